What follows belongs to an exercise in optimizing a design on an open flow for small area, a short achievable clock period and few clock cycles per item; a production flow would make more cautious choices.
RTL that was checked went through simulation tests only; none was proved equivalent to the original.
The runs stand in the order in which they began. Some may have run side by side, so a run need not build on the results above it, and the first need not be the original design.
The series may have gaps, and a smaller design here may also do less where the tests do not look.
Only the layout flow was run in runs 3, 4, 10 and 15 to 22; the RTL was not checked for function there.
Power and IR drop assume default switching activity.

## run.sh

```bash
#!/bin/bash
# synth_recipe.tcl (not shown) runs the flow's synth.tcl, then flattens the netlist and writes it again
# the make line also repeats each setting of config.mk as NAME=value (left out here)
make -C /OpenROAD-flow-scripts/flow DESIGN_CONFIG=/design/flow/config.mk WORK_HOME=/design/flow/orfs CLKGATE_MAP_FILE= SYNTH_SCRIPT=/design/flow/synth_recipe.tcl finish
```

## design.v

```verilog
module mult_ctl(
	input reset,              
	input mul_bit_0,          
	input start,
	input clk,
	output logic done,
	output logic [1:0] current_state
);
	logic [5:0] count;        
	logic cnt_ne32;
	assign cnt_ne32 = (count != 6'd32);
	assign done = (current_state == 2'b10) & ~cnt_ne32;
	always_ff @(posedge clk, negedge reset)
		begin
			if(~reset)
				current_state <= 2'b00;
			else
				case(current_state)
					2'b00: current_state <= start ? 2'b01 : 2'b00;      
					2'b01: current_state <= mul_bit_0 ? 2'b11 : 2'b10;  
					2'b11: current_state <= 2'b10;                      
					2'b10: current_state <= cnt_ne32 ? 2'b01 : 2'b00;   
				endcase
		end
	always_ff @(posedge clk, negedge reset)
		begin
			if(~reset)
				count <= 6'd0;
			else if(start || (count > 6'd32))
				count <= 6'd0;
			else if(current_state == 2'b10)
				count <= count + 6'd1;
		end
endmodule
module mult( 
  input  reset,
  input  clk,
  input  [31:0] a_in,
  input  [31:0] b_in,
  input  start,
  output logic [63:0] product,
  output logic done);
  logic [31:0] mult_reg;
  logic [31:0] prod_reg_hi;
  logic [31:0] prod_reg_lo;
  logic        carry;       
  logic [1:0] state;
  always_ff @(posedge clk, negedge reset)
	begin
		if(~reset)
			product <= 0;
		else	
			product <= {prod_reg_hi[31:0], prod_reg_lo[31:0]};
	end
  always_ff @(posedge clk, negedge reset)
	begin
		if(~reset)
			mult_reg <= 0;
		else	
			mult_reg <=a_in;
	end
  always_ff @ (posedge clk, negedge reset)
	begin
		if(~reset)
			{carry, prod_reg_hi} <= 0;
		else if (start)
			{carry, prod_reg_hi} <= 0;
		else if (state == 2'b11) 
			{carry, prod_reg_hi} <= {1'b0, prod_reg_hi} + {1'b0, mult_reg};
		else if(state == 2'b10) 
			{carry, prod_reg_hi} <= {1'b0, carry, prod_reg_hi[31:1]};
		else
			{carry, prod_reg_hi} <= {carry, prod_reg_hi};
	end
	always_ff @(posedge clk, negedge reset)
		begin
			if(~reset)
				prod_reg_lo <= 0;
			else if(start)
				prod_reg_lo <= b_in;
			else if(state == 2'b10) 
				prod_reg_lo <= {prod_reg_hi[0],prod_reg_lo[31:1]};
			else
				prod_reg_lo <= prod_reg_lo;
		end
mult_ctl mul(
	.reset(reset),
	.mul_bit_0(prod_reg_lo[0]),
	.start(start),
	.clk(clk),
	.done(done),
	.current_state(state)
);
endmodule
```

## constraint.sdc

```tcl
create_clock -name core_clock -period 3.5 [get_ports {clk}]
set_input_delay 0.7000 -clock core_clock [delete_from_list [all_inputs] [get_ports {clk}]]
set_output_delay 0.7000 -clock core_clock [all_outputs]
set_load 0.01 [all_outputs]
```

## config.mk

```make
export PLATFORM = sky130hd
export DESIGN_NAME = mult
export DESIGN_NICKNAME = mult
export VERILOG_FILES = /design/flow/design.v
export SDC_FILE = /design/flow/constraint.sdc
export NUM_CORES = 4
export LEC_CHECK = 0
export CAP_MARGIN = 20
export CORE_MARGIN = 2
export CORE_UTILIZATION = 40
export PLACE_DENSITY = 0.6
export SLEW_MARGIN = 20
```

==> summary.txt, run 1 <==
Status
  – Status: complete, no violations

Finish
  – Post-layout util: 53.3%
  – Filler cells: 1557
  – Fin cells: 1028
  – Layout cells sized above 1: 6.38%
  – Commonest cells after routing, fill and taps aside: dfrtp_1 (169), clkdlybuf4s50_1 (129), nand2_1 (70)
  – Post-Layout Inst Area: 9640 µm²
  – Most common cell after layout, fill and taps aside: dfrtp_1
  – Area grow syn2layout: 29.8%
  – Final nets: 889
  – Antenna cell count: 0
  – Max reg flops: 64

Timing
  – Final setup margin: 0.543 ns
  – Final Slew Violations: 0
  – Fin Hold WS: 0.0959 ns
  – Fmax achieved: 338 MHz
  – Worst-Margin Slew: 0.680 ns
  – Relative slew slack: 54.6%
  – Hold Fails Final Rpt: 0
  – Final min period: 2.96 ns
  – Setup TNS: 0 ns
  – RSZ-0062 raised after global routing: false
  – Final setup fails: 0
  – Part of the cycle the worst path needs: 84.5%
  – Setup Skew: 0.0120 ns

Floorplanning
  – Die W: 140 µm
  – Die area: 19700 µm²
  – Total I/O pin count: 132
  – Num rows: 49
  – Initial Util: 41.1%
  – Core area: 18100 µm²
  – Die span in y: 140 µm

Pwr
  – Leakage: 4.41 nW
  – NetSw: 3.02 mW
  – Clk network pwr share: 24.7%
  – Sequential Power Share: 34.4%
  – Sw frac: 35.8%
  – Pint: 5.40 mW
  – Pwr/cell area: 874 nW/µm²
  – Tot Pwr: 8.42 mW
  – Peak VDD IR: 0.445 mV
  – Part of the power in combinational logic: 40.9%

Flow run
  – MaxCap Viol Count: 0

Global routing
  – Total congestion overflow: 0
  – Largest net degree at the start of global routing: 108
  – Gr usage total: 18.6%
  – Vias in the first global route: 5686
  – Initial antenna violation count: 0
  – First-pass GRT wire length: 29200 µm

Clocking
  – Post_cts resized: 0
  – CTS buffer count: 17
  – CTS clock-pin slew for the worst setup and hold paths: 0.06 ns
  – Clock Tree Buf Depth: 2
  – Max H-tree Level: 4
  – CTS Hold Bufs: 0
  – Clock Sinks: 169
  – Post-CTS setup buffer count: 0
  – Clock latency at the later pin of the worst-skew pair: 0.43 ns
  – CTS tree: built
  – Clock root cell: clkbuf_16

Routing
  – Iter 0 DRT Violations: 430
  – WL final: 17700 µm
  – WL met2: 8150 µm
  – Top sig layer: met4
  – DRC violations left: 0
  – Drt pass-1 iters: 6
  – Routed wl met3: 956 µm
  – Via count of the routed design: 5512
  – Antenna-violating nets left: 0
  – Routed wire length per instance: 17.2 µm
  – Vias per inst: 5.36
  – M1 WL: 8370 µm

Worst setup path
  – WP data required: 3.83 ns
  – CP Class: register to register
  – Crit. End Element: register
  – Critical Path Source Type: register
  – Crit path max fanout: 5
  – WP data arrival: 3.29 ns

Synth
  – Syn Std Cell Area: 7420 µm²
  – Post-synthesis sequential area ratio: 57.0%
  – Mapped Nets: 763
  – Post-Synthesis Cells: 661
  – Post-synth EDFFs: 0
  – Top_reg_cell synth: dfrtp_1
  – Synthesized flop and latch total: 169
  – Ys Warns: 2
  – Post-synthesis cell type count: 55
  – Syn Area/Cell: 11.2 µm²
  – Ys async rst share: 100%

Placed design
  – IO Port Bufs: 131
  – DP Worst Slack: 0.575 ns
  – Post-DP HPWL: 12400 µm
  – Cell Area, Placed: 8980 µm²
  – DP Cell Count: 997
  – Placer Congestion: 0.905

Min path
  – Worst hold path class: input port to asynchronous set/reset pin
==> power groups by stage <==
stage                     Clock (mW)  Sequential (mW)  Combinational (mW)
after global placement             0             2.92                3.39
after detailed placement           0             2.93                3.43
final                           2.08             2.89                3.45
after CTS                       2.13             2.90                3.45
after global routing            2.22             2.96                3.80
after floorplan                    0             2.92                2.15
==> worst paths after layout <==
kind                                 from               to  slack (ns)  cells past startpoint
max in group asynchronous           reset     mult_reg[24]        2.59                      2
min reg2reg                prod_reg_lo[8]       product[8]        0.39                      0
max                        prod_reg_hi[0]  prod_reg_hi[22]        0.54                     10
min in group core_clock    prod_reg_lo[8]       product[8]        0.39                      0
min                                 reset   prod_reg_lo[4]         0.1                      1
max reg2reg                prod_reg_hi[0]  prod_reg_hi[22]        0.54                     10
==> area by class of cell <==
class	count	area (µm²)	area share, %
Timing Repair Buffer	139	1390	14.4
Multi-Input combinational cell	451	3040	31.5
Clock inverter	10	190	1.97
Clock buffer	21	470	4.88
Tap cell	229	287	2.97
Sequential cell	169	4230	43.9
Inverter	9	33.8	0.350
==> layer usage <==
| metal | vias to the layer above | global-route usage (%) |
|---|---|---|
| met5 | - | 0 |
| met3 | 23 | 4.27 |
| met1 | 2685 | 25.6 |
| met2 | 190 | 29.8 |
| li1 | 2614 | - |
| met4 | 0 | 5.10 |
==> worst max-delay path: stages, from the launching register on <==
cell and delay, ns:
dfrtp_1 0.41, ha_1 0.23, fa_1 0.43, a211oi_1 0.35, o21ai_1 0.15, a21oi_2 0.31, o21ai_0 0.28, a21oi_1 0.29
xnor2_1 0.15, a21oi_1 0.08, nor3_1 0.20
==> synth_stat cells (5+ instances only) <==
cell type,number,area [µm²]
dfrtp_1,169,4230
nand2_1,70,263
o21ai_0,52,260
nor2_1,51,191
mux2i_1,48,480
a21oi_1,44,220
ha_1,34,425
clkbuf_1,26,97.6
a211oi_1,19,143
xnor2_1,17,149
a21o_1,15,113
xor2_1,14,123
o22ai_1,11,68.8
inv_1,9,33.8
nand4_1,7,43.8
nor3_1,6,30.0
o21a_1,5,37.5
==> kinds of logic (layout without fill, tap and decap cells) <==
| family | Yosys count | in the layout | synth area share, % |
|---|---|---|---|
| compound gates | 185 | 185 | 15.9 |
| xor+xnor | 31 | 31 | 3.66 |
| fa+ha+maj | 35 | 35 | 6.00 |
| buf+inv | 41 | 179 | 2.17 |
| flops | 169 | 169 | 57.0 |
| simple gates | 152 | 152 | 8.81 |
| mux | 48 | 48 | 6.47 |
Testbench counts, summed over its fixed seeds: cycles 196,588, items 2,400.
==> inputs of run 2 (changes only) <==
==> design.v (replaced) <==
module mult_benc(input x2, input x1, input x0, input e1, input e2, input en,
                 input g, output one, output two, output neg);
  logic b1, b2;
  mult_enc u_enc (.x2(x2), .x1(x1), .x0(x0), .one(b1), .two(b2));
  mult_mux u_m1 (.s(g), .a(b1), .b(e1), .y(one));
  mult_mux u_m2 (.s(g), .a(b2), .b(e2), .y(two));
  mult_mux u_m3 (.s(g), .a(x2), .b(en), .y(neg));
endmodule
module mult_enc(input x2, input x1, input x0, output one, output two);
  assign one = x1 ^ x0;
  assign two = (x2 & ~x1 & ~x0) | (~x2 & x1 & x0);
endmodule
module mult_mux(input s, input a, input b, output y);
  assign y = s ? b : a;
endmodule
module mult_fa(input a, input b, input c, output s, output co);
  assign s  = a ^ b ^ c;
  assign co = (a & b) | (a & c) | (b & c);
endmodule
module mult_fx(input a, input b, input c, output s, output co);
  logic t;
  mult_x2 u_x0 (.a(a), .b(b), .y(t));
  mult_x2 u_x1 (.a(t), .b(c), .y(s));
  mult_mj u_mj (.a(a), .b(b), .c(c), .y(co));
endmodule
module mult_x2(input a, input b, output y);
  assign y = a ^ b;
endmodule
module mult_mj(input a, input b, input c, output y);
  assign y = (a & b) | (a & c) | (b & c);
endmodule
module mult_ha(input a, input b, output s, output co);
  assign s  = a ^ b;
  assign co = a & b;
endmodule
module mult_pc_nnnnt(input gh, input ph, input gl, input pl, output g, output p);
  wire gt = ~gh | (~ph & ~gl);
  wire pt = ~ph & ~pl;
  assign g = gt;
  assign p = pt;
endmodule
module mult_pc_nnttn(input gh, input ph, input gl, input pl, output g, output p);
  wire gt = ~gh | (~ph & gl);
  wire pt = ~ph & pl;
  assign g = ~gt;
  assign p = ~pt;
endmodule
module mult_pc_ttnnt(input gh, input ph, input gl, input pl, output g, output p);
  wire gt = gh | (ph & ~gl);
  wire pt = ph & ~pl;
  assign g = gt;
  assign p = pt;
endmodule
module mult_pc_ttttn(input gh, input ph, input gl, input pl, output g, output p);
  wire gt = gh | (ph & gl);
  wire pt = ph & pl;
  assign g = ~gt;
  assign p = ~pt;
endmodule
module mult(
  input  reset,
  input  clk,
  input  [31:0] a_in,
  input  [31:0] b_in,
  input  start,
  output logic [63:0] product,
  output logic done);
  logic p1, m;
  logic [8:0] g;
  logic [63:0] s_reg, c_reg;
  logic [11:0] b_reg;                   
  logic [5:0] eone, etwo, eneg;         
  logic [5:0] none, ntwo, nneg;
  logic [5:0] ng, ns;
  logic [63:0] accs, accc;
  always_ff @(posedge clk, negedge reset)
    if (~reset) begin
      p1 <= 1'b0;
      m  <= 1'b0;
    end else begin
      p1 <= start & ~g[8];
      m  <= (start & ~g[8]) | p1;
    end
  genvar j;
  generate
    for (j = 0; j <= 8; j = j + 1) begin : g_g
      always_ff @(posedge clk, negedge reset)
        if (~reset)
          g[j] <= 1'b0;
        else
          g[j] <= (start & ~g[j]) | m;
    end
  endgenerate
  assign done = g[8] & ~m;
  always_ff @(posedge clk)
    b_reg <= b_in[11:0];
  logic [12:0] nf;
  assign nf = p1 ? {b_reg, 1'b0} : b_in[23:11];
  generate
    for (j = 0; j < 6; j = j + 1) begin : g_enc
      assign none[j] = nf[2*j+1] ^ nf[2*j];
      assign ntwo[j] = (nf[2*j+2] & ~nf[2*j+1] & ~nf[2*j]) | (~nf[2*j+2] & nf[2*j+1] & nf[2*j]);
      assign nneg[j] = nf[2*j+2];
    end
  endgenerate
  always_ff @(posedge clk) begin
    if ((start & ~g[8]) | p1) begin
      eone <= none;
      etwo <= ntwo;
      eneg <= nneg;
    end else begin
      eone <= 6'b0;
      etwo <= 6'b0;
      eneg <= 6'b0;
    end
  end
  logic [8:0] sf;
  assign sf = b_in[31:23];
  logic [32:0] pp0;
  logic [1:0] one0, two0, neg0;
  logic [32:0] pp1;
  logic [1:0] one1, two1, neg1;
  logic [32:0] pp2;
  logic [1:0] one2, two2, neg2;
  logic [32:0] pp3;
  logic [1:0] one3, two3, neg3;
  logic [32:0] pp4;
  logic [1:0] one4, two4, neg4;
  logic [32:0] pp5;
  logic [1:0] one5, two5, neg5;
  mult_benc u_benc0_0 (.x2(sf[2]), .x1(sf[1]), .x0(sf[0]), .e1(eone[0]), .e2(etwo[0]), .en(eneg[0]), .g(g[8]), .one(one0[0]), .two(two0[0]), .neg(neg0[0]));
  mult_benc u_benc0_1 (.x2(sf[2]), .x1(sf[1]), .x0(sf[0]), .e1(eone[0]), .e2(etwo[0]), .en(eneg[0]), .g(g[8]), .one(one0[1]), .two(two0[1]), .neg(neg0[1]));
  assign ng[0] = neg0[0];
  assign ns[0] = ~neg0[1];
  mult_benc u_benc1_0 (.x2(sf[4]), .x1(sf[3]), .x0(sf[2]), .e1(eone[1]), .e2(etwo[1]), .en(eneg[1]), .g(g[8]), .one(one1[0]), .two(two1[0]), .neg(neg1[0]));
  mult_benc u_benc1_1 (.x2(sf[4]), .x1(sf[3]), .x0(sf[2]), .e1(eone[1]), .e2(etwo[1]), .en(eneg[1]), .g(g[8]), .one(one1[1]), .two(two1[1]), .neg(neg1[1]));
  assign ng[1] = neg1[0];
  assign ns[1] = ~neg1[1];
  mult_benc u_benc2_0 (.x2(sf[6]), .x1(sf[5]), .x0(sf[4]), .e1(eone[2]), .e2(etwo[2]), .en(eneg[2]), .g(g[8]), .one(one2[0]), .two(two2[0]), .neg(neg2[0]));
  mult_benc u_benc2_1 (.x2(sf[6]), .x1(sf[5]), .x0(sf[4]), .e1(eone[2]), .e2(etwo[2]), .en(eneg[2]), .g(g[8]), .one(one2[1]), .two(two2[1]), .neg(neg2[1]));
  assign ng[2] = neg2[0];
  assign ns[2] = ~neg2[1];
  mult_benc u_benc3_0 (.x2(sf[8]), .x1(sf[7]), .x0(sf[6]), .e1(eone[3]), .e2(etwo[3]), .en(eneg[3]), .g(g[8]), .one(one3[0]), .two(two3[0]), .neg(neg3[0]));
  mult_benc u_benc3_1 (.x2(sf[8]), .x1(sf[7]), .x0(sf[6]), .e1(eone[3]), .e2(etwo[3]), .en(eneg[3]), .g(g[8]), .one(one3[1]), .two(two3[1]), .neg(neg3[1]));
  assign ng[3] = neg3[0];
  assign ns[3] = ~neg3[1];
  assign one4[0] = eone[4];
  assign two4[0] = etwo[4];
  assign neg4[0] = eneg[4];
  assign one4[1] = eone[4];
  assign two4[1] = etwo[4];
  assign neg4[1] = eneg[4];
  assign ng[4] = neg4[0];
  assign ns[4] = ~neg4[1];
  assign one5[0] = eone[5];
  assign two5[0] = etwo[5];
  assign neg5[0] = eneg[5];
  assign one5[1] = eone[5];
  assign two5[1] = etwo[5];
  assign neg5[1] = eneg[5];
  assign ng[5] = neg5[0];
  assign ns[5] = ~neg5[1];
  assign pp0[16:0]  = (({a_in[16:0]} & {17{one0[0]}}) | ({a_in[15:0], 1'b0} & {17{two0[0]}})) ^ {17{neg0[0]}};
  assign pp0[32:17] = (({1'b0, a_in[31:17]} & {16{one0[1]}}) | ({a_in[31:16]} & {16{two0[1]}})) ^ {16{neg0[1]}};
  assign pp1[16:0]  = (({a_in[16:0]} & {17{one1[0]}}) | ({a_in[15:0], 1'b0} & {17{two1[0]}})) ^ {17{neg1[0]}};
  assign pp1[32:17] = (({1'b0, a_in[31:17]} & {16{one1[1]}}) | ({a_in[31:16]} & {16{two1[1]}})) ^ {16{neg1[1]}};
  assign pp2[16:0]  = (({a_in[16:0]} & {17{one2[0]}}) | ({a_in[15:0], 1'b0} & {17{two2[0]}})) ^ {17{neg2[0]}};
  assign pp2[32:17] = (({1'b0, a_in[31:17]} & {16{one2[1]}}) | ({a_in[31:16]} & {16{two2[1]}})) ^ {16{neg2[1]}};
  assign pp3[16:0]  = (({a_in[16:0]} & {17{one3[0]}}) | ({a_in[15:0], 1'b0} & {17{two3[0]}})) ^ {17{neg3[0]}};
  assign pp3[32:17] = (({1'b0, a_in[31:17]} & {16{one3[1]}}) | ({a_in[31:16]} & {16{two3[1]}})) ^ {16{neg3[1]}};
  assign pp4[16:0]  = (({a_in[16:0]} & {17{one4[0]}}) | ({a_in[15:0], 1'b0} & {17{two4[0]}})) ^ {17{neg4[0]}};
  assign pp4[32:17] = (({1'b0, a_in[31:17]} & {16{one4[1]}}) | ({a_in[31:16]} & {16{two4[1]}})) ^ {16{neg4[1]}};
  assign pp5[16:0]  = (({a_in[16:0]} & {17{one5[0]}}) | ({a_in[15:0], 1'b0} & {17{two5[0]}})) ^ {17{neg5[0]}};
  assign pp5[32:17] = (({1'b0, a_in[31:17]} & {16{one5[1]}}) | ({a_in[31:16]} & {16{two5[1]}})) ^ {16{neg5[1]}};
  logic [63:0] sh_s, sh_c, init_s;
  assign sh_s = {s_reg[51:0], 12'b0};
  assign sh_c = {c_reg[51:0], 12'b0};
  assign init_s = 64'h0000005555555600;
  logic [63:0] c_init;
  assign c_init = {24'b0, a_in & {32{b_in[31]}}, 8'b0};
  assign accs[14:0] = g[0] ? sh_s[14:0] : init_s[14:0];
  assign accc[14:0] = g[0] ? sh_c[14:0] : c_init[14:0];
  assign accs[21:15] = g[1] ? sh_s[21:15] : init_s[21:15];
  assign accc[21:15] = g[1] ? sh_c[21:15] : c_init[21:15];
  assign accs[28:22] = g[2] ? sh_s[28:22] : init_s[28:22];
  assign accc[28:22] = g[2] ? sh_c[28:22] : c_init[28:22];
  assign accs[35:29] = g[3] ? sh_s[35:29] : init_s[35:29];
  assign accc[35:29] = g[3] ? sh_c[35:29] : c_init[35:29];
  assign accs[42:36] = g[4] ? sh_s[42:36] : init_s[42:36];
  assign accc[42:36] = g[4] ? sh_c[42:36] : c_init[42:36];
  assign accs[49:43] = g[5] ? sh_s[49:43] : init_s[49:43];
  assign accc[49:43] = g[5] ? sh_c[49:43] : c_init[49:43];
  assign accs[56:50] = g[6] ? sh_s[56:50] : init_s[56:50];
  assign accc[56:50] = g[6] ? sh_c[56:50] : c_init[56:50];
  assign accs[63:57] = g[7] ? sh_s[63:57] : init_s[63:57];
  assign accc[63:57] = g[7] ? sh_c[63:57] : c_init[63:57];
  logic t1, t2;
  logic t3, t4;
  logic t5, t6;
  logic t7, t8;
  logic t9, t10;
  logic t11, t12;
  logic t13, t14;
  logic t15, t16;
  logic t17, t18;
  logic t19, t20;
  logic t21, t22;
  logic t23, t24;
  logic t25, t26;
  logic t27, t28;
  logic t29, t30;
  logic t31, t32;
  logic t33, t34;
  logic t35, t36;
  logic t37, t38;
  logic t39, t40;
  logic t41, t42;
  logic t43, t44;
  logic t45, t46;
  logic t47, t48;
  logic t49, t50;
  logic t51, t52;
  logic t53, t54;
  logic t55, t56;
  logic t57, t58;
  logic t59, t60;
  logic t61, t62;
  logic t63, t64;
  logic t65, t66;
  logic t67, t68;
  logic t69, t70;
  logic t71, t72;
  logic t73, t74;
  logic t75, t76;
  logic t77, t78;
  logic t79, t80;
  logic t81, t82;
  logic t83, t84;
  logic t85, t86;
  logic t87, t88;
  logic t89, t90;
  logic t91, t92;
  logic t93, t94;
  logic t95, t96;
  logic t97, t98;
  logic t99, t100;
  logic t101, t102;
  logic t103, t104;
  logic t105, t106;
  logic t107, t108;
  logic t109, t110;
  logic t111, t112;
  logic t113, t114;
  logic t115, t116;
  logic t117, t118;
  logic t119, t120;
  logic t121, t122;
  logic t123, t124;
  logic t125, t126;
  logic t127, t128;
  logic t129, t130;
  logic t131, t132;
  logic t133, t134;
  logic t135, t136;
  logic t137, t138;
  logic t139, t140;
  logic t141, t142;
  logic t143, t144;
  logic t145, t146;
  logic t147, t148;
  logic t149, t150;
  logic t151, t152;
  logic t153, t154;
  logic t155, t156;
  logic t157, t158;
  logic t159, t160;
  logic t161, t162;
  logic t163, t164;
  logic t165, t166;
  logic t167, t168;
  logic t169, t170;
  logic t171, t172;
  logic t173, t174;
  logic t175, t176;
  logic t177, t178;
  logic t179, t180;
  logic t181, t182;
  logic t183, t184;
  logic t185, t186;
  logic t187, t188;
  logic t189, t190;
  logic t191, t192;
  logic t193, t194;
  logic t195, t196;
  logic t197, t198;
  logic t199, t200;
  logic t201, t202;
  logic t203, t204;
  logic t205, t206;
  logic t207, t208;
  logic t209, t210;
  logic t211, t212;
  logic t213, t214;
  logic t215, t216;
  logic t217, t218;
  logic t219, t220;
  logic t221, t222;
  logic t223, t224;
  logic t225, t226;
  logic t227, t228;
  logic t229, t230;
  logic t231, t232;
  logic t233, t234;
  logic t235, t236;
  logic t237, t238;
  logic t239, t240;
  logic t241, t242;
  logic t243, t244;
  logic t245, t246;
  logic t247, t248;
  logic t249, t250;
  logic t251, t252;
  logic t253, t254;
  logic t255, t256;
  logic t257, t258;
  logic t259, t260;
  logic t261, t262;
  logic t263, t264;
  logic t265, t266;
  logic t267, t268;
  logic t269, t270;
  logic t271, t272;
  logic t273, t274;
  logic t275, t276;
  logic t277, t278;
  logic t279, t280;
  logic t281, t282;
  logic t283, t284;
  logic t285, t286;
  logic t287, t288;
  logic t289, t290;
  logic t291, t292;
  logic t293, t294;
  logic t295, t296;
  logic t297, t298;
  logic t299, t300;
  logic t301, t302;
  logic t303, t304;
  logic t305, t306;
  logic t307, t308;
  logic t309, t310;
  logic t311, t312;
  logic t313, t314;
  logic t315, t316;
  logic t317, t318;
  logic t319, t320;
  logic t321, t322;
  logic t323, t324;
  logic t325, t326;
  logic t327, t328;
  logic t329, t330;
  logic t331, t332;
  logic t333, t334;
  logic t335, t336;
  logic t337, t338;
  logic t339, t340;
  logic t341, t342;
  logic t343, t344;
  logic t345, t346;
  logic t347, t348;
  logic t349, t350;
  logic t351, t352;
  logic t353, t354;
  logic t355, t356;
  logic t357, t358;
  logic t359, t360;
  logic t361, t362;
  logic t363, t364;
  logic t365, t366;
  logic t367, t368;
  logic t369, t370;
  logic t371, t372;
  logic t373, t374;
  logic t375, t376;
  logic t377, t378;
  logic t379, t380;
  logic t381, t382;
  logic t383, t384;
  logic t385, t386;
  logic t387, t388;
  logic t389, t390;
  logic t391, t392;
  logic t393, t394;
  logic t395, t396;
  logic t397, t398;
  logic t399, t400;
  logic t401, t402;
  logic t403, t404;
  logic t405, t406;
  logic t407, t408;
  logic t409, t410;
  logic t411, t412;
  logic t413, t414;
  logic t415, t416;
  logic t417, t418;
  logic t419, t420;
  logic t421, t422;
  logic t423, t424;
  logic t425, t426;
  logic t427, t428;
  logic t429, t430;
  logic t431, t432;
  logic t433, t434;
  logic t435, t436;
  logic t437, t438;
  logic t439, t440;
  logic t441, t442;
  logic t443, t444;
  logic t445, t446;
  logic t447, t448;
  logic t449, t450;
  mult_ha u_t0 (.a(ng[1]), .b(pp0[2]), .s(t1), .co(t2));
  mult_ha u_t1 (.a(pp0[3]), .b(pp1[1]), .s(t3), .co(t4));
  mult_ha u_t2 (.a(ng[2]), .b(pp0[4]), .s(t5), .co(t6));
  mult_fa u_t3 (.a(pp1[2]), .b(pp2[0]), .c(t4), .s(t7), .co(t8));
  mult_ha u_t4 (.a(pp0[5]), .b(pp1[3]), .s(t9), .co(t10));
  mult_fa u_t5 (.a(pp2[1]), .b(t6), .c(t9), .s(t11), .co(t12));
  mult_ha u_t6 (.a(ng[3]), .b(pp0[6]), .s(t13), .co(t14));
  mult_fa u_t7 (.a(pp1[4]), .b(pp2[2]), .c(pp3[0]), .s(t15), .co(t16));
  mult_fa u_t8 (.a(t10), .b(t13), .c(t15), .s(t17), .co(t18));
  mult_ha u_t9 (.a(pp0[7]), .b(pp1[5]), .s(t19), .co(t20));
  mult_fa u_t10 (.a(pp2[3]), .b(pp3[1]), .c(t14), .s(t21), .co(t22));
  mult_fa u_t11 (.a(t19), .b(t16), .c(t21), .s(t23), .co(t24));
  mult_fa u_t12 (.a(ng[4]), .b(accc[8]), .c(pp4[0]), .s(t25), .co(t26));
  mult_fa u_t13 (.a(t25), .b(pp0[8]), .c(pp1[6]), .s(t27), .co(t28));
  mult_fa u_t14 (.a(pp2[4]), .b(pp3[2]), .c(t20), .s(t29), .co(t30));
  mult_fa u_t15 (.a(t27), .b(t29), .c(t22), .s(t31), .co(t32));
  mult_ha u_t16 (.a(accs[9]), .b(accc[9]), .s(t33), .co(t34));
  mult_fa u_t17 (.a(pp4[1]), .b(t33), .c(t26), .s(t35), .co(t36));
  mult_fa u_t18 (.a(pp0[9]), .b(pp1[7]), .c(pp2[5]), .s(t37), .co(t38));
  mult_fx u_t19 (.a(pp3[3]), .b(t35), .c(t28), .s(t39), .co(t40));
  mult_fa u_t20 (.a(t37), .b(t39), .c(t30), .s(t41), .co(t42));
  mult_fa u_t21 (.a(accs[10]), .b(ng[5]), .c(accc[10]), .s(t43), .co(t44));
  mult_fx u_t22 (.a(pp4[2]), .b(pp5[0]), .c(t34), .s(t45), .co(t46));
  mult_fa u_t23 (.a(t43), .b(t45), .c(pp0[10]), .s(t47), .co(t48));
  mult_fa u_t24 (.a(pp1[8]), .b(pp2[6]), .c(pp3[4]), .s(t49), .co(t50));
  mult_fx u_t25 (.a(t36), .b(t47), .c(t38), .s(t51), .co(t52));
  mult_fx u_t26 (.a(t49), .b(t51), .c(t40), .s(t53), .co(t54));
  mult_ha u_t27 (.a(accc[11]), .b(pp4[3]), .s(t55), .co(t56));
  mult_fa u_t28 (.a(pp5[1]), .b(t55), .c(t44), .s(t57), .co(t58));
  mult_fa u_t29 (.a(pp0[11]), .b(pp1[9]), .c(pp2[7]), .s(t59), .co(t60));
  mult_fa u_t30 (.a(pp3[5]), .b(t46), .c(t57), .s(t61), .co(t62));
  mult_fx u_t31 (.a(t48), .b(t50), .c(t59), .s(t63), .co(t64));
  mult_fx u_t32 (.a(t61), .b(t52), .c(t63), .s(t65), .co(t66));
  mult_fx u_t33 (.a(accs[12]), .b(accc[12]), .c(pp4[4]), .s(t67), .co(t68));
  mult_fx u_t34 (.a(pp5[2]), .b(t56), .c(t67), .s(t69), .co(t70));
  mult_fa u_t35 (.a(pp0[12]), .b(pp1[10]), .c(pp2[8]), .s(t71), .co(t72));
  mult_fx u_t36 (.a(pp3[6]), .b(t69), .c(t58), .s(t73), .co(t74));
  mult_fx u_t37 (.a(t60), .b(t71), .c(t73), .s(t75), .co(t76));
  mult_fx u_t38 (.a(t62), .b(t64), .c(t75), .s(t77), .co(t78));
  mult_fx u_t39 (.a(accs[13]), .b(accc[13]), .c(pp4[5]), .s(t79), .co(t80));
  mult_fx u_t40 (.a(pp5[3]), .b(t79), .c(t68), .s(t81), .co(t82));
  mult_fa u_t41 (.a(pp0[13]), .b(pp1[11]), .c(pp2[9]), .s(t83), .co(t84));
  mult_fa u_t42 (.a(pp3[7]), .b(t70), .c(t81), .s(t85), .co(t86));
  mult_fx u_t43 (.a(t72), .b(t83), .c(t74), .s(t87), .co(t88));
  mult_fx u_t44 (.a(t85), .b(t87), .c(t76), .s(t89), .co(t90));
  mult_fx u_t45 (.a(accs[14]), .b(accc[14]), .c(pp4[6]), .s(t91), .co(t92));
  mult_fa u_t46 (.a(pp5[4]), .b(t91), .c(t80), .s(t93), .co(t94));
  mult_fa u_t47 (.a(pp0[14]), .b(pp1[12]), .c(pp2[10]), .s(t95), .co(t96));
  mult_fa u_t48 (.a(pp3[8]), .b(t93), .c(t82), .s(t97), .co(t98));
  mult_fx u_t49 (.a(t84), .b(t95), .c(t86), .s(t99), .co(t100));
  mult_fx u_t50 (.a(t97), .b(t99), .c(t88), .s(t101), .co(t102));
  mult_fx u_t51 (.a(accs[15]), .b(accc[15]), .c(pp4[7]), .s(t103), .co(t104));
  mult_fx u_t52 (.a(pp5[5]), .b(t103), .c(t92), .s(t105), .co(t106));
  mult_fa u_t53 (.a(pp0[15]), .b(pp1[13]), .c(pp2[11]), .s(t107), .co(t108));
  mult_fx u_t54 (.a(pp3[9]), .b(t105), .c(t94), .s(t109), .co(t110));
  mult_fx u_t55 (.a(t96), .b(t107), .c(t109), .s(t111), .co(t112));
  mult_fx u_t56 (.a(t98), .b(t111), .c(t100), .s(t113), .co(t114));
  mult_fx u_t57 (.a(accs[16]), .b(accc[16]), .c(pp4[8]), .s(t115), .co(t116));
  mult_fx u_t58 (.a(pp5[6]), .b(t115), .c(t104), .s(t117), .co(t118));
  mult_fa u_t59 (.a(pp0[16]), .b(pp1[14]), .c(pp2[12]), .s(t119), .co(t120));
  mult_fx u_t60 (.a(pp3[10]), .b(t117), .c(t106), .s(t121), .co(t122));
  mult_fx u_t61 (.a(t108), .b(t119), .c(t121), .s(t123), .co(t124));
  mult_fx u_t62 (.a(t110), .b(t123), .c(t112), .s(t125), .co(t126));
  mult_fx u_t63 (.a(accs[17]), .b(accc[17]), .c(pp4[9]), .s(t127), .co(t128));
  mult_fx u_t64 (.a(pp5[7]), .b(t127), .c(t116), .s(t129), .co(t130));
  mult_fa u_t65 (.a(pp0[17]), .b(pp1[15]), .c(pp2[13]), .s(t131), .co(t132));
  mult_fx u_t66 (.a(pp3[11]), .b(t129), .c(t118), .s(t133), .co(t134));
  mult_fx u_t67 (.a(t120), .b(t131), .c(t133), .s(t135), .co(t136));
  mult_fx u_t68 (.a(t122), .b(t135), .c(t124), .s(t137), .co(t138));
  mult_fx u_t69 (.a(accs[18]), .b(accc[18]), .c(pp4[10]), .s(t139), .co(t140));
  mult_fx u_t70 (.a(pp5[8]), .b(t139), .c(t128), .s(t141), .co(t142));
  mult_fa u_t71 (.a(pp0[18]), .b(pp1[16]), .c(pp2[14]), .s(t143), .co(t144));
  mult_fx u_t72 (.a(pp3[12]), .b(t141), .c(t130), .s(t145), .co(t146));
  mult_fx u_t73 (.a(t132), .b(t143), .c(t145), .s(t147), .co(t148));
  mult_fx u_t74 (.a(t134), .b(t147), .c(t136), .s(t149), .co(t150));
  mult_fx u_t75 (.a(accs[19]), .b(accc[19]), .c(pp4[11]), .s(t151), .co(t152));
  mult_fx u_t76 (.a(pp5[9]), .b(t151), .c(t140), .s(t153), .co(t154));
  mult_fa u_t77 (.a(pp0[19]), .b(pp1[17]), .c(pp2[15]), .s(t155), .co(t156));
  mult_fx u_t78 (.a(pp3[13]), .b(t153), .c(t142), .s(t157), .co(t158));
  mult_fx u_t79 (.a(t144), .b(t155), .c(t157), .s(t159), .co(t160));
  mult_fx u_t80 (.a(t146), .b(t159), .c(t148), .s(t161), .co(t162));
  mult_fx u_t81 (.a(accs[20]), .b(accc[20]), .c(pp4[12]), .s(t163), .co(t164));
  mult_fx u_t82 (.a(pp5[10]), .b(t163), .c(t152), .s(t165), .co(t166));
  mult_fa u_t83 (.a(pp0[20]), .b(pp1[18]), .c(pp2[16]), .s(t167), .co(t168));
  mult_fx u_t84 (.a(pp3[14]), .b(t165), .c(t154), .s(t169), .co(t170));
  mult_fx u_t85 (.a(t156), .b(t167), .c(t169), .s(t171), .co(t172));
  mult_fx u_t86 (.a(t158), .b(t171), .c(t160), .s(t173), .co(t174));
  mult_fx u_t87 (.a(accs[21]), .b(accc[21]), .c(pp4[13]), .s(t175), .co(t176));
  mult_fx u_t88 (.a(pp5[11]), .b(t175), .c(t164), .s(t177), .co(t178));
  mult_fa u_t89 (.a(pp0[21]), .b(pp1[19]), .c(pp2[17]), .s(t179), .co(t180));
  mult_fx u_t90 (.a(pp3[15]), .b(t177), .c(t166), .s(t181), .co(t182));
  mult_fx u_t91 (.a(t168), .b(t179), .c(t181), .s(t183), .co(t184));
  mult_fx u_t92 (.a(t170), .b(t183), .c(t172), .s(t185), .co(t186));
  mult_fx u_t93 (.a(accs[22]), .b(accc[22]), .c(pp4[14]), .s(t187), .co(t188));
  mult_fx u_t94 (.a(pp5[12]), .b(t187), .c(t176), .s(t189), .co(t190));
  mult_fa u_t95 (.a(pp0[22]), .b(pp1[20]), .c(pp2[18]), .s(t191), .co(t192));
  mult_fx u_t96 (.a(pp3[16]), .b(t189), .c(t178), .s(t193), .co(t194));
  mult_fx u_t97 (.a(t180), .b(t191), .c(t193), .s(t195), .co(t196));
  mult_fx u_t98 (.a(t182), .b(t195), .c(t184), .s(t197), .co(t198));
  mult_fx u_t99 (.a(accs[23]), .b(accc[23]), .c(pp4[15]), .s(t199), .co(t200));
  mult_fx u_t100 (.a(pp5[13]), .b(t199), .c(t188), .s(t201), .co(t202));
  mult_fa u_t101 (.a(pp0[23]), .b(pp1[21]), .c(pp2[19]), .s(t203), .co(t204));
  mult_fx u_t102 (.a(pp3[17]), .b(t201), .c(t190), .s(t205), .co(t206));
  mult_fx u_t103 (.a(t192), .b(t203), .c(t205), .s(t207), .co(t208));
  mult_fx u_t104 (.a(t194), .b(t207), .c(t196), .s(t209), .co(t210));
  mult_fx u_t105 (.a(accs[24]), .b(accc[24]), .c(pp4[16]), .s(t211), .co(t212));
  mult_fx u_t106 (.a(pp5[14]), .b(t211), .c(t200), .s(t213), .co(t214));
  mult_fa u_t107 (.a(pp0[24]), .b(pp1[22]), .c(pp2[20]), .s(t215), .co(t216));
  mult_fx u_t108 (.a(pp3[18]), .b(t213), .c(t202), .s(t217), .co(t218));
  mult_fx u_t109 (.a(t204), .b(t215), .c(t217), .s(t219), .co(t220));
  mult_fx u_t110 (.a(t206), .b(t219), .c(t208), .s(t221), .co(t222));
  mult_fx u_t111 (.a(accs[25]), .b(accc[25]), .c(pp4[17]), .s(t223), .co(t224));
  mult_fx u_t112 (.a(pp5[15]), .b(t223), .c(t212), .s(t225), .co(t226));
  mult_fa u_t113 (.a(pp0[25]), .b(pp1[23]), .c(pp2[21]), .s(t227), .co(t228));
  mult_fx u_t114 (.a(pp3[19]), .b(t225), .c(t214), .s(t229), .co(t230));
  mult_fx u_t115 (.a(t216), .b(t227), .c(t229), .s(t231), .co(t232));
  mult_fx u_t116 (.a(t218), .b(t231), .c(t220), .s(t233), .co(t234));
  mult_fx u_t117 (.a(accs[26]), .b(accc[26]), .c(pp4[18]), .s(t235), .co(t236));
  mult_fx u_t118 (.a(pp5[16]), .b(t235), .c(t224), .s(t237), .co(t238));
  mult_fa u_t119 (.a(pp0[26]), .b(pp1[24]), .c(pp2[22]), .s(t239), .co(t240));
  mult_fx u_t120 (.a(pp3[20]), .b(t237), .c(t226), .s(t241), .co(t242));
  mult_fx u_t121 (.a(t228), .b(t239), .c(t241), .s(t243), .co(t244));
  mult_fx u_t122 (.a(t230), .b(t243), .c(t232), .s(t245), .co(t246));
  mult_fx u_t123 (.a(accs[27]), .b(accc[27]), .c(pp4[19]), .s(t247), .co(t248));
  mult_fx u_t124 (.a(pp5[17]), .b(t247), .c(t236), .s(t249), .co(t250));
  mult_fa u_t125 (.a(pp0[27]), .b(pp1[25]), .c(pp2[23]), .s(t251), .co(t252));
  mult_fx u_t126 (.a(pp3[21]), .b(t249), .c(t238), .s(t253), .co(t254));
  mult_fx u_t127 (.a(t240), .b(t251), .c(t253), .s(t255), .co(t256));
  mult_fx u_t128 (.a(t242), .b(t255), .c(t244), .s(t257), .co(t258));
  mult_fx u_t129 (.a(accs[28]), .b(accc[28]), .c(pp4[20]), .s(t259), .co(t260));
  mult_fx u_t130 (.a(pp5[18]), .b(t259), .c(t248), .s(t261), .co(t262));
  mult_fa u_t131 (.a(pp0[28]), .b(pp1[26]), .c(pp2[24]), .s(t263), .co(t264));
  mult_fx u_t132 (.a(pp3[22]), .b(t261), .c(t250), .s(t265), .co(t266));
  mult_fx u_t133 (.a(t252), .b(t263), .c(t265), .s(t267), .co(t268));
  mult_fx u_t134 (.a(t254), .b(t267), .c(t256), .s(t269), .co(t270));
  mult_fx u_t135 (.a(accs[29]), .b(accc[29]), .c(pp4[21]), .s(t271), .co(t272));
  mult_fx u_t136 (.a(pp5[19]), .b(t271), .c(t260), .s(t273), .co(t274));
  mult_fa u_t137 (.a(pp0[29]), .b(pp1[27]), .c(pp2[25]), .s(t275), .co(t276));
  mult_fx u_t138 (.a(pp3[23]), .b(t273), .c(t262), .s(t277), .co(t278));
  mult_fx u_t139 (.a(t264), .b(t275), .c(t277), .s(t279), .co(t280));
  mult_fx u_t140 (.a(t266), .b(t279), .c(t268), .s(t281), .co(t282));
  mult_fx u_t141 (.a(accs[30]), .b(accc[30]), .c(pp4[22]), .s(t283), .co(t284));
  mult_fx u_t142 (.a(pp5[20]), .b(t283), .c(t272), .s(t285), .co(t286));
  mult_fa u_t143 (.a(pp0[30]), .b(pp1[28]), .c(pp2[26]), .s(t287), .co(t288));
  mult_fx u_t144 (.a(pp3[24]), .b(t285), .c(t274), .s(t289), .co(t290));
  mult_fx u_t145 (.a(t276), .b(t287), .c(t289), .s(t291), .co(t292));
  mult_fx u_t146 (.a(t278), .b(t291), .c(t280), .s(t293), .co(t294));
  mult_fx u_t147 (.a(accs[31]), .b(accc[31]), .c(pp4[23]), .s(t295), .co(t296));
  mult_fx u_t148 (.a(pp5[21]), .b(t295), .c(t284), .s(t297), .co(t298));
  mult_fa u_t149 (.a(pp0[31]), .b(pp1[29]), .c(pp2[27]), .s(t299), .co(t300));
  mult_fx u_t150 (.a(pp3[25]), .b(t297), .c(t286), .s(t301), .co(t302));
  mult_fx u_t151 (.a(t288), .b(t299), .c(t301), .s(t303), .co(t304));
  mult_fx u_t152 (.a(t290), .b(t303), .c(t292), .s(t305), .co(t306));
  mult_fx u_t153 (.a(accs[32]), .b(accc[32]), .c(pp4[24]), .s(t307), .co(t308));
  mult_fx u_t154 (.a(pp5[22]), .b(t307), .c(t296), .s(t309), .co(t310));
  mult_fa u_t155 (.a(pp0[32]), .b(pp1[30]), .c(pp2[28]), .s(t311), .co(t312));
  mult_fx u_t156 (.a(pp3[26]), .b(t309), .c(t298), .s(t313), .co(t314));
  mult_fx u_t157 (.a(t300), .b(t311), .c(t313), .s(t315), .co(t316));
  mult_fx u_t158 (.a(t302), .b(t315), .c(t304), .s(t317), .co(t318));
  mult_fa u_t159 (.a(accs[33]), .b(ns[0]), .c(accc[33]), .s(t319), .co(t320));
  mult_fx u_t160 (.a(pp4[25]), .b(pp5[23]), .c(t319), .s(t321), .co(t322));
  mult_fx u_t161 (.a(t308), .b(t321), .c(pp1[31]), .s(t323), .co(t324));
  mult_fx u_t162 (.a(pp2[29]), .b(pp3[27]), .c(t310), .s(t325), .co(t326));
  mult_fx u_t163 (.a(t323), .b(t312), .c(t325), .s(t327), .co(t328));
  mult_fx u_t164 (.a(t314), .b(t327), .c(t316), .s(t329), .co(t330));
  mult_ha u_t165 (.a(accs[34]), .b(accc[34]), .s(t331), .co(t332));
  mult_fx u_t166 (.a(pp4[26]), .b(pp5[24]), .c(t331), .s(t333), .co(t334));
  mult_fa u_t167 (.a(t320), .b(t333), .c(pp1[32]), .s(t335), .co(t336));
  mult_fx u_t168 (.a(pp2[30]), .b(pp3[28]), .c(t322), .s(t337), .co(t338));
  mult_fx u_t169 (.a(t335), .b(t324), .c(t337), .s(t339), .co(t340));
  mult_fx u_t170 (.a(t326), .b(t339), .c(t328), .s(t341), .co(t342));
  mult_ha u_t171 (.a(accs[35]), .b(ns[1]), .s(t343), .co(t344));
  mult_fa u_t172 (.a(accc[35]), .b(pp4[27]), .c(pp5[25]), .s(t345), .co(t346));
  mult_fx u_t173 (.a(t332), .b(t343), .c(t345), .s(t347), .co(t348));
  mult_fx u_t174 (.a(pp2[31]), .b(pp3[29]), .c(t347), .s(t349), .co(t350));
  mult_fa u_t175 (.a(t334), .b(t336), .c(t349), .s(t351), .co(t352));
  mult_fx u_t176 (.a(t338), .b(t340), .c(t351), .s(t353), .co(t354));
  mult_fx u_t177 (.a(accs[36]), .b(accc[36]), .c(pp4[28]), .s(t355), .co(t356));
  mult_fx u_t178 (.a(pp5[26]), .b(t344), .c(t355), .s(t357), .co(t358));
  mult_fx u_t179 (.a(t346), .b(t357), .c(pp2[32]), .s(t359), .co(t360));
  mult_fa u_t180 (.a(pp3[30]), .b(t348), .c(t359), .s(t361), .co(t362));
  mult_fx u_t181 (.a(t350), .b(t361), .c(t352), .s(t363), .co(t364));
  mult_ha u_t182 (.a(accs[37]), .b(ns[2]), .s(t365), .co(t366));
  mult_fa u_t183 (.a(accc[37]), .b(pp4[29]), .c(pp5[27]), .s(t367), .co(t368));
  mult_fx u_t184 (.a(t365), .b(t356), .c(t367), .s(t369), .co(t370));
  mult_fa u_t185 (.a(pp3[31]), .b(t358), .c(t369), .s(t371), .co(t372));
  mult_fa u_t186 (.a(t360), .b(t371), .c(t362), .s(t373), .co(t374));
  mult_fa u_t187 (.a(accs[38]), .b(accc[38]), .c(pp4[30]), .s(t375), .co(t376));
  mult_fx u_t188 (.a(pp5[28]), .b(t366), .c(t375), .s(t377), .co(t378));
  mult_fa u_t189 (.a(t368), .b(t377), .c(pp3[32]), .s(t379), .co(t380));
  mult_fa u_t190 (.a(t370), .b(t379), .c(t372), .s(t381), .co(t382));
  mult_ha u_t191 (.a(accs[39]), .b(ns[3]), .s(t383), .co(t384));
  mult_fa u_t192 (.a(accc[39]), .b(pp4[31]), .c(pp5[29]), .s(t385), .co(t386));
  mult_fa u_t193 (.a(t383), .b(t376), .c(t385), .s(t387), .co(t388));
  mult_fa u_t194 (.a(t378), .b(t387), .c(t380), .s(t389), .co(t390));
  mult_fa u_t195 (.a(accs[40]), .b(accc[40]), .c(pp4[32]), .s(t391), .co(t392));
  mult_fa u_t196 (.a(pp5[30]), .b(t384), .c(t391), .s(t393), .co(t394));
  mult_fa u_t197 (.a(t386), .b(t393), .c(t388), .s(t395), .co(t396));
  mult_ha u_t198 (.a(accs[41]), .b(ns[4]), .s(t397), .co(t398));
  mult_fa u_t199 (.a(accc[41]), .b(pp5[31]), .c(t397), .s(t399), .co(t400));
  mult_fa u_t200 (.a(t392), .b(t399), .c(t394), .s(t401), .co(t402));
  mult_fa u_t201 (.a(accs[42]), .b(accc[42]), .c(pp5[32]), .s(t403), .co(t404));
  mult_fa u_t202 (.a(t398), .b(t403), .c(t400), .s(t405), .co(t406));
  mult_ha u_t203 (.a(accs[43]), .b(ns[5]), .s(t407), .co(t408));
  mult_fa u_t204 (.a(accc[43]), .b(t407), .c(t404), .s(t409), .co(t410));
  mult_fa u_t205 (.a(accs[44]), .b(accc[44]), .c(t408), .s(t411), .co(t412));
  mult_ha u_t206 (.a(accs[45]), .b(accc[45]), .s(t413), .co(t414));
  mult_ha u_t207 (.a(accs[46]), .b(accc[46]), .s(t415), .co(t416));
  mult_ha u_t208 (.a(accs[47]), .b(accc[47]), .s(t417), .co(t418));
  mult_ha u_t209 (.a(accs[48]), .b(accc[48]), .s(t419), .co(t420));
  mult_ha u_t210 (.a(accs[49]), .b(accc[49]), .s(t421), .co(t422));
  mult_ha u_t211 (.a(accs[50]), .b(accc[50]), .s(t423), .co(t424));
  mult_ha u_t212 (.a(accs[51]), .b(accc[51]), .s(t425), .co(t426));
  mult_ha u_t213 (.a(accs[52]), .b(accc[52]), .s(t427), .co(t428));
  mult_ha u_t214 (.a(accs[53]), .b(accc[53]), .s(t429), .co(t430));
  mult_ha u_t215 (.a(accs[54]), .b(accc[54]), .s(t431), .co(t432));
  mult_ha u_t216 (.a(accs[55]), .b(accc[55]), .s(t433), .co(t434));
  mult_ha u_t217 (.a(accs[56]), .b(accc[56]), .s(t435), .co(t436));
  mult_ha u_t218 (.a(accs[57]), .b(accc[57]), .s(t437), .co(t438));
  mult_ha u_t219 (.a(accs[58]), .b(accc[58]), .s(t439), .co(t440));
  mult_ha u_t220 (.a(accs[59]), .b(accc[59]), .s(t441), .co(t442));
  mult_ha u_t221 (.a(accs[60]), .b(accc[60]), .s(t443), .co(t444));
  mult_ha u_t222 (.a(accs[61]), .b(accc[61]), .s(t445), .co(t446));
  mult_ha u_t223 (.a(accs[62]), .b(accc[62]), .s(t447), .co(t448));
  mult_ha u_t224 (.a(accs[63]), .b(accc[63]), .s(t449), .co(t450));
  logic [63:0] s_nxt, c_nxt;
  assign s_nxt[0] = pp0[0];
  assign c_nxt[0] = ng[0];
  assign s_nxt[1] = pp0[1];
  assign c_nxt[1] = 1'b0;
  assign s_nxt[2] = pp1[0];
  assign c_nxt[2] = t1;
  assign s_nxt[3] = t2;
  assign c_nxt[3] = t3;
  assign s_nxt[4] = t5;
  assign c_nxt[4] = t7;
  assign s_nxt[5] = t8;
  assign c_nxt[5] = t11;
  assign s_nxt[6] = t12;
  assign c_nxt[6] = t17;
  assign s_nxt[7] = t18;
  assign c_nxt[7] = t23;
  assign s_nxt[8] = t24;
  assign c_nxt[8] = t31;
  assign s_nxt[9] = t32;
  assign c_nxt[9] = t41;
  assign s_nxt[10] = t42;
  assign c_nxt[10] = t53;
  assign s_nxt[11] = t54;
  assign c_nxt[11] = t65;
  assign s_nxt[12] = t66;
  assign c_nxt[12] = t77;
  assign s_nxt[13] = t78;
  assign c_nxt[13] = t89;
  assign s_nxt[14] = t90;
  assign c_nxt[14] = t101;
  assign s_nxt[15] = t102;
  assign c_nxt[15] = t113;
  assign s_nxt[16] = t114;
  assign c_nxt[16] = t125;
  assign s_nxt[17] = t126;
  assign c_nxt[17] = t137;
  assign s_nxt[18] = t138;
  assign c_nxt[18] = t149;
  assign s_nxt[19] = t150;
  assign c_nxt[19] = t161;
  assign s_nxt[20] = t162;
  assign c_nxt[20] = t173;
  assign s_nxt[21] = t174;
  assign c_nxt[21] = t185;
  assign s_nxt[22] = t186;
  assign c_nxt[22] = t197;
  assign s_nxt[23] = t198;
  assign c_nxt[23] = t209;
  assign s_nxt[24] = t210;
  assign c_nxt[24] = t221;
  assign s_nxt[25] = t222;
  assign c_nxt[25] = t233;
  assign s_nxt[26] = t234;
  assign c_nxt[26] = t245;
  assign s_nxt[27] = t246;
  assign c_nxt[27] = t257;
  assign s_nxt[28] = t258;
  assign c_nxt[28] = t269;
  assign s_nxt[29] = t270;
  assign c_nxt[29] = t281;
  assign s_nxt[30] = t282;
  assign c_nxt[30] = t293;
  assign s_nxt[31] = t294;
  assign c_nxt[31] = t305;
  assign s_nxt[32] = t306;
  assign c_nxt[32] = t317;
  assign s_nxt[33] = t318;
  assign c_nxt[33] = t329;
  assign s_nxt[34] = t330;
  assign c_nxt[34] = t341;
  assign s_nxt[35] = t342;
  assign c_nxt[35] = t353;
  assign s_nxt[36] = t354;
  assign c_nxt[36] = t363;
  assign s_nxt[37] = t364;
  assign c_nxt[37] = t373;
  assign s_nxt[38] = t374;
  assign c_nxt[38] = t381;
  assign s_nxt[39] = t382;
  assign c_nxt[39] = t389;
  assign s_nxt[40] = t390;
  assign c_nxt[40] = t395;
  assign s_nxt[41] = t396;
  assign c_nxt[41] = t401;
  assign s_nxt[42] = t402;
  assign c_nxt[42] = t405;
  assign s_nxt[43] = t406;
  assign c_nxt[43] = t409;
  assign s_nxt[44] = t410;
  assign c_nxt[44] = t411;
  assign s_nxt[45] = t412;
  assign c_nxt[45] = t413;
  assign s_nxt[46] = t414;
  assign c_nxt[46] = t415;
  assign s_nxt[47] = t416;
  assign c_nxt[47] = t417;
  assign s_nxt[48] = t418;
  assign c_nxt[48] = t419;
  assign s_nxt[49] = t420;
  assign c_nxt[49] = t421;
  assign s_nxt[50] = t422;
  assign c_nxt[50] = t423;
  assign s_nxt[51] = t424;
  assign c_nxt[51] = t425;
  assign s_nxt[52] = t426;
  assign c_nxt[52] = t427;
  assign s_nxt[53] = t428;
  assign c_nxt[53] = t429;
  assign s_nxt[54] = t430;
  assign c_nxt[54] = t431;
  assign s_nxt[55] = t432;
  assign c_nxt[55] = t433;
  assign s_nxt[56] = t434;
  assign c_nxt[56] = t435;
  assign s_nxt[57] = t436;
  assign c_nxt[57] = t437;
  assign s_nxt[58] = t438;
  assign c_nxt[58] = t439;
  assign s_nxt[59] = t440;
  assign c_nxt[59] = t441;
  assign s_nxt[60] = t442;
  assign c_nxt[60] = t443;
  assign s_nxt[61] = t444;
  assign c_nxt[61] = t445;
  assign s_nxt[62] = t446;
  assign c_nxt[62] = t447;
  assign s_nxt[63] = t448;
  assign c_nxt[63] = t449;
  always_ff @(posedge clk) begin
    s_reg <= s_nxt;
    c_reg <= c_nxt;
  end
  logic [63:0] pa_p, pa_g;
  mult_ha u_pa_pg0 (.a(s_reg[0]), .b(c_reg[0]), .s(pa_p[0]), .co(pa_g[0]));
  mult_ha u_pa_pg1 (.a(s_reg[1]), .b(c_reg[1]), .s(pa_p[1]), .co(pa_g[1]));
  mult_ha u_pa_pg2 (.a(s_reg[2]), .b(c_reg[2]), .s(pa_p[2]), .co(pa_g[2]));
  mult_ha u_pa_pg3 (.a(s_reg[3]), .b(c_reg[3]), .s(pa_p[3]), .co(pa_g[3]));
  mult_ha u_pa_pg4 (.a(s_reg[4]), .b(c_reg[4]), .s(pa_p[4]), .co(pa_g[4]));
  mult_ha u_pa_pg5 (.a(s_reg[5]), .b(c_reg[5]), .s(pa_p[5]), .co(pa_g[5]));
  mult_ha u_pa_pg6 (.a(s_reg[6]), .b(c_reg[6]), .s(pa_p[6]), .co(pa_g[6]));
  mult_ha u_pa_pg7 (.a(s_reg[7]), .b(c_reg[7]), .s(pa_p[7]), .co(pa_g[7]));
  mult_ha u_pa_pg8 (.a(s_reg[8]), .b(c_reg[8]), .s(pa_p[8]), .co(pa_g[8]));
  mult_ha u_pa_pg9 (.a(s_reg[9]), .b(c_reg[9]), .s(pa_p[9]), .co(pa_g[9]));
  mult_ha u_pa_pg10 (.a(s_reg[10]), .b(c_reg[10]), .s(pa_p[10]), .co(pa_g[10]));
  mult_ha u_pa_pg11 (.a(s_reg[11]), .b(c_reg[11]), .s(pa_p[11]), .co(pa_g[11]));
  mult_ha u_pa_pg12 (.a(s_reg[12]), .b(c_reg[12]), .s(pa_p[12]), .co(pa_g[12]));
  mult_ha u_pa_pg13 (.a(s_reg[13]), .b(c_reg[13]), .s(pa_p[13]), .co(pa_g[13]));
  mult_ha u_pa_pg14 (.a(s_reg[14]), .b(c_reg[14]), .s(pa_p[14]), .co(pa_g[14]));
  mult_ha u_pa_pg15 (.a(s_reg[15]), .b(c_reg[15]), .s(pa_p[15]), .co(pa_g[15]));
  mult_ha u_pa_pg16 (.a(s_reg[16]), .b(c_reg[16]), .s(pa_p[16]), .co(pa_g[16]));
  mult_ha u_pa_pg17 (.a(s_reg[17]), .b(c_reg[17]), .s(pa_p[17]), .co(pa_g[17]));
  mult_ha u_pa_pg18 (.a(s_reg[18]), .b(c_reg[18]), .s(pa_p[18]), .co(pa_g[18]));
  mult_ha u_pa_pg19 (.a(s_reg[19]), .b(c_reg[19]), .s(pa_p[19]), .co(pa_g[19]));
  mult_ha u_pa_pg20 (.a(s_reg[20]), .b(c_reg[20]), .s(pa_p[20]), .co(pa_g[20]));
  mult_ha u_pa_pg21 (.a(s_reg[21]), .b(c_reg[21]), .s(pa_p[21]), .co(pa_g[21]));
  mult_ha u_pa_pg22 (.a(s_reg[22]), .b(c_reg[22]), .s(pa_p[22]), .co(pa_g[22]));
  mult_ha u_pa_pg23 (.a(s_reg[23]), .b(c_reg[23]), .s(pa_p[23]), .co(pa_g[23]));
  mult_ha u_pa_pg24 (.a(s_reg[24]), .b(c_reg[24]), .s(pa_p[24]), .co(pa_g[24]));
  mult_ha u_pa_pg25 (.a(s_reg[25]), .b(c_reg[25]), .s(pa_p[25]), .co(pa_g[25]));
  mult_ha u_pa_pg26 (.a(s_reg[26]), .b(c_reg[26]), .s(pa_p[26]), .co(pa_g[26]));
  mult_ha u_pa_pg27 (.a(s_reg[27]), .b(c_reg[27]), .s(pa_p[27]), .co(pa_g[27]));
  mult_ha u_pa_pg28 (.a(s_reg[28]), .b(c_reg[28]), .s(pa_p[28]), .co(pa_g[28]));
  mult_ha u_pa_pg29 (.a(s_reg[29]), .b(c_reg[29]), .s(pa_p[29]), .co(pa_g[29]));
  mult_ha u_pa_pg30 (.a(s_reg[30]), .b(c_reg[30]), .s(pa_p[30]), .co(pa_g[30]));
  mult_ha u_pa_pg31 (.a(s_reg[31]), .b(c_reg[31]), .s(pa_p[31]), .co(pa_g[31]));
  mult_ha u_pa_pg32 (.a(s_reg[32]), .b(c_reg[32]), .s(pa_p[32]), .co(pa_g[32]));
  mult_ha u_pa_pg33 (.a(s_reg[33]), .b(c_reg[33]), .s(pa_p[33]), .co(pa_g[33]));
  mult_ha u_pa_pg34 (.a(s_reg[34]), .b(c_reg[34]), .s(pa_p[34]), .co(pa_g[34]));
  mult_ha u_pa_pg35 (.a(s_reg[35]), .b(c_reg[35]), .s(pa_p[35]), .co(pa_g[35]));
  mult_ha u_pa_pg36 (.a(s_reg[36]), .b(c_reg[36]), .s(pa_p[36]), .co(pa_g[36]));
  mult_ha u_pa_pg37 (.a(s_reg[37]), .b(c_reg[37]), .s(pa_p[37]), .co(pa_g[37]));
  mult_ha u_pa_pg38 (.a(s_reg[38]), .b(c_reg[38]), .s(pa_p[38]), .co(pa_g[38]));
  mult_ha u_pa_pg39 (.a(s_reg[39]), .b(c_reg[39]), .s(pa_p[39]), .co(pa_g[39]));
  mult_ha u_pa_pg40 (.a(s_reg[40]), .b(c_reg[40]), .s(pa_p[40]), .co(pa_g[40]));
  mult_ha u_pa_pg41 (.a(s_reg[41]), .b(c_reg[41]), .s(pa_p[41]), .co(pa_g[41]));
  mult_ha u_pa_pg42 (.a(s_reg[42]), .b(c_reg[42]), .s(pa_p[42]), .co(pa_g[42]));
  mult_ha u_pa_pg43 (.a(s_reg[43]), .b(c_reg[43]), .s(pa_p[43]), .co(pa_g[43]));
  mult_ha u_pa_pg44 (.a(s_reg[44]), .b(c_reg[44]), .s(pa_p[44]), .co(pa_g[44]));
  mult_ha u_pa_pg45 (.a(s_reg[45]), .b(c_reg[45]), .s(pa_p[45]), .co(pa_g[45]));
  mult_ha u_pa_pg46 (.a(s_reg[46]), .b(c_reg[46]), .s(pa_p[46]), .co(pa_g[46]));
  mult_ha u_pa_pg47 (.a(s_reg[47]), .b(c_reg[47]), .s(pa_p[47]), .co(pa_g[47]));
  mult_ha u_pa_pg48 (.a(s_reg[48]), .b(c_reg[48]), .s(pa_p[48]), .co(pa_g[48]));
  mult_ha u_pa_pg49 (.a(s_reg[49]), .b(c_reg[49]), .s(pa_p[49]), .co(pa_g[49]));
  mult_ha u_pa_pg50 (.a(s_reg[50]), .b(c_reg[50]), .s(pa_p[50]), .co(pa_g[50]));
  mult_ha u_pa_pg51 (.a(s_reg[51]), .b(c_reg[51]), .s(pa_p[51]), .co(pa_g[51]));
  mult_ha u_pa_pg52 (.a(s_reg[52]), .b(c_reg[52]), .s(pa_p[52]), .co(pa_g[52]));
  mult_ha u_pa_pg53 (.a(s_reg[53]), .b(c_reg[53]), .s(pa_p[53]), .co(pa_g[53]));
  mult_ha u_pa_pg54 (.a(s_reg[54]), .b(c_reg[54]), .s(pa_p[54]), .co(pa_g[54]));
  mult_ha u_pa_pg55 (.a(s_reg[55]), .b(c_reg[55]), .s(pa_p[55]), .co(pa_g[55]));
  mult_ha u_pa_pg56 (.a(s_reg[56]), .b(c_reg[56]), .s(pa_p[56]), .co(pa_g[56]));
  mult_ha u_pa_pg57 (.a(s_reg[57]), .b(c_reg[57]), .s(pa_p[57]), .co(pa_g[57]));
  mult_ha u_pa_pg58 (.a(s_reg[58]), .b(c_reg[58]), .s(pa_p[58]), .co(pa_g[58]));
  mult_ha u_pa_pg59 (.a(s_reg[59]), .b(c_reg[59]), .s(pa_p[59]), .co(pa_g[59]));
  mult_ha u_pa_pg60 (.a(s_reg[60]), .b(c_reg[60]), .s(pa_p[60]), .co(pa_g[60]));
  mult_ha u_pa_pg61 (.a(s_reg[61]), .b(c_reg[61]), .s(pa_p[61]), .co(pa_g[61]));
  mult_ha u_pa_pg62 (.a(s_reg[62]), .b(c_reg[62]), .s(pa_p[62]), .co(pa_g[62]));
  mult_ha u_pa_pg63 (.a(s_reg[63]), .b(c_reg[63]), .s(pa_p[63]), .co(pa_g[63]));
  logic pa0_1_g, pa0_1_p;
  mult_pc_ttttn u_pa0_1 (.gh(pa_g[1]), .ph(pa_p[1]), .gl(pa_g[0]), .pl(pa_p[0]), .g(pa0_1_g), .p(pa0_1_p));
  logic pa0_3_g, pa0_3_p;
  mult_pc_ttttn u_pa0_3 (.gh(pa_g[3]), .ph(pa_p[3]), .gl(pa_g[2]), .pl(pa_p[2]), .g(pa0_3_g), .p(pa0_3_p));
  logic pa0_5_g, pa0_5_p;
  mult_pc_ttttn u_pa0_5 (.gh(pa_g[5]), .ph(pa_p[5]), .gl(pa_g[4]), .pl(pa_p[4]), .g(pa0_5_g), .p(pa0_5_p));
  logic pa0_7_g, pa0_7_p;
  mult_pc_ttttn u_pa0_7 (.gh(pa_g[7]), .ph(pa_p[7]), .gl(pa_g[6]), .pl(pa_p[6]), .g(pa0_7_g), .p(pa0_7_p));
  logic pa0_9_g, pa0_9_p;
  mult_pc_ttttn u_pa0_9 (.gh(pa_g[9]), .ph(pa_p[9]), .gl(pa_g[8]), .pl(pa_p[8]), .g(pa0_9_g), .p(pa0_9_p));
  logic pa0_11_g, pa0_11_p;
  mult_pc_ttttn u_pa0_11 (.gh(pa_g[11]), .ph(pa_p[11]), .gl(pa_g[10]), .pl(pa_p[10]), .g(pa0_11_g), .p(pa0_11_p));
  logic pa0_13_g, pa0_13_p;
  mult_pc_ttttn u_pa0_13 (.gh(pa_g[13]), .ph(pa_p[13]), .gl(pa_g[12]), .pl(pa_p[12]), .g(pa0_13_g), .p(pa0_13_p));
  logic pa0_15_g, pa0_15_p;
  mult_pc_ttttn u_pa0_15 (.gh(pa_g[15]), .ph(pa_p[15]), .gl(pa_g[14]), .pl(pa_p[14]), .g(pa0_15_g), .p(pa0_15_p));
  logic pa0_17_g, pa0_17_p;
  mult_pc_ttttn u_pa0_17 (.gh(pa_g[17]), .ph(pa_p[17]), .gl(pa_g[16]), .pl(pa_p[16]), .g(pa0_17_g), .p(pa0_17_p));
  logic pa0_19_g, pa0_19_p;
  mult_pc_ttttn u_pa0_19 (.gh(pa_g[19]), .ph(pa_p[19]), .gl(pa_g[18]), .pl(pa_p[18]), .g(pa0_19_g), .p(pa0_19_p));
  logic pa0_21_g, pa0_21_p;
  mult_pc_ttttn u_pa0_21 (.gh(pa_g[21]), .ph(pa_p[21]), .gl(pa_g[20]), .pl(pa_p[20]), .g(pa0_21_g), .p(pa0_21_p));
  logic pa0_23_g, pa0_23_p;
  mult_pc_ttttn u_pa0_23 (.gh(pa_g[23]), .ph(pa_p[23]), .gl(pa_g[22]), .pl(pa_p[22]), .g(pa0_23_g), .p(pa0_23_p));
  logic pa0_25_g, pa0_25_p;
  mult_pc_ttttn u_pa0_25 (.gh(pa_g[25]), .ph(pa_p[25]), .gl(pa_g[24]), .pl(pa_p[24]), .g(pa0_25_g), .p(pa0_25_p));
  logic pa0_27_g, pa0_27_p;
  mult_pc_ttttn u_pa0_27 (.gh(pa_g[27]), .ph(pa_p[27]), .gl(pa_g[26]), .pl(pa_p[26]), .g(pa0_27_g), .p(pa0_27_p));
  logic pa0_29_g, pa0_29_p;
  mult_pc_ttttn u_pa0_29 (.gh(pa_g[29]), .ph(pa_p[29]), .gl(pa_g[28]), .pl(pa_p[28]), .g(pa0_29_g), .p(pa0_29_p));
  logic pa0_31_g, pa0_31_p;
  mult_pc_ttttn u_pa0_31 (.gh(pa_g[31]), .ph(pa_p[31]), .gl(pa_g[30]), .pl(pa_p[30]), .g(pa0_31_g), .p(pa0_31_p));
  logic pa0_33_g, pa0_33_p;
  mult_pc_ttttn u_pa0_33 (.gh(pa_g[33]), .ph(pa_p[33]), .gl(pa_g[32]), .pl(pa_p[32]), .g(pa0_33_g), .p(pa0_33_p));
  logic pa0_35_g, pa0_35_p;
  mult_pc_ttttn u_pa0_35 (.gh(pa_g[35]), .ph(pa_p[35]), .gl(pa_g[34]), .pl(pa_p[34]), .g(pa0_35_g), .p(pa0_35_p));
  logic pa0_37_g, pa0_37_p;
  mult_pc_ttttn u_pa0_37 (.gh(pa_g[37]), .ph(pa_p[37]), .gl(pa_g[36]), .pl(pa_p[36]), .g(pa0_37_g), .p(pa0_37_p));
  logic pa0_39_g, pa0_39_p;
  mult_pc_ttttn u_pa0_39 (.gh(pa_g[39]), .ph(pa_p[39]), .gl(pa_g[38]), .pl(pa_p[38]), .g(pa0_39_g), .p(pa0_39_p));
  logic pa0_41_g, pa0_41_p;
  mult_pc_ttttn u_pa0_41 (.gh(pa_g[41]), .ph(pa_p[41]), .gl(pa_g[40]), .pl(pa_p[40]), .g(pa0_41_g), .p(pa0_41_p));
  logic pa0_43_g, pa0_43_p;
  mult_pc_ttttn u_pa0_43 (.gh(pa_g[43]), .ph(pa_p[43]), .gl(pa_g[42]), .pl(pa_p[42]), .g(pa0_43_g), .p(pa0_43_p));
  logic pa0_45_g, pa0_45_p;
  mult_pc_ttttn u_pa0_45 (.gh(pa_g[45]), .ph(pa_p[45]), .gl(pa_g[44]), .pl(pa_p[44]), .g(pa0_45_g), .p(pa0_45_p));
  logic pa0_47_g, pa0_47_p;
  mult_pc_ttttn u_pa0_47 (.gh(pa_g[47]), .ph(pa_p[47]), .gl(pa_g[46]), .pl(pa_p[46]), .g(pa0_47_g), .p(pa0_47_p));
  logic pa0_49_g, pa0_49_p;
  mult_pc_ttttn u_pa0_49 (.gh(pa_g[49]), .ph(pa_p[49]), .gl(pa_g[48]), .pl(pa_p[48]), .g(pa0_49_g), .p(pa0_49_p));
  logic pa0_51_g, pa0_51_p;
  mult_pc_ttttn u_pa0_51 (.gh(pa_g[51]), .ph(pa_p[51]), .gl(pa_g[50]), .pl(pa_p[50]), .g(pa0_51_g), .p(pa0_51_p));
  logic pa0_53_g, pa0_53_p;
  mult_pc_ttttn u_pa0_53 (.gh(pa_g[53]), .ph(pa_p[53]), .gl(pa_g[52]), .pl(pa_p[52]), .g(pa0_53_g), .p(pa0_53_p));
  logic pa0_55_g, pa0_55_p;
  mult_pc_ttttn u_pa0_55 (.gh(pa_g[55]), .ph(pa_p[55]), .gl(pa_g[54]), .pl(pa_p[54]), .g(pa0_55_g), .p(pa0_55_p));
  logic pa0_57_g, pa0_57_p;
  mult_pc_ttttn u_pa0_57 (.gh(pa_g[57]), .ph(pa_p[57]), .gl(pa_g[56]), .pl(pa_p[56]), .g(pa0_57_g), .p(pa0_57_p));
  logic pa0_59_g, pa0_59_p;
  mult_pc_ttttn u_pa0_59 (.gh(pa_g[59]), .ph(pa_p[59]), .gl(pa_g[58]), .pl(pa_p[58]), .g(pa0_59_g), .p(pa0_59_p));
  logic pa0_61_g, pa0_61_p;
  mult_pc_ttttn u_pa0_61 (.gh(pa_g[61]), .ph(pa_p[61]), .gl(pa_g[60]), .pl(pa_p[60]), .g(pa0_61_g), .p(pa0_61_p));
  logic pa0_63_g, pa0_63_p;
  mult_pc_ttttn u_pa0_63 (.gh(pa_g[63]), .ph(pa_p[63]), .gl(pa_g[62]), .pl(pa_p[62]), .g(pa0_63_g), .p(pa0_63_p));
  logic pa1_2_g, pa1_2_p;
  mult_pc_ttnnt u_pa1_2 (.gh(pa_g[2]), .ph(pa_p[2]), .gl(pa0_1_g), .pl(pa0_1_p), .g(pa1_2_g), .p(pa1_2_p));
  logic pa1_3_g, pa1_3_p;
  mult_pc_nnnnt u_pa1_3 (.gh(pa0_3_g), .ph(pa0_3_p), .gl(pa0_1_g), .pl(pa0_1_p), .g(pa1_3_g), .p(pa1_3_p));
  logic pa1_6_g, pa1_6_p;
  mult_pc_ttnnt u_pa1_6 (.gh(pa_g[6]), .ph(pa_p[6]), .gl(pa0_5_g), .pl(pa0_5_p), .g(pa1_6_g), .p(pa1_6_p));
  logic pa1_7_g, pa1_7_p;
  mult_pc_nnnnt u_pa1_7 (.gh(pa0_7_g), .ph(pa0_7_p), .gl(pa0_5_g), .pl(pa0_5_p), .g(pa1_7_g), .p(pa1_7_p));
  logic pa1_10_g, pa1_10_p;
  mult_pc_ttnnt u_pa1_10 (.gh(pa_g[10]), .ph(pa_p[10]), .gl(pa0_9_g), .pl(pa0_9_p), .g(pa1_10_g), .p(pa1_10_p));
  logic pa1_11_g, pa1_11_p;
  mult_pc_nnnnt u_pa1_11 (.gh(pa0_11_g), .ph(pa0_11_p), .gl(pa0_9_g), .pl(pa0_9_p), .g(pa1_11_g), .p(pa1_11_p));
  logic pa1_14_g, pa1_14_p;
  mult_pc_ttnnt u_pa1_14 (.gh(pa_g[14]), .ph(pa_p[14]), .gl(pa0_13_g), .pl(pa0_13_p), .g(pa1_14_g), .p(pa1_14_p));
  logic pa1_15_g, pa1_15_p;
  mult_pc_nnnnt u_pa1_15 (.gh(pa0_15_g), .ph(pa0_15_p), .gl(pa0_13_g), .pl(pa0_13_p), .g(pa1_15_g), .p(pa1_15_p));
  logic pa1_18_g, pa1_18_p;
  mult_pc_ttnnt u_pa1_18 (.gh(pa_g[18]), .ph(pa_p[18]), .gl(pa0_17_g), .pl(pa0_17_p), .g(pa1_18_g), .p(pa1_18_p));
  logic pa1_19_g, pa1_19_p;
  mult_pc_nnnnt u_pa1_19 (.gh(pa0_19_g), .ph(pa0_19_p), .gl(pa0_17_g), .pl(pa0_17_p), .g(pa1_19_g), .p(pa1_19_p));
  logic pa1_22_g, pa1_22_p;
  mult_pc_ttnnt u_pa1_22 (.gh(pa_g[22]), .ph(pa_p[22]), .gl(pa0_21_g), .pl(pa0_21_p), .g(pa1_22_g), .p(pa1_22_p));
  logic pa1_23_g, pa1_23_p;
  mult_pc_nnnnt u_pa1_23 (.gh(pa0_23_g), .ph(pa0_23_p), .gl(pa0_21_g), .pl(pa0_21_p), .g(pa1_23_g), .p(pa1_23_p));
  logic pa1_26_g, pa1_26_p;
  mult_pc_ttnnt u_pa1_26 (.gh(pa_g[26]), .ph(pa_p[26]), .gl(pa0_25_g), .pl(pa0_25_p), .g(pa1_26_g), .p(pa1_26_p));
  logic pa1_27_g, pa1_27_p;
  mult_pc_nnnnt u_pa1_27 (.gh(pa0_27_g), .ph(pa0_27_p), .gl(pa0_25_g), .pl(pa0_25_p), .g(pa1_27_g), .p(pa1_27_p));
  logic pa1_30_g, pa1_30_p;
  mult_pc_ttnnt u_pa1_30 (.gh(pa_g[30]), .ph(pa_p[30]), .gl(pa0_29_g), .pl(pa0_29_p), .g(pa1_30_g), .p(pa1_30_p));
  logic pa1_31_g, pa1_31_p;
  mult_pc_nnnnt u_pa1_31 (.gh(pa0_31_g), .ph(pa0_31_p), .gl(pa0_29_g), .pl(pa0_29_p), .g(pa1_31_g), .p(pa1_31_p));
  logic pa1_34_g, pa1_34_p;
  mult_pc_ttnnt u_pa1_34 (.gh(pa_g[34]), .ph(pa_p[34]), .gl(pa0_33_g), .pl(pa0_33_p), .g(pa1_34_g), .p(pa1_34_p));
  logic pa1_35_g, pa1_35_p;
  mult_pc_nnnnt u_pa1_35 (.gh(pa0_35_g), .ph(pa0_35_p), .gl(pa0_33_g), .pl(pa0_33_p), .g(pa1_35_g), .p(pa1_35_p));
  logic pa1_38_g, pa1_38_p;
  mult_pc_ttnnt u_pa1_38 (.gh(pa_g[38]), .ph(pa_p[38]), .gl(pa0_37_g), .pl(pa0_37_p), .g(pa1_38_g), .p(pa1_38_p));
  logic pa1_39_g, pa1_39_p;
  mult_pc_nnnnt u_pa1_39 (.gh(pa0_39_g), .ph(pa0_39_p), .gl(pa0_37_g), .pl(pa0_37_p), .g(pa1_39_g), .p(pa1_39_p));
  logic pa1_42_g, pa1_42_p;
  mult_pc_ttnnt u_pa1_42 (.gh(pa_g[42]), .ph(pa_p[42]), .gl(pa0_41_g), .pl(pa0_41_p), .g(pa1_42_g), .p(pa1_42_p));
  logic pa1_43_g, pa1_43_p;
  mult_pc_nnnnt u_pa1_43 (.gh(pa0_43_g), .ph(pa0_43_p), .gl(pa0_41_g), .pl(pa0_41_p), .g(pa1_43_g), .p(pa1_43_p));
  logic pa1_46_g, pa1_46_p;
  mult_pc_ttnnt u_pa1_46 (.gh(pa_g[46]), .ph(pa_p[46]), .gl(pa0_45_g), .pl(pa0_45_p), .g(pa1_46_g), .p(pa1_46_p));
  logic pa1_47_g, pa1_47_p;
  mult_pc_nnnnt u_pa1_47 (.gh(pa0_47_g), .ph(pa0_47_p), .gl(pa0_45_g), .pl(pa0_45_p), .g(pa1_47_g), .p(pa1_47_p));
  logic pa1_50_g, pa1_50_p;
  mult_pc_ttnnt u_pa1_50 (.gh(pa_g[50]), .ph(pa_p[50]), .gl(pa0_49_g), .pl(pa0_49_p), .g(pa1_50_g), .p(pa1_50_p));
  logic pa1_51_g, pa1_51_p;
  mult_pc_nnnnt u_pa1_51 (.gh(pa0_51_g), .ph(pa0_51_p), .gl(pa0_49_g), .pl(pa0_49_p), .g(pa1_51_g), .p(pa1_51_p));
  logic pa1_54_g, pa1_54_p;
  mult_pc_ttnnt u_pa1_54 (.gh(pa_g[54]), .ph(pa_p[54]), .gl(pa0_53_g), .pl(pa0_53_p), .g(pa1_54_g), .p(pa1_54_p));
  logic pa1_55_g, pa1_55_p;
  mult_pc_nnnnt u_pa1_55 (.gh(pa0_55_g), .ph(pa0_55_p), .gl(pa0_53_g), .pl(pa0_53_p), .g(pa1_55_g), .p(pa1_55_p));
  logic pa1_58_g, pa1_58_p;
  mult_pc_ttnnt u_pa1_58 (.gh(pa_g[58]), .ph(pa_p[58]), .gl(pa0_57_g), .pl(pa0_57_p), .g(pa1_58_g), .p(pa1_58_p));
  logic pa1_59_g, pa1_59_p;
  mult_pc_nnnnt u_pa1_59 (.gh(pa0_59_g), .ph(pa0_59_p), .gl(pa0_57_g), .pl(pa0_57_p), .g(pa1_59_g), .p(pa1_59_p));
  logic pa1_62_g, pa1_62_p;
  mult_pc_ttnnt u_pa1_62 (.gh(pa_g[62]), .ph(pa_p[62]), .gl(pa0_61_g), .pl(pa0_61_p), .g(pa1_62_g), .p(pa1_62_p));
  logic pa1_63_g, pa1_63_p;
  mult_pc_nnnnt u_pa1_63 (.gh(pa0_63_g), .ph(pa0_63_p), .gl(pa0_61_g), .pl(pa0_61_p), .g(pa1_63_g), .p(pa1_63_p));
  logic pa2_4_g, pa2_4_p;
  mult_pc_ttttn u_pa2_4 (.gh(pa_g[4]), .ph(pa_p[4]), .gl(pa1_3_g), .pl(pa1_3_p), .g(pa2_4_g), .p(pa2_4_p));
  logic pa2_5_g, pa2_5_p;
  mult_pc_nnttn u_pa2_5 (.gh(pa0_5_g), .ph(pa0_5_p), .gl(pa1_3_g), .pl(pa1_3_p), .g(pa2_5_g), .p(pa2_5_p));
  logic pa2_6_g, pa2_6_p;
  mult_pc_ttttn u_pa2_6 (.gh(pa1_6_g), .ph(pa1_6_p), .gl(pa1_3_g), .pl(pa1_3_p), .g(pa2_6_g), .p(pa2_6_p));
  logic pa2_7_g, pa2_7_p;
  mult_pc_ttttn u_pa2_7 (.gh(pa1_7_g), .ph(pa1_7_p), .gl(pa1_3_g), .pl(pa1_3_p), .g(pa2_7_g), .p(pa2_7_p));
  logic pa2_12_g, pa2_12_p;
  mult_pc_ttttn u_pa2_12 (.gh(pa_g[12]), .ph(pa_p[12]), .gl(pa1_11_g), .pl(pa1_11_p), .g(pa2_12_g), .p(pa2_12_p));
  logic pa2_13_g, pa2_13_p;
  mult_pc_nnttn u_pa2_13 (.gh(pa0_13_g), .ph(pa0_13_p), .gl(pa1_11_g), .pl(pa1_11_p), .g(pa2_13_g), .p(pa2_13_p));
  logic pa2_14_g, pa2_14_p;
  mult_pc_ttttn u_pa2_14 (.gh(pa1_14_g), .ph(pa1_14_p), .gl(pa1_11_g), .pl(pa1_11_p), .g(pa2_14_g), .p(pa2_14_p));
  logic pa2_15_g, pa2_15_p;
  mult_pc_ttttn u_pa2_15 (.gh(pa1_15_g), .ph(pa1_15_p), .gl(pa1_11_g), .pl(pa1_11_p), .g(pa2_15_g), .p(pa2_15_p));
  logic pa2_20_g, pa2_20_p;
  mult_pc_ttttn u_pa2_20 (.gh(pa_g[20]), .ph(pa_p[20]), .gl(pa1_19_g), .pl(pa1_19_p), .g(pa2_20_g), .p(pa2_20_p));
  logic pa2_21_g, pa2_21_p;
  mult_pc_nnttn u_pa2_21 (.gh(pa0_21_g), .ph(pa0_21_p), .gl(pa1_19_g), .pl(pa1_19_p), .g(pa2_21_g), .p(pa2_21_p));
  logic pa2_22_g, pa2_22_p;
  mult_pc_ttttn u_pa2_22 (.gh(pa1_22_g), .ph(pa1_22_p), .gl(pa1_19_g), .pl(pa1_19_p), .g(pa2_22_g), .p(pa2_22_p));
  logic pa2_23_g, pa2_23_p;
  mult_pc_ttttn u_pa2_23 (.gh(pa1_23_g), .ph(pa1_23_p), .gl(pa1_19_g), .pl(pa1_19_p), .g(pa2_23_g), .p(pa2_23_p));
  logic pa2_28_g, pa2_28_p;
  mult_pc_ttttn u_pa2_28 (.gh(pa_g[28]), .ph(pa_p[28]), .gl(pa1_27_g), .pl(pa1_27_p), .g(pa2_28_g), .p(pa2_28_p));
  logic pa2_29_g, pa2_29_p;
  mult_pc_nnttn u_pa2_29 (.gh(pa0_29_g), .ph(pa0_29_p), .gl(pa1_27_g), .pl(pa1_27_p), .g(pa2_29_g), .p(pa2_29_p));
  logic pa2_30_g, pa2_30_p;
  mult_pc_ttttn u_pa2_30 (.gh(pa1_30_g), .ph(pa1_30_p), .gl(pa1_27_g), .pl(pa1_27_p), .g(pa2_30_g), .p(pa2_30_p));
  logic pa2_31_g, pa2_31_p;
  mult_pc_ttttn u_pa2_31 (.gh(pa1_31_g), .ph(pa1_31_p), .gl(pa1_27_g), .pl(pa1_27_p), .g(pa2_31_g), .p(pa2_31_p));
  logic pa2_36_g, pa2_36_p;
  mult_pc_ttttn u_pa2_36 (.gh(pa_g[36]), .ph(pa_p[36]), .gl(pa1_35_g), .pl(pa1_35_p), .g(pa2_36_g), .p(pa2_36_p));
  logic pa2_37_g, pa2_37_p;
  mult_pc_nnttn u_pa2_37 (.gh(pa0_37_g), .ph(pa0_37_p), .gl(pa1_35_g), .pl(pa1_35_p), .g(pa2_37_g), .p(pa2_37_p));
  logic pa2_38_g, pa2_38_p;
  mult_pc_ttttn u_pa2_38 (.gh(pa1_38_g), .ph(pa1_38_p), .gl(pa1_35_g), .pl(pa1_35_p), .g(pa2_38_g), .p(pa2_38_p));
  logic pa2_39_g, pa2_39_p;
  mult_pc_ttttn u_pa2_39 (.gh(pa1_39_g), .ph(pa1_39_p), .gl(pa1_35_g), .pl(pa1_35_p), .g(pa2_39_g), .p(pa2_39_p));
  logic pa2_44_g, pa2_44_p;
  mult_pc_ttttn u_pa2_44 (.gh(pa_g[44]), .ph(pa_p[44]), .gl(pa1_43_g), .pl(pa1_43_p), .g(pa2_44_g), .p(pa2_44_p));
  logic pa2_45_g, pa2_45_p;
  mult_pc_nnttn u_pa2_45 (.gh(pa0_45_g), .ph(pa0_45_p), .gl(pa1_43_g), .pl(pa1_43_p), .g(pa2_45_g), .p(pa2_45_p));
  logic pa2_46_g, pa2_46_p;
  mult_pc_ttttn u_pa2_46 (.gh(pa1_46_g), .ph(pa1_46_p), .gl(pa1_43_g), .pl(pa1_43_p), .g(pa2_46_g), .p(pa2_46_p));
  logic pa2_47_g, pa2_47_p;
  mult_pc_ttttn u_pa2_47 (.gh(pa1_47_g), .ph(pa1_47_p), .gl(pa1_43_g), .pl(pa1_43_p), .g(pa2_47_g), .p(pa2_47_p));
  logic pa2_52_g, pa2_52_p;
  mult_pc_ttttn u_pa2_52 (.gh(pa_g[52]), .ph(pa_p[52]), .gl(pa1_51_g), .pl(pa1_51_p), .g(pa2_52_g), .p(pa2_52_p));
  logic pa2_53_g, pa2_53_p;
  mult_pc_nnttn u_pa2_53 (.gh(pa0_53_g), .ph(pa0_53_p), .gl(pa1_51_g), .pl(pa1_51_p), .g(pa2_53_g), .p(pa2_53_p));
  logic pa2_54_g, pa2_54_p;
  mult_pc_ttttn u_pa2_54 (.gh(pa1_54_g), .ph(pa1_54_p), .gl(pa1_51_g), .pl(pa1_51_p), .g(pa2_54_g), .p(pa2_54_p));
  logic pa2_55_g, pa2_55_p;
  mult_pc_ttttn u_pa2_55 (.gh(pa1_55_g), .ph(pa1_55_p), .gl(pa1_51_g), .pl(pa1_51_p), .g(pa2_55_g), .p(pa2_55_p));
  logic pa2_60_g, pa2_60_p;
  mult_pc_ttttn u_pa2_60 (.gh(pa_g[60]), .ph(pa_p[60]), .gl(pa1_59_g), .pl(pa1_59_p), .g(pa2_60_g), .p(pa2_60_p));
  logic pa2_61_g, pa2_61_p;
  mult_pc_nnttn u_pa2_61 (.gh(pa0_61_g), .ph(pa0_61_p), .gl(pa1_59_g), .pl(pa1_59_p), .g(pa2_61_g), .p(pa2_61_p));
  logic pa2_62_g, pa2_62_p;
  mult_pc_ttttn u_pa2_62 (.gh(pa1_62_g), .ph(pa1_62_p), .gl(pa1_59_g), .pl(pa1_59_p), .g(pa2_62_g), .p(pa2_62_p));
  logic pa2_63_g, pa2_63_p;
  mult_pc_ttttn u_pa2_63 (.gh(pa1_63_g), .ph(pa1_63_p), .gl(pa1_59_g), .pl(pa1_59_p), .g(pa2_63_g), .p(pa2_63_p));
  logic pa3_8_g, pa3_8_p;
  mult_pc_ttnnt u_pa3_8 (.gh(pa_g[8]), .ph(pa_p[8]), .gl(pa2_7_g), .pl(pa2_7_p), .g(pa3_8_g), .p(pa3_8_p));
  logic pa3_9_g, pa3_9_p;
  mult_pc_nnnnt u_pa3_9 (.gh(pa0_9_g), .ph(pa0_9_p), .gl(pa2_7_g), .pl(pa2_7_p), .g(pa3_9_g), .p(pa3_9_p));
  logic pa3_10_g, pa3_10_p;
  mult_pc_ttnnt u_pa3_10 (.gh(pa1_10_g), .ph(pa1_10_p), .gl(pa2_7_g), .pl(pa2_7_p), .g(pa3_10_g), .p(pa3_10_p));
  logic pa3_11_g, pa3_11_p;
  mult_pc_ttnnt u_pa3_11 (.gh(pa1_11_g), .ph(pa1_11_p), .gl(pa2_7_g), .pl(pa2_7_p), .g(pa3_11_g), .p(pa3_11_p));
  logic pa3_12_g, pa3_12_p;
  mult_pc_nnnnt u_pa3_12 (.gh(pa2_12_g), .ph(pa2_12_p), .gl(pa2_7_g), .pl(pa2_7_p), .g(pa3_12_g), .p(pa3_12_p));
  logic pa3_13_g, pa3_13_p;
  mult_pc_nnnnt u_pa3_13 (.gh(pa2_13_g), .ph(pa2_13_p), .gl(pa2_7_g), .pl(pa2_7_p), .g(pa3_13_g), .p(pa3_13_p));
  logic pa3_14_g, pa3_14_p;
  mult_pc_nnnnt u_pa3_14 (.gh(pa2_14_g), .ph(pa2_14_p), .gl(pa2_7_g), .pl(pa2_7_p), .g(pa3_14_g), .p(pa3_14_p));
  logic pa3_15_g, pa3_15_p;
  mult_pc_nnnnt u_pa3_15 (.gh(pa2_15_g), .ph(pa2_15_p), .gl(pa2_7_g), .pl(pa2_7_p), .g(pa3_15_g), .p(pa3_15_p));
  logic pa3_24_g, pa3_24_p;
  mult_pc_ttnnt u_pa3_24 (.gh(pa_g[24]), .ph(pa_p[24]), .gl(pa2_23_g), .pl(pa2_23_p), .g(pa3_24_g), .p(pa3_24_p));
  logic pa3_25_g, pa3_25_p;
  mult_pc_nnnnt u_pa3_25 (.gh(pa0_25_g), .ph(pa0_25_p), .gl(pa2_23_g), .pl(pa2_23_p), .g(pa3_25_g), .p(pa3_25_p));
  logic pa3_26_g, pa3_26_p;
  mult_pc_ttnnt u_pa3_26 (.gh(pa1_26_g), .ph(pa1_26_p), .gl(pa2_23_g), .pl(pa2_23_p), .g(pa3_26_g), .p(pa3_26_p));
  logic pa3_27_g, pa3_27_p;
  mult_pc_ttnnt u_pa3_27 (.gh(pa1_27_g), .ph(pa1_27_p), .gl(pa2_23_g), .pl(pa2_23_p), .g(pa3_27_g), .p(pa3_27_p));
  logic pa3_28_g, pa3_28_p;
  mult_pc_nnnnt u_pa3_28 (.gh(pa2_28_g), .ph(pa2_28_p), .gl(pa2_23_g), .pl(pa2_23_p), .g(pa3_28_g), .p(pa3_28_p));
  logic pa3_29_g, pa3_29_p;
  mult_pc_nnnnt u_pa3_29 (.gh(pa2_29_g), .ph(pa2_29_p), .gl(pa2_23_g), .pl(pa2_23_p), .g(pa3_29_g), .p(pa3_29_p));
  logic pa3_30_g, pa3_30_p;
  mult_pc_nnnnt u_pa3_30 (.gh(pa2_30_g), .ph(pa2_30_p), .gl(pa2_23_g), .pl(pa2_23_p), .g(pa3_30_g), .p(pa3_30_p));
  logic pa3_31_g, pa3_31_p;
  mult_pc_nnnnt u_pa3_31 (.gh(pa2_31_g), .ph(pa2_31_p), .gl(pa2_23_g), .pl(pa2_23_p), .g(pa3_31_g), .p(pa3_31_p));
  logic pa3_40_g, pa3_40_p;
  mult_pc_ttnnt u_pa3_40 (.gh(pa_g[40]), .ph(pa_p[40]), .gl(pa2_39_g), .pl(pa2_39_p), .g(pa3_40_g), .p(pa3_40_p));
  logic pa3_41_g, pa3_41_p;
  mult_pc_nnnnt u_pa3_41 (.gh(pa0_41_g), .ph(pa0_41_p), .gl(pa2_39_g), .pl(pa2_39_p), .g(pa3_41_g), .p(pa3_41_p));
  logic pa3_42_g, pa3_42_p;
  mult_pc_ttnnt u_pa3_42 (.gh(pa1_42_g), .ph(pa1_42_p), .gl(pa2_39_g), .pl(pa2_39_p), .g(pa3_42_g), .p(pa3_42_p));
  logic pa3_43_g, pa3_43_p;
  mult_pc_ttnnt u_pa3_43 (.gh(pa1_43_g), .ph(pa1_43_p), .gl(pa2_39_g), .pl(pa2_39_p), .g(pa3_43_g), .p(pa3_43_p));
  logic pa3_44_g, pa3_44_p;
  mult_pc_nnnnt u_pa3_44 (.gh(pa2_44_g), .ph(pa2_44_p), .gl(pa2_39_g), .pl(pa2_39_p), .g(pa3_44_g), .p(pa3_44_p));
  logic pa3_45_g, pa3_45_p;
  mult_pc_nnnnt u_pa3_45 (.gh(pa2_45_g), .ph(pa2_45_p), .gl(pa2_39_g), .pl(pa2_39_p), .g(pa3_45_g), .p(pa3_45_p));
  logic pa3_46_g, pa3_46_p;
  mult_pc_nnnnt u_pa3_46 (.gh(pa2_46_g), .ph(pa2_46_p), .gl(pa2_39_g), .pl(pa2_39_p), .g(pa3_46_g), .p(pa3_46_p));
  logic pa3_47_g, pa3_47_p;
  mult_pc_nnnnt u_pa3_47 (.gh(pa2_47_g), .ph(pa2_47_p), .gl(pa2_39_g), .pl(pa2_39_p), .g(pa3_47_g), .p(pa3_47_p));
  logic pa3_56_g, pa3_56_p;
  mult_pc_ttnnt u_pa3_56 (.gh(pa_g[56]), .ph(pa_p[56]), .gl(pa2_55_g), .pl(pa2_55_p), .g(pa3_56_g), .p(pa3_56_p));
  logic pa3_57_g, pa3_57_p;
  mult_pc_nnnnt u_pa3_57 (.gh(pa0_57_g), .ph(pa0_57_p), .gl(pa2_55_g), .pl(pa2_55_p), .g(pa3_57_g), .p(pa3_57_p));
  logic pa3_58_g, pa3_58_p;
  mult_pc_ttnnt u_pa3_58 (.gh(pa1_58_g), .ph(pa1_58_p), .gl(pa2_55_g), .pl(pa2_55_p), .g(pa3_58_g), .p(pa3_58_p));
  logic pa3_59_g, pa3_59_p;
  mult_pc_ttnnt u_pa3_59 (.gh(pa1_59_g), .ph(pa1_59_p), .gl(pa2_55_g), .pl(pa2_55_p), .g(pa3_59_g), .p(pa3_59_p));
  logic pa3_60_g, pa3_60_p;
  mult_pc_nnnnt u_pa3_60 (.gh(pa2_60_g), .ph(pa2_60_p), .gl(pa2_55_g), .pl(pa2_55_p), .g(pa3_60_g), .p(pa3_60_p));
  logic pa3_61_g, pa3_61_p;
  mult_pc_nnnnt u_pa3_61 (.gh(pa2_61_g), .ph(pa2_61_p), .gl(pa2_55_g), .pl(pa2_55_p), .g(pa3_61_g), .p(pa3_61_p));
  logic pa3_62_g, pa3_62_p;
  mult_pc_nnnnt u_pa3_62 (.gh(pa2_62_g), .ph(pa2_62_p), .gl(pa2_55_g), .pl(pa2_55_p), .g(pa3_62_g), .p(pa3_62_p));
  logic pa3_63_g, pa3_63_p;
  mult_pc_nnnnt u_pa3_63 (.gh(pa2_63_g), .ph(pa2_63_p), .gl(pa2_55_g), .pl(pa2_55_p), .g(pa3_63_g), .p(pa3_63_p));
  logic pa4_16_g, pa4_16_p;
  mult_pc_ttttn u_pa4_16 (.gh(pa_g[16]), .ph(pa_p[16]), .gl(pa3_15_g), .pl(pa3_15_p), .g(pa4_16_g), .p(pa4_16_p));
  logic pa4_17_g, pa4_17_p;
  mult_pc_nnttn u_pa4_17 (.gh(pa0_17_g), .ph(pa0_17_p), .gl(pa3_15_g), .pl(pa3_15_p), .g(pa4_17_g), .p(pa4_17_p));
  logic pa4_18_g, pa4_18_p;
  mult_pc_ttttn u_pa4_18 (.gh(pa1_18_g), .ph(pa1_18_p), .gl(pa3_15_g), .pl(pa3_15_p), .g(pa4_18_g), .p(pa4_18_p));
  logic pa4_19_g, pa4_19_p;
  mult_pc_ttttn u_pa4_19 (.gh(pa1_19_g), .ph(pa1_19_p), .gl(pa3_15_g), .pl(pa3_15_p), .g(pa4_19_g), .p(pa4_19_p));
  logic pa4_20_g, pa4_20_p;
  mult_pc_nnttn u_pa4_20 (.gh(pa2_20_g), .ph(pa2_20_p), .gl(pa3_15_g), .pl(pa3_15_p), .g(pa4_20_g), .p(pa4_20_p));
  logic pa4_21_g, pa4_21_p;
  mult_pc_nnttn u_pa4_21 (.gh(pa2_21_g), .ph(pa2_21_p), .gl(pa3_15_g), .pl(pa3_15_p), .g(pa4_21_g), .p(pa4_21_p));
  logic pa4_22_g, pa4_22_p;
  mult_pc_nnttn u_pa4_22 (.gh(pa2_22_g), .ph(pa2_22_p), .gl(pa3_15_g), .pl(pa3_15_p), .g(pa4_22_g), .p(pa4_22_p));
  logic pa4_23_g, pa4_23_p;
  mult_pc_nnttn u_pa4_23 (.gh(pa2_23_g), .ph(pa2_23_p), .gl(pa3_15_g), .pl(pa3_15_p), .g(pa4_23_g), .p(pa4_23_p));
  logic pa4_24_g, pa4_24_p;
  mult_pc_ttttn u_pa4_24 (.gh(pa3_24_g), .ph(pa3_24_p), .gl(pa3_15_g), .pl(pa3_15_p), .g(pa4_24_g), .p(pa4_24_p));
  logic pa4_25_g, pa4_25_p;
  mult_pc_ttttn u_pa4_25 (.gh(pa3_25_g), .ph(pa3_25_p), .gl(pa3_15_g), .pl(pa3_15_p), .g(pa4_25_g), .p(pa4_25_p));
  logic pa4_26_g, pa4_26_p;
  mult_pc_ttttn u_pa4_26 (.gh(pa3_26_g), .ph(pa3_26_p), .gl(pa3_15_g), .pl(pa3_15_p), .g(pa4_26_g), .p(pa4_26_p));
  logic pa4_27_g, pa4_27_p;
  mult_pc_ttttn u_pa4_27 (.gh(pa3_27_g), .ph(pa3_27_p), .gl(pa3_15_g), .pl(pa3_15_p), .g(pa4_27_g), .p(pa4_27_p));
  logic pa4_28_g, pa4_28_p;
  mult_pc_ttttn u_pa4_28 (.gh(pa3_28_g), .ph(pa3_28_p), .gl(pa3_15_g), .pl(pa3_15_p), .g(pa4_28_g), .p(pa4_28_p));
  logic pa4_29_g, pa4_29_p;
  mult_pc_ttttn u_pa4_29 (.gh(pa3_29_g), .ph(pa3_29_p), .gl(pa3_15_g), .pl(pa3_15_p), .g(pa4_29_g), .p(pa4_29_p));
  logic pa4_30_g, pa4_30_p;
  mult_pc_ttttn u_pa4_30 (.gh(pa3_30_g), .ph(pa3_30_p), .gl(pa3_15_g), .pl(pa3_15_p), .g(pa4_30_g), .p(pa4_30_p));
  logic pa4_31_g, pa4_31_p;
  mult_pc_ttttn u_pa4_31 (.gh(pa3_31_g), .ph(pa3_31_p), .gl(pa3_15_g), .pl(pa3_15_p), .g(pa4_31_g), .p(pa4_31_p));
  logic pa4_48_g, pa4_48_p;
  mult_pc_ttttn u_pa4_48 (.gh(pa_g[48]), .ph(pa_p[48]), .gl(pa3_47_g), .pl(pa3_47_p), .g(pa4_48_g), .p(pa4_48_p));
  logic pa4_49_g, pa4_49_p;
  mult_pc_nnttn u_pa4_49 (.gh(pa0_49_g), .ph(pa0_49_p), .gl(pa3_47_g), .pl(pa3_47_p), .g(pa4_49_g), .p(pa4_49_p));
  logic pa4_50_g, pa4_50_p;
  mult_pc_ttttn u_pa4_50 (.gh(pa1_50_g), .ph(pa1_50_p), .gl(pa3_47_g), .pl(pa3_47_p), .g(pa4_50_g), .p(pa4_50_p));
  logic pa4_51_g, pa4_51_p;
  mult_pc_ttttn u_pa4_51 (.gh(pa1_51_g), .ph(pa1_51_p), .gl(pa3_47_g), .pl(pa3_47_p), .g(pa4_51_g), .p(pa4_51_p));
  logic pa4_52_g, pa4_52_p;
  mult_pc_nnttn u_pa4_52 (.gh(pa2_52_g), .ph(pa2_52_p), .gl(pa3_47_g), .pl(pa3_47_p), .g(pa4_52_g), .p(pa4_52_p));
  logic pa4_53_g, pa4_53_p;
  mult_pc_nnttn u_pa4_53 (.gh(pa2_53_g), .ph(pa2_53_p), .gl(pa3_47_g), .pl(pa3_47_p), .g(pa4_53_g), .p(pa4_53_p));
  logic pa4_54_g, pa4_54_p;
  mult_pc_nnttn u_pa4_54 (.gh(pa2_54_g), .ph(pa2_54_p), .gl(pa3_47_g), .pl(pa3_47_p), .g(pa4_54_g), .p(pa4_54_p));
  logic pa4_55_g, pa4_55_p;
  mult_pc_nnttn u_pa4_55 (.gh(pa2_55_g), .ph(pa2_55_p), .gl(pa3_47_g), .pl(pa3_47_p), .g(pa4_55_g), .p(pa4_55_p));
  logic pa4_56_g, pa4_56_p;
  mult_pc_ttttn u_pa4_56 (.gh(pa3_56_g), .ph(pa3_56_p), .gl(pa3_47_g), .pl(pa3_47_p), .g(pa4_56_g), .p(pa4_56_p));
  logic pa4_57_g, pa4_57_p;
  mult_pc_ttttn u_pa4_57 (.gh(pa3_57_g), .ph(pa3_57_p), .gl(pa3_47_g), .pl(pa3_47_p), .g(pa4_57_g), .p(pa4_57_p));
  logic pa4_58_g, pa4_58_p;
  mult_pc_ttttn u_pa4_58 (.gh(pa3_58_g), .ph(pa3_58_p), .gl(pa3_47_g), .pl(pa3_47_p), .g(pa4_58_g), .p(pa4_58_p));
  logic pa4_59_g, pa4_59_p;
  mult_pc_ttttn u_pa4_59 (.gh(pa3_59_g), .ph(pa3_59_p), .gl(pa3_47_g), .pl(pa3_47_p), .g(pa4_59_g), .p(pa4_59_p));
  logic pa4_60_g, pa4_60_p;
  mult_pc_ttttn u_pa4_60 (.gh(pa3_60_g), .ph(pa3_60_p), .gl(pa3_47_g), .pl(pa3_47_p), .g(pa4_60_g), .p(pa4_60_p));
  logic pa4_61_g, pa4_61_p;
  mult_pc_ttttn u_pa4_61 (.gh(pa3_61_g), .ph(pa3_61_p), .gl(pa3_47_g), .pl(pa3_47_p), .g(pa4_61_g), .p(pa4_61_p));
  logic pa4_62_g, pa4_62_p;
  mult_pc_ttttn u_pa4_62 (.gh(pa3_62_g), .ph(pa3_62_p), .gl(pa3_47_g), .pl(pa3_47_p), .g(pa4_62_g), .p(pa4_62_p));
  logic pa4_63_g, pa4_63_p;
  mult_pc_ttttn u_pa4_63 (.gh(pa3_63_g), .ph(pa3_63_p), .gl(pa3_47_g), .pl(pa3_47_p), .g(pa4_63_g), .p(pa4_63_p));
  logic pa5_32_g, pa5_32_p;
  mult_pc_ttnnt u_pa5_32 (.gh(pa_g[32]), .ph(pa_p[32]), .gl(pa4_31_g), .pl(pa4_31_p), .g(pa5_32_g), .p(pa5_32_p));
  logic pa5_33_g, pa5_33_p;
  mult_pc_nnnnt u_pa5_33 (.gh(pa0_33_g), .ph(pa0_33_p), .gl(pa4_31_g), .pl(pa4_31_p), .g(pa5_33_g), .p(pa5_33_p));
  logic pa5_34_g, pa5_34_p;
  mult_pc_ttnnt u_pa5_34 (.gh(pa1_34_g), .ph(pa1_34_p), .gl(pa4_31_g), .pl(pa4_31_p), .g(pa5_34_g), .p(pa5_34_p));
  logic pa5_35_g, pa5_35_p;
  mult_pc_ttnnt u_pa5_35 (.gh(pa1_35_g), .ph(pa1_35_p), .gl(pa4_31_g), .pl(pa4_31_p), .g(pa5_35_g), .p(pa5_35_p));
  logic pa5_36_g, pa5_36_p;
  mult_pc_nnnnt u_pa5_36 (.gh(pa2_36_g), .ph(pa2_36_p), .gl(pa4_31_g), .pl(pa4_31_p), .g(pa5_36_g), .p(pa5_36_p));
  logic pa5_37_g, pa5_37_p;
  mult_pc_nnnnt u_pa5_37 (.gh(pa2_37_g), .ph(pa2_37_p), .gl(pa4_31_g), .pl(pa4_31_p), .g(pa5_37_g), .p(pa5_37_p));
  logic pa5_38_g, pa5_38_p;
  mult_pc_nnnnt u_pa5_38 (.gh(pa2_38_g), .ph(pa2_38_p), .gl(pa4_31_g), .pl(pa4_31_p), .g(pa5_38_g), .p(pa5_38_p));
  logic pa5_39_g, pa5_39_p;
  mult_pc_nnnnt u_pa5_39 (.gh(pa2_39_g), .ph(pa2_39_p), .gl(pa4_31_g), .pl(pa4_31_p), .g(pa5_39_g), .p(pa5_39_p));
  logic pa5_40_g, pa5_40_p;
  mult_pc_ttnnt u_pa5_40 (.gh(pa3_40_g), .ph(pa3_40_p), .gl(pa4_31_g), .pl(pa4_31_p), .g(pa5_40_g), .p(pa5_40_p));
  logic pa5_41_g, pa5_41_p;
  mult_pc_ttnnt u_pa5_41 (.gh(pa3_41_g), .ph(pa3_41_p), .gl(pa4_31_g), .pl(pa4_31_p), .g(pa5_41_g), .p(pa5_41_p));
  logic pa5_42_g, pa5_42_p;
  mult_pc_ttnnt u_pa5_42 (.gh(pa3_42_g), .ph(pa3_42_p), .gl(pa4_31_g), .pl(pa4_31_p), .g(pa5_42_g), .p(pa5_42_p));
  logic pa5_43_g, pa5_43_p;
  mult_pc_ttnnt u_pa5_43 (.gh(pa3_43_g), .ph(pa3_43_p), .gl(pa4_31_g), .pl(pa4_31_p), .g(pa5_43_g), .p(pa5_43_p));
  logic pa5_44_g, pa5_44_p;
  mult_pc_ttnnt u_pa5_44 (.gh(pa3_44_g), .ph(pa3_44_p), .gl(pa4_31_g), .pl(pa4_31_p), .g(pa5_44_g), .p(pa5_44_p));
  logic pa5_45_g, pa5_45_p;
  mult_pc_ttnnt u_pa5_45 (.gh(pa3_45_g), .ph(pa3_45_p), .gl(pa4_31_g), .pl(pa4_31_p), .g(pa5_45_g), .p(pa5_45_p));
  logic pa5_46_g, pa5_46_p;
  mult_pc_ttnnt u_pa5_46 (.gh(pa3_46_g), .ph(pa3_46_p), .gl(pa4_31_g), .pl(pa4_31_p), .g(pa5_46_g), .p(pa5_46_p));
  logic pa5_47_g, pa5_47_p;
  mult_pc_ttnnt u_pa5_47 (.gh(pa3_47_g), .ph(pa3_47_p), .gl(pa4_31_g), .pl(pa4_31_p), .g(pa5_47_g), .p(pa5_47_p));
  logic pa5_48_g, pa5_48_p;
  mult_pc_nnnnt u_pa5_48 (.gh(pa4_48_g), .ph(pa4_48_p), .gl(pa4_31_g), .pl(pa4_31_p), .g(pa5_48_g), .p(pa5_48_p));
  logic pa5_49_g, pa5_49_p;
  mult_pc_nnnnt u_pa5_49 (.gh(pa4_49_g), .ph(pa4_49_p), .gl(pa4_31_g), .pl(pa4_31_p), .g(pa5_49_g), .p(pa5_49_p));
  logic pa5_50_g, pa5_50_p;
  mult_pc_nnnnt u_pa5_50 (.gh(pa4_50_g), .ph(pa4_50_p), .gl(pa4_31_g), .pl(pa4_31_p), .g(pa5_50_g), .p(pa5_50_p));
  logic pa5_51_g, pa5_51_p;
  mult_pc_nnnnt u_pa5_51 (.gh(pa4_51_g), .ph(pa4_51_p), .gl(pa4_31_g), .pl(pa4_31_p), .g(pa5_51_g), .p(pa5_51_p));
  logic pa5_52_g, pa5_52_p;
  mult_pc_nnnnt u_pa5_52 (.gh(pa4_52_g), .ph(pa4_52_p), .gl(pa4_31_g), .pl(pa4_31_p), .g(pa5_52_g), .p(pa5_52_p));
  logic pa5_53_g, pa5_53_p;
  mult_pc_nnnnt u_pa5_53 (.gh(pa4_53_g), .ph(pa4_53_p), .gl(pa4_31_g), .pl(pa4_31_p), .g(pa5_53_g), .p(pa5_53_p));
  logic pa5_54_g, pa5_54_p;
  mult_pc_nnnnt u_pa5_54 (.gh(pa4_54_g), .ph(pa4_54_p), .gl(pa4_31_g), .pl(pa4_31_p), .g(pa5_54_g), .p(pa5_54_p));
  logic pa5_55_g, pa5_55_p;
  mult_pc_nnnnt u_pa5_55 (.gh(pa4_55_g), .ph(pa4_55_p), .gl(pa4_31_g), .pl(pa4_31_p), .g(pa5_55_g), .p(pa5_55_p));
  logic pa5_56_g, pa5_56_p;
  mult_pc_nnnnt u_pa5_56 (.gh(pa4_56_g), .ph(pa4_56_p), .gl(pa4_31_g), .pl(pa4_31_p), .g(pa5_56_g), .p(pa5_56_p));
  logic pa5_57_g, pa5_57_p;
  mult_pc_nnnnt u_pa5_57 (.gh(pa4_57_g), .ph(pa4_57_p), .gl(pa4_31_g), .pl(pa4_31_p), .g(pa5_57_g), .p(pa5_57_p));
  logic pa5_58_g, pa5_58_p;
  mult_pc_nnnnt u_pa5_58 (.gh(pa4_58_g), .ph(pa4_58_p), .gl(pa4_31_g), .pl(pa4_31_p), .g(pa5_58_g), .p(pa5_58_p));
  logic pa5_59_g, pa5_59_p;
  mult_pc_nnnnt u_pa5_59 (.gh(pa4_59_g), .ph(pa4_59_p), .gl(pa4_31_g), .pl(pa4_31_p), .g(pa5_59_g), .p(pa5_59_p));
  logic pa5_60_g, pa5_60_p;
  mult_pc_nnnnt u_pa5_60 (.gh(pa4_60_g), .ph(pa4_60_p), .gl(pa4_31_g), .pl(pa4_31_p), .g(pa5_60_g), .p(pa5_60_p));
  logic pa5_61_g, pa5_61_p;
  mult_pc_nnnnt u_pa5_61 (.gh(pa4_61_g), .ph(pa4_61_p), .gl(pa4_31_g), .pl(pa4_31_p), .g(pa5_61_g), .p(pa5_61_p));
  logic pa5_62_g, pa5_62_p;
  mult_pc_nnnnt u_pa5_62 (.gh(pa4_62_g), .ph(pa4_62_p), .gl(pa4_31_g), .pl(pa4_31_p), .g(pa5_62_g), .p(pa5_62_p));
  logic pa5_63_g, pa5_63_p;
  mult_pc_nnnnt u_pa5_63 (.gh(pa4_63_g), .ph(pa4_63_p), .gl(pa4_31_g), .pl(pa4_31_p), .g(pa5_63_g), .p(pa5_63_p));
  assign product[0] = pa_p[0];
  assign product[1] = pa_p[1] ^ pa_g[0];
  assign product[2] = ~(pa_p[2] ^ pa0_1_g);
  assign product[3] = pa_p[3] ^ pa1_2_g;
  assign product[4] = pa_p[4] ^ pa1_3_g;
  assign product[5] = ~(pa_p[5] ^ pa2_4_g);
  assign product[6] = ~(pa_p[6] ^ pa2_5_g);
  assign product[7] = ~(pa_p[7] ^ pa2_6_g);
  assign product[8] = ~(pa_p[8] ^ pa2_7_g);
  assign product[9] = pa_p[9] ^ pa3_8_g;
  assign product[10] = pa_p[10] ^ pa3_9_g;
  assign product[11] = pa_p[11] ^ pa3_10_g;
  assign product[12] = pa_p[12] ^ pa3_11_g;
  assign product[13] = pa_p[13] ^ pa3_12_g;
  assign product[14] = pa_p[14] ^ pa3_13_g;
  assign product[15] = pa_p[15] ^ pa3_14_g;
  assign product[16] = pa_p[16] ^ pa3_15_g;
  assign product[17] = ~(pa_p[17] ^ pa4_16_g);
  assign product[18] = ~(pa_p[18] ^ pa4_17_g);
  assign product[19] = ~(pa_p[19] ^ pa4_18_g);
  assign product[20] = ~(pa_p[20] ^ pa4_19_g);
  assign product[21] = ~(pa_p[21] ^ pa4_20_g);
  assign product[22] = ~(pa_p[22] ^ pa4_21_g);
  assign product[23] = ~(pa_p[23] ^ pa4_22_g);
  assign product[24] = ~(pa_p[24] ^ pa4_23_g);
  assign product[25] = ~(pa_p[25] ^ pa4_24_g);
  assign product[26] = ~(pa_p[26] ^ pa4_25_g);
  assign product[27] = ~(pa_p[27] ^ pa4_26_g);
  assign product[28] = ~(pa_p[28] ^ pa4_27_g);
  assign product[29] = ~(pa_p[29] ^ pa4_28_g);
  assign product[30] = ~(pa_p[30] ^ pa4_29_g);
  assign product[31] = ~(pa_p[31] ^ pa4_30_g);
  assign product[32] = ~(pa_p[32] ^ pa4_31_g);
  assign product[33] = pa_p[33] ^ pa5_32_g;
  assign product[34] = pa_p[34] ^ pa5_33_g;
  assign product[35] = pa_p[35] ^ pa5_34_g;
  assign product[36] = pa_p[36] ^ pa5_35_g;
  assign product[37] = pa_p[37] ^ pa5_36_g;
  assign product[38] = pa_p[38] ^ pa5_37_g;
  assign product[39] = pa_p[39] ^ pa5_38_g;
  assign product[40] = pa_p[40] ^ pa5_39_g;
  assign product[41] = pa_p[41] ^ pa5_40_g;
  assign product[42] = pa_p[42] ^ pa5_41_g;
  assign product[43] = pa_p[43] ^ pa5_42_g;
  assign product[44] = pa_p[44] ^ pa5_43_g;
  assign product[45] = pa_p[45] ^ pa5_44_g;
  assign product[46] = pa_p[46] ^ pa5_45_g;
  assign product[47] = pa_p[47] ^ pa5_46_g;
  assign product[48] = pa_p[48] ^ pa5_47_g;
  assign product[49] = pa_p[49] ^ pa5_48_g;
  assign product[50] = pa_p[50] ^ pa5_49_g;
  assign product[51] = pa_p[51] ^ pa5_50_g;
  assign product[52] = pa_p[52] ^ pa5_51_g;
  assign product[53] = pa_p[53] ^ pa5_52_g;
  assign product[54] = pa_p[54] ^ pa5_53_g;
  assign product[55] = pa_p[55] ^ pa5_54_g;
  assign product[56] = pa_p[56] ^ pa5_55_g;
  assign product[57] = pa_p[57] ^ pa5_56_g;
  assign product[58] = pa_p[58] ^ pa5_57_g;
  assign product[59] = pa_p[59] ^ pa5_58_g;
  assign product[60] = pa_p[60] ^ pa5_59_g;
  assign product[61] = pa_p[61] ^ pa5_60_g;
  assign product[62] = pa_p[62] ^ pa5_61_g;
  assign product[63] = pa_p[63] ^ pa5_62_g;
endmodule
==> flow/run.sh (new file) <==
#!/bin/bash
set -euo pipefail
export BUFFER_PORTS_ARGS="-buffer_cell sky130_fd_sc_hd__buf_4"
bash standard.sh > standard_flow.log 2>&1
==> standard.sh (new file) <==
#!/bin/bash
# synth_recipe.tcl (not shown) runs the flow's synth.tcl, then flattens the netlist and writes it again
# the make line also repeats each setting of config.mk as NAME=value (left out here)
make -C /OpenROAD-flow-scripts/flow DESIGN_CONFIG=/design/flow/config.mk WORK_HOME=/design/flow/orfs CLKGATE_MAP_FILE= SYNTH_SCRIPT=/design/flow/synth_recipe.tcl "${@:-finish}"
--- a/config.mk
+++ b/config.mk
@@ -8,5 +8,7 @@
 export CAP_MARGIN = 20
 export CORE_MARGIN = 2
-export CORE_UTILIZATION = 40
-export PLACE_DENSITY = 0.6
+export CORE_UTILIZATION = 60
+export GPL_TIMING_DRIVEN = 0
+export PLACE_DENSITY = 0.75
 export SLEW_MARGIN = 20
+export SYNTH_HIERARCHICAL = 1
removed: run.sh
==> summary.txt, run 2 <==
Status
  – Status: complete, no violations

Finish
  – Commonest cells after routing, fill and taps aside: xor2_1 (301), xnor2_1 (217), a22oi_1 (186)
  – Filler cells: 2283 (+47%)
  – Area occupied by multi-input gates: 14500 µm² (+380%)
  – Most common cell after layout, fill and taps aside: xor2_1
  – Post-layout util: 71.6% (+18 points)
  – Post-Layout Inst Area: 21200 µm² (+120%)
  – Layout cells sized above 1: 28.6% (+22 points)
  – Max reg flops: 64 (unchanged)
  – Register area: 3450 µm² (-18%)
  – Antenna cell count: 0 (unchanged)
  – Area grow syn2layout: 17.8%
  – Final nets: 2326 (+160%)

Clocking
  – Clock Tree Buf Depth: 2 (unchanged)
  – CTS buffer count: 17 (unchanged)
  – CTS clock-pin slew for the worst setup and hold paths: 0.07 ns (about the same)
  – Clock Sinks: 168 (-0.59%)
  – Clock root cell: clkbuf_16
  – CTS tree: built
  – Clock latency at the later pin of the worst-skew pair: 0.46 ns (+0.03 ns)
  – Max H-tree Level: 4 (unchanged)
  – CTS Hold Bufs: 0 (unchanged)

Floorplanning
  – Core area: 29600 µm² (+63%)
  – Initial Util: 60.8% (+20 points)
  – Num rows: 63 (+29%)
  – Die span in y: 177 µm (+26%)
  – Die area: 31300 µm² (+59%)
  – Die W: 177 µm (+26%)
  – Total I/O pin count: 132 (unchanged)

Routing
  – Vias per inst: 5.99 (+12%)
  – Antenna-violating nets left: 0 (unchanged)
  – Via count of the routed design: 15000 (+170%)
  – Drt pass-1 iters: 6 (unchanged)
  – WL final: 51700 µm (+190%)
  – Routed wire length per instance: 20.7 µm (+20%)
  – Iter 0 DRT Violations: 919 (+110%)
  – DRC violations left: 0 (unchanged)

Timing
  – Part of the cycle the worst path needs: 98.7% (+14 points)
  – Relative slew slack: 55.3% (+0.66 points)
  – Final min period: 3.45 ns (+0.498 ns)
  – Setup Skew: 0.0163 ns (+0.00423 ns)
  – Final setup margin: 0.0453 ns (-0.498 ns)
  – Final setup fails: 0 (unchanged)
  – Hold Fails Final Rpt: 0 (unchanged)
  – Final Slew Violations: 0 (unchanged)
  – Fmax achieved: 289 MHz (-14%)
  – Worst-Margin Slew: 0.670 ns (-0.00991 ns)

Worst setup path
  – WP data arrival: 2.75 ns (-0.54 ns)
  – Critical path, cell by cell: ha_4 > nand2_1 > nor2_2 > a21oi_4 > buf_12 > o21ai_4 > buf_12 > a21oi_4 > buf_12 > buf_12 > inv_1 > a21o_1 > xor2_1 > buf_4
  – Critical-path top delay cell: dfxtp_1
  – CP peak stage delay: 0.40 ns (-0.03 ns)
  – Most common cell on crit path: buf_12
  – CP Buf/Inv Count: 6 (+6)
  – Crit path max fanout: 5 (unchanged)
  – Crit path max-delay family: buffers and inverters
  – WP data required: 2.80 ns (-1.03 ns)
  – CP Class: register to output pin
  – Crit. End Element: output pin
  – Critical Path Source Type: register

Flow run
  – MaxCap Viol Count: 0 (unchanged)

Global routing
  – Initial antenna violation count: 0 (unchanged)
  – Largest net degree at the start of global routing: 17 (-84%)
  – Gr usage total: 32.5% (+14 points)
  – Vias in the first global route: 15000 (+160%)
  – First-pass GRT wire length: 79000 µm (+170%)
  – Total congestion overflow: 0 (unchanged)

Synth
  – Mapped Nets: 2148 (+180%)
  – Syn Std Cell Area: 18000 µm² (+140%)
  – Syn Area/Cell: 9.36 µm² (-17%)
  – Ys Warns: 7 (+5)
  – Post-Synthesis Cells: 1918 (+190%)

Placed design
  – Cell Area, Placed: 19500 µm² (+120%)
  – IO Port Bufs: 131 (unchanged)
  – DP Worst Slack: -0.908 ns (-1.48 ns)
  – Placer Congestion: 0.997 (+10%)
  – Post-DP HPWL: 39000 µm (+220%)

Min path
  – Worst hold path class: input port to asynchronous set/reset pin
run 2: path summary, 6_finish.rpt:
kind	start	endpoint	slack [ns]	cells past startpoint
worst max-delay path	c_reg[4]	product[47]	0.05	14
worst min-delay path	reset	g[4]	0.08	1
worst max register to register	g[8]	c_reg[15]	0.07	10
worst min register to register	b_reg[0]	etwo[0]	0.44	1
max in group asynchronous	reset	g[8]	3.22	1
min in group core_clock	b_in[7]	b_reg[7]	0.35	1
run 2: stage by stage:
stage	TNS, ns	hold WS, ns	std cells
after floorplan	0	0.404	1918
after global placement	-38.40	0.424	2439
after detailed placement	-44.79	0.437	2440
after CTS	0	0.0713	2493
after global routing	-0.144	0.0874	2499
final	0	0.0808	2499
run 2: area by class of cell:
cell class | count | area share [%]
Tap cell | 390 | 2.31
Buffer | 88 | 2.12
Inverter | 74 | 1.31
Clock inverter | 12 | 0.520
Multi-Input combinational cell | 1568 | 68.3
Timing Repair Buffer | 179 | 7.03
Clock buffer | 20 | 2.11
Sequential cell | 168 | 16.3
run 2: per-layer routing:
metal | vias to the layer above | track usage (%) | share of wire, %
li1 | 6949 | - | -
met1 | 7246 | 36.1 | 38
met2 | 598 | 59.2 | 51
met3 | 174 | 4.10 | 5.3
met4 | 0 | 19.4 | 6.2
met5 | - | 0 | 0
run 2: repair_timing:
item | CTS | global route
cloned | 2 | 0
setup buffers | 24 | 23
setup endpoints to repair | 99 | 76
pin swaps | 20 | 39
resized for setup | 76 | 117
Testbench counts for the RTL of run 2, summed over its fixed seeds: cycles 9,600, items 2,400.
Power of run 2 is left out: the tool's default activity adds up to more than one toggle a clock period on the data nets, which glitch-free logic cannot reach.
==> inputs of run 3 (changes only) <==
--- a/design.v
+++ b/design.v
@@ -1,9 +1,9 @@
 module mult_benc(input x2, input x1, input x0, input e1, input e2, input en,
-                 input g, output one, output two, output neg);
+                 input s, output one, output two, output neg);
   logic b1, b2;
   mult_enc u_enc (.x2(x2), .x1(x1), .x0(x0), .one(b1), .two(b2));
-  mult_mux u_m1 (.s(g), .a(b1), .b(e1), .y(one));
-  mult_mux u_m2 (.s(g), .a(b2), .b(e2), .y(two));
-  mult_mux u_m3 (.s(g), .a(x2), .b(en), .y(neg));
+  mult_ao u_a1 (.s(s), .x(b1), .e(e1), .y(one));
+  mult_ao u_a2 (.s(s), .x(b2), .e(e2), .y(two));
+  mult_ao u_a3 (.s(s), .x(x2), .e(en), .y(neg));
 endmodule
 module mult_enc(input x2, input x1, input x0, output one, output two);
@@ -11,6 +11,6 @@
   assign two = (x2 & ~x1 & ~x0) | (~x2 & x1 & x0);
 endmodule
-module mult_mux(input s, input a, input b, output y);
-  assign y = s ? b : a;
+module mult_ao(input s, input x, input e, output y);
+  assign y = e | (s & x);
 endmodule
 module mult_fa(input a, input b, input c, output s, output co);
@@ -66,6 +66,5 @@
   output logic [63:0] product,
   output logic done);
-  logic p1, m;
-  logic [8:0] g;
+  logic p1, m, g;
   logic [63:0] s_reg, c_reg;
   logic [11:0] b_reg;                   
@@ -78,19 +77,12 @@
       p1 <= 1'b0;
       m  <= 1'b0;
+      g  <= 1'b0;
     end else begin
-      p1 <= start & ~g[8];
-      m  <= (start & ~g[8]) | p1;
+      p1 <= start & ~g;
+      m  <= (start & ~g) | p1;
+      g  <= (start & ~g) | m;
     end
+  assign done = g & ~m;
   genvar j;
-  generate
-    for (j = 0; j <= 8; j = j + 1) begin : g_g
-      always_ff @(posedge clk, negedge reset)
-        if (~reset)
-          g[j] <= 1'b0;
-        else
-          g[j] <= (start & ~g[j]) | m;
-    end
-  endgenerate
-  assign done = g[8] & ~m;
   always_ff @(posedge clk)
     b_reg <= b_in[11:0];
@@ -105,5 +97,5 @@
   endgenerate
   always_ff @(posedge clk) begin
-    if ((start & ~g[8]) | p1) begin
+    if ((start & ~g) | p1) begin
       eone <= none;
       etwo <= ntwo;
@@ -129,18 +121,18 @@
   logic [32:0] pp5;
   logic [1:0] one5, two5, neg5;
-  mult_benc u_benc0_0 (.x2(sf[2]), .x1(sf[1]), .x0(sf[0]), .e1(eone[0]), .e2(etwo[0]), .en(eneg[0]), .g(g[8]), .one(one0[0]), .two(two0[0]), .neg(neg0[0]));
-  mult_benc u_benc0_1 (.x2(sf[2]), .x1(sf[1]), .x0(sf[0]), .e1(eone[0]), .e2(etwo[0]), .en(eneg[0]), .g(g[8]), .one(one0[1]), .two(two0[1]), .neg(neg0[1]));
+  mult_benc u_benc0_0 (.x2(sf[2]), .x1(sf[1]), .x0(sf[0]), .e1(eone[0]), .e2(etwo[0]), .en(eneg[0]), .s(start), .one(one0[0]), .two(two0[0]), .neg(neg0[0]));
+  mult_benc u_benc0_1 (.x2(sf[2]), .x1(sf[1]), .x0(sf[0]), .e1(eone[0]), .e2(etwo[0]), .en(eneg[0]), .s(start), .one(one0[1]), .two(two0[1]), .neg(neg0[1]));
   assign ng[0] = neg0[0];
   assign ns[0] = ~neg0[1];
-  mult_benc u_benc1_0 (.x2(sf[4]), .x1(sf[3]), .x0(sf[2]), .e1(eone[1]), .e2(etwo[1]), .en(eneg[1]), .g(g[8]), .one(one1[0]), .two(two1[0]), .neg(neg1[0]));
-  mult_benc u_benc1_1 (.x2(sf[4]), .x1(sf[3]), .x0(sf[2]), .e1(eone[1]), .e2(etwo[1]), .en(eneg[1]), .g(g[8]), .one(one1[1]), .two(two1[1]), .neg(neg1[1]));
+  mult_benc u_benc1_0 (.x2(sf[4]), .x1(sf[3]), .x0(sf[2]), .e1(eone[1]), .e2(etwo[1]), .en(eneg[1]), .s(start), .one(one1[0]), .two(two1[0]), .neg(neg1[0]));
+  mult_benc u_benc1_1 (.x2(sf[4]), .x1(sf[3]), .x0(sf[2]), .e1(eone[1]), .e2(etwo[1]), .en(eneg[1]), .s(start), .one(one1[1]), .two(two1[1]), .neg(neg1[1]));
   assign ng[1] = neg1[0];
   assign ns[1] = ~neg1[1];
-  mult_benc u_benc2_0 (.x2(sf[6]), .x1(sf[5]), .x0(sf[4]), .e1(eone[2]), .e2(etwo[2]), .en(eneg[2]), .g(g[8]), .one(one2[0]), .two(two2[0]), .neg(neg2[0]));
-  mult_benc u_benc2_1 (.x2(sf[6]), .x1(sf[5]), .x0(sf[4]), .e1(eone[2]), .e2(etwo[2]), .en(eneg[2]), .g(g[8]), .one(one2[1]), .two(two2[1]), .neg(neg2[1]));
+  mult_benc u_benc2_0 (.x2(sf[6]), .x1(sf[5]), .x0(sf[4]), .e1(eone[2]), .e2(etwo[2]), .en(eneg[2]), .s(start), .one(one2[0]), .two(two2[0]), .neg(neg2[0]));
+  mult_benc u_benc2_1 (.x2(sf[6]), .x1(sf[5]), .x0(sf[4]), .e1(eone[2]), .e2(etwo[2]), .en(eneg[2]), .s(start), .one(one2[1]), .two(two2[1]), .neg(neg2[1]));
   assign ng[2] = neg2[0];
   assign ns[2] = ~neg2[1];
-  mult_benc u_benc3_0 (.x2(sf[8]), .x1(sf[7]), .x0(sf[6]), .e1(eone[3]), .e2(etwo[3]), .en(eneg[3]), .g(g[8]), .one(one3[0]), .two(two3[0]), .neg(neg3[0]));
-  mult_benc u_benc3_1 (.x2(sf[8]), .x1(sf[7]), .x0(sf[6]), .e1(eone[3]), .e2(etwo[3]), .en(eneg[3]), .g(g[8]), .one(one3[1]), .two(two3[1]), .neg(neg3[1]));
+  mult_benc u_benc3_0 (.x2(sf[8]), .x1(sf[7]), .x0(sf[6]), .e1(eone[3]), .e2(etwo[3]), .en(eneg[3]), .s(start), .one(one3[0]), .two(two3[0]), .neg(neg3[0]));
+  mult_benc u_benc3_1 (.x2(sf[8]), .x1(sf[7]), .x0(sf[6]), .e1(eone[3]), .e2(etwo[3]), .en(eneg[3]), .s(start), .one(one3[1]), .two(two3[1]), .neg(neg3[1]));
   assign ng[3] = neg3[0];
   assign ns[3] = ~neg3[1];
@@ -179,20 +171,6 @@
   logic [63:0] c_init;
   assign c_init = {24'b0, a_in & {32{b_in[31]}}, 8'b0};
-  assign accs[14:0] = g[0] ? sh_s[14:0] : init_s[14:0];
-  assign accc[14:0] = g[0] ? sh_c[14:0] : c_init[14:0];
-  assign accs[21:15] = g[1] ? sh_s[21:15] : init_s[21:15];
-  assign accc[21:15] = g[1] ? sh_c[21:15] : c_init[21:15];
-  assign accs[28:22] = g[2] ? sh_s[28:22] : init_s[28:22];
-  assign accc[28:22] = g[2] ? sh_c[28:22] : c_init[28:22];
-  assign accs[35:29] = g[3] ? sh_s[35:29] : init_s[35:29];
-  assign accc[35:29] = g[3] ? sh_c[35:29] : c_init[35:29];
-  assign accs[42:36] = g[4] ? sh_s[42:36] : init_s[42:36];
-  assign accc[42:36] = g[4] ? sh_c[42:36] : c_init[42:36];
-  assign accs[49:43] = g[5] ? sh_s[49:43] : init_s[49:43];
-  assign accc[49:43] = g[5] ? sh_c[49:43] : c_init[49:43];
-  assign accs[56:50] = g[6] ? sh_s[56:50] : init_s[56:50];
-  assign accc[56:50] = g[6] ? sh_c[56:50] : c_init[56:50];
-  assign accs[63:57] = g[7] ? sh_s[63:57] : init_s[63:57];
-  assign accc[63:57] = g[7] ? sh_c[63:57] : c_init[63:57];
+  assign accs = start ? init_s : sh_s;
+  assign accc = start ? c_init : sh_c;
   logic t1, t2;
   logic t3, t4;
==> summary.txt, run 3 <==
Finish
  – Post-layout util: 73.2% (+1.6 points)
  – Max reg flops: 64 (unchanged)
  – Layout cells sized above 1: 28.4% (-0.26 points)
  – Area grow syn2layout: 19.9%
  – Commonest cells after routing, fill and taps aside: xor2_1 (288), xnor2_1 (223), a22oi_1 (186)
  – Most common cell after layout, fill and taps aside: xor2_1
  – Final nets: 2370 (+1.9%)
  – Antenna cell count: 0 (unchanged)

Clocking
  – CTS clock-pin slew for the worst setup and hold paths: 0.07 ns (about the same)
  – Max H-tree Level: 4 (unchanged)
  – Clock Tree Buf Depth: 2 (unchanged)
  – CTS Hold Bufs: 0 (unchanged)
  – Clock Sinks: 160 (-4.8%)
  – Clock root cell: clkbuf_16
  – CTS tree: built
  – CTS buffer count: 17 (unchanged)
  – Clock latency at the later pin of the worst-skew pair: 0.45 ns (about the same)

Timing
  – Hold Fails Final Rpt: 0 (unchanged)
  – Final min period: 3.52 ns (+0.0646 ns)
  – RSZ-0062 raised after global routing: true
  – Part of the cycle the worst path needs: 101% (+1.8 points)
  – Worst-Margin Slew: 0.636 ns (-0.0343 ns)
  – Setup Skew: 0.0225 ns (+0.00624 ns)
  – Fin Hold WS: 0.0392 ns (-0.0416 ns)
  – Relative slew slack: 57.3% (+2.0 points)
  – Fmax achieved: 284 MHz (-1.8%)
  – Final Slew Violations: 0 (unchanged)
  – Final setup margin: -0.0193 ns (-0.0646 ns)
  – Final setup fails: 1 (+1)

Placed design
  – DP Worst Slack: -1.40 ns (-0.495 ns)
  – IO Port Bufs: 131 (unchanged)
  – Placer Congestion: 0.951 (-4.7%)
  – Post-DP HPWL: 38800 µm (-0.71%)

Flow run
  – MaxCap Viol Count: 0 (unchanged)

Floorplanning
  – Initial Util: 61.1% (+0.32 points)
  – Die area: 30700 µm² (-2.1%)
  – Total I/O pin count: 132 (unchanged)
  – Num rows: 62 (-1.6%)
  – Die span in y: 175 µm (-1.0%)
  – Die W: 175 µm (-1.0%)
  – Core area: 28800 µm² (-2.6%)

Status
  – Fail Reasons: negative setup slack
  – Status: complete, but fails checks

Synth
  – Syn Area/Cell: 9.07 µm² (-3.2%)
  – Ys Warns: 7 (unchanged)
  – Post-Synthesis Cells: 1939 (+1.1%)
  – Syn Std Cell Area: 17600 µm² (-2.1%)
  – Mapped Nets: 2169 (+0.98%)

Global routing
  – Initial antenna violation count: 2 (+2)
  – Gr usage total: 32.9% (+0.37 points)
  – Largest net degree at the start of global routing: 32 (+15)
  – Vias in the first global route: 15200 (+1.5%)
  – First-pass GRT wire length: 79400 µm (+0.52%)
  – Total congestion overflow: 0 (unchanged)

Routing
  – Vias per inst: 5.92 (-1.2%)
  – Top sig layer: met4
  – WL final: 51600 µm (-0.23%)
  – WL met2: 25400 µm (-3.6%)
  – Antenna-violating nets left: 0 (unchanged)
  – Drt pass-1 iters: 6 (unchanged)
  – Routed wire length per instance: 20.3 µm (-1.7%)
  – M1 WL: 19700 µm (+1.2%)
  – Via count of the routed design: 15000 (+0.31%)
  – Iter 0 DRT Violations: 981 (+6.7%)
  – DRC violations left: 0 (unchanged)
  – Routed wl met3: 2920 µm (+7.4%)

Worst setup path
  – CP Class: register to output pin
  – Crit. End Element: output pin
  – Critical Path Source Type: register
  – WP data arrival: 2.82 ns (+0.07 ns)
  – WP data required: 2.80 ns (about the same)
  – Crit path max fanout: 8 (+3)

Min path
  – Worst hold path class: input port to asynchronous set/reset pin
==> run 3: cell count changes in the layout (fill, tap and decap cells not counted), sizes merged, moves of 12 or more <==
cell    before  now
and2        67    1
nor2b       31   88
nand2b      27   10
a22o        25    2
clkbuf      79   96
a21o        47   63
nand2      105  120
mux2        26    2
buf        208  220
o21ai       59   81
inv         80   99
or2          1   15
==> run 3: repair_timing <==
action                                  in CTS  in global routing
endpoints found under the setup margin      98                 83
gates resized for setup                     82                120
pin swaps                                   25                 52
buffers inserted                            23                 29
cloned                                       2                  0
==> run 3: per-stage QoR <==
stage,cells,instance area [µm²],setup TNS (ns)
floorplan,1939,17600,0
global placement,2454,19100,-67.31
detailed placement,2455,19100,-72.75
CTS,2512,20400,0
global route,2537,21100,-1.06
finish,2537,21100,-0.0193
==> run 3: final timing paths <==
kind / startpoint / end / slack, ns / cells past startpoint
max: c_reg[3] / product[35] / -0.02 / 12
min: reset / m / 0.04 / 1
max reg2reg: eneg[4] / s_reg[21] / 0.15 / 11
min reg2reg: b_reg[0] / etwo[0] / 0.47 / 1
max in group asynchronous: reset / p1 / 3.37 / 1
min in group core_clock: b_in[0] / b_reg[0] / 0.36 / 1
==> run 3: area by class of cell <==
class | instances | area [µm²]
Timing Repair Buffer | 184 | 1510
Inverter | 93 | 349
Clock inverter | 14 | 194
Multi-Input combinational cell | 1570 | 14300
Fill cell | 2120 | 7710
Buffer | 114 | 553
Sequential cell | 160 | 3230
Clock buffer | 18 | 450
Tap cell | 384 | 480
==> run 3: metal layers <==
layer  vias up  track usage, %
li1       7000               -
met1      7241            37.5
met2       596            57.5
met3       177            4.26
met4         0            22.2
met5         -               0
==> run 3: worst max-delay path, cell delays in order, from the launching register on <==
cell and delay [ns]:
dfxtp_2 0.34, ha_4 0.26, a21oi_4 0.18, o21ai_4 0.09, a21oi_4 0.24, o21ai_4 0.08
buf_12 0.14, a21oi_4 0.19, buf_12 0.16, inv_1 0.04, a21o_1 0.19, xor2_1 0.26
buf_4 0.18
Power of run 3 is not shown: the default activity estimate is doubtful for this run.
==> inputs of run 4 (changes only) <==
--- a/design.v
+++ b/design.v
@@ -410,196 +410,196 @@
   mult_fa u_t10 (.a(pp2[3]), .b(pp3[1]), .c(t14), .s(t21), .co(t22));
   mult_fa u_t11 (.a(t19), .b(t16), .c(t21), .s(t23), .co(t24));
-  mult_fa u_t12 (.a(ng[4]), .b(accc[8]), .c(pp4[0]), .s(t25), .co(t26));
+  mult_fx u_t12 (.a(ng[4]), .b(pp4[0]), .c(accc[8]), .s(t25), .co(t26));
   mult_fa u_t13 (.a(t25), .b(pp0[8]), .c(pp1[6]), .s(t27), .co(t28));
   mult_fa u_t14 (.a(pp2[4]), .b(pp3[2]), .c(t20), .s(t29), .co(t30));
   mult_fa u_t15 (.a(t27), .b(t29), .c(t22), .s(t31), .co(t32));
-  mult_ha u_t16 (.a(accs[9]), .b(accc[9]), .s(t33), .co(t34));
-  mult_fa u_t17 (.a(pp4[1]), .b(t33), .c(t26), .s(t35), .co(t36));
-  mult_fa u_t18 (.a(pp0[9]), .b(pp1[7]), .c(pp2[5]), .s(t37), .co(t38));
-  mult_fx u_t19 (.a(pp3[3]), .b(t35), .c(t28), .s(t39), .co(t40));
-  mult_fa u_t20 (.a(t37), .b(t39), .c(t30), .s(t41), .co(t42));
-  mult_fa u_t21 (.a(accs[10]), .b(ng[5]), .c(accc[10]), .s(t43), .co(t44));
-  mult_fx u_t22 (.a(pp4[2]), .b(pp5[0]), .c(t34), .s(t45), .co(t46));
-  mult_fa u_t23 (.a(t43), .b(t45), .c(pp0[10]), .s(t47), .co(t48));
-  mult_fa u_t24 (.a(pp1[8]), .b(pp2[6]), .c(pp3[4]), .s(t49), .co(t50));
-  mult_fx u_t25 (.a(t36), .b(t47), .c(t38), .s(t51), .co(t52));
-  mult_fx u_t26 (.a(t49), .b(t51), .c(t40), .s(t53), .co(t54));
-  mult_ha u_t27 (.a(accc[11]), .b(pp4[3]), .s(t55), .co(t56));
-  mult_fa u_t28 (.a(pp5[1]), .b(t55), .c(t44), .s(t57), .co(t58));
+  mult_ha u_t16 (.a(pp4[1]), .b(accs[9]), .s(t33), .co(t34));
+  mult_fa u_t17 (.a(accc[9]), .b(t33), .c(pp0[9]), .s(t35), .co(t36));
+  mult_fa u_t18 (.a(pp1[7]), .b(pp2[5]), .c(pp3[3]), .s(t37), .co(t38));
+  mult_fx u_t19 (.a(t26), .b(t35), .c(t28), .s(t39), .co(t40));
+  mult_fa u_t20 (.a(t37), .b(t30), .c(t39), .s(t41), .co(t42));
+  mult_fa u_t21 (.a(ng[5]), .b(pp4[2]), .c(pp5[0]), .s(t43), .co(t44));
+  mult_fx u_t22 (.a(accs[10]), .b(accc[10]), .c(t43), .s(t45), .co(t46));
+  mult_fa u_t23 (.a(t34), .b(pp0[10]), .c(pp1[8]), .s(t47), .co(t48));
+  mult_fa u_t24 (.a(pp2[6]), .b(pp3[4]), .c(t45), .s(t49), .co(t50));
+  mult_fx u_t25 (.a(t36), .b(t38), .c(t47), .s(t51), .co(t52));
+  mult_fa u_t26 (.a(t49), .b(t40), .c(t51), .s(t53), .co(t54));
+  mult_ha u_t27 (.a(pp4[3]), .b(pp5[1]), .s(t55), .co(t56));
+  mult_fa u_t28 (.a(accc[11]), .b(t55), .c(t44), .s(t57), .co(t58));
   mult_fa u_t29 (.a(pp0[11]), .b(pp1[9]), .c(pp2[7]), .s(t59), .co(t60));
-  mult_fa u_t30 (.a(pp3[5]), .b(t46), .c(t57), .s(t61), .co(t62));
-  mult_fx u_t31 (.a(t48), .b(t50), .c(t59), .s(t63), .co(t64));
-  mult_fx u_t32 (.a(t61), .b(t52), .c(t63), .s(t65), .co(t66));
-  mult_fx u_t33 (.a(accs[12]), .b(accc[12]), .c(pp4[4]), .s(t67), .co(t68));
-  mult_fx u_t34 (.a(pp5[2]), .b(t56), .c(t67), .s(t69), .co(t70));
+  mult_fa u_t30 (.a(pp3[5]), .b(t57), .c(t46), .s(t61), .co(t62));
+  mult_fx u_t31 (.a(t48), .b(t59), .c(t50), .s(t63), .co(t64));
+  mult_fa u_t32 (.a(t61), .b(t52), .c(t63), .s(t65), .co(t66));
+  mult_fx u_t33 (.a(pp4[4]), .b(pp5[2]), .c(accs[12]), .s(t67), .co(t68));
+  mult_fx u_t34 (.a(accc[12]), .b(t56), .c(t67), .s(t69), .co(t70));
   mult_fa u_t35 (.a(pp0[12]), .b(pp1[10]), .c(pp2[8]), .s(t71), .co(t72));
   mult_fx u_t36 (.a(pp3[6]), .b(t69), .c(t58), .s(t73), .co(t74));
   mult_fx u_t37 (.a(t60), .b(t71), .c(t73), .s(t75), .co(t76));
-  mult_fx u_t38 (.a(t62), .b(t64), .c(t75), .s(t77), .co(t78));
-  mult_fx u_t39 (.a(accs[13]), .b(accc[13]), .c(pp4[5]), .s(t79), .co(t80));
-  mult_fx u_t40 (.a(pp5[3]), .b(t79), .c(t68), .s(t81), .co(t82));
-  mult_fa u_t41 (.a(pp0[13]), .b(pp1[11]), .c(pp2[9]), .s(t83), .co(t84));
-  mult_fa u_t42 (.a(pp3[7]), .b(t70), .c(t81), .s(t85), .co(t86));
+  mult_fx u_t38 (.a(t62), .b(t75), .c(t64), .s(t77), .co(t78));
+  mult_fx u_t39 (.a(pp4[5]), .b(pp5[3]), .c(accs[13]), .s(t79), .co(t80));
+  mult_fx u_t40 (.a(accc[13]), .b(t79), .c(pp0[13]), .s(t81), .co(t82));
+  mult_fa u_t41 (.a(pp1[11]), .b(pp2[9]), .c(pp3[7]), .s(t83), .co(t84));
+  mult_fa u_t42 (.a(t68), .b(t70), .c(t81), .s(t85), .co(t86));
   mult_fx u_t43 (.a(t72), .b(t83), .c(t74), .s(t87), .co(t88));
-  mult_fx u_t44 (.a(t85), .b(t87), .c(t76), .s(t89), .co(t90));
-  mult_fx u_t45 (.a(accs[14]), .b(accc[14]), .c(pp4[6]), .s(t91), .co(t92));
-  mult_fa u_t46 (.a(pp5[4]), .b(t91), .c(t80), .s(t93), .co(t94));
-  mult_fa u_t47 (.a(pp0[14]), .b(pp1[12]), .c(pp2[10]), .s(t95), .co(t96));
-  mult_fa u_t48 (.a(pp3[8]), .b(t93), .c(t82), .s(t97), .co(t98));
+  mult_fa u_t44 (.a(t85), .b(t87), .c(t76), .s(t89), .co(t90));
+  mult_fx u_t45 (.a(pp4[6]), .b(pp5[4]), .c(accs[14]), .s(t91), .co(t92));
+  mult_fa u_t46 (.a(accc[14]), .b(t91), .c(pp0[14]), .s(t93), .co(t94));
+  mult_fa u_t47 (.a(pp1[12]), .b(pp2[10]), .c(pp3[8]), .s(t95), .co(t96));
+  mult_fa u_t48 (.a(t80), .b(t93), .c(t82), .s(t97), .co(t98));
   mult_fx u_t49 (.a(t84), .b(t95), .c(t86), .s(t99), .co(t100));
   mult_fx u_t50 (.a(t97), .b(t99), .c(t88), .s(t101), .co(t102));
-  mult_fx u_t51 (.a(accs[15]), .b(accc[15]), .c(pp4[7]), .s(t103), .co(t104));
-  mult_fx u_t52 (.a(pp5[5]), .b(t103), .c(t92), .s(t105), .co(t106));
-  mult_fa u_t53 (.a(pp0[15]), .b(pp1[13]), .c(pp2[11]), .s(t107), .co(t108));
-  mult_fx u_t54 (.a(pp3[9]), .b(t105), .c(t94), .s(t109), .co(t110));
+  mult_fx u_t51 (.a(pp4[7]), .b(pp5[5]), .c(accs[15]), .s(t103), .co(t104));
+  mult_fx u_t52 (.a(accc[15]), .b(t103), .c(pp0[15]), .s(t105), .co(t106));
+  mult_fa u_t53 (.a(pp1[13]), .b(pp2[11]), .c(pp3[9]), .s(t107), .co(t108));
+  mult_fx u_t54 (.a(t92), .b(t105), .c(t94), .s(t109), .co(t110));
   mult_fx u_t55 (.a(t96), .b(t107), .c(t109), .s(t111), .co(t112));
   mult_fx u_t56 (.a(t98), .b(t111), .c(t100), .s(t113), .co(t114));
-  mult_fx u_t57 (.a(accs[16]), .b(accc[16]), .c(pp4[8]), .s(t115), .co(t116));
-  mult_fx u_t58 (.a(pp5[6]), .b(t115), .c(t104), .s(t117), .co(t118));
-  mult_fa u_t59 (.a(pp0[16]), .b(pp1[14]), .c(pp2[12]), .s(t119), .co(t120));
-  mult_fx u_t60 (.a(pp3[10]), .b(t117), .c(t106), .s(t121), .co(t122));
+  mult_fx u_t57 (.a(pp4[8]), .b(pp5[6]), .c(accs[16]), .s(t115), .co(t116));
+  mult_fx u_t58 (.a(accc[16]), .b(t115), .c(pp0[16]), .s(t117), .co(t118));
+  mult_fa u_t59 (.a(pp1[14]), .b(pp2[12]), .c(pp3[10]), .s(t119), .co(t120));
+  mult_fx u_t60 (.a(t104), .b(t117), .c(t106), .s(t121), .co(t122));
   mult_fx u_t61 (.a(t108), .b(t119), .c(t121), .s(t123), .co(t124));
   mult_fx u_t62 (.a(t110), .b(t123), .c(t112), .s(t125), .co(t126));
-  mult_fx u_t63 (.a(accs[17]), .b(accc[17]), .c(pp4[9]), .s(t127), .co(t128));
-  mult_fx u_t64 (.a(pp5[7]), .b(t127), .c(t116), .s(t129), .co(t130));
-  mult_fa u_t65 (.a(pp0[17]), .b(pp1[15]), .c(pp2[13]), .s(t131), .co(t132));
-  mult_fx u_t66 (.a(pp3[11]), .b(t129), .c(t118), .s(t133), .co(t134));
+  mult_fx u_t63 (.a(pp4[9]), .b(pp5[7]), .c(accs[17]), .s(t127), .co(t128));
+  mult_fx u_t64 (.a(accc[17]), .b(t127), .c(pp0[17]), .s(t129), .co(t130));
+  mult_fa u_t65 (.a(pp1[15]), .b(pp2[13]), .c(pp3[11]), .s(t131), .co(t132));
+  mult_fx u_t66 (.a(t116), .b(t129), .c(t118), .s(t133), .co(t134));
   mult_fx u_t67 (.a(t120), .b(t131), .c(t133), .s(t135), .co(t136));
   mult_fx u_t68 (.a(t122), .b(t135), .c(t124), .s(t137), .co(t138));
-  mult_fx u_t69 (.a(accs[18]), .b(accc[18]), .c(pp4[10]), .s(t139), .co(t140));
-  mult_fx u_t70 (.a(pp5[8]), .b(t139), .c(t128), .s(t141), .co(t142));
-  mult_fa u_t71 (.a(pp0[18]), .b(pp1[16]), .c(pp2[14]), .s(t143), .co(t144));
-  mult_fx u_t72 (.a(pp3[12]), .b(t141), .c(t130), .s(t145), .co(t146));
+  mult_fx u_t69 (.a(pp4[10]), .b(pp5[8]), .c(accs[18]), .s(t139), .co(t140));
+  mult_fx u_t70 (.a(accc[18]), .b(t139), .c(pp0[18]), .s(t141), .co(t142));
+  mult_fa u_t71 (.a(pp1[16]), .b(pp2[14]), .c(pp3[12]), .s(t143), .co(t144));
+  mult_fx u_t72 (.a(t128), .b(t141), .c(t130), .s(t145), .co(t146));
   mult_fx u_t73 (.a(t132), .b(t143), .c(t145), .s(t147), .co(t148));
   mult_fx u_t74 (.a(t134), .b(t147), .c(t136), .s(t149), .co(t150));
-  mult_fx u_t75 (.a(accs[19]), .b(accc[19]), .c(pp4[11]), .s(t151), .co(t152));
-  mult_fx u_t76 (.a(pp5[9]), .b(t151), .c(t140), .s(t153), .co(t154));
-  mult_fa u_t77 (.a(pp0[19]), .b(pp1[17]), .c(pp2[15]), .s(t155), .co(t156));
-  mult_fx u_t78 (.a(pp3[13]), .b(t153), .c(t142), .s(t157), .co(t158));
+  mult_fx u_t75 (.a(pp4[11]), .b(pp5[9]), .c(accs[19]), .s(t151), .co(t152));
+  mult_fx u_t76 (.a(accc[19]), .b(t151), .c(pp0[19]), .s(t153), .co(t154));
+  mult_fa u_t77 (.a(pp1[17]), .b(pp2[15]), .c(pp3[13]), .s(t155), .co(t156));
+  mult_fx u_t78 (.a(t140), .b(t153), .c(t142), .s(t157), .co(t158));
   mult_fx u_t79 (.a(t144), .b(t155), .c(t157), .s(t159), .co(t160));
   mult_fx u_t80 (.a(t146), .b(t159), .c(t148), .s(t161), .co(t162));
-  mult_fx u_t81 (.a(accs[20]), .b(accc[20]), .c(pp4[12]), .s(t163), .co(t164));
-  mult_fx u_t82 (.a(pp5[10]), .b(t163), .c(t152), .s(t165), .co(t166));
-  mult_fa u_t83 (.a(pp0[20]), .b(pp1[18]), .c(pp2[16]), .s(t167), .co(t168));
-  mult_fx u_t84 (.a(pp3[14]), .b(t165), .c(t154), .s(t169), .co(t170));
+  mult_fx u_t81 (.a(pp4[12]), .b(pp5[10]), .c(accs[20]), .s(t163), .co(t164));
+  mult_fx u_t82 (.a(accc[20]), .b(t163), .c(pp0[20]), .s(t165), .co(t166));
+  mult_fa u_t83 (.a(pp1[18]), .b(pp2[16]), .c(pp3[14]), .s(t167), .co(t168));
+  mult_fx u_t84 (.a(t152), .b(t165), .c(t154), .s(t169), .co(t170));
   mult_fx u_t85 (.a(t156), .b(t167), .c(t169), .s(t171), .co(t172));
   mult_fx u_t86 (.a(t158), .b(t171), .c(t160), .s(t173), .co(t174));
-  mult_fx u_t87 (.a(accs[21]), .b(accc[21]), .c(pp4[13]), .s(t175), .co(t176));
-  mult_fx u_t88 (.a(pp5[11]), .b(t175), .c(t164), .s(t177), .co(t178));
-  mult_fa u_t89 (.a(pp0[21]), .b(pp1[19]), .c(pp2[17]), .s(t179), .co(t180));
-  mult_fx u_t90 (.a(pp3[15]), .b(t177), .c(t166), .s(t181), .co(t182));
+  mult_fx u_t87 (.a(pp4[13]), .b(pp5[11]), .c(accs[21]), .s(t175), .co(t176));
+  mult_fx u_t88 (.a(accc[21]), .b(t175), .c(pp0[21]), .s(t177), .co(t178));
+  mult_fa u_t89 (.a(pp1[19]), .b(pp2[17]), .c(pp3[15]), .s(t179), .co(t180));
+  mult_fx u_t90 (.a(t164), .b(t177), .c(t166), .s(t181), .co(t182));
   mult_fx u_t91 (.a(t168), .b(t179), .c(t181), .s(t183), .co(t184));
   mult_fx u_t92 (.a(t170), .b(t183), .c(t172), .s(t185), .co(t186));
-  mult_fx u_t93 (.a(accs[22]), .b(accc[22]), .c(pp4[14]), .s(t187), .co(t188));
-  mult_fx u_t94 (.a(pp5[12]), .b(t187), .c(t176), .s(t189), .co(t190));
-  mult_fa u_t95 (.a(pp0[22]), .b(pp1[20]), .c(pp2[18]), .s(t191), .co(t192));
-  mult_fx u_t96 (.a(pp3[16]), .b(t189), .c(t178), .s(t193), .co(t194));
+  mult_fx u_t93 (.a(pp4[14]), .b(pp5[12]), .c(accs[22]), .s(t187), .co(t188));
+  mult_fx u_t94 (.a(accc[22]), .b(t187), .c(pp0[22]), .s(t189), .co(t190));
+  mult_fa u_t95 (.a(pp1[20]), .b(pp2[18]), .c(pp3[16]), .s(t191), .co(t192));
+  mult_fx u_t96 (.a(t176), .b(t189), .c(t178), .s(t193), .co(t194));
   mult_fx u_t97 (.a(t180), .b(t191), .c(t193), .s(t195), .co(t196));
   mult_fx u_t98 (.a(t182), .b(t195), .c(t184), .s(t197), .co(t198));
-  mult_fx u_t99 (.a(accs[23]), .b(accc[23]), .c(pp4[15]), .s(t199), .co(t200));
-  mult_fx u_t100 (.a(pp5[13]), .b(t199), .c(t188), .s(t201), .co(t202));
-  mult_fa u_t101 (.a(pp0[23]), .b(pp1[21]), .c(pp2[19]), .s(t203), .co(t204));
-  mult_fx u_t102 (.a(pp3[17]), .b(t201), .c(t190), .s(t205), .co(t206));
+  mult_fx u_t99 (.a(pp4[15]), .b(pp5[13]), .c(accs[23]), .s(t199), .co(t200));
+  mult_fx u_t100 (.a(accc[23]), .b(t199), .c(pp0[23]), .s(t201), .co(t202));
+  mult_fa u_t101 (.a(pp1[21]), .b(pp2[19]), .c(pp3[17]), .s(t203), .co(t204));
+  mult_fx u_t102 (.a(t188), .b(t201), .c(t190), .s(t205), .co(t206));
   mult_fx u_t103 (.a(t192), .b(t203), .c(t205), .s(t207), .co(t208));
   mult_fx u_t104 (.a(t194), .b(t207), .c(t196), .s(t209), .co(t210));
-  mult_fx u_t105 (.a(accs[24]), .b(accc[24]), .c(pp4[16]), .s(t211), .co(t212));
-  mult_fx u_t106 (.a(pp5[14]), .b(t211), .c(t200), .s(t213), .co(t214));
-  mult_fa u_t107 (.a(pp0[24]), .b(pp1[22]), .c(pp2[20]), .s(t215), .co(t216));
-  mult_fx u_t108 (.a(pp3[18]), .b(t213), .c(t202), .s(t217), .co(t218));
+  mult_fx u_t105 (.a(pp4[16]), .b(pp5[14]), .c(accs[24]), .s(t211), .co(t212));
+  mult_fx u_t106 (.a(accc[24]), .b(t211), .c(pp0[24]), .s(t213), .co(t214));
+  mult_fa u_t107 (.a(pp1[22]), .b(pp2[20]), .c(pp3[18]), .s(t215), .co(t216));
+  mult_fx u_t108 (.a(t200), .b(t213), .c(t202), .s(t217), .co(t218));
   mult_fx u_t109 (.a(t204), .b(t215), .c(t217), .s(t219), .co(t220));
   mult_fx u_t110 (.a(t206), .b(t219), .c(t208), .s(t221), .co(t222));
-  mult_fx u_t111 (.a(accs[25]), .b(accc[25]), .c(pp4[17]), .s(t223), .co(t224));
-  mult_fx u_t112 (.a(pp5[15]), .b(t223), .c(t212), .s(t225), .co(t226));
-  mult_fa u_t113 (.a(pp0[25]), .b(pp1[23]), .c(pp2[21]), .s(t227), .co(t228));
-  mult_fx u_t114 (.a(pp3[19]), .b(t225), .c(t214), .s(t229), .co(t230));
+  mult_fx u_t111 (.a(pp4[17]), .b(pp5[15]), .c(accs[25]), .s(t223), .co(t224));
+  mult_fx u_t112 (.a(accc[25]), .b(t223), .c(pp0[25]), .s(t225), .co(t226));
+  mult_fa u_t113 (.a(pp1[23]), .b(pp2[21]), .c(pp3[19]), .s(t227), .co(t228));
+  mult_fx u_t114 (.a(t212), .b(t225), .c(t214), .s(t229), .co(t230));
   mult_fx u_t115 (.a(t216), .b(t227), .c(t229), .s(t231), .co(t232));
   mult_fx u_t116 (.a(t218), .b(t231), .c(t220), .s(t233), .co(t234));
-  mult_fx u_t117 (.a(accs[26]), .b(accc[26]), .c(pp4[18]), .s(t235), .co(t236));
-  mult_fx u_t118 (.a(pp5[16]), .b(t235), .c(t224), .s(t237), .co(t238));
-  mult_fa u_t119 (.a(pp0[26]), .b(pp1[24]), .c(pp2[22]), .s(t239), .co(t240));
-  mult_fx u_t120 (.a(pp3[20]), .b(t237), .c(t226), .s(t241), .co(t242));
+  mult_fx u_t117 (.a(pp4[18]), .b(pp5[16]), .c(accs[26]), .s(t235), .co(t236));
+  mult_fx u_t118 (.a(accc[26]), .b(t235), .c(pp0[26]), .s(t237), .co(t238));
+  mult_fa u_t119 (.a(pp1[24]), .b(pp2[22]), .c(pp3[20]), .s(t239), .co(t240));
+  mult_fx u_t120 (.a(t224), .b(t237), .c(t226), .s(t241), .co(t242));
   mult_fx u_t121 (.a(t228), .b(t239), .c(t241), .s(t243), .co(t244));
   mult_fx u_t122 (.a(t230), .b(t243), .c(t232), .s(t245), .co(t246));
-  mult_fx u_t123 (.a(accs[27]), .b(accc[27]), .c(pp4[19]), .s(t247), .co(t248));
-  mult_fx u_t124 (.a(pp5[17]), .b(t247), .c(t236), .s(t249), .co(t250));
-  mult_fa u_t125 (.a(pp0[27]), .b(pp1[25]), .c(pp2[23]), .s(t251), .co(t252));
-  mult_fx u_t126 (.a(pp3[21]), .b(t249), .c(t238), .s(t253), .co(t254));
+  mult_fx u_t123 (.a(pp4[19]), .b(pp5[17]), .c(accs[27]), .s(t247), .co(t248));
+  mult_fx u_t124 (.a(accc[27]), .b(t247), .c(pp0[27]), .s(t249), .co(t250));
+  mult_fa u_t125 (.a(pp1[25]), .b(pp2[23]), .c(pp3[21]), .s(t251), .co(t252));
+  mult_fx u_t126 (.a(t236), .b(t249), .c(t238), .s(t253), .co(t254));
   mult_fx u_t127 (.a(t240), .b(t251), .c(t253), .s(t255), .co(t256));
   mult_fx u_t128 (.a(t242), .b(t255), .c(t244), .s(t257), .co(t258));
-  mult_fx u_t129 (.a(accs[28]), .b(accc[28]), .c(pp4[20]), .s(t259), .co(t260));
-  mult_fx u_t130 (.a(pp5[18]), .b(t259), .c(t248), .s(t261), .co(t262));
-  mult_fa u_t131 (.a(pp0[28]), .b(pp1[26]), .c(pp2[24]), .s(t263), .co(t264));
-  mult_fx u_t132 (.a(pp3[22]), .b(t261), .c(t250), .s(t265), .co(t266));
+  mult_fx u_t129 (.a(pp4[20]), .b(pp5[18]), .c(accs[28]), .s(t259), .co(t260));
+  mult_fx u_t130 (.a(accc[28]), .b(t259), .c(pp0[28]), .s(t261), .co(t262));
+  mult_fa u_t131 (.a(pp1[26]), .b(pp2[24]), .c(pp3[22]), .s(t263), .co(t264));
+  mult_fx u_t132 (.a(t248), .b(t261), .c(t250), .s(t265), .co(t266));
   mult_fx u_t133 (.a(t252), .b(t263), .c(t265), .s(t267), .co(t268));
   mult_fx u_t134 (.a(t254), .b(t267), .c(t256), .s(t269), .co(t270));
-  mult_fx u_t135 (.a(accs[29]), .b(accc[29]), .c(pp4[21]), .s(t271), .co(t272));
-  mult_fx u_t136 (.a(pp5[19]), .b(t271), .c(t260), .s(t273), .co(t274));
-  mult_fa u_t137 (.a(pp0[29]), .b(pp1[27]), .c(pp2[25]), .s(t275), .co(t276));
-  mult_fx u_t138 (.a(pp3[23]), .b(t273), .c(t262), .s(t277), .co(t278));
+  mult_fx u_t135 (.a(pp4[21]), .b(pp5[19]), .c(accs[29]), .s(t271), .co(t272));
+  mult_fx u_t136 (.a(accc[29]), .b(t271), .c(pp0[29]), .s(t273), .co(t274));
+  mult_fa u_t137 (.a(pp1[27]), .b(pp2[25]), .c(pp3[23]), .s(t275), .co(t276));
+  mult_fx u_t138 (.a(t260), .b(t273), .c(t262), .s(t277), .co(t278));
   mult_fx u_t139 (.a(t264), .b(t275), .c(t277), .s(t279), .co(t280));
   mult_fx u_t140 (.a(t266), .b(t279), .c(t268), .s(t281), .co(t282));
-  mult_fx u_t141 (.a(accs[30]), .b(accc[30]), .c(pp4[22]), .s(t283), .co(t284));
-  mult_fx u_t142 (.a(pp5[20]), .b(t283), .c(t272), .s(t285), .co(t286));
-  mult_fa u_t143 (.a(pp0[30]), .b(pp1[28]), .c(pp2[26]), .s(t287), .co(t288));
-  mult_fx u_t144 (.a(pp3[24]), .b(t285), .c(t274), .s(t289), .co(t290));
+  mult_fx u_t141 (.a(pp4[22]), .b(pp5[20]), .c(accs[30]), .s(t283), .co(t284));
+  mult_fx u_t142 (.a(accc[30]), .b(t283), .c(pp0[30]), .s(t285), .co(t286));
+  mult_fa u_t143 (.a(pp1[28]), .b(pp2[26]), .c(pp3[24]), .s(t287), .co(t288));
+  mult_fx u_t144 (.a(t272), .b(t285), .c(t274), .s(t289), .co(t290));
   mult_fx u_t145 (.a(t276), .b(t287), .c(t289), .s(t291), .co(t292));
   mult_fx u_t146 (.a(t278), .b(t291), .c(t280), .s(t293), .co(t294));
-  mult_fx u_t147 (.a(accs[31]), .b(accc[31]), .c(pp4[23]), .s(t295), .co(t296));
-  mult_fx u_t148 (.a(pp5[21]), .b(t295), .c(t284), .s(t297), .co(t298));
-  mult_fa u_t149 (.a(pp0[31]), .b(pp1[29]), .c(pp2[27]), .s(t299), .co(t300));
-  mult_fx u_t150 (.a(pp3[25]), .b(t297), .c(t286), .s(t301), .co(t302));
+  mult_fx u_t147 (.a(pp4[23]), .b(pp5[21]), .c(accs[31]), .s(t295), .co(t296));
+  mult_fx u_t148 (.a(accc[31]), .b(t295), .c(pp0[31]), .s(t297), .co(t298));
+  mult_fa u_t149 (.a(pp1[29]), .b(pp2[27]), .c(pp3[25]), .s(t299), .co(t300));
+  mult_fx u_t150 (.a(t284), .b(t297), .c(t286), .s(t301), .co(t302));
   mult_fx u_t151 (.a(t288), .b(t299), .c(t301), .s(t303), .co(t304));
   mult_fx u_t152 (.a(t290), .b(t303), .c(t292), .s(t305), .co(t306));
-  mult_fx u_t153 (.a(accs[32]), .b(accc[32]), .c(pp4[24]), .s(t307), .co(t308));
-  mult_fx u_t154 (.a(pp5[22]), .b(t307), .c(t296), .s(t309), .co(t310));
-  mult_fa u_t155 (.a(pp0[32]), .b(pp1[30]), .c(pp2[28]), .s(t311), .co(t312));
-  mult_fx u_t156 (.a(pp3[26]), .b(t309), .c(t298), .s(t313), .co(t314));
+  mult_fx u_t153 (.a(pp4[24]), .b(pp5[22]), .c(accs[32]), .s(t307), .co(t308));
+  mult_fx u_t154 (.a(accc[32]), .b(t307), .c(pp0[32]), .s(t309), .co(t310));
+  mult_fa u_t155 (.a(pp1[30]), .b(pp2[28]), .c(pp3[26]), .s(t311), .co(t312));
+  mult_fx u_t156 (.a(t296), .b(t309), .c(t298), .s(t313), .co(t314));
   mult_fx u_t157 (.a(t300), .b(t311), .c(t313), .s(t315), .co(t316));
   mult_fx u_t158 (.a(t302), .b(t315), .c(t304), .s(t317), .co(t318));
-  mult_fa u_t159 (.a(accs[33]), .b(ns[0]), .c(accc[33]), .s(t319), .co(t320));
-  mult_fx u_t160 (.a(pp4[25]), .b(pp5[23]), .c(t319), .s(t321), .co(t322));
-  mult_fx u_t161 (.a(t308), .b(t321), .c(pp1[31]), .s(t323), .co(t324));
-  mult_fx u_t162 (.a(pp2[29]), .b(pp3[27]), .c(t310), .s(t325), .co(t326));
-  mult_fx u_t163 (.a(t323), .b(t312), .c(t325), .s(t327), .co(t328));
+  mult_fa u_t159 (.a(ns[0]), .b(pp4[25]), .c(pp5[23]), .s(t319), .co(t320));
+  mult_fx u_t160 (.a(accs[33]), .b(accc[33]), .c(t319), .s(t321), .co(t322));
+  mult_fa u_t161 (.a(pp1[31]), .b(pp2[29]), .c(pp3[27]), .s(t323), .co(t324));
+  mult_fx u_t162 (.a(t308), .b(t321), .c(t310), .s(t325), .co(t326));
+  mult_fx u_t163 (.a(t312), .b(t323), .c(t325), .s(t327), .co(t328));
   mult_fx u_t164 (.a(t314), .b(t327), .c(t316), .s(t329), .co(t330));
-  mult_ha u_t165 (.a(accs[34]), .b(accc[34]), .s(t331), .co(t332));
-  mult_fx u_t166 (.a(pp4[26]), .b(pp5[24]), .c(t331), .s(t333), .co(t334));
-  mult_fa u_t167 (.a(t320), .b(t333), .c(pp1[32]), .s(t335), .co(t336));
-  mult_fx u_t168 (.a(pp2[30]), .b(pp3[28]), .c(t322), .s(t337), .co(t338));
-  mult_fx u_t169 (.a(t335), .b(t324), .c(t337), .s(t339), .co(t340));
+  mult_ha u_t165 (.a(pp4[26]), .b(pp5[24]), .s(t331), .co(t332));
+  mult_fa u_t166 (.a(accs[34]), .b(accc[34]), .c(t331), .s(t333), .co(t334));
+  mult_fa u_t167 (.a(t320), .b(pp1[32]), .c(pp2[30]), .s(t335), .co(t336));
+  mult_fx u_t168 (.a(pp3[28]), .b(t333), .c(t322), .s(t337), .co(t338));
+  mult_fx u_t169 (.a(t324), .b(t335), .c(t337), .s(t339), .co(t340));
   mult_fx u_t170 (.a(t326), .b(t339), .c(t328), .s(t341), .co(t342));
-  mult_ha u_t171 (.a(accs[35]), .b(ns[1]), .s(t343), .co(t344));
-  mult_fa u_t172 (.a(accc[35]), .b(pp4[27]), .c(pp5[25]), .s(t345), .co(t346));
-  mult_fx u_t173 (.a(t332), .b(t343), .c(t345), .s(t347), .co(t348));
-  mult_fx u_t174 (.a(pp2[31]), .b(pp3[29]), .c(t347), .s(t349), .co(t350));
-  mult_fa u_t175 (.a(t334), .b(t336), .c(t349), .s(t351), .co(t352));
-  mult_fx u_t176 (.a(t338), .b(t340), .c(t351), .s(t353), .co(t354));
-  mult_fx u_t177 (.a(accs[36]), .b(accc[36]), .c(pp4[28]), .s(t355), .co(t356));
-  mult_fx u_t178 (.a(pp5[26]), .b(t344), .c(t355), .s(t357), .co(t358));
-  mult_fx u_t179 (.a(t346), .b(t357), .c(pp2[32]), .s(t359), .co(t360));
-  mult_fa u_t180 (.a(pp3[30]), .b(t348), .c(t359), .s(t361), .co(t362));
-  mult_fx u_t181 (.a(t350), .b(t361), .c(t352), .s(t363), .co(t364));
-  mult_ha u_t182 (.a(accs[37]), .b(ns[2]), .s(t365), .co(t366));
-  mult_fa u_t183 (.a(accc[37]), .b(pp4[29]), .c(pp5[27]), .s(t367), .co(t368));
-  mult_fx u_t184 (.a(t365), .b(t356), .c(t367), .s(t369), .co(t370));
-  mult_fa u_t185 (.a(pp3[31]), .b(t358), .c(t369), .s(t371), .co(t372));
+  mult_ha u_t171 (.a(ns[1]), .b(pp4[27]), .s(t343), .co(t344));
+  mult_fx u_t172 (.a(pp5[25]), .b(accs[35]), .c(accc[35]), .s(t345), .co(t346));
+  mult_fx u_t173 (.a(t332), .b(t343), .c(pp2[31]), .s(t347), .co(t348));
+  mult_fx u_t174 (.a(pp3[29]), .b(t345), .c(t334), .s(t349), .co(t350));
+  mult_fa u_t175 (.a(t347), .b(t336), .c(t349), .s(t351), .co(t352));
+  mult_fx u_t176 (.a(t338), .b(t351), .c(t340), .s(t353), .co(t354));
+  mult_fx u_t177 (.a(pp4[28]), .b(pp5[26]), .c(accs[36]), .s(t355), .co(t356));
+  mult_fa u_t178 (.a(accc[36]), .b(t344), .c(t355), .s(t357), .co(t358));
+  mult_fx u_t179 (.a(pp2[32]), .b(pp3[30]), .c(t346), .s(t359), .co(t360));
+  mult_fa u_t180 (.a(t357), .b(t348), .c(t359), .s(t361), .co(t362));
+  mult_fa u_t181 (.a(t350), .b(t361), .c(t352), .s(t363), .co(t364));
+  mult_ha u_t182 (.a(ns[2]), .b(pp4[29]), .s(t365), .co(t366));
+  mult_fa u_t183 (.a(pp5[27]), .b(accs[37]), .c(accc[37]), .s(t367), .co(t368));
+  mult_fx u_t184 (.a(t365), .b(pp3[31]), .c(t356), .s(t369), .co(t370));
+  mult_fa u_t185 (.a(t367), .b(t358), .c(t369), .s(t371), .co(t372));
   mult_fa u_t186 (.a(t360), .b(t371), .c(t362), .s(t373), .co(t374));
-  mult_fa u_t187 (.a(accs[38]), .b(accc[38]), .c(pp4[30]), .s(t375), .co(t376));
-  mult_fx u_t188 (.a(pp5[28]), .b(t366), .c(t375), .s(t377), .co(t378));
-  mult_fa u_t189 (.a(t368), .b(t377), .c(pp3[32]), .s(t379), .co(t380));
+  mult_fx u_t187 (.a(pp4[30]), .b(pp5[28]), .c(accs[38]), .s(t375), .co(t376));
+  mult_fa u_t188 (.a(accc[38]), .b(t366), .c(t375), .s(t377), .co(t378));
+  mult_fa u_t189 (.a(pp3[32]), .b(t368), .c(t377), .s(t379), .co(t380));
   mult_fa u_t190 (.a(t370), .b(t379), .c(t372), .s(t381), .co(t382));
-  mult_ha u_t191 (.a(accs[39]), .b(ns[3]), .s(t383), .co(t384));
-  mult_fa u_t192 (.a(accc[39]), .b(pp4[31]), .c(pp5[29]), .s(t385), .co(t386));
+  mult_ha u_t191 (.a(ns[3]), .b(pp4[31]), .s(t383), .co(t384));
+  mult_fa u_t192 (.a(pp5[29]), .b(accs[39]), .c(accc[39]), .s(t385), .co(t386));
   mult_fa u_t193 (.a(t383), .b(t376), .c(t385), .s(t387), .co(t388));
   mult_fa u_t194 (.a(t378), .b(t387), .c(t380), .s(t389), .co(t390));
-  mult_fa u_t195 (.a(accs[40]), .b(accc[40]), .c(pp4[32]), .s(t391), .co(t392));
-  mult_fa u_t196 (.a(pp5[30]), .b(t384), .c(t391), .s(t393), .co(t394));
+  mult_fa u_t195 (.a(pp4[32]), .b(pp5[30]), .c(accs[40]), .s(t391), .co(t392));
+  mult_fa u_t196 (.a(accc[40]), .b(t384), .c(t391), .s(t393), .co(t394));
   mult_fa u_t197 (.a(t386), .b(t393), .c(t388), .s(t395), .co(t396));
-  mult_ha u_t198 (.a(accs[41]), .b(ns[4]), .s(t397), .co(t398));
-  mult_fa u_t199 (.a(accc[41]), .b(pp5[31]), .c(t397), .s(t399), .co(t400));
+  mult_ha u_t198 (.a(ns[4]), .b(pp5[31]), .s(t397), .co(t398));
+  mult_fa u_t199 (.a(accs[41]), .b(accc[41]), .c(t397), .s(t399), .co(t400));
   mult_fa u_t200 (.a(t392), .b(t399), .c(t394), .s(t401), .co(t402));
-  mult_fa u_t201 (.a(accs[42]), .b(accc[42]), .c(pp5[32]), .s(t403), .co(t404));
+  mult_fa u_t201 (.a(pp5[32]), .b(accs[42]), .c(accc[42]), .s(t403), .co(t404));
   mult_fa u_t202 (.a(t398), .b(t403), .c(t400), .s(t405), .co(t406));
-  mult_ha u_t203 (.a(accs[43]), .b(ns[5]), .s(t407), .co(t408));
+  mult_ha u_t203 (.a(ns[5]), .b(accs[43]), .s(t407), .co(t408));
   mult_fa u_t204 (.a(accc[43]), .b(t407), .c(t404), .s(t409), .co(t410));
   mult_fa u_t205 (.a(accs[44]), .b(accc[44]), .c(t408), .s(t411), .co(t412));
==> flow/run.sh (replaced) <==
#!/bin/bash
set -euo pipefail
export BUFFER_PORTS_ARGS="-buffer_cell sky130_fd_sc_hd__buf_2"
bash standard.sh > standard_flow.log 2>&1
==> summary.txt, run 4 <==
Status
  – Status: complete, but fails checks
  – Fail Reasons: negative setup slack

Finish
  – Most common cell after layout, fill and taps aside: xor2_1
  – Layout cells sized above 1: 28.6% (+0.21 points)
  – Final nets: 2335 (-1.5%)
  – Max reg flops: 64 (unchanged)
  – Post-layout util: 71.0% (-2.2 points)
  – Commonest cells after routing, fill and taps aside: xor2_1 (286), xnor2_1 (219), a22oi_1 (186)
  – Area grow syn2layout: 16.3%

Floorplanning
  – Total I/O pin count: 132 (unchanged)
  – Num rows: 62 (unchanged)
  – Die area: 30600 µm² (-0.25%)
  – Core area: 28700 µm² (-0.27%)
  – Die W: 175 µm (-0.12%)
  – Initial Util: 61.1% (about the same)
  – Die span in y: 175 µm (-0.12%)

Routing
  – Iter 0 DRT Violations: 1137 (+16%)
  – Vias per inst: 6.02 (+1.7%)
  – Routed wire length per instance: 20.5 µm (+0.74%)
  – WL final: 51100 µm (-0.81%)
  – Via count of the routed design: 15000 (+0.15%)
  – Drt pass-1 iters: 6 (unchanged)
  – DRC violations left: 0 (unchanged)
  – Antenna-violating nets left: 0 (unchanged)

Worst setup path
  – CP Class: register to output pin
  – CP Buf/Inv Count: 3 (-1)
  – CP peak stage delay: 0.40 ns (+0.06 ns)
  – Crit. End Element: output pin
  – Critical Path Source Type: register
  – Crit path max-delay family: compound AO/OA/AOI/OAI gates
  – WP data arrival: 2.81 ns (about the same)
  – Critical path, cell by cell: ha_4 > a21oi_2 > o21ai_4 > a21oi_4 > o21ai_4 > a21oi_4 > buf_12 > inv_2 > a21o_1 > xor2_1 > buf_2
  – WP data required: 2.80 ns (about the same)
  – Critical-path top delay cell: dfxtp_1
  – Crit path max fanout: 8 (unchanged)

Clocking
  – Clock latency at the later pin of the worst-skew pair: 0.45 ns (about the same)
  – Max H-tree Level: 4 (unchanged)
  – Clock root cell: clkbuf_16
  – Clock Tree Buf Depth: 2 (unchanged)
  – Clock Sinks: 160 (unchanged)
  – CTS buffer count: 17 (unchanged)
  – CTS clock-pin slew for the worst setup and hold paths: 0.08 ns (about the same)
  – CTS tree: built
  – CTS Hold Bufs: 0 (unchanged)

Synth
  – Ys Warns: 7 (unchanged)
  – Syn Area/Cell: 9.09 µm² (+0.27%)
  – Syn Std Cell Area: 17500 µm² (-0.25%)
  – Post-Synthesis Cells: 1929 (-0.52%)
  – Mapped Nets: 2164 (-0.23%)

Min path
  – Worst hold path class: input port to asynchronous set/reset pin

Placed design
  – IO Port Bufs: 131 (unchanged)
  – Post-DP HPWL: 38900 µm (+0.29%)
  – Placer Congestion: 0.992 (+4.4%)

Timing
  – Fmax achieved: 285 MHz (+0.36%)
  – Hold Fails Final Rpt: 0 (unchanged)
  – Worst-Margin Slew: 0.597 ns (-0.0389 ns)
  – Final setup margin: -0.00653 ns (+0.0128 ns)
  – Final min period: 3.51 ns (-0.0128 ns)
  – RSZ-0062 raised after global routing: true
  – Final setup fails: 1 (unchanged)
  – Setup Skew: 0.0185 ns (-0.00400 ns)
  – Final Slew Violations: 0 (unchanged)
  – Relative slew slack: 59.0% (+1.8 points)
  – Part of the cycle the worst path needs: 100% (-0.36 points)

Global routing
  – First-pass GRT wire length: 79600 µm (+0.23%)
  – Gr usage total: 33.1% (+0.18 points)
  – Vias in the first global route: 15500 (+2.0%)
  – Total congestion overflow: 0 (unchanged)
  – Largest net degree at the start of global routing: 33 (+3.1%)
  – Initial antenna violation count: 1 (-1)

Flow run
  – MaxCap Viol Count: 0 (unchanged)
-- run 4: metal layers --
layer  GRT usage (%)  wire [µm]  vias to the layer above
met3            4.87       3080                      188
li1                -          -                     6919
met1            35.5      18800                     7262
met5               0          0                        -
met2            60.0      25800                      667
met4            22.3       3440                        0
-- run 4: worst paths after layout --
kind | startpoint | to | slack (ns) | cells after the start
max in group asynchronous | reset | m | 3.36 | 1
min in group core_clock | b_in[6] | b_reg[6] | 0.36 | 1
setup reg to reg | eneg[4] | c_reg[27] | 0.17 | 12
setup / recovery | s_reg[19] | product[33] | -0.007 | 11
hold / removal | reset | p1 | 0.04 | 1
hold reg to reg | b_reg[0] | etwo[0] | 0.45 | 1
-- run 4: layout make-up --
cell class | instances | area (µm²)
multi-input cells | 1560 | 14100
fillers | 2268 | 8310
flip-flops and latches | 160 | 3240
repair buffers | 172 | 1100
plain buffers | 96 | 519
well taps | 384 | 480
clock buffers | 18 | 429
inverters | 93 | 349
clock inverters | 14 | 169
diodes | 1 | 2.50
-- run 4: what timing repair did --
| action | 4_1_cts | 5_1_grt |
|---|---|---|
| resized for setup | 92 | 131 |
| cloned | 2 | 0 |
| setup buffers | 20 | 20 |
| pin swaps | 19 | 23 |
| endpoints found under the setup margin | 109 | 88 |
-- run 4: stage by stage --
step	TNS (ns)	instances	worst slack [ns]	hold WS [ns]	area (µm²)
2_1_floorplan	0	1929	0.0885	0.404	17600
3_3_place_gp	-67.54	2444	-1.10	0.432	18700
3_5_place_dp	-73.11	2445	-1.19	0.450	18700
4_1_cts	-0.0159	2499	-0.0119	0.0220	20000
5_1_grt	-0.173	2497	-0.0527	0.0237	20400
6_report	-0.00653	2498	-0.00653	0.0364	20400
Power of run 4 is not shown: the default activity estimate is doubtful for this run.
==> inputs of run 5 (changes only) <==
--- a/design.v
+++ b/design.v
@@ -415,9 +415,9 @@
   mult_fa u_t15 (.a(t27), .b(t29), .c(t22), .s(t31), .co(t32));
   mult_ha u_t16 (.a(pp4[1]), .b(accs[9]), .s(t33), .co(t34));
-  mult_fa u_t17 (.a(accc[9]), .b(t33), .c(pp0[9]), .s(t35), .co(t36));
+  mult_fx u_t17 (.a(accc[9]), .b(t33), .c(pp0[9]), .s(t35), .co(t36));
   mult_fa u_t18 (.a(pp1[7]), .b(pp2[5]), .c(pp3[3]), .s(t37), .co(t38));
   mult_fx u_t19 (.a(t26), .b(t35), .c(t28), .s(t39), .co(t40));
   mult_fa u_t20 (.a(t37), .b(t30), .c(t39), .s(t41), .co(t42));
-  mult_fa u_t21 (.a(ng[5]), .b(pp4[2]), .c(pp5[0]), .s(t43), .co(t44));
+  mult_fx u_t21 (.a(ng[5]), .b(pp4[2]), .c(pp5[0]), .s(t43), .co(t44));
   mult_fx u_t22 (.a(accs[10]), .b(accc[10]), .c(t43), .s(t45), .co(t46));
   mult_fa u_t23 (.a(t34), .b(pp0[10]), .c(pp1[8]), .s(t47), .co(t48));
@@ -430,5 +430,5 @@
   mult_fa u_t30 (.a(pp3[5]), .b(t57), .c(t46), .s(t61), .co(t62));
   mult_fx u_t31 (.a(t48), .b(t59), .c(t50), .s(t63), .co(t64));
-  mult_fa u_t32 (.a(t61), .b(t52), .c(t63), .s(t65), .co(t66));
+  mult_fx u_t32 (.a(t61), .b(t52), .c(t63), .s(t65), .co(t66));
   mult_fx u_t33 (.a(pp4[4]), .b(pp5[2]), .c(accs[12]), .s(t67), .co(t68));
   mult_fx u_t34 (.a(accc[12]), .b(t56), .c(t67), .s(t69), .co(t70));
@@ -440,9 +440,9 @@
   mult_fx u_t40 (.a(accc[13]), .b(t79), .c(pp0[13]), .s(t81), .co(t82));
   mult_fa u_t41 (.a(pp1[11]), .b(pp2[9]), .c(pp3[7]), .s(t83), .co(t84));
-  mult_fa u_t42 (.a(t68), .b(t70), .c(t81), .s(t85), .co(t86));
+  mult_fx u_t42 (.a(t68), .b(t70), .c(t81), .s(t85), .co(t86));
   mult_fx u_t43 (.a(t72), .b(t83), .c(t74), .s(t87), .co(t88));
-  mult_fa u_t44 (.a(t85), .b(t87), .c(t76), .s(t89), .co(t90));
+  mult_fx u_t44 (.a(t85), .b(t87), .c(t76), .s(t89), .co(t90));
   mult_fx u_t45 (.a(pp4[6]), .b(pp5[4]), .c(accs[14]), .s(t91), .co(t92));
-  mult_fa u_t46 (.a(accc[14]), .b(t91), .c(pp0[14]), .s(t93), .co(t94));
+  mult_fx u_t46 (.a(accc[14]), .b(t91), .c(pp0[14]), .s(t93), .co(t94));
   mult_fa u_t47 (.a(pp1[12]), .b(pp2[10]), .c(pp3[8]), .s(t95), .co(t96));
   mult_fa u_t48 (.a(t80), .b(t93), .c(t82), .s(t97), .co(t98));
@@ -564,5 +564,5 @@
   mult_fx u_t164 (.a(t314), .b(t327), .c(t316), .s(t329), .co(t330));
   mult_ha u_t165 (.a(pp4[26]), .b(pp5[24]), .s(t331), .co(t332));
-  mult_fa u_t166 (.a(accs[34]), .b(accc[34]), .c(t331), .s(t333), .co(t334));
+  mult_fx u_t166 (.a(accs[34]), .b(accc[34]), .c(t331), .s(t333), .co(t334));
   mult_fa u_t167 (.a(t320), .b(pp1[32]), .c(pp2[30]), .s(t335), .co(t336));
   mult_fx u_t168 (.a(pp3[28]), .b(t333), .c(t322), .s(t337), .co(t338));
@@ -579,12 +579,12 @@
   mult_fx u_t179 (.a(pp2[32]), .b(pp3[30]), .c(t346), .s(t359), .co(t360));
   mult_fa u_t180 (.a(t357), .b(t348), .c(t359), .s(t361), .co(t362));
-  mult_fa u_t181 (.a(t350), .b(t361), .c(t352), .s(t363), .co(t364));
+  mult_fx u_t181 (.a(t350), .b(t361), .c(t352), .s(t363), .co(t364));
   mult_ha u_t182 (.a(ns[2]), .b(pp4[29]), .s(t365), .co(t366));
   mult_fa u_t183 (.a(pp5[27]), .b(accs[37]), .c(accc[37]), .s(t367), .co(t368));
   mult_fx u_t184 (.a(t365), .b(pp3[31]), .c(t356), .s(t369), .co(t370));
-  mult_fa u_t185 (.a(t367), .b(t358), .c(t369), .s(t371), .co(t372));
+  mult_fx u_t185 (.a(t367), .b(t358), .c(t369), .s(t371), .co(t372));
   mult_fa u_t186 (.a(t360), .b(t371), .c(t362), .s(t373), .co(t374));
   mult_fx u_t187 (.a(pp4[30]), .b(pp5[28]), .c(accs[38]), .s(t375), .co(t376));
-  mult_fa u_t188 (.a(accc[38]), .b(t366), .c(t375), .s(t377), .co(t378));
+  mult_fx u_t188 (.a(accc[38]), .b(t366), .c(t375), .s(t377), .co(t378));
   mult_fa u_t189 (.a(pp3[32]), .b(t368), .c(t377), .s(t379), .co(t380));
   mult_fa u_t190 (.a(t370), .b(t379), .c(t372), .s(t381), .co(t382));
==> flow/run.sh (replaced) <==
#!/bin/bash
set -euo pipefail
export BUFFER_PORTS_ARGS="-buffer_cell sky130_fd_sc_hd__buf_4"
bash standard.sh > standard_flow.log 2>&1
==> summary.txt, run 5 <==
Global routing
  – First-pass GRT wire length: 80500 µm (+1.2%)
  – Initial antenna violation count: 0 (-1)
  – Largest net degree at the start of global routing: 33 (unchanged)
  – Total congestion overflow: 0 (unchanged)
  – Gr usage total: 33.4% (+0.26 points)
  – Vias in the first global route: 15500 (-0.17%)

Timing
  – Relative slew slack: 57.9% (-1.1 points)
  – Worst-Margin Slew: 0.614 ns (+0.0163 ns)
  – Fmax achieved: 292 MHz (+2.5%)
  – RSZ-0062 raised after global routing: true
  – Final min period: 3.42 ns (-0.0852 ns)
  – Setup Skew: 0.0178 ns (-0.000746 ns)
  – Final setup fails: 0 (-1)
  – Part of the cycle the worst path needs: 97.8% (-2.4 points)
  – Hold Fails Final Rpt: 0 (unchanged)
  – Final Slew Violations: 0 (unchanged)

Routing
  – Iter 0 DRT Violations: 916 (-19%)
  – WL final: 51200 µm (about the same)
  – Via count of the routed design: 15000 (-0.20%)
  – DRC violations left: 0 (unchanged)
  – Antenna-violating nets left: 0 (unchanged)
  – Drt pass-1 iters: 6 (unchanged)
  – Vias per inst: 5.95 (-1.1%)
  – Routed wire length per instance: 20.3 µm (-0.90%)

Clocking
  – Clock latency at the later pin of the worst-skew pair: 0.45 ns (about the same)
  – CTS clock-pin slew for the worst setup and hold paths: 0.08 ns (about the same)
  – Clock root cell: clkbuf_16
  – Clock Sinks: 160 (unchanged)
  – Max H-tree Level: 4 (unchanged)
  – CTS tree: built
  – CTS buffer count: 17 (unchanged)
  – Clock Tree Buf Depth: 2 (unchanged)

Placed design
  – Placer Congestion: 0.985 (-0.72%)
  – IO Port Bufs: 131 (unchanged)
  – Cell Area, Placed: 19100 µm² (+2.3%)
  – Post-DP HPWL: 39100 µm (+0.64%)

Min path
  – Worst hold path class: input port to asynchronous set/reset pin

Finish
  – Antenna cell count: 0 (-1)
  – Commonest cells after routing, fill and taps aside: xor2_1 (304), xnor2_1 (221), a22oi_1 (186)
  – Max reg flops: 64 (unchanged)
  – Filler cells: 2194 (-3.3%)
  – Area grow syn2layout: 18.2%
  – Final nets: 2351 (+0.69%)
  – Post-Layout Inst Area: 20800 µm² (+2.2%)
  – Most common cell after layout, fill and taps aside: xor2_1
  – Layout cells sized above 1: 28.8% (+0.23 points)
  – Post-layout util: 72.4% (+1.4 points)

Floorplanning
  – Core area: 28800 µm² (+0.27%)
  – Total I/O pin count: 132 (unchanged)
  – Initial Util: 61.2% (+0.14 points)
  – Die W: 175 µm (+0.24%)
  – Die area: 30800 µm² (+0.49%)
  – Die span in y: 175 µm (+0.24%)
  – Num rows: 62 (unchanged)

Worst setup path
  – Critical-path top delay cell: dfxtp_2
  – Crit path max fanout: 8 (unchanged)
  – Critical path, cell by cell: ha_4 > nand2_2 > o21ai_4 > a21oi_4 > buf_12 > o21ai_4 > a21oi_4 > buf_12 > o21ai_1 > xor2_1 > buf_4
  – CP Class: register to output pin
  – Crit. End Element: output pin
  – Critical Path Source Type: register
  – WP data required: 2.80 ns (about the same)
  – CP peak stage delay: 0.35 ns (-0.05 ns)
  – WP data arrival: 2.72 ns (-0.09 ns)
  – R2R setup slack: 0.16 ns (about the same)

Synth
  – Syn Area/Cell: 9.04 µm² (-0.53%)
  – Ys Warns: 7 (unchanged)
  – Syn Std Cell Area: 17600 µm² (+0.50%)
  – Mapped Nets: 2174 (+0.46%)
  – Post-Synthesis Cells: 1949 (+1.0%)

Status
  – Status: complete, no violations

Flow run
  – MaxCap Viol Count: 0 (unchanged)
[run 5: worst paths after layout]
check                           cells past startpoint      from          end
worst max-delay path                               11  s_reg[3]  product[34]
worst min-delay path                                1     reset            m
worst max register to register                     11   eone[5]    s_reg[32]
worst min register to register                      1  b_reg[0]      etwo[0]
max in group asynchronous                           1     reset           p1
min in group core_clock                             1   b_in[5]     b_reg[5]
[run 5: area by class of cell]
type,count,area (µm²),area share [%]
Tap cell,384,480,2.31
Inverter,93,349,1.68
Timing Repair Buffer,175,1410,6.76
Clock buffer,20,478,2.29
Clock inverter,11,116,0.558
Sequential cell,160,3240,15.6
Buffer,99,519,2.49
Multi-Input combinational cell,1580,14200,68.4
[run 5: worst max-delay path: cells and delay by family, from the launching register on]
family / cells / cell delay, ns
AOI/OAI and AO/OA: 5 / 0.83
buffers and inverters: 3 / 0.47
DFF: 1 / 0.35
adders and majority gates: 1 / 0.29
xor gates and xnor gates: 1 / 0.25
and+or+nand+nor: 1 / 0.06
[run 5: stage by stage]
step | cells | setup slack, ns | hold WS (ns) | TNS [ns]
finish | 2522 | 0.0787 | 0.0340 | 0
global route | 2522 | -0.0512 | 0.0259 | -0.132
CTS | 2521 | 0.00198 | 0.0272 | 0
detailed placement | 2466 | -0.999 | 0.440 | -58.85
global placement | 2464 | -0.932 | 0.435 | -53.57
floorplan | 1949 | 0.0885 | 0.404 | 0
[run 5: repair_timing]
item                       in CTS  in global routing
hold endpoints to repair        0                  0
hold buffers                    0                  0
buffers inserted               23                 20
pin swaps                      20                 28
gates cloned                    2                  0
setup endpoints to repair     100                 85
resized for setup             103                103
[run 5: metal layers]
layer / part of all wire, % / GRT usage [%]
met1: 38 / 36.7
met2: 51 / 60.3
met3: 5.3 / 4.72
met4: 5.7 / 20.9
met5: 0 / 0
Testbench counts for the RTL of run 5, summed over its fixed seeds: cycles 9,600, items 2,400.
Power of run 5 is not shown: the default activity estimate is doubtful for this run.
==> inputs of run 6 (changes only) <==
==> flow/run.sh (replaced) <==
#!/bin/bash
set -euo pipefail
export BUFFER_PORTS_ARGS="-buffer_cell sky130_fd_sc_hd__buf_2"
bash standard.sh > standard_flow.log 2>&1
--- a/config.mk
+++ b/config.mk
@@ -11,4 +11,5 @@
 export GPL_TIMING_DRIVEN = 0
 export PLACE_DENSITY = 0.75
+export SETUP_SLACK_MARGIN = 0.05
 export SLEW_MARGIN = 20
 export SYNTH_HIERARCHICAL = 1
==> summary.txt, run 6 <==
Synth
  – Post-Synthesis Cells: 1949 (unchanged)
  – Mapped Nets: 2174 (unchanged)
  – Syn Std Cell Area: 17600 µm² (unchanged)
  – Ys Warns: 7 (unchanged)
  – Syn Area/Cell: 9.04 µm² (unchanged)

Floorplanning
  – Core area: 28800 µm² (unchanged)
  – Die area: 30800 µm² (unchanged)
  – Num rows: 62 (unchanged)
  – Die W: 175 µm (unchanged)
  – Die span in y: 175 µm (unchanged)
  – Initial Util: 61.2% (unchanged)
  – Total I/O pin count: 132 (unchanged)

Worst setup path
  – CP peak stage delay: 0.56 ns (+0.21 ns)
  – Most common cell on crit path: xor2_1
  – Critical Path Source Type: input port
  – WP data arrival: 3.76 ns (+1.04 ns)
  – Crit. End Element: register
  – WP data required: 3.82 ns (+1.02 ns)
  – CP Class: input port to register
  – Crit path max-delay family: XOR/XNOR gates
  – Critical path, cell by cell: buf_2 > nand2b_1 > o22ai_2 > a21o_1 > clkbuf_4 > a22oi_1 > xnor2_1 > fa_1 > xor2_1 > xor2_1 > xor2_1 > xor2_1
  – Critical-path top delay cell: fa_1
  – Crit path max fanout: 13 (+5)
  – CP Buf/Inv Count: 2 (-1)

Timing
  – RSZ-0062 raised after global routing: true
  – Hold Fails Final Rpt: 0 (unchanged)
  – Relative slew slack: 58.3% (+0.39 points)
  – Part of the cycle the worst path needs: 98.2% (+0.42 points)
  – Final setup fails: 0 (unchanged)
  – Setup Skew: 0.0214 ns (+0.00360 ns)
  – Final min period: 3.44 ns (+0.0146 ns)
  – Fmax achieved: 291 MHz (-0.43%)
  – Final setup margin: 0.0641 ns (-0.0146 ns)
  – Final Slew Violations: 0 (unchanged)
  – Worst-Margin Slew: 0.608 ns (-0.00574 ns)

Placed design
  – IO Port Bufs: 131 (unchanged)
  – Post-DP HPWL: 39000 µm (-0.39%)
  – DP Worst Slack: -1.16 ns (-0.162 ns)
  – Placer Congestion: 0.945 (-4.1%)

Clocking
  – Clock root cell: clkbuf_16
  – CTS clock-pin slew for the worst setup and hold paths: 0.08 ns (about the same)
  – Clock latency at the later pin of the worst-skew pair: 0.44 ns (about the same)
  – CTS buffer count: 17 (unchanged)
  – CTS tree: built
  – Max H-tree Level: 4 (unchanged)
  – Clock Sinks: 160 (unchanged)
  – Clock Tree Buf Depth: 2 (unchanged)

Routing
  – Iter 0 DRT Violations: 1098 (+20%)
  – Routed wire length per instance: 20.4 µm (+0.70%)
  – DRC violations left: 0 (unchanged)
  – Antenna-violating nets left: 0 (unchanged)
  – Drt pass-1 iters: 7 (+1)
  – WL final: 51800 µm (+1.3%)
  – Via count of the routed design: 15200 (+1.1%)
  – Vias per inst: 5.98 (+0.55%)

Global routing
  – Total congestion overflow: 0 (unchanged)
  – First-pass GRT wire length: 80600 µm (about the same)
  – Gr usage total: 33.2% (-0.15 points)
  – Initial antenna violation count: 3 (+3)
  – Vias in the first global route: 15500 (+0.045%)
  – Largest net degree at the start of global routing: 33 (unchanged)

Status
  – Status: complete, no violations

Finish
  – Max reg flops: 64 (unchanged)
  – Commonest cells after routing, fill and taps aside: xor2_1 (304), xnor2_1 (218), a22oi_1 (186)
  – Most common cell after layout, fill and taps aside: xor2_1
  – Final nets: 2362 (+0.47%)
  – Area grow syn2layout: 17.9%
  – Layout cells sized above 1: 31.0% (+2.2 points)

Flow run
  – MaxCap Viol Count: 0 (unchanged)

Min path
  – Worst hold path class: input port to asynchronous set/reset pin
==> run 6: timing repair <==
action / 4_1_cts / 5_1_grt
endpoints found under the setup margin: 109 / 82
gates resized for setup: 130 / 127
hold buffers: 0 / 0
pin swaps: 27 / 35
gates cloned: 2 / 1
buffers inserted: 32 / 24
==> run 6: per-stage QoR <==
stage	instance area (µm²)	std cells	hold WS (ns)	util (%)	setup TNS [ns]
2_1_floorplan	17600	1949	0.404	-	0
3_3_place_gp	18800	2464	0.439	65.2	-63.78
3_5_place_dp	18800	2465	0.443	65.3	-71.69
4_1_cts	20200	2521	0.0253	70.2	0
5_1_grt	20800	2534	0.0238	72.2	0
6_report	20800	2536	0.0322	72.2	0
==> run 6: layout make-up <==
type	count	area [µm²]
buffer	97	542
tap	384	480
antenna	2	5.00
sequential	160	3250
fill	2201	8010
clock inverter	14	163
multi-input combinational	1580	14400
clock buffer	18	439
timing repair buffer	188	1180
inverter	93	349
==> run 6: worst register-to-register path, stage by stage, from the launching register on <==
cell and delay (ns):
dfxtp_1 0.39, clkbuf_4 0.28, buf_4 0.26, xnor2_1 0.20, xor2_1 0.19, xor2_1 0.26
xor2_1 0.22, xor2_1 0.30, xor2_1 0.28, xor2_2 0.16, maj3_2 0.39, maj3_2 0.31
==> run 6: final timing paths <==
check,end,slack [ns],depth (start not counted),start
max,c_reg[13],0.06,12,b_in[31]
min,g,0.03,1,reset
max reg2reg,s_reg[33],0.14,11,eneg[4]
min reg2reg,etwo[0],0.44,1,b_reg[0]
max in group asynchronous,m,3.37,1,reset
min in group core_clock,b_reg[1],0.35,1,b_in[1]
==> run 6: metal layers <==
layer  share of wire, %  vias up  wire [µm]  track usage [%]
li1                   -     7013          -                -
met1                 38     7306      19600             37.2
met2                 50      641      25900             60.3
met3                5.2      212       2700             3.85
met4                7.0        0       3650             19.9
met5                  0        -          0                0
Power of run 6 is not shown: the default activity estimate is doubtful for this run.
==> inputs of run 7 (changes only) <==
--- a/design.v
+++ b/design.v
@@ -8,6 +8,14 @@
 endmodule
 module mult_enc(input x2, input x1, input x0, output one, output two);
-  assign one = x1 ^ x0;
-  assign two = (x2 & ~x1 & ~x0) | (~x2 & x1 & x0);
+  logic t;
+  mult_x2 u_one (.a(x1), .b(x0), .y(one));
+  mult_xn2 u_t (.a(x2), .b(x1), .y(t));
+  mult_nor2 u_two (.a(one), .b(t), .y(two));
+endmodule
+module mult_xn2(input a, input b, output y);
+  assign y = ~(a ^ b);
+endmodule
+module mult_nor2(input a, input b, output y);
+  assign y = ~(a | b);
 endmodule
 module mult_ao(input s, input x, input e, output y);
==> summary.txt, run 7 <==
Status
  – Status: complete, no violations

Routing
  – Antenna-violating nets left: 0 (unchanged)
  – DRC violations left: 0 (unchanged)
  – Vias per inst: 5.96 (-0.31%)
  – Drt pass-1 iters: 6 (-1)
  – Via count of the routed design: 15000 (-1.3%)
  – Routed wire length per instance: 20.7 µm (+1.2%)
  – Iter 0 DRT Violations: 1003 (-8.7%)
  – WL final: 51900 µm (+0.17%)

Floorplanning
  – Total I/O pin count: 132 (unchanged)
  – Initial Util: 61.0% (-0.28 points)
  – Die span in y: 175 µm (-0.22%)
  – Core area: 28800 µm² (unchanged)
  – Die area: 30600 µm² (-0.44%)
  – Die W: 175 µm (-0.22%)
  – Num rows: 62 (unchanged)

Worst setup path
  – Critical Path Start: c_reg[22]
  – R2R setup slack: 0.20 ns (+0.06 ns)
  – Reg2reg end: s_reg[32]
  – Crit path max fanout: 7 (-6)
  – CP Class: register to output pin
  – Crit. End Element: output pin
  – CP endpoint: product[52]
  – R2r startpoint: etwo[5]
  – Critical Path Source Type: register
  – Reg2reg path depth: 11 (unchanged)
  – WP data arrival: 2.71 ns (-1.05 ns)
  – WP data required: 2.80 ns (-1.02 ns)

Synth
  – Mapped Nets: 2166 (-0.37%)
  – Syn Area/Cell: 9.04 µm² (about the same)
  – Post-Synthesis Cells: 1941 (-0.41%)
  – Ys Warns: 7 (unchanged)
  – Syn Std Cell Area: 17500 µm² (-0.45%)

Timing
  – RSZ-0062 raised after global routing: true
  – Final Slew Violations: 0 (unchanged)
  – Hold Fails Final Rpt: 0 (unchanged)
  – Fin Hold WS: 0.0294 ns (-0.00280 ns)
  – Setup Skew: 0.0178 ns (-0.00354 ns)
  – Relative slew slack: 59.4% (+1.1 points)
  – Worst-Margin Slew: 0.592 ns (-0.0161 ns)
  – Final min period: 3.41 ns (-0.0223 ns)
  – Final setup fails: 0 (unchanged)
  – Part of the cycle the worst path needs: 97.5% (-0.64 points)
  – Fmax achieved: 293 MHz (+0.65%)
  – Setup TNS: 0 ns (unchanged)

Clocking
  – Max H-tree Level: 4 (unchanged)
  – CTS clock-pin slew for the worst setup and hold paths: 0.08 ns (about the same)
  – Clock latency at the later pin of the worst-skew pair: 0.45 ns (about the same)
  – CTS buffer count: 17 (unchanged)
  – CTS Hold Bufs: 0 (unchanged)
  – CTS tree: built
  – Clock Tree Buf Depth: 2 (unchanged)
  – Clock Sinks: 160 (unchanged)
  – Clock root cell: clkbuf_16

Finish
  – Area occupied by multi-input gates: 14300 µm² (-0.37%)
  – Max reg flops: 64 (unchanged)
  – Fin cells: 2510 (-1.0%)
  – Layout cells sized above 1: 29.9% (-1.1 points)
  – Final nets: 2336 (-1.1%)
  – Post-Layout Inst Area: 20500 µm² (-1.2%)
  – Area grow syn2layout: 17.0%
  – Register area: 3240 µm² (-0.27%)
  – Commonest cells after routing, fill and taps aside: xor2_1 (299), xnor2_1 (229), a22oi_1 (186)
  – Most common cell after layout, fill and taps aside: xor2_1
  – Filler cells: 2283 (+3.7%)

Placed design
  – IO Port Bufs: 131 (unchanged)
  – Placer Congestion: 0.961 (+1.7%)
  – Cell Area, Placed: 18700 µm² (-0.43%)
  – DP Cell Count: 2457 (-0.32%)
  – Post-DP HPWL: 38900 µm (about the same)

Global routing
  – Initial antenna violation count: 2 (-1)
  – Total congestion overflow: 0 (unchanged)
  – First-pass GRT wire length: 79700 µm (-1.2%)
  – Largest net degree at the start of global routing: 33 (unchanged)
  – Vias in the first global route: 15300 (-1.2%)
  – Gr usage total: 33.3% (+0.057 points)

Flow run
  – MaxCap Viol Count: 0 (unchanged)

Min path
  – Worst hold path class: input port to asynchronous set/reset pin
==> run 7: final cells by class <==
| class | instances | area share (%) |
|---|---|---|
| multi-input combinational | 1572 | 69.7 |
| timing repair buffer | 168 | 4.96 |
| clock inverter | 14 | 0.725 |
| inverter | 93 | 1.70 |
| clock buffer | 18 | 2.09 |
| buffer | 99 | 2.67 |
| sequential | 160 | 15.8 |
| tap | 384 | 2.34 |
| antenna | 2 | 0.0244 |
==> run 7: repair_timing <==
action,4_1_cts,5_1_grt
cloned,2,0
buffers inserted,24,13
endpoints found under the setup margin,106,87
pin swaps,30,32
resized for setup,120,135
==> run 7: per-layer routing <==
| metal | share of wire [%] | track usage (%) | vias to the layer above |
|---|---|---|---|
| met5 | 0 | 0 | - |
| met4 | 6.1 | 20.5 | 0 |
| met3 | 5.6 | 5.40 | 181 |
| met2 | 51 | 60.7 | 599 |
| met1 | 37 | 35.8 | 7250 |
| li1 | - | - | 6940 |
==> run 7: how the worst min path moves through the flow <==
| stage | start | end | depth (start not counted) |
|---|---|---|---|
| CTS | reset | p1 | 1 |
| global route | reset | p1 | 1 |
| detailed placement | b_reg[0] | etwo[0] | 1 |
| floorplan | reset | g | 0 |
| finish | reset | p1 | 1 |
| global placement | b_reg[0] | etwo[0] | 1 |
==> run 7: stage by stage <==
step / util (%) / setup WS [ns]
after floorplan: - / 0.0885
after global placement: 65.0 / -1.06
after detailed placement: 65.0 / -1.20
after CTS: 69.7 / 0.0347
after global routing: 71.3 / -0.0107
final: 71.3 / 0.0864
==> run 7: critical path, cell delays in order (launching register included) <==
cell and delay [ns]:
dfxtp_1 0.36, ha_4 0.30, nand2_1 0.13, nor2_4 0.20, a21oi_4 0.08, buf_12 0.14
o21ai_4 0.18, buf_4 0.17, a21oi_4 0.04, buf_4 0.17, o21ai_1 0.15, xor2_1 0.17
buf_2 0.15
Testbench counts for the RTL of run 7, summed over its fixed seeds: cycles 9,600, items 2,400.
Power of run 7 is not shown: the default activity estimate is doubtful for this run.
==> inputs of run 8 (changes only) <==
--- a/config.mk
+++ b/config.mk
@@ -11,5 +11,5 @@
 export GPL_TIMING_DRIVEN = 0
 export PLACE_DENSITY = 0.75
-export SETUP_SLACK_MARGIN = 0.05
+export SETUP_SLACK_MARGIN = 0.2
 export SLEW_MARGIN = 20
 export SYNTH_HIERARCHICAL = 1
==> summary.txt, run 8 <==
Routing
  – Drt pass-1 iters: 9 (+3)
  – Iter 0 DRT Violations: 1146 (+14%)
  – Routed wire length per instance: 20.5 µm (-0.72%)
  – DRC violations left: 0 (unchanged)
  – Antenna-violating nets left: 0 (unchanged)
  – WL final: 53000 µm (+2.0%)
  – Vias per inst: 5.95 (-0.19%)
  – Via count of the routed design: 15400 (+2.6%)

Timing
  – Final Slew Violations: 0 (unchanged)
  – RSZ-0062 raised after global routing: true
  – Part of the cycle the worst path needs: 97.7% (+0.17 points)
  – Fmax achieved: 292 MHz (-0.17%)
  – Relative slew slack: 58.0% (-1.5 points)
  – Hold Fails Final Rpt: 0 (unchanged)
  – Setup TNS: 0 ns (unchanged)
  – Setup Skew: 0.0179 ns (+0.000117 ns)
  – Fin Hold WS: 0.0392 ns (+0.00979 ns)
  – Final min period: 3.42 ns (+0.00578 ns)
  – Final setup fails: 0 (unchanged)
  – Worst-Margin Slew: 0.613 ns (+0.0212 ns)

Synth
  – Mapped Nets: 2166 (unchanged)
  – Ys Warns: 7 (unchanged)
  – Syn Std Cell Area: 17500 µm² (unchanged)
  – Syn Area/Cell: 9.04 µm² (unchanged)
  – Post-Synthesis Cells: 1941 (unchanged)

Status
  – Status: complete, no violations

Floorplanning
  – Die W: 175 µm (unchanged)
  – Initial Util: 61.0% (unchanged)
  – Total I/O pin count: 132 (unchanged)
  – Die area: 30600 µm² (unchanged)
  – Die span in y: 175 µm (unchanged)
  – Core area: 28800 µm² (unchanged)
  – Num rows: 62 (unchanged)

Finish
  – Max reg flops: 64 (unchanged)
  – Filler cells: 2042 (-11%)
  – Most common cell after layout, fill and taps aside: xor2_1
  – Area grow syn2layout: 23.1%
  – Fin cells: 2580 (+2.8%)
  – Register area: 3270 µm² (+0.85%)
  – Layout cells sized above 1: 35.4% (+5.5 points)
  – Commonest cells after routing, fill and taps aside: xor2_1 (296), xnor2_1 (219), a22oi_1 (170)
  – Final nets: 2405 (+3.0%)
  – Area occupied by multi-input gates: 14600 µm² (+2.3%)
  – Post-layout util: 75.0% (+3.7 points)

Global routing
  – Largest net degree at the start of global routing: 33 (unchanged)
  – Gr usage total: 33.6% (+0.30 points)
  – Initial antenna violation count: 3 (+1)
  – Total congestion overflow: 0 (unchanged)
  – First-pass GRT wire length: 80600 µm (+1.2%)
  – Vias in the first global route: 15400 (+0.69%)

Worst setup path
  – Critical-path top delay cell: dfxtp_2
  – Crit. End Element: output pin
  – Critical path, cell by cell: ha_4 > a21oi_4 > o21ai_4 > a21oi_4 > o21ai_4 > buf_12 > a21oi_4 > buf_4 > o21ai_2 > xor2_1 > buf_2
  – Most common cell on crit path: a21oi_4
  – Critical Path Source Type: register
  – WP data arrival: 2.72 ns (about the same)
  – CP peak stage delay: 0.34 ns (-0.02 ns)
  – CP Class: register to output pin
  – Crit path max fanout: 6 (-1)
  – WP data required: 2.80 ns (about the same)

Clocking
  – Max H-tree Level: 4 (unchanged)
  – Clock root cell: clkbuf_16
  – Clock latency at the later pin of the worst-skew pair: 0.44 ns (about the same)
  – CTS tree: built
  – CTS buffer count: 17 (unchanged)
  – Clock Tree Buf Depth: 2 (unchanged)
  – CTS Hold Bufs: 0 (unchanged)
  – Clock Sinks: 160 (unchanged)
  – CTS clock-pin slew for the worst setup and hold paths: 0.08 ns (about the same)

Placed design
  – DP Cell Count: 2456 (-0.041%)
  – Placer Congestion: 0.978 (+1.8%)
  – Post-DP HPWL: 38100 µm (-2.1%)
  – IO Port Bufs: 131 (unchanged)

Min path
  – Worst hold path class: input port to asynchronous set/reset pin

Flow run
  – MaxCap Viol Count: 0 (unchanged)
-- run 8: worst paths after layout --
check	slack, ns	endpoint	cells after the start	from
max	0.08	product[51]	11	c_reg[17]
min	0.04	m	1	reset
max reg2reg	0.30	c_reg[23]	12	eone[4]
min reg2reg	0.46	etwo[0]	1	b_reg[0]
max in group asynchronous	3.35	p1	1	reset
min in group core_clock	0.35	b_reg[7]	1	b_in[7]
-- run 8: critical path: cells and delay by family, from the launching register on --
family	cells	cell delay, ns
xor+xnor	1	0.19
flops	1	0.34
fa+ha+maj	1	0.25
buf+inv	3	0.49
compound gates	6	1.02
-- run 8: layout make-up --
type,count,area share [%]
multi-input cells,1573,67.8
flip-flops and latches,160,15.2
repair buffers,223,6.84
plain buffers,112,3.48
well taps,384,2.23
clock buffers,18,1.99
inverters,93,1.62
clock inverters,14,0.893
diodes,3,0.0348
-- run 8: metrics by stage --
| step | cell area, µm² | worst slack, ns |
|---|---|---|
| after CTS | 20500 | 0.112 |
| after global routing | 21600 | 0.0188 |
| after floorplan | 17600 | 0.226 |
| after detailed placement | 18700 | -1.04 |
| final | 21600 | 0.0806 |
| after global placement | 18700 | -0.997 |
-- run 8: metal layers --
metal | vias to the layer above | track usage (%) | part of all wire (%)
met5 | - | 0 | 0
met4 | 0 | 20.4 | 6.3
met3 | 179 | 4.42 | 5.8
met2 | 702 | 60.9 | 50
met1 | 7392 | 37.2 | 38
li1 | 7085 | - | -
-- run 8: timing repair --
action | CTS | global route
endpoints found under the setup margin | 115 | 93
gates resized for setup | 212 | 216
pin swaps | 52 | 95
setup buffers | 43 | 49
cloned | 2 | 0
Power of run 8 is not shown: the default activity estimate is doubtful for this run.
==> inputs of run 9 (changes only) <==
--- a/config.mk
+++ b/config.mk
@@ -9,7 +9,8 @@
 export CORE_MARGIN = 2
 export CORE_UTILIZATION = 60
+export CTS_BUF_LIST = sky130_fd_sc_hd__clkbuf_8
 export GPL_TIMING_DRIVEN = 0
 export PLACE_DENSITY = 0.75
-export SETUP_SLACK_MARGIN = 0.2
+export SETUP_SLACK_MARGIN = 0.05
 export SLEW_MARGIN = 20
 export SYNTH_HIERARCHICAL = 1
==> summary.txt, run 9 <==
Timing
  – Part of the cycle the worst path needs: 98.5% (+0.80 points)
  – Relative slew slack: 58.9% (+0.89 points)
  – RSZ-0062 raised after global routing: true
  – Setup Skew: 0.0236 ns (+0.00563 ns)
  – Setup TNS: 0 ns (unchanged)
  – Hold Fails Final Rpt: 0 (unchanged)
  – Final Slew Violations: 0 (unchanged)
  – Final setup fails: 0 (unchanged)
  – Final min period: 3.45 ns (+0.0279 ns)
  – Worst-Margin Slew: 0.600 ns (-0.0129 ns)
  – Fmax achieved: 290 MHz (-0.81%)

Worst setup path
  – Critical Path Source Type: register
  – CP Class: register to output pin
  – Crit path max-delay family: compound AO/OA/AOI/OAI gates
  – Critical path, cell by cell: ha_4 > nand2_4 > o21ai_4 > a21oi_4 > buf_12 > o21ai_4 > buf_6 > a21oi_4 > buf_8 > o21ai_2 > xor2_1 > buf_2
  – Critical-path top delay cell: dfxtp_4
  – Crit. End Element: output pin
  – CP Buf/Inv Count: 4 (+1)
  – CP peak stage delay: 0.39 ns (+0.05 ns)
  – Crit path max fanout: 7 (+1)
  – WP data required: 2.80 ns (about the same)
  – WP data arrival: 2.75 ns (+0.03 ns)

Synth
  – Ys Warns: 7 (unchanged)
  – Post-Synthesis Cells: 1941 (unchanged)
  – Syn Std Cell Area: 17500 µm² (unchanged)
  – Syn Area/Cell: 9.04 µm² (unchanged)
  – Mapped Nets: 2166 (unchanged)

Floorplanning
  – Core area: 28800 µm² (unchanged)
  – Die span in y: 175 µm (unchanged)
  – Die area: 30600 µm² (unchanged)
  – Die W: 175 µm (unchanged)
  – Num rows: 62 (unchanged)
  – Total I/O pin count: 132 (unchanged)
  – Initial Util: 61.0% (unchanged)

Routing
  – Via count of the routed design: 14900 (-2.7%)
  – Antenna-violating nets left: 0 (unchanged)
  – Iter 0 DRT Violations: 1154 (+0.70%)
  – Drt pass-1 iters: 5 (-4)
  – DRC violations left: 0 (unchanged)
  – WL final: 51500 µm (-2.7%)
  – Routed wire length per instance: 20.5 µm (-0.33%)
  – Vias per inst: 5.93 (-0.31%)

Finish
  – Commonest cells after routing, fill and taps aside: xor2_1 (303), xnor2_1 (227), a22oi_1 (186)
  – Area occupied by multi-input gates: 14400 µm² (-1.7%)
  – Register area: 3260 µm² (-0.38%)
  – Final nets: 2344 (-2.5%)
  – Max reg flops: 64 (unchanged)
  – Post-layout util: 71.3% (-3.7 points)
  – Area grow syn2layout: 17.0%
  – Fin cells: 2518 (-2.4%)
  – Layout cells sized above 1: 30.9% (-4.5 points)
  – Filler cells: 2265 (+11%)
  – Most common cell after layout, fill and taps aside: xor2_1

Placed design
  – Placer Congestion: 0.961 (-1.8%)
  – IO Port Bufs: 131 (unchanged)
  – DP Cell Count: 2457 (+0.041%)
  – Post-DP HPWL: 38900 µm (+2.2%)

Clocking
  – CTS buffer count: 17 (unchanged)
  – CTS clock-pin slew for the worst setup and hold paths: 0.12 ns (+0.04 ns)
  – Clock Sinks: 160 (unchanged)
  – CTS tree: built
  – Clock latency at the later pin of the worst-skew pair: 0.48 ns (+0.04 ns)
  – Clock root cell: clkbuf_8
  – Clock Tree Buf Depth: 2 (unchanged)
  – Max H-tree Level: 4 (unchanged)

Global routing
  – Total congestion overflow: 0 (unchanged)
  – First-pass GRT wire length: 79500 µm (-1.4%)
  – Initial antenna violation count: 2 (-1)
  – Largest net degree at the start of global routing: 33 (unchanged)
  – Gr usage total: 33.1% (-0.48 points)
  – Vias in the first global route: 15200 (-1.1%)

Min path
  – Worst hold path class: input port to register

Flow run
  – MaxCap Viol Count: 0 (unchanged)

Status
  – Status: complete, no violations
## run 9: changes by cell type in the layout (fill, tap and decap cells not counted), moves of 12 or more
cell       delta
clkbuf_16    -16
buf_6        -14
a22oi_2      -16
clkbuf_4     -14
buf_4        -53
a22oi_1      +16
o21ai_1      -12
clkbuf_8     +17
## run 9: worst paths after layout
kind / cells after the start / slack [ns] / to / start
worst max-delay path: 12 / 0.05 / product[38] / c_reg[7]
worst max register to register: 11 / 0.14 / s_reg[32] / eneg[5]
max in group asynchronous: 2 / 2.88 / m / reset
min in group asynchronous: 2 / 0.52 / p1 / reset
worst min register to register: 1 / 0.44 / etwo[0] / b_reg[0]
worst min-delay path: 1 / 0.30 / b_reg[4] / b_in[4]
## run 9: cell type report
class                   instances  area share (%)
inverters                      93            1.70
repair buffers                177            5.48
diodes                          2          0.0244
clock inverters                15           0.744
multi-input cells            1572            70.1
plain buffers                  98            2.62
flip-flops and latches        160            15.9
clock buffers                  17            1.14
well taps                     384            2.34
## run 9: timing repair
| action | in CTS | in global routing |
|---|---|---|
| cloned | 2 | 1 |
| pin swaps | 35 | 41 |
| hold buffers | 1 | 0 |
| resized for setup | 123 | 159 |
| setup endpoints to repair | 107 | 88 |
| buffers inserted | 25 | 19 |
| endpoints found under the hold margin | 3 | 0 |
## run 9: routing by layer
| metal | part of all wire [%] | routed length (µm) | GRT usage [%] |
|---|---|---|---|
| met1 | 38 | 19400 | 36.3 |
| met2 | 51 | 26100 | 59.7 |
| met3 | 5.5 | 2830 | 4.77 |
| met4 | 6.2 | 3210 | 21.0 |
| met5 | 0 | 0 | 0 |
## run 9: metrics by stage
step           hold slack (ns)  area [µm²]  worst slack, ns
6_report                 0.305       20500           0.0527
5_1_grt                  0.282       20500          -0.0510
4_1_cts                  0.283       19900          0.00567
3_5_place_dp             0.448       18700            -1.20
3_3_place_gp             0.432       18700            -1.06
2_1_floorplan            0.404       17600           0.0885
Power of run 9 is not shown: the default activity estimate is doubtful for this run.
--- run 10: outline of the changes from run 9 ---
design.v: 1279 -> 1279 lines; modules unchanged: 14
  mult: edited, 1212 -> 1212 lines, shown in part
==> module mult, changes in run 10, first 27 of 414 lines <==
@@ -342,194 +342,194 @@
   mult_ha u_t1 (.a(pp0[3]), .b(pp1[1]), .s(t3), .co(t4));
   mult_ha u_t2 (.a(ng[2]), .b(pp0[4]), .s(t5), .co(t6));
-  mult_fa u_t3 (.a(pp1[2]), .b(pp2[0]), .c(t4), .s(t7), .co(t8));
+  mult_fa u_t3 (.a(pp1[2]), .b(t5), .c(t4), .s(t7), .co(t8));
   mult_ha u_t4 (.a(pp0[5]), .b(pp1[3]), .s(t9), .co(t10));
   mult_fa u_t5 (.a(pp2[1]), .b(t6), .c(t9), .s(t11), .co(t12));
-  mult_ha u_t6 (.a(ng[3]), .b(pp0[6]), .s(t13), .co(t14));
-  mult_fa u_t7 (.a(pp1[4]), .b(pp2[2]), .c(pp3[0]), .s(t15), .co(t16));
-  mult_fa u_t8 (.a(t10), .b(t13), .c(t15), .s(t17), .co(t18));
-  mult_ha u_t9 (.a(pp0[7]), .b(pp1[5]), .s(t19), .co(t20));
-  mult_fa u_t10 (.a(pp2[3]), .b(pp3[1]), .c(t14), .s(t21), .co(t22));
+  mult_ha u_t6 (.a(ng[3]), .b(pp2[2]), .s(t13), .co(t14));
+  mult_fa u_t7 (.a(pp1[4]), .b(pp0[6]), .c(t10), .s(t15), .co(t16));
+  mult_fa u_t8 (.a(t13), .b(pp3[0]), .c(t15), .s(t17), .co(t18));
+  mult_ha u_t9 (.a(pp1[5]), .b(pp2[3]), .s(t19), .co(t20));
+  mult_fa u_t10 (.a(pp3[1]), .b(t14), .c(pp0[7]), .s(t21), .co(t22));
   mult_fa u_t11 (.a(t19), .b(t16), .c(t21), .s(t23), .co(t24));
-  mult_fx u_t12 (.a(ng[4]), .b(pp4[0]), .c(accc[8]), .s(t25), .co(t26));
-  mult_fa u_t13 (.a(t25), .b(pp0[8]), .c(pp1[6]), .s(t27), .co(t28));
-  mult_fa u_t14 (.a(pp2[4]), .b(pp3[2]), .c(t20), .s(t29), .co(t30));
-  mult_fa u_t15 (.a(t27), .b(t29), .c(t22), .s(t31), .co(t32));
+  mult_fa u_t12 (.a(ng[4]), .b(pp2[4]), .c(pp4[0]), .s(t25), .co(t26));
+  mult_fa u_t13 (.a(accc[8]), .b(pp3[2]), .c(t20), .s(t27), .co(t28));
+  mult_fa u_t14 (.a(pp1[6]), .b(pp0[8]), .c(t25), .s(t29), .co(t30));
+  mult_fa u_t15 (.a(t27), .b(t22), .c(t29), .s(t31), .co(t32));
   mult_ha u_t16 (.a(pp4[1]), .b(accs[9]), .s(t33), .co(t34));
--- a/config.mk
+++ b/config.mk
@@ -9,5 +9,4 @@
 export CORE_MARGIN = 2
 export CORE_UTILIZATION = 60
-export CTS_BUF_LIST = sky130_fd_sc_hd__clkbuf_8
 export GPL_TIMING_DRIVEN = 0
 export PLACE_DENSITY = 0.75
==> summary.txt, run 10 <==
Timing
  – Part of the cycle the worst path needs: 100% (+1.7 points)
  – Relative slew slack: 55.8% (-3.1 points)
  – Hold Fails Final Rpt: 0 (unchanged)
  – RSZ-0062 raised after global routing: true
  – Final setup margin: -0.00827 ns (-0.0610 ns)
  – Final min period: 3.51 ns (+0.0610 ns)
  – Final setup fails: 4 (+4)
  – Fmax achieved: 285 MHz (-1.7%)
  – Final Slew Violations: 0 (unchanged)
  – Setup Skew: 0.0178 ns (-0.00576 ns)
  – Worst-Margin Slew: 0.663 ns (+0.0631 ns)

Worst setup path
  – Critical Path Start: c_reg[5]
  – Critical Path Source Type: register
  – WP data required: 2.80 ns (about the same)
  – Reg2reg path depth: 9 (-2)
  – CP Class: register to output pin
  – Most common cell on crit path: a21oi_4
  – CP peak stage delay: 0.37 ns (-0.02 ns)
  – R2r startpoint: etwo[4]
  – Critical path, cell by cell: ha_4 > a21oi_4 > o21ai_2 > a21oi_4 > o21ai_4 > buf_12 > a21oi_4 > buf_12 > inv_1 > a21o_1 > xor2_2 > buf_2
  – Critical-path top delay cell: dfxtp_4
  – R2R setup slack: 0.05 ns (-0.09 ns)
  – Crit path max fanout: 8 (+1)
  – Crit path depth: 12 (unchanged)
  – Crit path max-delay family: compound AO/OA/AOI/OAI gates
  – Crit. End Element: output pin
  – CP Buf/Inv Count: 4 (unchanged)
  – WP data arrival: 2.81 ns (+0.06 ns)

Floorplanning
  – Num rows: 61 (-1.6%)
  – Initial Util: 61.2% (+0.23 points)
  – Die W: 173 µm (-1.4%)
  – Die span in y: 173 µm (-1.4%)
  – Total I/O pin count: 132 (unchanged)
  – Die area: 29800 µm² (-2.8%)
  – Core area: 27900 µm² (-3.2%)

Synth
  – Post-Synthesis Cells: 1827 (-5.9%)
  – Syn Std Cell Area: 17000 µm² (-2.8%)
  – Mapped Nets: 2109 (-2.6%)
  – Syn Area/Cell: 9.33 µm² (+3.2%)
  – Ys Warns: 7 (unchanged)

Clocking
  – CTS Hold Bufs: 0 (-1)
  – Max H-tree Level: 4 (unchanged)
  – CTS tree: built
  – Clock latency at the later pin of the worst-skew pair: 0.46 ns (-0.02 ns)
  – Clock root cell: clkbuf_16
  – CTS buffer count: 17 (unchanged)
  – Clock Sinks: 160 (unchanged)
  – CTS clock-pin slew for the worst setup and hold paths: 0.08 ns (-0.04 ns)
  – Clock Tree Buf Depth: 2 (unchanged)

Finish
  – Post-layout util: 71.5% (+0.22 points)
  – Final nets: 2286 (-2.5%)
  – Filler cells: 2133 (-5.8%)
  – Max reg flops: 64 (unchanged)
  – Antenna cell count: 0 (-2)
  – Area grow syn2layout: 17.0% (about the same)
  – Most common cell after layout, fill and taps aside: xnor2_1
  – Commonest cells after routing, fill and taps aside: xnor2_1 (231), xor2_1 (197), a22oi_1 (186)
  – Layout cells sized above 1: 27.9% (-3.0 points)

Global routing
  – Total congestion overflow: 0 (unchanged)
  – Initial antenna violation count: 0 (-2)
  – Largest net degree at the start of global routing: 32 (-3.0%)
  – First-pass GRT wire length: 77800 µm (-2.1%)
  – Vias in the first global route: 14600 (-4.2%)
  – Gr usage total: 33.2% (+0.095 points)

Routing
  – Routed wire length per instance: 21.0 µm (+2.5%)
  – Iter 0 DRT Violations: 1274 (+10%)
  – Via count of the routed design: 14400 (-3.9%)
  – Antenna-violating nets left: 0 (unchanged)
  – Drt pass-1 iters: 6 (+1)
  – DRC violations left: 0 (unchanged)
  – WL final: 50200 µm (-2.5%)
  – Vias per inst: 6.00 (+1.0%)

Status
  – Status: complete, but fails checks
  – Fail Reasons: negative setup slack

Placed design
  – IO Port Bufs: 131 (unchanged)
  – Post-DP HPWL: 38100 µm (-2.1%)
  – Placer Congestion: 0.950 (-1.1%)

Min path
  – Worst hold path class: input port to asynchronous set/reset pin

Flow run
  – MaxCap Viol Count: 0 (unchanged)
-- run 10: repair_timing --
item	4_1_cts	5_1_grt
resized for setup	109	119
pin swaps	28	26
buffers inserted	26	11
gates cloned	2	0
endpoints found under the setup margin	110	74
-- run 10: worst paths after layout --
check / to
min in group core_clock: b_reg[5]
min: p1
max in group asynchronous: g
max reg2reg: s_reg[17]
max: product[33]
min reg2reg: etwo[0]
-- run 10: layout make-up --
type / instances / area (µm²) / share of cell area, %
sequential: 160 / 3260 / 16.4
multi-input combinational: 1458 / 13700 / 68.6
buffer: 106 / 536 / 2.69
clock inverter: 14 / 163 / 0.816
clock buffer: 18 / 439 / 2.20
inverter: 93 / 349 / 1.75
timing repair buffer: 168 / 1040 / 5.22
tap: 378 / 473 / 2.37
-- run 10: per-stage QoR --
stage | TNS [ns] | area [µm²] | hold WS, ns | setup slack (ns) | std cells
6_report | -0.0210 | 19900 | 0.0277 | -0.00827 | 2395
2_1_floorplan | 0 | 17100 | 0.404 | 0.0885 | 1827
4_1_cts | 0 | 19600 | 0.0227 | 0.0357 | 2392
5_1_grt | -0.143 | 19900 | 0.0153 | -0.0464 | 2395
3_3_place_gp | -70.36 | 18200 | 0.434 | -1.10 | 2336
3_5_place_dp | -73.31 | 18200 | 0.427 | -1.09 | 2337
-- run 10: metal layers --
layer	wire [µm]	global-route usage (%)	share of wire [%]	vias to the layer above
met4	3540	21.3	7.0	0
met2	24800	58.6	49	657
met1	18500	37.4	37	6948
li1	-	-	-	6551
met5	0	0	0	-
met3	3310	4.93	6.6	205
Power of run 10 is not shown: the default activity estimate is doubtful for this run.
==> inputs of run 11 (changes only) <==
--- a/design.v
+++ b/design.v
@@ -512,5 +512,5 @@
   mult_fx u_t104 (.a(t205), .b(t207), .c(t196), .s(t209), .co(t210));
   mult_fa u_t105 (.a(pp4[16]), .b(pp5[14]), .c(accs[24]), .s(t211), .co(t212));
-  mult_fa u_t106 (.a(pp2[20]), .b(pp3[18]), .c(accc[24]), .s(t213), .co(t214));
+  mult_fx u_t106 (.a(pp2[20]), .b(pp3[18]), .c(accc[24]), .s(t213), .co(t214));
   mult_fa u_t107 (.a(t200), .b(t211), .c(pp1[22]), .s(t215), .co(t216));
   mult_fa u_t108 (.a(pp0[24]), .b(t202), .c(t213), .s(t217), .co(t218));
@@ -522,5 +522,5 @@
   mult_fa u_t114 (.a(pp1[23]), .b(t214), .c(t225), .s(t229), .co(t230));
   mult_fx u_t115 (.a(t216), .b(t227), .c(t218), .s(t231), .co(t232));
-  mult_fa u_t116 (.a(t229), .b(t231), .c(t220), .s(t233), .co(t234));
+  mult_fx u_t116 (.a(t229), .b(t231), .c(t220), .s(t233), .co(t234));
   mult_fx u_t117 (.a(pp4[18]), .b(pp5[16]), .c(accs[26]), .s(t235), .co(t236));
   mult_fa u_t118 (.a(pp3[20]), .b(accc[26]), .c(t235), .s(t237), .co(t238));
@@ -529,5 +529,5 @@
   mult_fa u_t121 (.a(t228), .b(t239), .c(t230), .s(t243), .co(t244));
   mult_fx u_t122 (.a(t241), .b(t232), .c(t243), .s(t245), .co(t246));
-  mult_fa u_t123 (.a(pp4[19]), .b(pp5[17]), .c(accs[27]), .s(t247), .co(t248));
+  mult_fx u_t123 (.a(pp4[19]), .b(pp5[17]), .c(accs[27]), .s(t247), .co(t248));
   mult_fx u_t124 (.a(pp3[21]), .b(accc[27]), .c(t247), .s(t249), .co(t250));
   mult_fa u_t125 (.a(t236), .b(pp0[27]), .c(pp2[23]), .s(t251), .co(t252));
@@ -549,11 +549,11 @@
   mult_fx u_t141 (.a(pp4[22]), .b(pp5[20]), .c(accs[30]), .s(t283), .co(t284));
   mult_fa u_t142 (.a(accc[30]), .b(t272), .c(t283), .s(t285), .co(t286));
-  mult_fa u_t143 (.a(pp0[30]), .b(pp2[26]), .c(pp1[28]), .s(t287), .co(t288));
-  mult_fa u_t144 (.a(pp3[24]), .b(t274), .c(t285), .s(t289), .co(t290));
+  mult_fx u_t143 (.a(pp0[30]), .b(pp2[26]), .c(pp1[28]), .s(t287), .co(t288));
+  mult_fx u_t144 (.a(pp3[24]), .b(t274), .c(t285), .s(t289), .co(t290));
   mult_fx u_t145 (.a(t276), .b(t287), .c(t278), .s(t291), .co(t292));
   mult_fx u_t146 (.a(t289), .b(t291), .c(t280), .s(t293), .co(t294));
   mult_fx u_t147 (.a(pp4[23]), .b(pp5[21]), .c(accs[31]), .s(t295), .co(t296));
   mult_fx u_t148 (.a(accc[31]), .b(t295), .c(pp2[27]), .s(t297), .co(t298));
-  mult_fa u_t149 (.a(t284), .b(pp0[31]), .c(pp1[29]), .s(t299), .co(t300));
+  mult_fx u_t149 (.a(t284), .b(pp0[31]), .c(pp1[29]), .s(t299), .co(t300));
   mult_fa u_t150 (.a(pp3[25]), .b(t286), .c(t297), .s(t301), .co(t302));
   mult_fx u_t151 (.a(t288), .b(t299), .c(t290), .s(t303), .co(t304));
@@ -561,5 +561,5 @@
   mult_fx u_t153 (.a(pp5[22]), .b(pp4[24]), .c(accs[32]), .s(t307), .co(t308));
   mult_fa u_t154 (.a(accc[32]), .b(t307), .c(t296), .s(t309), .co(t310));
-  mult_fa u_t155 (.a(pp0[32]), .b(pp2[28]), .c(pp3[26]), .s(t311), .co(t312));
+  mult_fx u_t155 (.a(pp0[32]), .b(pp2[28]), .c(pp3[26]), .s(t311), .co(t312));
   mult_fx u_t156 (.a(pp1[30]), .b(t309), .c(t298), .s(t313), .co(t314));
   mult_fx u_t157 (.a(t300), .b(t311), .c(t302), .s(t315), .co(t316));
@@ -567,5 +567,5 @@
   mult_fa u_t159 (.a(pp5[23]), .b(ns[0]), .c(accs[33]), .s(t319), .co(t320));
   mult_fx u_t160 (.a(pp4[25]), .b(accc[33]), .c(t308), .s(t321), .co(t322));
-  mult_fa u_t161 (.a(t319), .b(pp1[31]), .c(pp2[29]), .s(t323), .co(t324));
+  mult_fx u_t161 (.a(t319), .b(pp1[31]), .c(pp2[29]), .s(t323), .co(t324));
   mult_fa u_t162 (.a(pp3[27]), .b(t321), .c(t310), .s(t325), .co(t326));
   mult_fx u_t163 (.a(t312), .b(t323), .c(t314), .s(t327), .co(t328));
@@ -573,5 +573,5 @@
   mult_ha u_t165 (.a(pp5[24]), .b(pp4[26]), .s(t331), .co(t332));
   mult_fa u_t166 (.a(accs[34]), .b(t331), .c(accc[34]), .s(t333), .co(t334));
-  mult_fa u_t167 (.a(t320), .b(pp2[30]), .c(pp1[32]), .s(t335), .co(t336));
+  mult_fx u_t167 (.a(t320), .b(pp2[30]), .c(pp1[32]), .s(t335), .co(t336));
   mult_fa u_t168 (.a(t333), .b(pp3[28]), .c(t322), .s(t337), .co(t338));
   mult_fx u_t169 (.a(t324), .b(t335), .c(t326), .s(t339), .co(t340));
==> summary.txt, run 11 <==
Timing
  – Relative slew slack: 55.8% (about the same)
  – Final Slew Violations: 0 (unchanged)
  – Fmax achieved: 290 MHz (+1.8%)
  – Part of the cycle the worst path needs: 98.5% (-1.8 points)
  – Setup Skew: 0.0149 ns (-0.00293 ns)
  – Hold Fails Final Rpt: 0 (unchanged)
  – Final setup margin: 0.0532 ns (+0.0615 ns)
  – Worst-Margin Slew: 0.663 ns (+0.000362 ns)
  – RSZ-0062 raised after global routing: true
  – Setup TNS: 0 ns (+0.0210 ns)
  – Final min period: 3.45 ns (-0.0615 ns)
  – Final setup fails: 0 (-4)

Clocking
  – Clock latency at the later pin of the worst-skew pair: 0.45 ns (about the same)
  – CTS Hold Bufs: 0 (unchanged)
  – CTS clock-pin slew for the worst setup and hold paths: 0.08 ns (about the same)
  – CTS tree: built
  – CTS buffer count: 17 (unchanged)
  – Max H-tree Level: 4 (unchanged)
  – Clock root cell: clkbuf_16
  – Clock Tree Buf Depth: 2 (unchanged)
  – Clock Sinks: 160 (unchanged)

Global routing
  – Vias in the first global route: 14900 (+2.1%)
  – First-pass GRT wire length: 78200 µm (+0.53%)
  – Gr usage total: 33.1% (about the same)
  – Total congestion overflow: 0 (unchanged)
  – Largest net degree at the start of global routing: 32 (unchanged)
  – Initial antenna violation count: 0 (unchanged)

Worst setup path
  – R2R setup slack: 0.07 ns (+0.02 ns)
  – Reg2reg path depth: 9 (unchanged)
  – Crit. End Element: output pin
  – Crit path max fanout: 7 (-1)
  – Critical Path Source Type: register
  – R2r startpoint: eneg[5]
  – CP Class: register to output pin
  – Reg2reg end: s_reg[17]
  – WP data arrival: 2.75 ns (-0.06 ns)
  – WP data required: 2.80 ns (about the same)

Finish
  – Max reg flops: 64 (unchanged)
  – Final nets: 2303 (+0.74%)
  – Layout cells sized above 1: 29.0% (+1.1 points)
  – Commonest cells after routing, fill and taps aside: xnor2_1 (230), xor2_1 (215), a22oi_1 (186)
  – Antenna cell count: 0 (unchanged)
  – Most common cell after layout, fill and taps aside: xnor2_1
  – Area grow syn2layout: 17.6%
  – Filler cells: 2102 (-1.5%)
  – Fin cells: 2421 (+1.1%)

Placed design
  – IO Port Bufs: 131 (unchanged)
  – DP Worst Slack: -1.17 ns (-0.0764 ns)
  – Post-DP HPWL: 38000 µm (-0.37%)
  – Placer Congestion: 0.961 (+1.1%)
  – DP Cell Count: 2355 (+0.77%)

Status
  – Status: complete, no violations

Routing
  – WL final: 50600 µm (+0.81%)
  – Drt pass-1 iters: 8 (+2)
  – Routed wire length per instance: 20.9 µm (-0.28%)
  – Antenna-violating nets left: 0 (unchanged)
  – DRC violations left: 0 (unchanged)
  – Vias per inst: 5.94 (-0.95%)
  – Iter 0 DRT Violations: 1137 (-11%)
  – Via count of the routed design: 14400 (+0.13%)

Flow run
  – MaxCap Viol Count: 0 (unchanged)

Min path
  – Worst hold path class: input port to asynchronous set/reset pin

Floorplanning
  – Die W: 173 µm (+0.23%)
  – Total I/O pin count: 132 (unchanged)
  – Initial Util: 61.3% (+0.12 points)
  – Die span in y: 173 µm (+0.23%)
  – Num rows: 61 (unchanged)
  – Die area: 29900 µm² (+0.45%)
  – Core area: 27900 µm² (+0.27%)

Synth
  – Post-Synthesis Cells: 1845 (+0.99%)
  – Ys Warns: 7 (unchanged)
  – Syn Std Cell Area: 17100 µm² (+0.46%)
  – Syn Area/Cell: 9.28 µm² (-0.52%)
  – Mapped Nets: 2118 (+0.43%)
-- run 11: changes by cell type in the layout (fill, tap and decap cells not counted), sizes merged --
cell      previous run  this run
clkinv               8         4
xor2               199       217
clkbuf              91        89
inv                 99       100
buf                201       212
bufinv               0         1
maj3                74        83
clkinvlp             0         1
fa                 118       109
-- run 11: stage by stage --
| step | area [µm²] | util [%] | hold WS (ns) |
|---|---|---|---|
| detailed placement | 18300 | 65.5 | 0.447 |
| finish | 20100 | 72.1 | 0.0469 |
| global route | 20100 | 72.1 | 0.0433 |
| global placement | 18300 | 65.4 | 0.428 |
| CTS | 19700 | 70.5 | 0.0373 |
| floorplan | 17100 | - | 0.404 |
-- run 11: critical path: stages (launching register included) --
cell     delay, ns
dfxtp_4       0.37
ha_4          0.26
a21oi_4       0.17
o21ai_2       0.10
a21oi_4       0.23
o21ai_4       0.15
a21oi_4       0.17
buf_6         0.12
buf_12        0.12
buf_6         0.10
inv_2         0.02
a21o_1        0.18
xor2_1        0.14
buf_2         0.15
-- run 11: worst max-delay path by stage --
stage | endpoint | start | slack [ns]
5_1_grt | s_reg[29] | etwo[4] | -0.05
4_1_cts | product[35] | s_reg[1] | 0.004
3_3_place_gp | s_reg[17] | start | -1.11
2_1_floorplan | product[49] | s_reg[35] | 0.09
6_report | product[47] | c_reg[5] | 0.05
3_5_place_dp | s_reg[17] | start | -1.17
-- run 11: what timing repair did --
action,in CTS,in global routing
buffers inserted,32,12
gates resized for setup,115,134
pin swaps,34,25
gates cloned,2,1
endpoints found under the hold margin,0,0
endpoints found under the setup margin,113,86
-- run 11: cell type report --
type	instances	area, µm²	area share (%)
tap	378	473	2.35
sequential	160	3260	16.2
clock buffer	19	443	2.20
clock inverter	13	145	0.721
multi-input combinational	1476	13800	68.7
inverter	93	349	1.73
buffer	106	529	2.63
timing repair buffer	176	1110	5.50
-- run 11: metal layers --
layer	wire (µm)	part of all wire (%)	GRT usage, %	up-vias
met5	0	0	0	-
met4	3150	6.2	20.1	0
met3	3060	6.0	3.83	174
met2	25600	50	59.4	649
met1	18900	37	37.8	6918
li1	-	-	-	6638
Testbench counts for the RTL of run 11, summed over its fixed seeds: cycles 9,600, items 2,400.
Power of run 11 is not shown: the default activity estimate is doubtful for this run.
==> inputs of run 12 (changes only) <==
--- a/config.mk
+++ b/config.mk
@@ -11,5 +11,5 @@
 export GPL_TIMING_DRIVEN = 0
 export PLACE_DENSITY = 0.75
-export SETUP_SLACK_MARGIN = 0.05
+export SETUP_SLACK_MARGIN = 0.1
 export SLEW_MARGIN = 20
 export SYNTH_HIERARCHICAL = 1
==> summary.txt, run 12 <==
Timing
  – Final setup fails: 0 (unchanged)
  – Final setup margin: 0.134 ns (+0.0812 ns)
  – Setup Skew: 0.0211 ns (+0.00621 ns)
  – Worst-Margin Slew: 0.609 ns (-0.0540 ns)
  – Final min period: 3.37 ns (-0.0812 ns)
  – Final Slew Violations: 0 (unchanged)
  – Fin Hold WS: 0.0418 ns (-0.00504 ns)
  – Hold Fails Final Rpt: 0 (unchanged)
  – Fmax achieved: 297 MHz (+2.4%)
  – RSZ-0062 raised after global routing: true
  – Part of the cycle the worst path needs: 96.2% (-2.3 points)
  – Relative slew slack: 58.2% (+2.4 points)

Placed design
  – Placer Congestion: 0.979 (+1.9%)
  – DP Cell Count: 2354 (-0.042%)
  – DP Worst Slack: -1.14 ns (+0.0265 ns)
  – Post-DP HPWL: 38200 µm (+0.55%)
  – IO Port Bufs: 131 (unchanged)

Finish
  – Final nets: 2306 (+0.13%)
  – Area grow syn2layout: 18.2%
  – Commonest cells after routing, fill and taps aside: xnor2_1 (230), xor2_1 (215), a22oi_1 (184)
  – Layout cells sized above 1: 29.1% (+0.10 points)
  – Fin cells: 2424 (+0.12%)
  – Antenna cell count: 0 (unchanged)
  – Max reg flops: 64 (unchanged)
  – Most common cell after layout, fill and taps aside: xnor2_1

Clocking
  – CTS Hold Bufs: 0 (unchanged)
  – CTS clock-pin slew for the worst setup and hold paths: 0.08 ns (about the same)
  – Clock Sinks: 160 (unchanged)
  – Clock root cell: clkbuf_16
  – Clock latency at the later pin of the worst-skew pair: 0.44 ns (about the same)
  – Max H-tree Level: 4 (unchanged)
  – CTS buffer count: 17 (unchanged)
  – CTS tree: built
  – Clock Tree Buf Depth: 2 (unchanged)

Status
  – Status: complete, no violations

Global routing
  – Total congestion overflow: 0 (unchanged)
  – Largest net degree at the start of global routing: 32 (unchanged)
  – Gr usage total: 33.2% (+0.10 points)
  – Vias in the first global route: 14900 (-0.11%)
  – First-pass GRT wire length: 78500 µm (+0.35%)
  – Initial antenna violation count: 0 (unchanged)

Floorplanning
  – Die W: 173 µm (unchanged)
  – Num rows: 61 (unchanged)
  – Initial Util: 61.3% (unchanged)
  – Core area: 27900 µm² (unchanged)
  – Die area: 29900 µm² (unchanged)
  – Total I/O pin count: 132 (unchanged)
  – Die span in y: 173 µm (unchanged)

Synth
  – Mapped Nets: 2118 (unchanged)
  – Post-Synthesis Cells: 1845 (unchanged)
  – Syn Area/Cell: 9.28 µm² (unchanged)
  – Syn Std Cell Area: 17100 µm² (unchanged)
  – Ys Warns: 7 (unchanged)

Flow run
  – MaxCap Viol Count: 0 (unchanged)

Routing
  – DRC violations left: 0 (unchanged)
  – Iter 0 DRT Violations: 1250 (+9.9%)
  – Vias per inst: 6.03 (+1.5%)
  – WL final: 50800 µm (+0.37%)
  – Drt pass-1 iters: 8 (unchanged)
  – Routed wire length per instance: 21.0 µm (+0.24%)
  – Antenna-violating nets left: 0 (unchanged)
  – Via count of the routed design: 14600 (+1.6%)

Worst setup path
  – CP Buf/Inv Count: 4 (-1)
  – Critical Path Source Type: register
  – Crit path max-delay family: compound AO/OA/AOI/OAI gates
  – Most common cell on crit path: a21oi_4
  – CP peak stage delay: 0.37 ns (about the same)
  – CP Class: register to output pin
  – Critical-path top delay cell: dfxtp_1
  – Crit path max fanout: 3 (-4)
  – WP data arrival: 2.67 ns (-0.08 ns)
  – WP data required: 2.80 ns (about the same)
  – Crit. End Element: output pin
  – Critical path, cell by cell: ha_4 > a21oi_4 > o21ai_4 > a21oi_4 > o21ai_4 > buf_12 > a21oi_4 > buf_6 > inv_2 > a21o_1 > xor2_1 > buf_2

Min path
  – Worst hold path class: input port to asynchronous set/reset pin
==> run 12: changes by cell type in the layout (fill, tap and decap cells not counted), moves of 5 or more <==
cell      previous run  this run
clkbuf_2            34        44
a21o_2               5         0
nand2_1             95       100
a21o_1              58        63
o21ai_2              9         3
clkbuf_1            29        22
nand2_2             15         9
==> run 12: cell type report <==
class,instances,area [µm²]
plain buffers,110,572
clock buffers,19,433
clock inverters,13,170
fillers,2169,7700
inverters,93,349
multi-input cells,1477,13900
flip-flops and latches,160,3270
well taps,378,473
repair buffers,174,1110
==> run 12: routing by layer <==
layer	track usage, %	vias to the layer above	share of wire [%]
met5	0	-	0
met4	21.8	0	7.2
met3	4.24	198	6.0
met2	59.1	710	50
met1	37.4	7063	37
li1	-	6644	-
==> run 12: final timing paths <==
check | start | end | slack (ns) | cells after the start
worst min register to register | b_reg[0] | etwo[0] | 0.43 | 1
min in group core_clock | b_in[5] | b_reg[5] | 0.36 | 1
max in group asynchronous | reset | g | 3.35 | 1
worst max register to register | etwo[4] | c_reg[27] | 0.19 | 9
worst min-delay path | reset | p1 | 0.04 | 1
worst max-delay path | c_reg[21] | product[42] | 0.13 | 12
==> run 12: what timing repair did <==
action                     4_1_cts  5_1_grt
setup endpoints to repair      113       92
pin swaps                       27       35
buffers inserted                32       11
resized for setup              114      149
gates cloned                     2        0
==> run 12: stage by stage <==
| stage | setup TNS [ns] | cell area (µm²) | util (%) |
|---|---|---|---|
| final | 0 | 20200 | 72.4 |
| after global routing | 0 | 20200 | 72.4 |
| after CTS | 0 | 19700 | 70.5 |
| after detailed placement | -70.14 | 18300 | 65.4 |
| after global placement | -66.80 | 18300 | 65.4 |
| after floorplan | 0 | 17100 | - |
Power of run 12 is not shown: the default activity estimate is doubtful for this run.
==> inputs of run 13 (changes only) <==
--- a/config.mk
+++ b/config.mk
@@ -11,5 +11,5 @@
 export GPL_TIMING_DRIVEN = 0
 export PLACE_DENSITY = 0.75
-export SETUP_SLACK_MARGIN = 0.1
+export SETUP_SLACK_MARGIN = 0.15
 export SLEW_MARGIN = 20
 export SYNTH_HIERARCHICAL = 1
==> summary.txt, run 13 <==
Finish
  – Commonest cells after routing, fill and taps aside: xnor2_1 (229), xor2_1 (209), a22oi_1 (184)
  – Filler cells: 2144 (-1.2%)
  – Layout cells sized above 1: 30.1% (+0.98 points)
  – Most common cell after layout, fill and taps aside: xnor2_1
  – Final nets: 2306 (unchanged)
  – Area grow syn2layout: 18.6%
  – Max reg flops: 64 (unchanged)
  – Antenna cell count: 0 (unchanged)
  – Post-layout util: 72.7% (+0.24 points)

Worst setup path
  – WP data arrival: 2.76 ns (+0.09 ns)
  – Critical Path Start: c_reg[3]
  – CP Class: register to output pin
  – Reg2reg end: c_reg[27]
  – Crit path max-delay family: compound AO/OA/AOI/OAI gates
  – R2r startpoint: etwo[4]
  – Critical path, cell by cell: ha_4 > a21oi_4 > o21ai_4 > a21oi_4 > o21ai_4 > buf_12 > a21oi_4 > buf_12 > buf_16 > inv_2 > a21o_1 > xor2_1 > buf_2
  – Crit path max fanout: 8 (+5)
  – Critical Path Source Type: register
  – R2R setup slack: 0.22 ns (+0.03 ns)
  – Reg2reg path depth: 9 (unchanged)
  – CP peak stage delay: 0.35 ns (-0.02 ns)
  – Critical-path top delay cell: dfxtp_2
  – Crit. End Element: output pin
  – Most common cell on crit path: a21oi_4
  – CP Buf/Inv Count: 5 (+1)
  – WP data required: 2.80 ns (about the same)

Routing
  – Routed wire length per instance: 21.1 µm (+0.79%)
  – WL final: 51200 µm (+0.79%)
  – Antenna-violating nets left: 0 (unchanged)
  – Via count of the routed design: 14500 (-0.64%)
  – DRC violations left: 0 (unchanged)
  – Iter 0 DRT Violations: 1152 (-7.8%)
  – Vias per inst: 5.99 (-0.64%)
  – Drt pass-1 iters: 7 (-1)

Placed design
  – Post-DP HPWL: 38200 µm (about the same)
  – Placer Congestion: 0.967 (-1.2%)
  – IO Port Bufs: 131 (unchanged)
  – DP Worst Slack: -1.07 ns (+0.0735 ns)

Synth
  – Ys Warns: 7 (unchanged)
  – Syn Area/Cell: 9.28 µm² (unchanged)
  – Mapped Nets: 2118 (unchanged)
  – Post-Synthesis Cells: 1845 (unchanged)
  – Syn Std Cell Area: 17100 µm² (unchanged)

Floorplanning
  – Die area: 29900 µm² (unchanged)
  – Initial Util: 61.3% (unchanged)
  – Die span in y: 173 µm (unchanged)
  – Num rows: 61 (unchanged)
  – Total I/O pin count: 132 (unchanged)
  – Core area: 27900 µm² (unchanged)
  – Die W: 173 µm (unchanged)

Timing
  – Fmax achieved: 289 MHz (-2.8%)
  – RSZ-0062 raised after global routing: true
  – Final min period: 3.46 ns (+0.0956 ns)
  – Final setup fails: 0 (unchanged)
  – Final setup margin: 0.0388 ns (-0.0956 ns)
  – Fin Hold WS: 0.0432 ns (+0.00134 ns)
  – Part of the cycle the worst path needs: 98.9% (+2.7 points)
  – Hold Fails Final Rpt: 0 (unchanged)
  – Relative slew slack: 55.4% (-2.8 points)
  – Final Slew Violations: 0 (unchanged)
  – Worst-Margin Slew: 0.664 ns (+0.0545 ns)
  – Setup Skew: 0.0203 ns (-0.000779 ns)

Clocking
  – Max H-tree Level: 4 (unchanged)
  – Clock Tree Buf Depth: 2 (unchanged)
  – Clock latency at the later pin of the worst-skew pair: 0.45 ns (about the same)
  – CTS buffer count: 17 (unchanged)
  – CTS Hold Bufs: 0 (unchanged)
  – CTS tree: built
  – CTS clock-pin slew for the worst setup and hold paths: 0.08 ns (about the same)
  – Clock root cell: clkbuf_16
  – Clock Sinks: 160 (unchanged)

Status
  – Status: complete, no violations

Global routing
  – Vias in the first global route: 14800 (-0.41%)
  – First-pass GRT wire length: 79700 µm (+1.5%)
  – Largest net degree at the start of global routing: 32 (unchanged)
  – Initial antenna violation count: 1 (+1)
  – Total congestion overflow: 0 (unchanged)
  – Gr usage total: 33.9% (+0.65 points)

Min path
  – Worst hold path class: input port to asynchronous set/reset pin

Flow run
  – MaxCap Viol Count: 0 (unchanged)
==> run 13: area by class of cell <==
class / count / area (µm²) / share of cell area, %
Timing Repair Buffer: 170 / 1080 / 5.33
Buffer: 115 / 622 / 3.06
Clock buffer: 17 / 425 / 2.10
Multi-Input combinational cell: 1476 / 13900 / 68.4
Tap cell: 378 / 473 / 2.33
Sequential cell: 160 / 3250 / 16.0
Inverter: 93 / 352 / 1.73
Clock inverter: 15 / 218 / 1.07
==> run 13: worst max-delay path by stage <==
| stage | depth (start not counted) | to |
|---|---|---|
| 6_report | 13 | product[46] |
| 5_1_grt | 10 | product[57] |
| 4_1_cts | 12 | product[33] |
| 3_5_place_dp | 9 | s_reg[17] |
| 3_3_place_gp | 9 | s_reg[17] |
| 2_1_floorplan | 9 | c_reg[11] |
==> run 13: metrics by stage <==
stage,instance area (µm²),cells,TNS (ns)
after floorplan,17200,1845,0
after CTS,19900,2418,0
after global placement,18300,2354,-59.31
final,20300,2424,0
after detailed placement,18300,2354,-64.78
after global routing,20300,2424,-0.381
==> run 13: what timing repair did <==
action                     4_1_cts  5_1_grt
pin swaps                       42       28
gates cloned                     3        0
setup endpoints to repair      110       88
buffers inserted                29        8
gates resized for setup        162      128
hold endpoints to repair         0        0
==> run 13: routing by layer <==
metal | GRT usage, % | vias up | share of wire (%)
li1 | - | 6644 | -
met4 | 19.8 | 0 | 6.2
met2 | 60.6 | 663 | 51
met3 | 4.79 | 166 | 6.2
met5 | 0 | - | 0
met1 | 38.5 | 7049 | 37
Power of run 13 is not shown: the default activity estimate is doubtful for this run.
==> inputs of run 14 (changes only) <==
==> design.v: back to that of run 7 <==
--- a/config.mk
+++ b/config.mk
@@ -11,5 +11,5 @@
 export GPL_TIMING_DRIVEN = 0
 export PLACE_DENSITY = 0.75
-export SETUP_SLACK_MARGIN = 0.15
+export SETUP_SLACK_MARGIN = 0.1
 export SLEW_MARGIN = 20
 export SYNTH_HIERARCHICAL = 1
==> summary.txt, run 14 <==
Timing
  – Final min period: 3.47 ns (+0.00943 ns)
  – Part of the cycle the worst path needs: 99.2% (+0.27 points)
  – Setup Skew: 0.0156 ns (-0.00471 ns)
  – Final setup margin: 0.0294 ns (-0.00943 ns)
  – Worst-Margin Slew: 0.573 ns (-0.0913 ns)
  – Final Slew Violations: 0 (unchanged)
  – Fin Hold WS: 0.0412 ns (-0.00201 ns)
  – Hold Fails Final Rpt: 0 (unchanged)
  – Relative slew slack: 60.7% (+5.3 points)
  – Fmax achieved: 288 MHz (-0.27%)
  – Final setup fails: 0 (unchanged)
  – RSZ-0062 raised after global routing: true

Global routing
  – Total congestion overflow: 0 (unchanged)
  – Gr usage total: 32.9% (-1.0 points)
  – First-pass GRT wire length: 78800 µm (-1.2%)
  – Met2 GRT Util: 60.6% (about the same)
  – Vias in the first global route: 15100 (+2.4%)
  – Largest net degree at the start of global routing: 33 (+3.1%)
  – Initial antenna violation count: 1 (unchanged)
  – Gr busiest metal: met2
  – M1 GR Usage: 35.9% (-2.6 points)
  – M3 GR Usage: 4.16% (-0.64 points)

Floorplanning
  – Die area: 30600 µm² (+2.4%)
  – Initial Util: 61.0% (-0.34 points)
  – Die W: 175 µm (+1.2%)
  – Total I/O pin count: 132 (unchanged)
  – Core area: 28800 µm² (+3.0%)
  – Num rows: 62 (+1.6%)
  – Die span in y: 175 µm (+1.2%)

Placed design
  – Placer Congestion: 0.951 (-1.7%)
  – DP Cell Count: 2456 (+4.3%)
  – Post-DP HPWL: 38700 µm (+1.4%)
  – IO Port Bufs: 131 (unchanged)
  – DP Worst Slack: -1.04 ns (+0.0297 ns)

Clocking
  – Clock Sinks: 160 (unchanged)
  – Clock latency at the later pin of the worst-skew pair: 0.45 ns (about the same)
  – Clock Tree Buf Depth: 2 (unchanged)
  – Max H-tree Level: 4 (unchanged)
  – Clock root cell: clkbuf_16
  – CTS clock-pin slew for the worst setup and hold paths: 0.07 ns (about the same)
  – CTS Hold Bufs: 0 (unchanged)
  – CTS tree: built
  – CTS buffer count: 17 (unchanged)

Finish
  – Area grow syn2layout: 18.0%
  – Max reg flops: 64 (unchanged)
  – Layout cells sized above 1: 30.4% (+0.37 points)
  – Most common cell after layout, fill and taps aside: xor2_1
  – Final nets: 2345 (+1.7%)
  – Area occupied by multi-input gates: 14300 µm² (+2.9%)
  – Filler cells: 2182 (+1.8%)
  – Fin cells: 2518 (+3.9%)
  – Commonest cells after routing, fill and taps aside: xor2_1 (301), xnor2_1 (223), a22oi_1 (186)
  – Register area: 3250 µm² (about the same)

Worst setup path
  – WP data arrival: 2.77 ns (about the same)
  – Critical Path Source Type: register
  – Crit. End Element: output pin
  – CP Class: register to output pin
  – WP data required: 2.80 ns (about the same)
  – Crit path max fanout: 8 (unchanged)

Status
  – Status: complete, no violations

Routing
  – Vias per inst: 5.99 (about the same)
  – Drt pass-1 iters: 6 (-1)
  – Via count of the routed design: 15100 (+3.9%)
  – Antenna-violating nets left: 0 (unchanged)
  – WL final: 51300 µm (+0.21%)
  – Iter 0 DRT Violations: 1007 (-13%)
  – DRC violations left: 0 (unchanged)
  – Routed wire length per instance: 20.4 µm (-3.5%)

Synth
  – Ys Warns: 7 (unchanged)
  – Mapped Nets: 2166 (+2.3%)
  – Syn Area/Cell: 9.04 µm² (-2.6%)
  – Post-Synthesis Cells: 1941 (+5.2%)
  – Syn Std Cell Area: 17500 µm² (+2.5%)

Flow run
  – MaxCap Viol Count: 0 (unchanged)

Min path
  – Worst hold path class: input port to asynchronous set/reset pin
==> run 14: changes by cell type in the layout (fill, tap and decap cells not counted), moves of 5 or more <==
cell,before,now
xor2_1,209,301
maj3_2,83,131
fa_1,105,61
clkbuf_2,46,28
ha_1,68,77
ha_4,27,18
dfxtp_2,19,11
buf_2,150,156
dfxtp_1,136,142
xnor2_1,229,223
xnor2_2,3,9
clkinv_8,5,0
==> run 14: worst paths after layout <==
check	startpoint	slack, ns	depth (start not counted)	to
setup reg to reg	eneg[5]	0.16	12	s_reg[30]
setup / recovery	s_reg[9]	0.03	12	product[33]
max in group asynchronous	reset	3.36	1	m
min in group core_clock	b_in[0]	0.36	1	b_reg[0]
hold reg to reg	b_reg[0]	0.45	1	etwo[0]
hold / removal	reset	0.04	1	p1
==> run 14: metrics by stage <==
| step | cell area, µm² | TNS, ns | utilization (%) |
|---|---|---|---|
| 2_1_floorplan | 17600 | 0 | - |
| 3_3_place_gp | 18700 | -63.92 | 65.0 |
| 3_5_place_dp | 18700 | -71.12 | 65.0 |
| 4_1_cts | 20200 | 0 | 70.2 |
| 5_1_grt | 20700 | -0.335 | 71.9 |
| 6_report | 20700 | 0 | 71.9 |
==> run 14: per-layer routing <==
layer	share of wire [%]	up-vias
li1	-	6962
met2	50	661
met5	0	-
met4	7.0	0
met1	37	7268
met3	5.4	203
==> run 14: worst max-delay path: stages, from the launching register on <==
cell	delay [ns]
dfxtp_2	0.35
ha_4	0.26
a21oi_4	0.23
o21ai_4	0.12
a21oi_2	0.19
o21ai_4	0.08
buf_12	0.14
a21oi_4	0.19
buf_12	0.17
inv_2	0.03
a21o_1	0.15
xor2_1	0.22
buf_2	0.17
==> run 14: timing repair <==
action / 4_1_cts / 5_1_grt
gates cloned: 2 / 0
buffers inserted: 26 / 20
resized for setup: 133 / 147
pin swaps: 36 / 46
endpoints found under the setup margin: 114 / 92
hold endpoints to repair: 0 / 0
==> run 14: final cells by class <==
cell class | count | area share [%]
Antenna cell | 1 | 0.0121
Tap cell | 384 | 2.32
Clock inverter | 12 | 0.937
Multi-Input combinational cell | 1572 | 69.0
Clock buffer | 20 | 2.21
Timing Repair Buffer | 177 | 5.40
Sequential cell | 160 | 15.7
Buffer | 99 | 2.74
Inverter | 93 | 1.69
Testbench counts for the RTL of run 14, summed over its fixed seeds: cycles 9,600, items 2,400.
Power of run 14 is not shown: the default activity estimate is doubtful for this run.
==> inputs of run 15 (changes only) <==
==> design.v: back to that of run 10 <==
==> summary.txt, run 15 <==
Finish
  – Final nets: 2300 (-1.9%)
  – Layout cells sized above 1: 29.5% (-0.93 points)
  – Most common cell after layout, fill and taps aside: xnor2_1
  – Antenna cell count: 0 (-1)
  – Commonest cells after routing, fill and taps aside: xnor2_1 (229), xor2_1 (195), a22oi_1 (184)
  – Filler cells: 2061 (-5.5%)
  – Max reg flops: 64 (unchanged)
  – Post-Layout Inst Area: 20300 µm² (-2.1%)
  – Area grow syn2layout: 18.9%

Clocking
  – Clock latency at the later pin of the worst-skew pair: 0.46 ns (about the same)
  – Clock root cell: clkbuf_16
  – Clock Tree Buf Depth: 2 (unchanged)
  – CTS buffer count: 17 (unchanged)
  – CTS tree: built
  – Clock Sinks: 160 (unchanged)
  – CTS clock-pin slew for the worst setup and hold paths: 0.08 ns (about the same)
  – Max H-tree Level: 4 (unchanged)

Global routing
  – Vias in the first global route: 14600 (-3.5%)
  – Largest net degree at the start of global routing: 32 (-3.0%)
  – Gr usage total: 33.5% (+0.64 points)
  – First-pass GRT wire length: 78700 µm (about the same)
  – Total congestion overflow: 0 (unchanged)
  – Initial antenna violation count: 0 (-1)

Timing
  – Part of the cycle the worst path needs: 98.0% (-1.2 points)
  – Final setup fails: 0 (unchanged)
  – RSZ-0062 raised after global routing: true
  – Relative slew slack: 59.8% (-0.97 points)
  – Final Slew Violations: 0 (unchanged)
  – Hold Fails Final Rpt: 0 (unchanged)
  – Fmax achieved: 292 MHz (+1.2%)
  – Setup Skew: 0.0160 ns (+0.000368 ns)
  – Worst-Margin Slew: 0.603 ns (+0.0309 ns)
  – Final min period: 3.43 ns (-0.0412 ns)

Placed design
  – Cell Area, Placed: 18200 µm² (-2.7%)
  – Post-DP HPWL: 38400 µm (-0.85%)
  – IO Port Bufs: 131 (unchanged)
  – Placer Congestion: 0.968 (+1.8%)

Worst setup path
  – CP Class: register to output pin
  – Crit. End Element: output pin
  – Critical path, cell by cell: ha_4 > nand2_1 > nor2_2 > a21oi_4 > o21ai_4 > buf_12 > buf_8 > a21oi_4 > clkbuf_16 > o21ai_1 > xor2_1 > buf_2
  – R2R setup slack: 0.15 ns (about the same)
  – WP data arrival: 2.73 ns (-0.04 ns)
  – Crit path max-delay family: compound AO/OA/AOI/OAI gates
  – CP Buf/Inv Count: 4 (unchanged)
  – Reg2reg path depth: 9 (-3)
  – Critical-path top delay cell: dfxtp_1
  – CP peak stage delay: 0.41 ns (+0.06 ns)
  – R2r startpoint: eneg[5]
  – Critical Path Start: s_reg[6]
  – Critical Path Source Type: register
  – Reg2reg end: s_reg[17]
  – Crit path max fanout: 8 (unchanged)
  – Most common cell on crit path: a21oi_4
  – WP data required: 2.80 ns (about the same)

Min path
  – Worst hold path class: input port to asynchronous set/reset pin

Routing
  – M1 WL: 19100 µm (about the same)
  – Routed wire length per instance: 21.3 µm (+4.4%)
  – Drt pass-1 iters: 6 (unchanged)
  – WL met2: 25700 µm (-0.69%)
  – Vias per inst: 6.03 (+0.55%)
  – Via count of the routed design: 14500 (-3.8%)
  – WL final: 51300 µm (-0.13%)
  – Antenna-violating nets left: 0 (unchanged)
  – Top sig layer: met4
  – Routed wl met3: 3130 µm (+13%)
  – Iter 0 DRT Violations: 1249 (+24%)
  – DRC violations left: 0 (unchanged)

Status
  – Status: complete, no violations

Floorplanning
  – Num rows: 61 (-1.6%)
  – Die span in y: 173 µm (-1.4%)
  – Core area: 27900 µm² (-3.2%)
  – Total I/O pin count: 132 (unchanged)
  – Die area: 29800 µm² (-2.8%)
  – Initial Util: 61.2% (+0.23 points)
  – Die W: 173 µm (-1.4%)

Synth
  – Ys Warns: 7 (unchanged)
  – Post-Synthesis Cells: 1827 (-5.9%)
  – Syn Area/Cell: 9.33 µm² (+3.2%)
  – Mapped Nets: 2109 (-2.6%)
  – Syn Std Cell Area: 17000 µm² (-2.8%)

Flow run
  – MaxCap Viol Count: 0 (unchanged)
## run 15: layout make-up
type | instances | area (µm²) | share of cell area (%)
Buffer | 112 | 593 | 2.93
Clock buffer | 17 | 425 | 2.10
Clock inverter | 15 | 200 | 0.988
Inverter | 93 | 349 | 1.72
Multi-Input combinational cell | 1458 | 13800 | 68.2
Sequential cell | 160 | 3260 | 16.1
Tap cell | 378 | 473 | 2.33
Timing Repair Buffer | 176 | 1150 | 5.66
## run 15: worst max-delay path by stage
stage / to / slack [ns] / cells after the start
3_3_place_gp: s_reg[17] / -1.12 / 9
4_1_cts: product[35] / 0.08 / 12
3_5_place_dp: s_reg[17] / -1.13 / 9
6_report: product[50] / 0.07 / 12
2_1_floorplan: product[48] / 0.13 / 9
5_1_grt: product[58] / -0.04 / 10
## run 15: through the flow
stage          setup slack, ns  hold WS [ns]  util, %  std cells  TNS (ns)
3_5_place_dp             -1.13         0.465     65.3       2336    -73.93
3_3_place_gp             -1.12         0.437     65.3       2336    -69.75
2_1_floorplan            0.132         0.404        -       1827         0
4_1_cts                 0.0807        0.0257     70.6       2396         0
6_report                0.0705        0.0305     72.7       2409         0
5_1_grt                -0.0416        0.0290     72.7       2409   -0.0732
## run 15: metal layers
layer	track usage, %	vias to the layer above
li1	-	6585
met1	38.2	7061
met2	59.5	691
met3	4.64	183
met4	20.7	0
met5	0	-
## run 15: repair_timing
action                                  in CTS  in global routing
gates resized for setup                    134                144
hold buffers                                 0                  0
setup buffers                               28                 16
pin swaps                                   32                 29
gates cloned                                 1                  1
endpoints found under the setup margin     115                 91
Power of run 15 is not shown: the default activity estimate is doubtful for this run.
==> inputs of run 16 (changes only) <==
--- a/design.v
+++ b/design.v
@@ -407,203 +407,203 @@
   logic t449, t450;
   mult_ha u_t0 (.a(ng[1]), .b(pp0[2]), .s(t1), .co(t2));
-  mult_ha u_t1 (.a(pp0[3]), .b(pp1[1]), .s(t3), .co(t4));
+  mult_ha u_t1 (.a(pp1[1]), .b(pp0[3]), .s(t3), .co(t4));
   mult_ha u_t2 (.a(ng[2]), .b(pp0[4]), .s(t5), .co(t6));
-  mult_fa u_t3 (.a(pp1[2]), .b(t5), .c(t4), .s(t7), .co(t8));
-  mult_ha u_t4 (.a(pp0[5]), .b(pp1[3]), .s(t9), .co(t10));
+  mult_fa u_t3 (.a(pp1[2]), .b(pp2[0]), .c(t4), .s(t7), .co(t8));
+  mult_ha u_t4 (.a(pp1[3]), .b(pp0[5]), .s(t9), .co(t10));
   mult_fa u_t5 (.a(pp2[1]), .b(t6), .c(t9), .s(t11), .co(t12));
   mult_ha u_t6 (.a(ng[3]), .b(pp2[2]), .s(t13), .co(t14));
-  mult_fa u_t7 (.a(pp1[4]), .b(pp0[6]), .c(t10), .s(t15), .co(t16));
-  mult_fa u_t8 (.a(t13), .b(pp3[0]), .c(t15), .s(t17), .co(t18));
+  mult_fa u_t7 (.a(pp1[4]), .b(t10), .c(t13), .s(t15), .co(t16));
+  mult_fa u_t8 (.a(pp0[6]), .b(pp3[0]), .c(t12), .s(t17), .co(t18));
   mult_ha u_t9 (.a(pp1[5]), .b(pp2[3]), .s(t19), .co(t20));
-  mult_fa u_t10 (.a(pp3[1]), .b(t14), .c(pp0[7]), .s(t21), .co(t22));
-  mult_fa u_t11 (.a(t19), .b(t16), .c(t21), .s(t23), .co(t24));
-  mult_fa u_t12 (.a(ng[4]), .b(pp2[4]), .c(pp4[0]), .s(t25), .co(t26));
-  mult_fa u_t13 (.a(accc[8]), .b(pp3[2]), .c(t20), .s(t27), .co(t28));
-  mult_fa u_t14 (.a(pp1[6]), .b(pp0[8]), .c(t25), .s(t29), .co(t30));
+  mult_fa u_t10 (.a(pp3[1]), .b(t14), .c(t19), .s(t21), .co(t22));
+  mult_fa u_t11 (.a(pp0[7]), .b(t16), .c(t21), .s(t23), .co(t24));
+  mult_fa u_t12 (.a(ng[4]), .b(pp4[0]), .c(accc[8]), .s(t25), .co(t26));
+  mult_fa u_t13 (.a(pp3[2]), .b(pp2[4]), .c(t20), .s(t27), .co(t28));
+  mult_fa u_t14 (.a(pp0[8]), .b(t25), .c(pp1[6]), .s(t29), .co(t30));
   mult_fa u_t15 (.a(t27), .b(t22), .c(t29), .s(t31), .co(t32));
   mult_ha u_t16 (.a(pp4[1]), .b(accs[9]), .s(t33), .co(t34));
-  mult_fa u_t17 (.a(pp2[5]), .b(accc[9]), .c(pp3[3]), .s(t35), .co(t36));
-  mult_fa u_t18 (.a(t33), .b(pp1[7]), .c(t26), .s(t37), .co(t38));
-  mult_fa u_t19 (.a(pp0[9]), .b(t35), .c(t28), .s(t39), .co(t40));
-  mult_fa u_t20 (.a(t37), .b(t30), .c(t39), .s(t41), .co(t42));
-  mult_fa u_t21 (.a(ng[5]), .b(pp4[2]), .c(accs[10]), .s(t43), .co(t44));
-  mult_fa u_t22 (.a(pp5[0]), .b(accc[10]), .c(pp3[4]), .s(t45), .co(t46));
-  mult_fa u_t23 (.a(t34), .b(pp1[8]), .c(pp0[10]), .s(t47), .co(t48));
-  mult_fa u_t24 (.a(t43), .b(t36), .c(pp2[6]), .s(t49), .co(t50));
+  mult_fa u_t17 (.a(accc[9]), .b(pp2[5]), .c(pp3[3]), .s(t35), .co(t36));
+  mult_fa u_t18 (.a(t33), .b(t26), .c(pp0[9]), .s(t37), .co(t38));
+  mult_fa u_t19 (.a(pp1[7]), .b(t35), .c(t28), .s(t39), .co(t40));
+  mult_fa u_t20 (.a(t30), .b(t37), .c(t39), .s(t41), .co(t42));
+  mult_fa u_t21 (.a(pp4[2]), .b(pp5[0]), .c(ng[5]), .s(t43), .co(t44));
+  mult_fa u_t22 (.a(accs[10]), .b(accc[10]), .c(pp3[4]), .s(t45), .co(t46));
+  mult_fa u_t23 (.a(t34), .b(pp2[6]), .c(t43), .s(t47), .co(t48));
+  mult_fa u_t24 (.a(pp0[10]), .b(pp1[8]), .c(t36), .s(t49), .co(t50));
   mult_fa u_t25 (.a(t45), .b(t38), .c(t47), .s(t51), .co(t52));
   mult_fa u_t26 (.a(t49), .b(t40), .c(t51), .s(t53), .co(t54));
   mult_ha u_t27 (.a(pp4[3]), .b(pp5[1]), .s(t55), .co(t56));
   mult_fa u_t28 (.a(pp3[5]), .b(accc[11]), .c(t55), .s(t57), .co(t58));
-  mult_fa u_t29 (.a(pp2[7]), .b(pp1[9]), .c(pp0[11]), .s(t59), .co(t60));
-  mult_fa u_t30 (.a(t44), .b(t46), .c(t57), .s(t61), .co(t62));
-  mult_fa u_t31 (.a(t48), .b(t59), .c(t50), .s(t63), .co(t64));
+  mult_fa u_t29 (.a(t44), .b(pp2[7]), .c(pp1[9]), .s(t59), .co(t60));
+  mult_fa u_t30 (.a(pp0[11]), .b(t46), .c(t57), .s(t61), .co(t62));
+  mult_fa u_t31 (.a(t48), .b(t50), .c(t59), .s(t63), .co(t64));
   mult_fa u_t32 (.a(t61), .b(t52), .c(t63), .s(t65), .co(t66));
   mult_fa u_t33 (.a(pp4[4]), .b(pp5[2]), .c(accs[12]), .s(t67), .co(t68));
-  mult_fx u_t34 (.a(t56), .b(accc[12]), .c(pp2[8]), .s(t69), .co(t70));
-  mult_fa u_t35 (.a(pp1[10]), .b(pp0[12]), .c(t67), .s(t71), .co(t72));
-  mult_fa u_t36 (.a(pp3[6]), .b(t58), .c(t69), .s(t73), .co(t74));
+  mult_fx u_t34 (.a(accc[12]), .b(t56), .c(pp0[12]), .s(t69), .co(t70));
+  mult_fa u_t35 (.a(t67), .b(pp2[8]), .c(pp1[10]), .s(t71), .co(t72));
+  mult_fa u_t36 (.a(t58), .b(t69), .c(pp3[6]), .s(t73), .co(t74));
   mult_fx u_t37 (.a(t60), .b(t71), .c(t62), .s(t75), .co(t76));
   mult_fa u_t38 (.a(t73), .b(t64), .c(t75), .s(t77), .co(t78));
-  mult_fx u_t39 (.a(pp5[3]), .b(pp4[5]), .c(accs[13]), .s(t79), .co(t80));
-  mult_fx u_t40 (.a(t79), .b(accc[13]), .c(t68), .s(t81), .co(t82));
-  mult_fa u_t41 (.a(pp2[9]), .b(pp1[11]), .c(pp0[13]), .s(t83), .co(t84));
-  mult_fa u_t42 (.a(pp3[7]), .b(t70), .c(t81), .s(t85), .co(t86));
+  mult_fa u_t39 (.a(pp4[5]), .b(pp5[3]), .c(accs[13]), .s(t79), .co(t80));
+  mult_fx u_t40 (.a(accc[13]), .b(t79), .c(t68), .s(t81), .co(t82));
+  mult_fa u_t41 (.a(pp2[9]), .b(pp0[13]), .c(pp1[11]), .s(t83), .co(t84));
+  mult_fx u_t42 (.a(pp3[7]), .b(t70), .c(t81), .s(t85), .co(t86));
   mult_fx u_t43 (.a(t72), .b(t83), .c(t74), .s(t87), .co(t88));
   mult_fx u_t44 (.a(t85), .b(t87), .c(t76), .s(t89), .co(t90));
-  mult_fx u_t45 (.a(pp4[6]), .b(pp5[4]), .c(accs[14]), .s(t91), .co(t92));
+  mult_fx u_t45 (.a(pp5[4]), .b(pp4[6]), .c(accs[14]), .s(t91), .co(t92));
   mult_fa u_t46 (.a(accc[14]), .b(t80), .c(t91), .s(t93), .co(t94));
-  mult_fa u_t47 (.a(pp2[10]), .b(pp1[12]), .c(pp0[14]), .s(t95), .co(t96));
-  mult_fa u_t48 (.a(pp3[8]), .b(t82), .c(t93), .s(t97), .co(t98));
+  mult_fx u_t47 (.a(pp2[10]), .b(pp0[14]), .c(pp1[12]), .s(t95), .co(t96));
+  mult_fa u_t48 (.a(t93), .b(pp3[8]), .c(t82), .s(t97), .co(t98));
   mult_fx u_t49 (.a(t84), .b(t95), .c(t86), .s(t99), .co(t100));
   mult_fx u_t50 (.a(t97), .b(t99), .c(t88), .s(t101), .co(t102));
-  mult_fx u_t51 (.a(pp4[7]), .b(pp5[5]), .c(accs[15]), .s(t103), .co(t104));
-  mult_fx u_t52 (.a(accc[15]), .b(t103), .c(t92), .s(t105), .co(t106));
-  mult_fa u_t53 (.a(pp1[13]), .b(pp2[11]), .c(pp0[15]), .s(t107), .co(t108));
-  mult_fa u_t54 (.a(pp3[9]), .b(t94), .c(t105), .s(t109), .co(t110));
-  mult_fx u_t55 (.a(t96), .b(t107), .c(t98), .s(t111), .co(t112));
+  mult_fa u_t51 (.a(pp4[7]), .b(accs[15]), .c(pp5[5]), .s(t103), .co(t104));
+  mult_fa u_t52 (.a(accc[15]), .b(t103), .c(pp2[11]), .s(t105), .co(t106));
+  mult_fa u_t53 (.a(t92), .b(pp0[15]), .c(pp1[13]), .s(t107), .co(t108));
+  mult_fa u_t54 (.a(t94), .b(pp3[9]), .c(t96), .s(t109), .co(t110));
+  mult_fx u_t55 (.a(t105), .b(t107), .c(t98), .s(t111), .co(t112));
   mult_fx u_t56 (.a(t109), .b(t111), .c(t100), .s(t113), .co(t114));
-  mult_fa u_t57 (.a(pp5[6]), .b(pp4[8]), .c(accs[16]), .s(t115), .co(t116));
-  mult_fa u_t58 (.a(pp0[16]), .b(accc[16]), .c(t104), .s(t117), .co(t118));
+  mult_fx u_t57 (.a(pp4[8]), .b(pp5[6]), .c(accs[16]), .s(t115), .co(t116));
+  mult_fa u_t58 (.a(accc[16]), .b(pp0[16]), .c(t104), .s(t117), .co(t118));
   mult_fa u_t59 (.a(t115), .b(pp2[12]), .c(pp1[14]), .s(t119), .co(t120));
-  mult_fa u_t60 (.a(pp3[10]), .b(t117), .c(t106), .s(t121), .co(t122));
+  mult_fa u_t60 (.a(t117), .b(pp3[10]), .c(t106), .s(t121), .co(t122));
   mult_fx u_t61 (.a(t108), .b(t119), .c(t110), .s(t123), .co(t124));
   mult_fx u_t62 (.a(t121), .b(t123), .c(t112), .s(t125), .co(t126));
   mult_fa u_t63 (.a(pp4[9]), .b(pp5[7]), .c(accs[17]), .s(t127), .co(t128));
-  mult_fx u_t64 (.a(accc[17]), .b(pp0[17]), .c(t127), .s(t129), .co(t130));
-  mult_fa u_t65 (.a(t116), .b(pp2[13]), .c(pp1[15]), .s(t131), .co(t132));
-  mult_fa u_t66 (.a(pp3[11]), .b(t118), .c(t129), .s(t133), .co(t134));
+  mult_fa u_t64 (.a(accc[17]), .b(t127), .c(pp0[17]), .s(t129), .co(t130));
+  mult_fa u_t65 (.a(pp2[13]), .b(t116), .c(pp1[15]), .s(t131), .co(t132));
+  mult_fa u_t66 (.a(t118), .b(pp3[11]), .c(t129), .s(t133), .co(t134));
   mult_fx u_t67 (.a(t120), .b(t131), .c(t122), .s(t135), .co(t136));
   mult_fx u_t68 (.a(t133), .b(t135), .c(t124), .s(t137), .co(t138));
-  mult_fx u_t69 (.a(pp5[8]), .b(pp4[10]), .c(accs[18]), .s(t139), .co(t140));
-  mult_fa u_t70 (.a(pp0[18]), .b(pp1[16]), .c(accc[18]), .s(t141), .co(t142));
+  mult_fx u_t69 (.a(pp4[10]), .b(pp5[8]), .c(accs[18]), .s(t139), .co(t140));
+  mult_fa u_t70 (.a(pp0[18]), .b(accc[18]), .c(pp1[16]), .s(t141), .co(t142));
   mult_fa u_t71 (.a(t128), .b(t139), .c(pp2[14]), .s(t143), .co(t144));
-  mult_fa u_t72 (.a(pp3[12]), .b(t130), .c(t141), .s(t145), .co(t146));
-  mult_fx u_t73 (.a(t132), .b(t143), .c(t134), .s(t147), .co(t148));
+  mult_fa u_t72 (.a(t141), .b(t130), .c(pp3[12]), .s(t145), .co(t146));
+  mult_fx u_t73 (.a(t143), .b(t132), .c(t134), .s(t147), .co(t148));
   mult_fx u_t74 (.a(t145), .b(t147), .c(t136), .s(t149), .co(t150));
-  mult_fx u_t75 (.a(pp5[9]), .b(pp4[11]), .c(accs[19]), .s(t151), .co(t152));
-  mult_fa u_t76 (.a(pp0[19]), .b(accc[19]), .c(t151), .s(t153), .co(t154));
+  mult_fa u_t75 (.a(pp4[11]), .b(pp5[9]), .c(accs[19]), .s(t151), .co(t152));
+  mult_fx u_t76 (.a(accc[19]), .b(pp0[19]), .c(t151), .s(t153), .co(t154));
   mult_fa u_t77 (.a(pp1[17]), .b(pp2[15]), .c(t140), .s(t155), .co(t156));
-  mult_fa u_t78 (.a(pp3[13]), .b(t142), .c(t144), .s(t157), .co(t158));
-  mult_fx u_t79 (.a(t153), .b(t155), .c(t146), .s(t159), .co(t160));
+  mult_fa u_t78 (.a(t142), .b(t153), .c(pp3[13]), .s(t157), .co(t158));
+  mult_fx u_t79 (.a(t144), .b(t155), .c(t146), .s(t159), .co(t160));
   mult_fx u_t80 (.a(t157), .b(t159), .c(t148), .s(t161), .co(t162));
-  mult_fa u_t81 (.a(pp4[12]), .b(pp5[10]), .c(accs[20]), .s(t163), .co(t164));
-  mult_fa u_t82 (.a(pp0[20]), .b(pp2[16]), .c(accc[20]), .s(t165), .co(t166));
-  mult_fa u_t83 (.a(pp1[18]), .b(t163), .c(t152), .s(t167), .co(t168));
-  mult_fa u_t84 (.a(pp3[14]), .b(t165), .c(t154), .s(t169), .co(t170));
+  mult_fx u_t81 (.a(pp4[12]), .b(pp5[10]), .c(accs[20]), .s(t163), .co(t164));
+  mult_fa u_t82 (.a(accc[20]), .b(pp0[20]), .c(pp2[16]), .s(t165), .co(t166));
+  mult_fa u_t83 (.a(t152), .b(t163), .c(pp1[18]), .s(t167), .co(t168));
+  mult_fa u_t84 (.a(t165), .b(t154), .c(pp3[14]), .s(t169), .co(t170));
   mult_fx u_t85 (.a(t156), .b(t167), .c(t158), .s(t171), .co(t172));
   mult_fx u_t86 (.a(t169), .b(t171), .c(t160), .s(t173), .co(t174));
-  mult_fa u_t87 (.a(pp5[11]), .b(pp4[13]), .c(accs[21]), .s(t175), .co(t176));
-  mult_fa u_t88 (.a(pp0[21]), .b(pp2[17]), .c(pp1[19]), .s(t177), .co(t178));
+  mult_fa u_t87 (.a(pp5[11]), .b(accs[21]), .c(pp4[13]), .s(t175), .co(t176));
+  mult_fa u_t88 (.a(pp2[17]), .b(pp0[21]), .c(pp1[19]), .s(t177), .co(t178));
   mult_fa u_t89 (.a(accc[21]), .b(t175), .c(t164), .s(t179), .co(t180));
-  mult_fa u_t90 (.a(pp3[15]), .b(t166), .c(t177), .s(t181), .co(t182));
-  mult_fx u_t91 (.a(t168), .b(t179), .c(t170), .s(t183), .co(t184));
-  mult_fx u_t92 (.a(t181), .b(t183), .c(t172), .s(t185), .co(t186));
-  mult_fa u_t93 (.a(pp4[14]), .b(pp5[12]), .c(accs[22]), .s(t187), .co(t188));
-  mult_fa u_t94 (.a(pp2[18]), .b(pp1[20]), .c(pp3[16]), .s(t189), .co(t190));
-  mult_fa u_t95 (.a(accc[22]), .b(t176), .c(t187), .s(t191), .co(t192));
-  mult_fa u_t96 (.a(pp0[22]), .b(t178), .c(t189), .s(t193), .co(t194));
-  mult_fx u_t97 (.a(t180), .b(t191), .c(t182), .s(t195), .co(t196));
-  mult_fx u_t98 (.a(t193), .b(t195), .c(t184), .s(t197), .co(t198));
-  mult_fa u_t99 (.a(pp5[13]), .b(pp4[15]), .c(accs[23]), .s(t199), .co(t200));
-  mult_fa u_t100 (.a(pp2[19]), .b(pp3[17]), .c(accc[23]), .s(t201), .co(t202));
-  mult_fa u_t101 (.a(pp1[21]), .b(t199), .c(t188), .s(t203), .co(t204));
-  mult_fa u_t102 (.a(pp0[23]), .b(t190), .c(t201), .s(t205), .co(t206));
+  mult_fa u_t90 (.a(t177), .b(t166), .c(t168), .s(t181), .co(t182));
+  mult_fx u_t91 (.a(pp3[15]), .b(t179), .c(t181), .s(t183), .co(t184));
+  mult_fa u_t92 (.a(t170), .b(t183), .c(t172), .s(t185), .co(t186));
+  mult_fa u_t93 (.a(pp5[12]), .b(pp4[14]), .c(accs[22]), .s(t187), .co(t188));
+  mult_fa u_t94 (.a(pp2[18]), .b(pp1[20]), .c(accc[22]), .s(t189), .co(t190));
+  mult_fa u_t95 (.a(pp3[16]), .b(pp0[22]), .c(t176), .s(t191), .co(t192));
+  mult_fx u_t96 (.a(t187), .b(t178), .c(t189), .s(t193), .co(t194));
+  mult_fx u_t97 (.a(t180), .b(t191), .c(t193), .s(t195), .co(t196));
+  mult_fx u_t98 (.a(t182), .b(t195), .c(t184), .s(t197), .co(t198));
+  mult_fa u_t99 (.a(pp4[15]), .b(accs[23]), .c(pp5[13]), .s(t199), .co(t200));
+  mult_fx u_t100 (.a(pp2[19]), .b(pp3[17]), .c(pp1[21]), .s(t201), .co(t202));
+  mult_fa u_t101 (.a(accc[23]), .b(pp0[23]), .c(t188), .s(t203), .co(t204));
+  mult_fa u_t102 (.a(t199), .b(t190), .c(t201), .s(t205), .co(t206));
   mult_fx u_t103 (.a(t192), .b(t203), .c(t194), .s(t207), .co(t208));
-  mult_fx u_t104 (.a(t205), .b(t207), .c(t196), .s(t209), .co(t210));
+  mult_fa u_t104 (.a(t205), .b(t196), .c(t207), .s(t209), .co(t210));
   mult_fa u_t105 (.a(pp4[16]), .b(pp5[14]), .c(accs[24]), .s(t211), .co(t212));
   mult_fa u_t106 (.a(pp2[20]), .b(pp3[18]), .c(accc[24]), .s(t213), .co(t214));
-  mult_fa u_t107 (.a(t200), .b(t211), .c(pp1[22]), .s(t215), .co(t216));
-  mult_fa u_t108 (.a(pp0[24]), .b(t202), .c(t213), .s(t217), .co(t218));
-  mult_fx u_t109 (.a(t204), .b(t215), .c(t206), .s(t219), .co(t220));
-  mult_fx u_t110 (.a(t217), .b(t219), .c(t208), .s(t221), .co(t222));
+  mult_fa u_t107 (.a(t200), .b(t211), .c(pp0[24]), .s(t215), .co(t216));
+  mult_fa u_t108 (.a(pp1[22]), .b(t202), .c(t213), .s(t217), .co(t218));
+  mult_fa u_t109 (.a(t204), .b(t215), .c(t206), .s(t219), .co(t220));
+  mult_fa u_t110 (.a(t217), .b(t208), .c(t219), .s(t221), .co(t222));
   mult_fa u_t111 (.a(pp4[17]), .b(pp5[15]), .c(accs[25]), .s(t223), .co(t224));
-  mult_fx u_t112 (.a(pp2[21]), .b(pp3[19]), .c(accc[25]), .s(t225), .co(t226));
-  mult_fa u_t113 (.a(t212), .b(t223), .c(pp0[25]), .s(t227), .co(t228));
+  mult_fa u_t112 (.a(pp2[21]), .b(pp3[19]), .c(accc[25]), .s(t225), .co(t226));
+  mult_fa u_t113 (.a(t223), .b(t212), .c(pp0[25]), .s(t227), .co(t228));
   mult_fa u_t114 (.a(pp1[23]), .b(t214), .c(t225), .s(t229), .co(t230));
   mult_fx u_t115 (.a(t216), .b(t227), .c(t218), .s(t231), .co(t232));
-  mult_fa u_t116 (.a(t229), .b(t231), .c(t220), .s(t233), .co(t234));
-  mult_fx u_t117 (.a(pp4[18]), .b(pp5[16]), .c(accs[26]), .s(t235), .co(t236));
-  mult_fa u_t118 (.a(pp3[20]), .b(accc[26]), .c(t235), .s(t237), .co(t238));
-  mult_fa u_t119 (.a(t224), .b(pp2[22]), .c(pp0[26]), .s(t239), .co(t240));
+  mult_fa u_t116 (.a(t229), .b(t220), .c(t231), .s(t233), .co(t234));
+  mult_fa u_t117 (.a(pp4[18]), .b(pp5[16]), .c(accs[26]), .s(t235), .co(t236));
+  mult_fx u_t118 (.a(pp3[20]), .b(accc[26]), .c(t224), .s(t237), .co(t238));
+  mult_fa u_t119 (.a(t235), .b(pp2[22]), .c(pp0[26]), .s(t239), .co(t240));
   mult_fa u_t120 (.a(pp1[24]), .b(t226), .c(t237), .s(t241), .co(t242));
-  mult_fa u_t121 (.a(t228), .b(t239), .c(t230), .s(t243), .co(t244));
-  mult_fx u_t122 (.a(t241), .b(t232), .c(t243), .s(t245), .co(t246));
+  mult_fx u_t121 (.a(t228), .b(t239), .c(t230), .s(t243), .co(t244));
+  mult_fx u_t122 (.a(t241), .b(t243), .c(t232), .s(t245), .co(t246));
   mult_fa u_t123 (.a(pp4[19]), .b(pp5[17]), .c(accs[27]), .s(t247), .co(t248));
   mult_fx u_t124 (.a(pp3[21]), .b(accc[27]), .c(t247), .s(t249), .co(t250));
-  mult_fa u_t125 (.a(t236), .b(pp0[27]), .c(pp2[23]), .s(t251), .co(t252));
-  mult_fx u_t126 (.a(pp1[25]), .b(t238), .c(t249), .s(t253), .co(t254));
+  mult_fa u_t125 (.a(pp2[23]), .b(t236), .c(pp0[27]), .s(t251), .co(t252));
+  mult_fa u_t126 (.a(pp1[25]), .b(t238), .c(t249), .s(t253), .co(t254));
   mult_fx u_t127 (.a(t240), .b(t251), .c(t242), .s(t255), .co(t256));
-  mult_fa u_t128 (.a(t253), .b(t244), .c(t255), .s(t257), .co(t258));
+  mult_fx u_t128 (.a(t253), .b(t255), .c(t244), .s(t257), .co(t258));
   mult_fx u_t129 (.a(pp4[20]), .b(pp5[18]), .c(accs[28]), .s(t259), .co(t260));
   mult_fa u_t130 (.a(accc[28]), .b(t248), .c(t259), .s(t261), .co(t262));
-  mult_fx u_t131 (.a(pp0[28]), .b(pp2[24]), .c(pp3[22]), .s(t263), .co(t264));
-  mult_fx u_t132 (.a(pp1[26]), .b(t250), .c(t261), .s(t265), .co(t266));
-  mult_fx u_t133 (.a(t252), .b(t263), .c(t254), .s(t267), .co(t268));
-  mult_fx u_t134 (.a(t265), .b(t267), .c(t256), .s(t269), .co(t270));
+  mult_fa u_t131 (.a(pp2[24]), .b(pp0[28]), .c(pp1[26]), .s(t263), .co(t264));
+  mult_fa u_t132 (.a(pp3[22]), .b(t250), .c(t252), .s(t265), .co(t266));
+  mult_fx u_t133 (.a(t261), .b(t263), .c(t254), .s(t267), .co(t268));
+  mult_fa u_t134 (.a(t265), .b(t267), .c(t256), .s(t269), .co(t270));
   mult_fx u_t135 (.a(pp4[21]), .b(pp5[19]), .c(accs[29]), .s(t271), .co(t272));
-  mult_fx u_t136 (.a(accc[29]), .b(t271), .c(pp0[29]), .s(t273), .co(t274));
-  mult_fa u_t137 (.a(pp2[25]), .b(t260), .c(pp1[27]), .s(t275), .co(t276));
-  mult_fa u_t138 (.a(pp3[23]), .b(t262), .c(t273), .s(t277), .co(t278));
+  mult_fa u_t136 (.a(accc[29]), .b(t271), .c(pp2[25]), .s(t273), .co(t274));
+  mult_fx u_t137 (.a(t260), .b(pp0[29]), .c(pp1[27]), .s(t275), .co(t276));
+  mult_fx u_t138 (.a(pp3[23]), .b(t262), .c(t273), .s(t277), .co(t278));
   mult_fx u_t139 (.a(t264), .b(t275), .c(t266), .s(t279), .co(t280));
-  mult_fx u_t140 (.a(t277), .b(t268), .c(t279), .s(t281), .co(t282));
+  mult_fa u_t140 (.a(t277), .b(t268), .c(t279), .s(t281), .co(t282));
   mult_fx u_t141 (.a(pp4[22]), .b(pp5[20]), .c(accs[30]), .s(t283), .co(t284));
-  mult_fa u_t142 (.a(accc[30]), .b(t272), .c(t283), .s(t285), .co(t286));
-  mult_fa u_t143 (.a(pp0[30]), .b(pp2[26]), .c(pp1[28]), .s(t287), .co(t288));
-  mult_fa u_t144 (.a(pp3[24]), .b(t274), .c(t285), .s(t289), .co(t290));
-  mult_fx u_t145 (.a(t276), .b(t287), .c(t278), .s(t291), .co(t292));
+  mult_fa u_t142 (.a(accc[30]), .b(t283), .c(t272), .s(t285), .co(t286));
+  mult_fa u_t143 (.a(pp2[26]), .b(pp0[30]), .c(pp1[28]), .s(t287), .co(t288));
+  mult_fa u_t144 (.a(pp3[24]), .b(t274), .c(t276), .s(t289), .co(t290));
+  mult_fx u_t145 (.a(t285), .b(t287), .c(t278), .s(t291), .co(t292));
   mult_fx u_t146 (.a(t289), .b(t291), .c(t280), .s(t293), .co(t294));
-  mult_fx u_t147 (.a(pp4[23]), .b(pp5[21]), .c(accs[31]), .s(t295), .co(t296));
-  mult_fx u_t148 (.a(accc[31]), .b(t295), .c(pp2[27]), .s(t297), .co(t298));
-  mult_fa u_t149 (.a(t284), .b(pp0[31]), .c(pp1[29]), .s(t299), .co(t300));
-  mult_fa u_t150 (.a(pp3[25]), .b(t286), .c(t297), .s(t301), .co(t302));
+  mult_fa u_t147 (.a(pp5[21]), .b(pp4[23]), .c(accs[31]), .s(t295), .co(t296));
+  mult_fx u_t148 (.a(accc[31]), .b(t284), .c(t295), .s(t297), .co(t298));
+  mult_fa u_t149 (.a(pp0[31]), .b(pp2[27]), .c(pp1[29]), .s(t299), .co(t300));
+  mult_fx u_t150 (.a(pp3[25]), .b(t286), .c(t297), .s(t301), .co(t302));
   mult_fx u_t151 (.a(t288), .b(t299), .c(t290), .s(t303), .co(t304));
   mult_fx u_t152 (.a(t301), .b(t303), .c(t292), .s(t305), .co(t306));
-  mult_fx u_t153 (.a(pp5[22]), .b(pp4[24]), .c(accs[32]), .s(t307), .co(t308));
-  mult_fa u_t154 (.a(accc[32]), .b(t307), .c(t296), .s(t309), .co(t310));
-  mult_fa u_t155 (.a(pp0[32]), .b(pp2[28]), .c(pp3[26]), .s(t311), .co(t312));
-  mult_fx u_t156 (.a(pp1[30]), .b(t309), .c(t298), .s(t313), .co(t314));
+  mult_fa u_t153 (.a(pp5[22]), .b(pp4[24]), .c(accs[32]), .s(t307), .co(t308));
+  mult_fa u_t154 (.a(accc[32]), .b(t296), .c(pp2[28]), .s(t309), .co(t310));
+  mult_fx u_t155 (.a(t307), .b(pp0[32]), .c(pp3[26]), .s(t311), .co(t312));
+  mult_fa u_t156 (.a(pp1[30]), .b(t298), .c(t309), .s(t313), .co(t314));
   mult_fx u_t157 (.a(t300), .b(t311), .c(t302), .s(t315), .co(t316));
   mult_fx u_t158 (.a(t313), .b(t315), .c(t304), .s(t317), .co(t318));
-  mult_fa u_t159 (.a(pp5[23]), .b(ns[0]), .c(accs[33]), .s(t319), .co(t320));
-  mult_fx u_t160 (.a(pp4[25]), .b(accc[33]), .c(t308), .s(t321), .co(t322));
-  mult_fa u_t161 (.a(t319), .b(pp1[31]), .c(pp2[29]), .s(t323), .co(t324));
-  mult_fa u_t162 (.a(pp3[27]), .b(t321), .c(t310), .s(t325), .co(t326));
-  mult_fx u_t163 (.a(t312), .b(t323), .c(t314), .s(t327), .co(t328));
-  mult_fx u_t164 (.a(t325), .b(t327), .c(t316), .s(t329), .co(t330));
-  mult_ha u_t165 (.a(pp5[24]), .b(pp4[26]), .s(t331), .co(t332));
-  mult_fa u_t166 (.a(accs[34]), .b(t331), .c(accc[34]), .s(t333), .co(t334));
-  mult_fa u_t167 (.a(t320), .b(pp2[30]), .c(pp1[32]), .s(t335), .co(t336));
-  mult_fa u_t168 (.a(t333), .b(pp3[28]), .c(t322), .s(t337), .co(t338));
-  mult_fx u_t169 (.a(t324), .b(t335), .c(t326), .s(t339), .co(t340));
-  mult_fx u_t170 (.a(t337), .b(t339), .c(t328), .s(t341), .co(t342));
-  mult_ha u_t171 (.a(pp4[27]), .b(accs[35]), .s(t343), .co(t344));
-  mult_fa u_t172 (.a(pp5[25]), .b(ns[1]), .c(t332), .s(t345), .co(t346));
-  mult_fx u_t173 (.a(accc[35]), .b(t343), .c(pp2[31]), .s(t347), .co(t348));
-  mult_fa u_t174 (.a(t345), .b(t334), .c(pp3[29]), .s(t349), .co(t350));
+  mult_fx u_t159 (.a(accs[33]), .b(pp5[23]), .c(pp4[25]), .s(t319), .co(t320));
+  mult_fx u_t160 (.a(ns[0]), .b(accc[33]), .c(t308), .s(t321), .co(t322));
+  mult_fx u_t161 (.a(pp2[29]), .b(t319), .c(pp3[27]), .s(t323), .co(t324));
+  mult_fx u_t162 (.a(pp1[31]), .b(t321), .c(t310), .s(t325), .co(t326));
+  mult_fx u_t163 (.a(t312), .b(t323), .c(t325), .s(t327), .co(t328));
+  mult_fx u_t164 (.a(t314), .b(t327), .c(t316), .s(t329), .co(t330));
+  mult_ha u_t165 (.a(pp4[26]), .b(accs[34]), .s(t331), .co(t332));
+  mult_fx u_t166 (.a(pp5[24]), .b(accc[34]), .c(t331), .s(t333), .co(t334));
+  mult_fx u_t167 (.a(t320), .b(pp2[30]), .c(pp1[32]), .s(t335), .co(t336));
+  mult_fx u_t168 (.a(pp3[28]), .b(t333), .c(t322), .s(t337), .co(t338));
+  mult_fx u_t169 (.a(t324), .b(t335), .c(t337), .s(t339), .co(t340));
+  mult_fx u_t170 (.a(t326), .b(t339), .c(t328), .s(t341), .co(t342));
+  mult_ha u_t171 (.a(accs[35]), .b(pp4[27]), .s(t343), .co(t344));
+  mult_fa u_t172 (.a(pp5[25]), .b(ns[1]), .c(accc[35]), .s(t345), .co(t346));
+  mult_fx u_t173 (.a(t332), .b(t343), .c(pp3[29]), .s(t347), .co(t348));
+  mult_fa u_t174 (.a(pp2[31]), .b(t345), .c(t334), .s(t349), .co(t350));
   mult_fx u_t175 (.a(t347), .b(t336), .c(t349), .s(t351), .co(t352));
   mult_fx u_t176 (.a(t338), .b(t351), .c(t340), .s(t353), .co(t354));
-  mult_fa u_t177 (.a(pp5[26]), .b(pp4[28]), .c(accs[36]), .s(t355), .co(t356));
-  mult_fx u_t178 (.a(accc[36]), .b(t344), .c(t355), .s(t357), .co(t358));
-  mult_fa u_t179 (.a(t346), .b(pp2[32]), .c(pp3[30]), .s(t359), .co(t360));
+  mult_fa u_t177 (.a(pp4[28]), .b(accs[36]), .c(pp5[26]), .s(t355), .co(t356));
+  mult_fa u_t178 (.a(accc[36]), .b(t344), .c(t355), .s(t357), .co(t358));
+  mult_fa u_t179 (.a(pp2[32]), .b(t346), .c(pp3[30]), .s(t359), .co(t360));
   mult_fx u_t180 (.a(t357), .b(t348), .c(t350), .s(t361), .co(t362));
   mult_fx u_t181 (.a(t359), .b(t361), .c(t352), .s(t363), .co(t364));
-  mult_ha u_t182 (.a(pp4[29]), .b(pp5[27]), .s(t365), .co(t366));
-  mult_fa u_t183 (.a(accs[37]), .b(ns[2]), .c(accc[37]), .s(t367), .co(t368));
+  mult_ha u_t182 (.a(accs[37]), .b(pp5[27]), .s(t365), .co(t366));
+  mult_fa u_t183 (.a(pp4[29]), .b(ns[2]), .c(accc[37]), .s(t367), .co(t368));
   mult_fa u_t184 (.a(t365), .b(t356), .c(pp3[31]), .s(t369), .co(t370));
-  mult_fa u_t185 (.a(t367), .b(t358), .c(t369), .s(t371), .co(t372));
-  mult_fx u_t186 (.a(t360), .b(t362), .c(t371), .s(t373), .co(t374));
-  mult_fa u_t187 (.a(pp4[30]), .b(pp5[28]), .c(accs[38]), .s(t375), .co(t376));
-  mult_fx u_t188 (.a(t366), .b(accc[38]), .c(t375), .s(t377), .co(t378));
-  mult_fa u_t189 (.a(pp3[32]), .b(t368), .c(t377), .s(t379), .co(t380));
+  mult_fx u_t185 (.a(t367), .b(t358), .c(t369), .s(t371), .co(t372));
+  mult_fa u_t186 (.a(t360), .b(t371), .c(t362), .s(t373), .co(t374));
+  mult_fa u_t187 (.a(pp5[28]), .b(accs[38]), .c(pp4[30]), .s(t375), .co(t376));
+  mult_fa u_t188 (.a(t366), .b(accc[38]), .c(pp3[32]), .s(t377), .co(t378));
+  mult_fa u_t189 (.a(t375), .b(t368), .c(t377), .s(t379), .co(t380));
   mult_fa u_t190 (.a(t370), .b(t379), .c(t372), .s(t381), .co(t382));
-  mult_ha u_t191 (.a(pp4[31]), .b(accs[39]), .s(t383), .co(t384));
+  mult_ha u_t191 (.a(accs[39]), .b(pp4[31]), .s(t383), .co(t384));
   mult_fa u_t192 (.a(pp5[29]), .b(ns[3]), .c(accc[39]), .s(t385), .co(t386));
   mult_fa u_t193 (.a(t383), .b(t376), .c(t385), .s(t387), .co(t388));
   mult_fa u_t194 (.a(t378), .b(t387), .c(t380), .s(t389), .co(t390));
-  mult_fa u_t195 (.a(pp4[32]), .b(pp5[30]), .c(accs[40]), .s(t391), .co(t392));
+  mult_fa u_t195 (.a(accs[40]), .b(pp4[32]), .c(pp5[30]), .s(t391), .co(t392));
   mult_fa u_t196 (.a(accc[40]), .b(t384), .c(t391), .s(t393), .co(t394));
   mult_fa u_t197 (.a(t386), .b(t393), .c(t388), .s(t395), .co(t396));
   mult_ha u_t198 (.a(ns[4]), .b(pp5[31]), .s(t397), .co(t398));
-  mult_fa u_t199 (.a(accc[41]), .b(accs[41]), .c(t397), .s(t399), .co(t400));
+  mult_fa u_t199 (.a(accs[41]), .b(accc[41]), .c(t397), .s(t399), .co(t400));
   mult_fa u_t200 (.a(t392), .b(t399), .c(t394), .s(t401), .co(t402));
   mult_fa u_t201 (.a(pp5[32]), .b(accc[42]), .c(accs[42]), .s(t403), .co(t404));
@@ -611,17 +611,17 @@
   mult_ha u_t203 (.a(ns[5]), .b(accs[43]), .s(t407), .co(t408));
   mult_fa u_t204 (.a(accc[43]), .b(t407), .c(t404), .s(t409), .co(t410));
-  mult_fa u_t205 (.a(accc[44]), .b(accs[44]), .c(t408), .s(t411), .co(t412));
-  mult_ha u_t206 (.a(accc[45]), .b(accs[45]), .s(t413), .co(t414));
-  mult_ha u_t207 (.a(accs[46]), .b(accc[46]), .s(t415), .co(t416));
+  mult_fa u_t205 (.a(accs[44]), .b(accc[44]), .c(t408), .s(t411), .co(t412));
+  mult_ha u_t206 (.a(accs[45]), .b(accc[45]), .s(t413), .co(t414));
+  mult_ha u_t207 (.a(accc[46]), .b(accs[46]), .s(t415), .co(t416));
   mult_ha u_t208 (.a(accc[47]), .b(accs[47]), .s(t417), .co(t418));
   mult_ha u_t209 (.a(accc[48]), .b(accs[48]), .s(t419), .co(t420));
   mult_ha u_t210 (.a(accc[49]), .b(accs[49]), .s(t421), .co(t422));
   mult_ha u_t211 (.a(accc[50]), .b(accs[50]), .s(t423), .co(t424));
-  mult_ha u_t212 (.a(accs[51]), .b(accc[51]), .s(t425), .co(t426));
-  mult_ha u_t213 (.a(accs[52]), .b(accc[52]), .s(t427), .co(t428));
-  mult_ha u_t214 (.a(accs[53]), .b(accc[53]), .s(t429), .co(t430));
-  mult_ha u_t215 (.a(accs[54]), .b(accc[54]), .s(t431), .co(t432));
-  mult_ha u_t216 (.a(accs[55]), .b(accc[55]), .s(t433), .co(t434));
-  mult_ha u_t217 (.a(accs[56]), .b(accc[56]), .s(t435), .co(t436));
+  mult_ha u_t212 (.a(accc[51]), .b(accs[51]), .s(t425), .co(t426));
+  mult_ha u_t213 (.a(accc[52]), .b(accs[52]), .s(t427), .co(t428));
+  mult_ha u_t214 (.a(accc[53]), .b(accs[53]), .s(t429), .co(t430));
+  mult_ha u_t215 (.a(accc[54]), .b(accs[54]), .s(t431), .co(t432));
+  mult_ha u_t216 (.a(accc[55]), .b(accs[55]), .s(t433), .co(t434));
+  mult_ha u_t217 (.a(accc[56]), .b(accs[56]), .s(t435), .co(t436));
   mult_ha u_t218 (.a(accc[57]), .b(accs[57]), .s(t437), .co(t438));
   mult_ha u_t219 (.a(accc[58]), .b(accs[58]), .s(t439), .co(t440));
@@ -629,6 +629,6 @@
   mult_ha u_t221 (.a(accc[60]), .b(accs[60]), .s(t443), .co(t444));
   mult_ha u_t222 (.a(accc[61]), .b(accs[61]), .s(t445), .co(t446));
-  mult_ha u_t223 (.a(accs[62]), .b(accc[62]), .s(t447), .co(t448));
-  mult_ha u_t224 (.a(accc[63]), .b(accs[63]), .s(t449), .co(t450));
+  mult_ha u_t223 (.a(accc[62]), .b(accs[62]), .s(t447), .co(t448));
+  mult_ha u_t224 (.a(accs[63]), .b(accc[63]), .s(t449), .co(t450));
   logic [63:0] s_nxt, c_nxt;
   assign s_nxt[0] = pp0[0];
@@ -640,9 +640,9 @@
   assign s_nxt[3] = t2;
   assign c_nxt[3] = t3;
-  assign s_nxt[4] = pp2[0];
+  assign s_nxt[4] = t5;
   assign c_nxt[4] = t7;
   assign s_nxt[5] = t8;
   assign c_nxt[5] = t11;
-  assign s_nxt[6] = t12;
+  assign s_nxt[6] = t15;
   assign c_nxt[6] = t17;
   assign s_nxt[7] = t18;
==> summary.txt, run 16 <==
Worst setup path
  – Reg2reg end: c_reg[29]
  – Crit path max fanout: 8 (unchanged)
  – CP Class: register to output pin
  – WP data arrival: 2.72 ns (about the same)
  – R2r startpoint: eneg[5]
  – R2R setup slack: 0.18 ns (+0.03 ns)
  – WP data required: 2.80 ns (about the same)
  – Crit. End Element: output pin
  – Reg2reg path depth: 8 (-1)
  – Critical Path Source Type: register

Status
  – Status: complete, no violations

Clocking
  – CTS buffer count: 17 (unchanged)
  – Max H-tree Level: 4 (unchanged)
  – Clock root cell: clkbuf_16
  – CTS Hold Bufs: 0 (unchanged)
  – Clock Tree Buf Depth: 2 (unchanged)
  – Clock latency at the later pin of the worst-skew pair: 0.44 ns (-0.02 ns)
  – Clock Sinks: 160 (unchanged)
  – CTS tree: built
  – CTS clock-pin slew for the worst setup and hold paths: 0.08 ns (about the same)

Floorplanning
  – Die span in y: 172 µm (about the same)
  – Initial Util: 61.1% (-0.063 points)
  – Core area: 27900 µm² (unchanged)
  – Num rows: 61 (unchanged)
  – Total I/O pin count: 132 (unchanged)
  – Die W: 172 µm (about the same)
  – Die area: 29700 µm² (about the same)

Global routing
  – Total congestion overflow: 0 (unchanged)
  – First-pass GRT wire length: 77100 µm (-2.0%)
  – Vias in the first global route: 14500 (-1.1%)
  – Largest net degree at the start of global routing: 32 (unchanged)
  – Gr usage total: 34.1% (+0.55 points)
  – Initial antenna violation count: 1 (+1)

Finish
  – Layout cells sized above 1: 28.7% (-0.78 points)
  – Commonest cells after routing, fill and taps aside: xnor2_1 (229), xor2_1 (192), a22oi_1 (185)
  – Final nets: 2291 (-0.39%)
  – Max reg flops: 64 (unchanged)
  – Fin cells: 2399 (-0.42%)
  – Area grow syn2layout: 17.5%
  – Filler cells: 2107 (+2.2%)
  – Most common cell after layout, fill and taps aside: xnor2_1
  – Post-Layout Inst Area: 20000 µm² (-1.3%)

Timing
  – Relative slew slack: 60.2% (+0.43 points)
  – Final Slew Violations: 0 (unchanged)
  – Worst-Margin Slew: 0.597 ns (-0.00640 ns)
  – Final min period: 3.42 ns (-0.00758 ns)
  – Setup Skew: 0.0210 ns (+0.00506 ns)
  – Final setup fails: 0 (unchanged)
  – Part of the cycle the worst path needs: 97.8% (-0.22 points)
  – RSZ-0062 raised after global routing: true
  – Hold Fails Final Rpt: 0 (unchanged)
  – Fmax achieved: 292 MHz (+0.22%)

Routing
  – Via count of the routed design: 14300 (-1.6%)
  – Vias per inst: 5.96 (-1.2%)
  – Iter 0 DRT Violations: 991 (-21%)
  – WL final: 50100 µm (-2.2%)
  – DRC violations left: 0 (unchanged)
  – Routed wire length per instance: 20.9 µm (-1.8%)
  – Antenna-violating nets left: 0 (unchanged)
  – Drt pass-1 iters: 6 (unchanged)

Synth
  – Syn Std Cell Area: 17000 µm² (-0.10%)
  – Post-Synthesis Cells: 1823 (-0.22%)
  – Mapped Nets: 2107 (-0.095%)
  – Syn Area/Cell: 9.34 µm² (+0.12%)
  – Ys Warns: 7 (unchanged)

Placed design
  – Placer Congestion: 0.994 (+2.7%)
  – Cell Area, Placed: 18200 µm² (about the same)
  – DP Cell Count: 2332 (-0.17%)
  – IO Port Bufs: 131 (unchanged)
  – Post-DP HPWL: 37700 µm (-1.8%)

Min path
  – Worst hold path class: input port to asynchronous set/reset pin

Flow run
  – MaxCap Viol Count: 0 (unchanged)
[run 16: layer usage]
metal	global-route usage (%)	vias to the layer above	routed length, µm
met2	61.9	650	25400
met3	4.60	163	3060
met5	0	-	0
met4	18.5	0	2840
met1	38.6	6908	18800
li1	-	6567	-
[run 16: worst max-delay path by stage]
stage               from          end  slack [ns]  depth (start not counted)
6_report        c_reg[5]  product[36]        0.08                         12
3_5_place_dp       start    s_reg[17]       -1.18                          9
3_3_place_gp       start    s_reg[17]       -1.15                          9
4_1_cts         s_reg[1]  product[35]        0.05                         12
5_1_grt        c_reg[23]  product[37]       -0.02                         11
2_1_floorplan    a_in[7]    s_reg[20]        0.10                          8
[run 16: cell type report]
cell class	instances	area, µm²	share of cell area [%]
Antenna cell	1	2.50	0.0125
Multi-Input combinational cell	1454	13700	68.4
Timing Repair Buffer	174	1070	5.34
Tap cell	378	473	2.37
Clock buffer	18	429	2.15
Buffer	107	568	2.84
Sequential cell	160	3260	16.3
Clock inverter	14	168	0.838
Inverter	93	349	1.75
[run 16: worst max-delay path, cell delays in order, from the launching register on]
cell and delay [ns]:
dfxtp_4 0.36, ha_4 0.26, a21oi_4 0.17, o21ai_2 0.09, a21oi_4 0.22, o21ai_4 0.08, buf_12 0.14, a21oi_4 0.19
buf_12 0.18, inv_2 0.03, a21o_1 0.15, xor2_1 0.20, buf_2 0.17
[run 16: through the flow]
step	util, %	hold slack [ns]	worst slack, ns	TNS (ns)
floorplan	-	0.404	0.104	0
global placement	65.3	0.422	-1.15	-67.77
detailed placement	65.3	0.427	-1.18	-71.91
CTS	70.7	0.0398	0.0547	0
global route	71.8	0.0371	-0.0212	-0.0594
finish	71.8	0.0509	0.0781	0
[run 16: what timing repair did]
item | 4_1_cts | 5_1_grt
gates cloned | 2 | 0
pin swaps | 35 | 28
setup buffers | 34 | 8
setup endpoints to repair | 112 | 88
gates resized for setup | 146 | 102
Power of run 16 is not shown: the default activity estimate is doubtful for this run.
--- run 17: outline of the changes from run 16 ---
design.v: 1279 -> 1284 lines; modules unchanged: 14
  mult_and2: new, 3 lines
  mult: edited, 1212 -> 1214 lines, shown in part
==> module mult_and2 as of run 17 <==
module mult_and2(input a, input b, output y);
  assign y = a & b;
endmodule
==> module mult, changes in run 17, first 32 of 396 lines <==
@@ -111,5 +111,7 @@
   assign init_s = 64'h0000005555555600;
   logic [63:0] c_init;
-  assign c_init = {24'b0, a_in & {32{b_in[31]}}, 8'b0};
+  logic b31s;
+  mult_and2 u_b31 (.a(start), .b(b_in[31]), .y(b31s));
+  assign c_init = {24'b0, a_in & {32{b31s}}, 8'b0};
   assign accs = start ? init_s : sh_s;
   assign accc = start ? c_init : sh_c;
@@ -340,203 +342,203 @@
   logic t449, t450;
   mult_ha u_t0 (.a(ng[1]), .b(pp0[2]), .s(t1), .co(t2));
-  mult_ha u_t1 (.a(pp1[1]), .b(pp0[3]), .s(t3), .co(t4));
+  mult_ha u_t1 (.a(pp0[3]), .b(pp1[1]), .s(t3), .co(t4));
   mult_ha u_t2 (.a(ng[2]), .b(pp0[4]), .s(t5), .co(t6));
-  mult_fa u_t3 (.a(pp1[2]), .b(pp2[0]), .c(t4), .s(t7), .co(t8));
-  mult_ha u_t4 (.a(pp1[3]), .b(pp0[5]), .s(t9), .co(t10));
+  mult_fa u_t3 (.a(pp1[2]), .b(t5), .c(t4), .s(t7), .co(t8));
+  mult_ha u_t4 (.a(pp0[5]), .b(pp1[3]), .s(t9), .co(t10));
   mult_fa u_t5 (.a(pp2[1]), .b(t6), .c(t9), .s(t11), .co(t12));
   mult_ha u_t6 (.a(ng[3]), .b(pp2[2]), .s(t13), .co(t14));
-  mult_fa u_t7 (.a(pp1[4]), .b(t10), .c(t13), .s(t15), .co(t16));
-  mult_fa u_t8 (.a(pp0[6]), .b(pp3[0]), .c(t12), .s(t17), .co(t18));
+  mult_fa u_t7 (.a(pp1[4]), .b(pp0[6]), .c(t10), .s(t15), .co(t16));
+  mult_fa u_t8 (.a(t13), .b(pp3[0]), .c(t15), .s(t17), .co(t18));
   mult_ha u_t9 (.a(pp1[5]), .b(pp2[3]), .s(t19), .co(t20));
-  mult_fa u_t10 (.a(pp3[1]), .b(t14), .c(t19), .s(t21), .co(t22));
-  mult_fa u_t11 (.a(pp0[7]), .b(t16), .c(t21), .s(t23), .co(t24));
-  mult_fa u_t12 (.a(ng[4]), .b(pp4[0]), .c(accc[8]), .s(t25), .co(t26));
-  mult_fa u_t13 (.a(pp3[2]), .b(pp2[4]), .c(t20), .s(t27), .co(t28));
-  mult_fa u_t14 (.a(pp0[8]), .b(t25), .c(pp1[6]), .s(t29), .co(t30));
+  mult_fa u_t10 (.a(pp3[1]), .b(t14), .c(pp0[7]), .s(t21), .co(t22));
==> summary.txt, run 17 <==
Status
  – Status: complete, no violations

Finish
  – Area grow syn2layout: 17.8%
  – Commonest cells after routing, fill and taps aside: xnor2_1 (230), xor2_1 (213), a22oi_1 (184)
  – Antenna cell count: 0 (-1)
  – Post-layout util: 72.2% (+0.43 points)
  – Most common cell after layout, fill and taps aside: xnor2_1
  – Final nets: 2307 (+0.70%)
  – Max reg flops: 64 (unchanged)
  – Layout cells sized above 1: 28.7% (about the same)

Worst setup path
  – WP data arrival: 2.74 ns (+0.02 ns)
  – Crit. End Element: output pin
  – R2R setup slack: 0.18 ns (about the same)
  – CP Class: register to output pin
  – Reg2reg path depth: 9 (+1)
  – Most common cell on crit path: a21oi_4
  – Critical Path Source Type: register
  – WP data required: 2.80 ns (about the same)
  – Critical-path top delay cell: dfxtp_4
  – Reg2reg end: s_reg[29]
  – R2r startpoint: eone[4]
  – Critical path, cell by cell: ha_4 > a21oi_4 > o21ai_4 > a21oi_4 > o21ai_4 > buf_12 > a21oi_4 > buf_12 > buf_4 > o21ai_1 > xor2_1 > buf_2
  – Crit path max fanout: 11 (+3)
  – CP peak stage delay: 0.36 ns (about the same)

Placed design
  – Placer Congestion: 0.974 (-2.0%)
  – IO Port Bufs: 131 (unchanged)
  – Post-DP HPWL: 38100 µm (+1.1%)

Min path
  – Worst hold path class: input port to asynchronous set/reset pin

Timing
  – Fmax achieved: 291 MHz (-0.49%)
  – Final setup fails: 0 (unchanged)
  – Final min period: 3.44 ns (+0.0170 ns)
  – RSZ-0062 raised after global routing: true
  – Setup Skew: 0.0173 ns (-0.00375 ns)
  – Hold Fails Final Rpt: 0 (unchanged)
  – Relative slew slack: 59.3% (-0.89 points)
  – Part of the cycle the worst path needs: 98.3% (+0.48 points)
  – Worst-Margin Slew: 0.593 ns (-0.00369 ns)
  – Final Slew Violations: 0 (unchanged)

Global routing
  – Vias in the first global route: 14700 (+2.1%)
  – Gr usage total: 32.8% (-1.2 points)
  – Largest net degree at the start of global routing: 33 (+3.1%)
  – First-pass GRT wire length: 77600 µm (+0.68%)
  – Total congestion overflow: 0 (unchanged)
  – Initial antenna violation count: 2 (+1)

Routing
  – Routed wire length per instance: 20.8 µm (-0.34%)
  – WL final: 50500 µm (+0.74%)
  – Via count of the routed design: 14500 (+1.7%)
  – Vias per inst: 5.99 (+0.63%)
  – Drt pass-1 iters: 6 (unchanged)
  – DRC violations left: 0 (unchanged)
  – Iter 0 DRT Violations: 1006 (+1.5%)
  – Antenna-violating nets left: 0 (unchanged)

Flow run
  – MaxCap Viol Count: 0 (unchanged)

Synth
  – Ys Warns: 7 (unchanged)
  – Post-Synthesis Cells: 1846 (+1.3%)
  – Syn Std Cell Area: 17100 µm² (+0.60%)
  – Mapped Nets: 2119 (+0.57%)
  – Syn Area/Cell: 9.28 µm² (-0.65%)

Floorplanning
  – Die W: 173 µm (+0.29%)
  – Core area: 27900 µm² (+0.27%)
  – Num rows: 61 (unchanged)
  – Die span in y: 173 µm (+0.29%)
  – Die area: 29900 µm² (+0.59%)
  – Initial Util: 61.3% (+0.20 points)
  – Total I/O pin count: 132 (unchanged)

Clocking
  – Clock root cell: clkbuf_16
  – CTS clock-pin slew for the worst setup and hold paths: 0.09 ns (about the same)
  – CTS buffer count: 17 (unchanged)
  – CTS Hold Bufs: 0 (unchanged)
  – Max H-tree Level: 4 (unchanged)
  – Clock latency at the later pin of the worst-skew pair: 0.45 ns (about the same)
  – CTS tree: built
  – Clock Tree Buf Depth: 2 (unchanged)
  – Clock Sinks: 160 (unchanged)
-- run 17: through the flow --
stage | hold slack [ns] | setup WS (ns) | setup TNS [ns] | instances | cell area [µm²]
after floorplan | 0.404 | 0.132 | 0 | 1846 | 17200
after CTS | 0.0324 | 0.0438 | 0 | 2410 | 19600
final | 0.0375 | 0.0611 | 0 | 2425 | 20200
after global routing | 0.0270 | -0.0226 | -0.0662 | 2425 | 20200
after detailed placement | 0.419 | -1.04 | -74.43 | 2355 | 18300
after global placement | 0.422 | -1.03 | -70.63 | 2355 | 18300
-- run 17: cell type report --
cell class | count | area (µm²)
plain buffers | 114 | 594
inverters | 93 | 349
clock buffers | 17 | 425
well taps | 378 | 473
clock inverters | 15 | 161
repair buffers | 171 | 1060
multi-input cells | 1477 | 13900
fillers | 2220 | 7760
flip-flops and latches | 160 | 3250
-- run 17: how the worst max path moves through the flow --
stage               depth (start not counted)           to  slack, ns     start
finish                                     12  product[38]       0.06  s_reg[1]
floorplan                                   9  product[48]       0.13  s_reg[1]
detailed placement                          9    s_reg[17]      -1.04     start
global route                               13  product[46]      -0.02  c_reg[9]
global placement                            9    s_reg[17]      -1.03     start
CTS                                        12  product[36]       0.04  s_reg[1]
-- run 17: worst max-delay path: cells and delay by family (launching register included) --
family,cells,cell delay (ns)
compound gates,6,0.83
buf+inv,4,0.62
flops,1,0.36
xor+xnor,1,0.24
fa+ha+maj,1,0.23
-- run 17: routing by layer --
layer  routed length [µm]  vias up  GRT usage (%)
met5                   13        -              0
met4                 3410        2           20.1
met3                 3240      177           4.55
met2                25200      654           59.1
met1                18600     7053           36.7
li1                     -     6648              -
-- run 17: repair_timing --
item                                    in CTS  in global routing
pin swaps                                   20                 28
resized for setup                          110                157
buffers inserted                            23                 16
gates cloned                                 1                  1
endpoints found under the setup margin     115                 89
Power of run 17 is not shown: the default activity estimate is doubtful for this run.
==> inputs of run 18 (changes only) <==
--- a/design.v
+++ b/design.v
@@ -412,203 +412,203 @@
   logic t449, t450;
   mult_ha u_t0 (.a(ng[1]), .b(pp0[2]), .s(t1), .co(t2));
-  mult_ha u_t1 (.a(pp0[3]), .b(pp1[1]), .s(t3), .co(t4));
+  mult_ha u_t1 (.a(pp1[1]), .b(pp0[3]), .s(t3), .co(t4));
   mult_ha u_t2 (.a(ng[2]), .b(pp0[4]), .s(t5), .co(t6));
-  mult_fa u_t3 (.a(pp1[2]), .b(t5), .c(t4), .s(t7), .co(t8));
-  mult_ha u_t4 (.a(pp0[5]), .b(pp1[3]), .s(t9), .co(t10));
+  mult_fa u_t3 (.a(pp1[2]), .b(pp2[0]), .c(t4), .s(t7), .co(t8));
+  mult_ha u_t4 (.a(pp1[3]), .b(pp0[5]), .s(t9), .co(t10));
   mult_fa u_t5 (.a(pp2[1]), .b(t6), .c(t9), .s(t11), .co(t12));
   mult_ha u_t6 (.a(ng[3]), .b(pp2[2]), .s(t13), .co(t14));
-  mult_fa u_t7 (.a(pp1[4]), .b(pp0[6]), .c(t10), .s(t15), .co(t16));
-  mult_fa u_t8 (.a(t13), .b(pp3[0]), .c(t15), .s(t17), .co(t18));
+  mult_fa u_t7 (.a(pp1[4]), .b(t10), .c(t13), .s(t15), .co(t16));
+  mult_fa u_t8 (.a(pp0[6]), .b(pp3[0]), .c(t12), .s(t17), .co(t18));
   mult_ha u_t9 (.a(pp1[5]), .b(pp2[3]), .s(t19), .co(t20));
-  mult_fa u_t10 (.a(pp3[1]), .b(t14), .c(pp0[7]), .s(t21), .co(t22));
-  mult_fa u_t11 (.a(t19), .b(t16), .c(t21), .s(t23), .co(t24));
-  mult_fa u_t12 (.a(ng[4]), .b(pp2[4]), .c(pp4[0]), .s(t25), .co(t26));
-  mult_fa u_t13 (.a(accc[8]), .b(pp3[2]), .c(t20), .s(t27), .co(t28));
-  mult_fa u_t14 (.a(pp1[6]), .b(pp0[8]), .c(t25), .s(t29), .co(t30));
+  mult_fa u_t10 (.a(pp3[1]), .b(t14), .c(t19), .s(t21), .co(t22));
+  mult_fa u_t11 (.a(pp0[7]), .b(t16), .c(t21), .s(t23), .co(t24));
+  mult_fa u_t12 (.a(ng[4]), .b(pp4[0]), .c(accc[8]), .s(t25), .co(t26));
+  mult_fa u_t13 (.a(pp3[2]), .b(pp2[4]), .c(t20), .s(t27), .co(t28));
+  mult_fa u_t14 (.a(pp0[8]), .b(t25), .c(pp1[6]), .s(t29), .co(t30));
   mult_fa u_t15 (.a(t27), .b(t22), .c(t29), .s(t31), .co(t32));
   mult_ha u_t16 (.a(pp4[1]), .b(accs[9]), .s(t33), .co(t34));
-  mult_fa u_t17 (.a(pp2[5]), .b(accc[9]), .c(pp3[3]), .s(t35), .co(t36));
-  mult_fa u_t18 (.a(t33), .b(pp1[7]), .c(t26), .s(t37), .co(t38));
-  mult_fa u_t19 (.a(pp0[9]), .b(t35), .c(t28), .s(t39), .co(t40));
-  mult_fa u_t20 (.a(t37), .b(t30), .c(t39), .s(t41), .co(t42));
-  mult_fa u_t21 (.a(ng[5]), .b(pp4[2]), .c(accs[10]), .s(t43), .co(t44));
-  mult_fa u_t22 (.a(pp5[0]), .b(accc[10]), .c(pp3[4]), .s(t45), .co(t46));
-  mult_fa u_t23 (.a(t34), .b(pp1[8]), .c(pp0[10]), .s(t47), .co(t48));
-  mult_fa u_t24 (.a(t43), .b(t36), .c(pp2[6]), .s(t49), .co(t50));
+  mult_fa u_t17 (.a(accc[9]), .b(pp2[5]), .c(pp3[3]), .s(t35), .co(t36));
+  mult_fa u_t18 (.a(t33), .b(t26), .c(pp0[9]), .s(t37), .co(t38));
+  mult_fa u_t19 (.a(pp1[7]), .b(t35), .c(t28), .s(t39), .co(t40));
+  mult_fa u_t20 (.a(t30), .b(t37), .c(t39), .s(t41), .co(t42));
+  mult_fa u_t21 (.a(pp4[2]), .b(pp5[0]), .c(ng[5]), .s(t43), .co(t44));
+  mult_fa u_t22 (.a(accs[10]), .b(accc[10]), .c(pp3[4]), .s(t45), .co(t46));
+  mult_fa u_t23 (.a(t34), .b(pp2[6]), .c(t43), .s(t47), .co(t48));
+  mult_fa u_t24 (.a(pp0[10]), .b(pp1[8]), .c(t36), .s(t49), .co(t50));
   mult_fa u_t25 (.a(t45), .b(t38), .c(t47), .s(t51), .co(t52));
   mult_fa u_t26 (.a(t49), .b(t40), .c(t51), .s(t53), .co(t54));
   mult_ha u_t27 (.a(pp4[3]), .b(pp5[1]), .s(t55), .co(t56));
   mult_fa u_t28 (.a(pp3[5]), .b(accc[11]), .c(t55), .s(t57), .co(t58));
-  mult_fa u_t29 (.a(pp2[7]), .b(pp1[9]), .c(pp0[11]), .s(t59), .co(t60));
-  mult_fa u_t30 (.a(t44), .b(t46), .c(t57), .s(t61), .co(t62));
-  mult_fa u_t31 (.a(t48), .b(t59), .c(t50), .s(t63), .co(t64));
+  mult_fa u_t29 (.a(t44), .b(pp2[7]), .c(pp1[9]), .s(t59), .co(t60));
+  mult_fa u_t30 (.a(pp0[11]), .b(t46), .c(t57), .s(t61), .co(t62));
+  mult_fa u_t31 (.a(t48), .b(t50), .c(t59), .s(t63), .co(t64));
   mult_fa u_t32 (.a(t61), .b(t52), .c(t63), .s(t65), .co(t66));
   mult_fa u_t33 (.a(pp4[4]), .b(pp5[2]), .c(accs[12]), .s(t67), .co(t68));
-  mult_fx u_t34 (.a(t56), .b(accc[12]), .c(pp2[8]), .s(t69), .co(t70));
-  mult_fa u_t35 (.a(pp1[10]), .b(pp0[12]), .c(t67), .s(t71), .co(t72));
-  mult_fa u_t36 (.a(pp3[6]), .b(t58), .c(t69), .s(t73), .co(t74));
+  mult_fx u_t34 (.a(accc[12]), .b(t56), .c(pp0[12]), .s(t69), .co(t70));
+  mult_fa u_t35 (.a(t67), .b(pp2[8]), .c(pp1[10]), .s(t71), .co(t72));
+  mult_fa u_t36 (.a(t58), .b(t69), .c(pp3[6]), .s(t73), .co(t74));
   mult_fx u_t37 (.a(t60), .b(t71), .c(t62), .s(t75), .co(t76));
   mult_fa u_t38 (.a(t73), .b(t64), .c(t75), .s(t77), .co(t78));
-  mult_fx u_t39 (.a(pp5[3]), .b(pp4[5]), .c(accs[13]), .s(t79), .co(t80));
-  mult_fx u_t40 (.a(t79), .b(accc[13]), .c(t68), .s(t81), .co(t82));
-  mult_fa u_t41 (.a(pp2[9]), .b(pp1[11]), .c(pp0[13]), .s(t83), .co(t84));
-  mult_fa u_t42 (.a(pp3[7]), .b(t70), .c(t81), .s(t85), .co(t86));
+  mult_fa u_t39 (.a(pp4[5]), .b(pp5[3]), .c(accs[13]), .s(t79), .co(t80));
+  mult_fx u_t40 (.a(accc[13]), .b(t79), .c(t68), .s(t81), .co(t82));
+  mult_fa u_t41 (.a(pp2[9]), .b(pp0[13]), .c(pp1[11]), .s(t83), .co(t84));
+  mult_fx u_t42 (.a(pp3[7]), .b(t70), .c(t81), .s(t85), .co(t86));
   mult_fx u_t43 (.a(t72), .b(t83), .c(t74), .s(t87), .co(t88));
   mult_fx u_t44 (.a(t85), .b(t87), .c(t76), .s(t89), .co(t90));
-  mult_fx u_t45 (.a(pp4[6]), .b(pp5[4]), .c(accs[14]), .s(t91), .co(t92));
+  mult_fx u_t45 (.a(pp5[4]), .b(pp4[6]), .c(accs[14]), .s(t91), .co(t92));
   mult_fa u_t46 (.a(accc[14]), .b(t80), .c(t91), .s(t93), .co(t94));
-  mult_fa u_t47 (.a(pp2[10]), .b(pp1[12]), .c(pp0[14]), .s(t95), .co(t96));
-  mult_fa u_t48 (.a(pp3[8]), .b(t82), .c(t93), .s(t97), .co(t98));
+  mult_fx u_t47 (.a(pp2[10]), .b(pp0[14]), .c(pp1[12]), .s(t95), .co(t96));
+  mult_fa u_t48 (.a(t93), .b(pp3[8]), .c(t82), .s(t97), .co(t98));
   mult_fx u_t49 (.a(t84), .b(t95), .c(t86), .s(t99), .co(t100));
   mult_fx u_t50 (.a(t97), .b(t99), .c(t88), .s(t101), .co(t102));
-  mult_fx u_t51 (.a(pp4[7]), .b(pp5[5]), .c(accs[15]), .s(t103), .co(t104));
-  mult_fx u_t52 (.a(accc[15]), .b(t103), .c(t92), .s(t105), .co(t106));
-  mult_fa u_t53 (.a(pp1[13]), .b(pp2[11]), .c(pp0[15]), .s(t107), .co(t108));
-  mult_fa u_t54 (.a(pp3[9]), .b(t94), .c(t105), .s(t109), .co(t110));
-  mult_fx u_t55 (.a(t96), .b(t107), .c(t98), .s(t111), .co(t112));
+  mult_fa u_t51 (.a(pp4[7]), .b(accs[15]), .c(pp5[5]), .s(t103), .co(t104));
+  mult_fa u_t52 (.a(accc[15]), .b(t103), .c(pp2[11]), .s(t105), .co(t106));
+  mult_fa u_t53 (.a(t92), .b(pp0[15]), .c(pp1[13]), .s(t107), .co(t108));
+  mult_fa u_t54 (.a(t94), .b(pp3[9]), .c(t96), .s(t109), .co(t110));
+  mult_fx u_t55 (.a(t105), .b(t107), .c(t98), .s(t111), .co(t112));
   mult_fx u_t56 (.a(t109), .b(t111), .c(t100), .s(t113), .co(t114));
-  mult_fa u_t57 (.a(pp5[6]), .b(pp4[8]), .c(accs[16]), .s(t115), .co(t116));
-  mult_fa u_t58 (.a(pp0[16]), .b(accc[16]), .c(t104), .s(t117), .co(t118));
+  mult_fx u_t57 (.a(pp4[8]), .b(pp5[6]), .c(accs[16]), .s(t115), .co(t116));
+  mult_fa u_t58 (.a(accc[16]), .b(pp0[16]), .c(t104), .s(t117), .co(t118));
   mult_fa u_t59 (.a(t115), .b(pp2[12]), .c(pp1[14]), .s(t119), .co(t120));
-  mult_fa u_t60 (.a(pp3[10]), .b(t117), .c(t106), .s(t121), .co(t122));
+  mult_fa u_t60 (.a(t117), .b(pp3[10]), .c(t106), .s(t121), .co(t122));
   mult_fx u_t61 (.a(t108), .b(t119), .c(t110), .s(t123), .co(t124));
   mult_fx u_t62 (.a(t121), .b(t123), .c(t112), .s(t125), .co(t126));
   mult_fa u_t63 (.a(pp4[9]), .b(pp5[7]), .c(accs[17]), .s(t127), .co(t128));
-  mult_fx u_t64 (.a(accc[17]), .b(pp0[17]), .c(t127), .s(t129), .co(t130));
-  mult_fa u_t65 (.a(t116), .b(pp2[13]), .c(pp1[15]), .s(t131), .co(t132));
-  mult_fa u_t66 (.a(pp3[11]), .b(t118), .c(t129), .s(t133), .co(t134));
+  mult_fa u_t64 (.a(accc[17]), .b(t127), .c(pp0[17]), .s(t129), .co(t130));
+  mult_fa u_t65 (.a(pp2[13]), .b(t116), .c(pp1[15]), .s(t131), .co(t132));
+  mult_fa u_t66 (.a(t118), .b(pp3[11]), .c(t129), .s(t133), .co(t134));
   mult_fx u_t67 (.a(t120), .b(t131), .c(t122), .s(t135), .co(t136));
   mult_fx u_t68 (.a(t133), .b(t135), .c(t124), .s(t137), .co(t138));
-  mult_fx u_t69 (.a(pp5[8]), .b(pp4[10]), .c(accs[18]), .s(t139), .co(t140));
-  mult_fa u_t70 (.a(pp0[18]), .b(pp1[16]), .c(accc[18]), .s(t141), .co(t142));
+  mult_fx u_t69 (.a(pp4[10]), .b(pp5[8]), .c(accs[18]), .s(t139), .co(t140));
+  mult_fa u_t70 (.a(pp0[18]), .b(accc[18]), .c(pp1[16]), .s(t141), .co(t142));
   mult_fa u_t71 (.a(t128), .b(t139), .c(pp2[14]), .s(t143), .co(t144));
-  mult_fa u_t72 (.a(pp3[12]), .b(t130), .c(t141), .s(t145), .co(t146));
-  mult_fx u_t73 (.a(t132), .b(t143), .c(t134), .s(t147), .co(t148));
+  mult_fa u_t72 (.a(t141), .b(t130), .c(pp3[12]), .s(t145), .co(t146));
+  mult_fx u_t73 (.a(t143), .b(t132), .c(t134), .s(t147), .co(t148));
   mult_fx u_t74 (.a(t145), .b(t147), .c(t136), .s(t149), .co(t150));
-  mult_fx u_t75 (.a(pp5[9]), .b(pp4[11]), .c(accs[19]), .s(t151), .co(t152));
-  mult_fa u_t76 (.a(pp0[19]), .b(accc[19]), .c(t151), .s(t153), .co(t154));
+  mult_fa u_t75 (.a(pp4[11]), .b(pp5[9]), .c(accs[19]), .s(t151), .co(t152));
+  mult_fx u_t76 (.a(accc[19]), .b(pp0[19]), .c(t151), .s(t153), .co(t154));
   mult_fa u_t77 (.a(pp1[17]), .b(pp2[15]), .c(t140), .s(t155), .co(t156));
-  mult_fa u_t78 (.a(pp3[13]), .b(t142), .c(t144), .s(t157), .co(t158));
-  mult_fx u_t79 (.a(t153), .b(t155), .c(t146), .s(t159), .co(t160));
+  mult_fa u_t78 (.a(t142), .b(t153), .c(pp3[13]), .s(t157), .co(t158));
+  mult_fx u_t79 (.a(t144), .b(t155), .c(t146), .s(t159), .co(t160));
   mult_fx u_t80 (.a(t157), .b(t159), .c(t148), .s(t161), .co(t162));
-  mult_fa u_t81 (.a(pp4[12]), .b(pp5[10]), .c(accs[20]), .s(t163), .co(t164));
-  mult_fa u_t82 (.a(pp0[20]), .b(pp2[16]), .c(accc[20]), .s(t165), .co(t166));
-  mult_fa u_t83 (.a(pp1[18]), .b(t163), .c(t152), .s(t167), .co(t168));
-  mult_fa u_t84 (.a(pp3[14]), .b(t165), .c(t154), .s(t169), .co(t170));
+  mult_fx u_t81 (.a(pp4[12]), .b(pp5[10]), .c(accs[20]), .s(t163), .co(t164));
+  mult_fa u_t82 (.a(accc[20]), .b(pp0[20]), .c(pp2[16]), .s(t165), .co(t166));
+  mult_fa u_t83 (.a(t152), .b(t163), .c(pp1[18]), .s(t167), .co(t168));
+  mult_fa u_t84 (.a(t165), .b(t154), .c(pp3[14]), .s(t169), .co(t170));
   mult_fx u_t85 (.a(t156), .b(t167), .c(t158), .s(t171), .co(t172));
   mult_fx u_t86 (.a(t169), .b(t171), .c(t160), .s(t173), .co(t174));
-  mult_fa u_t87 (.a(pp5[11]), .b(pp4[13]), .c(accs[21]), .s(t175), .co(t176));
-  mult_fa u_t88 (.a(pp0[21]), .b(pp2[17]), .c(pp1[19]), .s(t177), .co(t178));
+  mult_fa u_t87 (.a(pp5[11]), .b(accs[21]), .c(pp4[13]), .s(t175), .co(t176));
+  mult_fa u_t88 (.a(pp2[17]), .b(pp0[21]), .c(pp1[19]), .s(t177), .co(t178));
   mult_fa u_t89 (.a(accc[21]), .b(t175), .c(t164), .s(t179), .co(t180));
-  mult_fa u_t90 (.a(pp3[15]), .b(t166), .c(t177), .s(t181), .co(t182));
-  mult_fx u_t91 (.a(t168), .b(t179), .c(t170), .s(t183), .co(t184));
-  mult_fx u_t92 (.a(t181), .b(t183), .c(t172), .s(t185), .co(t186));
-  mult_fa u_t93 (.a(pp4[14]), .b(pp5[12]), .c(accs[22]), .s(t187), .co(t188));
-  mult_fa u_t94 (.a(pp2[18]), .b(pp1[20]), .c(pp3[16]), .s(t189), .co(t190));
-  mult_fa u_t95 (.a(accc[22]), .b(t176), .c(t187), .s(t191), .co(t192));
-  mult_fa u_t96 (.a(pp0[22]), .b(t178), .c(t189), .s(t193), .co(t194));
-  mult_fx u_t97 (.a(t180), .b(t191), .c(t182), .s(t195), .co(t196));
-  mult_fx u_t98 (.a(t193), .b(t195), .c(t184), .s(t197), .co(t198));
-  mult_fa u_t99 (.a(pp5[13]), .b(pp4[15]), .c(accs[23]), .s(t199), .co(t200));
-  mult_fa u_t100 (.a(pp2[19]), .b(pp3[17]), .c(accc[23]), .s(t201), .co(t202));
-  mult_fa u_t101 (.a(pp1[21]), .b(t199), .c(t188), .s(t203), .co(t204));
-  mult_fa u_t102 (.a(pp0[23]), .b(t190), .c(t201), .s(t205), .co(t206));
+  mult_fa u_t90 (.a(t177), .b(t166), .c(t168), .s(t181), .co(t182));
+  mult_fx u_t91 (.a(pp3[15]), .b(t179), .c(t181), .s(t183), .co(t184));
+  mult_fa u_t92 (.a(t170), .b(t183), .c(t172), .s(t185), .co(t186));
+  mult_fa u_t93 (.a(pp5[12]), .b(pp4[14]), .c(accs[22]), .s(t187), .co(t188));
+  mult_fa u_t94 (.a(pp2[18]), .b(pp1[20]), .c(accc[22]), .s(t189), .co(t190));
+  mult_fa u_t95 (.a(pp3[16]), .b(pp0[22]), .c(t176), .s(t191), .co(t192));
+  mult_fx u_t96 (.a(t187), .b(t178), .c(t189), .s(t193), .co(t194));
+  mult_fx u_t97 (.a(t180), .b(t191), .c(t193), .s(t195), .co(t196));
+  mult_fx u_t98 (.a(t182), .b(t195), .c(t184), .s(t197), .co(t198));
+  mult_fa u_t99 (.a(pp4[15]), .b(accs[23]), .c(pp5[13]), .s(t199), .co(t200));
+  mult_fx u_t100 (.a(pp2[19]), .b(pp3[17]), .c(pp1[21]), .s(t201), .co(t202));
+  mult_fa u_t101 (.a(accc[23]), .b(pp0[23]), .c(t188), .s(t203), .co(t204));
+  mult_fa u_t102 (.a(t199), .b(t190), .c(t201), .s(t205), .co(t206));
   mult_fx u_t103 (.a(t192), .b(t203), .c(t194), .s(t207), .co(t208));
-  mult_fx u_t104 (.a(t205), .b(t207), .c(t196), .s(t209), .co(t210));
+  mult_fa u_t104 (.a(t205), .b(t196), .c(t207), .s(t209), .co(t210));
   mult_fa u_t105 (.a(pp4[16]), .b(pp5[14]), .c(accs[24]), .s(t211), .co(t212));
-  mult_fx u_t106 (.a(pp2[20]), .b(pp3[18]), .c(accc[24]), .s(t213), .co(t214));
-  mult_fa u_t107 (.a(t200), .b(t211), .c(pp1[22]), .s(t215), .co(t216));
-  mult_fa u_t108 (.a(pp0[24]), .b(t202), .c(t213), .s(t217), .co(t218));
-  mult_fx u_t109 (.a(t204), .b(t215), .c(t206), .s(t219), .co(t220));
-  mult_fx u_t110 (.a(t217), .b(t219), .c(t208), .s(t221), .co(t222));
+  mult_fa u_t106 (.a(pp2[20]), .b(pp3[18]), .c(accc[24]), .s(t213), .co(t214));
+  mult_fa u_t107 (.a(t200), .b(t211), .c(pp0[24]), .s(t215), .co(t216));
+  mult_fa u_t108 (.a(pp1[22]), .b(t202), .c(t213), .s(t217), .co(t218));
+  mult_fa u_t109 (.a(t204), .b(t215), .c(t206), .s(t219), .co(t220));
+  mult_fa u_t110 (.a(t217), .b(t208), .c(t219), .s(t221), .co(t222));
   mult_fa u_t111 (.a(pp4[17]), .b(pp5[15]), .c(accs[25]), .s(t223), .co(t224));
-  mult_fx u_t112 (.a(pp2[21]), .b(pp3[19]), .c(accc[25]), .s(t225), .co(t226));
-  mult_fa u_t113 (.a(t212), .b(t223), .c(pp0[25]), .s(t227), .co(t228));
+  mult_fa u_t112 (.a(pp2[21]), .b(pp3[19]), .c(accc[25]), .s(t225), .co(t226));
+  mult_fa u_t113 (.a(t223), .b(t212), .c(pp0[25]), .s(t227), .co(t228));
   mult_fa u_t114 (.a(pp1[23]), .b(t214), .c(t225), .s(t229), .co(t230));
   mult_fx u_t115 (.a(t216), .b(t227), .c(t218), .s(t231), .co(t232));
-  mult_fx u_t116 (.a(t229), .b(t231), .c(t220), .s(t233), .co(t234));
-  mult_fx u_t117 (.a(pp4[18]), .b(pp5[16]), .c(accs[26]), .s(t235), .co(t236));
-  mult_fa u_t118 (.a(pp3[20]), .b(accc[26]), .c(t235), .s(t237), .co(t238));
-  mult_fa u_t119 (.a(t224), .b(pp2[22]), .c(pp0[26]), .s(t239), .co(t240));
+  mult_fa u_t116 (.a(t229), .b(t220), .c(t231), .s(t233), .co(t234));
+  mult_fa u_t117 (.a(pp4[18]), .b(pp5[16]), .c(accs[26]), .s(t235), .co(t236));
+  mult_fx u_t118 (.a(pp3[20]), .b(accc[26]), .c(t224), .s(t237), .co(t238));
+  mult_fa u_t119 (.a(t235), .b(pp2[22]), .c(pp0[26]), .s(t239), .co(t240));
   mult_fa u_t120 (.a(pp1[24]), .b(t226), .c(t237), .s(t241), .co(t242));
-  mult_fa u_t121 (.a(t228), .b(t239), .c(t230), .s(t243), .co(t244));
-  mult_fx u_t122 (.a(t241), .b(t232), .c(t243), .s(t245), .co(t246));
-  mult_fx u_t123 (.a(pp4[19]), .b(pp5[17]), .c(accs[27]), .s(t247), .co(t248));
+  mult_fx u_t121 (.a(t228), .b(t239), .c(t230), .s(t243), .co(t244));
+  mult_fx u_t122 (.a(t241), .b(t243), .c(t232), .s(t245), .co(t246));
+  mult_fa u_t123 (.a(pp4[19]), .b(pp5[17]), .c(accs[27]), .s(t247), .co(t248));
   mult_fx u_t124 (.a(pp3[21]), .b(accc[27]), .c(t247), .s(t249), .co(t250));
-  mult_fa u_t125 (.a(t236), .b(pp0[27]), .c(pp2[23]), .s(t251), .co(t252));
-  mult_fx u_t126 (.a(pp1[25]), .b(t238), .c(t249), .s(t253), .co(t254));
+  mult_fa u_t125 (.a(pp2[23]), .b(t236), .c(pp0[27]), .s(t251), .co(t252));
+  mult_fa u_t126 (.a(pp1[25]), .b(t238), .c(t249), .s(t253), .co(t254));
   mult_fx u_t127 (.a(t240), .b(t251), .c(t242), .s(t255), .co(t256));
-  mult_fa u_t128 (.a(t253), .b(t244), .c(t255), .s(t257), .co(t258));
+  mult_fx u_t128 (.a(t253), .b(t255), .c(t244), .s(t257), .co(t258));
   mult_fx u_t129 (.a(pp4[20]), .b(pp5[18]), .c(accs[28]), .s(t259), .co(t260));
   mult_fa u_t130 (.a(accc[28]), .b(t248), .c(t259), .s(t261), .co(t262));
-  mult_fx u_t131 (.a(pp0[28]), .b(pp2[24]), .c(pp3[22]), .s(t263), .co(t264));
-  mult_fx u_t132 (.a(pp1[26]), .b(t250), .c(t261), .s(t265), .co(t266));
-  mult_fx u_t133 (.a(t252), .b(t263), .c(t254), .s(t267), .co(t268));
-  mult_fx u_t134 (.a(t265), .b(t267), .c(t256), .s(t269), .co(t270));
+  mult_fa u_t131 (.a(pp2[24]), .b(pp0[28]), .c(pp1[26]), .s(t263), .co(t264));
+  mult_fa u_t132 (.a(pp3[22]), .b(t250), .c(t252), .s(t265), .co(t266));
+  mult_fx u_t133 (.a(t261), .b(t263), .c(t254), .s(t267), .co(t268));
+  mult_fa u_t134 (.a(t265), .b(t267), .c(t256), .s(t269), .co(t270));
   mult_fx u_t135 (.a(pp4[21]), .b(pp5[19]), .c(accs[29]), .s(t271), .co(t272));
-  mult_fx u_t136 (.a(accc[29]), .b(t271), .c(pp0[29]), .s(t273), .co(t274));
-  mult_fa u_t137 (.a(pp2[25]), .b(t260), .c(pp1[27]), .s(t275), .co(t276));
-  mult_fa u_t138 (.a(pp3[23]), .b(t262), .c(t273), .s(t277), .co(t278));
+  mult_fa u_t136 (.a(accc[29]), .b(t271), .c(pp2[25]), .s(t273), .co(t274));
+  mult_fx u_t137 (.a(t260), .b(pp0[29]), .c(pp1[27]), .s(t275), .co(t276));
+  mult_fx u_t138 (.a(pp3[23]), .b(t262), .c(t273), .s(t277), .co(t278));
   mult_fx u_t139 (.a(t264), .b(t275), .c(t266), .s(t279), .co(t280));
-  mult_fx u_t140 (.a(t277), .b(t268), .c(t279), .s(t281), .co(t282));
+  mult_fa u_t140 (.a(t277), .b(t268), .c(t279), .s(t281), .co(t282));
   mult_fx u_t141 (.a(pp4[22]), .b(pp5[20]), .c(accs[30]), .s(t283), .co(t284));
-  mult_fa u_t142 (.a(accc[30]), .b(t272), .c(t283), .s(t285), .co(t286));
-  mult_fx u_t143 (.a(pp0[30]), .b(pp2[26]), .c(pp1[28]), .s(t287), .co(t288));
-  mult_fx u_t144 (.a(pp3[24]), .b(t274), .c(t285), .s(t289), .co(t290));
-  mult_fx u_t145 (.a(t276), .b(t287), .c(t278), .s(t291), .co(t292));
+  mult_fa u_t142 (.a(accc[30]), .b(t283), .c(t272), .s(t285), .co(t286));
+  mult_fa u_t143 (.a(pp2[26]), .b(pp0[30]), .c(pp1[28]), .s(t287), .co(t288));
+  mult_fa u_t144 (.a(pp3[24]), .b(t274), .c(t276), .s(t289), .co(t290));
+  mult_fx u_t145 (.a(t285), .b(t287), .c(t278), .s(t291), .co(t292));
   mult_fx u_t146 (.a(t289), .b(t291), .c(t280), .s(t293), .co(t294));
-  mult_fx u_t147 (.a(pp4[23]), .b(pp5[21]), .c(accs[31]), .s(t295), .co(t296));
-  mult_fx u_t148 (.a(accc[31]), .b(t295), .c(pp2[27]), .s(t297), .co(t298));
-  mult_fx u_t149 (.a(t284), .b(pp0[31]), .c(pp1[29]), .s(t299), .co(t300));
-  mult_fa u_t150 (.a(pp3[25]), .b(t286), .c(t297), .s(t301), .co(t302));
+  mult_fa u_t147 (.a(pp5[21]), .b(pp4[23]), .c(accs[31]), .s(t295), .co(t296));
+  mult_fx u_t148 (.a(accc[31]), .b(t284), .c(t295), .s(t297), .co(t298));
+  mult_fa u_t149 (.a(pp0[31]), .b(pp2[27]), .c(pp1[29]), .s(t299), .co(t300));
+  mult_fx u_t150 (.a(pp3[25]), .b(t286), .c(t297), .s(t301), .co(t302));
   mult_fx u_t151 (.a(t288), .b(t299), .c(t290), .s(t303), .co(t304));
   mult_fx u_t152 (.a(t301), .b(t303), .c(t292), .s(t305), .co(t306));
-  mult_fx u_t153 (.a(pp5[22]), .b(pp4[24]), .c(accs[32]), .s(t307), .co(t308));
-  mult_fa u_t154 (.a(accc[32]), .b(t307), .c(t296), .s(t309), .co(t310));
-  mult_fx u_t155 (.a(pp0[32]), .b(pp2[28]), .c(pp3[26]), .s(t311), .co(t312));
-  mult_fx u_t156 (.a(pp1[30]), .b(t309), .c(t298), .s(t313), .co(t314));
+  mult_fa u_t153 (.a(pp5[22]), .b(pp4[24]), .c(accs[32]), .s(t307), .co(t308));
+  mult_fa u_t154 (.a(accc[32]), .b(t296), .c(pp2[28]), .s(t309), .co(t310));
+  mult_fx u_t155 (.a(t307), .b(pp0[32]), .c(pp3[26]), .s(t311), .co(t312));
+  mult_fa u_t156 (.a(pp1[30]), .b(t298), .c(t309), .s(t313), .co(t314));
   mult_fx u_t157 (.a(t300), .b(t311), .c(t302), .s(t315), .co(t316));
   mult_fx u_t158 (.a(t313), .b(t315), .c(t304), .s(t317), .co(t318));
-  mult_fa u_t159 (.a(pp5[23]), .b(ns[0]), .c(accs[33]), .s(t319), .co(t320));
-  mult_fx u_t160 (.a(pp4[25]), .b(accc[33]), .c(t308), .s(t321), .co(t322));
-  mult_fx u_t161 (.a(t319), .b(pp1[31]), .c(pp2[29]), .s(t323), .co(t324));
-  mult_fa u_t162 (.a(pp3[27]), .b(t321), .c(t310), .s(t325), .co(t326));
-  mult_fx u_t163 (.a(t312), .b(t323), .c(t314), .s(t327), .co(t328));
-  mult_fx u_t164 (.a(t325), .b(t327), .c(t316), .s(t329), .co(t330));
-  mult_ha u_t165 (.a(pp5[24]), .b(pp4[26]), .s(t331), .co(t332));
-  mult_fa u_t166 (.a(accs[34]), .b(t331), .c(accc[34]), .s(t333), .co(t334));
+  mult_fx u_t159 (.a(accs[33]), .b(pp5[23]), .c(pp4[25]), .s(t319), .co(t320));
+  mult_fx u_t160 (.a(ns[0]), .b(accc[33]), .c(t308), .s(t321), .co(t322));
+  mult_fx u_t161 (.a(pp2[29]), .b(t319), .c(pp3[27]), .s(t323), .co(t324));
+  mult_fx u_t162 (.a(pp1[31]), .b(t321), .c(t310), .s(t325), .co(t326));
+  mult_fx u_t163 (.a(t312), .b(t323), .c(t325), .s(t327), .co(t328));
+  mult_fx u_t164 (.a(t314), .b(t327), .c(t316), .s(t329), .co(t330));
+  mult_ha u_t165 (.a(pp4[26]), .b(accs[34]), .s(t331), .co(t332));
+  mult_fx u_t166 (.a(pp5[24]), .b(accc[34]), .c(t331), .s(t333), .co(t334));
   mult_fx u_t167 (.a(t320), .b(pp2[30]), .c(pp1[32]), .s(t335), .co(t336));
-  mult_fa u_t168 (.a(t333), .b(pp3[28]), .c(t322), .s(t337), .co(t338));
-  mult_fx u_t169 (.a(t324), .b(t335), .c(t326), .s(t339), .co(t340));
-  mult_fx u_t170 (.a(t337), .b(t339), .c(t328), .s(t341), .co(t342));
-  mult_ha u_t171 (.a(pp4[27]), .b(accs[35]), .s(t343), .co(t344));
-  mult_fa u_t172 (.a(pp5[25]), .b(ns[1]), .c(t332), .s(t345), .co(t346));
-  mult_fx u_t173 (.a(accc[35]), .b(t343), .c(pp2[31]), .s(t347), .co(t348));
-  mult_fa u_t174 (.a(t345), .b(t334), .c(pp3[29]), .s(t349), .co(t350));
+  mult_fx u_t168 (.a(pp3[28]), .b(t333), .c(t322), .s(t337), .co(t338));
+  mult_fx u_t169 (.a(t324), .b(t335), .c(t337), .s(t339), .co(t340));
+  mult_fx u_t170 (.a(t326), .b(t339), .c(t328), .s(t341), .co(t342));
+  mult_ha u_t171 (.a(accs[35]), .b(pp4[27]), .s(t343), .co(t344));
+  mult_fa u_t172 (.a(pp5[25]), .b(ns[1]), .c(accc[35]), .s(t345), .co(t346));
+  mult_fx u_t173 (.a(t332), .b(t343), .c(pp3[29]), .s(t347), .co(t348));
+  mult_fa u_t174 (.a(pp2[31]), .b(t345), .c(t334), .s(t349), .co(t350));
   mult_fx u_t175 (.a(t347), .b(t336), .c(t349), .s(t351), .co(t352));
   mult_fx u_t176 (.a(t338), .b(t351), .c(t340), .s(t353), .co(t354));
-  mult_fa u_t177 (.a(pp5[26]), .b(pp4[28]), .c(accs[36]), .s(t355), .co(t356));
-  mult_fx u_t178 (.a(accc[36]), .b(t344), .c(t355), .s(t357), .co(t358));
-  mult_fa u_t179 (.a(t346), .b(pp2[32]), .c(pp3[30]), .s(t359), .co(t360));
+  mult_fa u_t177 (.a(pp4[28]), .b(accs[36]), .c(pp5[26]), .s(t355), .co(t356));
+  mult_fa u_t178 (.a(accc[36]), .b(t344), .c(t355), .s(t357), .co(t358));
+  mult_fa u_t179 (.a(pp2[32]), .b(t346), .c(pp3[30]), .s(t359), .co(t360));
   mult_fx u_t180 (.a(t357), .b(t348), .c(t350), .s(t361), .co(t362));
   mult_fx u_t181 (.a(t359), .b(t361), .c(t352), .s(t363), .co(t364));
-  mult_ha u_t182 (.a(pp4[29]), .b(pp5[27]), .s(t365), .co(t366));
-  mult_fa u_t183 (.a(accs[37]), .b(ns[2]), .c(accc[37]), .s(t367), .co(t368));
+  mult_ha u_t182 (.a(accs[37]), .b(pp5[27]), .s(t365), .co(t366));
+  mult_fa u_t183 (.a(pp4[29]), .b(ns[2]), .c(accc[37]), .s(t367), .co(t368));
   mult_fa u_t184 (.a(t365), .b(t356), .c(pp3[31]), .s(t369), .co(t370));
-  mult_fa u_t185 (.a(t367), .b(t358), .c(t369), .s(t371), .co(t372));
-  mult_fx u_t186 (.a(t360), .b(t362), .c(t371), .s(t373), .co(t374));
-  mult_fa u_t187 (.a(pp4[30]), .b(pp5[28]), .c(accs[38]), .s(t375), .co(t376));
-  mult_fx u_t188 (.a(t366), .b(accc[38]), .c(t375), .s(t377), .co(t378));
-  mult_fa u_t189 (.a(pp3[32]), .b(t368), .c(t377), .s(t379), .co(t380));
+  mult_fx u_t185 (.a(t367), .b(t358), .c(t369), .s(t371), .co(t372));
+  mult_fa u_t186 (.a(t360), .b(t371), .c(t362), .s(t373), .co(t374));
+  mult_fa u_t187 (.a(pp5[28]), .b(accs[38]), .c(pp4[30]), .s(t375), .co(t376));
+  mult_fa u_t188 (.a(t366), .b(accc[38]), .c(pp3[32]), .s(t377), .co(t378));
+  mult_fa u_t189 (.a(t375), .b(t368), .c(t377), .s(t379), .co(t380));
   mult_fa u_t190 (.a(t370), .b(t379), .c(t372), .s(t381), .co(t382));
-  mult_ha u_t191 (.a(pp4[31]), .b(accs[39]), .s(t383), .co(t384));
+  mult_ha u_t191 (.a(accs[39]), .b(pp4[31]), .s(t383), .co(t384));
   mult_fa u_t192 (.a(pp5[29]), .b(ns[3]), .c(accc[39]), .s(t385), .co(t386));
   mult_fa u_t193 (.a(t383), .b(t376), .c(t385), .s(t387), .co(t388));
   mult_fa u_t194 (.a(t378), .b(t387), .c(t380), .s(t389), .co(t390));
-  mult_fa u_t195 (.a(pp4[32]), .b(pp5[30]), .c(accs[40]), .s(t391), .co(t392));
+  mult_fa u_t195 (.a(accs[40]), .b(pp4[32]), .c(pp5[30]), .s(t391), .co(t392));
   mult_fa u_t196 (.a(accc[40]), .b(t384), .c(t391), .s(t393), .co(t394));
   mult_fa u_t197 (.a(t386), .b(t393), .c(t388), .s(t395), .co(t396));
   mult_ha u_t198 (.a(ns[4]), .b(pp5[31]), .s(t397), .co(t398));
-  mult_fa u_t199 (.a(accc[41]), .b(accs[41]), .c(t397), .s(t399), .co(t400));
+  mult_fa u_t199 (.a(accs[41]), .b(accc[41]), .c(t397), .s(t399), .co(t400));
   mult_fa u_t200 (.a(t392), .b(t399), .c(t394), .s(t401), .co(t402));
   mult_fa u_t201 (.a(pp5[32]), .b(accc[42]), .c(accs[42]), .s(t403), .co(t404));
@@ -616,17 +616,17 @@
   mult_ha u_t203 (.a(ns[5]), .b(accs[43]), .s(t407), .co(t408));
   mult_fa u_t204 (.a(accc[43]), .b(t407), .c(t404), .s(t409), .co(t410));
-  mult_fa u_t205 (.a(accc[44]), .b(accs[44]), .c(t408), .s(t411), .co(t412));
-  mult_ha u_t206 (.a(accc[45]), .b(accs[45]), .s(t413), .co(t414));
-  mult_ha u_t207 (.a(accs[46]), .b(accc[46]), .s(t415), .co(t416));
+  mult_fa u_t205 (.a(accs[44]), .b(accc[44]), .c(t408), .s(t411), .co(t412));
+  mult_ha u_t206 (.a(accs[45]), .b(accc[45]), .s(t413), .co(t414));
+  mult_ha u_t207 (.a(accc[46]), .b(accs[46]), .s(t415), .co(t416));
   mult_ha u_t208 (.a(accc[47]), .b(accs[47]), .s(t417), .co(t418));
   mult_ha u_t209 (.a(accc[48]), .b(accs[48]), .s(t419), .co(t420));
   mult_ha u_t210 (.a(accc[49]), .b(accs[49]), .s(t421), .co(t422));
   mult_ha u_t211 (.a(accc[50]), .b(accs[50]), .s(t423), .co(t424));
-  mult_ha u_t212 (.a(accs[51]), .b(accc[51]), .s(t425), .co(t426));
-  mult_ha u_t213 (.a(accs[52]), .b(accc[52]), .s(t427), .co(t428));
-  mult_ha u_t214 (.a(accs[53]), .b(accc[53]), .s(t429), .co(t430));
-  mult_ha u_t215 (.a(accs[54]), .b(accc[54]), .s(t431), .co(t432));
-  mult_ha u_t216 (.a(accs[55]), .b(accc[55]), .s(t433), .co(t434));
-  mult_ha u_t217 (.a(accs[56]), .b(accc[56]), .s(t435), .co(t436));
+  mult_ha u_t212 (.a(accc[51]), .b(accs[51]), .s(t425), .co(t426));
+  mult_ha u_t213 (.a(accc[52]), .b(accs[52]), .s(t427), .co(t428));
+  mult_ha u_t214 (.a(accc[53]), .b(accs[53]), .s(t429), .co(t430));
+  mult_ha u_t215 (.a(accc[54]), .b(accs[54]), .s(t431), .co(t432));
+  mult_ha u_t216 (.a(accc[55]), .b(accs[55]), .s(t433), .co(t434));
+  mult_ha u_t217 (.a(accc[56]), .b(accs[56]), .s(t435), .co(t436));
   mult_ha u_t218 (.a(accc[57]), .b(accs[57]), .s(t437), .co(t438));
   mult_ha u_t219 (.a(accc[58]), .b(accs[58]), .s(t439), .co(t440));
@@ -634,6 +634,6 @@
   mult_ha u_t221 (.a(accc[60]), .b(accs[60]), .s(t443), .co(t444));
   mult_ha u_t222 (.a(accc[61]), .b(accs[61]), .s(t445), .co(t446));
-  mult_ha u_t223 (.a(accs[62]), .b(accc[62]), .s(t447), .co(t448));
-  mult_ha u_t224 (.a(accc[63]), .b(accs[63]), .s(t449), .co(t450));
+  mult_ha u_t223 (.a(accc[62]), .b(accs[62]), .s(t447), .co(t448));
+  mult_ha u_t224 (.a(accs[63]), .b(accc[63]), .s(t449), .co(t450));
   logic [63:0] s_nxt, c_nxt;
   assign s_nxt[0] = pp0[0];
@@ -645,9 +645,9 @@
   assign s_nxt[3] = t2;
   assign c_nxt[3] = t3;
-  assign s_nxt[4] = pp2[0];
+  assign s_nxt[4] = t5;
   assign c_nxt[4] = t7;
   assign s_nxt[5] = t8;
   assign c_nxt[5] = t11;
-  assign s_nxt[6] = t12;
+  assign s_nxt[6] = t15;
   assign c_nxt[6] = t17;
   assign s_nxt[7] = t18;
==> summary.txt, run 18 <==
Finish
  – Area grow syn2layout: 18.5%
  – Commonest cells after routing, fill and taps aside: xnor2_1 (229), xor2_1 (190), a22oi_1 (183)
  – Filler cells: 2122 (-4.4%)
  – Post-Layout Inst Area: 20200 µm² (about the same)
  – Layout cells sized above 1: 29.2% (+0.49 points)
  – Final nets: 2287 (-0.87%)
  – Most common cell after layout, fill and taps aside: xnor2_1
  – Max reg flops: 64 (unchanged)

Timing
  – Worst-Margin Slew: 0.662 ns (+0.0688 ns)
  – Hold Fails Final Rpt: 0 (unchanged)
  – RSZ-0062 raised after global routing: true
  – Fin Hold WS: 0.0234 ns (-0.0141 ns)
  – Final Slew Violations: 0 (unchanged)
  – Final min period: 3.47 ns (+0.0283 ns)
  – Fmax achieved: 288 MHz (-0.82%)
  – Setup Skew: 0.0232 ns (+0.00592 ns)
  – Setup TNS: 0 ns (unchanged)
  – Relative slew slack: 55.9% (-3.5 points)
  – Part of the cycle the worst path needs: 99.1% (+0.81 points)
  – Final setup fails: 0 (unchanged)

Synth
  – Post-Synthesis Cells: 1824 (-1.2%)
  – Mapped Nets: 2108 (-0.52%)
  – Syn Std Cell Area: 17000 µm² (-0.56%)
  – Ys Warns: 7 (unchanged)
  – Syn Area/Cell: 9.34 µm² (+0.64%)

Flow run
  – MaxCap Viol Count: 0 (unchanged)

Clocking
  – CTS tree: built
  – CTS clock-pin slew for the worst setup and hold paths: 0.09 ns (about the same)
  – Clock latency at the later pin of the worst-skew pair: 0.45 ns (about the same)
  – Clock Sinks: 160 (unchanged)
  – CTS Hold Bufs: 0 (unchanged)
  – Clock Tree Buf Depth: 2 (unchanged)
  – Max H-tree Level: 4 (unchanged)
  – CTS buffer count: 17 (unchanged)
  – Clock root cell: clkbuf_16

Worst setup path
  – WP data arrival: 2.77 ns (+0.03 ns)
  – Critical path, cell by cell: ha_4 > a21oi_4 > o21ai_4 > a21oi_4 > o21ai_4 > buf_12 > a21oi_4 > buf_12 > inv_2 > a21o_1 > xor2_1 > buf_2
  – Crit path max-delay family: compound AO/OA/AOI/OAI gates
  – Most common cell on crit path: a21oi_4
  – Critical Path Source Type: register
  – WP data required: 2.80 ns (about the same)
  – CP peak stage delay: 0.36 ns (about the same)
  – Crit path max fanout: 8 (-3)
  – CP Class: register to output pin
  – Critical-path top delay cell: dfxtp_4
  – CP Buf/Inv Count: 4 (unchanged)
  – Crit. End Element: output pin

Routing
  – Routed wire length per instance: 21.2 µm (+1.8%)
  – Drt pass-1 iters: 5 (-1)
  – Vias per inst: 5.97 (-0.44%)
  – DRC violations left: 0 (unchanged)
  – Iter 0 DRT Violations: 1190 (+18%)
  – Top sig layer: met4
  – M1 WL: 19100 µm (+2.7%)
  – Antenna-violating nets left: 0 (unchanged)
  – WL met2: 25000 µm (-0.99%)
  – Routed wl met3: 3050 µm (-5.7%)
  – Via count of the routed design: 14300 (-1.7%)
  – WL final: 50800 µm (+0.52%)

Global routing
  – Vias in the first global route: 14500 (-1.6%)
  – Initial antenna violation count: 0 (-2)
  – Largest net degree at the start of global routing: 33 (unchanged)
  – Total congestion overflow: 0 (unchanged)
  – First-pass GRT wire length: 77600 µm (about the same)
  – Gr usage total: 34.4% (+1.6 points)

Placed design
  – Placer Congestion: 0.984 (+1.0%)
  – IO Port Bufs: 131 (unchanged)
  – Post-DP HPWL: 38100 µm (-0.10%)
  – Cell Area, Placed: 18200 µm² (-0.51%)

Floorplanning
  – Core area: 27900 µm² (-0.27%)
  – Die area: 29700 µm² (-0.55%)
  – Total I/O pin count: 132 (unchanged)
  – Die span in y: 172 µm (-0.27%)
  – Initial Util: 61.1% (-0.18 points)
  – Num rows: 61 (unchanged)
  – Die W: 172 µm (-0.27%)

Status
  – Status: complete, no violations

Min path
  – Worst hold path class: input port to asynchronous set/reset pin
run 18: cell count changes in the layout (fill, tap and decap cells not counted), moves of 5 or more:
| cell | delta |
|---|---|
| fa_1 | +10 |
| dfxtp_2 | +8 |
| inv_1 | -8 |
| maj3_2 | -11 |
| xor2_1 | -23 |
| clkbuf_2 | -6 |
| dfxtp_1 | -7 |
| clkbuf_1 | -5 |
run 18: metrics by stage:
| step | utilization (%) | cells | setup WS [ns] |
|---|---|---|---|
| after floorplan | - | 1824 | 0.104 |
| after global placement | 65.3 | 2333 | -1.15 |
| after detailed placement | 65.3 | 2333 | -1.18 |
| after CTS | 70.6 | 2388 | 0.0538 |
| after global routing | 72.4 | 2394 | -0.00991 |
| final | 72.4 | 2395 | 0.0329 |
run 18: worst paths after layout:
check | from | to | slack (ns) | cells past startpoint
setup / recovery | s_reg[3] | product[36] | 0.03 | 12
hold reg to reg | b_reg[0] | etwo[0] | 0.43 | 1
hold / removal | reset | m | 0.02 | 1
setup reg to reg | eone[4] | c_reg[21] | 0.22 | 8
min in group core_clock | b_in[7] | b_reg[7] | 0.34 | 1
max in group asynchronous | reset | g | 3.37 | 1
run 18: final cells by class:
| type | instances | area [µm²] | share of cell area, % |
|---|---|---|---|
| plain buffers | 107 | 599 | 2.97 |
| clock buffers | 18 | 439 | 2.18 |
| well taps | 378 | 473 | 2.34 |
| inverters | 93 | 369 | 1.83 |
| diodes | 1 | 2.50 | 0.0124 |
| multi-input cells | 1455 | 13800 | 68.3 |
| repair buffers | 169 | 1090 | 5.41 |
| clock inverters | 14 | 163 | 0.806 |
| flip-flops and latches | 160 | 3260 | 16.1 |
run 18: per-layer routing:
metal / GRT usage (%) / vias to the layer above
met2: 59.9 / 633
met1: 39.7 / 6921
li1: - / 6545
met5: 0 / -
met4: 22.1 / 0
met3: 4.83 / 192
run 18: what timing repair did:
item | in CTS | in global routing
gates cloned | 2 | 1
pin swaps | 32 | 28
gates resized for setup | 141 | 144
setup endpoints to repair | 112 | 86
hold endpoints to repair | 0 | 0
buffers inserted | 27 | 11
Power of run 18 is not shown: the default activity estimate is doubtful for this run.
## Run 19: large edit since run 18, in outline
design.v: 1284 -> 1363 lines; modules unchanged: 13
  mult: edited, 1214 -> 1305 lines, shown in part
  removed: mult_pc_nnttn, mult_pc_ttnnt
==> module mult, changes in run 19, first 32 of 1005 lines <==
@@ -111,7 +111,5 @@
   assign init_s = 64'h0000005555555600;
   logic [63:0] c_init;
-  logic b31s;
-  mult_and2 u_b31 (.a(start), .b(b_in[31]), .y(b31s));
-  assign c_init = {24'b0, a_in & {32{b31s}}, 8'b0};
+  assign c_init = {24'b0, a_in & {32{b_in[31]}}, 8'b0};
   assign accs = start ? init_s : sh_s;
   assign accc = start ? c_init : sh_c;
@@ -342,203 +340,203 @@
   logic t449, t450;
   mult_ha u_t0 (.a(ng[1]), .b(pp0[2]), .s(t1), .co(t2));
-  mult_ha u_t1 (.a(pp1[1]), .b(pp0[3]), .s(t3), .co(t4));
+  mult_ha u_t1 (.a(pp0[3]), .b(pp1[1]), .s(t3), .co(t4));
   mult_ha u_t2 (.a(ng[2]), .b(pp0[4]), .s(t5), .co(t6));
-  mult_fa u_t3 (.a(pp1[2]), .b(pp2[0]), .c(t4), .s(t7), .co(t8));
-  mult_ha u_t4 (.a(pp1[3]), .b(pp0[5]), .s(t9), .co(t10));
+  mult_fa u_t3 (.a(pp1[2]), .b(t5), .c(t4), .s(t7), .co(t8));
+  mult_ha u_t4 (.a(pp0[5]), .b(pp1[3]), .s(t9), .co(t10));
   mult_fa u_t5 (.a(pp2[1]), .b(t6), .c(t9), .s(t11), .co(t12));
   mult_ha u_t6 (.a(ng[3]), .b(pp2[2]), .s(t13), .co(t14));
-  mult_fa u_t7 (.a(pp1[4]), .b(t10), .c(t13), .s(t15), .co(t16));
-  mult_fa u_t8 (.a(pp0[6]), .b(pp3[0]), .c(t12), .s(t17), .co(t18));
+  mult_fa u_t7 (.a(pp1[4]), .b(pp0[6]), .c(t10), .s(t15), .co(t16));
+  mult_fa u_t8 (.a(t13), .b(pp3[0]), .c(t15), .s(t17), .co(t18));
   mult_ha u_t9 (.a(pp1[5]), .b(pp2[3]), .s(t19), .co(t20));
-  mult_fa u_t10 (.a(pp3[1]), .b(t14), .c(t19), .s(t21), .co(t22));
-  mult_fa u_t11 (.a(pp0[7]), .b(t16), .c(t21), .s(t23), .co(t24));
-  mult_fa u_t12 (.a(ng[4]), .b(pp4[0]), .c(accc[8]), .s(t25), .co(t26));
-  mult_fa u_t13 (.a(pp3[2]), .b(pp2[4]), .c(t20), .s(t27), .co(t28));
-  mult_fa u_t14 (.a(pp0[8]), .b(t25), .c(pp1[6]), .s(t29), .co(t30));
+  mult_fa u_t10 (.a(pp3[1]), .b(t14), .c(pp0[7]), .s(t21), .co(t22));
==> summary.txt, run 19 <==
Status
  – Status: complete, but fails checks
  – Fail Reasons: negative setup slack

Clocking
  – CTS clock-pin slew for the worst setup and hold paths: 0.08 ns (about the same)
  – Max H-tree Level: 4 (unchanged)
  – CTS buffer count: 17 (unchanged)
  – Clock root cell: clkbuf_16
  – Clock latency at the later pin of the worst-skew pair: 0.44 ns (about the same)
  – Clock Sinks: 160 (unchanged)
  – Clock Tree Buf Depth: 2 (unchanged)
  – CTS tree: built

Synth
  – Ys Warns: 7 (unchanged)
  – Syn Std Cell Area: 17000 µm² (-0.31%)
  – Syn Area/Cell: 9.20 µm² (-1.4%)
  – Post-Synthesis Cells: 1845 (+1.2%)
  – Mapped Nets: 2118 (+0.47%)

Worst setup path
  – R2r startpoint: etwo[4]
  – Critical Path Start: s_reg[3]
  – Most common cell on crit path: a21oi_4
  – WP data required: 2.80 ns (about the same)
  – CP Class: register to output pin
  – Reg2reg path depth: 9 (+1)
  – Crit path max fanout: 12 (+4)
  – Reg2reg end: c_reg[27]
  – WP data arrival: 2.86 ns (+0.09 ns)
  – R2R setup slack: 0.20 ns (-0.02 ns)
  – Critical Path Source Type: register
  – CP peak stage delay: 0.34 ns (-0.02 ns)
  – Crit. End Element: output pin
  – Critical-path top delay cell: dfxtp_2
  – Critical path, cell by cell: ha_4 > a21oi_4 > o21ai_4 > a21oi_4 > o21ai_4 > buf_12 > a21oi_4 > clkinvlp_4 > buf_12 > a21oi_2 > xnor2_1 > buf_2

Floorplanning
  – Die area: 29700 µm² (-0.30%)
  – Die W: 172 µm (-0.15%)
  – Initial Util: 60.9% (-0.19 points)
  – Total I/O pin count: 132 (unchanged)
  – Num rows: 61 (unchanged)
  – Die span in y: 172 µm (-0.15%)
  – Core area: 27900 µm² (unchanged)

Routing
  – WL final: 50200 µm (-1.1%)
  – Via count of the routed design: 14500 (+1.4%)
  – Vias per inst: 6.02 (+0.86%)
  – DRC violations left: 0 (unchanged)
  – Iter 0 DRT Violations: 1115 (-6.3%)
  – Antenna-violating nets left: 0 (unchanged)
  – Drt pass-1 iters: 6 (+1)
  – Routed wire length per instance: 20.9 µm (-1.6%)

Timing
  – Relative slew slack: 53.0% (-2.8 points)
  – Worst-Margin Slew: 0.699 ns (+0.0372 ns)
  – Fmax achieved: 281 MHz (-2.7%)
  – Final min period: 3.56 ns (+0.0963 ns)
  – Setup TNS: -0.215 ns (-0.215 ns)
  – Final setup margin: -0.0634 ns (-0.0963 ns)
  – Part of the cycle the worst path needs: 102% (+2.8 points)
  – Final setup fails: 10 (+10)
  – Hold Fails Final Rpt: 0 (unchanged)
  – RSZ-0062 raised after global routing: true
  – Final Slew Violations: 0 (unchanged)
  – Setup Skew: 0.0178 ns (-0.00536 ns)

Placed design
  – IO Port Bufs: 131 (unchanged)
  – Placer Congestion: 0.943 (-4.1%)
  – Post-DP HPWL: 38700 µm (+1.7%)

Finish
  – Commonest cells after routing, fill and taps aside: xnor2_1 (239), xor2_1 (202), a22oi_1 (184)
  – Most common cell after layout, fill and taps aside: xnor2_1
  – Post-layout util: 70.9% (-1.5 points)
  – Final nets: 2290 (+0.13%)
  – Max reg flops: 64 (unchanged)
  – Antenna cell count: 0 (-1)
  – Area grow syn2layout: 16.3%
  – Layout cells sized above 1: 29.2% (about the same)

Min path
  – Worst hold path class: input port to asynchronous set/reset pin

Flow run
  – MaxCap Viol Count: 0 (unchanged)

Global routing
  – Gr usage total: 33.9% (-0.57 points)
  – First-pass GRT wire length: 76300 µm (-1.6%)
  – Total congestion overflow: 0 (unchanged)
  – Vias in the first global route: 14300 (-1.5%)
  – Largest net degree at the start of global routing: 32 (-3.0%)
  – Initial antenna violation count: 0 (unchanged)
[run 19: timing repair]
action,CTS,global route
hold buffers,0,0
endpoints found under the setup margin,111,86
resized for setup,102,156
pin swaps,13,22
setup buffers,19,12
[run 19: worst max-delay path by stage]
stage                  endpoint  slack (ns)  cells after the start
global placement    product[39]       -1.08                     10
CTS                 product[33]       -0.09                     12
global route        product[33]       -0.11                     11
floorplan           product[48]        0.11                      9
detailed placement  product[38]       -1.22                     10
finish              product[33]       -0.06                     12
[run 19: final cells by class]
cell class,instances,area (µm²)
multi-input cells,1475,13600
fillers,2159,8110
flip-flops and latches,160,3250
repair buffers,162,936
plain buffers,108,586
well taps,378,473
clock buffers,17,425
inverters,93,360
clock inverters,15,163
[run 19: stage by stage]
stage	area, µm²	cells	worst slack (ns)	hold WS (ns)
after floorplan	17000	1845	0.105	0.404
after global placement	18100	2354	-1.08	0.422
after detailed placement	18100	2354	-1.22	0.425
after CTS	19300	2403	-0.0912	0.0284
after global routing	19800	2408	-0.112	0.0183
final	19800	2408	-0.0634	0.0311
[run 19: layer usage]
layer	share of wire [%]	vias up	global-route usage [%]
met1	37	7023	38.3
met5	0	-	0
met3	6.2	175	4.42
met2	50	688	60.0
met4	7.0	0	22.2
li1	-	6606	-
[run 19: critical path, delay by kind of cell (launching register included)]
family	cells	cell delay (ns)
compound gates	6	0.97
buf+inv	4	0.68
flops	1	0.34
fa+ha+maj	1	0.26
xor+xnor	1	0.16
Power of run 19 is not shown: the default activity estimate is doubtful for this run.
==> inputs of run 20 (changes only) <==
--- a/design.v
+++ b/design.v
@@ -398,203 +398,203 @@
   logic t449, t450;
   mult_ha u_t0 (.a(ng[1]), .b(pp0[2]), .s(t1), .co(t2));
-  mult_ha u_t1 (.a(pp0[3]), .b(pp1[1]), .s(t3), .co(t4));
+  mult_ha u_t1 (.a(pp1[1]), .b(pp0[3]), .s(t3), .co(t4));
   mult_ha u_t2 (.a(ng[2]), .b(pp0[4]), .s(t5), .co(t6));
-  mult_fa u_t3 (.a(pp1[2]), .b(t5), .c(t4), .s(t7), .co(t8));
-  mult_ha u_t4 (.a(pp0[5]), .b(pp1[3]), .s(t9), .co(t10));
+  mult_fa u_t3 (.a(pp1[2]), .b(pp2[0]), .c(t4), .s(t7), .co(t8));
+  mult_ha u_t4 (.a(pp1[3]), .b(pp0[5]), .s(t9), .co(t10));
   mult_fa u_t5 (.a(pp2[1]), .b(t6), .c(t9), .s(t11), .co(t12));
   mult_ha u_t6 (.a(ng[3]), .b(pp2[2]), .s(t13), .co(t14));
-  mult_fa u_t7 (.a(pp1[4]), .b(pp0[6]), .c(t10), .s(t15), .co(t16));
-  mult_fa u_t8 (.a(t13), .b(pp3[0]), .c(t15), .s(t17), .co(t18));
+  mult_fa u_t7 (.a(pp1[4]), .b(t10), .c(t13), .s(t15), .co(t16));
+  mult_fa u_t8 (.a(pp0[6]), .b(pp3[0]), .c(t12), .s(t17), .co(t18));
   mult_ha u_t9 (.a(pp1[5]), .b(pp2[3]), .s(t19), .co(t20));
-  mult_fa u_t10 (.a(pp3[1]), .b(t14), .c(pp0[7]), .s(t21), .co(t22));
-  mult_fa u_t11 (.a(t19), .b(t16), .c(t21), .s(t23), .co(t24));
-  mult_fa u_t12 (.a(ng[4]), .b(pp2[4]), .c(pp4[0]), .s(t25), .co(t26));
-  mult_fa u_t13 (.a(accc[8]), .b(pp3[2]), .c(t20), .s(t27), .co(t28));
-  mult_fa u_t14 (.a(pp1[6]), .b(pp0[8]), .c(t25), .s(t29), .co(t30));
+  mult_fa u_t10 (.a(pp3[1]), .b(t14), .c(t19), .s(t21), .co(t22));
+  mult_fa u_t11 (.a(pp0[7]), .b(t16), .c(t21), .s(t23), .co(t24));
+  mult_fa u_t12 (.a(ng[4]), .b(pp4[0]), .c(accc[8]), .s(t25), .co(t26));
+  mult_fa u_t13 (.a(pp3[2]), .b(pp2[4]), .c(t20), .s(t27), .co(t28));
+  mult_fa u_t14 (.a(pp0[8]), .b(t25), .c(pp1[6]), .s(t29), .co(t30));
   mult_fa u_t15 (.a(t27), .b(t22), .c(t29), .s(t31), .co(t32));
   mult_ha u_t16 (.a(pp4[1]), .b(accs[9]), .s(t33), .co(t34));
-  mult_fa u_t17 (.a(pp2[5]), .b(accc[9]), .c(pp3[3]), .s(t35), .co(t36));
-  mult_fa u_t18 (.a(t33), .b(pp1[7]), .c(t26), .s(t37), .co(t38));
-  mult_fa u_t19 (.a(pp0[9]), .b(t35), .c(t28), .s(t39), .co(t40));
-  mult_fa u_t20 (.a(t37), .b(t30), .c(t39), .s(t41), .co(t42));
-  mult_fa u_t21 (.a(ng[5]), .b(pp4[2]), .c(accs[10]), .s(t43), .co(t44));
-  mult_fa u_t22 (.a(pp5[0]), .b(accc[10]), .c(pp3[4]), .s(t45), .co(t46));
-  mult_fa u_t23 (.a(t34), .b(pp1[8]), .c(pp0[10]), .s(t47), .co(t48));
-  mult_fa u_t24 (.a(t43), .b(t36), .c(pp2[6]), .s(t49), .co(t50));
+  mult_fa u_t17 (.a(accc[9]), .b(pp2[5]), .c(pp3[3]), .s(t35), .co(t36));
+  mult_fa u_t18 (.a(t33), .b(t26), .c(pp0[9]), .s(t37), .co(t38));
+  mult_fa u_t19 (.a(pp1[7]), .b(t35), .c(t28), .s(t39), .co(t40));
+  mult_fa u_t20 (.a(t30), .b(t37), .c(t39), .s(t41), .co(t42));
+  mult_fa u_t21 (.a(pp4[2]), .b(pp5[0]), .c(ng[5]), .s(t43), .co(t44));
+  mult_fa u_t22 (.a(accs[10]), .b(accc[10]), .c(pp3[4]), .s(t45), .co(t46));
+  mult_fa u_t23 (.a(t34), .b(pp2[6]), .c(t43), .s(t47), .co(t48));
+  mult_fa u_t24 (.a(pp0[10]), .b(pp1[8]), .c(t36), .s(t49), .co(t50));
   mult_fa u_t25 (.a(t45), .b(t38), .c(t47), .s(t51), .co(t52));
   mult_fa u_t26 (.a(t49), .b(t40), .c(t51), .s(t53), .co(t54));
   mult_ha u_t27 (.a(pp4[3]), .b(pp5[1]), .s(t55), .co(t56));
   mult_fa u_t28 (.a(pp3[5]), .b(accc[11]), .c(t55), .s(t57), .co(t58));
-  mult_fa u_t29 (.a(pp2[7]), .b(pp1[9]), .c(pp0[11]), .s(t59), .co(t60));
-  mult_fa u_t30 (.a(t44), .b(t46), .c(t57), .s(t61), .co(t62));
-  mult_fa u_t31 (.a(t48), .b(t59), .c(t50), .s(t63), .co(t64));
+  mult_fa u_t29 (.a(t44), .b(pp2[7]), .c(pp1[9]), .s(t59), .co(t60));
+  mult_fa u_t30 (.a(pp0[11]), .b(t46), .c(t57), .s(t61), .co(t62));
+  mult_fa u_t31 (.a(t48), .b(t50), .c(t59), .s(t63), .co(t64));
   mult_fa u_t32 (.a(t61), .b(t52), .c(t63), .s(t65), .co(t66));
   mult_fa u_t33 (.a(pp4[4]), .b(pp5[2]), .c(accs[12]), .s(t67), .co(t68));
-  mult_fx u_t34 (.a(t56), .b(accc[12]), .c(pp2[8]), .s(t69), .co(t70));
-  mult_fa u_t35 (.a(pp1[10]), .b(pp0[12]), .c(t67), .s(t71), .co(t72));
-  mult_fa u_t36 (.a(pp3[6]), .b(t58), .c(t69), .s(t73), .co(t74));
+  mult_fx u_t34 (.a(accc[12]), .b(t56), .c(pp0[12]), .s(t69), .co(t70));
+  mult_fa u_t35 (.a(t67), .b(pp2[8]), .c(pp1[10]), .s(t71), .co(t72));
+  mult_fa u_t36 (.a(t58), .b(t69), .c(pp3[6]), .s(t73), .co(t74));
   mult_fx u_t37 (.a(t60), .b(t71), .c(t62), .s(t75), .co(t76));
   mult_fa u_t38 (.a(t73), .b(t64), .c(t75), .s(t77), .co(t78));
-  mult_fx u_t39 (.a(pp5[3]), .b(pp4[5]), .c(accs[13]), .s(t79), .co(t80));
-  mult_fx u_t40 (.a(t79), .b(accc[13]), .c(t68), .s(t81), .co(t82));
-  mult_fa u_t41 (.a(pp2[9]), .b(pp1[11]), .c(pp0[13]), .s(t83), .co(t84));
-  mult_fa u_t42 (.a(pp3[7]), .b(t70), .c(t81), .s(t85), .co(t86));
+  mult_fa u_t39 (.a(pp4[5]), .b(pp5[3]), .c(accs[13]), .s(t79), .co(t80));
+  mult_fx u_t40 (.a(accc[13]), .b(t79), .c(t68), .s(t81), .co(t82));
+  mult_fa u_t41 (.a(pp2[9]), .b(pp0[13]), .c(pp1[11]), .s(t83), .co(t84));
+  mult_fx u_t42 (.a(pp3[7]), .b(t70), .c(t81), .s(t85), .co(t86));
   mult_fx u_t43 (.a(t72), .b(t83), .c(t74), .s(t87), .co(t88));
   mult_fx u_t44 (.a(t85), .b(t87), .c(t76), .s(t89), .co(t90));
-  mult_fx u_t45 (.a(pp4[6]), .b(pp5[4]), .c(accs[14]), .s(t91), .co(t92));
+  mult_fx u_t45 (.a(pp5[4]), .b(pp4[6]), .c(accs[14]), .s(t91), .co(t92));
   mult_fa u_t46 (.a(accc[14]), .b(t80), .c(t91), .s(t93), .co(t94));
-  mult_fa u_t47 (.a(pp2[10]), .b(pp1[12]), .c(pp0[14]), .s(t95), .co(t96));
-  mult_fa u_t48 (.a(pp3[8]), .b(t82), .c(t93), .s(t97), .co(t98));
+  mult_fx u_t47 (.a(pp2[10]), .b(pp0[14]), .c(pp1[12]), .s(t95), .co(t96));
+  mult_fa u_t48 (.a(t93), .b(pp3[8]), .c(t82), .s(t97), .co(t98));
   mult_fx u_t49 (.a(t84), .b(t95), .c(t86), .s(t99), .co(t100));
   mult_fx u_t50 (.a(t97), .b(t99), .c(t88), .s(t101), .co(t102));
-  mult_fx u_t51 (.a(pp4[7]), .b(pp5[5]), .c(accs[15]), .s(t103), .co(t104));
-  mult_fx u_t52 (.a(accc[15]), .b(t103), .c(t92), .s(t105), .co(t106));
-  mult_fa u_t53 (.a(pp1[13]), .b(pp2[11]), .c(pp0[15]), .s(t107), .co(t108));
-  mult_fa u_t54 (.a(pp3[9]), .b(t94), .c(t105), .s(t109), .co(t110));
-  mult_fx u_t55 (.a(t96), .b(t107), .c(t98), .s(t111), .co(t112));
+  mult_fa u_t51 (.a(pp4[7]), .b(accs[15]), .c(pp5[5]), .s(t103), .co(t104));
+  mult_fa u_t52 (.a(accc[15]), .b(t103), .c(pp2[11]), .s(t105), .co(t106));
+  mult_fa u_t53 (.a(t92), .b(pp0[15]), .c(pp1[13]), .s(t107), .co(t108));
+  mult_fa u_t54 (.a(t94), .b(pp3[9]), .c(t96), .s(t109), .co(t110));
+  mult_fx u_t55 (.a(t105), .b(t107), .c(t98), .s(t111), .co(t112));
   mult_fx u_t56 (.a(t109), .b(t111), .c(t100), .s(t113), .co(t114));
-  mult_fa u_t57 (.a(pp5[6]), .b(pp4[8]), .c(accs[16]), .s(t115), .co(t116));
-  mult_fa u_t58 (.a(pp0[16]), .b(accc[16]), .c(t104), .s(t117), .co(t118));
+  mult_fx u_t57 (.a(pp4[8]), .b(pp5[6]), .c(accs[16]), .s(t115), .co(t116));
+  mult_fa u_t58 (.a(accc[16]), .b(pp0[16]), .c(t104), .s(t117), .co(t118));
   mult_fa u_t59 (.a(t115), .b(pp2[12]), .c(pp1[14]), .s(t119), .co(t120));
-  mult_fa u_t60 (.a(pp3[10]), .b(t117), .c(t106), .s(t121), .co(t122));
+  mult_fa u_t60 (.a(t117), .b(pp3[10]), .c(t106), .s(t121), .co(t122));
   mult_fx u_t61 (.a(t108), .b(t119), .c(t110), .s(t123), .co(t124));
   mult_fx u_t62 (.a(t121), .b(t123), .c(t112), .s(t125), .co(t126));
   mult_fa u_t63 (.a(pp4[9]), .b(pp5[7]), .c(accs[17]), .s(t127), .co(t128));
-  mult_fx u_t64 (.a(accc[17]), .b(pp0[17]), .c(t127), .s(t129), .co(t130));
-  mult_fa u_t65 (.a(t116), .b(pp2[13]), .c(pp1[15]), .s(t131), .co(t132));
-  mult_fa u_t66 (.a(pp3[11]), .b(t118), .c(t129), .s(t133), .co(t134));
+  mult_fa u_t64 (.a(accc[17]), .b(t127), .c(pp0[17]), .s(t129), .co(t130));
+  mult_fa u_t65 (.a(pp2[13]), .b(t116), .c(pp1[15]), .s(t131), .co(t132));
+  mult_fa u_t66 (.a(t118), .b(pp3[11]), .c(t129), .s(t133), .co(t134));
   mult_fx u_t67 (.a(t120), .b(t131), .c(t122), .s(t135), .co(t136));
   mult_fx u_t68 (.a(t133), .b(t135), .c(t124), .s(t137), .co(t138));
-  mult_fx u_t69 (.a(pp5[8]), .b(pp4[10]), .c(accs[18]), .s(t139), .co(t140));
-  mult_fa u_t70 (.a(pp0[18]), .b(pp1[16]), .c(accc[18]), .s(t141), .co(t142));
+  mult_fx u_t69 (.a(pp4[10]), .b(pp5[8]), .c(accs[18]), .s(t139), .co(t140));
+  mult_fa u_t70 (.a(pp0[18]), .b(accc[18]), .c(pp1[16]), .s(t141), .co(t142));
   mult_fa u_t71 (.a(t128), .b(t139), .c(pp2[14]), .s(t143), .co(t144));
-  mult_fa u_t72 (.a(pp3[12]), .b(t130), .c(t141), .s(t145), .co(t146));
-  mult_fx u_t73 (.a(t132), .b(t143), .c(t134), .s(t147), .co(t148));
+  mult_fa u_t72 (.a(t141), .b(t130), .c(pp3[12]), .s(t145), .co(t146));
+  mult_fx u_t73 (.a(t143), .b(t132), .c(t134), .s(t147), .co(t148));
   mult_fx u_t74 (.a(t145), .b(t147), .c(t136), .s(t149), .co(t150));
-  mult_fx u_t75 (.a(pp5[9]), .b(pp4[11]), .c(accs[19]), .s(t151), .co(t152));
-  mult_fa u_t76 (.a(pp0[19]), .b(accc[19]), .c(t151), .s(t153), .co(t154));
+  mult_fa u_t75 (.a(pp4[11]), .b(pp5[9]), .c(accs[19]), .s(t151), .co(t152));
+  mult_fx u_t76 (.a(accc[19]), .b(pp0[19]), .c(t151), .s(t153), .co(t154));
   mult_fa u_t77 (.a(pp1[17]), .b(pp2[15]), .c(t140), .s(t155), .co(t156));
-  mult_fa u_t78 (.a(pp3[13]), .b(t142), .c(t144), .s(t157), .co(t158));
-  mult_fx u_t79 (.a(t153), .b(t155), .c(t146), .s(t159), .co(t160));
+  mult_fa u_t78 (.a(t142), .b(t153), .c(pp3[13]), .s(t157), .co(t158));
+  mult_fx u_t79 (.a(t144), .b(t155), .c(t146), .s(t159), .co(t160));
   mult_fx u_t80 (.a(t157), .b(t159), .c(t148), .s(t161), .co(t162));
-  mult_fa u_t81 (.a(pp4[12]), .b(pp5[10]), .c(accs[20]), .s(t163), .co(t164));
-  mult_fa u_t82 (.a(pp0[20]), .b(pp2[16]), .c(accc[20]), .s(t165), .co(t166));
-  mult_fa u_t83 (.a(pp1[18]), .b(t163), .c(t152), .s(t167), .co(t168));
-  mult_fa u_t84 (.a(pp3[14]), .b(t165), .c(t154), .s(t169), .co(t170));
+  mult_fx u_t81 (.a(pp4[12]), .b(pp5[10]), .c(accs[20]), .s(t163), .co(t164));
+  mult_fa u_t82 (.a(accc[20]), .b(pp0[20]), .c(pp2[16]), .s(t165), .co(t166));
+  mult_fa u_t83 (.a(t152), .b(t163), .c(pp1[18]), .s(t167), .co(t168));
+  mult_fa u_t84 (.a(t165), .b(t154), .c(pp3[14]), .s(t169), .co(t170));
   mult_fx u_t85 (.a(t156), .b(t167), .c(t158), .s(t171), .co(t172));
   mult_fx u_t86 (.a(t169), .b(t171), .c(t160), .s(t173), .co(t174));
-  mult_fa u_t87 (.a(pp5[11]), .b(pp4[13]), .c(accs[21]), .s(t175), .co(t176));
-  mult_fa u_t88 (.a(pp0[21]), .b(pp2[17]), .c(pp1[19]), .s(t177), .co(t178));
+  mult_fa u_t87 (.a(pp5[11]), .b(accs[21]), .c(pp4[13]), .s(t175), .co(t176));
+  mult_fa u_t88 (.a(pp2[17]), .b(pp0[21]), .c(pp1[19]), .s(t177), .co(t178));
   mult_fa u_t89 (.a(accc[21]), .b(t175), .c(t164), .s(t179), .co(t180));
-  mult_fa u_t90 (.a(pp3[15]), .b(t166), .c(t177), .s(t181), .co(t182));
-  mult_fx u_t91 (.a(t168), .b(t179), .c(t170), .s(t183), .co(t184));
-  mult_fx u_t92 (.a(t181), .b(t183), .c(t172), .s(t185), .co(t186));
-  mult_fa u_t93 (.a(pp4[14]), .b(pp5[12]), .c(accs[22]), .s(t187), .co(t188));
-  mult_fa u_t94 (.a(pp2[18]), .b(pp1[20]), .c(pp3[16]), .s(t189), .co(t190));
-  mult_fa u_t95 (.a(accc[22]), .b(t176), .c(t187), .s(t191), .co(t192));
-  mult_fa u_t96 (.a(pp0[22]), .b(t178), .c(t189), .s(t193), .co(t194));
-  mult_fx u_t97 (.a(t180), .b(t191), .c(t182), .s(t195), .co(t196));
-  mult_fx u_t98 (.a(t193), .b(t195), .c(t184), .s(t197), .co(t198));
-  mult_fa u_t99 (.a(pp5[13]), .b(pp4[15]), .c(accs[23]), .s(t199), .co(t200));
-  mult_fa u_t100 (.a(pp2[19]), .b(pp3[17]), .c(accc[23]), .s(t201), .co(t202));
-  mult_fa u_t101 (.a(pp1[21]), .b(t199), .c(t188), .s(t203), .co(t204));
-  mult_fa u_t102 (.a(pp0[23]), .b(t190), .c(t201), .s(t205), .co(t206));
+  mult_fa u_t90 (.a(t177), .b(t166), .c(t168), .s(t181), .co(t182));
+  mult_fx u_t91 (.a(pp3[15]), .b(t179), .c(t181), .s(t183), .co(t184));
+  mult_fa u_t92 (.a(t170), .b(t183), .c(t172), .s(t185), .co(t186));
+  mult_fa u_t93 (.a(pp5[12]), .b(pp4[14]), .c(accs[22]), .s(t187), .co(t188));
+  mult_fa u_t94 (.a(pp2[18]), .b(pp1[20]), .c(accc[22]), .s(t189), .co(t190));
+  mult_fa u_t95 (.a(pp3[16]), .b(pp0[22]), .c(t176), .s(t191), .co(t192));
+  mult_fx u_t96 (.a(t187), .b(t178), .c(t189), .s(t193), .co(t194));
+  mult_fx u_t97 (.a(t180), .b(t191), .c(t193), .s(t195), .co(t196));
+  mult_fx u_t98 (.a(t182), .b(t195), .c(t184), .s(t197), .co(t198));
+  mult_fa u_t99 (.a(pp4[15]), .b(accs[23]), .c(pp5[13]), .s(t199), .co(t200));
+  mult_fx u_t100 (.a(pp2[19]), .b(pp3[17]), .c(pp1[21]), .s(t201), .co(t202));
+  mult_fa u_t101 (.a(accc[23]), .b(pp0[23]), .c(t188), .s(t203), .co(t204));
+  mult_fa u_t102 (.a(t199), .b(t190), .c(t201), .s(t205), .co(t206));
   mult_fx u_t103 (.a(t192), .b(t203), .c(t194), .s(t207), .co(t208));
-  mult_fx u_t104 (.a(t205), .b(t207), .c(t196), .s(t209), .co(t210));
+  mult_fa u_t104 (.a(t205), .b(t196), .c(t207), .s(t209), .co(t210));
   mult_fa u_t105 (.a(pp4[16]), .b(pp5[14]), .c(accs[24]), .s(t211), .co(t212));
-  mult_fx u_t106 (.a(pp2[20]), .b(pp3[18]), .c(accc[24]), .s(t213), .co(t214));
-  mult_fa u_t107 (.a(t200), .b(t211), .c(pp1[22]), .s(t215), .co(t216));
-  mult_fa u_t108 (.a(pp0[24]), .b(t202), .c(t213), .s(t217), .co(t218));
-  mult_fx u_t109 (.a(t204), .b(t215), .c(t206), .s(t219), .co(t220));
-  mult_fx u_t110 (.a(t217), .b(t219), .c(t208), .s(t221), .co(t222));
+  mult_fa u_t106 (.a(pp2[20]), .b(pp3[18]), .c(accc[24]), .s(t213), .co(t214));
+  mult_fa u_t107 (.a(t200), .b(t211), .c(pp0[24]), .s(t215), .co(t216));
+  mult_fa u_t108 (.a(pp1[22]), .b(t202), .c(t213), .s(t217), .co(t218));
+  mult_fa u_t109 (.a(t204), .b(t215), .c(t206), .s(t219), .co(t220));
+  mult_fa u_t110 (.a(t217), .b(t208), .c(t219), .s(t221), .co(t222));
   mult_fa u_t111 (.a(pp4[17]), .b(pp5[15]), .c(accs[25]), .s(t223), .co(t224));
-  mult_fx u_t112 (.a(pp2[21]), .b(pp3[19]), .c(accc[25]), .s(t225), .co(t226));
-  mult_fa u_t113 (.a(t212), .b(t223), .c(pp0[25]), .s(t227), .co(t228));
+  mult_fa u_t112 (.a(pp2[21]), .b(pp3[19]), .c(accc[25]), .s(t225), .co(t226));
+  mult_fa u_t113 (.a(t223), .b(t212), .c(pp0[25]), .s(t227), .co(t228));
   mult_fa u_t114 (.a(pp1[23]), .b(t214), .c(t225), .s(t229), .co(t230));
   mult_fx u_t115 (.a(t216), .b(t227), .c(t218), .s(t231), .co(t232));
-  mult_fx u_t116 (.a(t229), .b(t231), .c(t220), .s(t233), .co(t234));
-  mult_fx u_t117 (.a(pp4[18]), .b(pp5[16]), .c(accs[26]), .s(t235), .co(t236));
-  mult_fa u_t118 (.a(pp3[20]), .b(accc[26]), .c(t235), .s(t237), .co(t238));
-  mult_fa u_t119 (.a(t224), .b(pp2[22]), .c(pp0[26]), .s(t239), .co(t240));
+  mult_fa u_t116 (.a(t229), .b(t220), .c(t231), .s(t233), .co(t234));
+  mult_fa u_t117 (.a(pp4[18]), .b(pp5[16]), .c(accs[26]), .s(t235), .co(t236));
+  mult_fx u_t118 (.a(pp3[20]), .b(accc[26]), .c(t224), .s(t237), .co(t238));
+  mult_fa u_t119 (.a(t235), .b(pp2[22]), .c(pp0[26]), .s(t239), .co(t240));
   mult_fa u_t120 (.a(pp1[24]), .b(t226), .c(t237), .s(t241), .co(t242));
-  mult_fa u_t121 (.a(t228), .b(t239), .c(t230), .s(t243), .co(t244));
-  mult_fx u_t122 (.a(t241), .b(t232), .c(t243), .s(t245), .co(t246));
-  mult_fx u_t123 (.a(pp4[19]), .b(pp5[17]), .c(accs[27]), .s(t247), .co(t248));
+  mult_fx u_t121 (.a(t228), .b(t239), .c(t230), .s(t243), .co(t244));
+  mult_fx u_t122 (.a(t241), .b(t243), .c(t232), .s(t245), .co(t246));
+  mult_fa u_t123 (.a(pp4[19]), .b(pp5[17]), .c(accs[27]), .s(t247), .co(t248));
   mult_fx u_t124 (.a(pp3[21]), .b(accc[27]), .c(t247), .s(t249), .co(t250));
-  mult_fa u_t125 (.a(t236), .b(pp0[27]), .c(pp2[23]), .s(t251), .co(t252));
-  mult_fx u_t126 (.a(pp1[25]), .b(t238), .c(t249), .s(t253), .co(t254));
+  mult_fa u_t125 (.a(pp2[23]), .b(t236), .c(pp0[27]), .s(t251), .co(t252));
+  mult_fa u_t126 (.a(pp1[25]), .b(t238), .c(t249), .s(t253), .co(t254));
   mult_fx u_t127 (.a(t240), .b(t251), .c(t242), .s(t255), .co(t256));
-  mult_fa u_t128 (.a(t253), .b(t244), .c(t255), .s(t257), .co(t258));
+  mult_fx u_t128 (.a(t253), .b(t255), .c(t244), .s(t257), .co(t258));
   mult_fx u_t129 (.a(pp4[20]), .b(pp5[18]), .c(accs[28]), .s(t259), .co(t260));
   mult_fa u_t130 (.a(accc[28]), .b(t248), .c(t259), .s(t261), .co(t262));
-  mult_fx u_t131 (.a(pp0[28]), .b(pp2[24]), .c(pp3[22]), .s(t263), .co(t264));
-  mult_fx u_t132 (.a(pp1[26]), .b(t250), .c(t261), .s(t265), .co(t266));
-  mult_fx u_t133 (.a(t252), .b(t263), .c(t254), .s(t267), .co(t268));
-  mult_fx u_t134 (.a(t265), .b(t267), .c(t256), .s(t269), .co(t270));
+  mult_fa u_t131 (.a(pp2[24]), .b(pp0[28]), .c(pp1[26]), .s(t263), .co(t264));
+  mult_fa u_t132 (.a(pp3[22]), .b(t250), .c(t252), .s(t265), .co(t266));
+  mult_fx u_t133 (.a(t261), .b(t263), .c(t254), .s(t267), .co(t268));
+  mult_fa u_t134 (.a(t265), .b(t267), .c(t256), .s(t269), .co(t270));
   mult_fx u_t135 (.a(pp4[21]), .b(pp5[19]), .c(accs[29]), .s(t271), .co(t272));
-  mult_fx u_t136 (.a(accc[29]), .b(t271), .c(pp0[29]), .s(t273), .co(t274));
-  mult_fa u_t137 (.a(pp2[25]), .b(t260), .c(pp1[27]), .s(t275), .co(t276));
-  mult_fa u_t138 (.a(pp3[23]), .b(t262), .c(t273), .s(t277), .co(t278));
+  mult_fa u_t136 (.a(accc[29]), .b(t271), .c(pp2[25]), .s(t273), .co(t274));
+  mult_fx u_t137 (.a(t260), .b(pp0[29]), .c(pp1[27]), .s(t275), .co(t276));
+  mult_fx u_t138 (.a(pp3[23]), .b(t262), .c(t273), .s(t277), .co(t278));
   mult_fx u_t139 (.a(t264), .b(t275), .c(t266), .s(t279), .co(t280));
-  mult_fx u_t140 (.a(t277), .b(t268), .c(t279), .s(t281), .co(t282));
+  mult_fa u_t140 (.a(t277), .b(t268), .c(t279), .s(t281), .co(t282));
   mult_fx u_t141 (.a(pp4[22]), .b(pp5[20]), .c(accs[30]), .s(t283), .co(t284));
-  mult_fa u_t142 (.a(accc[30]), .b(t272), .c(t283), .s(t285), .co(t286));
-  mult_fx u_t143 (.a(pp0[30]), .b(pp2[26]), .c(pp1[28]), .s(t287), .co(t288));
-  mult_fx u_t144 (.a(pp3[24]), .b(t274), .c(t285), .s(t289), .co(t290));
-  mult_fx u_t145 (.a(t276), .b(t287), .c(t278), .s(t291), .co(t292));
+  mult_fa u_t142 (.a(accc[30]), .b(t283), .c(t272), .s(t285), .co(t286));
+  mult_fa u_t143 (.a(pp2[26]), .b(pp0[30]), .c(pp1[28]), .s(t287), .co(t288));
+  mult_fa u_t144 (.a(pp3[24]), .b(t274), .c(t276), .s(t289), .co(t290));
+  mult_fx u_t145 (.a(t285), .b(t287), .c(t278), .s(t291), .co(t292));
   mult_fx u_t146 (.a(t289), .b(t291), .c(t280), .s(t293), .co(t294));
-  mult_fx u_t147 (.a(pp4[23]), .b(pp5[21]), .c(accs[31]), .s(t295), .co(t296));
-  mult_fx u_t148 (.a(accc[31]), .b(t295), .c(pp2[27]), .s(t297), .co(t298));
-  mult_fx u_t149 (.a(t284), .b(pp0[31]), .c(pp1[29]), .s(t299), .co(t300));
-  mult_fa u_t150 (.a(pp3[25]), .b(t286), .c(t297), .s(t301), .co(t302));
+  mult_fa u_t147 (.a(pp5[21]), .b(pp4[23]), .c(accs[31]), .s(t295), .co(t296));
+  mult_fx u_t148 (.a(accc[31]), .b(t284), .c(t295), .s(t297), .co(t298));
+  mult_fa u_t149 (.a(pp0[31]), .b(pp2[27]), .c(pp1[29]), .s(t299), .co(t300));
+  mult_fx u_t150 (.a(pp3[25]), .b(t286), .c(t297), .s(t301), .co(t302));
   mult_fx u_t151 (.a(t288), .b(t299), .c(t290), .s(t303), .co(t304));
   mult_fx u_t152 (.a(t301), .b(t303), .c(t292), .s(t305), .co(t306));
-  mult_fx u_t153 (.a(pp5[22]), .b(pp4[24]), .c(accs[32]), .s(t307), .co(t308));
-  mult_fa u_t154 (.a(accc[32]), .b(t307), .c(t296), .s(t309), .co(t310));
-  mult_fx u_t155 (.a(pp0[32]), .b(pp2[28]), .c(pp3[26]), .s(t311), .co(t312));
-  mult_fx u_t156 (.a(pp1[30]), .b(t309), .c(t298), .s(t313), .co(t314));
+  mult_fa u_t153 (.a(pp5[22]), .b(pp4[24]), .c(accs[32]), .s(t307), .co(t308));
+  mult_fa u_t154 (.a(accc[32]), .b(t296), .c(pp2[28]), .s(t309), .co(t310));
+  mult_fx u_t155 (.a(t307), .b(pp0[32]), .c(pp3[26]), .s(t311), .co(t312));
+  mult_fa u_t156 (.a(pp1[30]), .b(t298), .c(t309), .s(t313), .co(t314));
   mult_fx u_t157 (.a(t300), .b(t311), .c(t302), .s(t315), .co(t316));
   mult_fx u_t158 (.a(t313), .b(t315), .c(t304), .s(t317), .co(t318));
-  mult_fa u_t159 (.a(pp5[23]), .b(ns[0]), .c(accs[33]), .s(t319), .co(t320));
-  mult_fx u_t160 (.a(pp4[25]), .b(accc[33]), .c(t308), .s(t321), .co(t322));
-  mult_fx u_t161 (.a(t319), .b(pp1[31]), .c(pp2[29]), .s(t323), .co(t324));
-  mult_fa u_t162 (.a(pp3[27]), .b(t321), .c(t310), .s(t325), .co(t326));
-  mult_fx u_t163 (.a(t312), .b(t323), .c(t314), .s(t327), .co(t328));
-  mult_fx u_t164 (.a(t325), .b(t327), .c(t316), .s(t329), .co(t330));
-  mult_ha u_t165 (.a(pp5[24]), .b(pp4[26]), .s(t331), .co(t332));
-  mult_fa u_t166 (.a(accs[34]), .b(t331), .c(accc[34]), .s(t333), .co(t334));
+  mult_fx u_t159 (.a(accs[33]), .b(pp5[23]), .c(pp4[25]), .s(t319), .co(t320));
+  mult_fx u_t160 (.a(ns[0]), .b(accc[33]), .c(t308), .s(t321), .co(t322));
+  mult_fx u_t161 (.a(pp2[29]), .b(t319), .c(pp3[27]), .s(t323), .co(t324));
+  mult_fx u_t162 (.a(pp1[31]), .b(t321), .c(t310), .s(t325), .co(t326));
+  mult_fx u_t163 (.a(t312), .b(t323), .c(t325), .s(t327), .co(t328));
+  mult_fx u_t164 (.a(t314), .b(t327), .c(t316), .s(t329), .co(t330));
+  mult_ha u_t165 (.a(pp4[26]), .b(accs[34]), .s(t331), .co(t332));
+  mult_fx u_t166 (.a(pp5[24]), .b(accc[34]), .c(t331), .s(t333), .co(t334));
   mult_fx u_t167 (.a(t320), .b(pp2[30]), .c(pp1[32]), .s(t335), .co(t336));
-  mult_fa u_t168 (.a(t333), .b(pp3[28]), .c(t322), .s(t337), .co(t338));
-  mult_fx u_t169 (.a(t324), .b(t335), .c(t326), .s(t339), .co(t340));
-  mult_fx u_t170 (.a(t337), .b(t339), .c(t328), .s(t341), .co(t342));
-  mult_ha u_t171 (.a(pp4[27]), .b(accs[35]), .s(t343), .co(t344));
-  mult_fa u_t172 (.a(pp5[25]), .b(ns[1]), .c(t332), .s(t345), .co(t346));
-  mult_fx u_t173 (.a(accc[35]), .b(t343), .c(pp2[31]), .s(t347), .co(t348));
-  mult_fa u_t174 (.a(t345), .b(t334), .c(pp3[29]), .s(t349), .co(t350));
+  mult_fx u_t168 (.a(pp3[28]), .b(t333), .c(t322), .s(t337), .co(t338));
+  mult_fx u_t169 (.a(t324), .b(t335), .c(t337), .s(t339), .co(t340));
+  mult_fx u_t170 (.a(t326), .b(t339), .c(t328), .s(t341), .co(t342));
+  mult_ha u_t171 (.a(accs[35]), .b(pp4[27]), .s(t343), .co(t344));
+  mult_fa u_t172 (.a(pp5[25]), .b(ns[1]), .c(accc[35]), .s(t345), .co(t346));
+  mult_fx u_t173 (.a(t332), .b(t343), .c(pp3[29]), .s(t347), .co(t348));
+  mult_fa u_t174 (.a(pp2[31]), .b(t345), .c(t334), .s(t349), .co(t350));
   mult_fx u_t175 (.a(t347), .b(t336), .c(t349), .s(t351), .co(t352));
   mult_fx u_t176 (.a(t338), .b(t351), .c(t340), .s(t353), .co(t354));
-  mult_fa u_t177 (.a(pp5[26]), .b(pp4[28]), .c(accs[36]), .s(t355), .co(t356));
-  mult_fx u_t178 (.a(accc[36]), .b(t344), .c(t355), .s(t357), .co(t358));
-  mult_fa u_t179 (.a(t346), .b(pp2[32]), .c(pp3[30]), .s(t359), .co(t360));
+  mult_fa u_t177 (.a(pp4[28]), .b(accs[36]), .c(pp5[26]), .s(t355), .co(t356));
+  mult_fa u_t178 (.a(accc[36]), .b(t344), .c(t355), .s(t357), .co(t358));
+  mult_fa u_t179 (.a(pp2[32]), .b(t346), .c(pp3[30]), .s(t359), .co(t360));
   mult_fx u_t180 (.a(t357), .b(t348), .c(t350), .s(t361), .co(t362));
   mult_fx u_t181 (.a(t359), .b(t361), .c(t352), .s(t363), .co(t364));
-  mult_ha u_t182 (.a(pp4[29]), .b(pp5[27]), .s(t365), .co(t366));
-  mult_fa u_t183 (.a(accs[37]), .b(ns[2]), .c(accc[37]), .s(t367), .co(t368));
+  mult_ha u_t182 (.a(accs[37]), .b(pp5[27]), .s(t365), .co(t366));
+  mult_fa u_t183 (.a(pp4[29]), .b(ns[2]), .c(accc[37]), .s(t367), .co(t368));
   mult_fa u_t184 (.a(t365), .b(t356), .c(pp3[31]), .s(t369), .co(t370));
-  mult_fa u_t185 (.a(t367), .b(t358), .c(t369), .s(t371), .co(t372));
-  mult_fx u_t186 (.a(t360), .b(t362), .c(t371), .s(t373), .co(t374));
-  mult_fa u_t187 (.a(pp4[30]), .b(pp5[28]), .c(accs[38]), .s(t375), .co(t376));
-  mult_fx u_t188 (.a(t366), .b(accc[38]), .c(t375), .s(t377), .co(t378));
-  mult_fa u_t189 (.a(pp3[32]), .b(t368), .c(t377), .s(t379), .co(t380));
+  mult_fx u_t185 (.a(t367), .b(t358), .c(t369), .s(t371), .co(t372));
+  mult_fa u_t186 (.a(t360), .b(t371), .c(t362), .s(t373), .co(t374));
+  mult_fa u_t187 (.a(pp5[28]), .b(accs[38]), .c(pp4[30]), .s(t375), .co(t376));
+  mult_fa u_t188 (.a(t366), .b(accc[38]), .c(pp3[32]), .s(t377), .co(t378));
+  mult_fa u_t189 (.a(t375), .b(t368), .c(t377), .s(t379), .co(t380));
   mult_fa u_t190 (.a(t370), .b(t379), .c(t372), .s(t381), .co(t382));
-  mult_ha u_t191 (.a(pp4[31]), .b(accs[39]), .s(t383), .co(t384));
+  mult_ha u_t191 (.a(accs[39]), .b(pp4[31]), .s(t383), .co(t384));
   mult_fa u_t192 (.a(pp5[29]), .b(ns[3]), .c(accc[39]), .s(t385), .co(t386));
   mult_fa u_t193 (.a(t383), .b(t376), .c(t385), .s(t387), .co(t388));
   mult_fa u_t194 (.a(t378), .b(t387), .c(t380), .s(t389), .co(t390));
-  mult_fa u_t195 (.a(pp4[32]), .b(pp5[30]), .c(accs[40]), .s(t391), .co(t392));
+  mult_fa u_t195 (.a(accs[40]), .b(pp4[32]), .c(pp5[30]), .s(t391), .co(t392));
   mult_fa u_t196 (.a(accc[40]), .b(t384), .c(t391), .s(t393), .co(t394));
   mult_fa u_t197 (.a(t386), .b(t393), .c(t388), .s(t395), .co(t396));
   mult_ha u_t198 (.a(ns[4]), .b(pp5[31]), .s(t397), .co(t398));
-  mult_fa u_t199 (.a(accc[41]), .b(accs[41]), .c(t397), .s(t399), .co(t400));
+  mult_fa u_t199 (.a(accs[41]), .b(accc[41]), .c(t397), .s(t399), .co(t400));
   mult_fa u_t200 (.a(t392), .b(t399), .c(t394), .s(t401), .co(t402));
   mult_fa u_t201 (.a(pp5[32]), .b(accc[42]), .c(accs[42]), .s(t403), .co(t404));
@@ -602,17 +602,17 @@
   mult_ha u_t203 (.a(ns[5]), .b(accs[43]), .s(t407), .co(t408));
   mult_fa u_t204 (.a(accc[43]), .b(t407), .c(t404), .s(t409), .co(t410));
-  mult_fa u_t205 (.a(accc[44]), .b(accs[44]), .c(t408), .s(t411), .co(t412));
-  mult_ha u_t206 (.a(accc[45]), .b(accs[45]), .s(t413), .co(t414));
-  mult_ha u_t207 (.a(accs[46]), .b(accc[46]), .s(t415), .co(t416));
+  mult_fa u_t205 (.a(accs[44]), .b(accc[44]), .c(t408), .s(t411), .co(t412));
+  mult_ha u_t206 (.a(accs[45]), .b(accc[45]), .s(t413), .co(t414));
+  mult_ha u_t207 (.a(accc[46]), .b(accs[46]), .s(t415), .co(t416));
   mult_ha u_t208 (.a(accc[47]), .b(accs[47]), .s(t417), .co(t418));
   mult_ha u_t209 (.a(accc[48]), .b(accs[48]), .s(t419), .co(t420));
   mult_ha u_t210 (.a(accc[49]), .b(accs[49]), .s(t421), .co(t422));
   mult_ha u_t211 (.a(accc[50]), .b(accs[50]), .s(t423), .co(t424));
-  mult_ha u_t212 (.a(accs[51]), .b(accc[51]), .s(t425), .co(t426));
-  mult_ha u_t213 (.a(accs[52]), .b(accc[52]), .s(t427), .co(t428));
-  mult_ha u_t214 (.a(accs[53]), .b(accc[53]), .s(t429), .co(t430));
-  mult_ha u_t215 (.a(accs[54]), .b(accc[54]), .s(t431), .co(t432));
-  mult_ha u_t216 (.a(accs[55]), .b(accc[55]), .s(t433), .co(t434));
-  mult_ha u_t217 (.a(accs[56]), .b(accc[56]), .s(t435), .co(t436));
+  mult_ha u_t212 (.a(accc[51]), .b(accs[51]), .s(t425), .co(t426));
+  mult_ha u_t213 (.a(accc[52]), .b(accs[52]), .s(t427), .co(t428));
+  mult_ha u_t214 (.a(accc[53]), .b(accs[53]), .s(t429), .co(t430));
+  mult_ha u_t215 (.a(accc[54]), .b(accs[54]), .s(t431), .co(t432));
+  mult_ha u_t216 (.a(accc[55]), .b(accs[55]), .s(t433), .co(t434));
+  mult_ha u_t217 (.a(accc[56]), .b(accs[56]), .s(t435), .co(t436));
   mult_ha u_t218 (.a(accc[57]), .b(accs[57]), .s(t437), .co(t438));
   mult_ha u_t219 (.a(accc[58]), .b(accs[58]), .s(t439), .co(t440));
@@ -620,6 +620,6 @@
   mult_ha u_t221 (.a(accc[60]), .b(accs[60]), .s(t443), .co(t444));
   mult_ha u_t222 (.a(accc[61]), .b(accs[61]), .s(t445), .co(t446));
-  mult_ha u_t223 (.a(accs[62]), .b(accc[62]), .s(t447), .co(t448));
-  mult_ha u_t224 (.a(accc[63]), .b(accs[63]), .s(t449), .co(t450));
+  mult_ha u_t223 (.a(accc[62]), .b(accs[62]), .s(t447), .co(t448));
+  mult_ha u_t224 (.a(accs[63]), .b(accc[63]), .s(t449), .co(t450));
   logic [63:0] s_nxt, c_nxt;
   assign s_nxt[0] = pp0[0];
@@ -631,9 +631,9 @@
   assign s_nxt[3] = t2;
   assign c_nxt[3] = t3;
-  assign s_nxt[4] = pp2[0];
+  assign s_nxt[4] = t5;
   assign c_nxt[4] = t7;
   assign s_nxt[5] = t8;
   assign c_nxt[5] = t11;
-  assign s_nxt[6] = t12;
+  assign s_nxt[6] = t15;
   assign c_nxt[6] = t17;
   assign s_nxt[7] = t18;
==> summary.txt, run 20 <==
Status
  – Status: complete, but fails checks
  – Fail Reasons: negative setup slack

Synth
  – Mapped Nets: 2107 (-0.52%)
  – Syn Area/Cell: 9.26 µm² (+0.63%)
  – Ys Warns: 7 (unchanged)
  – Post-Synthesis Cells: 1823 (-1.2%)
  – Syn Std Cell Area: 16900 µm² (-0.57%)

Worst setup path
  – Most common cell on crit path: a21oi_4
  – Critical Path Source Type: register
  – CP endpoint: product[36]
  – WP data required: 2.80 ns (about the same)
  – Critical Path Start: s_reg[5]
  – R2R setup slack: 0.12 ns (-0.08 ns)
  – Crit. End Element: output pin
  – CP Class: register to output pin
  – WP data arrival: 2.94 ns (+0.08 ns)
  – CP peak stage delay: 0.35 ns (about the same)
  – Crit path max fanout: 8 (-4)
  – Critical path, cell by cell: ha_4 > a21oi_4 > o21ai_2 > a21oi_4 > o21ai_4 > buf_12 > a21oi_4 > clkinvlp_4 > buf_12 > a21oi_2 > xnor2_1 > buf_2
  – Reg2reg end: s_reg[17]
  – Reg2reg path depth: 9 (unchanged)
  – R2r startpoint: eneg[5]
  – Critical-path top delay cell: dfxtp_2

Floorplanning
  – Core area: 27800 µm² (-0.27%)
  – Total I/O pin count: 132 (unchanged)
  – Num rows: 61 (unchanged)
  – Die W: 172 µm (-0.28%)
  – Die span in y: 172 µm (-0.28%)
  – Initial Util: 60.8% (-0.18 points)
  – Die area: 29500 µm² (-0.56%)

Clocking
  – Clock latency at the later pin of the worst-skew pair: 0.45 ns (about the same)
  – CTS buffer count: 17 (unchanged)
  – Max H-tree Level: 4 (unchanged)
  – Clock Sinks: 160 (unchanged)
  – Clock Tree Buf Depth: 2 (unchanged)
  – CTS Hold Bufs: 0 (unchanged)
  – Clock root cell: clkbuf_16
  – CTS clock-pin slew for the worst setup and hold paths: 0.08 ns (about the same)
  – CTS tree: built

Routing
  – Via count of the routed design: 14500 (+0.16%)
  – Drt pass-1 iters: 6 (unchanged)
  – WL final: 50800 µm (+1.2%)
  – Iter 0 DRT Violations: 1257 (+13%)
  – Routed wire length per instance: 21.2 µm (+1.6%)
  – Vias per inst: 6.06 (+0.62%)
  – Antenna-violating nets left: 0 (unchanged)
  – DRC violations left: 0 (unchanged)

Finish
  – Antenna cell count: 0 (unchanged)
  – Max reg flops: 64 (unchanged)
  – Commonest cells after routing, fill and taps aside: xnor2_1 (233), a22oi_1 (186), xor2_1 (180)
  – Final nets: 2290 (unchanged)
  – Layout cells sized above 1: 30.1% (+0.85 points)
  – Most common cell after layout, fill and taps aside: xnor2_1
  – Area grow syn2layout: 18.4%
  – Post-Layout Inst Area: 20000 µm² (+1.2%)

Min path
  – Worst hold path class: input port to asynchronous set/reset pin

Timing
  – Fmax achieved: 275 MHz (-2.1%)
  – Final setup fails: 21 (+11)
  – Setup Skew: 0.0153 ns (-0.00255 ns)
  – Hold Fails Final Rpt: 0 (unchanged)
  – Final Slew Violations: 0 (unchanged)
  – Part of the cycle the worst path needs: 104% (+2.1 points)
  – RSZ-0062 raised after global routing: true
  – Final setup margin: -0.138 ns (-0.0747 ns)
  – Worst-Margin Slew: 0.636 ns (-0.0638 ns)
  – Final min period: 3.64 ns (+0.0747 ns)
  – Relative slew slack: 57.6% (+4.6 points)

Global routing
  – Total congestion overflow: 0 (unchanged)
  – Largest net degree at the start of global routing: 32 (unchanged)
  – Initial antenna violation count: 0 (unchanged)
  – First-pass GRT wire length: 77700 µm (+1.8%)
  – Vias in the first global route: 14400 (+0.57%)
  – Gr usage total: 34.6% (+0.78 points)

Placed design
  – Post-DP HPWL: 38200 µm (-1.3%)
  – Placer Congestion: 1.00 (+6.5%)
  – Cell Area, Placed: 18000 µm² (-0.51%)
  – IO Port Bufs: 131 (unchanged)

Flow run
  – MaxCap Viol Count: 0 (unchanged)
-- run 20: worst min path at each step --
stage / startpoint / endpoint / slack, ns / cells past startpoint
floorplan: reset / g / 0.40 / 0
global placement: b_reg[0] / etwo[0] / 0.43 / 1
detailed placement: b_reg[0] / etwo[0] / 0.43 / 1
CTS: reset / g / 0.03 / 1
global route: reset / g / 0.03 / 1
finish: reset / g / 0.03 / 1
-- run 20: per-layer routing --
layer	share of wire (%)	vias to the layer above	routed length [µm]	global-route usage (%)
li1	-	6567	-	-
met1	37	7064	18900	40.2
met2	49	714	24800	60.0
met3	6.8	170	3460	4.95
met4	7.1	0	3610	22.0
met5	0	-	0	0
-- run 20: layout make-up --
| type | instances | area (µm²) |
|---|---|---|
| clock inverters | 15 | 165 |
| fillers | 2163 | 7790 |
| well taps | 378 | 473 |
| flip-flops and latches | 160 | 3260 |
| multi-input cells | 1453 | 13700 |
| repair buffers | 172 | 1060 |
| clock buffers | 17 | 425 |
| inverters | 93 | 360 |
| plain buffers | 109 | 587 |
-- run 20: what timing repair did --
action | 4_1_cts | 5_1_grt
gates cloned | 1 | 0
pin swaps | 32 | 39
buffers inserted | 20 | 20
resized for setup | 142 | 149
endpoints found under the hold margin | 0 | 0
setup endpoints to repair | 111 | 93
-- run 20: worst max-delay path, delay by kind of cell (launching register included) --
kind,cells,cell delay (ns)
xor+xnor,1,0.18
buf+inv,4,0.71
fa+ha+maj,1,0.26
compound gates,6,0.98
flops,1,0.35
-- run 20: per-stage QoR --
step	setup TNS (ns)	cells	util, %	hold WS, ns	setup WS, ns
6_report	-0.835	2397	72.0	0.0347	-0.138
5_1_grt	-2.54	2397	72.0	0.0284	-0.175
4_1_cts	-1.38	2382	69.9	0.0270	-0.123
3_5_place_dp	-71.43	2332	64.9	0.430	-1.20
3_3_place_gp	-70.90	2332	64.9	0.428	-1.19
2_1_floorplan	0	1823	-	0.404	0.104
Power of run 20 is not shown: the default activity estimate is doubtful for this run.
## Run 21: large edit since run 20, in outline
design.v: 1363 -> 1366 lines; modules unchanged: 13
  mult_pc_nnttn: new, 6 lines
  mult_pc_ttnnt: new, 6 lines
  mult: edited, 1305 -> 1296 lines, shown in part
==> module mult_pc_nnttn as of run 21 <==
module mult_pc_nnttn(input gh, input ph, input gl, input pl, output g, output p);
  wire gt = ~gh | (~ph & gl);
  wire pt = ~ph & pl;
  assign g = ~gt;
  assign p = ~pt;
endmodule
==> module mult_pc_ttnnt as of run 21 <==
module mult_pc_ttnnt(input gh, input ph, input gl, input pl, output g, output p);
  wire gt = gh | (ph & ~gl);
  wire pt = ph & ~pl;
  assign g = gt;
  assign p = pt;
endmodule
==> module mult, changes in run 21, first 28 of 635 lines <==
@@ -340,203 +340,203 @@
   logic t449, t450;
   mult_ha u_t0 (.a(ng[1]), .b(pp0[2]), .s(t1), .co(t2));
-  mult_ha u_t1 (.a(pp1[1]), .b(pp0[3]), .s(t3), .co(t4));
+  mult_ha u_t1 (.a(pp0[3]), .b(pp1[1]), .s(t3), .co(t4));
   mult_ha u_t2 (.a(ng[2]), .b(pp0[4]), .s(t5), .co(t6));
-  mult_fa u_t3 (.a(pp1[2]), .b(pp2[0]), .c(t4), .s(t7), .co(t8));
-  mult_ha u_t4 (.a(pp1[3]), .b(pp0[5]), .s(t9), .co(t10));
+  mult_fa u_t3 (.a(pp1[2]), .b(t5), .c(t4), .s(t7), .co(t8));
+  mult_ha u_t4 (.a(pp0[5]), .b(pp1[3]), .s(t9), .co(t10));
   mult_fa u_t5 (.a(pp2[1]), .b(t6), .c(t9), .s(t11), .co(t12));
   mult_ha u_t6 (.a(ng[3]), .b(pp2[2]), .s(t13), .co(t14));
-  mult_fa u_t7 (.a(pp1[4]), .b(t10), .c(t13), .s(t15), .co(t16));
-  mult_fa u_t8 (.a(pp0[6]), .b(pp3[0]), .c(t12), .s(t17), .co(t18));
+  mult_fa u_t7 (.a(pp1[4]), .b(pp0[6]), .c(t10), .s(t15), .co(t16));
+  mult_fa u_t8 (.a(t13), .b(pp3[0]), .c(t15), .s(t17), .co(t18));
   mult_ha u_t9 (.a(pp1[5]), .b(pp2[3]), .s(t19), .co(t20));
-  mult_fa u_t10 (.a(pp3[1]), .b(t14), .c(t19), .s(t21), .co(t22));
-  mult_fa u_t11 (.a(pp0[7]), .b(t16), .c(t21), .s(t23), .co(t24));
-  mult_fa u_t12 (.a(ng[4]), .b(pp4[0]), .c(accc[8]), .s(t25), .co(t26));
-  mult_fa u_t13 (.a(pp3[2]), .b(pp2[4]), .c(t20), .s(t27), .co(t28));
-  mult_fa u_t14 (.a(pp0[8]), .b(t25), .c(pp1[6]), .s(t29), .co(t30));
+  mult_fa u_t10 (.a(pp3[1]), .b(t14), .c(pp0[7]), .s(t21), .co(t22));
+  mult_fa u_t11 (.a(t19), .b(t16), .c(t21), .s(t23), .co(t24));
+  mult_fa u_t12 (.a(ng[4]), .b(pp2[4]), .c(pp4[0]), .s(t25), .co(t26));
+  mult_fa u_t13 (.a(accc[8]), .b(pp3[2]), .c(t20), .s(t27), .co(t28));
+  mult_fa u_t14 (.a(pp1[6]), .b(pp0[8]), .c(t25), .s(t29), .co(t30));
   mult_fa u_t15 (.a(t27), .b(t22), .c(t29), .s(t31), .co(t32));
==> summary.txt, run 21 <==
Clocking
  – CTS clock-pin slew for the worst setup and hold paths: 0.08 ns (about the same)
  – Clock Sinks: 160 (unchanged)
  – CTS buffer count: 17 (unchanged)
  – Max H-tree Level: 4 (unchanged)
  – Clock Tree Buf Depth: 2 (unchanged)
  – Clock latency at the later pin of the worst-skew pair: 0.44 ns (about the same)
  – CTS tree: built
  – Clock root cell: clkbuf_16

Global routing
  – First-pass GRT wire length: 78900 µm (+1.5%)
  – M1 GR Usage: 37.5% (-2.7 points)
  – Total congestion overflow: 0 (unchanged)
  – Gr usage total: 33.4% (-1.2 points)
  – Gr busiest metal: met2
  – M3 GR Usage: 4.79% (-0.15 points)
  – Initial antenna violation count: 0 (unchanged)
  – Met2 GRT Util: 59.8% (-0.23 points)
  – Vias in the first global route: 15000 (+4.4%)
  – Largest net degree at the start of global routing: 32 (unchanged)

Timing
  – Part of the cycle the worst path needs: 98.4% (-5.5 points)
  – Worst-Margin Slew: 0.642 ns (+0.00666 ns)
  – Setup Skew: 0.0189 ns (+0.00364 ns)
  – Hold Fails Final Rpt: 0 (unchanged)
  – Final min period: 3.44 ns (-0.193 ns)
  – Final setup fails: 0 (-100%)
  – RSZ-0062 raised after global routing: true
  – Final Slew Violations: 0 (unchanged)
  – Relative slew slack: 57.2% (-0.44 points)
  – Fmax achieved: 290 MHz (+5.6%)

Placed design
  – Cell Area, Placed: 18300 µm² (+1.4%)
  – Post-DP HPWL: 38200 µm (-0.17%)
  – IO Port Bufs: 131 (unchanged)
  – Placer Congestion: 0.935 (-6.9%)

Worst setup path
  – Critical-path top delay cell: dfxtp_1
  – CP endpoint: product[33]
  – Reg2reg end: s_reg[17]
  – CP Class: register to output pin
  – R2R setup slack: 0.15 ns (+0.03 ns)
  – Crit. End Element: output pin
  – Critical path, cell by cell: ha_4 > a21oi_2 > o21ai_1 > a21oi_2 > o21ai_4 > buf_12 > a21oi_4 > buf_12 > inv_2 > a21o_1 > xor2_1 > buf_2
  – Reg2reg path depth: 9 (unchanged)
  – WP data arrival: 2.74 ns (-0.20 ns)
  – CP peak stage delay: 0.41 ns (+0.06 ns)
  – R2r startpoint: etwo[5]
  – Crit path max fanout: 8 (unchanged)
  – WP data required: 2.80 ns (about the same)
  – Critical Path Start: s_reg[13]
  – Critical Path Source Type: register

Floorplanning
  – Total I/O pin count: 132 (unchanged)
  – Die span in y: 173 µm (+0.67%)
  – Core area: 27900 µm² (+0.55%)
  – Num rows: 61 (unchanged)
  – Die W: 173 µm (+0.67%)
  – Die area: 29900 µm² (+1.3%)
  – Initial Util: 61.3% (+0.50 points)

Finish
  – Post-Layout Inst Area: 20300 µm² (+1.7%)
  – Antenna cell count: 0 (unchanged)
  – Max reg flops: 64 (unchanged)
  – Area grow syn2layout: 18.8%
  – Final nets: 2326 (+1.6%)
  – Most common cell after layout, fill and taps aside: xnor2_1
  – Layout cells sized above 1: 31.0% (+0.96 points)
  – Filler cells: 2089 (-3.4%)
  – Post-layout util: 72.8% (+0.83 points)
  – Commonest cells after routing, fill and taps aside: xnor2_1 (233), xor2_1 (212), a22oi_1 (184)

Routing
  – Iter 0 DRT Violations: 1280 (+1.8%)
  – Antenna-violating nets left: 0 (unchanged)
  – Drt pass-1 iters: 6 (unchanged)
  – Via count of the routed design: 14700 (+1.4%)
  – DRC violations left: 0 (unchanged)
  – Vias per inst: 6.02 (-0.57%)
  – WL final: 51400 µm (+1.1%)
  – Routed wire length per instance: 21.0 µm (-0.83%)

Synth
  – Post-Synthesis Cells: 1865 (+2.3%)
  – Mapped Nets: 2138 (+1.5%)
  – Ys Warns: 7 (unchanged)
  – Syn Std Cell Area: 17100 µm² (+1.4%)
  – Syn Area/Cell: 9.18 µm² (-0.90%)

Min path
  – Worst hold path class: input port to asynchronous set/reset pin

Status
  – Status: complete, no violations

Flow run
  – MaxCap Viol Count: 0 (unchanged)
[run 21: layout make-up]
class | instances | area [µm²] | share of cell area (%)
Inverter | 113 | 429 | 2.11
Buffer | 110 | 594 | 2.92
Tap cell | 378 | 473 | 2.33
Timing Repair Buffer | 175 | 1100 | 5.40
Multi-Input combinational cell | 1476 | 13800 | 68.1
Clock inverter | 14 | 200 | 0.985
Sequential cell | 160 | 3270 | 16.1
Clock buffer | 18 | 429 | 2.11
[run 21: worst min-delay path by stage]
stage / slack [ns] / end / depth (start not counted)
2_1_floorplan: 0.40 / g / 0
3_3_place_gp: 0.44 / etwo[0] / 1
3_5_place_dp: 0.45 / etwo[0] / 1
4_1_cts: 0.02 / p1 / 1
5_1_grt: 0.02 / m / 1
6_report: 0.04 / p1 / 1
[run 21: routing by layer]
| layer | vias up | wire length (µm) |
|---|---|---|
| li1 | 6682 | - |
| met5 | - | 0 |
| met1 | 7122 | 18900 |
| met2 | 712 | 25900 |
| met4 | 0 | 3270 |
| met3 | 199 | 3280 |
[run 21: worst max-delay path, delay by kind of cell, from the launching register on]
family	cells	cell delay, ns
DFF	1	0.41
adders and majority gates	1	0.25
buffers and inverters	4	0.51
AOI/OAI and AO/OA	6	0.91
xor gates and xnor gates	1	0.21
[run 21: stage by stage]
stage | setup WS, ns | setup TNS (ns) | instances | hold slack, ns
6_report | 0.0551 | 0 | 2444 | 0.0359
2_1_floorplan | 0.138 | 0 | 1865 | 0.404
4_1_cts | 0.0772 | 0 | 2427 | 0.0234
3_3_place_gp | -1.15 | -73.27 | 2374 | 0.445
3_5_place_dp | -1.14 | -66.68 | 2375 | 0.450
5_1_grt | -0.0384 | -0.105 | 2444 | 0.0159
[run 21: timing repair]
item                       CTS  global route
gates cloned                 2             0
resized for setup          121           182
setup endpoints to repair  111            90
pin swaps                   21            35
hold buffers                 0             0
buffers inserted            21            22
Power of run 21 is not shown: the default activity estimate is doubtful for this run.
==> inputs of run 22 (changes only) <==
--- a/design.v
+++ b/design.v
@@ -904,16 +904,4 @@
   assign pa2_j59_gi = ~pa1_59_g;
   assign pa2_j59_pi = ~pa1_59_p;
-  logic pa3_j7_gi, pa3_j7_pi;
-  assign pa3_j7_gi = ~pa2_7_g;
-  assign pa3_j7_pi = ~pa2_7_p;
-  logic pa3_j23_gi, pa3_j23_pi;
-  assign pa3_j23_gi = ~pa2_23_g;
-  assign pa3_j23_pi = ~pa2_23_p;
-  logic pa3_j39_gi, pa3_j39_pi;
-  assign pa3_j39_gi = ~pa2_39_g;
-  assign pa3_j39_pi = ~pa2_39_p;
-  logic pa3_j55_gi, pa3_j55_pi;
-  assign pa3_j55_gi = ~pa2_55_g;
-  assign pa3_j55_pi = ~pa2_55_p;
   logic pa0_1_g, pa0_1_p;
   mult_pc_ttttn u_pa0_1 (.gh(pa_g[1]), .ph(pa_p[1]), .gl(pa_g[0]), .pl(pa_p[0]), .g(pa0_1_g), .p(pa0_1_p));
@@ -1109,5 +1097,5 @@
   mult_pc_ttttn u_pa2_63 (.gh(pa1_63_g), .ph(pa1_63_p), .gl(pa1_59_g), .pl(pa1_59_p), .g(pa2_63_g), .p(pa2_63_p));
   logic pa3_8_g, pa3_8_p;
-  mult_pc_ttttn u_pa3_8 (.gh(pa_g[8]), .ph(pa_p[8]), .gl(pa3_j7_gi), .pl(pa3_j7_pi), .g(pa3_8_g), .p(pa3_8_p));
+  mult_pc_ttnnt u_pa3_8 (.gh(pa_g[8]), .ph(pa_p[8]), .gl(pa2_7_g), .pl(pa2_7_p), .g(pa3_8_g), .p(pa3_8_p));
   logic pa3_9_g, pa3_9_p;
   mult_pc_nnnnt u_pa3_9 (.gh(pa0_9_g), .ph(pa0_9_p), .gl(pa2_7_g), .pl(pa2_7_p), .g(pa3_9_g), .p(pa3_9_p));
@@ -1115,15 +1103,15 @@
   mult_pc_nnnnt u_pa3_10 (.gh(pa1_10_g), .ph(pa1_10_p), .gl(pa2_7_g), .pl(pa2_7_p), .g(pa3_10_g), .p(pa3_10_p));
   logic pa3_11_g, pa3_11_p;
-  mult_pc_ttttn u_pa3_11 (.gh(pa1_11_g), .ph(pa1_11_p), .gl(pa3_j7_gi), .pl(pa3_j7_pi), .g(pa3_11_g), .p(pa3_11_p));
+  mult_pc_ttnnt u_pa3_11 (.gh(pa1_11_g), .ph(pa1_11_p), .gl(pa2_7_g), .pl(pa2_7_p), .g(pa3_11_g), .p(pa3_11_p));
   logic pa3_12_g, pa3_12_p;
   mult_pc_nnnnt u_pa3_12 (.gh(pa2_12_g), .ph(pa2_12_p), .gl(pa2_7_g), .pl(pa2_7_p), .g(pa3_12_g), .p(pa3_12_p));
   logic pa3_13_g, pa3_13_p;
-  mult_pc_ttttn u_pa3_13 (.gh(pa2_13_g), .ph(pa2_13_p), .gl(pa3_j7_gi), .pl(pa3_j7_pi), .g(pa3_13_g), .p(pa3_13_p));
+  mult_pc_ttnnt u_pa3_13 (.gh(pa2_13_g), .ph(pa2_13_p), .gl(pa2_7_g), .pl(pa2_7_p), .g(pa3_13_g), .p(pa3_13_p));
   logic pa3_14_g, pa3_14_p;
-  mult_pc_ttttn u_pa3_14 (.gh(pa2_14_g), .ph(pa2_14_p), .gl(pa3_j7_gi), .pl(pa3_j7_pi), .g(pa3_14_g), .p(pa3_14_p));
+  mult_pc_ttnnt u_pa3_14 (.gh(pa2_14_g), .ph(pa2_14_p), .gl(pa2_7_g), .pl(pa2_7_p), .g(pa3_14_g), .p(pa3_14_p));
   logic pa3_15_g, pa3_15_p;
   mult_pc_nnnnt u_pa3_15 (.gh(pa2_15_g), .ph(pa2_15_p), .gl(pa2_7_g), .pl(pa2_7_p), .g(pa3_15_g), .p(pa3_15_p));
   logic pa3_24_g, pa3_24_p;
-  mult_pc_ttttn u_pa3_24 (.gh(pa_g[24]), .ph(pa_p[24]), .gl(pa3_j23_gi), .pl(pa3_j23_pi), .g(pa3_24_g), .p(pa3_24_p));
+  mult_pc_ttnnt u_pa3_24 (.gh(pa_g[24]), .ph(pa_p[24]), .gl(pa2_23_g), .pl(pa2_23_p), .g(pa3_24_g), .p(pa3_24_p));
   logic pa3_25_g, pa3_25_p;
   mult_pc_nnnnt u_pa3_25 (.gh(pa0_25_g), .ph(pa0_25_p), .gl(pa2_23_g), .pl(pa2_23_p), .g(pa3_25_g), .p(pa3_25_p));
@@ -1131,15 +1119,15 @@
   mult_pc_nnnnt u_pa3_26 (.gh(pa1_26_g), .ph(pa1_26_p), .gl(pa2_23_g), .pl(pa2_23_p), .g(pa3_26_g), .p(pa3_26_p));
   logic pa3_27_g, pa3_27_p;
-  mult_pc_ttttn u_pa3_27 (.gh(pa1_27_g), .ph(pa1_27_p), .gl(pa3_j23_gi), .pl(pa3_j23_pi), .g(pa3_27_g), .p(pa3_27_p));
+  mult_pc_ttnnt u_pa3_27 (.gh(pa1_27_g), .ph(pa1_27_p), .gl(pa2_23_g), .pl(pa2_23_p), .g(pa3_27_g), .p(pa3_27_p));
   logic pa3_28_g, pa3_28_p;
   mult_pc_nnnnt u_pa3_28 (.gh(pa2_28_g), .ph(pa2_28_p), .gl(pa2_23_g), .pl(pa2_23_p), .g(pa3_28_g), .p(pa3_28_p));
   logic pa3_29_g, pa3_29_p;
-  mult_pc_ttttn u_pa3_29 (.gh(pa2_29_g), .ph(pa2_29_p), .gl(pa3_j23_gi), .pl(pa3_j23_pi), .g(pa3_29_g), .p(pa3_29_p));
+  mult_pc_ttnnt u_pa3_29 (.gh(pa2_29_g), .ph(pa2_29_p), .gl(pa2_23_g), .pl(pa2_23_p), .g(pa3_29_g), .p(pa3_29_p));
   logic pa3_30_g, pa3_30_p;
-  mult_pc_ttttn u_pa3_30 (.gh(pa2_30_g), .ph(pa2_30_p), .gl(pa3_j23_gi), .pl(pa3_j23_pi), .g(pa3_30_g), .p(pa3_30_p));
+  mult_pc_ttnnt u_pa3_30 (.gh(pa2_30_g), .ph(pa2_30_p), .gl(pa2_23_g), .pl(pa2_23_p), .g(pa3_30_g), .p(pa3_30_p));
   logic pa3_31_g, pa3_31_p;
   mult_pc_nnnnt u_pa3_31 (.gh(pa2_31_g), .ph(pa2_31_p), .gl(pa2_23_g), .pl(pa2_23_p), .g(pa3_31_g), .p(pa3_31_p));
   logic pa3_40_g, pa3_40_p;
-  mult_pc_ttttn u_pa3_40 (.gh(pa_g[40]), .ph(pa_p[40]), .gl(pa3_j39_gi), .pl(pa3_j39_pi), .g(pa3_40_g), .p(pa3_40_p));
+  mult_pc_ttnnt u_pa3_40 (.gh(pa_g[40]), .ph(pa_p[40]), .gl(pa2_39_g), .pl(pa2_39_p), .g(pa3_40_g), .p(pa3_40_p));
   logic pa3_41_g, pa3_41_p;
   mult_pc_nnnnt u_pa3_41 (.gh(pa0_41_g), .ph(pa0_41_p), .gl(pa2_39_g), .pl(pa2_39_p), .g(pa3_41_g), .p(pa3_41_p));
@@ -1147,15 +1135,15 @@
   mult_pc_nnnnt u_pa3_42 (.gh(pa1_42_g), .ph(pa1_42_p), .gl(pa2_39_g), .pl(pa2_39_p), .g(pa3_42_g), .p(pa3_42_p));
   logic pa3_43_g, pa3_43_p;
-  mult_pc_ttttn u_pa3_43 (.gh(pa1_43_g), .ph(pa1_43_p), .gl(pa3_j39_gi), .pl(pa3_j39_pi), .g(pa3_43_g), .p(pa3_43_p));
+  mult_pc_ttnnt u_pa3_43 (.gh(pa1_43_g), .ph(pa1_43_p), .gl(pa2_39_g), .pl(pa2_39_p), .g(pa3_43_g), .p(pa3_43_p));
   logic pa3_44_g, pa3_44_p;
   mult_pc_nnnnt u_pa3_44 (.gh(pa2_44_g), .ph(pa2_44_p), .gl(pa2_39_g), .pl(pa2_39_p), .g(pa3_44_g), .p(pa3_44_p));
   logic pa3_45_g, pa3_45_p;
-  mult_pc_ttttn u_pa3_45 (.gh(pa2_45_g), .ph(pa2_45_p), .gl(pa3_j39_gi), .pl(pa3_j39_pi), .g(pa3_45_g), .p(pa3_45_p));
+  mult_pc_ttnnt u_pa3_45 (.gh(pa2_45_g), .ph(pa2_45_p), .gl(pa2_39_g), .pl(pa2_39_p), .g(pa3_45_g), .p(pa3_45_p));
   logic pa3_46_g, pa3_46_p;
-  mult_pc_ttttn u_pa3_46 (.gh(pa2_46_g), .ph(pa2_46_p), .gl(pa3_j39_gi), .pl(pa3_j39_pi), .g(pa3_46_g), .p(pa3_46_p));
+  mult_pc_ttnnt u_pa3_46 (.gh(pa2_46_g), .ph(pa2_46_p), .gl(pa2_39_g), .pl(pa2_39_p), .g(pa3_46_g), .p(pa3_46_p));
   logic pa3_47_g, pa3_47_p;
   mult_pc_nnnnt u_pa3_47 (.gh(pa2_47_g), .ph(pa2_47_p), .gl(pa2_39_g), .pl(pa2_39_p), .g(pa3_47_g), .p(pa3_47_p));
   logic pa3_56_g, pa3_56_p;
-  mult_pc_ttttn u_pa3_56 (.gh(pa_g[56]), .ph(pa_p[56]), .gl(pa3_j55_gi), .pl(pa3_j55_pi), .g(pa3_56_g), .p(pa3_56_p));
+  mult_pc_ttnnt u_pa3_56 (.gh(pa_g[56]), .ph(pa_p[56]), .gl(pa2_55_g), .pl(pa2_55_p), .g(pa3_56_g), .p(pa3_56_p));
   logic pa3_57_g, pa3_57_p;
   mult_pc_nnnnt u_pa3_57 (.gh(pa0_57_g), .ph(pa0_57_p), .gl(pa2_55_g), .pl(pa2_55_p), .g(pa3_57_g), .p(pa3_57_p));
@@ -1163,11 +1151,11 @@
   mult_pc_nnnnt u_pa3_58 (.gh(pa1_58_g), .ph(pa1_58_p), .gl(pa2_55_g), .pl(pa2_55_p), .g(pa3_58_g), .p(pa3_58_p));
   logic pa3_59_g, pa3_59_p;
-  mult_pc_ttttn u_pa3_59 (.gh(pa1_59_g), .ph(pa1_59_p), .gl(pa3_j55_gi), .pl(pa3_j55_pi), .g(pa3_59_g), .p(pa3_59_p));
+  mult_pc_ttnnt u_pa3_59 (.gh(pa1_59_g), .ph(pa1_59_p), .gl(pa2_55_g), .pl(pa2_55_p), .g(pa3_59_g), .p(pa3_59_p));
   logic pa3_60_g, pa3_60_p;
   mult_pc_nnnnt u_pa3_60 (.gh(pa2_60_g), .ph(pa2_60_p), .gl(pa2_55_g), .pl(pa2_55_p), .g(pa3_60_g), .p(pa3_60_p));
   logic pa3_61_g, pa3_61_p;
-  mult_pc_ttttn u_pa3_61 (.gh(pa2_61_g), .ph(pa2_61_p), .gl(pa3_j55_gi), .pl(pa3_j55_pi), .g(pa3_61_g), .p(pa3_61_p));
+  mult_pc_ttnnt u_pa3_61 (.gh(pa2_61_g), .ph(pa2_61_p), .gl(pa2_55_g), .pl(pa2_55_p), .g(pa3_61_g), .p(pa3_61_p));
   logic pa3_62_g, pa3_62_p;
-  mult_pc_ttttn u_pa3_62 (.gh(pa2_62_g), .ph(pa2_62_p), .gl(pa3_j55_gi), .pl(pa3_j55_pi), .g(pa3_62_g), .p(pa3_62_p));
+  mult_pc_ttnnt u_pa3_62 (.gh(pa2_62_g), .ph(pa2_62_p), .gl(pa2_55_g), .pl(pa2_55_p), .g(pa3_62_g), .p(pa3_62_p));
   logic pa3_63_g, pa3_63_p;
   mult_pc_nnnnt u_pa3_63 (.gh(pa2_63_g), .ph(pa2_63_p), .gl(pa2_55_g), .pl(pa2_55_p), .g(pa3_63_g), .p(pa3_63_p));
@@ -1189,5 +1177,5 @@
   mult_pc_nnttn u_pa4_23 (.gh(pa2_23_g), .ph(pa2_23_p), .gl(pa3_15_g), .pl(pa3_15_p), .g(pa4_23_g), .p(pa4_23_p));
   logic pa4_24_g, pa4_24_p;
-  mult_pc_nnttn u_pa4_24 (.gh(pa3_24_g), .ph(pa3_24_p), .gl(pa3_15_g), .pl(pa3_15_p), .g(pa4_24_g), .p(pa4_24_p));
+  mult_pc_ttttn u_pa4_24 (.gh(pa3_24_g), .ph(pa3_24_p), .gl(pa3_15_g), .pl(pa3_15_p), .g(pa4_24_g), .p(pa4_24_p));
   logic pa4_25_g, pa4_25_p;
   mult_pc_ttttn u_pa4_25 (.gh(pa3_25_g), .ph(pa3_25_p), .gl(pa3_15_g), .pl(pa3_15_p), .g(pa4_25_g), .p(pa4_25_p));
@@ -1195,11 +1183,11 @@
   mult_pc_ttttn u_pa4_26 (.gh(pa3_26_g), .ph(pa3_26_p), .gl(pa3_15_g), .pl(pa3_15_p), .g(pa4_26_g), .p(pa4_26_p));
   logic pa4_27_g, pa4_27_p;
-  mult_pc_nnttn u_pa4_27 (.gh(pa3_27_g), .ph(pa3_27_p), .gl(pa3_15_g), .pl(pa3_15_p), .g(pa4_27_g), .p(pa4_27_p));
+  mult_pc_ttttn u_pa4_27 (.gh(pa3_27_g), .ph(pa3_27_p), .gl(pa3_15_g), .pl(pa3_15_p), .g(pa4_27_g), .p(pa4_27_p));
   logic pa4_28_g, pa4_28_p;
   mult_pc_ttttn u_pa4_28 (.gh(pa3_28_g), .ph(pa3_28_p), .gl(pa3_15_g), .pl(pa3_15_p), .g(pa4_28_g), .p(pa4_28_p));
   logic pa4_29_g, pa4_29_p;
-  mult_pc_nnttn u_pa4_29 (.gh(pa3_29_g), .ph(pa3_29_p), .gl(pa3_15_g), .pl(pa3_15_p), .g(pa4_29_g), .p(pa4_29_p));
+  mult_pc_ttttn u_pa4_29 (.gh(pa3_29_g), .ph(pa3_29_p), .gl(pa3_15_g), .pl(pa3_15_p), .g(pa4_29_g), .p(pa4_29_p));
   logic pa4_30_g, pa4_30_p;
-  mult_pc_nnttn u_pa4_30 (.gh(pa3_30_g), .ph(pa3_30_p), .gl(pa3_15_g), .pl(pa3_15_p), .g(pa4_30_g), .p(pa4_30_p));
+  mult_pc_ttttn u_pa4_30 (.gh(pa3_30_g), .ph(pa3_30_p), .gl(pa3_15_g), .pl(pa3_15_p), .g(pa4_30_g), .p(pa4_30_p));
   logic pa4_31_g, pa4_31_p;
   mult_pc_ttttn u_pa4_31 (.gh(pa3_31_g), .ph(pa3_31_p), .gl(pa3_15_g), .pl(pa3_15_p), .g(pa4_31_g), .p(pa4_31_p));
@@ -1221,5 +1209,5 @@
   mult_pc_nnttn u_pa4_55 (.gh(pa2_55_g), .ph(pa2_55_p), .gl(pa3_47_g), .pl(pa3_47_p), .g(pa4_55_g), .p(pa4_55_p));
   logic pa4_56_g, pa4_56_p;
-  mult_pc_nnttn u_pa4_56 (.gh(pa3_56_g), .ph(pa3_56_p), .gl(pa3_47_g), .pl(pa3_47_p), .g(pa4_56_g), .p(pa4_56_p));
+  mult_pc_ttttn u_pa4_56 (.gh(pa3_56_g), .ph(pa3_56_p), .gl(pa3_47_g), .pl(pa3_47_p), .g(pa4_56_g), .p(pa4_56_p));
   logic pa4_57_g, pa4_57_p;
   mult_pc_ttttn u_pa4_57 (.gh(pa3_57_g), .ph(pa3_57_p), .gl(pa3_47_g), .pl(pa3_47_p), .g(pa4_57_g), .p(pa4_57_p));
@@ -1227,11 +1215,11 @@
   mult_pc_ttttn u_pa4_58 (.gh(pa3_58_g), .ph(pa3_58_p), .gl(pa3_47_g), .pl(pa3_47_p), .g(pa4_58_g), .p(pa4_58_p));
   logic pa4_59_g, pa4_59_p;
-  mult_pc_nnttn u_pa4_59 (.gh(pa3_59_g), .ph(pa3_59_p), .gl(pa3_47_g), .pl(pa3_47_p), .g(pa4_59_g), .p(pa4_59_p));
+  mult_pc_ttttn u_pa4_59 (.gh(pa3_59_g), .ph(pa3_59_p), .gl(pa3_47_g), .pl(pa3_47_p), .g(pa4_59_g), .p(pa4_59_p));
   logic pa4_60_g, pa4_60_p;
   mult_pc_ttttn u_pa4_60 (.gh(pa3_60_g), .ph(pa3_60_p), .gl(pa3_47_g), .pl(pa3_47_p), .g(pa4_60_g), .p(pa4_60_p));
   logic pa4_61_g, pa4_61_p;
-  mult_pc_nnttn u_pa4_61 (.gh(pa3_61_g), .ph(pa3_61_p), .gl(pa3_47_g), .pl(pa3_47_p), .g(pa4_61_g), .p(pa4_61_p));
+  mult_pc_ttttn u_pa4_61 (.gh(pa3_61_g), .ph(pa3_61_p), .gl(pa3_47_g), .pl(pa3_47_p), .g(pa4_61_g), .p(pa4_61_p));
   logic pa4_62_g, pa4_62_p;
-  mult_pc_nnttn u_pa4_62 (.gh(pa3_62_g), .ph(pa3_62_p), .gl(pa3_47_g), .pl(pa3_47_p), .g(pa4_62_g), .p(pa4_62_p));
+  mult_pc_ttttn u_pa4_62 (.gh(pa3_62_g), .ph(pa3_62_p), .gl(pa3_47_g), .pl(pa3_47_p), .g(pa4_62_g), .p(pa4_62_p));
   logic pa4_63_g, pa4_63_p;
   mult_pc_ttttn u_pa4_63 (.gh(pa3_63_g), .ph(pa3_63_p), .gl(pa3_47_g), .pl(pa3_47_p), .g(pa4_63_g), .p(pa4_63_p));
@@ -1253,5 +1241,5 @@
   mult_pc_nnnnt u_pa5_39 (.gh(pa2_39_g), .ph(pa2_39_p), .gl(pa4_31_g), .pl(pa4_31_p), .g(pa5_39_g), .p(pa5_39_p));
   logic pa5_40_g, pa5_40_p;
-  mult_pc_nnnnt u_pa5_40 (.gh(pa3_40_g), .ph(pa3_40_p), .gl(pa4_31_g), .pl(pa4_31_p), .g(pa5_40_g), .p(pa5_40_p));
+  mult_pc_ttnnt u_pa5_40 (.gh(pa3_40_g), .ph(pa3_40_p), .gl(pa4_31_g), .pl(pa4_31_p), .g(pa5_40_g), .p(pa5_40_p));
   logic pa5_41_g, pa5_41_p;
   mult_pc_ttnnt u_pa5_41 (.gh(pa3_41_g), .ph(pa3_41_p), .gl(pa4_31_g), .pl(pa4_31_p), .g(pa5_41_g), .p(pa5_41_p));
@@ -1259,11 +1247,11 @@
   mult_pc_ttnnt u_pa5_42 (.gh(pa3_42_g), .ph(pa3_42_p), .gl(pa4_31_g), .pl(pa4_31_p), .g(pa5_42_g), .p(pa5_42_p));
   logic pa5_43_g, pa5_43_p;
-  mult_pc_nnnnt u_pa5_43 (.gh(pa3_43_g), .ph(pa3_43_p), .gl(pa4_31_g), .pl(pa4_31_p), .g(pa5_43_g), .p(pa5_43_p));
+  mult_pc_ttnnt u_pa5_43 (.gh(pa3_43_g), .ph(pa3_43_p), .gl(pa4_31_g), .pl(pa4_31_p), .g(pa5_43_g), .p(pa5_43_p));
   logic pa5_44_g, pa5_44_p;
   mult_pc_ttnnt u_pa5_44 (.gh(pa3_44_g), .ph(pa3_44_p), .gl(pa4_31_g), .pl(pa4_31_p), .g(pa5_44_g), .p(pa5_44_p));
   logic pa5_45_g, pa5_45_p;
-  mult_pc_nnnnt u_pa5_45 (.gh(pa3_45_g), .ph(pa3_45_p), .gl(pa4_31_g), .pl(pa4_31_p), .g(pa5_45_g), .p(pa5_45_p));
+  mult_pc_ttnnt u_pa5_45 (.gh(pa3_45_g), .ph(pa3_45_p), .gl(pa4_31_g), .pl(pa4_31_p), .g(pa5_45_g), .p(pa5_45_p));
   logic pa5_46_g, pa5_46_p;
-  mult_pc_nnnnt u_pa5_46 (.gh(pa3_46_g), .ph(pa3_46_p), .gl(pa4_31_g), .pl(pa4_31_p), .g(pa5_46_g), .p(pa5_46_p));
+  mult_pc_ttnnt u_pa5_46 (.gh(pa3_46_g), .ph(pa3_46_p), .gl(pa4_31_g), .pl(pa4_31_p), .g(pa5_46_g), .p(pa5_46_p));
   logic pa5_47_g, pa5_47_p;
   mult_pc_ttnnt u_pa5_47 (.gh(pa3_47_g), .ph(pa3_47_p), .gl(pa4_31_g), .pl(pa4_31_p), .g(pa5_47_g), .p(pa5_47_p));
@@ -1309,11 +1297,11 @@
   assign product[7] = pa_p[7] ^ pa2_6_g;
   assign product[8] = ~(pa_p[8] ^ pa2_7_g);
-  assign product[9] = ~(pa_p[9] ^ pa3_8_g);
+  assign product[9] = pa_p[9] ^ pa3_8_g;
   assign product[10] = pa_p[10] ^ pa3_9_g;
   assign product[11] = pa_p[11] ^ pa3_10_g;
-  assign product[12] = ~(pa_p[12] ^ pa3_11_g);
+  assign product[12] = pa_p[12] ^ pa3_11_g;
   assign product[13] = pa_p[13] ^ pa3_12_g;
-  assign product[14] = ~(pa_p[14] ^ pa3_13_g);
-  assign product[15] = ~(pa_p[15] ^ pa3_14_g);
+  assign product[14] = pa_p[14] ^ pa3_13_g;
+  assign product[15] = pa_p[15] ^ pa3_14_g;
   assign product[16] = pa_p[16] ^ pa3_15_g;
   assign product[17] = ~(pa_p[17] ^ pa4_16_g);
==> summary.txt, run 22 <==
Status
  – Status: complete, no violations

Routing
  – Antenna-violating nets left: 0 (unchanged)
  – Drt pass-1 iters: 6 (unchanged)
  – Routed wire length per instance: 21.0 µm (+0.12%)
  – Iter 0 DRT Violations: 1235 (-3.5%)
  – Vias per inst: 5.96 (-0.96%)
  – Via count of the routed design: 14600 (-0.88%)
  – DRC violations left: 0 (unchanged)
  – WL final: 51500 µm (+0.20%)

Worst setup path
  – Crit path max fanout: 8 (unchanged)
  – CP Class: register to output pin
  – Reg2reg end: s_reg[17]
  – Crit. End Element: output pin
  – WP data required: 2.80 ns (about the same)
  – CP endpoint: product[38]
  – Critical Path Start: c_reg[7]
  – WP data arrival: 2.75 ns (about the same)
  – Critical Path Source Type: register
  – R2r startpoint: eone[4]
  – R2R setup slack: 0.13 ns (-0.02 ns)
  – Reg2reg path depth: 9 (unchanged)

Placed design
  – Post-DP HPWL: 38500 µm (+0.99%)
  – IO Port Bufs: 131 (unchanged)
  – DP Cell Count: 2383 (+0.34%)
  – Placer Congestion: 0.962 (+2.9%)

Floorplanning
  – Total I/O pin count: 132 (unchanged)
  – Die W: 173 µm (about the same)
  – Die area: 29900 µm² (about the same)
  – Core area: 27900 µm² (unchanged)
  – Num rows: 61 (unchanged)
  – Initial Util: 61.3% (about the same)
  – Die span in y: 173 µm (about the same)

Global routing
  – Vias in the first global route: 15000 (-0.060%)
  – Gr usage total: 33.7% (+0.28 points)
  – Largest net degree at the start of global routing: 32 (unchanged)
  – Initial antenna violation count: 1 (+1)
  – Total congestion overflow: 0 (unchanged)
  – First-pass GRT wire length: 79400 µm (+0.67%)

Clocking
  – CTS tree: built
  – CTS buffer count: 17 (unchanged)
  – CTS clock-pin slew for the worst setup and hold paths: 0.09 ns (about the same)
  – CTS Hold Bufs: 0 (unchanged)
  – Max H-tree Level: 4 (unchanged)
  – Clock latency at the later pin of the worst-skew pair: 0.46 ns (+0.02 ns)
  – Clock root cell: clkbuf_16
  – Clock Tree Buf Depth: 2 (unchanged)
  – Clock Sinks: 160 (unchanged)

Synth
  – Ys Warns: 7 (unchanged)
  – Post-Synthesis Cells: 1873 (+0.43%)
  – Syn Std Cell Area: 17100 µm² (about the same)
  – Mapped Nets: 2146 (+0.37%)
  – Syn Area/Cell: 9.15 µm² (-0.35%)

Timing
  – Fmax achieved: 290 MHz (about the same)
  – Final Slew Violations: 0 (unchanged)
  – Worst-Margin Slew: 0.611 ns (-0.0313 ns)
  – Final setup fails: 0 (unchanged)
  – Setup Skew: 0.0276 ns (+0.00873 ns)
  – Final min period: 3.45 ns (+0.00312 ns)
  – Hold Fails Final Rpt: 0 (unchanged)
  – RSZ-0062 raised after global routing: true
  – Relative slew slack: 58.1% (+0.92 points)
  – Part of the cycle the worst path needs: 98.5% (about the same)

Finish
  – Filler cells: 2116 (+1.3%)
  – Max reg flops: 64 (unchanged)
  – Antenna cell count: 0 (unchanged)
  – Fin cells: 2446 (+0.082%)
  – Layout cells sized above 1: 29.2% (-1.8 points)
  – Commonest cells after routing, fill and taps aside: xnor2_1 (228), xor2_1 (213), a22oi_1 (184)
  – Area grow syn2layout: 18.0%
  – Most common cell after layout, fill and taps aside: xnor2_1
  – Final nets: 2328 (+0.086%)

Flow run
  – MaxCap Viol Count: 0 (unchanged)

Min path
  – Worst hold path class: input port to asynchronous set/reset pin
run 22: routing by layer:
layer  vias to the layer above  wire (µm)  GRT usage (%)
li1                       6680          -              -
met4                         0       3190           20.8
met1                      6981      19400           38.4
met3                       186       3310           4.53
met2                       739      25600           59.8
met5                         -          0              0
run 22: critical path, cell delays in order (launching register included):
cell and delay, ns:
dfxtp_2 0.41, ha_4 0.23, a21oi_2 0.16, o21ai_2 0.09, a21oi_4 0.24, o21ai_4 0.10
buf_12 0.16, a21oi_4 0.14, buf_12 0.14, inv_2 0.03, a21o_1 0.16, xor2_1 0.23
buf_2 0.18
run 22: final cells by class:
type                    count  area, µm²  area share, %
multi-input cells        1481      13800           68.3
flip-flops and latches    160       3260           16.1
repair buffers            169       1050           5.20
plain buffers             108        566           2.80
well taps                 378        473           2.34
inverters                 118        443           2.19
clock buffers              17        425           2.11
clock inverters            15        181          0.898
run 22: per-stage QoR:
stage          TNS, ns  setup slack [ns]  utilization, %  instance area [µm²]  hold WS [ns]
6_report             0            0.0520            72.3                20200        0.0176
5_1_grt              0            0.0210            72.3                20200        0.0133
4_1_cts              0            0.0960            70.2                19600        0.0186
3_5_place_dp    -78.50             -1.24            65.5                18300         0.429
3_3_place_gp    -73.65             -1.20            65.4                18300         0.431
2_1_floorplan        0             0.138               -                17100         0.404
run 22: worst min-delay path by stage:
stage,endpoint
after global placement,etwo[0]
after global routing,g
final,g
after detailed placement,etwo[0]
after CTS,g
after floorplan,g
run 22: repair_timing:
action / CTS / global route
cloned: 2 / 0
resized for setup: 116 / 166
setup buffers: 25 / 12
setup endpoints to repair: 116 / 87
pin swaps: 23 / 22
hold endpoints to repair: 0 / 0
Power of run 22 is not shown: the default activity estimate is doubtful for this run.

==> static timing again, ports no longer ideal <==
Ports are ideal in the flow. The routed layouts listed here were re-timed in OpenROAD. Step 1: set_driving_cell puts a clkbuf_16 on clk and a buf_2 on each other input, an assumption about the parent block. Step 2 adds t to the input delays and takes it off the output delays; t is the mean of the earliest and latest rising clock arrival at the registers after step 1. Input paths then give back, and output paths get back, about the clock's delay inside the block. Slacks: ideal / step 1 / step 2; pairs: ideal / step 1.
run | t, ns | setup WS [ns] | hold slack, ns | clock arrival spread, ns | slew at the worst register clock pin (ns)
run 1 | 0.463 | 0.543 / 0.543 / 0.543 | 0.096 / 0.092 / 0.393 | 0.013 / 0.012 | 0.07 / 0.07
run 2 | 0.506 | 0.045 / -0.010 / -0.403 | 0.081 / 0.056 / 0.438 | 0.016 / 0.016 | 0.08 / 0.08
run 3 | 0.492 | -0.019 / -0.074 / -0.428 | 0.039 / 0.011 / 0.472 | 0.023 / 0.023 | 0.09 / 0.09
run 4 | 0.487 | -0.007 / -0.054 / -0.360 | 0.036 / 0.013 / 0.453 | 0.022 / 0.022 | 0.08 / 0.08
run 5 | 0.494 | 0.079 / 0.028 / -0.393 | 0.034 / 0.008 / 0.446 | 0.020 / 0.020 | 0.08 / 0.08
run 6 | 0.483 | 0.064 / 0.027 / -0.389 | 0.032 / 0.005 / 0.444 | 0.023 / 0.023 | 0.09 / 0.09
run 7 | 0.496 | 0.086 / 0.031 / -0.316 | 0.029 / -0.006 / 0.441 | 0.018 / 0.019 | 0.08 / 0.08
run 8 | 0.486 | 0.081 / 0.028 / -0.333 | 0.039 / 0.007 / 0.458 | 0.019 / 0.018 | 0.08 / 0.08
run 9 | 0.522 | 0.053 / 0.003 / -0.403 | 0.305 / 0.276 / 0.441 | 0.025 / 0.025 | 0.12 / 0.12
run 10 | 0.497 | -0.008 / -0.061 / -0.381 | 0.028 / -0.004 / 0.440 | 0.020 / 0.021 | 0.08 / 0.08
run 11 | 0.489 | 0.053 / 0.004 / -0.384 | 0.047 / 0.018 / 0.445 | 0.016 / 0.016 | 0.08 / 0.08
run 12 | 0.480 | 0.134 / 0.084 / -0.303 | 0.042 / 0.011 / 0.425 | 0.021 / 0.021 | 0.08 / 0.08
run 13 | 0.495 | 0.039 / -0.015 / -0.288 | 0.043 / 0.011 / 0.430 | 0.020 / 0.020 | 0.08 / 0.08
run 14 | 0.493 | 0.029 / -0.025 / -0.328 | 0.041 / 0.012 / 0.453 | 0.016 / 0.016 | 0.08 / 0.08
run 15 | 0.505 | 0.071 / 0.018 / -0.367 | 0.031 / 0.001 / 0.474 | 0.016 / 0.016 | 0.08 / 0.08
run 16 | 0.485 | 0.078 / 0.024 / -0.352 | 0.051 / 0.017 / 0.430 | 0.021 / 0.022 | 0.08 / 0.08
run 17 | 0.486 | 0.061 / 0.011 / -0.338 | 0.037 / 0.009 / 0.425 | 0.018 / 0.019 | 0.09 / 0.09
run 18 | 0.488 | 0.033 / -0.017 / -0.302 | 0.023 / -0.004 / 0.433 | 0.024 / 0.024 | 0.09 / 0.09
run 19 | 0.487 | -0.063 / -0.116 / -0.354 | 0.031 / 0.003 / 0.435 | 0.019 / 0.019 | 0.08 / 0.08
run 20 | 0.491 | -0.138 / -0.188 / -0.334 | 0.035 / 0.006 / 0.437 | 0.016 / 0.016 | 0.08 / 0.08
run 21 | 0.480 | 0.055 / 0.003 / -0.376 | 0.036 / 0.005 / 0.464 | 0.019 / 0.019 | 0.08 / 0.08
run 22 | 0.495 | 0.052 / 0.001 / -0.335 | 0.018 / -0.014 / 0.440 | 0.028 / 0.028 | 0.09 / 0.09
Met with ideal ports but missed after step 2: setup timing in 16 of these runs. The setup slack of run 5, which loses most, moves by -0.051 ns with the drivers and by -0.472 ns with both steps.
